From an optimization exercise on the open Yosys and OpenROAD flow, aimed at small area and a short achievable clock period; shortcuts taken in it are not production practice.
RTL that was checked went through simulation tests only; none was proved equivalent to the original.
The runs stand in the order in which they began. Some may have run side by side, so a run need not build on the results above it, and the first need not be the original design.
The series may have gaps, and a smaller design here may also do less where the tests do not look.
The RTL of runs 3, 5, 6 and 13 to 16 was laid out without a check of its function.

==> flow/design.v <==
module alu_design #(parameter OPERAND_WIDTH = 16, parameter CMD_WIDTH = 4)(
	input CLK, RST, MODE, CE, CIN,
	input [CMD_WIDTH-1:0] CMD,
	input [1:0] INP_VALID,
	input [OPERAND_WIDTH-1:0] OPA, OPB,
	output reg ERR, OFLOW, E, G, L,
	output COUT,
	output reg [(2*OPERAND_WIDTH)-1:0] RES
);
	reg [3:0] t_CMD;
	reg [OPERAND_WIDTH-1:0] t_OPA, t_OPB;
	reg t_CIN, temp_ovr_cin;
	reg t_MODE;
	reg TEMP_MODE;
	reg [3:0]TEMP_CMD;
	reg [1:0] t_INP_VALID;
	reg [OPERAND_WIDTH-1:0] shf_MUL;
	reg [(2*OPERAND_WIDTH)-1:0] t_MUL;
	reg [OPERAND_WIDTH-1:0] temp_ovr_a, temp_ovr_b;
	always @ (posedge CLK or posedge RST) begin
		if(RST) begin
			t_OPA <= 0;
			t_OPB <= 0;
			t_CMD <= 0;
			temp_ovr_a <= 0;
			temp_ovr_b <= 0;
			TEMP_MODE <= 0;
			TEMP_CMD <= 0;
			temp_ovr_cin <= 0;
			t_MODE <= 0;
			t_INP_VALID <=0;
			t_CIN <= 0;
		end
		else if(CE) begin
			t_OPA <= OPA;
			t_OPB <= OPB;
			temp_ovr_a <= t_OPA;
			temp_ovr_b <= t_OPB;
			TEMP_MODE <= t_MODE;
			TEMP_CMD <= t_CMD;
			temp_ovr_cin <= t_CIN;
			t_CMD <= CMD;
			t_MODE <= MODE;
			t_INP_VALID <= INP_VALID;
			t_CIN <= CIN;       
		end
		else begin
			t_OPA <= 0;
			t_OPB <= 0;
			t_CMD <= 0;
			temp_ovr_a <= 0;
			temp_ovr_b <= 0;
			t_MODE <= 0;
			t_INP_VALID <= 0;
			t_CIN <= 0;
		end  
	end
	always @ (posedge CLK or posedge RST) begin
		if(RST) begin            
			RES <= 0;
			ERR <= 1'b0;
			t_MUL <= 0;
			E <= 1'b0;
			G <= 1'b0;
			L <= 1'b0;
		end
		else begin
			if(CE) begin
				if(t_MODE) begin                 
					if(t_CMD != 4'd9 && t_CMD != 4'd10)      
						RES <= 0;
					ERR <= 1'b0;
					E <= 1'b0;
					G <= 1'b0;
					L <= 1'b0;
					t_MUL <= 0;
					case(t_INP_VALID)
						2'b00 : begin                    
							RES <= 0;
							ERR <= 1'b1;
							E <= 1'b0;
							G <= 1'b0;
							L <= 1'b0;
						end
						2'b01 : begin                    
							case(t_CMD)     
								4'b0100 : begin
									RES[OPERAND_WIDTH:0] <= t_OPA + 1;       
								end
								4'b0101 : begin
									RES[OPERAND_WIDTH:0] <= t_OPA - 1;       
								end
								default : begin                                      
									RES <= 0;
									ERR <= 1'b1;
									E <= 1'b0;
									G <= 1'b0;
									L <= 1'b0;
								end
							endcase
						end
						2'b10 : begin                    
							case(t_CMD)
								4'b0110 : begin
									RES[OPERAND_WIDTH:0] <= t_OPB + 1;       
								end
								4'b0111 : begin
									RES[OPERAND_WIDTH:0] <= t_OPB - 1;       
								end
								default : begin                                      
									RES <= 0;   
									ERR <= 1'b1;
									E <= 1'b0;
									G <= 1'b0;
									L <= 1'b0;
								end
							endcase
						end
						default : begin                                                      
							case(t_CMD)
								4'b0000 : begin
									RES[OPERAND_WIDTH:0] <= t_OPA + t_OPB;           
								end
								4'b0001 : begin
									RES[OPERAND_WIDTH:0] <= t_OPA - t_OPB;           
								end
								4'b0010 : begin
									RES[OPERAND_WIDTH:0] <= t_OPA + t_OPB + t_CIN;   
								end
								4'b0011 : begin
									RES[OPERAND_WIDTH:0] <= t_OPA - t_OPB - t_CIN;   
								end
								4'b0100 : begin
									RES[OPERAND_WIDTH:0] <= t_OPA + 1;               
								end
								4'b0101 : begin
									RES[OPERAND_WIDTH:0] <= t_OPA - 1;               
								end
								4'b0110 : begin
									RES[OPERAND_WIDTH:0] <= t_OPB + 1;               
								end
								4'b0111 : begin
									RES[OPERAND_WIDTH:0] <= t_OPB - 1;               
								end
								4'b1000 : begin                                              
									RES <= 0;
									if(t_OPA == t_OPB) begin
										E <= 1;
										G <= 0;
										L <= 0;
									end
									else if(t_OPA > t_OPB) begin
										E <= 0;
										G <= 1;
										L <= 0;
									end
									else begin
										E <= 0;
										G <= 0;
										L <= 1;
									end
								end
								4'b1001 : begin
									t_MUL <= (t_OPA + 1) * (t_OPB + 1);              
									RES <= t_MUL;
								end
								4'b1010 : begin
									t_MUL <= (shf_MUL) * (t_OPB);                    
									RES <= t_MUL;
								end
								4'b1011 : begin                                              
									RES[OPERAND_WIDTH:0] <= ($signed(t_OPA)) + ($signed(t_OPB));
									if(t_OPA == t_OPB) begin
										E <= 1;
										G <= 0;
										L <= 0;
									end
									else if(($signed(t_OPA)) > ($signed(t_OPB))) begin
										E <= 0;
										G <= 1;
										L <= 0;
									end
									else begin
										E <= 0;
										G <= 0;
										L <= 1;
									end
								end
								4'b1100 : begin                                              
									RES[OPERAND_WIDTH:0] <= ($signed(t_OPA)) - ($signed(t_OPB));
									if(t_OPA == t_OPB) begin
										E <= 1;
										G <= 0;
										L <= 0;
									end
									else if(($signed(t_OPA)) > ($signed(t_OPB))) begin
										E <= 0;
										G <= 1;
										L <= 0;
									end
									else begin
										E <= 0;
										G <= 0;
										L <= 1;
									end
								end
								default :  begin                                             
									RES <= 0;
									ERR <= 1'b1;
									E <= 1'b0;
									G <= 1'b0;
									L <= 1'b0;
								end
							endcase
						end
					endcase
				end
				else begin                   
					RES <= 0;
					ERR <= 1'b0;
					E <= 1'b0;
					G <= 1'b0;
					L <= 1'b0;
					case(t_INP_VALID)           
						2'b00 : begin                    
							RES <= 0;
							ERR <= 1'b1;
							E <= 1'b0;
							G <= 1'b0;
							L <= 1'b0;
						end
						2'b01 : begin                    
							case(t_CMD)
								4'b0110 : RES[OPERAND_WIDTH:0] <= {1'b0, ~(t_OPA)};          
								4'b1000 : RES[OPERAND_WIDTH:0] <= {1'b0, (t_OPA >> 1)};      
								4'b1001 : RES[OPERAND_WIDTH:0] <= {1'b0, (t_OPA << 1)};      
								default : begin                                              
									RES <= 0;
									ERR <= 1'b1;
									E <= 1'b0;
									G <= 1'b0;
									L <= 1'b0;
								end
							endcase
						end
						2'b10 : begin                    
							case(t_CMD)
								4'b0111 : RES[OPERAND_WIDTH:0] <= {1'b0, ~(t_OPB)};          
								4'b1010 : RES[OPERAND_WIDTH:0] <= {1'b0, (t_OPB >> 1)};      
								4'b1011 : RES[OPERAND_WIDTH:0] <= {1'b0, (t_OPB << 1)};      
								default : begin                                              
									RES <= 0;
									ERR <= 1'b1;
									E <= 1'b0;
									G <= 1'b0;
									L <= 1'b0;
								end
							endcase
						end
						default : begin
							case(t_CMD)
								4'b0000 : RES[OPERAND_WIDTH:0] <= {1'b0, (t_OPA & t_OPB)};   
								4'b0001 : RES[OPERAND_WIDTH:0] <= {1'b0, ~(t_OPA & t_OPB)};  
								4'b0010 : RES[OPERAND_WIDTH:0] <= {1'b0, (t_OPA | t_OPB)};   
								4'b0011 : RES[OPERAND_WIDTH:0] <= {1'b0, ~(t_OPA | t_OPB)};  
								4'b0100 : RES[OPERAND_WIDTH:0] <= {1'b0, (t_OPA ^ t_OPB)};   
								4'b0101 : RES[OPERAND_WIDTH:0] <= {1'b0, ~(t_OPA ^ t_OPB)};  
								4'b0110 : RES[OPERAND_WIDTH:0] <= {1'b0, ~(t_OPA)};          
								4'b0111 : RES[OPERAND_WIDTH:0] <= {1'b0, ~(t_OPB)};          
								4'b1000 : RES[OPERAND_WIDTH:0] <= {1'b0, (t_OPA >> 1)};      
								4'b1001 : RES[OPERAND_WIDTH:0] <= {1'b0, (t_OPA << 1)};      
								4'b1010 : RES[OPERAND_WIDTH:0] <= {1'b0, (t_OPB >> 1)};      
								4'b1011 : RES[OPERAND_WIDTH:0] <= {1'b0, (t_OPB << 1)};      
								4'b1100 :   begin                                            
									RES[OPERAND_WIDTH-1:0] <= (t_OPA << t_OPB[($clog2(OPERAND_WIDTH) - 1):0]) | (t_OPA >> (OPERAND_WIDTH - t_OPB[($clog2(OPERAND_WIDTH) - 1):0]));
									if(|(t_OPB[OPERAND_WIDTH-1 : ($clog2(OPERAND_WIDTH) + 1)]))
										ERR <= 1;
									else
										ERR <= 0;
								end
								4'b1101 :   begin                                            
									RES[OPERAND_WIDTH-1:0] <= (t_OPA >> t_OPB[($clog2(OPERAND_WIDTH) - 1):0]) | (t_OPA << (OPERAND_WIDTH - t_OPB[($clog2(OPERAND_WIDTH) - 1):0]));
									if(|(t_OPB[OPERAND_WIDTH-1 : ($clog2(OPERAND_WIDTH) + 1)]))
										ERR <= 1;
									else
										ERR <= 0;
								end
								default :  begin                                             
									RES <= 0;
									ERR <= 1'b1;
									E <= 1'b0;
									G <= 1'b0;
									L <= 1'b0;
								end
							endcase
						end
					endcase
				end
			end
			else begin    
				RES <= RES;
				ERR <= 1'b0;
				E <= 1'b0;
				G <= 1'b0;
				L <= 1'b0;
			end
		end   
	end
	always @ (*) begin  
		if(t_CMD == 4'hA)
			shf_MUL = t_OPA << 1;
		else
			shf_MUL = 0;
	end
	always @ (*) begin
		if(TEMP_MODE) begin
			case(TEMP_CMD)
				4'd1 : OFLOW = (temp_ovr_a < temp_ovr_b);
				4'd3 : OFLOW = ((temp_ovr_a < temp_ovr_b) || (temp_ovr_a == temp_ovr_b && temp_ovr_cin == 1));
				4'd5 : OFLOW = (temp_ovr_a < 1);
				4'd7 : OFLOW = (temp_ovr_b < 1);
				4'd11 : OFLOW = (temp_ovr_a[OPERAND_WIDTH-1] & temp_ovr_b[OPERAND_WIDTH-1] & (~RES[OPERAND_WIDTH-1])) | ((~temp_ovr_a[OPERAND_WIDTH-1]) & (~temp_ovr_b[OPERAND_WIDTH-1]) & RES[OPERAND_WIDTH-1]);
				4'd12 : OFLOW = ((~temp_ovr_a[OPERAND_WIDTH-1]) & temp_ovr_b[OPERAND_WIDTH-1] & RES[OPERAND_WIDTH-1]) | (temp_ovr_a[OPERAND_WIDTH-1] & (~temp_ovr_b[OPERAND_WIDTH-1]) & (~RES[OPERAND_WIDTH-1]));
				default : OFLOW = 0;
			endcase
		end
		else
			OFLOW = 0;
	end
	assign COUT = ((TEMP_MODE) && (TEMP_CMD == 4'd0 || TEMP_CMD == 4'd2 || TEMP_CMD == 4'd4 || TEMP_CMD == 4'd6 || TEMP_CMD == 4'd11)) ? RES[OPERAND_WIDTH] : 0;
endmodule
==> flow/run.sh <==
#!/bin/bash
# synth_recipe.tcl (not shown) runs the flow's synth.tcl, then flattens the netlist and writes it again
# the make line also repeats each setting of config.mk as NAME=value (left out here)
make -C /OpenROAD-flow-scripts/flow DESIGN_CONFIG=/design/flow/config.mk WORK_HOME=/design/flow/orfs CLKGATE_MAP_FILE= SYNTH_SCRIPT=/design/flow/synth_recipe.tcl finish
==> flow/config.mk <==
export PLATFORM = sky130hd
export DESIGN_NAME = alu_design
export DESIGN_NICKNAME = alu_design
export VERILOG_FILES = /design/flow/design.v
export SDC_FILE = /design/flow/constraint.sdc
export NUM_CORES = 4
export LEC_CHECK = 0
export CAP_MARGIN = 20
export CORE_MARGIN = 2
export CORE_UTILIZATION = 40
export SLEW_MARGIN = 20
==> flow/constraint.sdc <==
create_clock -name core_clock -period 8.0 [get_ports {CLK}]
set_input_delay 1.6000 -clock core_clock [delete_from_list [all_inputs] [get_ports {CLK}]]
set_output_delay 1.6000 -clock core_clock [all_outputs]
set_load 0.01 [all_outputs]
==> impl_metrics.csv, run 1 <==
group,metric,value,unit
die,rows,104,
cts,worstSkewPairLatency,0.52,ns
critical_path,reg2reg_depth,25,
yosys,ys_ff_latch,146,
layout,finish.utilization,44.83,%
die,coreArea,0.08003,mm2
cts,cts-root-buf,"clkbuf_16",
yosys,synth_edf_count,0,
critical_path,critPathRequiredTime,8.42,ns
grt,gr-total-overflow,0,
grt,grt_pass1_wl,218300,um
critical_path,worstSetupPathType,"flip-flop to flip-flop",
timing,setup-tns-final,0,ns
timing,worstMarginPinSlew,1.279,ns
layout,synthToLayoutAreaGrowth,11.49,%
grt,grt_util_all_layers,36.58,%
placed_design,dpl_cell_area,0.03518,mm2
critical_path,arrival,8.16,ns
layout,fill_cells,8108,
routing,postRouteAntennaNets,0,
routing,first_iter_violations,3904,
routing,dr.pass1.iters,10,
run,drv_cap,0,
grt,antenna_found_initial,12,
critical_path,cp-start-kind,"flip-flop",
hold_path,min_to,"RES[20]$_DFFE_PP0P_",
hold_path,worstHoldStart,"t_MUL[20]$_DFFE_PP0P_",
routing,routed_via_density,6.082,
cts,cts_buffers,17,
hold_path,hold_path_depth,2,
grt,grt_pass1_vias,30975,
yosys,async_reset_ff_share,100.0,%
die,start_util,40.21,%
timing,fmax,129.1,MHz
run_status,status,"no timing/DRC/antenna violations",
layout,design_area,0.03588,mm2
critical_path,reg2reg_slack,0.25,ns
routing,num_vias,31315,
yosys,yosysSeqAreaShare,11.35,%
layout,drive_gt1_share,8.570,%
grt,grt_start_max_net_pins,85,
timing,fin_crit_sh,96.84,%
cts,ctsHoldBuffers,0,
placed_design,dpl.hpwl,116000,um
routing,wl_per_cell,29.04,um
critical_path,end_kind,"flip-flop",
layout,nNetsFinal,4796,
timing,skew,0.04167,ns
cts,path_clk_slew,0.07,ns
timing,slew_headroom,14.21,%
die,die_w,287.6,um
placed_design,portBuffers,80,
layout,regArea,0.003657,mm2
yosys,yosysMostFrequentCell,"inv_1",
timing,rsz0062_at_grt,"false",
timing,whs,0.4860,ns
yosys,synth_top_cell_area_share,25.19,%
yosys,ys.flop_type,"dfrtp_1",
hold_path,hp-class,"flip-flop to flip-flop",
yosys,synth_cell_types,93,
routing,post-route-drc-count,0,
timing,setup_viol,0,
critical_path,cp_max_fo,7,
cts,cts_tree,"done",
timing,hold_viol,0,
yosys,synth_area_leaders,"fa_1 (25%), dfrtp_1 (11%), ha_1 (11%)",
yosys,syn-cell-area,0.03218,mm2
cts,htree_levels,4,
timing,finalMaxSlewViolations,0,
die,io_pins,81,
yosys,avgSynthCellArea,8.053,um2
yosys,synth_top_area_cell,"fa_1",
yosys,syn_inst,3996,
die,chipHeight,287.6,um
timing,period_minus_slack,7.747,ns
routing,wl,149500,um
critical_path,r2r_start,"t_OPB[0]$_DFF_PP0_",
cts,cts_sinks,146,
yosys,synth_common_cells,"inv_1 (604), nand2_1 (514), fa_1 (405)",
placed_design,gp_congestion,1.057,
layout,multiInputGateArea,0.02540,mm2
yosys,yosysWarnings,1,
yosys,syn_nets,4721,
cts,clock_path_buffers,2,
critical_path,rr_endpoint,"t_MUL[29]$_DFFE_PP0P_",
die,dieArea,0.08274,mm2
per-stage QoR:
step	setup slack, ns	instances
global placement	0.2046	5112
finish	0.2531	5149
detailed placement	0.05335	5112
global route	0.003499	5144
CTS	0.07079	5144
floorplan	0.3611	3996
layout make-up:
cell class | instances | area share, %
diodes | 5 | 0.03487
clock buffers | 18 | 1.224
clock inverters | 14 | 0.4568
inverters | 622 | 6.521
multi-input cells | 2980 | 70.79
flip-flops and latches | 146 | 10.19
well taps | 1060 | 3.696
repair buffers | 304 | 7.086
worst max-delay path: stages (launching register included):
cell,delay (ns)
dfrtp_2,0.45
ha_1,0.28
and3_1,0.27
nand2_1,0.27
nor2_1,0.16
xnor2_1,0.62
nor2_1,0.16
fa_1,0.58
fa_1,0.43
fa_1,0.53
fa_1,0.43
fa_1,0.49
inv_1,0.05
fa_1,0.48
inv_1,0.04
ha_1,0.33
a21o_1,0.21
a21o_1,0.18
a21o_1,0.18
o2bb2ai_1,0.11
o21ba_2,0.31
o21ai_0,0.15
or4b_2,0.61
o21ai_0,0.10
a221oi_1,0.10
o21ai_0,0.14
registers in the layout, indices dropped and copies added, names as in the netlist, 2 cells and up:
register	flops
t_OPA	16
temp_ovr_a	16
t_INP_VALID	2
t_OPB	16
temp_ovr_b	16
RES	32
t_CMD	4
t_MUL	32
TEMP_CMD	4
worst max path at each step:
| stage | start | to | cells after the start |
|---|---|---|---|
| after global routing | t_CMD[2]$_DFF_PP0_ | t_MUL[30]$_DFFE_PP0P_ | 23 |
| final | t_OPB[0]$_DFF_PP0_ | t_MUL[29]$_DFFE_PP0P_ | 25 |
| after CTS | t_OPA[0]$_DFF_PP0_ | t_MUL[29]$_DFFE_PP0P_ | 26 |
| after global placement | t_CMD[2]$_DFF_PP0_ | t_MUL[30]$_DFFE_PP0P_ | 23 |
| after detailed placement | t_OPA[0]$_DFF_PP0_ | t_MUL[29]$_DFFE_PP0P_ | 26 |
| after floorplan | t_OPB[0]$_DFF_PP0_ | t_MUL[29]$_DFFE_PP0P_ | 28 |
routing by layer:
layer	part of all wire [%]	track usage, %
met1	42	50.35
met2	41	53.02
met3	10	8.471
met4	6.2	19.70
met5	0.046	0
logic make-up after synthesis:
group,share of synthesized area [%]
flip-flops,11.35
AO/OA/AOI/OAI,15.72
AND/OR/NAND/NOR,18.32
buffers and inverters,10.32
multiplexers,3.180
adder cells (fa/ha/maj),35.96
XOR/XNOR,5.144
placed cells by master (no fill, tap or decap), drive strengths merged, types with 11 or more instances in the layout:
| master | n |
|---|---|
| fa | 405 |
| and3 | 25 |
| or3 | 16 |
| a211oi | 39 |
| mux2i | 64 |
| a21o | 35 |
| o21ai | 178 |
| a21oi | 173 |
| a2111oi | 16 |
| nor2b | 25 |
| o31ai | 11 |
| nand4 | 18 |
| a221oi | 38 |
| nand2 | 514 |
| xor2 | 47 |
| and2 | 94 |
| o221ai | 30 |
| mux2 | 16 |
| nand2b | 31 |
| o211ai | 17 |
| inv | 616 |
| nor2 | 281 |
| nor4 | 96 |
| a221o | 20 |
| a22oi | 33 |
| clkbuf | 18 |
| clkinv | 19 |
| nand3 | 48 |
| nor3 | 75 |
| buf | 225 |
| clkdlybuf4s50 | 79 |
| a31oi | 22 |
| dfrtp | 146 |
| o22ai | 42 |
| o21a | 15 |
| ha | 277 |
| xnor2 | 139 |
repair_timing:
item                       in CTS  in global routing
resized for setup               0                 14
setup buffers                   0                  0
setup endpoints to repair       0                  9
Power of run 1 is not shown: the default activity estimate is doubtful for this run.
==> run 2: changes to the inputs <==
==> flow/design.v (replaced) <==
module alu_design #(parameter OPERAND_WIDTH = 16, parameter CMD_WIDTH = 4)(
	input CLK, RST, MODE, CE, CIN,
	input [CMD_WIDTH-1:0] CMD,
	input [1:0] INP_VALID,
	input [OPERAND_WIDTH-1:0] OPA, OPB,
	output reg ERR, OFLOW, E, G, L,
	output reg COUT,
	output reg [(2*OPERAND_WIDTH)-1:0] RES
);
	reg [15:0] a, b;
	reg [3:0] cmd;
	reg cin;
	reg mode;
	reg [1:0] iv;
	always @(posedge CLK) begin
		a <= OPA;
		b <= OPB;
		cmd <= CMD;
		cin <= CIN;
	end
	always @(posedge CLK or posedge RST) begin
		if (RST) begin
			mode <= 1'b0;
			iv <= 2'b00;
		end else begin
			mode <= CE & MODE;
			iv <= CE ? INP_VALID : 2'b00;
		end
	end
	wire v11 = iv == 2'b11;
	wire vA  = iv == 2'b01;
	wire vB  = iv == 2'b10;
	reg xb;           
	reg [1:0] ysel;   
	reg c0, xe_s, ye_s;
	always @(*) begin
		xb = 1'b0; ysel = 2'd0; c0 = 1'b0; xe_s = 1'b0; ye_s = 1'b0;
		case (cmd)
			4'd0: begin ysel = 2'd0; end
			4'd1: begin ysel = 2'd1; c0 = 1'b1; end
			4'd2: begin ysel = 2'd0; c0 = cin; end
			4'd3: begin ysel = 2'd1; c0 = ~cin; end
			4'd4: begin ysel = 2'd2; c0 = 1'b1; end
			4'd5: begin ysel = 2'd3; end
			4'd6: begin xb = 1'b1; ysel = 2'd2; c0 = 1'b1; end
			4'd7: begin xb = 1'b1; ysel = 2'd3; end
			4'd11: begin ysel = 2'd0; xe_s = 1'b1; ye_s = 1'b1; end
			4'd12: begin ysel = 2'd1; c0 = 1'b1; xe_s = 1'b1; ye_s = 1'b1; end
			default: begin ysel = 2'd1; c0 = 1'b1; end
		endcase
	end
	wire [15:0] ax = xb ? b : a;
	wire [15:0] ay = ysel == 2'd0 ? b : ysel == 2'd1 ? ~b : ysel == 2'd2 ? 16'h0000 : 16'hffff;
	wire xe = xe_s & ax[15];
	wire ye = ye_s ? ay[15] : ysel[0];
	wire [16:0] sum = {xe, ax} + {ye, ay} + {16'b0, c0};
	wire eq = a == b;
	wire sgn = cmd != 4'd8;
	wire lt = {a[15] ^ sgn, a[14:0]} < {b[15] ^ sgn, b[14:0]};
	wire [3:0] rs = cmd[0] ? (4'd0 - b[3:0]) : b[3:0];
	wire [31:0] rdbl = {a, a} << rs;
	wire [15:0] rot = rdbl[31:16];
	reg [15:0] lres;
	reg lok;
	always @(*) begin
		lres = 16'h0000;
		lok = 1'b1;
		case (cmd)
			4'd0: lres = a & b;
			4'd1: lres = ~(a & b);
			4'd2: lres = a | b;
			4'd3: lres = ~(a | b);
			4'd4: lres = a ^ b;
			4'd5: lres = ~(a ^ b);
			4'd6: lres = ~a;
			4'd7: lres = ~b;
			4'd8: lres = a >> 1;
			4'd9: lres = a << 1;
			4'd10: lres = b >> 1;
			4'd11: lres = b << 1;
			4'd12: lres = rot;
			4'd13: lres = rot;
			default: lok = 1'b0;
		endcase
		case (iv)
			2'b00: lok = 1'b0;
			2'b01: lok = lok & (cmd == 4'd6 || cmd == 4'd8 || cmd == 4'd9);
			2'b10: lok = lok & (cmd == 4'd7 || cmd == 4'd10 || cmd == 4'd11);
			default: ;
		endcase
	end
	wire rot_err = (cmd == 4'd12 || cmd == 4'd13) && (|b[15:5]);
	wire m9 = cmd[0];
	wire [15:0] mx = m9 ? a : {a[14:0], 1'b0};
	wire [31:0] prod = mx * b + (m9 ? ({16'b0, a} + {16'b0, b} + 32'd1) : 32'd0);
	reg [31:0] P;
	reg pvalid;
	wire is_mul = v11 && (cmd == 4'd9 || cmd == 4'd10);
	wire add_ok = (v11 && (cmd <= 4'd7 || cmd == 4'd11 || cmd == 4'd12)) ||
	              (vA && (cmd == 4'd4 || cmd == 4'd5)) ||
	              (vB && (cmd == 4'd6 || cmd == 4'd7));
	wire is_cmp8 = v11 && cmd == 4'd8;
	wire is_scmp = v11 && (cmd == 4'd11 || cmd == 4'd12);
	reg [31:0] res_n;
	reg err_n, e_n, g_n, l_n;
	always @(*) begin
		res_n = 32'd0;
		err_n = 1'b0; e_n = 1'b0; g_n = 1'b0; l_n = 1'b0;
		if (mode) begin
			if (is_mul)
				res_n = pvalid ? P : 32'd0;
			else if (add_ok)
				res_n[16:0] = sum;
			else if (!is_cmp8)
				err_n = 1'b1;
			if (is_cmp8 || is_scmp) begin
				e_n = eq;
				l_n = !eq && lt;
				g_n = !eq && !lt;
			end
		end else begin
			if (lok)
				res_n[15:0] = lres;
			err_n = !lok || (v11 && rot_err);
		end
	end
	reg oflow_idle;
	wire cmd_sub = cmd == 4'd1 || cmd == 4'd3 || cmd == 4'd5 || cmd == 4'd7;
	wire oflow_n = mode && (cmd_sub ? sum[16] :
	                        cmd == 4'd11 ? ((a[15] & b[15] & ~res_n[15]) | (~a[15] & ~b[15] & res_n[15])) :
	                        cmd == 4'd12 ? ((~a[15] & b[15] & res_n[15]) | (a[15] & ~b[15] & ~res_n[15])) : 1'b0);
	wire oflow_idle_n = mode && ((cmd == 4'd3 && cin) || cmd == 4'd5 || cmd == 4'd7 || (cmd == 4'd11 && res_n[15]));
	wire cout_n = mode && (cmd == 4'd0 || cmd == 4'd2 || cmd == 4'd4 || cmd == 4'd6 || cmd == 4'd11) && res_n[16];
	always @(posedge CLK or posedge RST) begin
		if (RST) begin
			RES <= 32'd0;
			ERR <= 1'b0; E <= 1'b0; G <= 1'b0; L <= 1'b0;
			OFLOW <= 1'b0; oflow_idle <= 1'b0; COUT <= 1'b0;
			pvalid <= 1'b0;
		end else if (CE) begin
			RES <= res_n;
			ERR <= err_n; E <= e_n; G <= g_n; L <= l_n;
			OFLOW <= oflow_n; oflow_idle <= oflow_idle_n; COUT <= cout_n;
			if (mode)
				pvalid <= is_mul;
		end else begin
			ERR <= 1'b0; E <= 1'b0; G <= 1'b0; L <= 1'b0;
			OFLOW <= oflow_idle;
		end
	end
	always @(posedge CLK) begin
		if (CE && mode && is_mul)
			P <= prod;
	end
endmodule
==> run 2 against run 1 <==
Still clean on timing, DRC and antenna. Clock skew fell by 0.020 ns. Non-clock buffer count fell by 138. Area after synthesis fell by 44%. Via count fell by 48%. Global-route usage fell by 6.6 points. Flip-flop and latch count fell by 34. Critical path depth rose by 3. Hold slack got worse by 0.011 ns. First-iteration DRC count fell by 61%. Clock-buffer cell count fell by 9.
==> impl_metrics.csv, run 2 <==
group,metric,value,unit
yosys,ys.flop_type,"dfrtp_1",
yosys,yosysWarnings,1,
routing,postRouteAntennaNets,0,
layout,reg.largest.list,"P x32, RES x32",
die,io_pins,81,
yosys,async_reset_ff_share,38.39,%
die,start_util,40.32,%
timing,fmax,129.2,MHz
timing,hold_viol,0,
critical_path,cp_num_buf_inv,4,
cts,post_cts_buffers,0,
routing,wl_per_cell,24.14,um
layout,nNetsFinal,2636,
die,rows,78,
hold_path,hp-class,"flip-flop to flip-flop",
die,chipHeight,217.2,um
yosys,yosysMostFrequentCell,"inv_1",
yosys,synth_top_area_cell,"fa_1",
yosys,syn_nets,2597,
yosys,avgSynthCellArea,8.397,um2
placed_design,gp_congestion,0.9848,
grt,grt_start_max_net_pins,65,
critical_path,worst_path_max_delay_cell,"o31ai_1",
grt,gr-total-overflow,0,
grt,antenna_found_initial,2,
critical_path,critPathRequiredTime,8.19,ns
cts,cts_sinks,112,
layout,layout_commonest_cell,"inv_1",
yosys,synth_edf_count,32,
cts,worstSkewPairLatency,0.42,ns
routing,num_vias,16313,
timing,slew_headroom,19.45,%
critical_path,arrival,7.93,ns
grt,grt_pass1_vias,16930,
routing,wl,67820,um
timing,period_minus_slack,7.738,ns
cts,htree_levels,3,
yosys,ys_ff_latch,112,
layout,synthToLayoutAreaGrowth,11.00,%
run_status,status,"no timing/DRC/antenna violations",
placed_design,portBuffers,80,
die,die_w,217.2,um
critical_path,end_kind,"flip-flop",
cts,cts_resized,0,
die,dieArea,0.04717,mm2
yosys,synth_cell_types,80,
routing,post-route-drc-count,0,
layout,antenna-diode-count,0,
critical_path,worstSetupPathType,"flip-flop to flip-flop",
run,drv_cap,0,
cts,cts_buffers,9,
timing,rsz0062_at_grt,"false",
grt,grt_util_all_layers,29.99,%
critical_path,critPathTopFamily,"compound AO/OA/AOI/OAI gates",
yosys,syn-cell-area,0.01818,mm2
cts,ctsHoldBuffers,0,
timing,worstMarginPinSlew,1.200,ns
routing,routed_via_density,5.807,
routing,dr.pass1.iters,6,
yosys,synth_common_cells,"inv_1 (326), nand2_1 (282), fa_1 (214)",
critical_path,cpPeakStageDelay,0.55,ns
yosys,synth_top_cell_area_share,23.57,%
yosys,synth_area_leaders,"fa_1 (24%), ha_1 (12%), inv_1 (6.7%)",
timing,fin_crit_sh,96.73,%
cts,cts_tree,"done",
die,coreArea,0.04509,mm2
timing,skew,0.02186,ns
timing,setup-tns-final,0,ns
yosys,syn_inst,2165,
critical_path,cp_max_fo,5,
grt,grt_pass1_wl,104500,um
routing,first_iter_violations,1531,
layout,drive_gt1_share,6.700,%
layout,mostFrequentLayoutCells,"inv_1 (325), nand2_1 (282), fa_1 (214)",
placed_design,dpl.hpwl,51910,um
cts,path_clk_slew,0.10,ns
yosys,yosysSeqAreaShare,15.28,%
cts,cts-root-buf,"clkbuf_16",
timing,finalMaxSlewViolations,0,
timing,setup_viol,0,
critical_path,cp-start-kind,"flip-flop",
cts,clock_path_buffers,2,
## run 2: cell types whose count changed after synthesis, moves of 79 or more
cell / before / now
clkbuf_1: 198 / 100
dfrtp_1: 146 / 43
fa_1: 405 / 214
ha_1: 277 / 175
inv_1: 604 / 326
nand2_1: 514 / 282
nor2_1: 279 / 152
nor4_1: 93 / 5
o21ai_0: 171 / 92
xnor2_1: 137 / 41
## run 2: per-stage QoR
stage	hold slack [ns]	util (%)	setup WS, ns	instance area, um2	cells
4_1_cts	0.4763	44.75	0.2449	20180	2809
3_5_place_dp	0.4573	44.03	0.2989	19850	2793
6_report	0.4748	44.75	0.2617	20180	2809
2_1_floorplan	0.4392	-	0.7002	18180	2165
3_3_place_gp	0.4477	43.99	0.3640	19830	2792
5_1_grt	0.4866	44.75	0.005498	20180	2809
## run 2: logic make-up after synthesis
logic type	Yosys count	share of synthesized area (%)
AND/OR/NAND/NOR	616	14.99
buffers and inverters	471	9.911
AO/OA/AOI/OAI	465	16.92
adder cells (fa/ha/maj)	389	35.61
flip-flops	112	15.28
XOR/XNOR	61	2.980
multiplexers	51	4.302
## run 2: layer usage
layer | global-route usage (%) | part of all wire [%] | up-vias
met5 | 0 | 0.018 | -
li1 | - | - | 7245
met1 | 35.99 | 38 | 8110
met2 | 48.81 | 46 | 728
met3 | 5.031 | 6.8 | 228
met4 | 21.60 | 8.3 | 2
## run 2: worst paths after layout
check                      depth (start not counted)            start  slack, ns                  end
setup / recovery                                  28     b[1]$_DFF_P_       0.26      P[30]$_DFFE_PP_
hold reg to reg                                    1  P[25]$_DFFE_PP_       0.47  RES[25]$_DFFE_PP0P_
hold / removal                                     1  P[25]$_DFFE_PP_       0.47  RES[25]$_DFFE_PP0P_
max in group asynchronous                          2              RST       5.88  RES[10]$_DFFE_PP0P_
setup reg to reg                                  28     b[1]$_DFF_P_       0.26      P[30]$_DFFE_PP_
min in group asynchronous                          2              RST       1.64   RES[9]$_DFFE_PP0P_
## run 2: layout make-up
| class | instances | area, um2 |
|---|---|---|
| fill | 4502 | 24910 |
| inverter | 333 | 1251 |
| timing repair buffer | 166 | 1450 |
| tap | 600 | 750.7 |
| clock inverter | 7 | 100.1 |
| sequential | 112 | 2784 |
| multi-input combinational | 1582 | 13620 |
| clock buffer | 9 | 225.2 |
## run 2: worst reg2reg max path, delay by kind of cell, from the launching register on
kind | cells | cell delay, ns
buf+inv | 4 | 0.24
flops | 1 | 0.42
compound gates | 13 | 3.51
simple gates | 3 | 0.33
fa+ha+maj | 6 | 2.79
xor+xnor | 2 | 0.22
Power of run 2 is not shown: the default activity estimate is doubtful for this run.
==> run 3: changes to the inputs <==
--- a/flow/design.v
+++ b/flow/design.v
@@ -92,6 +92,7 @@
 	wire rot_err = (cmd == 4'd12 || cmd == 4'd13) && (|b[15:5]);
 	wire m9 = cmd[0];
-	wire [15:0] mx = m9 ? a : {a[14:0], 1'b0};
-	wire [31:0] prod = mx * b + (m9 ? ({16'b0, a} + {16'b0, b} + 32'd1) : 32'd0);
+	wire [31:0] ts, tc;
+	mul_tree u_tree (.a(a), .b(b), .m9(m9), .s(ts), .c(tc));
+	wire [31:0] prod = ts + tc;
 	reg [31:0] P;
 	reg pvalid;
@@ -154,2 +155,592 @@
 	end
 endmodule
+module mul_tree(input [15:0] a, input [15:0] b, input m9, output [31:0] s, output [31:0] c);
+	wire [15:0] mx = m9 ? a : {a[14:0], 1'b0};
+	wire [15:0] a9 = a & {16{m9}};
+	wire [15:0] b9 = b & {16{m9}};
+	wire [15:0] pp [0:15];
+	genvar gi;
+	generate for (gi = 0; gi < 16; gi = gi + 1) begin : g_pp
+		assign pp[gi] = b & {16{mx[gi]}};
+	end endgenerate
+	wire [225:0] fs, fc;
+	wire [30:0] hs, hc;
+	assign hs[0] = a9[11] ^ b9[11];
+	assign hc[0] = a9[11] & b9[11];
+	assign fs[0] = a9[12] ^ b9[12] ^ pp[0][12];
+	assign fc[0] = (a9[12] & b9[12]) | (a9[12] & pp[0][12]) | (b9[12] & pp[0][12]);
+	assign hs[1] = pp[10][2] ^ pp[11][1];
+	assign hc[1] = pp[10][2] & pp[11][1];
+	assign fs[1] = a9[13] ^ b9[13] ^ pp[0][13];
+	assign fc[1] = (a9[13] & b9[13]) | (a9[13] & pp[0][13]) | (b9[13] & pp[0][13]);
+	assign fs[2] = pp[10][3] ^ pp[11][2] ^ pp[12][1];
+	assign fc[2] = (pp[10][3] & pp[11][2]) | (pp[10][3] & pp[12][1]) | (pp[11][2] & pp[12][1]);
+	assign hs[2] = pp[13][0] ^ pp[1][12];
+	assign hc[2] = pp[13][0] & pp[1][12];
+	assign fs[3] = a9[14] ^ b9[14] ^ pp[0][14];
+	assign fc[3] = (a9[14] & b9[14]) | (a9[14] & pp[0][14]) | (b9[14] & pp[0][14]);
+	assign fs[4] = pp[10][4] ^ pp[11][3] ^ pp[12][2];
+	assign fc[4] = (pp[10][4] & pp[11][3]) | (pp[10][4] & pp[12][2]) | (pp[11][3] & pp[12][2]);
+	assign fs[5] = pp[13][1] ^ pp[14][0] ^ pp[1][13];
+	assign fc[5] = (pp[13][1] & pp[14][0]) | (pp[13][1] & pp[1][13]) | (pp[14][0] & pp[1][13]);
+	assign hs[3] = pp[2][12] ^ pp[3][11];
+	assign hc[3] = pp[2][12] & pp[3][11];
+	assign fs[6] = a9[15] ^ b9[15] ^ pp[0][15];
+	assign fc[6] = (a9[15] & b9[15]) | (a9[15] & pp[0][15]) | (b9[15] & pp[0][15]);
+	assign fs[7] = pp[10][5] ^ pp[11][4] ^ pp[12][3];
+	assign fc[7] = (pp[10][5] & pp[11][4]) | (pp[10][5] & pp[12][3]) | (pp[11][4] & pp[12][3]);
+	assign fs[8] = pp[13][2] ^ pp[14][1] ^ pp[15][0];
+	assign fc[8] = (pp[13][2] & pp[14][1]) | (pp[13][2] & pp[15][0]) | (pp[14][1] & pp[15][0]);
+	assign fs[9] = pp[1][14] ^ pp[2][13] ^ pp[3][12];
+	assign fc[9] = (pp[1][14] & pp[2][13]) | (pp[1][14] & pp[3][12]) | (pp[2][13] & pp[3][12]);
+	assign hs[4] = pp[4][11] ^ pp[5][10];
+	assign hc[4] = pp[4][11] & pp[5][10];
+	assign fs[10] = pp[10][6] ^ pp[11][5] ^ pp[12][4];
+	assign fc[10] = (pp[10][6] & pp[11][5]) | (pp[10][6] & pp[12][4]) | (pp[11][5] & pp[12][4]);
+	assign fs[11] = pp[13][3] ^ pp[14][2] ^ pp[15][1];
+	assign fc[11] = (pp[13][3] & pp[14][2]) | (pp[13][3] & pp[15][1]) | (pp[14][2] & pp[15][1]);
+	assign fs[12] = pp[1][15] ^ pp[2][14] ^ pp[3][13];
+	assign fc[12] = (pp[1][15] & pp[2][14]) | (pp[1][15] & pp[3][13]) | (pp[2][14] & pp[3][13]);
+	assign hs[5] = pp[4][12] ^ pp[5][11];
+	assign hc[5] = pp[4][12] & pp[5][11];
+	assign fs[13] = pp[10][7] ^ pp[11][6] ^ pp[12][5];
+	assign fc[13] = (pp[10][7] & pp[11][6]) | (pp[10][7] & pp[12][5]) | (pp[11][6] & pp[12][5]);
+	assign fs[14] = pp[13][4] ^ pp[14][3] ^ pp[15][2];
+	assign fc[14] = (pp[13][4] & pp[14][3]) | (pp[13][4] & pp[15][2]) | (pp[14][3] & pp[15][2]);
+	assign hs[6] = pp[2][15] ^ pp[3][14];
+	assign hc[6] = pp[2][15] & pp[3][14];
+	assign fs[15] = pp[10][8] ^ pp[11][7] ^ pp[12][6];
+	assign fc[15] = (pp[10][8] & pp[11][7]) | (pp[10][8] & pp[12][6]) | (pp[11][7] & pp[12][6]);
+	assign hs[7] = pp[13][5] ^ pp[14][4];
+	assign hc[7] = pp[13][5] & pp[14][4];
+	assign hs[8] = pp[10][9] ^ pp[11][8];
+	assign hc[8] = pp[10][9] & pp[11][8];
+	assign hs[9] = a9[7] ^ b9[7];
+	assign hc[9] = a9[7] & b9[7];
+	assign fs[16] = a9[8] ^ b9[8] ^ pp[0][8];
+	assign fc[16] = (a9[8] & b9[8]) | (a9[8] & pp[0][8]) | (b9[8] & pp[0][8]);
+	assign hs[10] = pp[1][7] ^ pp[2][6];
+	assign hc[10] = pp[1][7] & pp[2][6];
+	assign fs[17] = a9[9] ^ b9[9] ^ pp[0][9];
+	assign fc[17] = (a9[9] & b9[9]) | (a9[9] & pp[0][9]) | (b9[9] & pp[0][9]);
+	assign fs[18] = pp[1][8] ^ pp[2][7] ^ pp[3][6];
+	assign fc[18] = (pp[1][8] & pp[2][7]) | (pp[1][8] & pp[3][6]) | (pp[2][7] & pp[3][6]);
+	assign hs[11] = pp[4][5] ^ pp[5][4];
+	assign hc[11] = pp[4][5] & pp[5][4];
+	assign fs[19] = a9[10] ^ b9[10] ^ pp[0][10];
+	assign fc[19] = (a9[10] & b9[10]) | (a9[10] & pp[0][10]) | (b9[10] & pp[0][10]);
+	assign fs[20] = pp[10][0] ^ pp[1][9] ^ pp[2][8];
+	assign fc[20] = (pp[10][0] & pp[1][9]) | (pp[10][0] & pp[2][8]) | (pp[1][9] & pp[2][8]);
+	assign fs[21] = pp[3][7] ^ pp[4][6] ^ pp[5][5];
+	assign fc[21] = (pp[3][7] & pp[4][6]) | (pp[3][7] & pp[5][5]) | (pp[4][6] & pp[5][5]);
+	assign hs[12] = pp[6][4] ^ pp[7][3];
+	assign hc[12] = pp[6][4] & pp[7][3];
+	assign fs[22] = pp[0][11] ^ pp[10][1] ^ pp[11][0];
+	assign fc[22] = (pp[0][11] & pp[10][1]) | (pp[0][11] & pp[11][0]) | (pp[10][1] & pp[11][0]);
+	assign fs[23] = pp[1][10] ^ pp[2][9] ^ pp[3][8];
+	assign fc[23] = (pp[1][10] & pp[2][9]) | (pp[1][10] & pp[3][8]) | (pp[2][9] & pp[3][8]);
+	assign fs[24] = pp[4][7] ^ pp[5][6] ^ pp[6][5];
+	assign fc[24] = (pp[4][7] & pp[5][6]) | (pp[4][7] & pp[6][5]) | (pp[5][6] & pp[6][5]);
+	assign fs[25] = pp[7][4] ^ pp[8][3] ^ pp[9][2];
+	assign fc[25] = (pp[7][4] & pp[8][3]) | (pp[7][4] & pp[9][2]) | (pp[8][3] & pp[9][2]);
+	assign fs[26] = pp[12][0] ^ pp[1][11] ^ pp[2][10];
+	assign fc[26] = (pp[12][0] & pp[1][11]) | (pp[12][0] & pp[2][10]) | (pp[1][11] & pp[2][10]);
+	assign fs[27] = pp[3][9] ^ pp[4][8] ^ pp[5][7];
+	assign fc[27] = (pp[3][9] & pp[4][8]) | (pp[3][9] & pp[5][7]) | (pp[4][8] & pp[5][7]);
+	assign fs[28] = pp[6][6] ^ pp[7][5] ^ pp[8][4];
+	assign fc[28] = (pp[6][6] & pp[7][5]) | (pp[6][6] & pp[8][4]) | (pp[7][5] & pp[8][4]);
+	assign fs[29] = pp[9][3] ^ hc[0] ^ hs[1];
+	assign fc[29] = (pp[9][3] & hc[0]) | (pp[9][3] & hs[1]) | (hc[0] & hs[1]);
+	assign fs[30] = pp[2][11] ^ pp[3][10] ^ pp[4][9];
+	assign fc[30] = (pp[2][11] & pp[3][10]) | (pp[2][11] & pp[4][9]) | (pp[3][10] & pp[4][9]);
+	assign fs[31] = pp[5][8] ^ pp[6][7] ^ pp[7][6];
+	assign fc[31] = (pp[5][8] & pp[6][7]) | (pp[5][8] & pp[7][6]) | (pp[6][7] & pp[7][6]);
+	assign fs[32] = pp[8][5] ^ pp[9][4] ^ hc[1];
+	assign fc[32] = (pp[8][5] & pp[9][4]) | (pp[8][5] & hc[1]) | (pp[9][4] & hc[1]);
+	assign fs[33] = hs[2] ^ fc[0] ^ fs[1];
+	assign fc[33] = (hs[2] & fc[0]) | (hs[2] & fs[1]) | (fc[0] & fs[1]);
+	assign fs[34] = pp[4][10] ^ pp[5][9] ^ pp[6][8];
+	assign fc[34] = (pp[4][10] & pp[5][9]) | (pp[4][10] & pp[6][8]) | (pp[5][9] & pp[6][8]);
+	assign fs[35] = pp[7][7] ^ pp[8][6] ^ pp[9][5];
+	assign fc[35] = (pp[7][7] & pp[8][6]) | (pp[7][7] & pp[9][5]) | (pp[8][6] & pp[9][5]);
+	assign fs[36] = hc[2] ^ hs[3] ^ fc[1];
+	assign fc[36] = (hc[2] & hs[3]) | (hc[2] & fc[1]) | (hs[3] & fc[1]);
+	assign fs[37] = fc[2] ^ fs[3] ^ fs[4];
+	assign fc[37] = (fc[2] & fs[3]) | (fc[2] & fs[4]) | (fs[3] & fs[4]);
+	assign fs[38] = pp[6][9] ^ pp[7][8] ^ pp[8][7];
+	assign fc[38] = (pp[6][9] & pp[7][8]) | (pp[6][9] & pp[8][7]) | (pp[7][8] & pp[8][7]);
+	assign fs[39] = pp[9][6] ^ hc[3] ^ hs[4];
+	assign fc[39] = (pp[9][6] & hc[3]) | (pp[9][6] & hs[4]) | (hc[3] & hs[4]);
+	assign fs[40] = fc[3] ^ fc[4] ^ fc[5];
+	assign fc[40] = (fc[3] & fc[4]) | (fc[3] & fc[5]) | (fc[4] & fc[5]);
+	assign fs[41] = fs[6] ^ fs[7] ^ fs[8];
+	assign fc[41] = (fs[6] & fs[7]) | (fs[6] & fs[8]) | (fs[7] & fs[8]);
+	assign fs[42] = pp[6][10] ^ pp[7][9] ^ pp[8][8];
+	assign fc[42] = (pp[6][10] & pp[7][9]) | (pp[6][10] & pp[8][8]) | (pp[7][9] & pp[8][8]);
+	assign fs[43] = pp[9][7] ^ hc[4] ^ hs[5];
+	assign fc[43] = (pp[9][7] & hc[4]) | (pp[9][7] & hs[5]) | (hc[4] & hs[5]);
+	assign fs[44] = fc[6] ^ fc[7] ^ fc[8];
+	assign fc[44] = (fc[6] & fc[7]) | (fc[6] & fc[8]) | (fc[7] & fc[8]);
+	assign fs[45] = fc[9] ^ fs[10] ^ fs[11];
+	assign fc[45] = (fc[9] & fs[10]) | (fc[9] & fs[11]) | (fs[10] & fs[11]);
+	assign fs[46] = pp[4][13] ^ pp[5][12] ^ pp[6][11];
+	assign fc[46] = (pp[4][13] & pp[5][12]) | (pp[4][13] & pp[6][11]) | (pp[5][12] & pp[6][11]);
+	assign fs[47] = pp[7][10] ^ pp[8][9] ^ pp[9][8];
+	assign fc[47] = (pp[7][10] & pp[8][9]) | (pp[7][10] & pp[9][8]) | (pp[8][9] & pp[9][8]);
+	assign fs[48] = hc[5] ^ hs[6] ^ fc[10];
+	assign fc[48] = (hc[5] & hs[6]) | (hc[5] & fc[10]) | (hs[6] & fc[10]);
+	assign fs[49] = fc[11] ^ fc[12] ^ fs[13];
+	assign fc[49] = (fc[11] & fc[12]) | (fc[11] & fs[13]) | (fc[12] & fs[13]);
+	assign fs[50] = pp[15][3] ^ pp[3][15] ^ pp[4][14];
+	assign fc[50] = (pp[15][3] & pp[3][15]) | (pp[15][3] & pp[4][14]) | (pp[3][15] & pp[4][14]);
+	assign fs[51] = pp[5][13] ^ pp[6][12] ^ pp[7][11];
+	assign fc[51] = (pp[5][13] & pp[6][12]) | (pp[5][13] & pp[7][11]) | (pp[6][12] & pp[7][11]);
+	assign fs[52] = pp[8][10] ^ pp[9][9] ^ hc[6];
+	assign fc[52] = (pp[8][10] & pp[9][9]) | (pp[8][10] & hc[6]) | (pp[9][9] & hc[6]);
+	assign fs[53] = hs[7] ^ fc[13] ^ fc[14];
+	assign fc[53] = (hs[7] & fc[13]) | (hs[7] & fc[14]) | (fc[13] & fc[14]);
+	assign fs[54] = pp[12][7] ^ pp[13][6] ^ pp[14][5];
+	assign fc[54] = (pp[12][7] & pp[13][6]) | (pp[12][7] & pp[14][5]) | (pp[13][6] & pp[14][5]);
+	assign fs[55] = pp[15][4] ^ pp[4][15] ^ pp[5][14];
+	assign fc[55] = (pp[15][4] & pp[4][15]) | (pp[15][4] & pp[5][14]) | (pp[4][15] & pp[5][14]);
+	assign fs[56] = pp[6][13] ^ pp[7][12] ^ pp[8][11];
+	assign fc[56] = (pp[6][13] & pp[7][12]) | (pp[6][13] & pp[8][11]) | (pp[7][12] & pp[8][11]);
+	assign fs[57] = pp[9][10] ^ hc[7] ^ hs[8];
+	assign fc[57] = (pp[9][10] & hc[7]) | (pp[9][10] & hs[8]) | (hc[7] & hs[8]);
+	assign fs[58] = pp[10][10] ^ pp[11][9] ^ pp[12][8];
+	assign fc[58] = (pp[10][10] & pp[11][9]) | (pp[10][10] & pp[12][8]) | (pp[11][9] & pp[12][8]);
+	assign fs[59] = pp[13][7] ^ pp[14][6] ^ pp[15][5];
+	assign fc[59] = (pp[13][7] & pp[14][6]) | (pp[13][7] & pp[15][5]) | (pp[14][6] & pp[15][5]);
+	assign fs[60] = pp[5][15] ^ pp[6][14] ^ pp[7][13];
+	assign fc[60] = (pp[5][15] & pp[6][14]) | (pp[5][15] & pp[7][13]) | (pp[6][14] & pp[7][13]);
+	assign hs[13] = pp[8][12] ^ pp[9][11];
+	assign hc[13] = pp[8][12] & pp[9][11];
+	assign fs[61] = pp[10][11] ^ pp[11][10] ^ pp[12][9];
+	assign fc[61] = (pp[10][11] & pp[11][10]) | (pp[10][11] & pp[12][9]) | (pp[11][10] & pp[12][9]);
+	assign fs[62] = pp[13][8] ^ pp[14][7] ^ pp[15][6];
+	assign fc[62] = (pp[13][8] & pp[14][7]) | (pp[13][8] & pp[15][6]) | (pp[14][7] & pp[15][6]);
+	assign hs[14] = pp[6][15] ^ pp[7][14];
+	assign hc[14] = pp[6][15] & pp[7][14];
+	assign fs[63] = pp[10][12] ^ pp[11][11] ^ pp[12][10];
+	assign fc[63] = (pp[10][12] & pp[11][11]) | (pp[10][12] & pp[12][10]) | (pp[11][11] & pp[12][10]);
+	assign hs[15] = pp[13][9] ^ pp[14][8];
+	assign hc[15] = pp[13][9] & pp[14][8];
+	assign hs[16] = pp[10][13] ^ pp[11][12];
+	assign hc[16] = pp[10][13] & pp[11][12];
+	assign hs[17] = a9[4] ^ b9[4];
+	assign hc[17] = a9[4] & b9[4];
+	assign fs[64] = a9[5] ^ b9[5] ^ pp[0][5];
+	assign fc[64] = (a9[5] & b9[5]) | (a9[5] & pp[0][5]) | (b9[5] & pp[0][5]);
+	assign hs[18] = pp[1][4] ^ pp[2][3];
+	assign hc[18] = pp[1][4] & pp[2][3];
+	assign fs[65] = a9[6] ^ b9[6] ^ pp[0][6];
+	assign fc[65] = (a9[6] & b9[6]) | (a9[6] & pp[0][6]) | (b9[6] & pp[0][6]);
+	assign fs[66] = pp[1][5] ^ pp[2][4] ^ pp[3][3];
+	assign fc[66] = (pp[1][5] & pp[2][4]) | (pp[1][5] & pp[3][3]) | (pp[2][4] & pp[3][3]);
+	assign hs[19] = pp[4][2] ^ pp[5][1];
+	assign hc[19] = pp[4][2] & pp[5][1];
+	assign fs[67] = pp[0][7] ^ pp[1][6] ^ pp[2][5];
+	assign fc[67] = (pp[0][7] & pp[1][6]) | (pp[0][7] & pp[2][5]) | (pp[1][6] & pp[2][5]);
+	assign fs[68] = pp[3][4] ^ pp[4][3] ^ pp[5][2];
+	assign fc[68] = (pp[3][4] & pp[4][3]) | (pp[3][4] & pp[5][2]) | (pp[4][3] & pp[5][2]);
+	assign fs[69] = pp[6][1] ^ pp[7][0] ^ hs[9];
+	assign fc[69] = (pp[6][1] & pp[7][0]) | (pp[6][1] & hs[9]) | (pp[7][0] & hs[9]);
+	assign fs[70] = pp[3][5] ^ pp[4][4] ^ pp[5][3];
+	assign fc[70] = (pp[3][5] & pp[4][4]) | (pp[3][5] & pp[5][3]) | (pp[4][4] & pp[5][3]);
+	assign fs[71] = pp[6][2] ^ pp[7][1] ^ pp[8][0];
+	assign fc[71] = (pp[6][2] & pp[7][1]) | (pp[6][2] & pp[8][0]) | (pp[7][1] & pp[8][0]);
+	assign fs[72] = hc[9] ^ hs[10] ^ fs[16];
+	assign fc[72] = (hc[9] & hs[10]) | (hc[9] & fs[16]) | (hs[10] & fs[16]);
+	assign fs[73] = pp[6][3] ^ pp[7][2] ^ pp[8][1];
+	assign fc[73] = (pp[6][3] & pp[7][2]) | (pp[6][3] & pp[8][1]) | (pp[7][2] & pp[8][1]);
+	assign fs[74] = pp[9][0] ^ hc[10] ^ hs[11];
+	assign fc[74] = (pp[9][0] & hc[10]) | (pp[9][0] & hs[11]) | (hc[10] & hs[11]);
+	assign fs[75] = fc[16] ^ fs[17] ^ fs[18];
+	assign fc[75] = (fc[16] & fs[17]) | (fc[16] & fs[18]) | (fs[17] & fs[18]);
+	assign fs[76] = pp[8][2] ^ pp[9][1] ^ hc[11];
+	assign fc[76] = (pp[8][2] & pp[9][1]) | (pp[8][2] & hc[11]) | (pp[9][1] & hc[11]);
+	assign fs[77] = hs[12] ^ fc[17] ^ fc[18];
+	assign fc[77] = (hs[12] & fc[17]) | (hs[12] & fc[18]) | (fc[17] & fc[18]);
+	assign fs[78] = fs[19] ^ fs[20] ^ fs[21];
+	assign fc[78] = (fs[19] & fs[20]) | (fs[19] & fs[21]) | (fs[20] & fs[21]);
+	assign fs[79] = hs[0] ^ hc[12] ^ fc[19];
+	assign fc[79] = (hs[0] & hc[12]) | (hs[0] & fc[19]) | (hc[12] & fc[19]);
+	assign fs[80] = fc[20] ^ fc[21] ^ fs[22];
+	assign fc[80] = (fc[20] & fc[21]) | (fc[20] & fs[22]) | (fc[21] & fs[22]);
+	assign fs[81] = fs[23] ^ fs[24] ^ fs[25];
+	assign fc[81] = (fs[23] & fs[24]) | (fs[23] & fs[25]) | (fs[24] & fs[25]);
+	assign fs[82] = fc[22] ^ fc[23] ^ fc[24];
+	assign fc[82] = (fc[22] & fc[23]) | (fc[22] & fc[24]) | (fc[23] & fc[24]);
+	assign fs[83] = fc[25] ^ fs[0] ^ fs[26];
+	assign fc[83] = (fc[25] & fs[0]) | (fc[25] & fs[26]) | (fs[0] & fs[26]);
+	assign fs[84] = fs[27] ^ fs[28] ^ fs[29];
+	assign fc[84] = (fs[27] & fs[28]) | (fs[27] & fs[29]) | (fs[28] & fs[29]);
+	assign fs[85] = fc[26] ^ fc[27] ^ fc[28];
+	assign fc[85] = (fc[26] & fc[27]) | (fc[26] & fc[28]) | (fc[27] & fc[28]);
+	assign fs[86] = fs[2] ^ fs[30] ^ fs[31];
+	assign fc[86] = (fs[2] & fs[30]) | (fs[2] & fs[31]) | (fs[30] & fs[31]);
+	assign fs[87] = fc[29] ^ fs[32] ^ fs[33];
+	assign fc[87] = (fc[29] & fs[32]) | (fc[29] & fs[33]) | (fs[32] & fs[33]);
+	assign fs[88] = fc[30] ^ fc[31] ^ fs[34];
+	assign fc[88] = (fc[30] & fc[31]) | (fc[30] & fs[34]) | (fc[31] & fs[34]);
+	assign fs[89] = fs[35] ^ fs[5] ^ fc[32];
+	assign fc[89] = (fs[35] & fs[5]) | (fs[35] & fc[32]) | (fs[5] & fc[32]);
+	assign fs[90] = fc[33] ^ fs[36] ^ fs[37];
+	assign fc[90] = (fc[33] & fs[36]) | (fc[33] & fs[37]) | (fs[36] & fs[37]);
+	assign fs[91] = fc[34] ^ fc[35] ^ fs[38];
+	assign fc[91] = (fc[34] & fc[35]) | (fc[34] & fs[38]) | (fc[35] & fs[38]);
+	assign fs[92] = fs[9] ^ fc[36] ^ fs[39];
+	assign fc[92] = (fs[9] & fc[36]) | (fs[9] & fs[39]) | (fc[36] & fs[39]);
+	assign fs[93] = fc[37] ^ fs[40] ^ fs[41];
+	assign fc[93] = (fc[37] & fs[40]) | (fc[37] & fs[41]) | (fs[40] & fs[41]);
+	assign fs[94] = fc[38] ^ fs[12] ^ fs[42];
+	assign fc[94] = (fc[38] & fs[12]) | (fc[38] & fs[42]) | (fs[12] & fs[42]);
+	assign fs[95] = fc[39] ^ fc[40] ^ fs[43];
+	assign fc[95] = (fc[39] & fc[40]) | (fc[39] & fs[43]) | (fc[40] & fs[43]);
+	assign fs[96] = fc[41] ^ fs[44] ^ fs[45];
+	assign fc[96] = (fc[41] & fs[44]) | (fc[41] & fs[45]) | (fs[44] & fs[45]);
+	assign fs[97] = fc[42] ^ fs[14] ^ fs[46];
+	assign fc[97] = (fc[42] & fs[14]) | (fc[42] & fs[46]) | (fs[14] & fs[46]);
+	assign fs[98] = fs[47] ^ fc[43] ^ fc[44];
+	assign fc[98] = (fs[47] & fc[43]) | (fs[47] & fc[44]) | (fc[43] & fc[44]);
+	assign fs[99] = fc[45] ^ fs[48] ^ fs[49];
+	assign fc[99] = (fc[45] & fs[48]) | (fc[45] & fs[49]) | (fs[48] & fs[49]);
+	assign fs[100] = fc[46] ^ fc[47] ^ fs[15];
+	assign fc[100] = (fc[46] & fc[47]) | (fc[46] & fs[15]) | (fc[47] & fs[15]);
+	assign fs[101] = fs[50] ^ fs[51] ^ fs[52];
+	assign fc[101] = (fs[50] & fs[51]) | (fs[50] & fs[52]) | (fs[51] & fs[52]);
+	assign fs[102] = fc[48] ^ fc[49] ^ fs[53];
+	assign fc[102] = (fc[48] & fc[49]) | (fc[48] & fs[53]) | (fc[49] & fs[53]);
+	assign fs[103] = fc[15] ^ fc[50] ^ fc[51];
+	assign fc[103] = (fc[15] & fc[50]) | (fc[15] & fc[51]) | (fc[50] & fc[51]);
+	assign fs[104] = fs[54] ^ fs[55] ^ fs[56];
+	assign fc[104] = (fs[54] & fs[55]) | (fs[54] & fs[56]) | (fs[55] & fs[56]);
+	assign fs[105] = fc[52] ^ fc[53] ^ fs[57];
+	assign fc[105] = (fc[52] & fc[53]) | (fc[52] & fs[57]) | (fc[53] & fs[57]);
+	assign fs[106] = hc[8] ^ hs[13] ^ fc[54];
+	assign fc[106] = (hc[8] & hs[13]) | (hc[8] & fc[54]) | (hs[13] & fc[54]);
+	assign fs[107] = fc[55] ^ fc[56] ^ fs[58];
+	assign fc[107] = (fc[55] & fc[56]) | (fc[55] & fs[58]) | (fc[56] & fs[58]);
+	assign fs[108] = fs[59] ^ fs[60] ^ fc[57];
+	assign fc[108] = (fs[59] & fs[60]) | (fs[59] & fc[57]) | (fs[60] & fc[57]);
+	assign fs[109] = pp[8][13] ^ pp[9][12] ^ hc[13];
+	assign fc[109] = (pp[8][13] & pp[9][12]) | (pp[8][13] & hc[13]) | (pp[9][12] & hc[13]);
+	assign fs[110] = hs[14] ^ fc[58] ^ fc[59];
+	assign fc[110] = (hs[14] & fc[58]) | (hs[14] & fc[59]) | (fc[58] & fc[59]);
+	assign fs[111] = fc[60] ^ fs[61] ^ fs[62];
+	assign fc[111] = (fc[60] & fs[61]) | (fc[60] & fs[62]) | (fs[61] & fs[62]);
+	assign fs[112] = pp[15][7] ^ pp[7][15] ^ pp[8][14];
+	assign fc[112] = (pp[15][7] & pp[7][15]) | (pp[15][7] & pp[8][14]) | (pp[7][15] & pp[8][14]);
+	assign fs[113] = pp[9][13] ^ hc[14] ^ hs[15];
+	assign fc[113] = (pp[9][13] & hc[14]) | (pp[9][13] & hs[15]) | (hc[14] & hs[15]);
+	assign fs[114] = fc[61] ^ fc[62] ^ fs[63];
+	assign fc[114] = (fc[61] & fc[62]) | (fc[61] & fs[63]) | (fc[62] & fs[63]);
+	assign fs[115] = pp[12][11] ^ pp[13][10] ^ pp[14][9];
+	assign fc[115] = (pp[12][11] & pp[13][10]) | (pp[12][11] & pp[14][9]) | (pp[13][10] & pp[14][9]);
+	assign fs[116] = pp[15][8] ^ pp[8][15] ^ pp[9][14];
+	assign fc[116] = (pp[15][8] & pp[8][15]) | (pp[15][8] & pp[9][14]) | (pp[8][15] & pp[9][14]);
+	assign fs[117] = hc[15] ^ hs[16] ^ fc[63];
+	assign fc[117] = (hc[15] & hs[16]) | (hc[15] & fc[63]) | (hs[16] & fc[63]);
+	assign fs[118] = pp[10][14] ^ pp[11][13] ^ pp[12][12];
+	assign fc[118] = (pp[10][14] & pp[11][13]) | (pp[10][14] & pp[12][12]) | (pp[11][13] & pp[12][12]);
+	assign fs[119] = pp[13][11] ^ pp[14][10] ^ pp[15][9];
+	assign fc[119] = (pp[13][11] & pp[14][10]) | (pp[13][11] & pp[15][9]) | (pp[14][10] & pp[15][9]);
+	assign hs[20] = pp[9][15] ^ hc[16];
+	assign hc[20] = pp[9][15] & hc[16];
+	assign fs[120] = pp[10][15] ^ pp[11][14] ^ pp[12][13];
+	assign fc[120] = (pp[10][15] & pp[11][14]) | (pp[10][15] & pp[12][13]) | (pp[11][14] & pp[12][13]);
+	assign hs[21] = pp[13][12] ^ pp[14][11];
+	assign hc[21] = pp[13][12] & pp[14][11];
+	assign hs[22] = pp[11][15] ^ pp[12][14];
+	assign hc[22] = pp[11][15] & pp[12][14];
+	assign hs[23] = a9[2] ^ b9[2];
+	assign hc[23] = a9[2] & b9[2];
+	assign fs[121] = a9[3] ^ b9[3] ^ pp[0][3];
+	assign fc[121] = (a9[3] & b9[3]) | (a9[3] & pp[0][3]) | (b9[3] & pp[0][3]);
+	assign hs[24] = pp[1][2] ^ pp[2][1];
+	assign hc[24] = pp[1][2] & pp[2][1];
+	assign fs[122] = pp[0][4] ^ pp[1][3] ^ pp[2][2];
+	assign fc[122] = (pp[0][4] & pp[1][3]) | (pp[0][4] & pp[2][2]) | (pp[1][3] & pp[2][2]);
+	assign fs[123] = pp[3][1] ^ pp[4][0] ^ hs[17];
+	assign fc[123] = (pp[3][1] & pp[4][0]) | (pp[3][1] & hs[17]) | (pp[4][0] & hs[17]);
+	assign fs[124] = pp[3][2] ^ pp[4][1] ^ pp[5][0];
+	assign fc[124] = (pp[3][2] & pp[4][1]) | (pp[3][2] & pp[5][0]) | (pp[4][1] & pp[5][0]);
+	assign fs[125] = hc[17] ^ hs[18] ^ fs[64];
+	assign fc[125] = (hc[17] & hs[18]) | (hc[17] & fs[64]) | (hs[18] & fs[64]);
+	assign fs[126] = pp[6][0] ^ hc[18] ^ hs[19];
+	assign fc[126] = (pp[6][0] & hc[18]) | (pp[6][0] & hs[19]) | (hc[18] & hs[19]);
+	assign fs[127] = fc[64] ^ fs[65] ^ fs[66];
+	assign fc[127] = (fc[64] & fs[65]) | (fc[64] & fs[66]) | (fs[65] & fs[66]);
+	assign fs[128] = hc[19] ^ fc[65] ^ fc[66];
+	assign fc[128] = (hc[19] & fc[65]) | (hc[19] & fc[66]) | (fc[65] & fc[66]);
+	assign fs[129] = fs[67] ^ fs[68] ^ fs[69];
+	assign fc[129] = (fs[67] & fs[68]) | (fs[67] & fs[69]) | (fs[68] & fs[69]);
+	assign fs[130] = fc[67] ^ fc[68] ^ fs[70];
+	assign fc[130] = (fc[67] & fc[68]) | (fc[67] & fs[70]) | (fc[68] & fs[70]);
+	assign fs[131] = fs[71] ^ fc[69] ^ fs[72];
+	assign fc[131] = (fs[71] & fc[69]) | (fs[71] & fs[72]) | (fc[69] & fs[72]);
+	assign fs[132] = fc[70] ^ fc[71] ^ fs[73];
+	assign fc[132] = (fc[70] & fc[71]) | (fc[70] & fs[73]) | (fc[71] & fs[73]);
+	assign fs[133] = fs[74] ^ fc[72] ^ fs[75];
+	assign fc[133] = (fs[74] & fc[72]) | (fs[74] & fs[75]) | (fc[72] & fs[75]);
+	assign fs[134] = fc[73] ^ fc[74] ^ fs[76];
+	assign fc[134] = (fc[73] & fc[74]) | (fc[73] & fs[76]) | (fc[74] & fs[76]);
+	assign fs[135] = fc[75] ^ fs[77] ^ fs[78];
+	assign fc[135] = (fc[75] & fs[77]) | (fc[75] & fs[78]) | (fs[77] & fs[78]);
+	assign fs[136] = fc[76] ^ fc[77] ^ fc[78];
+	assign fc[136] = (fc[76] & fc[77]) | (fc[76] & fc[78]) | (fc[77] & fc[78]);
+	assign fs[137] = fs[79] ^ fs[80] ^ fs[81];
+	assign fc[137] = (fs[79] & fs[80]) | (fs[79] & fs[81]) | (fs[80] & fs[81]);
+	assign fs[138] = fc[79] ^ fc[80] ^ fc[81];
+	assign fc[138] = (fc[79] & fc[80]) | (fc[79] & fc[81]) | (fc[80] & fc[81]);
+	assign fs[139] = fs[82] ^ fs[83] ^ fs[84];
+	assign fc[139] = (fs[82] & fs[83]) | (fs[82] & fs[84]) | (fs[83] & fs[84]);
+	assign fs[140] = fc[82] ^ fc[83] ^ fs[85];
+	assign fc[140] = (fc[82] & fc[83]) | (fc[82] & fs[85]) | (fc[83] & fs[85]);
+	assign fs[141] = fs[86] ^ fc[84] ^ fs[87];
+	assign fc[141] = (fs[86] & fc[84]) | (fs[86] & fs[87]) | (fc[84] & fs[87]);
+	assign fs[142] = fc[85] ^ fc[86] ^ fs[88];
+	assign fc[142] = (fc[85] & fc[86]) | (fc[85] & fs[88]) | (fc[86] & fs[88]);
+	assign fs[143] = fs[89] ^ fc[87] ^ fs[90];
+	assign fc[143] = (fs[89] & fc[87]) | (fs[89] & fs[90]) | (fc[87] & fs[90]);
+	assign fs[144] = fc[88] ^ fc[89] ^ fs[91];
+	assign fc[144] = (fc[88] & fc[89]) | (fc[88] & fs[91]) | (fc[89] & fs[91]);
+	assign fs[145] = fs[92] ^ fc[90] ^ fs[93];
+	assign fc[145] = (fs[92] & fc[90]) | (fs[92] & fs[93]) | (fc[90] & fs[93]);
+	assign fs[146] = fc[91] ^ fs[94] ^ fc[92];
+	assign fc[146] = (fc[91] & fs[94]) | (fc[91] & fc[92]) | (fs[94] & fc[92]);
+	assign fs[147] = fs[95] ^ fc[93] ^ fs[96];
+	assign fc[147] = (fs[95] & fc[93]) | (fs[95] & fs[96]) | (fc[93] & fs[96]);
+	assign fs[148] = fc[94] ^ fs[97] ^ fc[95];
+	assign fc[148] = (fc[94] & fs[97]) | (fc[94] & fc[95]) | (fs[97] & fc[95]);
+	assign fs[149] = fs[98] ^ fc[96] ^ fs[99];
+	assign fc[149] = (fs[98] & fc[96]) | (fs[98] & fs[99]) | (fc[96] & fs[99]);
+	assign fs[150] = fc[97] ^ fs[100] ^ fc[98];
+	assign fc[150] = (fc[97] & fs[100]) | (fc[97] & fc[98]) | (fs[100] & fc[98]);
+	assign fs[151] = fs[101] ^ fs[102] ^ fc[99];
+	assign fc[151] = (fs[101] & fs[102]) | (fs[101] & fc[99]) | (fs[102] & fc[99]);
+	assign fs[152] = fc[100] ^ fs[103] ^ fs[104];
+	assign fc[152] = (fc[100] & fs[103]) | (fc[100] & fs[104]) | (fs[103] & fs[104]);
+	assign fs[153] = fc[101] ^ fc[102] ^ fs[105];
+	assign fc[153] = (fc[101] & fc[102]) | (fc[101] & fs[105]) | (fc[102] & fs[105]);
+	assign fs[154] = fc[103] ^ fc[104] ^ fs[106];
+	assign fc[154] = (fc[103] & fc[104]) | (fc[103] & fs[106]) | (fc[104] & fs[106]);
+	assign fs[155] = fs[107] ^ fc[105] ^ fs[108];
+	assign fc[155] = (fs[107] & fc[105]) | (fs[107] & fs[108]) | (fc[105] & fs[108]);
+	assign fs[156] = fs[109] ^ fc[106] ^ fc[107];
+	assign fc[156] = (fs[109] & fc[106]) | (fs[109] & fc[107]) | (fc[106] & fc[107]);
+	assign fs[157] = fs[110] ^ fs[111] ^ fc[108];
+	assign fc[157] = (fs[110] & fs[111]) | (fs[110] & fc[108]) | (fs[111] & fc[108]);
+	assign fs[158] = fs[112] ^ fc[109] ^ fc[110];
+	assign fc[158] = (fs[112] & fc[109]) | (fs[112] & fc[110]) | (fc[109] & fc[110]);
+	assign fs[159] = fs[113] ^ fc[111] ^ fs[114];
+	assign fc[159] = (fs[113] & fc[111]) | (fs[113] & fs[114]) | (fc[111] & fs[114]);
+	assign fs[160] = fc[112] ^ fs[115] ^ fs[116];
+	assign fc[160] = (fc[112] & fs[115]) | (fc[112] & fs[116]) | (fs[115] & fs[116]);
+	assign fs[161] = fc[113] ^ fc[114] ^ fs[117];
+	assign fc[161] = (fc[113] & fc[114]) | (fc[113] & fs[117]) | (fc[114] & fs[117]);
+	assign fs[162] = fc[115] ^ fc[116] ^ fs[118];
+	assign fc[162] = (fc[115] & fc[116]) | (fc[115] & fs[118]) | (fc[116] & fs[118]);
+	assign fs[163] = fs[119] ^ hs[20] ^ fc[117];
+	assign fc[163] = (fs[119] & hs[20]) | (fs[119] & fc[117]) | (hs[20] & fc[117]);
+	assign fs[164] = pp[15][10] ^ hs[21] ^ fc[118];
+	assign fc[164] = (pp[15][10] & hs[21]) | (pp[15][10] & fc[118]) | (hs[21] & fc[118]);
+	assign fs[165] = fc[119] ^ hc[20] ^ fs[120];
+	assign fc[165] = (fc[119] & hc[20]) | (fc[119] & fs[120]) | (hc[20] & fs[120]);
+	assign fs[166] = pp[13][13] ^ pp[14][12] ^ pp[15][11];
+	assign fc[166] = (pp[13][13] & pp[14][12]) | (pp[13][13] & pp[15][11]) | (pp[14][12] & pp[15][11]);
+	assign fs[167] = hc[21] ^ hs[22] ^ fc[120];
+	assign fc[167] = (hc[21] & hs[22]) | (hc[21] & fc[120]) | (hs[22] & fc[120]);
+	assign fs[168] = pp[12][15] ^ pp[13][14] ^ pp[14][13];
+	assign fc[168] = (pp[12][15] & pp[13][14]) | (pp[12][15] & pp[14][13]) | (pp[13][14] & pp[14][13]);
+	assign hs[25] = pp[15][12] ^ hc[22];
+	assign hc[25] = pp[15][12] & hc[22];
+	assign hs[26] = pp[13][15] ^ pp[14][14];
+	assign hc[26] = pp[13][15] & pp[14][14];
+	assign hs[27] = a9[0] ^ b9[0];
+	assign hc[27] = a9[0] & b9[0];
+	assign fs[169] = a9[1] ^ b9[1] ^ pp[0][1];
+	assign fc[169] = (a9[1] & b9[1]) | (a9[1] & pp[0][1]) | (b9[1] & pp[0][1]);
+	assign fs[170] = pp[0][2] ^ pp[1][1] ^ pp[2][0];
+	assign fc[170] = (pp[0][2] & pp[1][1]) | (pp[0][2] & pp[2][0]) | (pp[1][1] & pp[2][0]);
+	assign fs[171] = pp[3][0] ^ hc[23] ^ hs[24];
+	assign fc[171] = (pp[3][0] & hc[23]) | (pp[3][0] & hs[24]) | (hc[23] & hs[24]);
+	assign fs[172] = hc[24] ^ fc[121] ^ fs[122];
+	assign fc[172] = (hc[24] & fc[121]) | (hc[24] & fs[122]) | (fc[121] & fs[122]);
+	assign fs[173] = fc[122] ^ fs[124] ^ fc[123];
+	assign fc[173] = (fc[122] & fs[124]) | (fc[122] & fc[123]) | (fs[124] & fc[123]);
+	assign fs[174] = fc[124] ^ fs[126] ^ fc[125];
+	assign fc[174] = (fc[124] & fs[126]) | (fc[124] & fc[125]) | (fs[126] & fc[125]);
+	assign fs[175] = fc[126] ^ fc[127] ^ fs[128];
+	assign fc[175] = (fc[126] & fc[127]) | (fc[126] & fs[128]) | (fc[127] & fs[128]);
+	assign fs[176] = fc[128] ^ fs[130] ^ fc[129];
+	assign fc[176] = (fc[128] & fs[130]) | (fc[128] & fc[129]) | (fs[130] & fc[129]);
+	assign fs[177] = fc[130] ^ fs[132] ^ fc[131];
+	assign fc[177] = (fc[130] & fs[132]) | (fc[130] & fc[131]) | (fs[132] & fc[131]);
+	assign fs[178] = fc[132] ^ fs[134] ^ fc[133];
+	assign fc[178] = (fc[132] & fs[134]) | (fc[132] & fc[133]) | (fs[134] & fc[133]);
+	assign fs[179] = fc[134] ^ fs[136] ^ fc[135];
+	assign fc[179] = (fc[134] & fs[136]) | (fc[134] & fc[135]) | (fs[136] & fc[135]);
+	assign fs[180] = fc[136] ^ fs[138] ^ fc[137];
+	assign fc[180] = (fc[136] & fs[138]) | (fc[136] & fc[137]) | (fs[138] & fc[137]);
+	assign fs[181] = fc[138] ^ fs[140] ^ fc[139];
+	assign fc[181] = (fc[138] & fs[140]) | (fc[138] & fc[139]) | (fs[140] & fc[139]);
+	assign fs[182] = fc[140] ^ fs[142] ^ fc[141];
+	assign fc[182] = (fc[140] & fs[142]) | (fc[140] & fc[141]) | (fs[142] & fc[141]);
+	assign fs[183] = fc[142] ^ fs[144] ^ fc[143];
+	assign fc[183] = (fc[142] & fs[144]) | (fc[142] & fc[143]) | (fs[144] & fc[143]);
+	assign fs[184] = fc[144] ^ fs[146] ^ fc[145];
+	assign fc[184] = (fc[144] & fs[146]) | (fc[144] & fc[145]) | (fs[146] & fc[145]);
+	assign fs[185] = fc[146] ^ fs[148] ^ fc[147];
+	assign fc[185] = (fc[146] & fs[148]) | (fc[146] & fc[147]) | (fs[148] & fc[147]);
+	assign fs[186] = fc[148] ^ fs[150] ^ fc[149];
+	assign fc[186] = (fc[148] & fs[150]) | (fc[148] & fc[149]) | (fs[150] & fc[149]);
+	assign fs[187] = fs[152] ^ fc[150] ^ fc[151];
+	assign fc[187] = (fs[152] & fc[150]) | (fs[152] & fc[151]) | (fc[150] & fc[151]);
+	assign fs[188] = fs[154] ^ fc[152] ^ fc[153];
+	assign fc[188] = (fs[154] & fc[152]) | (fs[154] & fc[153]) | (fc[152] & fc[153]);
+	assign fs[189] = fc[154] ^ fs[156] ^ fc[155];
+	assign fc[189] = (fc[154] & fs[156]) | (fc[154] & fc[155]) | (fs[156] & fc[155]);
+	assign fs[190] = fs[158] ^ fc[156] ^ fs[159];
+	assign fc[190] = (fs[158] & fc[156]) | (fs[158] & fs[159]) | (fc[156] & fs[159]);
+	assign fs[191] = fs[160] ^ fc[158] ^ fs[161];
+	assign fc[191] = (fs[160] & fc[158]) | (fs[160] & fs[161]) | (fc[158] & fs[161]);
+	assign fs[192] = fc[160] ^ fs[162] ^ fs[163];
+	assign fc[192] = (fc[160] & fs[162]) | (fc[160] & fs[163]) | (fs[162] & fs[163]);
+	assign fs[193] = fc[162] ^ fs[164] ^ fs[165];
+	assign fc[193] = (fc[162] & fs[164]) | (fc[162] & fs[165]) | (fs[164] & fs[165]);
+	assign fs[194] = fs[166] ^ fc[164] ^ fc[165];
+	assign fc[194] = (fs[166] & fc[164]) | (fs[166] & fc[165]) | (fc[164] & fc[165]);
+	assign fs[195] = fc[166] ^ fs[168] ^ hs[25];
+	assign fc[195] = (fc[166] & fs[168]) | (fc[166] & hs[25]) | (fs[168] & hs[25]);
+	assign fs[196] = pp[15][13] ^ hs[26] ^ fc[168];
+	assign fc[196] = (pp[15][13] & hs[26]) | (pp[15][13] & fc[168]) | (hs[26] & fc[168]);
+	assign hs[28] = pp[14][15] ^ pp[15][14];
+	assign hc[28] = pp[14][15] & pp[15][14];
+	assign hs[29] = m9 ^ pp[0][0];
+	assign hc[29] = m9 & pp[0][0];
+	assign fs[197] = pp[1][0] ^ hc[27] ^ fs[169];
+	assign fc[197] = (pp[1][0] & hc[27]) | (pp[1][0] & fs[169]) | (hc[27] & fs[169]);
+	assign fs[198] = hs[23] ^ fc[169] ^ fs[170];
+	assign fc[198] = (hs[23] & fc[169]) | (hs[23] & fs[170]) | (fc[169] & fs[170]);
+	assign fs[199] = fc[170] ^ fs[121] ^ fs[171];
+	assign fc[199] = (fc[170] & fs[121]) | (fc[170] & fs[171]) | (fs[121] & fs[171]);
+	assign fs[200] = fs[123] ^ fc[171] ^ fs[172];
+	assign fc[200] = (fs[123] & fc[171]) | (fs[123] & fs[172]) | (fc[171] & fs[172]);
+	assign fs[201] = fc[172] ^ fs[125] ^ fs[173];
+	assign fc[201] = (fc[172] & fs[125]) | (fc[172] & fs[173]) | (fs[125] & fs[173]);
+	assign fs[202] = fc[173] ^ fs[127] ^ fs[174];
+	assign fc[202] = (fc[173] & fs[127]) | (fc[173] & fs[174]) | (fs[127] & fs[174]);
+	assign fs[203] = fs[129] ^ fc[174] ^ fs[175];
+	assign fc[203] = (fs[129] & fc[174]) | (fs[129] & fs[175]) | (fc[174] & fs[175]);
+	assign fs[204] = fc[175] ^ fs[131] ^ fs[176];
+	assign fc[204] = (fc[175] & fs[131]) | (fc[175] & fs[176]) | (fs[131] & fs[176]);
+	assign fs[205] = fc[176] ^ fs[133] ^ fs[177];
+	assign fc[205] = (fc[176] & fs[133]) | (fc[176] & fs[177]) | (fs[133] & fs[177]);
+	assign fs[206] = fs[135] ^ fc[177] ^ fs[178];
+	assign fc[206] = (fs[135] & fc[177]) | (fs[135] & fs[178]) | (fc[177] & fs[178]);
+	assign fs[207] = fs[137] ^ fc[178] ^ fs[179];
+	assign fc[207] = (fs[137] & fc[178]) | (fs[137] & fs[179]) | (fc[178] & fs[179]);
+	assign fs[208] = fc[179] ^ fs[139] ^ fs[180];
+	assign fc[208] = (fc[179] & fs[139]) | (fc[179] & fs[180]) | (fs[139] & fs[180]);
+	assign fs[209] = fc[180] ^ fs[141] ^ fs[181];
+	assign fc[209] = (fc[180] & fs[141]) | (fc[180] & fs[181]) | (fs[141] & fs[181]);
+	assign fs[210] = fs[143] ^ fc[181] ^ fs[182];
+	assign fc[210] = (fs[143] & fc[181]) | (fs[143] & fs[182]) | (fc[181] & fs[182]);
+	assign fs[211] = fs[145] ^ fc[182] ^ fs[183];
+	assign fc[211] = (fs[145] & fc[182]) | (fs[145] & fs[183]) | (fc[182] & fs[183]);
+	assign fs[212] = fs[147] ^ fc[183] ^ fs[184];
+	assign fc[212] = (fs[147] & fc[183]) | (fs[147] & fs[184]) | (fc[183] & fs[184]);
+	assign fs[213] = fs[149] ^ fc[184] ^ fs[185];
+	assign fc[213] = (fs[149] & fc[184]) | (fs[149] & fs[185]) | (fc[184] & fs[185]);
+	assign fs[214] = fs[151] ^ fc[185] ^ fs[186];
+	assign fc[214] = (fs[151] & fc[185]) | (fs[151] & fs[186]) | (fc[185] & fs[186]);
+	assign fs[215] = fs[153] ^ fc[186] ^ fs[187];
+	assign fc[215] = (fs[153] & fc[186]) | (fs[153] & fs[187]) | (fc[186] & fs[187]);
+	assign fs[216] = fs[155] ^ fc[187] ^ fs[188];
+	assign fc[216] = (fs[155] & fc[187]) | (fs[155] & fs[188]) | (fc[187] & fs[188]);
+	assign fs[217] = fs[157] ^ fc[188] ^ fs[189];
+	assign fc[217] = (fs[157] & fc[188]) | (fs[157] & fs[189]) | (fc[188] & fs[189]);
+	assign fs[218] = fc[157] ^ fc[189] ^ fs[190];
+	assign fc[218] = (fc[157] & fc[189]) | (fc[157] & fs[190]) | (fc[189] & fs[190]);
+	assign fs[219] = fc[159] ^ fc[190] ^ fs[191];
+	assign fc[219] = (fc[159] & fc[190]) | (fc[159] & fs[191]) | (fc[190] & fs[191]);
+	assign fs[220] = fc[161] ^ fc[191] ^ fs[192];
+	assign fc[220] = (fc[161] & fc[191]) | (fc[161] & fs[192]) | (fc[191] & fs[192]);
+	assign fs[221] = fc[163] ^ fs[193] ^ fc[192];
+	assign fc[221] = (fc[163] & fs[193]) | (fc[163] & fc[192]) | (fs[193] & fc[192]);
+	assign fs[222] = fs[167] ^ fs[194] ^ fc[193];
+	assign fc[222] = (fs[167] & fs[194]) | (fs[167] & fc[193]) | (fs[194] & fc[193]);
+	assign fs[223] = fc[167] ^ fs[195] ^ fc[194];
+	assign fc[223] = (fc[167] & fs[195]) | (fc[167] & fc[194]) | (fs[195] & fc[194]);
+	assign fs[224] = hc[25] ^ fs[196] ^ fc[195];
+	assign fc[224] = (hc[25] & fs[196]) | (hc[25] & fc[195]) | (fs[196] & fc[195]);
+	assign fs[225] = hc[26] ^ hs[28] ^ fc[196];
+	assign fc[225] = (hc[26] & hs[28]) | (hc[26] & fc[196]) | (hs[28] & fc[196]);
+	assign hs[30] = pp[15][15] ^ hc[28];
+	assign hc[30] = pp[15][15] & hc[28];
+	assign s[0] = hs[27];
+	assign c[0] = hs[29];
+	assign s[1] = hc[29];
+	assign c[1] = fs[197];
+	assign s[2] = fc[197];
+	assign c[2] = fs[198];
+	assign s[3] = fc[198];
+	assign c[3] = fs[199];
+	assign s[4] = fc[199];
+	assign c[4] = fs[200];
+	assign s[5] = fc[200];
+	assign c[5] = fs[201];
+	assign s[6] = fc[201];
+	assign c[6] = fs[202];
+	assign s[7] = fc[202];
+	assign c[7] = fs[203];
+	assign s[8] = fc[203];
+	assign c[8] = fs[204];
+	assign s[9] = fc[204];
+	assign c[9] = fs[205];
+	assign s[10] = fc[205];
+	assign c[10] = fs[206];
+	assign s[11] = fc[206];
+	assign c[11] = fs[207];
+	assign s[12] = fc[207];
+	assign c[12] = fs[208];
+	assign s[13] = fc[208];
+	assign c[13] = fs[209];
+	assign s[14] = fc[209];
+	assign c[14] = fs[210];
+	assign s[15] = fc[210];
+	assign c[15] = fs[211];
+	assign s[16] = fc[211];
+	assign c[16] = fs[212];
+	assign s[17] = fc[212];
+	assign c[17] = fs[213];
+	assign s[18] = fc[213];
+	assign c[18] = fs[214];
+	assign s[19] = fc[214];
+	assign c[19] = fs[215];
+	assign s[20] = fc[215];
+	assign c[20] = fs[216];
+	assign s[21] = fc[216];
+	assign c[21] = fs[217];
+	assign s[22] = fc[217];
+	assign c[22] = fs[218];
+	assign s[23] = fc[218];
+	assign c[23] = fs[219];
+	assign s[24] = fc[219];
+	assign c[24] = fs[220];
+	assign s[25] = fc[220];
+	assign c[25] = fs[221];
+	assign s[26] = fs[222];
+	assign c[26] = fc[221];
+	assign s[27] = fc[222];
+	assign c[27] = fs[223];
+	assign s[28] = fs[224];
+	assign c[28] = fc[223];
+	assign s[29] = fs[225];
+	assign c[29] = fc[224];
+	assign s[30] = hs[30];
+	assign c[30] = fc[225];
+	assign s[31] = hc[30];
+	assign c[31] = 1'b0;
+endmodule
--- a/flow/config.mk
+++ b/flow/config.mk
@@ -9,3 +9,4 @@
 export CORE_MARGIN = 2
 export CORE_UTILIZATION = 40
+export SETUP_SLACK_MARGIN = 4.0
 export SLEW_MARGIN = 20
==> run 3 against run 2 <==
Still clean. Die area shrank 3.8%. Hold slack lost 0.013 ns. Register-to-register slack gained 1.7 ns. Clock-buffer cell count is the same. Worst setup slack gained 1.7 ns. Synthesized cell count shrank 4.0%. Cell area grew 10%. Flip-flop and latch count is the same. Sequential share of layout area shrank 1.1 points. Utilization grew 6.8 points. Wire length grew 1.3%. First-iteration DRC count grew 0.13%. Critical path type unchanged. Largest cell class unchanged.
==> impl_metrics.csv, run 3 <==
group,metric,value,unit
cts,cts_tree,"done",
cts,path_clk_slew,0.08,ns
die,start_util,40.55,%
timing,rsz0062_at_grt,"true",
grt,grt_pass1_wl,101600,um
cts,ctsHoldBuffers,0,
layout,reg.largest.list,"P x32, RES x32",
timing,slew_headroom,34.71,%
routing,wl_per_cell,24.00,um
placed_design,dpl.hpwl,48560,um
timing,fin_crit_sh,76.04,%
yosys,avgSynthCellArea,8.402,um2
yosys,ys.flop_type,"dfrtp_1",
placed_design,gp_congestion,0.9658,
timing,worstMarginPinSlew,0.9770,ns
critical_path,arrival,6.25,ns
routing,num_vias,16526,
yosys,synth_area_leaders,"fa_1 (26%), ha_1 (9.4%), inv_1 (7.3%)",
critical_path,worst_path_max_delay_cell,"fa_1",
timing,finalMaxSlewViolations,0,
yosys,synth_cell_types,69,
layout,mostFrequentLayoutCells,"inv_1 (301), nor2_1 (252), fa_1 (204)",
die,die_w,213.0,um
critical_path,reg2reg_slack,1.92,ns
placed_design,pre_cts_ws,0.8799,ns
cts,worstSkewPairLatency,0.42,ns
timing,setup_viol,0,
routing,first_iter_violations,1533,
cts,cts_buffers,9,
die,chipHeight,213.0,um
hold_path,hp-class,"flip-flop to flip-flop",
hold_path,min_to,"RES[25]$_DFFE_PP0P_",
grt,grt_start_max_net_pins,63,
die,coreArea,0.04308,mm2
die,rows,76,
critical_path,end_kind,"flip-flop",
layout,fill_cells,3953,
timing,setup-tns-final,0,ns
placed_design,portBuffers,80,
layout,layout_commonest_cell,"inv_1",
timing,skew,0.02091,ns
routing,post-route-drc-count,0,
yosys,synth_top_area_cell,"fa_1",
yosys,async_reset_ff_share,38.39,%
cts,clock_path_buffers,2,
timing,fmax,164.4,MHz
yosys,yosysWarnings,2,
layout,regArea,0.002810,mm2
yosys,yosysMostFrequentCell,"inv_1",
critical_path,reg2reg_depth,25,
critical_path,r2r_start,"cmd[0]$_DFF_P_",
critical_path,cp_max_fo,6,
layout,multiInputGateArea,0.01395,mm2
grt,grt_util_all_layers,30.64,%
hold_path,worstHoldStart,"P[25]$_DFFE_PP_",
yosys,yosysSeqAreaShare,15.90,%
layout,drive_gt1_share,21.50,%
routing,routed_via_density,5.770,
critical_path,cpPeakStageDelay,0.56,ns
cts,cts_sinks,112,
routing,wl,68730,um
routing,postRouteAntennaNets,0,
yosys,synth_edf_count,32,
hold_path,hold_path_depth,1,
timing,hold_viol,0,
die,dieArea,0.04535,mm2
yosys,ys_ff_latch,112,
grt,gr-total-overflow,0,
run,drv_cap,0,
run_status,status,"no timing/DRC/antenna violations",
timing,postLayoutSetupSlackWorst,1.917,ns
yosys,syn-cell-area,0.01747,mm2
timing,period_minus_slack,6.083,ns
grt,antenna_found_initial,1,
yosys,synth_common_cells,"inv_1 (340), nor2_1 (273), fa_1 (229)",
critical_path,critPathRequiredTime,8.16,ns
cts,htree_levels,3,
critical_path,worstSetupPathType,"flip-flop to flip-flop",
routing,dr.pass1.iters,7,
critical_path,crit_top_cell,"fa_1",
die,io_pins,81,
yosys,syn_nets,2482,
grt,grt_pass1_vias,16888,
critical_path,cp-start-kind,"flip-flop",
layout,nNetsFinal,2677,
yosys,synth_top_cell_area_share,26.25,%
cts,cts-root-buf,"clkbuf_16",
yosys,syn_inst,2079,
layout,antenna-diode-count,0,
layout,synthToLayoutAreaGrowth,27.11,%
critical_path,rr_endpoint,"P[28]$_DFFE_PP_",
run 3: cell types whose count changed in the layout (fill, tap and decap cells not counted), sizes merged, moves of 17 or more:
cell / before / now
and2: 63 / 8
buf: 86 / 222
ha: 175 / 131
mux2i: 26 / 67
nand2: 282 / 184
nor2: 152 / 273
o21ai: 97 / 80
run 3: per-layer routing:
metal / global-route usage (%) / routed length (um)
met5: 0 / 0
met3: 5.824 / 5342
met2: 49.68 / 31960
met1: 36.60 / 25900
met4: 21.82 / 5528
run 3: timing repair:
| item | 4_1_cts | 5_1_grt |
|---|---|---|
| gates cloned | 4 | 6 |
| resized for setup | 113 | 177 |
| pin swaps | 37 | 80 |
| setup endpoints to repair | 47 | 45 |
| setup buffers | 75 | 85 |
run 3: cells by family (layout without fill, tap and decap cells):
group           after synthesis  in the layout  share of synthesized area (%)
mux                          80             80                          5.473
compound gates              425            425                          16.05
fa+ha+maj                   360            360                          35.63
buf+inv                     475            675                          10.36
simple gates                571            571                          13.63
flops                       112            112                          15.90
xor+xnor                     56             56                          2.958
run 3: critical path: cells and delay by family (launching register included):
| family | cells | cell delay (ns) |
|---|---|---|
| AOI/OAI and AO/OA | 5 | 0.97 |
| xor gates and xnor gates | 1 | 0.14 |
| adders and majority gates | 7 | 3.09 |
| buffers and inverters | 6 | 0.58 |
| DFF | 1 | 0.38 |
| and+or+nand+nor | 6 | 0.67 |
run 3: metrics by stage:
stage / cell area [um2] / std cells / hold slack, ns / util, %
3_3_place_gp: 19290 / 2676 / 0.4518 / 44.77
4_1_cts: 20690 / 2771 / 0.4684 / 48.02
6_report: 22200 / 2864 / 0.4614 / 51.54
2_1_floorplan: 18020 / 2079 / 0.4392 / -
5_1_grt: 22200 / 2864 / 0.4789 / 51.54
3_5_place_dp: 19290 / 2676 / 0.4554 / 44.77
run 3: cell type report:
cell class / instances / area share, %
clock buffer: 9 / 1.014
timing repair inverter: 4 / 0.2085
inverter: 347 / 6.261
tap: 585 / 3.297
timing repair buffer: 308 / 13.36
sequential: 112 / 12.66
clock inverter: 7 / 0.3663
multi-input combinational: 1492 / 62.84
run 3: worst max path at each step:
| stage | start | to | slack (ns) | depth (start not counted) |
|---|---|---|---|---|
| global route | cmd[0]$_DFF_P_ | P[28]$_DFFE_PP_ | 1.69 | 25 |
| CTS | cmd[0]$_DFF_P_ | P[31]$_DFFE_PP_ | 1.85 | 23 |
| global placement | cmd[0]$_DFF_P_ | P[31]$_DFFE_PP_ | 1.00 | 24 |
| finish | cmd[0]$_DFF_P_ | P[28]$_DFFE_PP_ | 1.92 | 25 |
| detailed placement | cmd[0]$_DFF_P_ | P[31]$_DFFE_PP_ | 0.88 | 24 |
| floorplan | cmd[0]$_DFF_P_ | P[28]$_DFFE_PP_ | 2.07 | 25 |
Power of run 3 is not shown: the default activity estimate is doubtful for this run.
==> run 4: changes to the inputs <==
--- a/flow/design.v
+++ b/flow/design.v
@@ -94,6 +94,6 @@
 	wire [31:0] ts, tc;
 	mul_tree u_tree (.a(a), .b(b), .m9(m9), .s(ts), .c(tc));
-	wire [31:0] prod = ts + tc;
-	reg [31:0] P;
+	reg [31:0] PS, PC;
+	wire [31:0] P = PS + PC;
 	reg pvalid;
 	wire is_mul = v11 && (cmd == 4'd9 || cmd == 4'd10);
@@ -152,5 +152,8 @@
 	always @(posedge CLK) begin
 		if (CE && mode && is_mul)
-			P <= prod;
+		begin
+			PS <= ts;
+			PC <= tc;
+		end
 	end
 endmodule
==> run 4 against run 3 <==
Global-route usage is 0.74 points lower. Cell count is 0.21% lower. Flip-flop and latch count is 31 higher. Hold slack better by 0.026 ns. First-iteration DRC count is 25% higher. Area after synthesis is 4.5% higher. Die area is 4.4% higher. Worst setup slack better by 1.8 ns. Critical path type unchanged. Highest routed layer unchanged.
==> impl_metrics.csv, run 4 <==
group,metric,value,unit
yosys,synth_top_area_cell,"fa_1",
layout,layout_commonest_cell,"inv_1",
critical_path,reg2reg_slack,3.72,ns
cts,clock_path_buffers,2,
yosys,synth_edf_count,63,
yosys,syn_nets,2470,
timing,rsz0062_at_grt,"true",
routing,first_iter_violations,1916,
run,drv_cap,0,
yosys,yosysWarnings,2,
layout,fill_cells,4125,
timing,setup_viol,0,
yosys,synth_area_leaders,"fa_1 (25%), edfxtp_1 (10%), ha_1 (9.0%)",
routing,post-route-drc-count,0,
die,coreArea,0.04519,mm2
grt,gr-total-overflow,0,
yosys,synth_cell_types,81,
placed_design,portBuffers,80,
layout,nNetsFinal,2647,
critical_path,cp_num_buf_inv,7,
die,rows,78,
yosys,yosysMostFrequentCell,"inv_1",
layout,synthToLayoutAreaGrowth,25.66,%
critical_path,critPathRequiredTime,8.20,ns
timing,skew,0.01062,ns
timing,slew_headroom,40.13,%
timing,hold_viol,0,
critical_path,rr_endpoint,"PC[17]$_DFFE_PP_",
die,die_w,217.6,um
yosys,ys.flop_type,"edfxtp_1",
grt,grt_util_all_layers,29.90,%
yosys,syn_inst,2067,
routing,wl,69850,um
yosys,synth_top_cell_area_share,25.12,%
cts,cts_tree,"done",
placed_design,dpl.hpwl,48610,um
grt,grt_pass1_vias,16748,
grt,grt_start_max_net_pins,65,
timing,worstMarginPinSlew,0.8980,ns
timing,fin_crit_sh,53.46,%
cts,cts-root-buf,"clkbuf_16",
critical_path,arrival,4.48,ns
layout,fin_cells,2858,
routing,dr.pass1.iters,8,
layout,design_area,0.02293,mm2
hold_path,min_to,"RES[27]$_DFFE_PP0P_",
hold_path,hp-class,"flip-flop to flip-flop",
routing,routed_via_density,5.808,
cts,htree_levels,4,
yosys,avgSynthCellArea,8.830,um2
grt,antenna_found_initial,2,
critical_path,worst_path_max_delay_cell,"dfxtp_4",
cts,cts_buffers,17,
placed_design,dp_cells,2663,
yosys,syn-cell-area,0.01825,mm2
timing,period_minus_slack,4.277,ns
critical_path,critPathTopFamily,"adder cells",
yosys,async_reset_ff_share,30.07,%
die,io_pins,81,
timing,fmax,233.8,MHz
critical_path,reg2reg_depth,16,
layout,reg.largest.list,"PS x32, RES x32, PC x31",
critical_path,worstPathCellList,"inv_16 -> buf_16 -> nor2_4 -> a21oi_4 -> buf_12 -> nor2_2 -> fa_1 -> inv_1 -> fa_2 -> fa_1 -> inv_1 -> fa_2 -> inv_2 -> fa_1 -> inv_2 -> fa_2",
timing,setup-tns-final,0,ns
critical_path,r2r_start,"cmd[0]$_DFF_P_",
layout,mostFrequentLayoutCells,"inv_1 (275), nor2_1 (253), fa_1 (188)",
critical_path,cpPeakStageDelay,0.49,ns
grt,grt_pass1_wl,104500,um
placed_design,dpl_cell_area,0.01991,mm2
placed_design,gp_congestion,0.9783,
critical_path,cp-start-kind,"flip-flop",
cts,path_clk_slew,0.06,ns
cts,worstSkewPairLatency,0.47,ns
critical_path,end_kind,"flip-flop",
run_status,status,"no timing/DRC/antenna violations",
yosys,ys_ff_latch,143,
critical_path,worstSetupPathType,"flip-flop to flip-flop",
cts,cts_sinks,143,
hold_path,hold_path_depth,1,
timing,finalMaxSlewViolations,0,
routing,postRouteAntennaNets,0,
yosys,yosysSeqAreaShare,20.32,%
critical_path,cp_max_fo,8,
die,chipHeight,217.6,um
layout,drive_gt1_share,20.74,%
hold_path,worstHoldStart,"RES[27]$_DFFE_PP0P_",
yosys,synth_common_cells,"inv_1 (307), nor2_1 (304), fa_1 (229)",
routing,num_vias,16599,
routing,wl_per_cell,24.44,um
die,start_util,40.39,%
die,dieArea,0.04735,mm2
==> run 4: metrics by stage <==
stage,utilization (%),hold WS [ns],setup slack [ns]
floorplan,-,0.4635,3.621
global placement,44.03,0.4747,2.431
detailed placement,44.06,0.4765,2.586
CTS,49.27,0.4920,3.784
global route,50.75,0.5213,3.652
finish,50.76,0.4869,3.723
==> run 4: logic make-up after synthesis <==
group           count (synthesis)  share of synthesized area (%)
xor+xnor                       48                          2.303
flops                         143                          20.32
compound gates                396                          14.60
buf+inv                       439                          9.234
fa+ha+maj                     360                          34.10
mux                            86                          5.416
simple gates                  595                          14.03
==> run 4: how the worst max path moves through the flow <==
stage,startpoint,end,slack [ns],cells after the start
4_1_cts,cmd[0]$_DFF_P_,PC[15]$_DFFE_PP_,3.78,16
3_5_place_dp,cmd[0]$_DFF_P_,PC[16]$_DFFE_PP_,2.59,15
6_report,cmd[0]$_DFF_P_,PC[17]$_DFFE_PP_,3.72,16
3_3_place_gp,cmd[1]$_DFF_P_,OFLOW$_DFF_PP0_,2.43,13
2_1_floorplan,CE,PC[0]$_DFFE_PP_,3.62,3
5_1_grt,cmd[0]$_DFF_P_,PC[18]$_DFFE_PP_,3.65,16
==> run 4: layout make-up <==
| type | instances | area (um2) | share of cell area (%) |
|---|---|---|---|
| multi-input combinational | 1486 | 13660 | 59.57 |
| antenna | 1 | 2.502 | 0.01091 |
| inverter | 323 | 1313 | 5.723 |
| clock buffer | 23 | 510.5 | 2.226 |
| timing repair inverter | 2 | 20.02 | 0.08729 |
| clock inverter | 9 | 126.4 | 0.5510 |
| tap | 600 | 750.7 | 3.273 |
| timing repair buffer | 271 | 2793 | 12.18 |
| sequential | 143 | 3757 | 16.38 |
==> run 4: timing repair <==
item	in CTS	in global routing
hold endpoints to repair	0	0
hold buffers	0	0
resized for setup	189	63
cloned	10	2
endpoints found under the setup margin	65	35
pin swaps	25	29
setup buffers	100	50
==> run 4: worst register-to-register path: stages (launching register included) <==
cell and delay [ns]:
dfxtp_4 0.49, inv_16 0.08, buf_16 0.16, nor2_4 0.14
a21oi_4 0.06, buf_12 0.17, nor2_2 0.12, fa_1 0.41
inv_1 0.09, fa_2 0.45, fa_1 0.50, inv_1 0.05
fa_2 0.33, inv_2 0.06, fa_1 0.42, inv_2 0.07
fa_2 0.42
==> run 4: layer usage <==
layer,vias to the layer above,track usage [%],wire length [um]
met1,8159,40.69,29070
met4,0,14.59,4226
met3,251,7.406,7063
li1,7209,-,-
met5,-,0,0
met2,980,44.41,29490
Power of run 4 is not shown: the default activity estimate is doubtful for this run.
==> run 5: changes to the inputs <==
==> flow/design.v (replaced) <==
module alu_design #(parameter OPERAND_WIDTH = 16, parameter CMD_WIDTH = 4)(
	input CLK, RST, MODE, CE, CIN,
	input [CMD_WIDTH-1:0] CMD,
	input [1:0] INP_VALID,
	input [OPERAND_WIDTH-1:0] OPA, OPB,
	output reg ERR, OFLOW, E, G, L,
	output reg COUT,
	output reg [(2*OPERAND_WIDTH)-1:0] RES
);
	reg [15:0] a, b;
	reg [3:0] cmd;
	reg cin;
	reg mode;
	reg [1:0] iv;
	always @(posedge CLK) begin
		a <= OPA;
		b <= OPB;
		cmd <= CMD;
		cin <= CIN;
	end
	always @(posedge CLK or posedge RST) begin
		if (RST) begin
			mode <= 1'b0;
			iv <= 2'b00;
		end else begin
			mode <= CE & MODE;
			iv <= CE ? INP_VALID : 2'b00;
		end
	end
	wire v11 = iv == 2'b11;
	wire vA  = iv == 2'b01;
	wire vB  = iv == 2'b10;
	reg xb;           
	reg [1:0] ysel;   
	reg c0, xe_s, ye_s;
	always @(*) begin
		xb = 1'b0; ysel = 2'd0; c0 = 1'b0; xe_s = 1'b0; ye_s = 1'b0;
		case (cmd)
			4'd0: begin ysel = 2'd0; end
			4'd1: begin ysel = 2'd1; c0 = 1'b1; end
			4'd2: begin ysel = 2'd0; c0 = cin; end
			4'd3: begin ysel = 2'd1; c0 = ~cin; end
			4'd4: begin ysel = 2'd2; c0 = 1'b1; end
			4'd5: begin ysel = 2'd3; end
			4'd6: begin xb = 1'b1; ysel = 2'd2; c0 = 1'b1; end
			4'd7: begin xb = 1'b1; ysel = 2'd3; end
			4'd11: begin ysel = 2'd0; xe_s = 1'b1; ye_s = 1'b1; end
			4'd12: begin ysel = 2'd1; c0 = 1'b1; xe_s = 1'b1; ye_s = 1'b1; end
			default: begin ysel = 2'd1; c0 = 1'b1; end
		endcase
	end
	wire [15:0] ax = xb ? b : a;
	wire [15:0] ay = ysel == 2'd0 ? b : ysel == 2'd1 ? ~b : ysel == 2'd2 ? 16'h0000 : 16'hffff;
	wire xe = xe_s & ax[15];
	wire ye = ye_s ? ay[15] : ysel[0];
	wire [16:0] sum = {xe, ax} + {ye, ay} + {16'b0, c0};
	wire eq = a == b;
	wire sgn = cmd != 4'd8;
	wire lt = {a[15] ^ sgn, a[14:0]} < {b[15] ^ sgn, b[14:0]};
	wire [3:0] rs = cmd[0] ? (4'd0 - b[3:0]) : b[3:0];
	wire [31:0] rdbl = {a, a} << rs;
	wire [15:0] rot = rdbl[31:16];
	reg [15:0] lres;
	reg lok;
	always @(*) begin
		lres = 16'h0000;
		lok = 1'b1;
		case (cmd)
			4'd0: lres = a & b;
			4'd1: lres = ~(a & b);
			4'd2: lres = a | b;
			4'd3: lres = ~(a | b);
			4'd4: lres = a ^ b;
			4'd5: lres = ~(a ^ b);
			4'd6: lres = ~a;
			4'd7: lres = ~b;
			4'd8: lres = a >> 1;
			4'd9: lres = a << 1;
			4'd10: lres = b >> 1;
			4'd11: lres = b << 1;
			4'd12: lres = rot;
			4'd13: lres = rot;
			default: lok = 1'b0;
		endcase
		case (iv)
			2'b00: lok = 1'b0;
			2'b01: lok = lok & (cmd == 4'd6 || cmd == 4'd8 || cmd == 4'd9);
			2'b10: lok = lok & (cmd == 4'd7 || cmd == 4'd10 || cmd == 4'd11);
			default: ;
		endcase
	end
	wire rot_err = (cmd == 4'd12 || cmd == 4'd13) && (|b[15:5]);
	wire m9 = cmd[0];
	wire [31:0] ts, tc;
	wire [15:0] nmx, nb, pp [0:15];
	wire nm9;
	wire [15:0] a9, b9;
	mt_inv u_nm9 (.a(m9), .y(nm9));
	genvar gi, gj;
	generate for (gi = 0; gi < 16; gi = gi + 1) begin : g_in
		if (gi == 0) begin : g0
			mt_nand u_mx (.a(m9), .b(a[0]), .y(nmx[gi]));
		end else begin : gn
			mt_muxi u_mx (.s(m9), .d1(a[gi]), .d0(a[gi-1]), .y(nmx[gi]));
		end
		mt_inv u_nb (.a(b[gi]), .y(nb[gi]));
		mt_and u_a9 (.a(a[gi]), .b(m9), .y(a9[gi]));
		mt_and u_b9 (.a(b[gi]), .b(m9), .y(b9[gi]));
		for (gj = 0; gj < 16; gj = gj + 1) begin : g_pp
			mt_nor u_pp (.a(nmx[gi]), .b(nb[gj]), .y(pp[gi][gj]));
		end
	end endgenerate
	wire [225:0] fs, fc;
	wire [30:0] hs, hc;
	mt_ha u_ha0 (.a(a9[11]), .b(b9[11]), .s(hs[0]), .co(hc[0]));
	mt_fa u_fa0 (.a(a9[12]), .b(b9[12]), .c(pp[0][12]), .s(fs[0]), .co(fc[0]));
	mt_ha u_ha1 (.a(pp[10][2]), .b(pp[11][1]), .s(hs[1]), .co(hc[1]));
	mt_fa u_fa1 (.a(a9[13]), .b(b9[13]), .c(pp[0][13]), .s(fs[1]), .co(fc[1]));
	mt_fa u_fa2 (.a(pp[10][3]), .b(pp[11][2]), .c(pp[12][1]), .s(fs[2]), .co(fc[2]));
	mt_ha u_ha2 (.a(pp[13][0]), .b(pp[1][12]), .s(hs[2]), .co(hc[2]));
	mt_fa u_fa3 (.a(a9[14]), .b(b9[14]), .c(pp[0][14]), .s(fs[3]), .co(fc[3]));
	mt_fa u_fa4 (.a(pp[10][4]), .b(pp[11][3]), .c(pp[12][2]), .s(fs[4]), .co(fc[4]));
	mt_fa u_fa5 (.a(pp[13][1]), .b(pp[14][0]), .c(pp[1][13]), .s(fs[5]), .co(fc[5]));
	mt_ha u_ha3 (.a(pp[2][12]), .b(pp[3][11]), .s(hs[3]), .co(hc[3]));
	mt_fa u_fa6 (.a(a9[15]), .b(b9[15]), .c(pp[0][15]), .s(fs[6]), .co(fc[6]));
	mt_fa u_fa7 (.a(pp[10][5]), .b(pp[11][4]), .c(pp[12][3]), .s(fs[7]), .co(fc[7]));
	mt_fa u_fa8 (.a(pp[13][2]), .b(pp[14][1]), .c(pp[15][0]), .s(fs[8]), .co(fc[8]));
	mt_fa u_fa9 (.a(pp[1][14]), .b(pp[2][13]), .c(pp[3][12]), .s(fs[9]), .co(fc[9]));
	mt_ha u_ha4 (.a(pp[4][11]), .b(pp[5][10]), .s(hs[4]), .co(hc[4]));
	mt_fa u_fa10 (.a(pp[10][6]), .b(pp[11][5]), .c(pp[12][4]), .s(fs[10]), .co(fc[10]));
	mt_fa u_fa11 (.a(pp[13][3]), .b(pp[14][2]), .c(pp[15][1]), .s(fs[11]), .co(fc[11]));
	mt_fa u_fa12 (.a(pp[1][15]), .b(pp[2][14]), .c(pp[3][13]), .s(fs[12]), .co(fc[12]));
	mt_ha u_ha5 (.a(pp[4][12]), .b(pp[5][11]), .s(hs[5]), .co(hc[5]));
	mt_fa u_fa13 (.a(pp[10][7]), .b(pp[11][6]), .c(pp[12][5]), .s(fs[13]), .co(fc[13]));
	mt_fa u_fa14 (.a(pp[13][4]), .b(pp[14][3]), .c(pp[15][2]), .s(fs[14]), .co(fc[14]));
	mt_ha u_ha6 (.a(pp[2][15]), .b(pp[3][14]), .s(hs[6]), .co(hc[6]));
	mt_fa u_fa15 (.a(pp[10][8]), .b(pp[11][7]), .c(pp[12][6]), .s(fs[15]), .co(fc[15]));
	mt_ha u_ha7 (.a(pp[13][5]), .b(pp[14][4]), .s(hs[7]), .co(hc[7]));
	mt_ha u_ha8 (.a(pp[10][9]), .b(pp[11][8]), .s(hs[8]), .co(hc[8]));
	mt_ha u_ha9 (.a(a9[7]), .b(b9[7]), .s(hs[9]), .co(hc[9]));
	mt_fa u_fa16 (.a(a9[8]), .b(b9[8]), .c(pp[0][8]), .s(fs[16]), .co(fc[16]));
	mt_ha u_ha10 (.a(pp[1][7]), .b(pp[2][6]), .s(hs[10]), .co(hc[10]));
	mt_fa u_fa17 (.a(a9[9]), .b(b9[9]), .c(pp[0][9]), .s(fs[17]), .co(fc[17]));
	mt_fa u_fa18 (.a(pp[1][8]), .b(pp[2][7]), .c(pp[3][6]), .s(fs[18]), .co(fc[18]));
	mt_ha u_ha11 (.a(pp[4][5]), .b(pp[5][4]), .s(hs[11]), .co(hc[11]));
	mt_fa u_fa19 (.a(a9[10]), .b(b9[10]), .c(pp[0][10]), .s(fs[19]), .co(fc[19]));
	mt_fa u_fa20 (.a(pp[10][0]), .b(pp[1][9]), .c(pp[2][8]), .s(fs[20]), .co(fc[20]));
	mt_fa u_fa21 (.a(pp[3][7]), .b(pp[4][6]), .c(pp[5][5]), .s(fs[21]), .co(fc[21]));
	mt_ha u_ha12 (.a(pp[6][4]), .b(pp[7][3]), .s(hs[12]), .co(hc[12]));
	mt_fa u_fa22 (.a(pp[0][11]), .b(pp[10][1]), .c(pp[11][0]), .s(fs[22]), .co(fc[22]));
	mt_fa u_fa23 (.a(pp[1][10]), .b(pp[2][9]), .c(pp[3][8]), .s(fs[23]), .co(fc[23]));
	mt_fa u_fa24 (.a(pp[4][7]), .b(pp[5][6]), .c(pp[6][5]), .s(fs[24]), .co(fc[24]));
	mt_fa u_fa25 (.a(pp[7][4]), .b(pp[8][3]), .c(pp[9][2]), .s(fs[25]), .co(fc[25]));
	mt_fa u_fa26 (.a(pp[12][0]), .b(pp[1][11]), .c(pp[2][10]), .s(fs[26]), .co(fc[26]));
	mt_fa u_fa27 (.a(pp[3][9]), .b(pp[4][8]), .c(pp[5][7]), .s(fs[27]), .co(fc[27]));
	mt_fa u_fa28 (.a(pp[6][6]), .b(pp[7][5]), .c(pp[8][4]), .s(fs[28]), .co(fc[28]));
	mt_fa u_fa29 (.a(pp[9][3]), .b(hc[0]), .c(hs[1]), .s(fs[29]), .co(fc[29]));
	mt_fa u_fa30 (.a(pp[2][11]), .b(pp[3][10]), .c(pp[4][9]), .s(fs[30]), .co(fc[30]));
	mt_fa u_fa31 (.a(pp[5][8]), .b(pp[6][7]), .c(pp[7][6]), .s(fs[31]), .co(fc[31]));
	mt_fa u_fa32 (.a(pp[8][5]), .b(pp[9][4]), .c(hc[1]), .s(fs[32]), .co(fc[32]));
	mt_fa u_fa33 (.a(hs[2]), .b(fc[0]), .c(fs[1]), .s(fs[33]), .co(fc[33]));
	mt_fa u_fa34 (.a(pp[4][10]), .b(pp[5][9]), .c(pp[6][8]), .s(fs[34]), .co(fc[34]));
	mt_fa u_fa35 (.a(pp[7][7]), .b(pp[8][6]), .c(pp[9][5]), .s(fs[35]), .co(fc[35]));
	mt_fa u_fa36 (.a(hc[2]), .b(hs[3]), .c(fc[1]), .s(fs[36]), .co(fc[36]));
	mt_fa u_fa37 (.a(fc[2]), .b(fs[3]), .c(fs[4]), .s(fs[37]), .co(fc[37]));
	mt_fa u_fa38 (.a(pp[6][9]), .b(pp[7][8]), .c(pp[8][7]), .s(fs[38]), .co(fc[38]));
	mt_fa u_fa39 (.a(pp[9][6]), .b(hc[3]), .c(hs[4]), .s(fs[39]), .co(fc[39]));
	mt_fa u_fa40 (.a(fc[3]), .b(fc[4]), .c(fc[5]), .s(fs[40]), .co(fc[40]));
	mt_fa u_fa41 (.a(fs[6]), .b(fs[7]), .c(fs[8]), .s(fs[41]), .co(fc[41]));
	mt_fa u_fa42 (.a(pp[6][10]), .b(pp[7][9]), .c(pp[8][8]), .s(fs[42]), .co(fc[42]));
	mt_fa u_fa43 (.a(pp[9][7]), .b(hc[4]), .c(hs[5]), .s(fs[43]), .co(fc[43]));
	mt_fa u_fa44 (.a(fc[6]), .b(fc[7]), .c(fc[8]), .s(fs[44]), .co(fc[44]));
	mt_fa u_fa45 (.a(fc[9]), .b(fs[10]), .c(fs[11]), .s(fs[45]), .co(fc[45]));
	mt_fa u_fa46 (.a(pp[4][13]), .b(pp[5][12]), .c(pp[6][11]), .s(fs[46]), .co(fc[46]));
	mt_fa u_fa47 (.a(pp[7][10]), .b(pp[8][9]), .c(pp[9][8]), .s(fs[47]), .co(fc[47]));
	mt_fa u_fa48 (.a(hc[5]), .b(hs[6]), .c(fc[10]), .s(fs[48]), .co(fc[48]));
	mt_fa u_fa49 (.a(fc[11]), .b(fc[12]), .c(fs[13]), .s(fs[49]), .co(fc[49]));
	mt_fa u_fa50 (.a(pp[15][3]), .b(pp[3][15]), .c(pp[4][14]), .s(fs[50]), .co(fc[50]));
	mt_fa u_fa51 (.a(pp[5][13]), .b(pp[6][12]), .c(pp[7][11]), .s(fs[51]), .co(fc[51]));
	mt_fa u_fa52 (.a(pp[8][10]), .b(pp[9][9]), .c(hc[6]), .s(fs[52]), .co(fc[52]));
	mt_fa u_fa53 (.a(hs[7]), .b(fc[13]), .c(fc[14]), .s(fs[53]), .co(fc[53]));
	mt_fa u_fa54 (.a(pp[12][7]), .b(pp[13][6]), .c(pp[14][5]), .s(fs[54]), .co(fc[54]));
	mt_fa u_fa55 (.a(pp[15][4]), .b(pp[4][15]), .c(pp[5][14]), .s(fs[55]), .co(fc[55]));
	mt_fa u_fa56 (.a(pp[6][13]), .b(pp[7][12]), .c(pp[8][11]), .s(fs[56]), .co(fc[56]));
	mt_fa u_fa57 (.a(pp[9][10]), .b(hc[7]), .c(hs[8]), .s(fs[57]), .co(fc[57]));
	mt_fa u_fa58 (.a(pp[10][10]), .b(pp[11][9]), .c(pp[12][8]), .s(fs[58]), .co(fc[58]));
	mt_fa u_fa59 (.a(pp[13][7]), .b(pp[14][6]), .c(pp[15][5]), .s(fs[59]), .co(fc[59]));
	mt_fa u_fa60 (.a(pp[5][15]), .b(pp[6][14]), .c(pp[7][13]), .s(fs[60]), .co(fc[60]));
	mt_ha u_ha13 (.a(pp[8][12]), .b(pp[9][11]), .s(hs[13]), .co(hc[13]));
	mt_fa u_fa61 (.a(pp[10][11]), .b(pp[11][10]), .c(pp[12][9]), .s(fs[61]), .co(fc[61]));
	mt_fa u_fa62 (.a(pp[13][8]), .b(pp[14][7]), .c(pp[15][6]), .s(fs[62]), .co(fc[62]));
	mt_ha u_ha14 (.a(pp[6][15]), .b(pp[7][14]), .s(hs[14]), .co(hc[14]));
	mt_fa u_fa63 (.a(pp[10][12]), .b(pp[11][11]), .c(pp[12][10]), .s(fs[63]), .co(fc[63]));
	mt_ha u_ha15 (.a(pp[13][9]), .b(pp[14][8]), .s(hs[15]), .co(hc[15]));
	mt_ha u_ha16 (.a(pp[10][13]), .b(pp[11][12]), .s(hs[16]), .co(hc[16]));
	mt_ha u_ha17 (.a(a9[4]), .b(b9[4]), .s(hs[17]), .co(hc[17]));
	mt_fa u_fa64 (.a(a9[5]), .b(b9[5]), .c(pp[0][5]), .s(fs[64]), .co(fc[64]));
	mt_ha u_ha18 (.a(pp[1][4]), .b(pp[2][3]), .s(hs[18]), .co(hc[18]));
	mt_fa u_fa65 (.a(a9[6]), .b(b9[6]), .c(pp[0][6]), .s(fs[65]), .co(fc[65]));
	mt_fa u_fa66 (.a(pp[1][5]), .b(pp[2][4]), .c(pp[3][3]), .s(fs[66]), .co(fc[66]));
	mt_ha u_ha19 (.a(pp[4][2]), .b(pp[5][1]), .s(hs[19]), .co(hc[19]));
	mt_fa u_fa67 (.a(pp[0][7]), .b(pp[1][6]), .c(pp[2][5]), .s(fs[67]), .co(fc[67]));
	mt_fa u_fa68 (.a(pp[3][4]), .b(pp[4][3]), .c(pp[5][2]), .s(fs[68]), .co(fc[68]));
	mt_fa u_fa69 (.a(pp[6][1]), .b(pp[7][0]), .c(hs[9]), .s(fs[69]), .co(fc[69]));
	mt_fa u_fa70 (.a(pp[3][5]), .b(pp[4][4]), .c(pp[5][3]), .s(fs[70]), .co(fc[70]));
	mt_fa u_fa71 (.a(pp[6][2]), .b(pp[7][1]), .c(pp[8][0]), .s(fs[71]), .co(fc[71]));
	mt_fa u_fa72 (.a(hc[9]), .b(hs[10]), .c(fs[16]), .s(fs[72]), .co(fc[72]));
	mt_fa u_fa73 (.a(pp[6][3]), .b(pp[7][2]), .c(pp[8][1]), .s(fs[73]), .co(fc[73]));
	mt_fa u_fa74 (.a(pp[9][0]), .b(hc[10]), .c(hs[11]), .s(fs[74]), .co(fc[74]));
	mt_fa u_fa75 (.a(fc[16]), .b(fs[17]), .c(fs[18]), .s(fs[75]), .co(fc[75]));
	mt_fa u_fa76 (.a(pp[8][2]), .b(pp[9][1]), .c(hc[11]), .s(fs[76]), .co(fc[76]));
	mt_fa u_fa77 (.a(hs[12]), .b(fc[17]), .c(fc[18]), .s(fs[77]), .co(fc[77]));
	mt_fa u_fa78 (.a(fs[19]), .b(fs[20]), .c(fs[21]), .s(fs[78]), .co(fc[78]));
	mt_fa u_fa79 (.a(hs[0]), .b(hc[12]), .c(fc[19]), .s(fs[79]), .co(fc[79]));
	mt_fa u_fa80 (.a(fc[20]), .b(fc[21]), .c(fs[22]), .s(fs[80]), .co(fc[80]));
	mt_fa u_fa81 (.a(fs[23]), .b(fs[24]), .c(fs[25]), .s(fs[81]), .co(fc[81]));
	mt_fa u_fa82 (.a(fc[22]), .b(fc[23]), .c(fc[24]), .s(fs[82]), .co(fc[82]));
	mt_fa u_fa83 (.a(fc[25]), .b(fs[0]), .c(fs[26]), .s(fs[83]), .co(fc[83]));
	mt_fa u_fa84 (.a(fs[27]), .b(fs[28]), .c(fs[29]), .s(fs[84]), .co(fc[84]));
	mt_fa u_fa85 (.a(fc[26]), .b(fc[27]), .c(fc[28]), .s(fs[85]), .co(fc[85]));
	mt_fa u_fa86 (.a(fs[2]), .b(fs[30]), .c(fs[31]), .s(fs[86]), .co(fc[86]));
	mt_fa u_fa87 (.a(fc[29]), .b(fs[32]), .c(fs[33]), .s(fs[87]), .co(fc[87]));
	mt_fa u_fa88 (.a(fc[30]), .b(fc[31]), .c(fs[34]), .s(fs[88]), .co(fc[88]));
	mt_fa u_fa89 (.a(fs[35]), .b(fs[5]), .c(fc[32]), .s(fs[89]), .co(fc[89]));
	mt_fa u_fa90 (.a(fc[33]), .b(fs[36]), .c(fs[37]), .s(fs[90]), .co(fc[90]));
	mt_fa u_fa91 (.a(fc[34]), .b(fc[35]), .c(fs[38]), .s(fs[91]), .co(fc[91]));
	mt_fa u_fa92 (.a(fs[9]), .b(fc[36]), .c(fs[39]), .s(fs[92]), .co(fc[92]));
	mt_fa u_fa93 (.a(fc[37]), .b(fs[40]), .c(fs[41]), .s(fs[93]), .co(fc[93]));
	mt_fa u_fa94 (.a(fc[38]), .b(fs[12]), .c(fs[42]), .s(fs[94]), .co(fc[94]));
	mt_fa u_fa95 (.a(fc[39]), .b(fc[40]), .c(fs[43]), .s(fs[95]), .co(fc[95]));
	mt_fa u_fa96 (.a(fc[41]), .b(fs[44]), .c(fs[45]), .s(fs[96]), .co(fc[96]));
	mt_fa u_fa97 (.a(fc[42]), .b(fs[14]), .c(fs[46]), .s(fs[97]), .co(fc[97]));
	mt_fa u_fa98 (.a(fs[47]), .b(fc[43]), .c(fc[44]), .s(fs[98]), .co(fc[98]));
	mt_fa u_fa99 (.a(fc[45]), .b(fs[48]), .c(fs[49]), .s(fs[99]), .co(fc[99]));
	mt_fa u_fa100 (.a(fc[46]), .b(fc[47]), .c(fs[15]), .s(fs[100]), .co(fc[100]));
	mt_fa u_fa101 (.a(fs[50]), .b(fs[51]), .c(fs[52]), .s(fs[101]), .co(fc[101]));
	mt_fa u_fa102 (.a(fc[48]), .b(fc[49]), .c(fs[53]), .s(fs[102]), .co(fc[102]));
	mt_fa u_fa103 (.a(fc[15]), .b(fc[50]), .c(fc[51]), .s(fs[103]), .co(fc[103]));
	mt_fa u_fa104 (.a(fs[54]), .b(fs[55]), .c(fs[56]), .s(fs[104]), .co(fc[104]));
	mt_fa u_fa105 (.a(fc[52]), .b(fc[53]), .c(fs[57]), .s(fs[105]), .co(fc[105]));
	mt_fa u_fa106 (.a(hc[8]), .b(hs[13]), .c(fc[54]), .s(fs[106]), .co(fc[106]));
	mt_fa u_fa107 (.a(fc[55]), .b(fc[56]), .c(fs[58]), .s(fs[107]), .co(fc[107]));
	mt_fa u_fa108 (.a(fs[59]), .b(fs[60]), .c(fc[57]), .s(fs[108]), .co(fc[108]));
	mt_fa u_fa109 (.a(pp[8][13]), .b(pp[9][12]), .c(hc[13]), .s(fs[109]), .co(fc[109]));
	mt_fa u_fa110 (.a(hs[14]), .b(fc[58]), .c(fc[59]), .s(fs[110]), .co(fc[110]));
	mt_fa u_fa111 (.a(fc[60]), .b(fs[61]), .c(fs[62]), .s(fs[111]), .co(fc[111]));
	mt_fa u_fa112 (.a(pp[15][7]), .b(pp[7][15]), .c(pp[8][14]), .s(fs[112]), .co(fc[112]));
	mt_fa u_fa113 (.a(pp[9][13]), .b(hc[14]), .c(hs[15]), .s(fs[113]), .co(fc[113]));
	mt_fa u_fa114 (.a(fc[61]), .b(fc[62]), .c(fs[63]), .s(fs[114]), .co(fc[114]));
	mt_fa u_fa115 (.a(pp[12][11]), .b(pp[13][10]), .c(pp[14][9]), .s(fs[115]), .co(fc[115]));
	mt_fa u_fa116 (.a(pp[15][8]), .b(pp[8][15]), .c(pp[9][14]), .s(fs[116]), .co(fc[116]));
	mt_fa u_fa117 (.a(hc[15]), .b(hs[16]), .c(fc[63]), .s(fs[117]), .co(fc[117]));
	mt_fa u_fa118 (.a(pp[10][14]), .b(pp[11][13]), .c(pp[12][12]), .s(fs[118]), .co(fc[118]));
	mt_fa u_fa119 (.a(pp[13][11]), .b(pp[14][10]), .c(pp[15][9]), .s(fs[119]), .co(fc[119]));
	mt_ha u_ha20 (.a(pp[9][15]), .b(hc[16]), .s(hs[20]), .co(hc[20]));
	mt_fa u_fa120 (.a(pp[10][15]), .b(pp[11][14]), .c(pp[12][13]), .s(fs[120]), .co(fc[120]));
	mt_ha u_ha21 (.a(pp[13][12]), .b(pp[14][11]), .s(hs[21]), .co(hc[21]));
	mt_ha u_ha22 (.a(pp[11][15]), .b(pp[12][14]), .s(hs[22]), .co(hc[22]));
	mt_ha u_ha23 (.a(a9[2]), .b(b9[2]), .s(hs[23]), .co(hc[23]));
	mt_fa u_fa121 (.a(a9[3]), .b(b9[3]), .c(pp[0][3]), .s(fs[121]), .co(fc[121]));
	mt_ha u_ha24 (.a(pp[1][2]), .b(pp[2][1]), .s(hs[24]), .co(hc[24]));
	mt_fa u_fa122 (.a(pp[0][4]), .b(pp[1][3]), .c(pp[2][2]), .s(fs[122]), .co(fc[122]));
	mt_fa u_fa123 (.a(pp[3][1]), .b(pp[4][0]), .c(hs[17]), .s(fs[123]), .co(fc[123]));
	mt_fa u_fa124 (.a(pp[3][2]), .b(pp[4][1]), .c(pp[5][0]), .s(fs[124]), .co(fc[124]));
	mt_fa u_fa125 (.a(hc[17]), .b(hs[18]), .c(fs[64]), .s(fs[125]), .co(fc[125]));
	mt_fa u_fa126 (.a(pp[6][0]), .b(hc[18]), .c(hs[19]), .s(fs[126]), .co(fc[126]));
	mt_fa u_fa127 (.a(fc[64]), .b(fs[65]), .c(fs[66]), .s(fs[127]), .co(fc[127]));
	mt_fa u_fa128 (.a(hc[19]), .b(fc[65]), .c(fc[66]), .s(fs[128]), .co(fc[128]));
	mt_fa u_fa129 (.a(fs[67]), .b(fs[68]), .c(fs[69]), .s(fs[129]), .co(fc[129]));
	mt_fa u_fa130 (.a(fc[67]), .b(fc[68]), .c(fs[70]), .s(fs[130]), .co(fc[130]));
	mt_fa u_fa131 (.a(fs[71]), .b(fc[69]), .c(fs[72]), .s(fs[131]), .co(fc[131]));
	mt_fa u_fa132 (.a(fc[70]), .b(fc[71]), .c(fs[73]), .s(fs[132]), .co(fc[132]));
	mt_fa u_fa133 (.a(fs[74]), .b(fc[72]), .c(fs[75]), .s(fs[133]), .co(fc[133]));
	mt_fa u_fa134 (.a(fc[73]), .b(fc[74]), .c(fs[76]), .s(fs[134]), .co(fc[134]));
	mt_fa u_fa135 (.a(fc[75]), .b(fs[77]), .c(fs[78]), .s(fs[135]), .co(fc[135]));
	mt_fa u_fa136 (.a(fc[76]), .b(fc[77]), .c(fc[78]), .s(fs[136]), .co(fc[136]));
	mt_fa u_fa137 (.a(fs[79]), .b(fs[80]), .c(fs[81]), .s(fs[137]), .co(fc[137]));
	mt_fa u_fa138 (.a(fc[79]), .b(fc[80]), .c(fc[81]), .s(fs[138]), .co(fc[138]));
	mt_fa u_fa139 (.a(fs[82]), .b(fs[83]), .c(fs[84]), .s(fs[139]), .co(fc[139]));
	mt_fa u_fa140 (.a(fc[82]), .b(fc[83]), .c(fs[85]), .s(fs[140]), .co(fc[140]));
	mt_fa u_fa141 (.a(fs[86]), .b(fc[84]), .c(fs[87]), .s(fs[141]), .co(fc[141]));
	mt_fa u_fa142 (.a(fc[85]), .b(fc[86]), .c(fs[88]), .s(fs[142]), .co(fc[142]));
	mt_fa u_fa143 (.a(fs[89]), .b(fc[87]), .c(fs[90]), .s(fs[143]), .co(fc[143]));
	mt_fa u_fa144 (.a(fc[88]), .b(fc[89]), .c(fs[91]), .s(fs[144]), .co(fc[144]));
	mt_fa u_fa145 (.a(fs[92]), .b(fc[90]), .c(fs[93]), .s(fs[145]), .co(fc[145]));
	mt_fa u_fa146 (.a(fc[91]), .b(fs[94]), .c(fc[92]), .s(fs[146]), .co(fc[146]));
	mt_fa u_fa147 (.a(fs[95]), .b(fc[93]), .c(fs[96]), .s(fs[147]), .co(fc[147]));
	mt_fa u_fa148 (.a(fc[94]), .b(fs[97]), .c(fc[95]), .s(fs[148]), .co(fc[148]));
	mt_fa u_fa149 (.a(fs[98]), .b(fc[96]), .c(fs[99]), .s(fs[149]), .co(fc[149]));
	mt_fa u_fa150 (.a(fc[97]), .b(fs[100]), .c(fc[98]), .s(fs[150]), .co(fc[150]));
	mt_fa u_fa151 (.a(fs[101]), .b(fs[102]), .c(fc[99]), .s(fs[151]), .co(fc[151]));
	mt_fa u_fa152 (.a(fc[100]), .b(fs[103]), .c(fs[104]), .s(fs[152]), .co(fc[152]));
	mt_fa u_fa153 (.a(fc[101]), .b(fc[102]), .c(fs[105]), .s(fs[153]), .co(fc[153]));
	mt_fa u_fa154 (.a(fc[103]), .b(fc[104]), .c(fs[106]), .s(fs[154]), .co(fc[154]));
	mt_fa u_fa155 (.a(fs[107]), .b(fc[105]), .c(fs[108]), .s(fs[155]), .co(fc[155]));
	mt_fa u_fa156 (.a(fs[109]), .b(fc[106]), .c(fc[107]), .s(fs[156]), .co(fc[156]));
	mt_fa u_fa157 (.a(fs[110]), .b(fs[111]), .c(fc[108]), .s(fs[157]), .co(fc[157]));
	mt_fa u_fa158 (.a(fs[112]), .b(fc[109]), .c(fc[110]), .s(fs[158]), .co(fc[158]));
	mt_fa u_fa159 (.a(fs[113]), .b(fc[111]), .c(fs[114]), .s(fs[159]), .co(fc[159]));
	mt_fa u_fa160 (.a(fc[112]), .b(fs[115]), .c(fs[116]), .s(fs[160]), .co(fc[160]));
	mt_fa u_fa161 (.a(fc[113]), .b(fc[114]), .c(fs[117]), .s(fs[161]), .co(fc[161]));
	mt_fa u_fa162 (.a(fc[115]), .b(fc[116]), .c(fs[118]), .s(fs[162]), .co(fc[162]));
	mt_fa u_fa163 (.a(fs[119]), .b(hs[20]), .c(fc[117]), .s(fs[163]), .co(fc[163]));
	mt_fa u_fa164 (.a(pp[15][10]), .b(hs[21]), .c(fc[118]), .s(fs[164]), .co(fc[164]));
	mt_fa u_fa165 (.a(fc[119]), .b(hc[20]), .c(fs[120]), .s(fs[165]), .co(fc[165]));
	mt_fa u_fa166 (.a(pp[13][13]), .b(pp[14][12]), .c(pp[15][11]), .s(fs[166]), .co(fc[166]));
	mt_fa u_fa167 (.a(hc[21]), .b(hs[22]), .c(fc[120]), .s(fs[167]), .co(fc[167]));
	mt_fa u_fa168 (.a(pp[12][15]), .b(pp[13][14]), .c(pp[14][13]), .s(fs[168]), .co(fc[168]));
	mt_ha u_ha25 (.a(pp[15][12]), .b(hc[22]), .s(hs[25]), .co(hc[25]));
	mt_ha u_ha26 (.a(pp[13][15]), .b(pp[14][14]), .s(hs[26]), .co(hc[26]));
	mt_ha u_ha27 (.a(a9[0]), .b(b9[0]), .s(hs[27]), .co(hc[27]));
	mt_fa u_fa169 (.a(a9[1]), .b(b9[1]), .c(pp[0][1]), .s(fs[169]), .co(fc[169]));
	mt_fa u_fa170 (.a(pp[0][2]), .b(pp[1][1]), .c(pp[2][0]), .s(fs[170]), .co(fc[170]));
	mt_fa u_fa171 (.a(pp[3][0]), .b(hc[23]), .c(hs[24]), .s(fs[171]), .co(fc[171]));
	mt_fa u_fa172 (.a(hc[24]), .b(fc[121]), .c(fs[122]), .s(fs[172]), .co(fc[172]));
	mt_fa u_fa173 (.a(fc[122]), .b(fs[124]), .c(fc[123]), .s(fs[173]), .co(fc[173]));
	mt_fa u_fa174 (.a(fc[124]), .b(fs[126]), .c(fc[125]), .s(fs[174]), .co(fc[174]));
	mt_fa u_fa175 (.a(fc[126]), .b(fc[127]), .c(fs[128]), .s(fs[175]), .co(fc[175]));
	mt_fa u_fa176 (.a(fc[128]), .b(fs[130]), .c(fc[129]), .s(fs[176]), .co(fc[176]));
	mt_fa u_fa177 (.a(fc[130]), .b(fs[132]), .c(fc[131]), .s(fs[177]), .co(fc[177]));
	mt_fa u_fa178 (.a(fc[132]), .b(fs[134]), .c(fc[133]), .s(fs[178]), .co(fc[178]));
	mt_fa u_fa179 (.a(fc[134]), .b(fs[136]), .c(fc[135]), .s(fs[179]), .co(fc[179]));
	mt_fa u_fa180 (.a(fc[136]), .b(fs[138]), .c(fc[137]), .s(fs[180]), .co(fc[180]));
	mt_fa u_fa181 (.a(fc[138]), .b(fs[140]), .c(fc[139]), .s(fs[181]), .co(fc[181]));
	mt_fa u_fa182 (.a(fc[140]), .b(fs[142]), .c(fc[141]), .s(fs[182]), .co(fc[182]));
	mt_fa u_fa183 (.a(fc[142]), .b(fs[144]), .c(fc[143]), .s(fs[183]), .co(fc[183]));
	mt_fa u_fa184 (.a(fc[144]), .b(fs[146]), .c(fc[145]), .s(fs[184]), .co(fc[184]));
	mt_fa u_fa185 (.a(fc[146]), .b(fs[148]), .c(fc[147]), .s(fs[185]), .co(fc[185]));
	mt_fa u_fa186 (.a(fc[148]), .b(fs[150]), .c(fc[149]), .s(fs[186]), .co(fc[186]));
	mt_fa u_fa187 (.a(fs[152]), .b(fc[150]), .c(fc[151]), .s(fs[187]), .co(fc[187]));
	mt_fa u_fa188 (.a(fs[154]), .b(fc[152]), .c(fc[153]), .s(fs[188]), .co(fc[188]));
	mt_fa u_fa189 (.a(fc[154]), .b(fs[156]), .c(fc[155]), .s(fs[189]), .co(fc[189]));
	mt_fa u_fa190 (.a(fs[158]), .b(fc[156]), .c(fs[159]), .s(fs[190]), .co(fc[190]));
	mt_fa u_fa191 (.a(fs[160]), .b(fc[158]), .c(fs[161]), .s(fs[191]), .co(fc[191]));
	mt_fa u_fa192 (.a(fc[160]), .b(fs[162]), .c(fs[163]), .s(fs[192]), .co(fc[192]));
	mt_fa u_fa193 (.a(fc[162]), .b(fs[164]), .c(fs[165]), .s(fs[193]), .co(fc[193]));
	mt_fa u_fa194 (.a(fs[166]), .b(fc[164]), .c(fc[165]), .s(fs[194]), .co(fc[194]));
	mt_fa u_fa195 (.a(fc[166]), .b(fs[168]), .c(hs[25]), .s(fs[195]), .co(fc[195]));
	mt_fa u_fa196 (.a(pp[15][13]), .b(hs[26]), .c(fc[168]), .s(fs[196]), .co(fc[196]));
	mt_ha u_ha28 (.a(pp[14][15]), .b(pp[15][14]), .s(hs[28]), .co(hc[28]));
	mt_ha u_ha29 (.a(m9), .b(pp[0][0]), .s(hs[29]), .co(hc[29]));
	mt_fa u_fa197 (.a(pp[1][0]), .b(hc[27]), .c(fs[169]), .s(fs[197]), .co(fc[197]));
	mt_fa u_fa198 (.a(hs[23]), .b(fc[169]), .c(fs[170]), .s(fs[198]), .co(fc[198]));
	mt_fa u_fa199 (.a(fc[170]), .b(fs[121]), .c(fs[171]), .s(fs[199]), .co(fc[199]));
	mt_fa u_fa200 (.a(fs[123]), .b(fc[171]), .c(fs[172]), .s(fs[200]), .co(fc[200]));
	mt_fa u_fa201 (.a(fc[172]), .b(fs[125]), .c(fs[173]), .s(fs[201]), .co(fc[201]));
	mt_fa u_fa202 (.a(fc[173]), .b(fs[127]), .c(fs[174]), .s(fs[202]), .co(fc[202]));
	mt_fa u_fa203 (.a(fs[129]), .b(fc[174]), .c(fs[175]), .s(fs[203]), .co(fc[203]));
	mt_fa u_fa204 (.a(fc[175]), .b(fs[131]), .c(fs[176]), .s(fs[204]), .co(fc[204]));
	mt_fa u_fa205 (.a(fc[176]), .b(fs[133]), .c(fs[177]), .s(fs[205]), .co(fc[205]));
	mt_fa u_fa206 (.a(fs[135]), .b(fc[177]), .c(fs[178]), .s(fs[206]), .co(fc[206]));
	mt_fa u_fa207 (.a(fs[137]), .b(fc[178]), .c(fs[179]), .s(fs[207]), .co(fc[207]));
	mt_fa u_fa208 (.a(fc[179]), .b(fs[139]), .c(fs[180]), .s(fs[208]), .co(fc[208]));
	mt_fa u_fa209 (.a(fc[180]), .b(fs[141]), .c(fs[181]), .s(fs[209]), .co(fc[209]));
	mt_fa u_fa210 (.a(fs[143]), .b(fc[181]), .c(fs[182]), .s(fs[210]), .co(fc[210]));
	mt_fa u_fa211 (.a(fs[145]), .b(fc[182]), .c(fs[183]), .s(fs[211]), .co(fc[211]));
	mt_fa u_fa212 (.a(fs[147]), .b(fc[183]), .c(fs[184]), .s(fs[212]), .co(fc[212]));
	mt_fa u_fa213 (.a(fs[149]), .b(fc[184]), .c(fs[185]), .s(fs[213]), .co(fc[213]));
	mt_fa u_fa214 (.a(fs[151]), .b(fc[185]), .c(fs[186]), .s(fs[214]), .co(fc[214]));
	mt_fa u_fa215 (.a(fs[153]), .b(fc[186]), .c(fs[187]), .s(fs[215]), .co(fc[215]));
	mt_fa u_fa216 (.a(fs[155]), .b(fc[187]), .c(fs[188]), .s(fs[216]), .co(fc[216]));
	mt_fa u_fa217 (.a(fs[157]), .b(fc[188]), .c(fs[189]), .s(fs[217]), .co(fc[217]));
	mt_fa u_fa218 (.a(fc[157]), .b(fc[189]), .c(fs[190]), .s(fs[218]), .co(fc[218]));
	mt_fa u_fa219 (.a(fc[159]), .b(fc[190]), .c(fs[191]), .s(fs[219]), .co(fc[219]));
	mt_fa u_fa220 (.a(fc[161]), .b(fc[191]), .c(fs[192]), .s(fs[220]), .co(fc[220]));
	mt_fa u_fa221 (.a(fc[163]), .b(fs[193]), .c(fc[192]), .s(fs[221]), .co(fc[221]));
	mt_fa u_fa222 (.a(fs[167]), .b(fs[194]), .c(fc[193]), .s(fs[222]), .co(fc[222]));
	mt_fa u_fa223 (.a(fc[167]), .b(fs[195]), .c(fc[194]), .s(fs[223]), .co(fc[223]));
	mt_fa u_fa224 (.a(hc[25]), .b(fs[196]), .c(fc[195]), .s(fs[224]), .co(fc[224]));
	mt_fa u_fa225 (.a(hc[26]), .b(hs[28]), .c(fc[196]), .s(fs[225]), .co(fc[225]));
	mt_ha u_ha30 (.a(pp[15][15]), .b(hc[28]), .s(hs[30]), .co(hc[30]));
	assign ts[0] = hs[27];
	assign tc[0] = hs[29];
	assign ts[1] = hc[29];
	assign tc[1] = fs[197];
	assign ts[2] = fc[197];
	assign tc[2] = fs[198];
	assign ts[3] = fc[198];
	assign tc[3] = fs[199];
	assign ts[4] = fc[199];
	assign tc[4] = fs[200];
	assign ts[5] = fc[200];
	assign tc[5] = fs[201];
	assign ts[6] = fc[201];
	assign tc[6] = fs[202];
	assign ts[7] = fc[202];
	assign tc[7] = fs[203];
	assign ts[8] = fc[203];
	assign tc[8] = fs[204];
	assign ts[9] = fc[204];
	assign tc[9] = fs[205];
	assign ts[10] = fc[205];
	assign tc[10] = fs[206];
	assign ts[11] = fc[206];
	assign tc[11] = fs[207];
	assign ts[12] = fc[207];
	assign tc[12] = fs[208];
	assign ts[13] = fc[208];
	assign tc[13] = fs[209];
	assign ts[14] = fc[209];
	assign tc[14] = fs[210];
	assign ts[15] = fc[210];
	assign tc[15] = fs[211];
	assign ts[16] = fc[211];
	assign tc[16] = fs[212];
	assign ts[17] = fc[212];
	assign tc[17] = fs[213];
	assign ts[18] = fc[213];
	assign tc[18] = fs[214];
	assign ts[19] = fc[214];
	assign tc[19] = fs[215];
	assign ts[20] = fc[215];
	assign tc[20] = fs[216];
	assign ts[21] = fc[216];
	assign tc[21] = fs[217];
	assign ts[22] = fc[217];
	assign tc[22] = fs[218];
	assign ts[23] = fc[218];
	assign tc[23] = fs[219];
	assign ts[24] = fc[219];
	assign tc[24] = fs[220];
	assign ts[25] = fc[220];
	assign tc[25] = fs[221];
	assign ts[26] = fs[222];
	assign tc[26] = fc[221];
	assign ts[27] = fc[222];
	assign tc[27] = fs[223];
	assign ts[28] = fs[224];
	assign tc[28] = fc[223];
	assign ts[29] = fs[225];
	assign tc[29] = fc[224];
	assign ts[30] = hs[30];
	assign tc[30] = fc[225];
	assign ts[31] = hc[30];
	assign tc[31] = 1'b0;
	reg [31:0] PS, PC;
	wire [31:0] P = PS + PC;
	reg pvalid;
	wire is_mul = v11 && (cmd == 4'd9 || cmd == 4'd10);
	wire add_ok = (v11 && (cmd <= 4'd7 || cmd == 4'd11 || cmd == 4'd12)) ||
	              (vA && (cmd == 4'd4 || cmd == 4'd5)) ||
	              (vB && (cmd == 4'd6 || cmd == 4'd7));
	wire is_cmp8 = v11 && cmd == 4'd8;
	wire is_scmp = v11 && (cmd == 4'd11 || cmd == 4'd12);
	reg [31:0] res_n;
	reg err_n, e_n, g_n, l_n;
	always @(*) begin
		res_n = 32'd0;
		err_n = 1'b0; e_n = 1'b0; g_n = 1'b0; l_n = 1'b0;
		if (mode) begin
			if (is_mul)
				res_n = pvalid ? P : 32'd0;
			else if (add_ok)
				res_n[16:0] = sum;
			else if (!is_cmp8)
				err_n = 1'b1;
			if (is_cmp8 || is_scmp) begin
				e_n = eq;
				l_n = !eq && lt;
				g_n = !eq && !lt;
			end
		end else begin
			if (lok)
				res_n[15:0] = lres;
			err_n = !lok || (v11 && rot_err);
		end
	end
	reg oflow_idle;
	wire cmd_sub = cmd == 4'd1 || cmd == 4'd3 || cmd == 4'd5 || cmd == 4'd7;
	wire ovf_s = (a[15] ^ ay[15] ^ 1'b1) & (sum[15] ^ a[15]);
	wire oflow_n = mode && (cmd_sub ? sum[16] :
	                        cmd == 4'd11 ? (v11 ? ovf_s : (a[15] & b[15])) :
	                        cmd == 4'd12 ? (v11 ? ovf_s : (a[15] & ~b[15])) : 1'b0);
	wire oflow_idle_n = mode && ((cmd == 4'd3 && cin) || cmd == 4'd5 || cmd == 4'd7 || (cmd == 4'd11 && v11 && sum[15]));
	wire cout_n = mode && add_ok && (cmd == 4'd0 || cmd == 4'd2 || cmd == 4'd4 || cmd == 4'd6 || cmd == 4'd11) && sum[16];
	always @(posedge CLK or posedge RST) begin
		if (RST) begin
			RES <= 32'd0;
			ERR <= 1'b0; E <= 1'b0; G <= 1'b0; L <= 1'b0;
			OFLOW <= 1'b0; oflow_idle <= 1'b0; COUT <= 1'b0;
			pvalid <= 1'b0;
		end else if (CE) begin
			RES <= res_n;
			ERR <= err_n; E <= e_n; G <= g_n; L <= l_n;
			OFLOW <= oflow_n; oflow_idle <= oflow_idle_n; COUT <= cout_n;
			if (mode)
				pvalid <= is_mul;
		end else begin
			ERR <= 1'b0; E <= 1'b0; G <= 1'b0; L <= 1'b0;
			OFLOW <= oflow_idle;
		end
	end
	always @(posedge CLK) begin
		if (CE && mode && is_mul)
		begin
			PS <= ts;
			PC <= tc;
		end
	end
endmodule
module mt_fa(input a, input b, input c, output s, output co);
	assign s = a ^ b ^ c;
	assign co = (a & b) | (a & c) | (b & c);
endmodule
module mt_ha(input a, input b, output s, output co);
	assign s = a ^ b;
	assign co = a & b;
endmodule
module mt_inv(input a, output y);
	assign y = ~a;
endmodule
module mt_nand(input a, input b, output y);
	assign y = ~(a & b);
endmodule
module mt_and(input a, input b, output y);
	assign y = a & b;
endmodule
module mt_nor(input a, input b, output y);
	assign y = ~(a | b);
endmodule
module mt_muxi(input s, input d1, input d0, output y);
	assign y = ~(s ? d1 : d0);
endmodule
--- a/flow/config.mk
+++ b/flow/config.mk
@@ -11,2 +11,3 @@
 export SETUP_SLACK_MARGIN = 4.0
 export SLEW_MARGIN = 20
+export SYNTH_HIERARCHICAL = 1
==> run 5 against run 4 <==
Non-clock buffer count shrank 64. Sequential share of layout area up 2.0 points. Via count is 14% lower. Synthesized cell count is 16% lower. Register-to-register slack improved by 0.16 ns. Utilization is 2.1 points lower. Critical path depth is 6 lower. Clock-buffer cell count fell by 6. Wire length is 15% lower. Highest routed layer unchanged. Hold slack better by 0.0099 ns. Die area shrank 7.5%. Flip-flop and latch count unchanged.
==> impl_metrics.csv, run 5 <==
group,metric,value,unit
layout,antenna-diode-count,0,
layout,design_area,0.02031,mm2
critical_path,cp_num_buf_inv,2,
routing,dr.pass1.iters,8,
die,io_pins,81,
layout,finish.utilization,48.65,%
run,drv_cap,0,
yosys,synth_top_cell_area_share,27.20,%
grt,grt_pass1_wl,91490,um
layout,reg.largest.list,"PS x32, RES x32, PC x31",
yosys,synth_cell_types,73,
yosys,synth_edf_count,63,
critical_path,cp-start-kind,"flip-flop",
cts,htree_levels,4,
timing,fmax,242.7,MHz
cts,clock_path_buffers,2,
hold_path,hp-class,"flip-flop to flip-flop",
routing,routed_via_density,5.809,
layout,multiInputGateArea,0.01300,mm2
critical_path,critPathTopFamily,"adder cells",
layout,layout_commonest_cell,"nor2_1",
yosys,yosysSeqAreaShare,22.00,%
yosys,async_reset_ff_share,30.07,%
grt,grt_start_max_net_pins,82,
cts,cts-root-buf,"clkbuf_16",
critical_path,cpPeakStageDelay,0.54,ns
routing,wl,59560,um
die,coreArea,0.04176,mm2
routing,num_vias,14262,
critical_path,cp_max_fo,8,
cts,cts_tree,"done",
timing,whs,0.4968,ns
routing,postRouteAntennaNets,0,
die,rows,75,
run_status,status,"no timing/DRC/antenna violations",
die,chipHeight,209.3,um
placed_design,portBuffers,80,
timing,finalMaxSlewViolations,0,
critical_path,worstSetupPathType,"flip-flop to flip-flop",
routing,first_iter_violations,1743,
grt,grt_pass1_vias,14682,
timing,setup-tns-final,0,ns
layout,nNetsFinal,2305,
critical_path,arrival,4.32,ns
yosys,syn-cell-area,0.01686,mm2
timing,rsz0062_at_grt,"true",
critical_path,critPathRequiredTime,8.20,ns
grt,grt_util_all_layers,28.15,%
die,dieArea,0.04380,mm2
critical_path,worstPathCellList,"buf_16 -> mux2i_4 -> buf_12 -> nor2_4 -> fa_1 -> fa_1 -> fa_1 -> fa_2 -> fa_1 -> fa_2",
layout,synthToLayoutAreaGrowth,20.51,%
cts,worstSkewPairLatency,0.48,ns
routing,wl_per_cell,24.26,um
critical_path,crit_top_cell,"fa_1",
timing,worstMarginPinSlew,0.9318,ns
die,start_util,40.37,%
yosys,yosysWarnings,7,
timing,fin_crit_sh,51.50,%
layout,mostFrequentLayoutCells,"nor2_1 (323), fa_1 (193), ha_1 (130)",
yosys,ys.flop_type,"edfxtp_1",
cts,path_clk_slew,0.06,ns
grt,gr-total-overflow,0,
yosys,avgSynthCellArea,9.694,um2
layout,drive_gt1_share,15.55,%
yosys,yosysMostFrequentCell,"nor2_1",
placed_design,gp_congestion,0.9209,
timing,period_minus_slack,4.120,ns
cts,cts_sinks,143,
layout,regArea,0.003741,mm2
timing,hold_viol,0,
timing,slew_headroom,37.79,%
cts,cts_buffers,17,
critical_path,end_kind,"flip-flop",
yosys,synth_top_area_cell,"fa_1",
yosys,syn_inst,1739,
die,die_w,209.3,um
yosys,ys_ff_latch,143,
timing,skew,0.02291,ns
placed_design,dpl_cell_area,0.01848,mm2
routing,post-route-drc-count,0,
yosys,synth_common_cells,"nor2_1 (342), fa_1 (229), ha_1 (130)",
timing,setup_viol,0,
yosys,synth_area_leaders,"fa_1 (27%), edfxtp_1 (11%), ha_1 (9.6%)",
critical_path,worst_path_max_delay_cell,"fa_1",
layout,fill_cells,3820,
grt,antenna_found_initial,0,
yosys,syn_nets,2141,
placed_design,dpl.hpwl,42260,um
-- run 5: cell count changes after synthesis, moves of 28 or more --
cell / previous run / this run
clkbuf_1: 80 / 35
and2_1: 14 / 42
xnor2_1: 27 / 58
nor2_1: 304 / 342
inv_1: 307 / 72
nand2_1: 149 / 110
-- run 5: Yosys stat by module (local to each module, per instance) --
module,cell area [um2],flip-flops and latches,copies in the design
mt_inv,3.754,0,16
mt_and,6.256,0,32
mt_muxi,10.01,0,15
mt_ha,12.51,0,31
mt_nor,3.754,0,256
mt_nand,3.754,0,1
alu_design,10570,143,1
mt_fa,20.02,0,226
-- run 5: path summary, 6_finish.rpt --
path                                              from                      to  slack [ns]  cells past startpoint
max in group asynchronous                          RST     RES[15]$_DFFE_PP0P_        5.74                      2
worst max register to register          cmd[0]$_DFF_P_        PC[17]$_DFFE_PP_        3.88                     10
worst min register to register  oflow_idle$_DFFE_PP0P_  oflow_idle$_DFFE_PP0P_        0.50                      2
worst max-delay path                    cmd[0]$_DFF_P_        PC[17]$_DFFE_PP_        3.88                     10
min in group asynchronous                          RST     RES[24]$_DFFE_PP0P_        1.66                      2
worst min-delay path            oflow_idle$_DFFE_PP0P_  oflow_idle$_DFFE_PP0P_        0.50                      2
-- run 5: worst min-delay path, stage by stage, from the launching register on --
cell,delay [ns]
dfrtp_1,0.32
nand2_1,0.06
o311ai_0,0.08
-- run 5: stage by stage --
| step | instances | worst slack [ns] |
|---|---|---|
| floorplan | 1739 | 3.722 |
| global placement | 2320 | 2.690 |
| detailed placement | 2320 | 2.601 |
| CTS | 2448 | 3.896 |
| global route | 2455 | 3.822 |
| finish | 2455 | 3.880 |
-- run 5: final cells by class --
cell class	instances	area share [%]
inverters	74	1.669
clock inverters	15	0.6159
flip-flops and latches	143	18.42
repair buffers	207	9.910
well taps	539	3.320
multi-input cells	1460	63.97
clock buffers	17	2.094
-- run 5: logic make-up after synthesis --
family	count (synthesis)	synth area share [%]
AOI/OAI and AO/OA	364	14.21
xor gates and xnor gates	81	4.253
adders and majority gates	359	36.84
buffers and inverters	137	3.251
DFF	143	22.00
muxes	74	4.772
and+or+nand+nor	581	14.67
-- run 5: timing repair --
item                       in CTS  in global routing
setup endpoints to repair      64                 38
hold buffers                    0                  0
hold endpoints to repair        0                  0
pin swaps                       7                 10
cloned                          3                  0
resized for setup              73                 33
buffers inserted               93                  7
-- run 5: layer usage --
metal | track usage [%] | vias up | part of all wire [%]
li1 | - | 6358 | -
met1 | 38.25 | 7051 | 43
met2 | 42.46 | 728 | 44
met3 | 8.589 | 125 | 9.6
met4 | 10.39 | 0 | 3.5
met5 | 0 | - | 0
Power of run 5 is not shown: the default activity estimate is doubtful for this run.
==> run 6: changes to the inputs <==
--- a/flow/design.v
+++ b/flow/design.v
@@ -8,62 +8,72 @@
 	output reg [(2*OPERAND_WIDTH)-1:0] RES
 );
+	wire in_v11 = INP_VALID == 2'b11;
+	wire in_vA  = INP_VALID == 2'b01;
+	wire in_vB  = INP_VALID == 2'b10;
+	wire in_add_ok = (in_v11 && (CMD <= 4'd7 || CMD == 4'd11 || CMD == 4'd12)) ||
+	                 (in_vA && (CMD == 4'd4 || CMD == 4'd5)) ||
+	                 (in_vB && (CMD == 4'd6 || CMD == 4'd7));
+	wire in_mul = in_v11 && (CMD == 4'd9 || CMD == 4'd10);
+	wire in_cmp = in_v11 && (CMD == 4'd8 || CMD == 4'd11 || CMD == 4'd12);
+	wire in_lok = (in_v11 && CMD <= 4'd13) ||
+	              (in_vA && (CMD == 4'd6 || CMD == 4'd8 || CMD == 4'd9)) ||
+	              (in_vB && (CMD == 4'd7 || CMD == 4'd10 || CMD == 4'd11));
+	wire in_rot_err = in_v11 && (CMD == 4'd12 || CMD == 4'd13) && (|OPB[15:5]);
+	wire in_err = MODE ? !(in_add_ok || in_mul || in_cmp) : (!in_lok || in_rot_err);
 	reg [15:0] a, b;
 	reg [3:0] cmd;
-	reg cin;
-	reg mode;
-	reg [1:0] iv;
+	reg xb, yb, yi, c0, xs;
+	reg sgn;     
 	always @(posedge CLK) begin
-		a <= OPA;
+		a <= (CMD == 4'd10) ? {OPA[14:0], 1'b0} : OPA;
 		b <= OPB;
 		cmd <= CMD;
-		cin <= CIN;
+		xb <= CMD == 4'd6 || CMD == 4'd7;
+		yb <= CMD <= 4'd3 || CMD == 4'd11 || CMD == 4'd12;
+		yi <= CMD == 4'd12 || (CMD <= 4'd7 && CMD[0]);
+		c0 <= CMD == 4'd12 || CMD == 4'd1 || CMD == 4'd4 || CMD == 4'd6 ||
+		      (CMD == 4'd2 && CIN) || (CMD == 4'd3 && !CIN);
+		xs <= CMD == 4'd11 || CMD == 4'd12;
+		sgn <= CMD != 4'd8;
 	end
+	reg c_add, c_mul, c_arith, c_log, c_nerr, c_cmp;
+	reg c_ofsub, c_of11v, c_of11n, c_of12v, c_of12n, c_ofidle, c_cout;
 	always @(posedge CLK or posedge RST) begin
 		if (RST) begin
-			mode <= 1'b0;
-			iv <= 2'b00;
+			c_add <= 1'b0; c_mul <= 1'b0; c_arith <= 1'b0; c_log <= 1'b0;
+			c_nerr <= 1'b0; c_cmp <= 1'b0;
+			c_ofsub <= 1'b0; c_of11v <= 1'b0; c_of11n <= 1'b0;
+			c_of12v <= 1'b0; c_of12n <= 1'b0; c_ofidle <= 1'b0; c_cout <= 1'b0;
 		end else begin
-			mode <= CE & MODE;
-			iv <= CE ? INP_VALID : 2'b00;
+			c_add   <= CE && MODE && in_add_ok;
+			c_mul   <= CE && MODE && in_mul;
+			c_arith <= CE && MODE;
+			c_log   <= CE && !MODE && in_lok;
+			c_nerr  <= CE && !in_err;
+			c_cmp   <= CE && MODE && in_cmp;
+			c_ofsub <= CE && MODE && (CMD == 4'd1 || CMD == 4'd3 || CMD == 4'd5 || CMD == 4'd7);
+			c_of11v <= CE && MODE && CMD == 4'd11 && in_v11;
+			c_of11n <= CE && MODE && CMD == 4'd11 && !in_v11;
+			c_of12v <= CE && MODE && CMD == 4'd12 && in_v11;
+			c_of12n <= CE && MODE && CMD == 4'd12 && !in_v11;
+			c_ofidle <= CE && MODE && ((CMD == 4'd3 && CIN) || CMD == 4'd5 || CMD == 4'd7);
+			c_cout  <= CE && MODE && in_add_ok &&
+			           (CMD == 4'd0 || CMD == 4'd2 || CMD == 4'd4 || CMD == 4'd6 || CMD == 4'd11);
 		end
 	end
-	wire v11 = iv == 2'b11;
-	wire vA  = iv == 2'b01;
-	wire vB  = iv == 2'b10;
-	reg xb;           
-	reg [1:0] ysel;   
-	reg c0, xe_s, ye_s;
-	always @(*) begin
-		xb = 1'b0; ysel = 2'd0; c0 = 1'b0; xe_s = 1'b0; ye_s = 1'b0;
-		case (cmd)
-			4'd0: begin ysel = 2'd0; end
-			4'd1: begin ysel = 2'd1; c0 = 1'b1; end
-			4'd2: begin ysel = 2'd0; c0 = cin; end
-			4'd3: begin ysel = 2'd1; c0 = ~cin; end
-			4'd4: begin ysel = 2'd2; c0 = 1'b1; end
-			4'd5: begin ysel = 2'd3; end
-			4'd6: begin xb = 1'b1; ysel = 2'd2; c0 = 1'b1; end
-			4'd7: begin xb = 1'b1; ysel = 2'd3; end
-			4'd11: begin ysel = 2'd0; xe_s = 1'b1; ye_s = 1'b1; end
-			4'd12: begin ysel = 2'd1; c0 = 1'b1; xe_s = 1'b1; ye_s = 1'b1; end
-			default: begin ysel = 2'd1; c0 = 1'b1; end
-		endcase
-	end
 	wire [15:0] ax = xb ? b : a;
-	wire [15:0] ay = ysel == 2'd0 ? b : ysel == 2'd1 ? ~b : ysel == 2'd2 ? 16'h0000 : 16'hffff;
-	wire xe = xe_s & ax[15];
-	wire ye = ye_s ? ay[15] : ysel[0];
+	wire [15:0] ay = (b & {16{yb}}) ^ {16{yi}};
+	wire xe = xs & ax[15];
+	wire ye = xs ? ay[15] : yi;
 	wire [16:0] sum = {xe, ax} + {ye, ay} + {16'b0, c0};
 	wire eq = a == b;
-	wire sgn = cmd != 4'd8;
 	wire lt = {a[15] ^ sgn, a[14:0]} < {b[15] ^ sgn, b[14:0]};
 	wire [3:0] rs = cmd[0] ? (4'd0 - b[3:0]) : b[3:0];
-	wire [31:0] rdbl = {a, a} << rs;
-	wire [15:0] rot = rdbl[31:16];
+	wire [15:0] r1 = rs[0] ? {a[14:0], a[15]} : a;
+	wire [15:0] r2 = rs[1] ? {r1[13:0], r1[15:14]} : r1;
+	wire [15:0] r3 = rs[2] ? {r2[11:0], r2[15:12]} : r2;
+	wire [15:0] rot = rs[3] ? {r3[7:0], r3[15:8]} : r3;
 	reg [15:0] lres;
-	reg lok;
 	always @(*) begin
-		lres = 16'h0000;
-		lok = 1'b1;
 		case (cmd)
 			4'd0: lres = a & b;
@@ -79,34 +89,19 @@
 			4'd10: lres = b >> 1;
 			4'd11: lres = b << 1;
-			4'd12: lres = rot;
-			4'd13: lres = rot;
-			default: lok = 1'b0;
-		endcase
-		case (iv)
-			2'b00: lok = 1'b0;
-			2'b01: lok = lok & (cmd == 4'd6 || cmd == 4'd8 || cmd == 4'd9);
-			2'b10: lok = lok & (cmd == 4'd7 || cmd == 4'd10 || cmd == 4'd11);
-			default: ;
+			default: lres = rot;
 		endcase
 	end
-	wire rot_err = (cmd == 4'd12 || cmd == 4'd13) && (|b[15:5]);
 	wire m9 = cmd[0];
 	wire [31:0] ts, tc;
-	wire [15:0] nmx, nb, pp [0:15];
-	wire nm9;
+	wire [15:0] na, nb, pp [0:15];
 	wire [15:0] a9, b9;
-	mt_inv u_nm9 (.a(m9), .y(nm9));
 	genvar gi, gj;
 	generate for (gi = 0; gi < 16; gi = gi + 1) begin : g_in
-		if (gi == 0) begin : g0
-			mt_nand u_mx (.a(m9), .b(a[0]), .y(nmx[gi]));
-		end else begin : gn
-			mt_muxi u_mx (.s(m9), .d1(a[gi]), .d0(a[gi-1]), .y(nmx[gi]));
-		end
+		mt_inv u_na (.a(a[gi]), .y(na[gi]));
 		mt_inv u_nb (.a(b[gi]), .y(nb[gi]));
 		mt_and u_a9 (.a(a[gi]), .b(m9), .y(a9[gi]));
 		mt_and u_b9 (.a(b[gi]), .b(m9), .y(b9[gi]));
 		for (gj = 0; gj < 16; gj = gj + 1) begin : g_pp
-			mt_nor u_pp (.a(nmx[gi]), .b(nb[gj]), .y(pp[gi][gj]));
+			mt_nor u_pp (.a(na[gi]), .b(nb[gj]), .y(pp[gi][gj]));
 		end
 	end endgenerate
@@ -435,43 +430,16 @@
 	assign tc[31] = 1'b0;
 	reg [31:0] PS, PC;
-	wire [31:0] P = PS + PC;
 	reg pvalid;
-	wire is_mul = v11 && (cmd == 4'd9 || cmd == 4'd10);
-	wire add_ok = (v11 && (cmd <= 4'd7 || cmd == 4'd11 || cmd == 4'd12)) ||
-	              (vA && (cmd == 4'd4 || cmd == 4'd5)) ||
-	              (vB && (cmd == 4'd6 || cmd == 4'd7));
-	wire is_cmp8 = v11 && cmd == 4'd8;
-	wire is_scmp = v11 && (cmd == 4'd11 || cmd == 4'd12);
-	reg [31:0] res_n;
-	reg err_n, e_n, g_n, l_n;
-	always @(*) begin
-		res_n = 32'd0;
-		err_n = 1'b0; e_n = 1'b0; g_n = 1'b0; l_n = 1'b0;
-		if (mode) begin
-			if (is_mul)
-				res_n = pvalid ? P : 32'd0;
-			else if (add_ok)
-				res_n[16:0] = sum;
-			else if (!is_cmp8)
-				err_n = 1'b1;
-			if (is_cmp8 || is_scmp) begin
-				e_n = eq;
-				l_n = !eq && lt;
-				g_n = !eq && !lt;
-			end
-		end else begin
-			if (lok)
-				res_n[15:0] = lres;
-			err_n = !lok || (v11 && rot_err);
-		end
-	end
+	wire [31:0] P = PS + PC;
+	wire pv = c_mul & pvalid;
+	wire [31:0] res_n = {{15{pv}} & P[31:17],
+	                     (c_add & sum[16]) | (pv & P[16]),
+	                     ({16{c_add}} & sum[15:0]) | ({16{c_log}} & lres) | ({16{pv}} & P[15:0])};
+	wire ovf_s = (ax[15] ~^ ay[15]) & (sum[15] ^ ax[15]);
+	wire oflow_n = (c_ofsub & sum[16]) | ((c_of11v | c_of12v) & ovf_s) |
+	               (c_of11n & a[15] & b[15]) | (c_of12n & a[15] & ~b[15]);
+	wire oflow_idle_n = c_ofidle | (c_of11v & sum[15]);
+	wire cout_n = c_cout & sum[16];
 	reg oflow_idle;
-	wire cmd_sub = cmd == 4'd1 || cmd == 4'd3 || cmd == 4'd5 || cmd == 4'd7;
-	wire ovf_s = (a[15] ^ ay[15] ^ 1'b1) & (sum[15] ^ a[15]);
-	wire oflow_n = mode && (cmd_sub ? sum[16] :
-	                        cmd == 4'd11 ? (v11 ? ovf_s : (a[15] & b[15])) :
-	                        cmd == 4'd12 ? (v11 ? ovf_s : (a[15] & ~b[15])) : 1'b0);
-	wire oflow_idle_n = mode && ((cmd == 4'd3 && cin) || cmd == 4'd5 || cmd == 4'd7 || (cmd == 4'd11 && v11 && sum[15]));
-	wire cout_n = mode && add_ok && (cmd == 4'd0 || cmd == 4'd2 || cmd == 4'd4 || cmd == 4'd6 || cmd == 4'd11) && sum[16];
 	always @(posedge CLK or posedge RST) begin
 		if (RST) begin
@@ -482,8 +450,11 @@
 		end else if (CE) begin
 			RES <= res_n;
-			ERR <= err_n; E <= e_n; G <= g_n; L <= l_n;
+			ERR <= !c_nerr;
+			E <= c_cmp & eq;
+			G <= c_cmp & !eq & !lt;
+			L <= c_cmp & !eq & lt;
 			OFLOW <= oflow_n; oflow_idle <= oflow_idle_n; COUT <= cout_n;
-			if (mode)
-				pvalid <= is_mul;
+			if (c_arith)
+				pvalid <= c_mul;
 		end else begin
 			ERR <= 1'b0; E <= 1'b0; G <= 1'b0; L <= 1'b0;
@@ -492,6 +463,5 @@
 	end
 	always @(posedge CLK) begin
-		if (CE && mode && is_mul)
-		begin
+		if (CE && c_mul) begin
 			PS <= ts;
 			PC <= tc;
--- a/flow/config.mk
+++ b/flow/config.mk
@@ -9,5 +9,5 @@
 export CORE_MARGIN = 2
 export CORE_UTILIZATION = 40
-export SETUP_SLACK_MARGIN = 4.0
+export SETUP_SLACK_MARGIN = 4.8
 export SLEW_MARGIN = 20
 export SYNTH_HIERARCHICAL = 1
==> run 6 against run 5 <==
Sequential share of layout area rose by 0.85 points. Flip-flop and latch count rose by 15. Non-clock buffer count decreased by 18. Highest routed layer is now met5. Utilization grew 0.44 points. Register-to-register slack improved by 0.49 ns. Via count is 11% higher. Synthesized cell count is 6.4% higher. Worst setup slack gained 0.49 ns. Critical path depth shrank 2. Fmax grew 13%. Clock-buffer cell count increased by 1. Hold slack worse by 0.096 ns.
==> impl_metrics.csv, run 6 <==
group,metric,value,unit
run_status,status,"no timing/DRC/antenna violations",
routing,wl_per_cell,25.07,um
yosys,async_reset_ff_share,33.54,%
die,chipHeight,216.1,um
routing,num_vias,15804,
timing,rsz0062_at_grt,"true",
timing,fmax,275.3,MHz
critical_path,critPathRequiredTime,8.19,ns
layout,nNetsFinal,2387,
yosys,synth_edf_count,63,
cts,worstSkewPairLatency,0.46,ns
layout,multiInputGateArea,0.01388,mm2
routing,post-route-drc-count,0,
cts,cts_tree,"done",
timing,period_minus_slack,3.633,ns
cts,htree_levels,4,
yosys,syn-cell-area,0.01800,mm2
yosys,syn_nets,2248,
yosys,yosysSeqAreaShare,22.55,%
grt,grt_start_max_net_pins,64,
yosys,synth_common_cells,"nor2_1 (334), fa_1 (229), ha_1 (125)",
die,start_util,40.61,%
timing,finalMaxSlewViolations,0,
cts,cts_buffers,17,
layout,reg.largest.list,"PS x32, RES x32, PC x31",
critical_path,cp_max_fo,7,
routing,postRouteAntennaNets,0,
critical_path,end_kind,"flip-flop",
critical_path,worstSetupPathType,"flip-flop to flip-flop",
die,die_w,216.1,um
layout,layout_commonest_cell,"nor2_1",
cts,cts-root-buf,"clkbuf_16",
run,drv_cap,0,
die,io_pins,81,
routing,first_iter_violations,1789,
timing,worstMarginPinSlew,0.9343,ns
placed_design,dpl.hpwl,45080,um
die,dieArea,0.04670,mm2
yosys,ys_ff_latch,158,
grt,grt_util_all_layers,28.06,%
timing,setup-tns-final,0,ns
yosys,yosysMostFrequentCell,"nor2_1",
placed_design,portBuffers,80,
grt,antenna_found_initial,1,
die,rows,77,
routing,wl,65050,um
layout,fill_cells,4091,
layout,mostFrequentLayoutCells,"nor2_1 (286), fa_1 (155), ha_1 (121)",
layout,drive_gt1_share,20.17,%
layout,synthToLayoutAreaGrowth,20.89,%
yosys,syn_inst,1851,
yosys,synth_top_cell_area_share,25.47,%
routing,routed_via_density,6.090,
hold_path,hp-class,"flip-flop to flip-flop",
yosys,ys.flop_type,"edfxtp_1",
timing,fin_crit_sh,45.41,%
yosys,synth_cell_types,86,
placed_design,gp_congestion,0.9407,
cts,cts_sinks,158,
yosys,avgSynthCellArea,9.722,um2
layout,regArea,0.004190,mm2
timing,skew,0.01695,ns
cts,path_clk_slew,0.07,ns
layout,antenna-diode-count,0,
timing,hold_viol,0,
routing,dr.pass1.iters,6,
critical_path,cp-start-kind,"flip-flop",
die,coreArea,0.04432,mm2
critical_path,arrival,3.82,ns
grt,gr-total-overflow,0,
timing,setup_viol,0,
grt,grt_pass1_wl,99390,um
grt,grt_pass1_vias,15921,
yosys,synth_top_area_cell,"fa_1",
yosys,synth_area_leaders,"fa_1 (25%), edfxtp_1 (11%), ha_1 (8.7%)",
timing,slew_headroom,37.58,%
cts,clock_path_buffers,2,
yosys,yosysWarnings,7,
-- run 6: cell types whose count changed after synthesis, sizes merged, moves of 14 or more --
| cell | delta |
|---|---|
| inv | +22 |
| mux2i | -27 |
| a221o | -16 |
| mux2 | +21 |
| o22ai | -14 |
| xnor2 | -17 |
-- run 6: Yosys stat by module, one instance, submodules excluded --
module	cell area, um2	flip-flops and latches	cells
alu_design	11800	158	1274
mt_and	6.256	0	1
mt_fa	20.02	0	1
mt_ha	12.51	0	1
mt_inv	3.754	0	1
mt_nor	3.754	0	1
-- run 6: final timing paths --
check,endpoint,from,slack (ns),cells past startpoint
setup reg to reg,PC[17]$_DFFE_PP_,b[5]$_DFF_P_,4.37,8
min in group asynchronous,ERR$_DFF_PP0_,RST,1.67,3
setup / recovery,PC[17]$_DFFE_PP_,b[5]$_DFF_P_,4.37,8
hold / removal,ERR$_DFF_PP0_,c_nerr$_DFF_PP0_,0.40,1
hold reg to reg,ERR$_DFF_PP0_,c_nerr$_DFF_PP0_,0.40,1
max in group asynchronous,RES[3]$_DFFE_PP0P_,RST,5.82,3
-- run 6: final cells by class --
class | count | area share (%)
multi-input combinational | 1528 | 63.78
timing repair buffer | 189 | 8.081
sequential | 158 | 19.26
tap | 592 | 3.405
clock inverter | 14 | 0.4831
clock buffer | 18 | 2.019
inverter | 95 | 2.927
timing repair inverter | 1 | 0.04026
-- run 6: logic make-up (layout without fill, tap and decap cells) --
family	after synthesis	after routing	share of synthesized area, %
compound gates	401	401	15.25
simple gates	638	638	15.83
flops	158	158	22.55
xor+xnor	56	56	2.830
buf+inv	166	317	3.733
fa+ha+maj	354	354	34.17
mux	78	79	5.639
-- run 6: repair_timing --
action | 4_1_cts | 5_1_grt
setup buffers | 76 | 25
hold buffers | 0 | 0
endpoints found under the setup margin | 74 | 73
resized for setup | 160 | 64
gates cloned | 2 | 0
pin swaps | 23 | 32
-- run 6: metal layers --
| metal | GRT usage, % | vias to the layer above | part of all wire (%) |
|---|---|---|---|
| met5 | 0 | - | 0.020 |
| li1 | - | 6829 | - |
| met4 | 13.65 | 2 | 5.1 |
| met2 | 44.25 | 880 | 46 |
| met3 | 3.888 | 191 | 7.8 |
| met1 | 38.13 | 7902 | 41 |
-- run 6: metrics by stage --
step	cells	hold WS, ns	area [um2]	utilization [%]	worst slack, ns
after floorplan	1851	0.3730	18350	-	4.505
after global placement	2459	0.3906	19620	44.28	3.946
after detailed placement	2460	0.3942	19630	44.29	3.864
after CTS	2570	0.4051	21300	48.07	4.383
after global routing	2595	0.4267	21750	49.09	4.308
final	2595	0.4005	21750	49.09	4.367
-- run 6: critical path, stage by stage (launching register included) --
cell and delay, ns:
dfxtp_4 0.43, inv_12 0.07, nor2_2 0.12, fa_1 0.46, fa_1 0.55, fa_1 0.44, fa_2 0.35, fa_2 0.53
fa_1 0.41
Power of run 6 is not shown: the default activity estimate is doubtful for this run.
==> run 7: changes to the inputs <==
--- a/flow/design.v
+++ b/flow/design.v
@@ -93,5 +93,5 @@
 	end
 	wire m9 = cmd[0];
-	wire [31:0] ts, tc;
+	wire [31:0] ts, tc, td;
 	wire [15:0] na, nb, pp [0:15];
 	wire [15:0] a9, b9;
@@ -106,6 +106,6 @@
 		end
 	end endgenerate
-	wire [225:0] fs, fc;
-	wire [30:0] hs, hc;
+	wire [196:0] fs, fc;
+	wire [28:0] hs, hc;
 	mt_ha u_ha0 (.a(a9[11]), .b(b9[11]), .s(hs[0]), .co(hc[0]));
 	mt_fa u_fa0 (.a(a9[12]), .b(b9[12]), .c(pp[0][12]), .s(fs[0]), .co(fc[0]));
@@ -334,102 +334,105 @@
 	mt_fa u_fa196 (.a(pp[15][13]), .b(hs[26]), .c(fc[168]), .s(fs[196]), .co(fc[196]));
 	mt_ha u_ha28 (.a(pp[14][15]), .b(pp[15][14]), .s(hs[28]), .co(hc[28]));
-	mt_ha u_ha29 (.a(m9), .b(pp[0][0]), .s(hs[29]), .co(hc[29]));
-	mt_fa u_fa197 (.a(pp[1][0]), .b(hc[27]), .c(fs[169]), .s(fs[197]), .co(fc[197]));
-	mt_fa u_fa198 (.a(hs[23]), .b(fc[169]), .c(fs[170]), .s(fs[198]), .co(fc[198]));
-	mt_fa u_fa199 (.a(fc[170]), .b(fs[121]), .c(fs[171]), .s(fs[199]), .co(fc[199]));
-	mt_fa u_fa200 (.a(fs[123]), .b(fc[171]), .c(fs[172]), .s(fs[200]), .co(fc[200]));
-	mt_fa u_fa201 (.a(fc[172]), .b(fs[125]), .c(fs[173]), .s(fs[201]), .co(fc[201]));
-	mt_fa u_fa202 (.a(fc[173]), .b(fs[127]), .c(fs[174]), .s(fs[202]), .co(fc[202]));
-	mt_fa u_fa203 (.a(fs[129]), .b(fc[174]), .c(fs[175]), .s(fs[203]), .co(fc[203]));
-	mt_fa u_fa204 (.a(fc[175]), .b(fs[131]), .c(fs[176]), .s(fs[204]), .co(fc[204]));
-	mt_fa u_fa205 (.a(fc[176]), .b(fs[133]), .c(fs[177]), .s(fs[205]), .co(fc[205]));
-	mt_fa u_fa206 (.a(fs[135]), .b(fc[177]), .c(fs[178]), .s(fs[206]), .co(fc[206]));
-	mt_fa u_fa207 (.a(fs[137]), .b(fc[178]), .c(fs[179]), .s(fs[207]), .co(fc[207]));
-	mt_fa u_fa208 (.a(fc[179]), .b(fs[139]), .c(fs[180]), .s(fs[208]), .co(fc[208]));
-	mt_fa u_fa209 (.a(fc[180]), .b(fs[141]), .c(fs[181]), .s(fs[209]), .co(fc[209]));
-	mt_fa u_fa210 (.a(fs[143]), .b(fc[181]), .c(fs[182]), .s(fs[210]), .co(fc[210]));
-	mt_fa u_fa211 (.a(fs[145]), .b(fc[182]), .c(fs[183]), .s(fs[211]), .co(fc[211]));
-	mt_fa u_fa212 (.a(fs[147]), .b(fc[183]), .c(fs[184]), .s(fs[212]), .co(fc[212]));
-	mt_fa u_fa213 (.a(fs[149]), .b(fc[184]), .c(fs[185]), .s(fs[213]), .co(fc[213]));
-	mt_fa u_fa214 (.a(fs[151]), .b(fc[185]), .c(fs[186]), .s(fs[214]), .co(fc[214]));
-	mt_fa u_fa215 (.a(fs[153]), .b(fc[186]), .c(fs[187]), .s(fs[215]), .co(fc[215]));
-	mt_fa u_fa216 (.a(fs[155]), .b(fc[187]), .c(fs[188]), .s(fs[216]), .co(fc[216]));
-	mt_fa u_fa217 (.a(fs[157]), .b(fc[188]), .c(fs[189]), .s(fs[217]), .co(fc[217]));
-	mt_fa u_fa218 (.a(fc[157]), .b(fc[189]), .c(fs[190]), .s(fs[218]), .co(fc[218]));
-	mt_fa u_fa219 (.a(fc[159]), .b(fc[190]), .c(fs[191]), .s(fs[219]), .co(fc[219]));
-	mt_fa u_fa220 (.a(fc[161]), .b(fc[191]), .c(fs[192]), .s(fs[220]), .co(fc[220]));
-	mt_fa u_fa221 (.a(fc[163]), .b(fs[193]), .c(fc[192]), .s(fs[221]), .co(fc[221]));
-	mt_fa u_fa222 (.a(fs[167]), .b(fs[194]), .c(fc[193]), .s(fs[222]), .co(fc[222]));
-	mt_fa u_fa223 (.a(fc[167]), .b(fs[195]), .c(fc[194]), .s(fs[223]), .co(fc[223]));
-	mt_fa u_fa224 (.a(hc[25]), .b(fs[196]), .c(fc[195]), .s(fs[224]), .co(fc[224]));
-	mt_fa u_fa225 (.a(hc[26]), .b(hs[28]), .c(fc[196]), .s(fs[225]), .co(fc[225]));
-	mt_ha u_ha30 (.a(pp[15][15]), .b(hc[28]), .s(hs[30]), .co(hc[30]));
-	assign ts[0] = hs[27];
-	assign tc[0] = hs[29];
-	assign ts[1] = hc[29];
-	assign tc[1] = fs[197];
-	assign ts[2] = fc[197];
-	assign tc[2] = fs[198];
-	assign ts[3] = fc[198];
-	assign tc[3] = fs[199];
-	assign ts[4] = fc[199];
-	assign tc[4] = fs[200];
-	assign ts[5] = fc[200];
-	assign tc[5] = fs[201];
-	assign ts[6] = fc[201];
-	assign tc[6] = fs[202];
-	assign ts[7] = fc[202];
-	assign tc[7] = fs[203];
-	assign ts[8] = fc[203];
-	assign tc[8] = fs[204];
-	assign ts[9] = fc[204];
-	assign tc[9] = fs[205];
-	assign ts[10] = fc[205];
-	assign tc[10] = fs[206];
-	assign ts[11] = fc[206];
-	assign tc[11] = fs[207];
-	assign ts[12] = fc[207];
-	assign tc[12] = fs[208];
-	assign ts[13] = fc[208];
-	assign tc[13] = fs[209];
-	assign ts[14] = fc[209];
-	assign tc[14] = fs[210];
-	assign ts[15] = fc[210];
-	assign tc[15] = fs[211];
-	assign ts[16] = fc[211];
-	assign tc[16] = fs[212];
-	assign ts[17] = fc[212];
-	assign tc[17] = fs[213];
-	assign ts[18] = fc[213];
-	assign tc[18] = fs[214];
-	assign ts[19] = fc[214];
-	assign tc[19] = fs[215];
-	assign ts[20] = fc[215];
-	assign tc[20] = fs[216];
-	assign ts[21] = fc[216];
-	assign tc[21] = fs[217];
-	assign ts[22] = fc[217];
-	assign tc[22] = fs[218];
-	assign ts[23] = fc[218];
-	assign tc[23] = fs[219];
-	assign ts[24] = fc[219];
-	assign tc[24] = fs[220];
-	assign ts[25] = fc[220];
-	assign tc[25] = fs[221];
-	assign ts[26] = fs[222];
-	assign tc[26] = fc[221];
-	assign ts[27] = fc[222];
-	assign tc[27] = fs[223];
-	assign ts[28] = fs[224];
-	assign tc[28] = fc[223];
-	assign ts[29] = fs[225];
-	assign tc[29] = fc[224];
-	assign ts[30] = hs[30];
-	assign tc[30] = fc[225];
-	assign ts[31] = hc[30];
+	assign ts[0] = m9;
+	assign tc[0] = pp[0][0];
+	assign td[0] = hs[27];
+	assign ts[1] = pp[1][0];
+	assign tc[1] = hc[27];
+	assign td[1] = fs[169];
+	assign ts[2] = hs[23];
+	assign tc[2] = fc[169];
+	assign td[2] = fs[170];
+	assign ts[3] = fc[170];
+	assign tc[3] = fs[121];
+	assign td[3] = fs[171];
+	assign ts[4] = fs[123];
+	assign tc[4] = fc[171];
+	assign td[4] = fs[172];
+	assign ts[5] = fc[172];
+	assign tc[5] = fs[125];
+	assign td[5] = fs[173];
+	assign ts[6] = fc[173];
+	assign tc[6] = fs[127];
+	assign td[6] = fs[174];
+	assign ts[7] = fs[129];
+	assign tc[7] = fc[174];
+	assign td[7] = fs[175];
+	assign ts[8] = fc[175];
+	assign tc[8] = fs[131];
+	assign td[8] = fs[176];
+	assign ts[9] = fc[176];
+	assign tc[9] = fs[133];
+	assign td[9] = fs[177];
+	assign ts[10] = fs[135];
+	assign tc[10] = fc[177];
+	assign td[10] = fs[178];
+	assign ts[11] = fs[137];
+	assign tc[11] = fc[178];
+	assign td[11] = fs[179];
+	assign ts[12] = fc[179];
+	assign tc[12] = fs[139];
+	assign td[12] = fs[180];
+	assign ts[13] = fc[180];
+	assign tc[13] = fs[141];
+	assign td[13] = fs[181];
+	assign ts[14] = fs[143];
+	assign tc[14] = fc[181];
+	assign td[14] = fs[182];
+	assign ts[15] = fs[145];
+	assign tc[15] = fc[182];
+	assign td[15] = fs[183];
+	assign ts[16] = fs[147];
+	assign tc[16] = fc[183];
+	assign td[16] = fs[184];
+	assign ts[17] = fs[149];
+	assign tc[17] = fc[184];
+	assign td[17] = fs[185];
+	assign ts[18] = fs[151];
+	assign tc[18] = fc[185];
+	assign td[18] = fs[186];
+	assign ts[19] = fs[153];
+	assign tc[19] = fc[186];
+	assign td[19] = fs[187];
+	assign ts[20] = fs[155];
+	assign tc[20] = fc[187];
+	assign td[20] = fs[188];
+	assign ts[21] = fs[157];
+	assign tc[21] = fc[188];
+	assign td[21] = fs[189];
+	assign ts[22] = fc[157];
+	assign tc[22] = fc[189];
+	assign td[22] = fs[190];
+	assign ts[23] = fc[159];
+	assign tc[23] = fc[190];
+	assign td[23] = fs[191];
+	assign ts[24] = fc[161];
+	assign tc[24] = fc[191];
+	assign td[24] = fs[192];
+	assign ts[25] = fc[163];
+	assign tc[25] = fs[193];
+	assign td[25] = fc[192];
+	assign ts[26] = fs[167];
+	assign tc[26] = fs[194];
+	assign td[26] = fc[193];
+	assign ts[27] = fc[167];
+	assign tc[27] = fs[195];
+	assign td[27] = fc[194];
+	assign ts[28] = hc[25];
+	assign tc[28] = fs[196];
+	assign td[28] = fc[195];
+	assign ts[29] = hc[26];
+	assign tc[29] = hs[28];
+	assign td[29] = fc[196];
+	assign ts[30] = pp[15][15];
+	assign tc[30] = hc[28];
+	assign td[30] = 1'b0;
+	assign ts[31] = 1'b0;
 	assign tc[31] = 1'b0;
-	reg [31:0] PS, PC;
+	assign td[31] = 1'b0;
+	reg [31:0] PS, PC, PD;
 	reg pvalid;
-	wire [31:0] P = PS + PC;
+	wire [31:0] p2s = PS ^ PC ^ PD;
+	wire [31:0] p2c = (PS & PC) | (PS & PD) | (PC & PD);
+	wire [31:0] P = p2s + {p2c[30:0], 1'b0};
 	wire pv = c_mul & pvalid;
 	wire [31:0] res_n = {{15{pv}} & P[31:17],
@@ -466,4 +469,5 @@
 			PS <= ts;
 			PC <= tc;
+			PD <= td;
 		end
 	end
==> flow/flow/run.sh (new file) <==
#!/bin/bash
set -e
cp standard.sh standard_sh.txt
export BUFFER_PORTS_ARGS="-buffer_cell sky130_fd_sc_hd__buf_1"
bash standard.sh > standard.log 2>&1
==> flow/standard.sh (new file) <==
#!/bin/bash
# synth_recipe.tcl (not shown) runs the flow's synth.tcl, then flattens the netlist and writes it again
# the make line also repeats each setting of config.mk as NAME=value (left out here)
make -C /OpenROAD-flow-scripts/flow DESIGN_CONFIG=/design/flow/config.mk WORK_HOME=/design/flow/orfs CLKGATE_MAP_FILE= SYNTH_SCRIPT=/design/flow/synth_recipe.tcl "${@:-finish}"
removed: flow/run.sh
==> run 7 against run 6 <==
Still clean on timing, DRC and antenna. Wire length shrank 3.5%. Die area is 3.3% higher. Via count down 1.3%. Clock-buffer cell count up 3. Synthesized cell count up 1.5%. Register-to-register slack gained 0.40 ns. Clock skew down 0.0013 ns.
==> impl_metrics.csv, run 7 <==
group,metric,value,unit
yosys,synth_area_leaders,"fa_1 (25%), edfxtp_1 (15%), ha_1 (8.3%)",
critical_path,cp-start-kind,"flip-flop",
cts,cts-root-buf,"clkbuf_16",
timing,rsz0062_at_grt,"true",
cts,ctsHoldBuffers,0,
critical_path,worstPathCellList,"buf_8 -> clkinv_8 -> nor2_4 -> fa_1 -> fa_2 -> fa_1 -> fa_2 -> fa_1",
timing,setup_viol,0,
routing,wl_per_cell,23.68,um
yosys,synthMuxAreaShare,4.985,%
yosys,syn_nets,2274,
critical_path,cpPeakStageDelay,0.56,ns
routing,dr.pass1.iters,7,
layout,mostFrequentLayoutCells,"nor2_1 (323), fa_1 (206), nand2_1 (121)",
layout,regArea,0.005026,mm2
timing,whs,0.3920,ns
layout,largest_register_ffs,32,
critical_path,worstSetupPathType,"flip-flop to flip-flop",
critical_path,crit_top_cell,"fa_1",
layout,layout_commonest_cell,"nor2_1",
critical_path,end_kind,"flip-flop",
yosys,synth_edf_count,92,
grt,antenna_found_initial,2,
yosys,ys.flop_type,"edfxtp_1",
timing,hold_viol,0,
run_status,status,"no timing/DRC/antenna violations",
timing,fin_crit_sh,40.39,%
die,io_pins,81,
yosys,yosys.area_share.simple,15.24,%
timing,postLayoutSetupSlackWorst,4.769,ns
run,drv_cap,0,
yosys,synth_top_area_cell,"fa_1",
placed_design,pre_cts_ws,4.104,ns
die,die_w,219.6,um
grt,grt_util_all_layers,26.48,%
layout,drive_gt1_share,17.66,%
cts,cts_buffers,17,
routing,postRouteAntennaNets,0,
yosys,synth_fa_ha_area_share,33.03,%
routing,wl,62790,um
yosys,yosysMostFrequentCell,"nor2_1",
timing,fmax,309.5,MHz
layout,reg.largest.list,"RES x32, PC x31, PS x31",
timing,finalMaxSlewViolations,0,
yosys,syn-cell-area,0.01860,mm2
layout,finish.utilization,47.21,%
yosys,yosysSeqAreaShare,26.51,%
timing,skew,0.01568,ns
critical_path,cp_max_fo,16,
critical_path,critPathRequiredTime,8.21,ns
routing,top_layer,"met5",
timing,slew_headroom,41.05,%
timing,period_minus_slack,3.231,ns
placed_design,dpl.hpwl,43880,um
critical_path,arrival,3.45,ns
yosys,avgSynthCellArea,9.903,um2
placed_design,gp_congestion,1.005,
critical_path,worst_path_max_delay_cell,"fa_2",
routing,routed_via_density,5.884,
timing,worstMarginPinSlew,0.8842,ns
die,dieArea,0.04824,mm2
yosys,synth_common_cells,"nor2_1 (351), fa_1 (230), ha_1 (123)",
grt,gr-total-overflow,0,
cts,worstSkewPairLatency,0.48,ns
cts,cts_sinks,187,
yosys,async_reset_ff_share,28.34,%
die,coreArea,0.04626,mm2
routing,met1_length,25620,um
grt,grt_start_max_net_pins,85,
yosys,synth-compound-area-share,13.83,%
layout,nNetsFinal,2427,
yosys,synth_xor_area_share,2.725,%
routing,num_vias,15604,
placed_design,portBuffers,80,
timing,setup-tns-final,0,ns
layout,max_flop_register,"RES",
grt,grt_pass1_wl,95740,um
grt,grt_pass1_vias,15721,
cts,htree_levels,4,
cts,clock_path_buffers,2,
layout,fill_cells,4212,
yosys,synth_top_cell_area_share,24.76,%
yosys,synth_top_family_by_area,"adder cells",
routing,wl_met2,28900,um
die,start_util,40.20,%
routing,post-route-drc-count,0,
routing,wl_met3,5242,um
hold_path,hp-class,"flip-flop to flip-flop",
layout,multiInputGateArea,0.01340,mm2
yosys,ys_ff_latch,187,
cts,cts_tree,"done",
yosys,synth_cell_types,84,
die,chipHeight,219.6,um
yosys,yosysWarnings,7,
die,rows,79,
layout,synthToLayoutAreaGrowth,17.42,%
yosys,syn_inst,1878,
cts,path_clk_slew,0.07,ns
routing,first_iter_violations,1809,
## run 7: cell types whose count changed in the layout (fill, tap and decap cells not counted), moves of 22 or more
cell,previous run,this run
buf_1,1,79
clkdlybuf4s50_1,77,0
edfxtp_1,63,92
fa_1,155,206
fa_2,74,24
nor2_1,286,323
nor2_4,26,4
## run 7: final cells by class
type / instances / area share (%)
Multi-Input combinational cell: 1516 / 61.37
Sequential cell: 187 / 23.01
Timing Repair Buffer: 207 / 6.663
Tap cell: 607 / 3.478
Inverter: 102 / 2.658
Clock buffer: 21 / 2.212
Clock inverter: 11 / 0.5901
Antenna cell: 1 / 0.01146
## run 7: path summary, 6_finish.rpt
check                                       to  slack, ns             start  depth (start not counted)
min in group asynchronous  RES[23]$_DFFE_PP0P_       1.29               RST                          3
min                              ERR$_DFF_PP0_       0.39  c_nerr$_DFF_PP0_                          1
max in group asynchronous   RES[4]$_DFFE_PP0P_       6.26               RST                          3
max reg2reg                   PD[16]$_DFFE_PP_       4.77     a[12]$_DFF_P_                          8
max                           PD[16]$_DFFE_PP_       4.77     a[12]$_DFF_P_                          8
min reg2reg                      ERR$_DFF_PP0_       0.39  c_nerr$_DFF_PP0_                          1
## run 7: cells by family (layout without fill, tap and decap cells)
logic type | after synthesis | count (layout)
adders and majority gates | 353 | 353
other | 0 | 1
DFF | 187 | 187
AOI/OAI and AO/OA | 380 | 380
muxes | 77 | 77
buffers and inverters | 175 | 341
xor gates and xnor gates | 57 | 57
and+or+nand+nor | 649 | 649
## run 7: layer usage
metal / up-vias / GRT usage, %
li1: 6849 / -
met1: 7783 / 35.11
met2: 801 / 41.87
met3: 169 / 4.928
met4: 2 / 12.68
met5: - / 0
## run 7: modules after synthesis, one instance, submodules excluded
module,flip-flops and latches,cells inside,area (um2),times used
mt_nor,0,1,3.754,256
mt_inv,0,1,3.754,32
alu_design,187,1332,13010,1
mt_and,0,1,6.256,32
mt_fa,0,1,20.02,197
mt_ha,0,1,12.51,29
## run 7: what timing repair did
action / CTS / global route
setup endpoints to repair: 135 / 87
pin swaps: 21 / 36
cloned: 1 / 1
resized for setup: 160 / 99
setup buffers: 67 / 35
## run 7: stage by stage
stage          cell area [um2]  cells
2_1_floorplan            18620   1878
3_3_place_gp             19560   2515
3_5_place_dp             19560   2515
4_1_cts                  21200   2615
5_1_grt                  21840   2651
6_report                 21840   2652
## run 7: worst max-delay path: cells and delay by family (launching register included)
kind / cells / cell delay, ns
simple gates: 1 / 0.11
fa+ha+maj: 5 / 2.27
flops: 1 / 0.34
buf+inv: 2 / 0.26
Power of run 7 is not shown: the default activity estimate is doubtful for this run.
==> run 8: changes to the inputs <==
==> flow/run.sh (new file) <==
#!/bin/bash
# synth_recipe.tcl (not shown) runs the flow's synth.tcl, then flattens the netlist and writes it again
# the make line also repeats each setting of config.mk as NAME=value (left out here)
make -C /OpenROAD-flow-scripts/flow DESIGN_CONFIG=/design/flow/config.mk WORK_HOME=/design/flow/orfs CLKGATE_MAP_FILE= SYNTH_SCRIPT=/design/flow/synth_recipe.tcl finish
removed: flow/flow/run.sh
removed: flow/standard.sh
==> run 8 against run 7 <==
Critical path type unchanged. Utilization rose by 1.4 points. Area after synthesis did not move. Flip-flop and latch count unchanged. Die area unchanged. Global-route usage up 0.54 points. Wire length rose by 0.86%. First-iteration DRC count is 21% higher. Clock skew up 0.0015 ns.
==> impl_metrics.csv, run 8 <==
group,metric,value,unit
run_status,status,"no timing/DRC/antenna violations",
routing,wl_per_cell,23.76,um
cts,clock_path_buffers,2,
die,coreArea,0.04626,mm2
timing,fmax,309.1,MHz
grt,gr-max-usage-layer,"met2",
grt,met2_usage,42.05,%
routing,wl,63330,um
critical_path,cp-start-kind,"flip-flop",
timing,skew,0.01714,ns
grt,use_met3,5.093,%
die,die_w,219.6,um
layout,mostFrequentLayoutCells,"nor2_1 (326), fa_1 (201), nand2_1 (121)",
placed_design,gp_congestion,1.002,
critical_path,end_kind,"flip-flop",
yosys,synth_area_leaders,"fa_1 (25%), edfxtp_1 (15%), ha_1 (8.3%)",
critical_path,r2r_start,"a[15]$_DFF_P_",
timing,setup-tns-final,0,ns
routing,num_vias,15771,
cts,ctsHoldBuffers,0,
grt,grt_pass1_wl,96550,um
timing,period_minus_slack,3.236,ns
timing,setup_viol,0,
yosys,avgSynthCellArea,9.903,um2
critical_path,arrival,3.45,ns
die,io_pins,81,
yosys,ys.flop_type,"edfxtp_1",
timing,fin_crit_sh,40.45,%
yosys,yosysMostFrequentCell,"nor2_1",
routing,dr.pass1.iters,6,
placed_design,dpl.hpwl,43540,um
cts,htree_levels,4,
layout,largest_register_ffs,32,
timing,worstMarginPinSlew,0.9333,ns
critical_path,rr_endpoint,"PD[17]$_DFFE_PP_",
hold_path,min_to,"ERR$_DFF_PP0_",
layout,finish.utilization,48.59,%
critical_path,cp_max_fo,4,
critical_path,reg2reg_depth,8,
yosys,syn_inst,1878,
critical_path,worstSetupPathType,"flip-flop to flip-flop",
yosys,synth_top_cell_area_share,24.76,%
yosys,syn-cell-area,0.01860,mm2
yosys,ys_ff_latch,187,
timing,slew_headroom,37.78,%
die,start_util,40.20,%
grt,grt_util_all_layers,27.02,%
cts,path_clk_slew,0.08,ns
yosys,synth_cell_types,84,
critical_path,crit_top_cell,"fa_1",
critical_path,critPathRequiredTime,8.21,ns
layout,reg.largest.list,"RES x32, PC x31, PS x31",
critical_path,cpPeakStageDelay,0.55,ns
cts,cts_buffers,17,
cts,cts_tree,"done",
yosys,async_reset_ff_share,28.34,%
grt,grt_start_max_net_pins,85,
yosys,synth_edf_count,92,
hold_path,hold_path_depth,1,
die,dieArea,0.04824,mm2
grt,gr-total-overflow,0,
critical_path,reg2reg_slack,4.76,ns
die,rows,79,
timing,hold_viol,0,
routing,post-route-drc-count,0,
hold_path,hp-class,"flip-flop to flip-flop",
routing,routed_via_density,5.916,
yosys,yosysWarnings,7,
layout,layout_commonest_cell,"nor2_1",
cts,cts_sinks,187,
critical_path,worst_path_max_delay_cell,"fa_1",
routing,postRouteAntennaNets,0,
grt,grt_pass1_vias,15941,
routing,first_iter_violations,2186,
cts,cts-root-buf,"clkbuf_16",
timing,rsz0062_at_grt,"true",
placed_design,portBuffers,80,
layout,max_flop_register,"RES",
yosys,synth_common_cells,"nor2_1 (351), fa_1 (230), ha_1 (123)",
layout,drive_gt1_share,18.70,%
layout,synthToLayoutAreaGrowth,20.86,%
cts,worstSkewPairLatency,0.48,ns
timing,finalMaxSlewViolations,0,
yosys,yosysSeqAreaShare,26.51,%
grt,met1_usage,35.84,%
yosys,synth_top_area_cell,"fa_1",
critical_path,worstPathCellList,"buf_12 -> clkinvlp_4 -> nor2_2 -> fa_1 -> fa_1 -> fa_1 -> fa_2 -> fa_2",
yosys,syn_nets,2274,
hold_path,worstHoldStart,"c_nerr$_DFF_PP0_",
layout,nNetsFinal,2442,
die,chipHeight,219.6,um
layout,antenna-diode-count,0,
run,drv_cap,0,
grt,antenna_found_initial,2,
-- run 8: changes by cell type in the layout (fill, tap and decap cells not counted), moves of 4 or more --
cell,previous run,this run
buf_1,79,0
buf_4,100,117
buf_6,14,10
clkdlybuf4s50_1,0,75
fa_1,206,201
fa_2,24,29
ha_1,111,117
ha_2,5,1
inv_6,6,10
-- run 8: layer usage --
metal	share of wire, %	wire length (um)	up-vias
met5	0.021	13	-
met4	5.1	3252	2
met3	9.0	5693	179
met2	45	28690	855
met1	41	25680	7839
li1	-	-	6896
-- run 8: area by class of cell --
type | count | area, um2
Timing Repair Buffer | 220 | 2042
Clock inverter | 15 | 156.4
Multi-Input combinational cell | 1518 | 13480
Fill cell | 4245 | 23780
Clock buffer | 17 | 425.4
Sequential cell | 187 | 5034
Tap cell | 607 | 759.5
Inverter | 102 | 585.6
-- run 8: metrics by stage --
stage               std cells  cell area [um2]  hold WS (ns)  setup WS [ns]
detailed placement       2512            20050        0.3874          3.931
finish                   2666            22480        0.3949          4.764
CTS                      2632            21820        0.3995          4.735
global route             2666            22480        0.4107          4.712
floorplan                1878            18620        0.3730          4.788
global placement         2512            20030        0.3913          4.072
-- run 8: worst max-delay path by stage --
stage	startpoint	to	slack, ns	cells past startpoint
floorplan	b[0]$_DFF_P_	OFLOW$_DFF_PP0_	4.79	14
global placement	b[2]$_DFF_P_	PD[17]$_DFFE_PP_	4.07	7
detailed placement	b[2]$_DFF_P_	PD[17]$_DFFE_PP_	3.93	7
CTS	a[15]$_DFF_P_	PD[17]$_DFFE_PP_	4.74	8
global route	PD[1]$_DFFE_PP_	RES[29]$_DFFE_PP0P_	4.71	11
finish	a[15]$_DFF_P_	PD[17]$_DFFE_PP_	4.76	8
-- run 8: cells by family after synthesis --
family | Yosys count | synth area share [%]
buffers and inverters | 175 | 3.687
adders and majority gates | 353 | 33.03
and+or+nand+nor | 649 | 15.24
AOI/OAI and AO/OA | 380 | 13.83
xor gates and xnor gates | 57 | 2.725
DFF | 187 | 26.51
muxes | 77 | 4.985
-- run 8: critical path, delay by kind of cell, from the launching register on --
kind                     cells  cell delay, ns
adder cells (fa/ha/maj)      5            2.21
flip-flops                   1            0.35
buffers and inverters        2            0.27
AND/OR/NAND/NOR              1            0.15
-- run 8: Yosys stat by module, one instance, submodules excluded --
module      flops+latches  times used
mt_inv                  0          32
mt_and                  0          32
mt_nor                  0         256
mt_ha                   0          29
mt_fa                   0         197
alu_design            187           1
-- run 8: repair_timing --
item | 4_1_cts | 5_1_grt
cloned | 2 | 2
pin swaps | 19 | 44
buffers inserted | 86 | 32
resized for setup | 166 | 97
hold endpoints to repair | 0 | 0
setup endpoints to repair | 143 | 86
Power of run 8 is not shown: the default activity estimate is doubtful for this run.
==> run 9: changes to the inputs <==
==> flow/flow/run.sh (new file) <==
#!/bin/bash
set -e
cp standard.sh standard_sh.txt
export BUFFER_PORTS_ARGS="-buffer_cell sky130_fd_sc_hd__buf_1"
bash standard.sh > standard.log 2>&1
==> flow/standard.sh (new file) <==
#!/bin/bash
# synth_recipe.tcl (not shown) runs the flow's synth.tcl, then flattens the netlist and writes it again
# the make line also repeats each setting of config.mk as NAME=value (left out here)
make -C /OpenROAD-flow-scripts/flow DESIGN_CONFIG=/design/flow/config.mk WORK_HOME=/design/flow/orfs CLKGATE_MAP_FILE= SYNTH_SCRIPT=/design/flow/synth_recipe.tcl "${@:-finish}"
--- a/flow/config.mk
+++ b/flow/config.mk
@@ -9,5 +9,5 @@
 export CORE_MARGIN = 2
 export CORE_UTILIZATION = 40
-export SETUP_SLACK_MARGIN = 4.8
+export SETUP_SLACK_MARGIN = 5.0
 export SLEW_MARGIN = 20
 export SYNTH_HIERARCHICAL = 1
removed: flow/run.sh
==> run 9 against run 8 <==
Sequential share of layout area is 0.25 points lower. First-iteration DRC count is 3.6% lower. Cell area is 1.6% higher. Hold slack better by 0.00097 ns. Flip-flop and latch count stayed put. Critical path depth stayed put. Global-route usage is 1.0 points higher. Register-to-register slack better by 0.04 ns. Utilization is 0.80 points higher.
==> impl_metrics.csv, run 9 <==
group,metric,value,unit
run_status,status,"no timing/DRC/antenna violations",
layout,mostFrequentLayoutCells,"nor2_1 (314), fa_1 (173), buf_4 (129)",
routing,wl_per_cell,24.66,um
timing,rsz0062_at_grt,"true",
grt,grt_util_all_layers,28.02,%
placed_design,pre_cts_ws,4.056,ns
yosys,synth_common_cells,"nor2_1 (351), fa_1 (230), ha_1 (123)",
die,io_pins,81,
critical_path,worst_path_max_delay_cell,"fa_2",
layout,largest_register_ffs,32,
yosys,syn_inst,1878,
yosys,synth_cell_types,84,
cts,cts_tree,"done",
critical_path,cpPeakStageDelay,0.57,ns
run,drv_cap,0,
die,chipHeight,219.6,um
yosys,synth_top_cell_area_share,24.76,%
cts,cts_sinks,187,
layout,drive_gt1_share,24.27,%
critical_path,critPathRequiredTime,8.20,ns
yosys,ys_ff_latch,187,
yosys,yosysSeqAreaShare,26.51,%
timing,slew_headroom,35.63,%
routing,wl,66530,um
timing,skew,0.01337,ns
timing,postLayoutSetupSlackWorst,4.801,ns
yosys,syn_nets,2274,
layout,layout_commonest_cell,"nor2_1",
yosys,synth_top_area_cell,"fa_1",
yosys,yosysMostFrequentCell,"nor2_1",
die,start_util,40.20,%
cts,clock_path_buffers,2,
timing,fin_crit_sh,39.99,%
critical_path,r2r_start,"b[0]$_DFF_P_",
routing,num_vias,16000,
critical_path,worstSetupPathType,"flip-flop to flip-flop",
placed_design,portBuffers,80,
timing,worstMarginPinSlew,0.9655,ns
critical_path,arrival,3.40,ns
layout,synthToLayoutAreaGrowth,22.85,%
placed_design,dpl.hpwl,44820,um
yosys,synth_area_leaders,"fa_1 (25%), edfxtp_1 (15%), ha_1 (8.3%)",
timing,hold_viol,0,
cts,path_clk_slew,0.08,ns
grt,grt_pass1_wl,100900,um
critical_path,end_kind,"flip-flop",
grt,grt_start_max_net_pins,85,
cts,cts-root-buf,"clkbuf_16",
routing,postRouteAntennaNets,0,
layout,design_area,0.02285,mm2
yosys,avgSynthCellArea,9.903,um2
placed_design,gp_congestion,0.9715,
yosys,async_reset_ff_share,28.34,%
grt,grt_pass1_vias,16249,
cts,worstSkewPairLatency,0.47,ns
timing,setup-tns-final,0,ns
die,rows,79,
yosys,yosysWarnings,7,
yosys,ys.flop_type,"edfxtp_1",
die,coreArea,0.04626,mm2
critical_path,critPathTopFamily,"adder cells",
cts,cts_buffers,17,
critical_path,startpoint,"b[0]$_DFF_P_",
grt,gr-total-overflow,0,
routing,routed_via_density,5.930,
timing,setup_viol,0,
timing,whs,0.3959,ns
routing,dr.pass1.iters,6,
critical_path,cp_num_buf_inv,2,
placed_design,dpl_cell_area,0.01968,mm2
grt,antenna_found_initial,1,
routing,post-route-drc-count,0,
yosys,synth_edf_count,92,
layout,reg.largest.list,"RES x32, PC x31, PS x31",
layout,nNetsFinal,2472,
die,die_w,219.6,um
timing,fmax,312.6,MHz
critical_path,worstPathCellList,"buf_12 -> inv_8 -> nor2_4 -> fa_2 -> fa_2 -> fa_2 -> fa_2 -> fa_2",
critical_path,cp_max_fo,5,
timing,finalMaxSlewViolations,0,
yosys,syn-cell-area,0.01860,mm2
hold_path,hp-class,"flip-flop to flip-flop",
die,dieArea,0.04824,mm2
routing,first_iter_violations,2108,
critical_path,cp-start-kind,"flip-flop",
critical_path,crit_top_cell,"fa_2",
cts,htree_levels,4,
layout,max_flop_register,"RES",
hold_path,worstHoldStart,"c_nerr$_DFF_PP0_",
timing,period_minus_slack,3.199,ns
==> run 9: cell count changes in the layout (fill, tap and decap cells not counted), moves of 28 or more <==
cell / before / now
buf_1: 0 / 76
clkdlybuf4s50_1: 75 / 0
fa_1: 201 / 173
fa_2: 29 / 57
==> run 9: per-module statistics from Yosys (local to each module, per instance) <==
module	times used	cell area (um2)
alu_design	1	13010
mt_and	32	6.256
mt_fa	197	20.02
mt_ha	29	12.51
mt_inv	32	3.754
mt_nor	256	3.754
==> run 9: final cells by class <==
class | instances | area (um2)
repair inverters | 2 | 11.26
well taps | 607 | 759.5
fillers | 4109 | 23410
flip-flops and latches | 187 | 5059
diodes | 2 | 5.005
repair buffers | 249 | 1871
clock buffers | 19 | 464.2
clock inverters | 13 | 125.1
inverters | 102 | 633.1
multi-input cells | 1517 | 13920
==> run 9: path summary, 6_finish.rpt <==
check                                            to  slack (ns)  depth (start not counted)
worst max-delay path               PD[16]$_DFFE_PP_        4.80                          8
worst min-delay path                  ERR$_DFF_PP0_        0.40                          1
worst max register to register     PD[16]$_DFFE_PP_        4.80                          8
worst min register to register        ERR$_DFF_PP0_        0.40                          1
max in group asynchronous        RES[4]$_DFFE_PP0P_        6.23                          3
min in group asynchronous       RES[25]$_DFFE_PP0P_        1.29                          3
==> run 9: cell families (layout without fill, tap and decap cells) <==
logic type      Yosys count  after routing  synth area share, %
flops                   187            187                26.51
other cells               0              2                    0
compound gates          380            380                13.83
xor+xnor                 57             58                2.725
mux                      77             77                4.985
buf+inv                 175            385                3.687
simple gates            649            649                15.24
fa+ha+maj               353            353                33.03
==> run 9: timing repair <==
| item | CTS | global route |
|---|---|---|
| hold buffers | 0 | 0 |
| buffers inserted | 128 | 31 |
| endpoints found under the setup margin | 164 | 62 |
| pin swaps | 66 | 73 |
| gates resized for setup | 205 | 123 |
| gates cloned | 3 | 0 |
==> run 9: routing by layer <==
layer	global-route usage [%]	part of all wire, %	up-vias
met5	0	0	-
met4	13.49	5.5	0
met3	4.762	8.2	185
met2	44.93	46	838
met1	36.93	40	8027
li1	-	-	6950
==> run 9: metrics by stage <==
step	utilization [%]	instances
after floorplan	-	1878
after global placement	42.49	2501
after detailed placement	42.55	2502
after CTS	47.73	2665
after global routing	49.38	2696
final	49.39	2698
Power of run 9 is not shown: the default activity estimate is doubtful for this run.
==> run 10: changes to the inputs <==
--- a/flow/config.mk
+++ b/flow/config.mk
@@ -8,6 +8,7 @@
 export CAP_MARGIN = 20
 export CORE_MARGIN = 2
-export CORE_UTILIZATION = 40
-export SETUP_SLACK_MARGIN = 5.0
+export CORE_UTILIZATION = 55
+export SETUP_SLACK_MARGIN = 4.8
 export SLEW_MARGIN = 20
 export SYNTH_HIERARCHICAL = 1
+export TNS_END_PERCENT = 5
==> run 10 against run 9 <==
Flip-flop and latch count did not move. Utilization up 15 points. Critical path depth fell by 1. Sequential share of layout area rose by 1.4 points. Synthesized cell count stayed put. Global-route usage grew 7.4 points. First-iteration DRC count shrank 15%. Still clean. Wire length is 9.1% lower. Cell area is 6.1% lower.
==> impl_metrics.csv, run 10 <==
group,metric,value,unit
routing,routed_via_density,6.248,
grt,antenna_found_initial,1,
layout,largest_register_ffs,32,
timing,worstMarginPinSlew,0.9655,ns
timing,skew,0.01445,ns
critical_path,cp-start-kind,"flip-flop",
timing,hold_viol,0,
grt,grt_util_all_layers,35.40,%
yosys,synth_edf_count,92,
yosys,yosysWarnings,7,
critical_path,worstSetupPathType,"flip-flop to flip-flop",
yosys,synth_fa_ha_area_share,33.03,%
yosys,avgSynthCellArea,9.903,um2
critical_path,critPathRequiredTime,8.21,ns
grt,grt_pass1_wl,93680,um
cts,ctsHoldBuffers,0,
hold_path,hp-class,"flip-flop to flip-flop",
die,die_w,187.9,um
placed_design,portBuffers,80,
yosys,synth_area_leaders,"fa_1 (25%), edfxtp_1 (15%), ha_1 (8.3%)",
hold_path,hold_path_depth,1,
routing,wl,60440,um
timing,finalMaxSlewViolations,0,
critical_path,cp_max_fo,11,
yosys,ys.flop_type,"edfxtp_1",
yosys,syn_nets,2274,
critical_path,end_kind,"flip-flop",
yosys,synth_common_cells,"nor2_1 (351), fa_1 (230), ha_1 (123)",
timing,rsz0062_at_grt,"true",
routing,first_iter_violations,1787,
yosys,yosysMostFrequentCell,"nor2_1",
timing,setup-tns-final,0,ns
die,io_pins,81,
timing,slew_headroom,34.81,%
grt,grt_pass1_vias,15520,
yosys,ys_ff_latch,187,
die,rows,67,
layout,mostFrequentLayoutCells,"nor2_1 (340), fa_1 (217), nand2_1 (121)",
routing,wl_per_cell,24.15,um
grt,grt_start_max_net_pins,85,
placed_design,dpl.hpwl,43370,um
yosys,synth_top_family_by_area,"adder cells",
yosys,synth-compound-area-share,13.83,%
layout,max_flop_register,"RES",
run_status,status,"no timing/DRC/antenna violations",
yosys,synth_cell_types,84,
layout,layout_commonest_cell,"nor2_1",
layout,multiInputGateArea,0.01327,mm2
cts,cts_buffers,17,
placed_design,dpl_cell_area,0.01931,mm2
layout,synthToLayoutAreaGrowth,15.36,%
yosys,async_reset_ff_share,28.34,%
timing,setup_viol,0,
yosys,yosysSeqAreaShare,26.51,%
yosys,syn-cell-area,0.01860,mm2
die,chipHeight,187.9,um
layout,fill_cells,2734,
layout,design_area,0.02145,mm2
layout,nNetsFinal,2437,
die,dieArea,0.03530,mm2
yosys,synth_top_area_cell,"fa_1",
layout,regArea,0.005047,mm2
cts,clock_path_buffers,2,
timing,fmax,303.5,MHz
yosys,synth_top_cell_area_share,24.76,%
critical_path,arrival,3.50,ns
cts,htree_levels,4,
grt,gr-total-overflow,0,
run,drv_cap,0,
timing,fin_crit_sh,41.18,%
yosys,synth_xor_area_share,2.725,%
die,start_util,55.60,%
routing,post-route-drc-count,0,
die,coreArea,0.03345,mm2
yosys,yosys.area_share.simple,15.24,%
routing,num_vias,15639,
routing,postRouteAntennaNets,0,
cts,cts-root-buf,"clkbuf_16",
yosys,syn_inst,1878,
timing,period_minus_slack,3.294,ns
yosys,synthMuxAreaShare,4.985,%
cts,path_clk_slew,0.08,ns
cts,worstSkewPairLatency,0.47,ns
placed_design,gp_congestion,1.048,
critical_path,reg2reg_depth,7,
routing,dr.pass1.iters,6,
cts,cts_sinks,187,
layout,reg.largest.list,"RES x32, PC x31, PS x31",
layout,drive_gt1_share,16.80,%
cts,cts_tree,"done",
[run 10: final timing paths]
path,from,to,slack (ns)
worst max-delay path,a[8]$_DFF_P_,PD[16]$_DFFE_PP_,4.71
worst min-delay path,c_nerr$_DFF_PP0_,ERR$_DFF_PP0_,0.40
worst max register to register,a[8]$_DFF_P_,PD[16]$_DFFE_PP_,4.71
worst min register to register,c_nerr$_DFF_PP0_,ERR$_DFF_PP0_,0.40
max in group asynchronous,RST,RES[3]$_DFFE_PP0P_,6.26
min in group asynchronous,RST,RES[27]$_DFFE_PP0P_,1.18
[run 10: cell type report]
type / count / area share, %
Tap cell: 448 / 2.613
Clock inverter: 12 / 0.5832
Timing Repair Buffer: 217 / 6.823
Sequential cell: 187 / 23.53
Clock buffer: 20 / 2.228
Multi-Input combinational cell: 1516 / 61.86
Inverter: 102 / 2.350
Antenna cell: 1 / 0.01166
[run 10: timing repair]
| item | 4_1_cts | 5_1_grt |
|---|---|---|
| gates cloned | 1 | 0 |
| gates resized for setup | 142 | 36 |
| pin swaps | 19 | 33 |
| buffers inserted | 112 | 9 |
| setup endpoints to repair | 138 | 121 |
[run 10: kinds of logic after synthesis]
group / after synthesis
AOI/OAI and AO/OA: 380
buffers and inverters: 175
and+or+nand+nor: 649
adders and majority gates: 353
DFF: 187
muxes: 77
xor gates and xnor gates: 57
[run 10: worst max-delay path, cell delays in order, from the launching register on]
cell	delay, ns
dfxtp_2	0.58
clkinvlp_4	0.14
buf_4	0.20
nor2_1	0.13
fa_1	0.47
fa_1	0.58
fa_1	0.46
fa_1	0.47
[run 10: Yosys stat by module (local to each module, per instance)]
module,copies in the design,area (um2),flops+latches
mt_fa,197,20.02,0
mt_inv,32,3.754,0
alu_design,1,13010,187
mt_ha,29,12.51,0
mt_nor,256,3.754,0
mt_and,32,6.256,0
[run 10: routing by layer]
| metal | track usage [%] | share of wire, % | wire length [um] | up-vias |
|---|---|---|---|---|
| met5 | 0 | 0 | 0 | - |
| met3 | 8.179 | 9.7 | 5856 | 139 |
| li1 | - | - | - | 6881 |
| met2 | 52.22 | 44 | 26400 | 845 |
| met1 | 51.22 | 43 | 26110 | 7774 |
| met4 | 13.02 | 3.4 | 2071 | 0 |
[run 10: metrics by stage]
step	utilization (%)	setup WS (ns)	instances	hold slack, ns
global placement	57.68	4.043	2347	0.3851
detailed placement	57.74	4.073	2348	0.3831
floorplan	-	4.651	1878	0.3730
finish	64.14	4.706	2503	0.4005
global route	64.13	4.604	2502	0.4088
CTS	63.41	4.711	2493	0.3956
Power of run 10 is not shown: the default activity estimate is doubtful for this run.
==> run 11: changes to the inputs <==
--- a/flow/design.v
+++ b/flow/design.v
@@ -25,4 +25,5 @@
 	reg xb, yb, yi, c0, xs;
 	reg sgn;     
+	reg [3:0] rs;   
 	always @(posedge CLK) begin
 		a <= (CMD == 4'd10) ? {OPA[14:0], 1'b0} : OPA;
@@ -36,13 +37,14 @@
 		xs <= CMD == 4'd11 || CMD == 4'd12;
 		sgn <= CMD != 4'd8;
+		rs <= (CMD == 4'd13) ? (4'd0 - OPB[3:0]) : OPB[3:0];
 	end
 	reg c_add, c_mul, c_arith, c_log, c_nerr, c_cmp;
-	reg c_ofsub, c_of11v, c_of11n, c_of12v, c_of12n, c_ofidle, c_cout;
+	reg c_ofsub, c_ofsv, c_ofk, c_of11v, c_ofidle, c_cout;
 	always @(posedge CLK or posedge RST) begin
 		if (RST) begin
 			c_add <= 1'b0; c_mul <= 1'b0; c_arith <= 1'b0; c_log <= 1'b0;
 			c_nerr <= 1'b0; c_cmp <= 1'b0;
-			c_ofsub <= 1'b0; c_of11v <= 1'b0; c_of11n <= 1'b0;
-			c_of12v <= 1'b0; c_of12n <= 1'b0; c_ofidle <= 1'b0; c_cout <= 1'b0;
+			c_ofsub <= 1'b0; c_ofsv <= 1'b0; c_ofk <= 1'b0; c_of11v <= 1'b0;
+			c_ofidle <= 1'b0; c_cout <= 1'b0;
 		end else begin
 			c_add   <= CE && MODE && in_add_ok;
@@ -53,8 +55,8 @@
 			c_cmp   <= CE && MODE && in_cmp;
 			c_ofsub <= CE && MODE && (CMD == 4'd1 || CMD == 4'd3 || CMD == 4'd5 || CMD == 4'd7);
+			c_ofsv  <= CE && MODE && (CMD == 4'd11 || CMD == 4'd12) && in_v11;
+			c_ofk   <= CE && MODE && !in_v11 && OPA[15] &&
+			           ((CMD == 4'd11 && OPB[15]) || (CMD == 4'd12 && !OPB[15]));
 			c_of11v <= CE && MODE && CMD == 4'd11 && in_v11;
-			c_of11n <= CE && MODE && CMD == 4'd11 && !in_v11;
-			c_of12v <= CE && MODE && CMD == 4'd12 && in_v11;
-			c_of12n <= CE && MODE && CMD == 4'd12 && !in_v11;
 			c_ofidle <= CE && MODE && ((CMD == 4'd3 && CIN) || CMD == 4'd5 || CMD == 4'd7);
 			c_cout  <= CE && MODE && in_add_ok &&
@@ -69,9 +71,12 @@
 	wire eq = a == b;
 	wire lt = {a[15] ^ sgn, a[14:0]} < {b[15] ^ sgn, b[14:0]};
-	wire [3:0] rs = cmd[0] ? (4'd0 - b[3:0]) : b[3:0];
-	wire [15:0] r1 = rs[0] ? {a[14:0], a[15]} : a;
-	wire [15:0] r2 = rs[1] ? {r1[13:0], r1[15:14]} : r1;
-	wire [15:0] r3 = rs[2] ? {r2[11:0], r2[15:12]} : r2;
-	wire [15:0] rot = rs[3] ? {r3[7:0], r3[15:8]} : r3;
+	wire [15:0] r1, r2, r3, rot;
+	genvar ri;
+	generate for (ri = 0; ri < 16; ri = ri + 1) begin : g_rot
+		mt_muxi u_r1 (.s(rs[0]), .d1(a[(ri + 15) % 16]), .d0(a[ri]), .y(r1[ri]));
+		mt_muxi u_r2 (.s(rs[1]), .d1(r1[(ri + 14) % 16]), .d0(r1[ri]), .y(r2[ri]));
+		mt_muxi u_r3 (.s(rs[2]), .d1(r2[(ri + 12) % 16]), .d0(r2[ri]), .y(r3[ri]));
+		mt_muxi u_r4 (.s(rs[3]), .d1(r3[(ri + 8) % 16]), .d0(r3[ri]), .y(rot[ri]));
+	end endgenerate
 	reg [15:0] lres;
 	always @(*) begin
@@ -440,6 +445,5 @@
 	                     ({16{c_add}} & sum[15:0]) | ({16{c_log}} & lres) | ({16{pv}} & P[15:0])};
 	wire ovf_s = (ax[15] ~^ ay[15]) & (sum[15] ^ ax[15]);
-	wire oflow_n = (c_ofsub & sum[16]) | ((c_of11v | c_of12v) & ovf_s) |
-	               (c_of11n & a[15] & b[15]) | (c_of12n & a[15] & ~b[15]);
+	wire oflow_n = (c_ofsub & sum[16]) | (c_ofsv & ovf_s) | c_ofk;
 	wire oflow_idle_n = c_ofidle | (c_of11v & sum[15]);
 	wire cout_n = c_cout & sum[16];
--- a/flow/config.mk
+++ b/flow/config.mk
@@ -8,7 +8,6 @@
 export CAP_MARGIN = 20
 export CORE_MARGIN = 2
-export CORE_UTILIZATION = 55
+export CORE_UTILIZATION = 40
 export SETUP_SLACK_MARGIN = 4.8
 export SLEW_MARGIN = 20
 export SYNTH_HIERARCHICAL = 1
-export TNS_END_PERCENT = 5
==> run 11 against run 10 <==
Synthesized cell count shrank 2.4%. Largest cell class unchanged. Cell count increased by 3.9%. Area after synthesis decreased by 0.78%. Via count is 4.0% lower.
==> impl_metrics.csv, run 11 <==
group,metric,value,unit
grt,grt_start_max_net_pins,70,
layout,antenna-diode-count,0,
routing,postRouteAntennaNets,0,
die,io_pins,81,
cts,htree_levels,4,
yosys,synth_top_family_by_area,"adder cells",
grt,grt_util_all_layers,25.06,%
yosys,yosysWarnings,7,
run,drv_cap,0,
layout,drive_gt1_share,17.14,%
routing,dr.pass1.iters,5,
layout,fill_cells,4201,
timing,finalMaxSlewViolations,0,
yosys,syn_nets,2228,
timing,hold_viol,0,
timing,setup-tns-final,0,ns
cts,ctsHoldBuffers,0,
timing,setup_viol,0,
yosys,synth_edf_count,92,
critical_path,cp_max_fo,5,
routing,wl,59310,um
yosys,avgSynthCellArea,10.07,um2
yosys,syn-cell-area,0.01845,mm2
yosys,synth_top_cell_area_share,24.95,%
cts,clock_path_buffers,2,
timing,fin_crit_sh,40.78,%
yosys,synth_top_area_cell,"fa_1",
timing,period_minus_slack,3.263,ns
yosys,synthMuxAreaShare,6.292,%
cts,path_clk_slew,0.09,ns
yosys,ys_ff_latch,189,
routing,post-route-drc-count,0,
timing,fmax,306.5,MHz
layout,max_flop_register,"RES",
cts,cts_buffers,17,
cts,worstSkewPairLatency,0.49,ns
run_status,status,"no timing/DRC/antenna violations",
die,start_util,40.57,%
critical_path,cp_num_buf_inv,2,
layout,synthToLayoutAreaGrowth,17.07,%
grt,grt_pass1_wl,90070,um
yosys,synth_area_leaders,"fa_1 (25%), edfxtp_1 (15%), ha_1 (8.3%)",
die,coreArea,0.04548,mm2
yosys,synth_xor_area_share,3.845,%
critical_path,worstPathCellList,"clkinvlp_4 -> buf_6 -> nor2_4 -> fa_1 -> fa_2 -> fa_2 -> fa_2 -> fa_1",
grt,antenna_found_initial,0,
routing,routed_via_density,5.771,
grt,gr-total-overflow,0,
critical_path,crit_top_cell,"fa_2",
timing,slew_headroom,38.42,%
yosys,ys.flop_type,"edfxtp_1",
critical_path,end_kind,"flip-flop",
critical_path,arrival,3.49,ns
yosys,synth_common_cells,"nor2_1 (336), fa_1 (230), ha_1 (123)",
hold_path,hp-class,"flip-flop to flip-flop",
timing,worstMarginPinSlew,0.9225,ns
placed_design,portBuffers,80,
cts,cts_sinks,189,
critical_path,worstSetupPathType,"flip-flop to flip-flop",
routing,first_iter_violations,1888,
layout,reg.largest.list,"RES x32, PC x31, PS x31",
yosys,syn_inst,1832,
die,die_w,218.8,um
cts,cts_tree,"done",
critical_path,worst_path_max_delay_cell,"fa_2",
critical_path,critPathTopFamily,"adder cells",
yosys,yosys.area_share.simple,13.40,%
routing,wl_per_cell,22.80,um
die,rows,78,
layout,largest_register_ffs,32,
grt,grt_pass1_vias,15219,
critical_path,cpPeakStageDelay,0.57,ns
layout,nNetsFinal,2384,
routing,num_vias,15011,
yosys,async_reset_ff_share,27.51,%
yosys,synth_fa_ha_area_share,33.29,%
timing,rsz0062_at_grt,"true",
yosys,synth_cell_types,75,
critical_path,critPathRequiredTime,8.23,ns
yosys,yosysSeqAreaShare,26.91,%
die,chipHeight,218.8,um
die,dieArea,0.04787,mm2
placed_design,dpl.hpwl,40940,um
cts,cts-root-buf,"clkbuf_16",
layout,mostFrequentLayoutCells,"nor2_1 (310), fa_1 (198), ha_1 (114)",
critical_path,cp-start-kind,"flip-flop",
layout,layout_commonest_cell,"nor2_1",
placed_design,gp_congestion,0.9325,
yosys,yosysMostFrequentCell,"nor2_1",
yosys,synth-compound-area-share,12.44,%
timing,skew,0.01865,ns
## run 11: changes by cell type after synthesis, sizes merged, moves of 10 or more
cell	previous run	this run
a21oi	97	68
a22o	13	0
inv	101	111
mux2i	42	89
nand2	122	105
nor2	352	336
o2bb2ai	1	16
xnor2	40	54
xor2	17	27
## run 11: what timing repair did
| item | 4_1_cts | 5_1_grt |
|---|---|---|
| endpoints found under the setup margin | 123 | 73 |
| pin swaps | 14 | 41 |
| resized for setup | 136 | 97 |
| gates cloned | 0 | 1 |
| endpoints found under the hold margin | 0 | 0 |
| buffers inserted | 80 | 31 |
## run 11: cells by family after synthesis
logic type	count (synthesis)
AO/OA/AOI/OAI	344
adder cells (fa/ha/maj)	353
XOR/XNOR	81
multiplexers	110
AND/OR/NAND/NOR	575
buffers and inverters	180
flip-flops	189
## run 11: path summary, 6_finish.rpt
path	startpoint	to	slack [ns]	cells past startpoint
max reg2reg	b[5]$_DFF_P_	PD[18]$_DFFE_PP_	4.74	8
min reg2reg	c_nerr$_DFF_PP0_	ERR$_DFF_PP0_	0.40	1
max in group asynchronous	RST	RES[7]$_DFFE_PP0P_	6.27	3
min in group asynchronous	RST	RES[28]$_DFFE_PP0P_	1.27	3
min	c_nerr$_DFF_PP0_	ERR$_DFF_PP0_	0.40	1
max	b[5]$_DFF_P_	PD[18]$_DFFE_PP_	4.74	8
## run 11: cell type report
cell class / count / area [um2] / share of cell area, %
flip-flops and latches: 189 / 5084 / 23.53
inverters: 111 / 553.0 / 2.560
clock inverters: 11 / 121.4 / 0.5618
well taps: 600 / 750.7 / 3.475
repair buffers: 206 / 1423 / 6.585
multi-input cells: 1463 / 13180 / 61.00
clock buffers: 21 / 493.0 / 2.282
## run 11: layer usage
metal,GRT usage [%],vias up,part of all wire (%)
met5,0,-,0
li1,-,6629,-
met4,9.550,0,3.7
met1,34.83,7533,43
met3,3.631,108,7.7
met2,39.70,741,46
## run 11: Yosys stat by module (local to each module, per instance)
module | flip-flops and latches | times used | cells
alu_design | 189 | 1 | 1222
mt_and | 0 | 32 | 1
mt_fa | 0 | 197 | 1
mt_ha | 0 | 29 | 1
mt_inv | 0 | 32 | 1
mt_muxi | 0 | 64 | 1
mt_nor | 0 | 256 | 1
## run 11: through the flow
step                      util (%)  worst slack [ns]  area (um2)  instances  hold slack [ns]
after floorplan                  -             4.667       18480       1832           0.3730
after global placement       42.54             4.222       19350       2457           0.3911
after detailed placement     42.54             4.214       19350       2457           0.4020
after CTS                    46.16             4.722       20990       2569           0.4087
final                        47.50             4.737       21600       2601           0.3971
after global routing         47.50             4.663       21600       2601           0.4173
## run 11: worst register-to-register path, cell delays in order (launching register included)
cell	delay (ns)
dfxtp_4	0.40
clkinvlp_4	0.10
buf_6	0.15
nor2_4	0.12
fa_1	0.43
fa_2	0.57
fa_2	0.45
fa_2	0.36
fa_1	0.43
Power of run 11 is not shown: the default activity estimate is doubtful for this run.
==> run 12: changes to the inputs <==
--- a/flow/config.mk
+++ b/flow/config.mk
@@ -9,5 +9,5 @@
 export CORE_MARGIN = 2
 export CORE_UTILIZATION = 40
-export SETUP_SLACK_MARGIN = 4.8
+export SETUP_SLACK_MARGIN = 4.6
 export SLEW_MARGIN = 20
 export SYNTH_HIERARCHICAL = 1
==> run 12 against run 11 <==
Area after synthesis did not move. Clock skew fell by 0.0031 ns. Flip-flop and latch count did not move. Wire length rose by 1.1%. Non-clock buffer count rose by 5. Utilization fell by 0.78 points. Register-to-register slack got worse by 0.14 ns. Global-route usage rose by 0.60 points. Critical path type unchanged. Critical endpoint is now PD[16]$_DFFE_PP_.
==> impl_metrics.csv, run 12 <==
group,metric,value,unit
layout,design_area,0.02125,mm2
layout,fill_cells,4200,
grt,grt_start_max_net_pins,63,
cts,cts_tree,"done",
critical_path,worst_path_max_delay_cell,"fa_2",
critical_path,cp-start-kind,"flip-flop",
run_status,status,"no timing/DRC/antenna violations",
timing,setup-tns-final,0,ns
critical_path,end_kind,"flip-flop",
hold_path,hp-class,"flip-flop to flip-flop",
yosys,syn_inst,1832,
timing,slew_headroom,39.87,%
die,chipHeight,218.8,um
critical_path,worstSetupPathType,"flip-flop to flip-flop",
timing,fmax,294.3,MHz
cts,clock_path_buffers,2,
routing,wl,59970,um
yosys,ys.flop_type,"edfxtp_1",
yosys,yosysSeqAreaShare,26.91,%
die,dieArea,0.04787,mm2
routing,num_vias,14905,
routing,dr.pass1.iters,6,
layout,mostFrequentLayoutCells,"nor2_1 (327), fa_1 (223), ha_1 (121)",
die,rows,78,
critical_path,reg2reg_slack,4.60,ns
yosys,syn_nets,2228,
yosys,synth_common_cells,"nor2_1 (336), fa_1 (230), ha_1 (123)",
timing,fin_crit_sh,42.47,%
yosys,synth_top_area_cell,"fa_1",
layout,drive_gt1_share,14.31,%
cts,cts_sinks,189,
timing,hold_viol,0,
cts,htree_levels,4,
yosys,syn-cell-area,0.01845,mm2
timing,finalMaxSlewViolations,0,
cts,worstSkewPairLatency,0.48,ns
yosys,avgSynthCellArea,10.07,um2
grt,grt_util_all_layers,25.66,%
placed_design,pre_cts_ws,4.021,ns
run,drv_cap,0,
placed_design,dpl.hpwl,42250,um
yosys,async_reset_ff_share,27.51,%
routing,postRouteAntennaNets,0,
yosys,yosysMostFrequentCell,"nor2_1",
die,die_w,218.8,um
critical_path,critPathRequiredTime,8.22,ns
layout,max_flop_register,"RES",
yosys,synth_area_leaders,"fa_1 (25%), edfxtp_1 (15%), ha_1 (8.3%)",
placed_design,dpl_cell_area,0.01933,mm2
layout,layout_commonest_cell,"nor2_1",
critical_path,crit_top_cell,"fa_1",
critical_path,cp_num_buf_inv,2,
critical_path,arrival,3.61,ns
yosys,synth_top_cell_area_share,24.95,%
grt,gr-total-overflow,0,
critical_path,cp_max_fo,8,
yosys,synth_edf_count,92,
hold_path,worstHoldStart,"c_nerr$_DFF_PP0_",
placed_design,gp_congestion,0.9469,
cts,ctsHoldBuffers,0,
yosys,ys_ff_latch,189,
critical_path,r2r_start,"a[11]$_DFF_P_",
layout,reg.largest.list,"RES x32, PC x31, PS x31",
yosys,yosysWarnings,7,
critical_path,critPathTopFamily,"adder cells",
routing,first_iter_violations,1737,
critical_path,path_depth,8,
timing,worstMarginPinSlew,0.9007,ns
layout,nNetsFinal,2389,
layout,largest_register_ffs,32,
critical_path,startpoint,"a[11]$_DFF_P_",
grt,grt_pass1_vias,15143,
grt,grt_pass1_wl,91660,um
grt,antenna_found_initial,0,
die,start_util,40.57,%
hold_path,hold_path_depth,1,
die,coreArea,0.04548,mm2
cts,cts_buffers,17,
timing,period_minus_slack,3.398,ns
critical_path,worstPathCellList,"clkinvlp_4 -> buf_4 -> nor2_1 -> fa_1 -> fa_2 -> fa_1 -> fa_2 -> fa_1",
timing,setup_viol,0,
timing,rsz0062_at_grt,"true",
routing,routed_via_density,5.719,
cts,path_clk_slew,0.08,ns
timing,whs,0.3915,ns
layout,synthToLayoutAreaGrowth,15.15,%
routing,post-route-drc-count,0,
routing,wl_per_cell,23.01,um
timing,skew,0.01559,ns
critical_path,cpPeakStageDelay,0.57,ns
placed_design,portBuffers,80,
critical_path,reg2reg_depth,8,
cts,cts-root-buf,"clkbuf_16",
timing,postLayoutSetupSlackWorst,4.602,ns
layout,antenna-diode-count,0,
die,io_pins,81,
yosys,synth_cell_types,75,
==> run 12: final timing paths <==
kind	endpoint
worst max-delay path	PD[16]$_DFFE_PP_
worst min-delay path	ERR$_DFF_PP0_
worst max register to register	PD[16]$_DFFE_PP_
worst min register to register	ERR$_DFF_PP0_
max in group asynchronous	RES[7]$_DFFE_PP0P_
min in group asynchronous	RES[27]$_DFFE_PP0P_
==> run 12: kinds of logic (layout without fill, tap and decap cells) <==
| group | after synthesis | count (layout) | synth area share [%] |
|---|---|---|---|
| AND/OR/NAND/NOR | 575 | 575 | 13.40 |
| AO/OA/AOI/OAI | 344 | 344 | 12.44 |
| XOR/XNOR | 81 | 81 | 3.845 |
| multiplexers | 110 | 110 | 6.292 |
| buffers and inverters | 180 | 354 | 3.824 |
| flip-flops | 189 | 189 | 26.91 |
| adder cells (fa/ha/maj) | 353 | 353 | 33.29 |
==> run 12: through the flow <==
step	utilization (%)	cells
2_1_floorplan	-	1832
3_3_place_gp	42.51	2457
3_5_place_dp	42.51	2457
4_1_cts	46.05	2591
5_1_grt	46.72	2606
6_report	46.72	2606
==> run 12: final cells by class <==
class	count	area (um2)	area share [%]
Multi-Input combinational cell	1463	12890	60.65
Inverter	111	533.0	2.508
Clock inverter	15	152.6	0.7184
Tap cell	600	750.7	3.533
Timing Repair Buffer	211	1434	6.748
Clock buffer	17	425.4	2.002
Sequential cell	189	5066	23.84
==> run 12: metal layers <==
metal / vias up / track usage, % / wire, um
met2: 662 / 40.63 / 27640
met1: 7474 / 35.33 / 26000
met5: - / 0 / 0
li1: 6635 / - / -
met3: 134 / 4.089 / 4116
met4: 0 / 10.07 / 2214
==> run 12: timing repair <==
action,CTS,global route
setup buffers,102,14
setup endpoints to repair,42,81
resized for setup,77,51
pin swaps,1,9
cloned,0,1
==> run 12: worst reg2reg max path: stages, from the launching register on <==
cell	delay [ns]
dfxtp_4	0.44
clkinvlp_4	0.11
buf_4	0.18
nor2_1	0.14
fa_1	0.46
fa_2	0.57
fa_1	0.45
fa_2	0.35
fa_1	0.44
==> run 12: per-module statistics from Yosys (local to each module, per instance) <==
module / copies in the design / cells inside
mt_and: 32 / 1
mt_fa: 197 / 1
mt_inv: 32 / 1
mt_muxi: 64 / 1
alu_design: 1 / 1222
mt_nor: 256 / 1
mt_ha: 29 / 1
Power of run 12 is not shown: the default activity estimate is doubtful for this run.
==> run 13: changes to the inputs <==
--- a/flow/design.v
+++ b/flow/design.v
@@ -111,6 +111,7 @@
 		end
 	end endgenerate
-	wire [196:0] fs, fc;
+	wire [204:0] fs, fc;
 	wire [28:0] hs, hc;
+	localparam MT_K = 23;
 	mt_ha u_ha0 (.a(a9[11]), .b(b9[11]), .s(hs[0]), .co(hc[0]));
 	mt_fa u_fa0 (.a(a9[12]), .b(b9[12]), .c(pp[0][12]), .s(fs[0]), .co(fc[0]));
@@ -339,4 +340,12 @@
 	mt_fa u_fa196 (.a(pp[15][13]), .b(hs[26]), .c(fc[168]), .s(fs[196]), .co(fc[196]));
 	mt_ha u_ha28 (.a(pp[14][15]), .b(pp[15][14]), .s(hs[28]), .co(hc[28]));
+	mt_fa u_fa197 (.a(fc[159]), .b(fc[190]), .c(fs[191]), .s(fs[197]), .co(fc[197]));
+	mt_fa u_fa198 (.a(fc[161]), .b(fc[191]), .c(fs[192]), .s(fs[198]), .co(fc[198]));
+	mt_fa u_fa199 (.a(fc[163]), .b(fs[193]), .c(fc[192]), .s(fs[199]), .co(fc[199]));
+	mt_fa u_fa200 (.a(fs[167]), .b(fs[194]), .c(fc[193]), .s(fs[200]), .co(fc[200]));
+	mt_fa u_fa201 (.a(fc[167]), .b(fs[195]), .c(fc[194]), .s(fs[201]), .co(fc[201]));
+	mt_fa u_fa202 (.a(hc[25]), .b(fs[196]), .c(fc[195]), .s(fs[202]), .co(fc[202]));
+	mt_fa u_fa203 (.a(hc[26]), .b(hs[28]), .c(fc[196]), .s(fs[203]), .co(fc[203]));
+	mt_fa u_fa204 (.a(pp[15][15]), .b(hc[28]), .c(fc[203]), .s(fs[204]), .co(fc[204]));
 	assign ts[0] = m9;
 	assign tc[0] = pp[0][0];
@@ -408,29 +417,29 @@
 	assign tc[22] = fc[189];
 	assign td[22] = fs[190];
-	assign ts[23] = fc[159];
-	assign tc[23] = fc[190];
-	assign td[23] = fs[191];
-	assign ts[24] = fc[161];
-	assign tc[24] = fc[191];
-	assign td[24] = fs[192];
-	assign ts[25] = fc[163];
-	assign tc[25] = fs[193];
-	assign td[25] = fc[192];
-	assign ts[26] = fs[167];
-	assign tc[26] = fs[194];
-	assign td[26] = fc[193];
-	assign ts[27] = fc[167];
-	assign tc[27] = fs[195];
-	assign td[27] = fc[194];
-	assign ts[28] = hc[25];
-	assign tc[28] = fs[196];
-	assign td[28] = fc[195];
-	assign ts[29] = hc[26];
-	assign tc[29] = hs[28];
-	assign td[29] = fc[196];
-	assign ts[30] = pp[15][15];
-	assign tc[30] = hc[28];
+	assign ts[23] = fs[197];
+	assign tc[23] = 1'b0;
+	assign td[23] = 1'b0;
+	assign ts[24] = fs[198];
+	assign tc[24] = fc[197];
+	assign td[24] = 1'b0;
+	assign ts[25] = fs[199];
+	assign tc[25] = fc[198];
+	assign td[25] = 1'b0;
+	assign ts[26] = fs[200];
+	assign tc[26] = fc[199];
+	assign td[26] = 1'b0;
+	assign ts[27] = fs[201];
+	assign tc[27] = fc[200];
+	assign td[27] = 1'b0;
+	assign ts[28] = fs[202];
+	assign tc[28] = fc[201];
+	assign td[28] = 1'b0;
+	assign ts[29] = fs[203];
+	assign tc[29] = fc[202];
+	assign td[29] = 1'b0;
+	assign ts[30] = fs[204];
+	assign tc[30] = 1'b0;
 	assign td[30] = 1'b0;
-	assign ts[31] = 1'b0;
+	assign ts[31] = fc[204];
 	assign tc[31] = 1'b0;
 	assign td[31] = 1'b0;
@@ -439,5 +448,7 @@
 	wire [31:0] p2s = PS ^ PC ^ PD;
 	wire [31:0] p2c = (PS & PC) | (PS & PD) | (PC & PD);
-	wire [31:0] P = p2s + {p2c[30:0], 1'b0};
+	wire [31:0] px = {PS[31:MT_K], p2s[MT_K-1:0]};
+	wire [31:0] py = {PC[31:MT_K+1], p2c[MT_K-1:0], 1'b0};
+	wire [31:0] P = px + py;
 	wire pv = c_mul & pvalid;
 	wire [31:0] res_n = {{15{pv}} & P[31:17],
--- a/flow/config.mk
+++ b/flow/config.mk
@@ -9,5 +9,5 @@
 export CORE_MARGIN = 2
 export CORE_UTILIZATION = 40
-export SETUP_SLACK_MARGIN = 4.6
+export SETUP_SLACK_MARGIN = 4.8
 export SLEW_MARGIN = 20
 export SYNTH_HIERARCHICAL = 1
==> run 13 against run 12 <==
Still clean. Worst setup slack gained 0.13 ns. Synthesized cell count shrank 0.22%. Global-route usage grew 0.91 points. Critical path type unchanged. Critical endpoint is now PD[17]$_DFFE_PP_. Largest cell class unchanged.
==> impl_metrics.csv, run 13 <==
group,metric,value,unit
yosys,synth_common_cells,"nor2_1 (357), fa_1 (231), ha_1 (121)",
hold_path,hp-class,"flip-flop to flip-flop",
routing,post-route-drc-count,0,
yosys,async_reset_ff_share,28.73,%
yosys,synth_top_cell_area_share,25.54,%
grt,grt_pass1_vias,15365,
timing,hold_viol,0,
critical_path,critPathTopFamily,"adder cells",
critical_path,worstSetupPathType,"flip-flop to flip-flop",
cts,cts-root-buf,"clkbuf_16",
routing,num_vias,15161,
critical_path,r2r_start,"a[15]$_DFF_P_",
yosys,yosysMostFrequentCell,"nor2_1",
layout,synthToLayoutAreaGrowth,19.01,%
layout,nNetsFinal,2414,
critical_path,reg2reg_depth,9,
cts,worstSkewPairLatency,0.47,ns
cts,cts_sinks,181,
cts,cts_tree,"done",
layout,antenna-diode-count,0,
grt,antenna_found_initial,0,
routing,first_iter_violations,1488,
timing,finalMaxSlewViolations,0,
placed_design,dpl.hpwl,43360,um
placed_design,gp_congestion,0.9934,
hold_path,hold_path_depth,1,
routing,dr.pass1.iters,6,
grt,gr-total-overflow,0,
yosys,ys_ff_latch,181,
critical_path,cp-start-kind,"flip-flop",
yosys,synth_edf_count,84,
critical_path,cp_max_fo,4,
grt,grt_start_max_net_pins,61,
die,io_pins,81,
yosys,syn_nets,2223,
hold_path,min_to,"ERR$_DFF_PP0_",
critical_path,cpPeakStageDelay,0.51,ns
critical_path,reg2reg_slack,4.73,ns
timing,whs,0.3969,ns
yosys,synth_top_area_cell,"fa_1",
yosys,syn-cell-area,0.01811,mm2
timing,slew_headroom,22.77,%
yosys,syn_inst,1828,
timing,setup_viol,0,
timing,skew,0.01651,ns
routing,wl_per_cell,23.49,um
timing,worstMarginPinSlew,1.154,ns
run_status,status,"no timing/DRC/antenna violations",
critical_path,arrival,3.48,ns
layout,reg.largest.list,"PS x32, RES x32, PC x29",
critical_path,critPathRequiredTime,8.22,ns
placed_design,portBuffers,80,
critical_path,worstPathCellList,"buf_6 -> clkinvlp_4 -> buf_6 -> nor2_4 -> fa_1 -> fa_1 -> fa_2 -> fa_2 -> fa_2",
layout,drive_gt1_share,18.95,%
timing,setup-tns-final,0,ns
timing,rsz0062_at_grt,"true",
hold_path,worstHoldStart,"c_nerr$_DFF_PP0_",
yosys,ys.flop_type,"edfxtp_1",
routing,routed_via_density,5.778,
grt,grt_pass1_wl,93650,um
critical_path,end_kind,"flip-flop",
critical_path,crit_top_cell,"fa_2",
critical_path,worst_path_max_delay_cell,"fa_1",
timing,fmax,306.0,MHz
yosys,yosysSeqAreaShare,26.09,%
critical_path,rr_endpoint,"PD[17]$_DFFE_PP_",
yosys,synth_cell_types,77,
cts,clock_path_buffers,2,
grt,grt_util_all_layers,26.57,%
run,drv_cap,0,
routing,postRouteAntennaNets,0,
cts,htree_levels,4,
die,die_w,216.8,um
die,rows,77,
yosys,synth_area_leaders,"fa_1 (26%), edfxtp_1 (14%), ha_1 (8.4%)",
die,chipHeight,216.8,um
layout,mostFrequentLayoutCells,"nor2_1 (330), fa_1 (187), nand2_1 (117), ha_1 (117), buf_4 (111)",
critical_path,cp_num_buf_inv,3,
timing,period_minus_slack,3.268,ns
die,coreArea,0.04441,mm2
yosys,yosysWarnings,7,
timing,fin_crit_sh,40.85,%
die,start_util,40.77,%
cts,cts_buffers,17,
cts,path_clk_slew,0.07,ns
routing,wl,61630,um
die,dieArea,0.04699,mm2
layout,layout_commonest_cell,"nor2_1",
yosys,avgSynthCellArea,9.906,um2
## run 13: cell types whose count changed after synthesis, sizes merged, moves of 9 or more
cell | before | now
nand2 | 105 | 118
inv | 111 | 94
xnor2 | 54 | 44
o21bai | 13 | 4
mux2i | 89 | 77
buf | 23 | 13
a31oi | 28 | 19
a21oi | 68 | 89
nor2 | 336 | 357
o21ai | 82 | 91
a211oi | 6 | 17
## run 13: worst register-to-register path, delay by kind of cell (launching register included)
family / cells / cell delay (ns)
fa+ha+maj: 5 / 2.17
buf+inv: 3 / 0.46
flops: 1 / 0.33
simple gates: 1 / 0.07
## run 13: worst max-delay path by stage
stage	from	to	slack (ns)	depth (start not counted)
global placement	b[13]$_DFF_P_	PD[14]$_DFFE_PP_	4.19	7
global route	a[10]$_DFF_P_	PS[23]$_DFFE_PP_	4.68	9
CTS	a[1]$_DFF_P_	PD[18]$_DFFE_PP_	4.74	8
finish	a[15]$_DFF_P_	PD[17]$_DFFE_PP_	4.73	9
floorplan	rs[0]$_DFF_P_	PD[16]$_DFFE_PP_	4.67	7
detailed placement	b[13]$_DFF_P_	PD[14]$_DFFE_PP_	4.19	7
## run 13: layout make-up
class / count / area [um2]
Inverter: 95 / 534.3
Tap cell: 592 / 740.7
Sequential cell: 181 / 4813
Clock inverter: 14 / 133.9
Multi-Input combinational cell: 1495 / 13240
Timing Repair Buffer: 228 / 1644
Timing Repair inverter: 1 / 7.507
Fill cell: 4086 / 22860
Clock buffer: 18 / 439.2
## run 13: stage by stage
stage | setup WS (ns) | instance area, um2 | instances | utilization, %
2_1_floorplan | 4.672 | 18120 | 1828 | -
3_3_place_gp | 4.194 | 19050 | 2464 | 42.90
3_5_place_dp | 4.189 | 19070 | 2465 | 42.95
4_1_cts | 4.739 | 20840 | 2588 | 46.93
5_1_grt | 4.682 | 21550 | 2624 | 48.52
6_report | 4.732 | 21550 | 2624 | 48.52
## run 13: cell families after synthesis
group,after synthesis,synth area share [%]
compound gates,362,13.15
xor+xnor,79,3.821
fa+ha+maj,352,33.90
buf+inv,152,3.427
flops,181,26.09
mux,95,5.438
simple gates,607,14.18
## run 13: repair_timing
item                       CTS  global route
gates resized for setup    162           109
pin swaps                   19            49
hold buffers                 0             0
gates cloned                 1             2
setup buffers               90            34
setup endpoints to repair  122            62
## run 13: metal layers
layer | vias up | GRT usage (%) | part of all wire (%)
li1 | 6718 | - | -
met1 | 7606 | 35.69 | 42
met2 | 716 | 42.25 | 46
met3 | 121 | 4.738 | 7.9
met4 | 0 | 11.55 | 4.4
met5 | - | 0 | 0
## run 13: Yosys stat by module (local to each module, per instance)
| module | cells inside | cell area (um2) | flops+latches |
|---|---|---|---|
| mt_and | 1 | 6.256 | 0 |
| alu_design | 1210 | 11720 | 181 |
| mt_nor | 1 | 3.754 | 0 |
| mt_fa | 1 | 20.02 | 0 |
| mt_ha | 1 | 12.51 | 0 |
| mt_muxi | 1 | 10.01 | 0 |
| mt_inv | 1 | 3.754 | 0 |
Power of run 13 is not shown: the default activity estimate is doubtful for this run.
==> run 14: changes to the inputs <==
--- a/flow/design.v
+++ b/flow/design.v
@@ -21,6 +21,20 @@
 	wire in_rot_err = in_v11 && (CMD == 4'd12 || CMD == 4'd13) && (|OPB[15:5]);
 	wire in_err = MODE ? !(in_add_ok || in_mul || in_cmp) : (!in_lok || in_rot_err);
+	reg [3:0] in_lt;
+	always @(*) begin
+		case (CMD)
+			4'd0: in_lt = 4'b1000;    
+			4'd1: in_lt = 4'b0111;    
+			4'd2: in_lt = 4'b1110;    
+			4'd3: in_lt = 4'b0001;    
+			4'd4: in_lt = 4'b0110;    
+			4'd5: in_lt = 4'b1001;    
+			4'd6: in_lt = 4'b0011;    
+			4'd7: in_lt = 4'b0101;    
+			default: in_lt = 4'b0000;
+		endcase
+	end
 	reg [15:0] a, b;
-	reg [3:0] cmd;
+	reg m9;      
 	reg xb, yb, yi, c0, xs;
 	reg sgn;     
@@ -29,5 +43,5 @@
 		a <= (CMD == 4'd10) ? {OPA[14:0], 1'b0} : OPA;
 		b <= OPB;
-		cmd <= CMD;
+		m9 <= CMD[0];
 		xb <= CMD == 4'd6 || CMD == 4'd7;
 		yb <= CMD <= 4'd3 || CMD == 4'd11 || CMD == 4'd12;
@@ -39,9 +53,13 @@
 		rs <= (CMD == 4'd13) ? (4'd0 - OPB[3:0]) : OPB[3:0];
 	end
-	reg c_add, c_mul, c_arith, c_log, c_nerr, c_cmp;
+	reg c_add, c_mul, c_arith, c_nerr, c_cmp;
+	reg [3:0] ltt;
+	reg l_sra, l_sla, l_srb, l_slb, l_rot;
 	reg c_ofsub, c_ofsv, c_ofk, c_of11v, c_ofidle, c_cout;
 	always @(posedge CLK or posedge RST) begin
 		if (RST) begin
-			c_add <= 1'b0; c_mul <= 1'b0; c_arith <= 1'b0; c_log <= 1'b0;
+			c_add <= 1'b0; c_mul <= 1'b0; c_arith <= 1'b0;
+			ltt <= 4'b0000;
+			l_sra <= 1'b0; l_sla <= 1'b0; l_srb <= 1'b0; l_slb <= 1'b0; l_rot <= 1'b0;
 			c_nerr <= 1'b0; c_cmp <= 1'b0;
 			c_ofsub <= 1'b0; c_ofsv <= 1'b0; c_ofk <= 1'b0; c_of11v <= 1'b0;
@@ -51,5 +69,10 @@
 			c_mul   <= CE && MODE && in_mul;
 			c_arith <= CE && MODE;
-			c_log   <= CE && !MODE && in_lok;
+			ltt     <= (CE && !MODE && in_lok) ? in_lt : 4'b0000;
+			l_sra   <= CE && !MODE && in_lok && CMD == 4'd8;
+			l_sla   <= CE && !MODE && in_lok && CMD == 4'd9;
+			l_srb   <= CE && !MODE && in_lok && CMD == 4'd10;
+			l_slb   <= CE && !MODE && in_lok && CMD == 4'd11;
+			l_rot   <= CE && !MODE && in_lok && (CMD == 4'd12 || CMD == 4'd13);
 			c_nerr  <= CE && !in_err;
 			c_cmp   <= CE && MODE && in_cmp;
@@ -79,23 +102,9 @@
 		mt_muxi u_r4 (.s(rs[3]), .d1(r3[(ri + 8) % 16]), .d0(r3[ri]), .y(rot[ri]));
 	end endgenerate
-	reg [15:0] lres;
-	always @(*) begin
-		case (cmd)
-			4'd0: lres = a & b;
-			4'd1: lres = ~(a & b);
-			4'd2: lres = a | b;
-			4'd3: lres = ~(a | b);
-			4'd4: lres = a ^ b;
-			4'd5: lres = ~(a ^ b);
-			4'd6: lres = ~a;
-			4'd7: lres = ~b;
-			4'd8: lres = a >> 1;
-			4'd9: lres = a << 1;
-			4'd10: lres = b >> 1;
-			4'd11: lres = b << 1;
-			default: lres = rot;
-		endcase
-	end
-	wire m9 = cmd[0];
+	wire [15:0] lres = (a & b & {16{ltt[3]}}) | (a & ~b & {16{ltt[2]}}) |
+	                   (~a & b & {16{ltt[1]}}) | (~a & ~b & {16{ltt[0]}}) |
+	                   ({1'b0, a[15:1]} & {16{l_sra}}) | ({a[14:0], 1'b0} & {16{l_sla}}) |
+	                   ({1'b0, b[15:1]} & {16{l_srb}}) | ({b[14:0], 1'b0} & {16{l_slb}}) |
+	                   (rot & {16{l_rot}});
 	wire [31:0] ts, tc, td;
 	wire [15:0] na, nb, pp [0:15];
@@ -454,5 +463,5 @@
 	wire [31:0] res_n = {{15{pv}} & P[31:17],
 	                     (c_add & sum[16]) | (pv & P[16]),
-	                     ({16{c_add}} & sum[15:0]) | ({16{c_log}} & lres) | ({16{pv}} & P[15:0])};
+	                     ({16{c_add}} & sum[15:0]) | lres | ({16{pv}} & P[15:0])};
 	wire ovf_s = (ax[15] ~^ ay[15]) & (sum[15] ^ ax[15]);
 	wire oflow_n = (c_ofsub & sum[16]) | (c_ofsv & ovf_s) | c_ofk;
==> run 14 against run 13 <==
Area after synthesis fell by 3.3%. Synthesized cell count decreased by 8.6%. Clock skew decreased by 0.0051 ns. Highest routed layer unchanged. Still clean on timing, DRC and antenna.
==> impl_metrics.csv, run 14 <==
group,metric,value,unit
run_status,status,"no timing/DRC/antenna violations",
critical_path,worstSetupPathType,"flip-flop to flip-flop",
yosys,synth_cell_types,70,
yosys,synth_top_cell_area_share,26.42,%
grt,grt_util_all_layers,24.90,%
grt,grt_pass1_vias,13974,
timing,slew_headroom,33.36,%
timing,fmax,285.6,MHz
routing,wl_per_cell,22.36,um
cts,cts_buffers,17,
die,coreArea,0.04317,mm2
yosys,ys.flop_type,"edfxtp_1",
die,start_util,40.55,%
layout,antenna-diode-count,0,
cts,path_clk_slew,0.07,ns
placed_design,dp_cells,2302,
hold_path,hold_path_depth,1,
yosys,yosysWarnings,7,
cts,htree_levels,4,
grt,grt_start_max_net_pins,75,
cts,ctsHoldBuffers,0,
yosys,yosysMostFrequentCell,"nor2_1",
die,dieArea,0.04545,mm2
timing,skew,0.01137,ns
timing,whs,0.4283,ns
routing,first_iter_violations,1479,
timing,fin_crit_sh,43.77,%
routing,routed_via_density,5.572,
yosys,yosysSeqAreaShare,27.79,%
die,io_pins,81,
routing,num_vias,13668,
timing,finalMaxSlewViolations,0,
yosys,ys_ff_latch,186,
critical_path,arrival,3.90,ns
yosys,synth_top_area_cell,"fa_1",
critical_path,r2r_start,"PD[1]$_DFFE_PP_",
grt,gr-total-overflow,0,
layout,fin_cells,2453,
die,die_w,213.2,um
timing,rsz0062_at_grt,"true",
cts,cts_sinks,186,
timing,setup_viol,0,
critical_path,rr_endpoint,"RES[15]$_DFFE_PP0P_",
cts,clock_path_buffers,2,
critical_path,cp-start-kind,"flip-flop",
cts,cts-root-buf,"clkbuf_16",
hold_path,min_to,"ERR$_DFF_PP0_",
critical_path,reg2reg_depth,12,
hold_path,worstHoldStart,"c_nerr$_DFF_PP0_",
timing,hold_viol,0,
critical_path,cp_max_fo,5,
layout,mostFrequentLayoutCells,"nor2_1 (288), fa_1 (184), ha_1 (135)",
routing,post-route-drc-count,0,
timing,period_minus_slack,3.501,ns
layout,nNetsFinal,2272,
yosys,syn_inst,1670,
grt,antenna_found_initial,0,
routing,dr.pass1.iters,5,
timing,worstMarginPinSlew,0.9997,ns
critical_path,reg2reg_slack,4.50,ns
placed_design,dpl.hpwl,38960,um
run,drv_cap,0,
critical_path,end_kind,"flip-flop",
yosys,avgSynthCellArea,10.48,um2
yosys,synth_common_cells,"nor2_1 (322), fa_1 (231), ha_1 (143)",
yosys,async_reset_ff_share,32.26,%
layout,drive_gt1_share,20.72,%
yosys,syn_nets,2087,
routing,wl,54850,um
cts,worstSkewPairLatency,0.47,ns
layout,layout_commonest_cell,"nor2_1",
yosys,syn-cell-area,0.01751,mm2
timing,setup-tns-final,0,ns
routing,postRouteAntennaNets,0,
placed_design,gp_congestion,0.8914,
yosys,synth_area_leaders,"fa_1 (26%), edfxtp_1 (14%), ha_1 (10%)",
yosys,synth_edf_count,84,
hold_path,hp-class,"flip-flop to flip-flop",
grt,grt_pass1_wl,83380,um
die,rows,76,
die,chipHeight,213.2,um
critical_path,critPathRequiredTime,8.40,ns
placed_design,portBuffers,80,
layout,synthToLayoutAreaGrowth,19.57,%
layout,reg.largest.list,"PS x32, RES x32, PC x29",
cts,cts_tree,"done",
run 14: critical path, cell delays in order (launching register included):
cell      delay, ns
edfxtp_1       0.40
fa_1           0.53
ha_4           0.19
fa_2           0.36
a211oi_2       0.19
o21bai_1       0.13
o211a_1        0.24
o21a_4         0.22
o31a_1         0.40
buf_4          0.19
xor2_2         0.33
a221oi_2       0.10
nor2_1         0.14
run 14: final cells by class:
type,instances,area [um2]
well taps,585,732.0
clock buffers,18,439.2
clock inverters,14,95.09
flip-flops and latches,186,4985
inverters,110,611.8
repair buffers,208,1418
multi-input cells,1331,12640
fillers,3977,22240
repair inverters,1,7.507
run 14: per-layer routing:
| layer | track usage, % | share of wire [%] | wire, um |
|---|---|---|---|
| met5 | 0 | 0 | 0 |
| met4 | 9.291 | 3.3 | 1794 |
| met3 | 4.148 | 6.9 | 3770 |
| met2 | 40.76 | 48 | 26170 |
| met1 | 33.27 | 42 | 23110 |
run 14: Yosys stat by module (local to each module, per instance):
module	flip-flops and latches	cell area [um2]
mt_muxi	0	10.01
mt_fa	0	20.02
mt_inv	0	3.754
mt_ha	0	12.51
mt_and	0	6.256
alu_design	186	11120
mt_nor	0	3.754
run 14: what timing repair did:
item | in CTS | in global routing
endpoints found under the setup margin | 142 | 68
cloned | 1 | 2
pin swaps | 35 | 63
resized for setup | 183 | 132
buffers inserted | 85 | 31
run 14: worst max-delay path by stage:
stage                                to            start  cells after the start  slack, ns
global placement    RES[16]$_DFFE_PP0P_       xb$_DFF_P_                     12       3.82
floorplan              PD[16]$_DFFE_PP_    rs[0]$_DFF_P_                      7       4.66
global route        RES[23]$_DFFE_PP0P_  PD[1]$_DFFE_PP_                     12       4.37
finish              RES[15]$_DFFE_PP0P_  PD[1]$_DFFE_PP_                     12       4.50
CTS                 RES[25]$_DFFE_PP0P_  PS[1]$_DFFE_PP_                     12       4.47
detailed placement  RES[16]$_DFFE_PP0P_       yi$_DFF_P_                     12       3.77
run 14: cell families (layout without fill, tap and decap cells):
logic type / count (synthesis) / in the layout / synth area share [%]
AND/OR/NAND/NOR: 546 / 546 / 13.35
XOR/XNOR: 60 / 60 / 3.002
AO/OA/AOI/OAI: 267 / 267 / 11.01
buffers and inverters: 153 / 351 / 3.288
multiplexers: 84 / 84 / 4.925
adder cells (fa/ha/maj): 374 / 374 / 36.64
flip-flops: 186 / 186 / 27.79
run 14: metrics by stage:
stage                     setup WS (ns)  area (um2)  utilization [%]
after floorplan                   4.664       17530                -
after global placement            3.817       18460            42.77
after detailed placement          3.767       18460            42.77
after CTS                         4.474       20210            46.81
after global routing              4.366       20930            48.48
final                             4.499       20930            48.48
Power of run 14 is not shown: the default activity estimate is doubtful for this run.
==> run 15: changes to the inputs <==
==> flow/design.v: back to that of run 13 <==
--- a/flow/config.mk
+++ b/flow/config.mk
@@ -6,8 +6,8 @@
 export NUM_CORES = 4
 export LEC_CHECK = 0
-export CAP_MARGIN = 20
+export CAP_MARGIN = 5
 export CORE_MARGIN = 2
 export CORE_UTILIZATION = 40
 export SETUP_SLACK_MARGIN = 4.8
-export SLEW_MARGIN = 20
+export SLEW_MARGIN = 5
 export SYNTH_HIERARCHICAL = 1
==> run 15 against run 14 <==
Synthesized cell count is 9.5% higher. Cell area is 2.5% higher. Non-clock buffer count is 12 higher. Via count is 12% higher. Hold slack worse by 0.027 ns. Utilization is 0.20 points lower. Wire length is 12% higher. Still clean. Cell count is 6.7% higher. Global-route usage is 1.8 points higher.
==> impl_metrics.csv, run 15 <==
group,metric,value,unit
run_status,status,"no timing/DRC/antenna violations",
yosys,syn-cell-area,0.01811,mm2
cts,clock_path_buffers,2,
critical_path,reg2reg_slack,4.71,ns
die,start_util,40.77,%
placed_design,dpl_cell_area,0.01905,mm2
timing,setup_viol,0,
timing,worstMarginPinSlew,1.146,ns
yosys,yosysSeqAreaShare,26.09,%
cts,cts-root-buf,"clkbuf_16",
timing,setup-tns-final,0,ns
yosys,ys_ff_latch,181,
placed_design,dpl.hpwl,43220,um
layout,design_area,0.02144,mm2
layout,finish.utilization,48.28,%
timing,hold_viol,0,
run,drv_cap,0,
die,rows,77,
yosys,synth_common_cells,"nor2_1 (357), fa_1 (231), ha_1 (121)",
timing,fmax,303.6,MHz
yosys,yosysMostFrequentCell,"nor2_1",
hold_path,worstHoldStart,"c_nerr$_DFF_PP0_",
layout,nNetsFinal,2407,
routing,routed_via_density,5.834,
yosys,ys.flop_type,"edfxtp_1",
yosys,avgSynthCellArea,9.906,um2
die,dieArea,0.04699,mm2
hold_path,min_to,"ERR$_DFF_PP0_",
layout,mostFrequentLayoutCells,"nor2_1 (328), fa_1 (191), nand2_1 (117)",
cts,cts_tree,"done",
cts,cts_sinks,181,
grt,grt_util_all_layers,26.70,%
timing,finalMaxSlewViolations,0,
critical_path,cp_max_fo,7,
die,coreArea,0.04441,mm2
critical_path,worstSetupPathType,"flip-flop to flip-flop",
hold_path,hold_path_depth,1,
placed_design,gp_congestion,0.9934,
yosys,synth_edf_count,84,
yosys,synth_top_cell_area_share,25.54,%
critical_path,cpPeakStageDelay,0.56,ns
routing,wl,61670,um
yosys,synth_area_leaders,"fa_1 (26%), edfxtp_1 (14%), ha_1 (8.4%)",
layout,drive_gt1_share,18.32,%
routing,wl_per_cell,23.57,um
yosys,syn_nets,2223,
critical_path,cp-start-kind,"flip-flop",
hold_path,hp-class,"flip-flop to flip-flop",
critical_path,critPathRequiredTime,8.22,ns
routing,post-route-drc-count,0,
grt,gr-total-overflow,0,
critical_path,arrival,3.52,ns
cts,cts_buffers,17,
yosys,synth_top_area_cell,"fa_1",
timing,fin_crit_sh,41.17,%
critical_path,rr_endpoint,"PD[14]$_DFFE_PP_",
routing,postRouteAntennaNets,0,
die,io_pins,81,
cts,htree_levels,4,
routing,dr.pass1.iters,6,
critical_path,r2r_start,"a[6]$_DFF_P_",
grt,grt_pass1_wl,93820,um
layout,reg.largest.list,"PS x32, RES x32, PC x29",
critical_path,end_kind,"flip-flop",
grt,grt_start_max_net_pins,61,
timing,rsz0062_at_grt,"true",
critical_path,worst_path_max_delay_cell,"fa_2",
timing,slew_headroom,23.30,%
critical_path,reg2reg_depth,8,
grt,grt_pass1_vias,15276,
die,die_w,216.8,um
yosys,async_reset_ff_share,28.73,%
layout,layout_commonest_cell,"nor2_1",
layout,antenna-diode-count,0,
critical_path,worstPathCellList,"buf_6 -> clkinvlp_4 -> buf_6 -> nor2_1 -> fa_1 -> fa_1 -> fa_2 -> fa_2",
yosys,syn_inst,1828,
cts,worstSkewPairLatency,0.50,ns
timing,period_minus_slack,3.294,ns
routing,first_iter_violations,1602,
grt,antenna_found_initial,0,
yosys,synth_cell_types,77,
placed_design,portBuffers,80,
die,chipHeight,216.8,um
cts,path_clk_slew,0.07,ns
layout,synthToLayoutAreaGrowth,18.42,%
yosys,yosysWarnings,7,
routing,num_vias,15268,
timing,skew,0.01772,ns
[run 15: final cells by class]
cell class	count	area, um2
fill	4089	22970
multi-input combinational	1495	13200
sequential	181	4812
timing repair buffer	220	1556
tap	592	740.7
inverter	95	531.8
clock buffer	19	464.2
clock inverter	13	127.6
timing repair inverter	2	15.01
[run 15: logic make-up (layout without fill, tap and decap cells)]
group / Yosys count / in the layout / share of synthesized area (%)
and+or+nand+nor: 607 / 607 / 14.18
AOI/OAI and AO/OA: 362 / 362 / 13.15
adders and majority gates: 352 / 352 / 33.90
DFF: 181 / 181 / 26.09
buffers and inverters: 152 / 349 / 3.427
muxes: 95 / 95 / 5.438
xor gates and xnor gates: 79 / 79 / 3.821
[run 15: how the worst max path moves through the flow]
stage,cells after the start,end,slack [ns],from
2_1_floorplan,7,PD[16]$_DFFE_PP_,4.67,rs[0]$_DFF_P_
3_3_place_gp,7,PD[14]$_DFFE_PP_,4.19,b[13]$_DFF_P_
3_5_place_dp,7,PD[14]$_DFFE_PP_,4.18,b[13]$_DFF_P_
4_1_cts,7,PD[15]$_DFFE_PP_,4.73,a[13]$_DFF_P_
5_1_grt,9,PS[23]$_DFFE_PP_,4.67,a[15]$_DFF_P_
6_report,8,PD[14]$_DFFE_PP_,4.71,a[6]$_DFF_P_
[run 15: per-stage QoR]
stage | setup WS, ns | std cells | hold slack [ns]
final | 4.706 | 2617 | 0.4011
after global routing | 4.672 | 2617 | 0.4209
after CTS | 4.733 | 2583 | 0.4057
after detailed placement | 4.180 | 2464 | 0.3947
after global placement | 4.194 | 2464 | 0.3907
after floorplan | 4.672 | 1828 | 0.3730
[run 15: routing by layer]
metal	routed length, um	GRT usage [%]	part of all wire, %
met5	0	0	0
met4	2726	12.21	4.4
met3	5071	4.808	8.2
met2	28400	42.09	46
met1	25480	35.93	41
[run 15: repair_timing]
item / 4_1_cts / 5_1_grt
resized for setup: 160 / 102
setup buffers: 86 / 32
setup endpoints to repair: 107 / 49
gates cloned: 1 / 2
hold buffers: 0 / 0
pin swaps: 27 / 35
[run 15: worst max-delay path, delay by kind of cell (launching register included)]
family        cells  cell delay, ns
flops             1            0.35
buf+inv           3            0.64
simple gates      1            0.12
fa+ha+maj         4            1.91
[run 15: per-module statistics from Yosys, one instance, submodules excluded]
module | flops+latches | times used | area (um2)
mt_muxi | 0 | 64 | 10.01
mt_fa | 0 | 205 | 20.02
mt_nor | 0 | 256 | 3.754
mt_inv | 0 | 32 | 3.754
alu_design | 181 | 1 | 11720
mt_and | 0 | 32 | 6.256
mt_ha | 0 | 29 | 12.51
Power of run 15 is not shown: the default activity estimate is doubtful for this run.
==> run 16: changes to the inputs <==
--- a/flow/design.v
+++ b/flow/design.v
@@ -68,5 +68,147 @@
 	wire xe = xs & ax[15];
 	wire ye = xs ? ay[15] : yi;
-	wire [16:0] sum = {xe, ax} + {ye, ay} + {16'b0, c0};
+	wire [16:0] sum;
+	wire [16:0] aa_s;
+	wire [138:0] aa_w;
+	mt_ha u_aa_h0 (.a(ax[0]), .b(ay[0]), .s(aa_w[0]), .co(aa_w[1]));
+	mt_ha u_aa_h1 (.a(ax[1]), .b(ay[1]), .s(aa_w[2]), .co(aa_w[3]));
+	mt_ha u_aa_h2 (.a(ax[2]), .b(ay[2]), .s(aa_w[4]), .co(aa_w[5]));
+	mt_ha u_aa_h3 (.a(ax[3]), .b(ay[3]), .s(aa_w[6]), .co(aa_w[7]));
+	mt_ha u_aa_h4 (.a(ax[4]), .b(ay[4]), .s(aa_w[8]), .co(aa_w[9]));
+	mt_ha u_aa_h5 (.a(ax[5]), .b(ay[5]), .s(aa_w[10]), .co(aa_w[11]));
+	mt_ha u_aa_h6 (.a(ax[6]), .b(ay[6]), .s(aa_w[12]), .co(aa_w[13]));
+	mt_ha u_aa_h7 (.a(ax[7]), .b(ay[7]), .s(aa_w[14]), .co(aa_w[15]));
+	mt_ha u_aa_h8 (.a(ax[8]), .b(ay[8]), .s(aa_w[16]), .co(aa_w[17]));
+	mt_ha u_aa_h9 (.a(ax[9]), .b(ay[9]), .s(aa_w[18]), .co(aa_w[19]));
+	mt_ha u_aa_h10 (.a(ax[10]), .b(ay[10]), .s(aa_w[20]), .co(aa_w[21]));
+	mt_ha u_aa_h11 (.a(ax[11]), .b(ay[11]), .s(aa_w[22]), .co(aa_w[23]));
+	mt_ha u_aa_h12 (.a(ax[12]), .b(ay[12]), .s(aa_w[24]), .co(aa_w[25]));
+	mt_ha u_aa_h13 (.a(ax[13]), .b(ay[13]), .s(aa_w[26]), .co(aa_w[27]));
+	mt_ha u_aa_h14 (.a(ax[14]), .b(ay[14]), .s(aa_w[28]), .co(aa_w[29]));
+	mt_ha u_aa_h15 (.a(ax[15]), .b(ay[15]), .s(aa_w[30]), .co(aa_w[31]));
+	mt_ha u_aa_h16 (.a(xe), .b(ye), .s(aa_w[32]), .co(aa_w[33]));
+	mt_aoi21 u_aa_g35 (.a(aa_w[1]), .b(aa_w[0]), .c(c0), .y(aa_w[34]));
+	mt_aoi21 u_aa_g36 (.a(aa_w[3]), .b(aa_w[2]), .c(aa_w[1]), .y(aa_w[35]));
+	mt_nand u_aa_p37 (.a(aa_w[2]), .b(aa_w[0]), .y(aa_w[36]));
+	mt_aoi21 u_aa_g38 (.a(aa_w[5]), .b(aa_w[4]), .c(aa_w[3]), .y(aa_w[37]));
+	mt_nand u_aa_p39 (.a(aa_w[4]), .b(aa_w[2]), .y(aa_w[38]));
+	mt_aoi21 u_aa_g40 (.a(aa_w[7]), .b(aa_w[6]), .c(aa_w[5]), .y(aa_w[39]));
+	mt_nand u_aa_p41 (.a(aa_w[6]), .b(aa_w[4]), .y(aa_w[40]));
+	mt_aoi21 u_aa_g42 (.a(aa_w[9]), .b(aa_w[8]), .c(aa_w[7]), .y(aa_w[41]));
+	mt_nand u_aa_p43 (.a(aa_w[8]), .b(aa_w[6]), .y(aa_w[42]));
+	mt_aoi21 u_aa_g44 (.a(aa_w[11]), .b(aa_w[10]), .c(aa_w[9]), .y(aa_w[43]));
+	mt_nand u_aa_p45 (.a(aa_w[10]), .b(aa_w[8]), .y(aa_w[44]));
+	mt_aoi21 u_aa_g46 (.a(aa_w[13]), .b(aa_w[12]), .c(aa_w[11]), .y(aa_w[45]));
+	mt_nand u_aa_p47 (.a(aa_w[12]), .b(aa_w[10]), .y(aa_w[46]));
+	mt_aoi21 u_aa_g48 (.a(aa_w[15]), .b(aa_w[14]), .c(aa_w[13]), .y(aa_w[47]));
+	mt_nand u_aa_p49 (.a(aa_w[14]), .b(aa_w[12]), .y(aa_w[48]));
+	mt_aoi21 u_aa_g50 (.a(aa_w[17]), .b(aa_w[16]), .c(aa_w[15]), .y(aa_w[49]));
+	mt_nand u_aa_p51 (.a(aa_w[16]), .b(aa_w[14]), .y(aa_w[50]));
+	mt_aoi21 u_aa_g52 (.a(aa_w[19]), .b(aa_w[18]), .c(aa_w[17]), .y(aa_w[51]));
+	mt_nand u_aa_p53 (.a(aa_w[18]), .b(aa_w[16]), .y(aa_w[52]));
+	mt_aoi21 u_aa_g54 (.a(aa_w[21]), .b(aa_w[20]), .c(aa_w[19]), .y(aa_w[53]));
+	mt_nand u_aa_p55 (.a(aa_w[20]), .b(aa_w[18]), .y(aa_w[54]));
+	mt_aoi21 u_aa_g56 (.a(aa_w[23]), .b(aa_w[22]), .c(aa_w[21]), .y(aa_w[55]));
+	mt_nand u_aa_p57 (.a(aa_w[22]), .b(aa_w[20]), .y(aa_w[56]));
+	mt_aoi21 u_aa_g58 (.a(aa_w[25]), .b(aa_w[24]), .c(aa_w[23]), .y(aa_w[57]));
+	mt_nand u_aa_p59 (.a(aa_w[24]), .b(aa_w[22]), .y(aa_w[58]));
+	mt_aoi21 u_aa_g60 (.a(aa_w[27]), .b(aa_w[26]), .c(aa_w[25]), .y(aa_w[59]));
+	mt_nand u_aa_p61 (.a(aa_w[26]), .b(aa_w[24]), .y(aa_w[60]));
+	mt_aoi21 u_aa_g62 (.a(aa_w[29]), .b(aa_w[28]), .c(aa_w[27]), .y(aa_w[61]));
+	mt_nand u_aa_p63 (.a(aa_w[28]), .b(aa_w[26]), .y(aa_w[62]));
+	mt_aoi21 u_aa_g64 (.a(aa_w[31]), .b(aa_w[30]), .c(aa_w[29]), .y(aa_w[63]));
+	mt_nand u_aa_p65 (.a(aa_w[30]), .b(aa_w[28]), .y(aa_w[64]));
+	mt_aoi21 u_aa_g66 (.a(aa_w[33]), .b(aa_w[32]), .c(aa_w[31]), .y(aa_w[65]));
+	mt_nand u_aa_p67 (.a(aa_w[32]), .b(aa_w[30]), .y(aa_w[66]));
+	mt_inv u_aa_i68 (.a(c0), .y(aa_w[67]));
+	mt_oai21 u_aa_g69 (.a(aa_w[35]), .b(aa_w[36]), .c(aa_w[67]), .y(aa_w[68]));
+	mt_oai21 u_aa_g70 (.a(aa_w[37]), .b(aa_w[38]), .c(aa_w[34]), .y(aa_w[69]));
+	mt_oai21 u_aa_g71 (.a(aa_w[39]), .b(aa_w[40]), .c(aa_w[35]), .y(aa_w[70]));
+	mt_nor u_aa_p72 (.a(aa_w[40]), .b(aa_w[36]), .y(aa_w[71]));
+	mt_oai21 u_aa_g73 (.a(aa_w[41]), .b(aa_w[42]), .c(aa_w[37]), .y(aa_w[72]));
+	mt_nor u_aa_p74 (.a(aa_w[42]), .b(aa_w[38]), .y(aa_w[73]));
+	mt_oai21 u_aa_g75 (.a(aa_w[43]), .b(aa_w[44]), .c(aa_w[39]), .y(aa_w[74]));
+	mt_nor u_aa_p76 (.a(aa_w[44]), .b(aa_w[40]), .y(aa_w[75]));
+	mt_oai21 u_aa_g77 (.a(aa_w[45]), .b(aa_w[46]), .c(aa_w[41]), .y(aa_w[76]));
+	mt_nor u_aa_p78 (.a(aa_w[46]), .b(aa_w[42]), .y(aa_w[77]));
+	mt_oai21 u_aa_g79 (.a(aa_w[47]), .b(aa_w[48]), .c(aa_w[43]), .y(aa_w[78]));
+	mt_nor u_aa_p80 (.a(aa_w[48]), .b(aa_w[44]), .y(aa_w[79]));
+	mt_oai21 u_aa_g81 (.a(aa_w[49]), .b(aa_w[50]), .c(aa_w[45]), .y(aa_w[80]));
+	mt_nor u_aa_p82 (.a(aa_w[50]), .b(aa_w[46]), .y(aa_w[81]));
+	mt_oai21 u_aa_g83 (.a(aa_w[51]), .b(aa_w[52]), .c(aa_w[47]), .y(aa_w[82]));
+	mt_nor u_aa_p84 (.a(aa_w[52]), .b(aa_w[48]), .y(aa_w[83]));
+	mt_oai21 u_aa_g85 (.a(aa_w[53]), .b(aa_w[54]), .c(aa_w[49]), .y(aa_w[84]));
+	mt_nor u_aa_p86 (.a(aa_w[54]), .b(aa_w[50]), .y(aa_w[85]));
+	mt_oai21 u_aa_g87 (.a(aa_w[55]), .b(aa_w[56]), .c(aa_w[51]), .y(aa_w[86]));
+	mt_nor u_aa_p88 (.a(aa_w[56]), .b(aa_w[52]), .y(aa_w[87]));
+	mt_oai21 u_aa_g89 (.a(aa_w[57]), .b(aa_w[58]), .c(aa_w[53]), .y(aa_w[88]));
+	mt_nor u_aa_p90 (.a(aa_w[58]), .b(aa_w[54]), .y(aa_w[89]));
+	mt_oai21 u_aa_g91 (.a(aa_w[59]), .b(aa_w[60]), .c(aa_w[55]), .y(aa_w[90]));
+	mt_nor u_aa_p92 (.a(aa_w[60]), .b(aa_w[56]), .y(aa_w[91]));
+	mt_oai21 u_aa_g93 (.a(aa_w[61]), .b(aa_w[62]), .c(aa_w[57]), .y(aa_w[92]));
+	mt_nor u_aa_p94 (.a(aa_w[62]), .b(aa_w[58]), .y(aa_w[93]));
+	mt_oai21 u_aa_g95 (.a(aa_w[63]), .b(aa_w[64]), .c(aa_w[59]), .y(aa_w[94]));
+	mt_nor u_aa_p96 (.a(aa_w[64]), .b(aa_w[60]), .y(aa_w[95]));
+	mt_oai21 u_aa_g97 (.a(aa_w[65]), .b(aa_w[66]), .c(aa_w[61]), .y(aa_w[96]));
+	mt_nor u_aa_p98 (.a(aa_w[66]), .b(aa_w[62]), .y(aa_w[97]));
+	mt_aoi21 u_aa_g99 (.a(aa_w[70]), .b(aa_w[71]), .c(c0), .y(aa_w[98]));
+	mt_inv u_aa_i100 (.a(aa_w[34]), .y(aa_w[99]));
+	mt_aoi21 u_aa_g101 (.a(aa_w[72]), .b(aa_w[73]), .c(aa_w[99]), .y(aa_w[100]));
+	mt_aoi21 u_aa_g102 (.a(aa_w[74]), .b(aa_w[75]), .c(aa_w[68]), .y(aa_w[101]));
+	mt_aoi21 u_aa_g103 (.a(aa_w[76]), .b(aa_w[77]), .c(aa_w[69]), .y(aa_w[102]));
+	mt_aoi21 u_aa_g104 (.a(aa_w[78]), .b(aa_w[79]), .c(aa_w[70]), .y(aa_w[103]));
+	mt_nand u_aa_p105 (.a(aa_w[79]), .b(aa_w[71]), .y(aa_w[104]));
+	mt_aoi21 u_aa_g106 (.a(aa_w[80]), .b(aa_w[81]), .c(aa_w[72]), .y(aa_w[105]));
+	mt_nand u_aa_p107 (.a(aa_w[81]), .b(aa_w[73]), .y(aa_w[106]));
+	mt_aoi21 u_aa_g108 (.a(aa_w[82]), .b(aa_w[83]), .c(aa_w[74]), .y(aa_w[107]));
+	mt_nand u_aa_p109 (.a(aa_w[83]), .b(aa_w[75]), .y(aa_w[108]));
+	mt_aoi21 u_aa_g110 (.a(aa_w[84]), .b(aa_w[85]), .c(aa_w[76]), .y(aa_w[109]));
+	mt_nand u_aa_p111 (.a(aa_w[85]), .b(aa_w[77]), .y(aa_w[110]));
+	mt_aoi21 u_aa_g112 (.a(aa_w[86]), .b(aa_w[87]), .c(aa_w[78]), .y(aa_w[111]));
+	mt_nand u_aa_p113 (.a(aa_w[87]), .b(aa_w[79]), .y(aa_w[112]));
+	mt_aoi21 u_aa_g114 (.a(aa_w[88]), .b(aa_w[89]), .c(aa_w[80]), .y(aa_w[113]));
+	mt_nand u_aa_p115 (.a(aa_w[89]), .b(aa_w[81]), .y(aa_w[114]));
+	mt_aoi21 u_aa_g116 (.a(aa_w[90]), .b(aa_w[91]), .c(aa_w[82]), .y(aa_w[115]));
+	mt_nand u_aa_p117 (.a(aa_w[91]), .b(aa_w[83]), .y(aa_w[116]));
+	mt_aoi21 u_aa_g118 (.a(aa_w[92]), .b(aa_w[93]), .c(aa_w[84]), .y(aa_w[117]));
+	mt_nand u_aa_p119 (.a(aa_w[93]), .b(aa_w[85]), .y(aa_w[118]));
+	mt_aoi21 u_aa_g120 (.a(aa_w[94]), .b(aa_w[95]), .c(aa_w[86]), .y(aa_w[119]));
+	mt_nand u_aa_p121 (.a(aa_w[95]), .b(aa_w[87]), .y(aa_w[120]));
+	mt_aoi21 u_aa_g122 (.a(aa_w[96]), .b(aa_w[97]), .c(aa_w[88]), .y(aa_w[121]));
+	mt_nand u_aa_p123 (.a(aa_w[97]), .b(aa_w[89]), .y(aa_w[122]));
+	mt_oai21 u_aa_g124 (.a(aa_w[103]), .b(aa_w[104]), .c(aa_w[67]), .y(aa_w[123]));
+	mt_oai21 u_aa_g125 (.a(aa_w[105]), .b(aa_w[106]), .c(aa_w[34]), .y(aa_w[124]));
+	mt_inv u_aa_i126 (.a(aa_w[68]), .y(aa_w[125]));
+	mt_oai21 u_aa_g127 (.a(aa_w[107]), .b(aa_w[108]), .c(aa_w[125]), .y(aa_w[126]));
+	mt_inv u_aa_i128 (.a(aa_w[69]), .y(aa_w[127]));
+	mt_oai21 u_aa_g129 (.a(aa_w[109]), .b(aa_w[110]), .c(aa_w[127]), .y(aa_w[128]));
+	mt_oai21 u_aa_g130 (.a(aa_w[111]), .b(aa_w[112]), .c(aa_w[98]), .y(aa_w[129]));
+	mt_oai21 u_aa_g131 (.a(aa_w[113]), .b(aa_w[114]), .c(aa_w[100]), .y(aa_w[130]));
+	mt_oai21 u_aa_g132 (.a(aa_w[115]), .b(aa_w[116]), .c(aa_w[101]), .y(aa_w[131]));
+	mt_oai21 u_aa_g133 (.a(aa_w[117]), .b(aa_w[118]), .c(aa_w[102]), .y(aa_w[132]));
+	mt_oai21 u_aa_g134 (.a(aa_w[119]), .b(aa_w[120]), .c(aa_w[103]), .y(aa_w[133]));
+	mt_nor u_aa_p135 (.a(aa_w[120]), .b(aa_w[104]), .y(aa_w[134]));
+	mt_oai21 u_aa_g136 (.a(aa_w[121]), .b(aa_w[122]), .c(aa_w[105]), .y(aa_w[135]));
+	mt_nor u_aa_p137 (.a(aa_w[122]), .b(aa_w[106]), .y(aa_w[136]));
+	mt_aoi21 u_aa_g138 (.a(aa_w[133]), .b(aa_w[134]), .c(c0), .y(aa_w[137]));
+	mt_aoi21 u_aa_g139 (.a(aa_w[135]), .b(aa_w[136]), .c(aa_w[99]), .y(aa_w[138]));
+	mt_xor u_aa_x0 (.a(aa_w[0]), .b(c0), .y(aa_s[0]));
+	mt_xnor u_aa_x1 (.a(aa_w[2]), .b(aa_w[34]), .y(aa_s[1]));
+	mt_xor u_aa_x2 (.a(aa_w[4]), .b(aa_w[68]), .y(aa_s[2]));
+	mt_xor u_aa_x3 (.a(aa_w[6]), .b(aa_w[69]), .y(aa_s[3]));
+	mt_xnor u_aa_x4 (.a(aa_w[8]), .b(aa_w[98]), .y(aa_s[4]));
+	mt_xnor u_aa_x5 (.a(aa_w[10]), .b(aa_w[100]), .y(aa_s[5]));
+	mt_xnor u_aa_x6 (.a(aa_w[12]), .b(aa_w[101]), .y(aa_s[6]));
+	mt_xnor u_aa_x7 (.a(aa_w[14]), .b(aa_w[102]), .y(aa_s[7]));
+	mt_xor u_aa_x8 (.a(aa_w[16]), .b(aa_w[123]), .y(aa_s[8]));
+	mt_xor u_aa_x9 (.a(aa_w[18]), .b(aa_w[124]), .y(aa_s[9]));
+	mt_xor u_aa_x10 (.a(aa_w[20]), .b(aa_w[126]), .y(aa_s[10]));
+	mt_xor u_aa_x11 (.a(aa_w[22]), .b(aa_w[128]), .y(aa_s[11]));
+	mt_xor u_aa_x12 (.a(aa_w[24]), .b(aa_w[129]), .y(aa_s[12]));
+	mt_xor u_aa_x13 (.a(aa_w[26]), .b(aa_w[130]), .y(aa_s[13]));
+	mt_xor u_aa_x14 (.a(aa_w[28]), .b(aa_w[131]), .y(aa_s[14]));
+	mt_xor u_aa_x15 (.a(aa_w[30]), .b(aa_w[132]), .y(aa_s[15]));
+	mt_xnor u_aa_x16 (.a(aa_w[32]), .b(aa_w[137]), .y(aa_s[16]));
+	assign sum = aa_s;
 	wire eq = a == b;
 	wire lt = {a[15] ^ sgn, a[14:0]} < {b[15] ^ sgn, b[14:0]};
@@ -113,5 +255,4 @@
 	wire [204:0] fs, fc;
 	wire [28:0] hs, hc;
-	localparam MT_K = 23;
 	mt_ha u_ha0 (.a(a9[11]), .b(b9[11]), .s(hs[0]), .co(hc[0]));
 	mt_fa u_fa0 (.a(a9[12]), .b(b9[12]), .c(pp[0][12]), .s(fs[0]), .co(fc[0]));
@@ -446,9 +587,318 @@
 	reg [31:0] PS, PC, PD;
 	reg pvalid;
-	wire [31:0] p2s = PS ^ PC ^ PD;
-	wire [31:0] p2c = (PS & PC) | (PS & PD) | (PC & PD);
-	wire [31:0] px = {PS[31:MT_K], p2s[MT_K-1:0]};
-	wire [31:0] py = {PC[31:MT_K+1], p2c[MT_K-1:0], 1'b0};
-	wire [31:0] P = px + py;
+	wire [31:0] P;
+	wire [31:0] sb_s, sb_c;
+	mt_fa u_sb0 (.a(PS[0]), .b(PC[0]), .c(PD[0]), .s(sb_s[0]), .co(sb_c[0]));
+	mt_fa u_sb1 (.a(PS[1]), .b(PC[1]), .c(PD[1]), .s(sb_s[1]), .co(sb_c[1]));
+	mt_fa u_sb2 (.a(PS[2]), .b(PC[2]), .c(PD[2]), .s(sb_s[2]), .co(sb_c[2]));
+	mt_fa u_sb3 (.a(PS[3]), .b(PC[3]), .c(PD[3]), .s(sb_s[3]), .co(sb_c[3]));
+	mt_fa u_sb4 (.a(PS[4]), .b(PC[4]), .c(PD[4]), .s(sb_s[4]), .co(sb_c[4]));
+	mt_fa u_sb5 (.a(PS[5]), .b(PC[5]), .c(PD[5]), .s(sb_s[5]), .co(sb_c[5]));
+	mt_fa u_sb6 (.a(PS[6]), .b(PC[6]), .c(PD[6]), .s(sb_s[6]), .co(sb_c[6]));
+	mt_fa u_sb7 (.a(PS[7]), .b(PC[7]), .c(PD[7]), .s(sb_s[7]), .co(sb_c[7]));
+	mt_fa u_sb8 (.a(PS[8]), .b(PC[8]), .c(PD[8]), .s(sb_s[8]), .co(sb_c[8]));
+	mt_fa u_sb9 (.a(PS[9]), .b(PC[9]), .c(PD[9]), .s(sb_s[9]), .co(sb_c[9]));
+	mt_fa u_sb10 (.a(PS[10]), .b(PC[10]), .c(PD[10]), .s(sb_s[10]), .co(sb_c[10]));
+	mt_fa u_sb11 (.a(PS[11]), .b(PC[11]), .c(PD[11]), .s(sb_s[11]), .co(sb_c[11]));
+	mt_fa u_sb12 (.a(PS[12]), .b(PC[12]), .c(PD[12]), .s(sb_s[12]), .co(sb_c[12]));
+	mt_fa u_sb13 (.a(PS[13]), .b(PC[13]), .c(PD[13]), .s(sb_s[13]), .co(sb_c[13]));
+	mt_fa u_sb14 (.a(PS[14]), .b(PC[14]), .c(PD[14]), .s(sb_s[14]), .co(sb_c[14]));
+	mt_fa u_sb15 (.a(PS[15]), .b(PC[15]), .c(PD[15]), .s(sb_s[15]), .co(sb_c[15]));
+	mt_fa u_sb16 (.a(PS[16]), .b(PC[16]), .c(PD[16]), .s(sb_s[16]), .co(sb_c[16]));
+	mt_fa u_sb17 (.a(PS[17]), .b(PC[17]), .c(PD[17]), .s(sb_s[17]), .co(sb_c[17]));
+	mt_fa u_sb18 (.a(PS[18]), .b(PC[18]), .c(PD[18]), .s(sb_s[18]), .co(sb_c[18]));
+	mt_fa u_sb19 (.a(PS[19]), .b(PC[19]), .c(PD[19]), .s(sb_s[19]), .co(sb_c[19]));
+	mt_fa u_sb20 (.a(PS[20]), .b(PC[20]), .c(PD[20]), .s(sb_s[20]), .co(sb_c[20]));
+	mt_fa u_sb21 (.a(PS[21]), .b(PC[21]), .c(PD[21]), .s(sb_s[21]), .co(sb_c[21]));
+	mt_fa u_sb22 (.a(PS[22]), .b(PC[22]), .c(PD[22]), .s(sb_s[22]), .co(sb_c[22]));
+	wire [30:0] pk_s;
+	wire [283:0] pk_w;
+	mt_ha u_pk_h0 (.a(sb_s[1]), .b(sb_c[0]), .s(pk_w[0]), .co(pk_w[1]));
+	mt_ha u_pk_h1 (.a(sb_s[2]), .b(sb_c[1]), .s(pk_w[2]), .co(pk_w[3]));
+	mt_ha u_pk_h2 (.a(sb_s[3]), .b(sb_c[2]), .s(pk_w[4]), .co(pk_w[5]));
+	mt_ha u_pk_h3 (.a(sb_s[4]), .b(sb_c[3]), .s(pk_w[6]), .co(pk_w[7]));
+	mt_ha u_pk_h4 (.a(sb_s[5]), .b(sb_c[4]), .s(pk_w[8]), .co(pk_w[9]));
+	mt_ha u_pk_h5 (.a(sb_s[6]), .b(sb_c[5]), .s(pk_w[10]), .co(pk_w[11]));
+	mt_ha u_pk_h6 (.a(sb_s[7]), .b(sb_c[6]), .s(pk_w[12]), .co(pk_w[13]));
+	mt_ha u_pk_h7 (.a(sb_s[8]), .b(sb_c[7]), .s(pk_w[14]), .co(pk_w[15]));
+	mt_ha u_pk_h8 (.a(sb_s[9]), .b(sb_c[8]), .s(pk_w[16]), .co(pk_w[17]));
+	mt_ha u_pk_h9 (.a(sb_s[10]), .b(sb_c[9]), .s(pk_w[18]), .co(pk_w[19]));
+	mt_ha u_pk_h10 (.a(sb_s[11]), .b(sb_c[10]), .s(pk_w[20]), .co(pk_w[21]));
+	mt_ha u_pk_h11 (.a(sb_s[12]), .b(sb_c[11]), .s(pk_w[22]), .co(pk_w[23]));
+	mt_ha u_pk_h12 (.a(sb_s[13]), .b(sb_c[12]), .s(pk_w[24]), .co(pk_w[25]));
+	mt_ha u_pk_h13 (.a(sb_s[14]), .b(sb_c[13]), .s(pk_w[26]), .co(pk_w[27]));
+	mt_ha u_pk_h14 (.a(sb_s[15]), .b(sb_c[14]), .s(pk_w[28]), .co(pk_w[29]));
+	mt_ha u_pk_h15 (.a(sb_s[16]), .b(sb_c[15]), .s(pk_w[30]), .co(pk_w[31]));
+	mt_ha u_pk_h16 (.a(sb_s[17]), .b(sb_c[16]), .s(pk_w[32]), .co(pk_w[33]));
+	mt_ha u_pk_h17 (.a(sb_s[18]), .b(sb_c[17]), .s(pk_w[34]), .co(pk_w[35]));
+	mt_ha u_pk_h18 (.a(sb_s[19]), .b(sb_c[18]), .s(pk_w[36]), .co(pk_w[37]));
+	mt_ha u_pk_h19 (.a(sb_s[20]), .b(sb_c[19]), .s(pk_w[38]), .co(pk_w[39]));
+	mt_ha u_pk_h20 (.a(sb_s[21]), .b(sb_c[20]), .s(pk_w[40]), .co(pk_w[41]));
+	mt_ha u_pk_h21 (.a(sb_s[22]), .b(sb_c[21]), .s(pk_w[42]), .co(pk_w[43]));
+	mt_ha u_pk_h22 (.a(PS[23]), .b(sb_c[22]), .s(pk_w[44]), .co(pk_w[45]));
+	mt_ha u_pk_h23 (.a(PS[24]), .b(PC[24]), .s(pk_w[46]), .co(pk_w[47]));
+	mt_ha u_pk_h24 (.a(PS[25]), .b(PC[25]), .s(pk_w[48]), .co(pk_w[49]));
+	mt_ha u_pk_h25 (.a(PS[26]), .b(PC[26]), .s(pk_w[50]), .co(pk_w[51]));
+	mt_ha u_pk_h26 (.a(PS[27]), .b(PC[27]), .s(pk_w[52]), .co(pk_w[53]));
+	mt_ha u_pk_h27 (.a(PS[28]), .b(PC[28]), .s(pk_w[54]), .co(pk_w[55]));
+	mt_ha u_pk_h28 (.a(PS[29]), .b(PC[29]), .s(pk_w[56]), .co(pk_w[57]));
+	mt_aoi21 u_pk_g59 (.a(pk_w[3]), .b(pk_w[2]), .c(pk_w[1]), .y(pk_w[58]));
+	mt_aoi21 u_pk_g60 (.a(pk_w[5]), .b(pk_w[4]), .c(pk_w[3]), .y(pk_w[59]));
+	mt_nand u_pk_p61 (.a(pk_w[4]), .b(pk_w[2]), .y(pk_w[60]));
+	mt_aoi21 u_pk_g62 (.a(pk_w[7]), .b(pk_w[6]), .c(pk_w[5]), .y(pk_w[61]));
+	mt_nand u_pk_p63 (.a(pk_w[6]), .b(pk_w[4]), .y(pk_w[62]));
+	mt_aoi21 u_pk_g64 (.a(pk_w[9]), .b(pk_w[8]), .c(pk_w[7]), .y(pk_w[63]));
+	mt_nand u_pk_p65 (.a(pk_w[8]), .b(pk_w[6]), .y(pk_w[64]));
+	mt_aoi21 u_pk_g66 (.a(pk_w[11]), .b(pk_w[10]), .c(pk_w[9]), .y(pk_w[65]));
+	mt_nand u_pk_p67 (.a(pk_w[10]), .b(pk_w[8]), .y(pk_w[66]));
+	mt_aoi21 u_pk_g68 (.a(pk_w[13]), .b(pk_w[12]), .c(pk_w[11]), .y(pk_w[67]));
+	mt_nand u_pk_p69 (.a(pk_w[12]), .b(pk_w[10]), .y(pk_w[68]));
+	mt_aoi21 u_pk_g70 (.a(pk_w[15]), .b(pk_w[14]), .c(pk_w[13]), .y(pk_w[69]));
+	mt_nand u_pk_p71 (.a(pk_w[14]), .b(pk_w[12]), .y(pk_w[70]));
+	mt_aoi21 u_pk_g72 (.a(pk_w[17]), .b(pk_w[16]), .c(pk_w[15]), .y(pk_w[71]));
+	mt_nand u_pk_p73 (.a(pk_w[16]), .b(pk_w[14]), .y(pk_w[72]));
+	mt_aoi21 u_pk_g74 (.a(pk_w[19]), .b(pk_w[18]), .c(pk_w[17]), .y(pk_w[73]));
+	mt_nand u_pk_p75 (.a(pk_w[18]), .b(pk_w[16]), .y(pk_w[74]));
+	mt_aoi21 u_pk_g76 (.a(pk_w[21]), .b(pk_w[20]), .c(pk_w[19]), .y(pk_w[75]));
+	mt_nand u_pk_p77 (.a(pk_w[20]), .b(pk_w[18]), .y(pk_w[76]));
+	mt_aoi21 u_pk_g78 (.a(pk_w[23]), .b(pk_w[22]), .c(pk_w[21]), .y(pk_w[77]));
+	mt_nand u_pk_p79 (.a(pk_w[22]), .b(pk_w[20]), .y(pk_w[78]));
+	mt_aoi21 u_pk_g80 (.a(pk_w[25]), .b(pk_w[24]), .c(pk_w[23]), .y(pk_w[79]));
+	mt_nand u_pk_p81 (.a(pk_w[24]), .b(pk_w[22]), .y(pk_w[80]));
+	mt_aoi21 u_pk_g82 (.a(pk_w[27]), .b(pk_w[26]), .c(pk_w[25]), .y(pk_w[81]));
+	mt_nand u_pk_p83 (.a(pk_w[26]), .b(pk_w[24]), .y(pk_w[82]));
+	mt_aoi21 u_pk_g84 (.a(pk_w[29]), .b(pk_w[28]), .c(pk_w[27]), .y(pk_w[83]));
+	mt_nand u_pk_p85 (.a(pk_w[28]), .b(pk_w[26]), .y(pk_w[84]));
+	mt_aoi21 u_pk_g86 (.a(pk_w[31]), .b(pk_w[30]), .c(pk_w[29]), .y(pk_w[85]));
+	mt_nand u_pk_p87 (.a(pk_w[30]), .b(pk_w[28]), .y(pk_w[86]));
+	mt_aoi21 u_pk_g88 (.a(pk_w[33]), .b(pk_w[32]), .c(pk_w[31]), .y(pk_w[87]));
+	mt_nand u_pk_p89 (.a(pk_w[32]), .b(pk_w[30]), .y(pk_w[88]));
+	mt_aoi21 u_pk_g90 (.a(pk_w[35]), .b(pk_w[34]), .c(pk_w[33]), .y(pk_w[89]));
+	mt_nand u_pk_p91 (.a(pk_w[34]), .b(pk_w[32]), .y(pk_w[90]));
+	mt_aoi21 u_pk_g92 (.a(pk_w[37]), .b(pk_w[36]), .c(pk_w[35]), .y(pk_w[91]));
+	mt_nand u_pk_p93 (.a(pk_w[36]), .b(pk_w[34]), .y(pk_w[92]));
+	mt_aoi21 u_pk_g94 (.a(pk_w[39]), .b(pk_w[38]), .c(pk_w[37]), .y(pk_w[93]));
+	mt_nand u_pk_p95 (.a(pk_w[38]), .b(pk_w[36]), .y(pk_w[94]));
+	mt_aoi21 u_pk_g96 (.a(pk_w[41]), .b(pk_w[40]), .c(pk_w[39]), .y(pk_w[95]));
+	mt_nand u_pk_p97 (.a(pk_w[40]), .b(pk_w[38]), .y(pk_w[96]));
+	mt_aoi21 u_pk_g98 (.a(pk_w[43]), .b(pk_w[42]), .c(pk_w[41]), .y(pk_w[97]));
+	mt_nand u_pk_p99 (.a(pk_w[42]), .b(pk_w[40]), .y(pk_w[98]));
+	mt_aoi21 u_pk_g100 (.a(pk_w[45]), .b(pk_w[44]), .c(pk_w[43]), .y(pk_w[99]));
+	mt_nand u_pk_p101 (.a(pk_w[44]), .b(pk_w[42]), .y(pk_w[100]));
+	mt_aoi21 u_pk_g102 (.a(pk_w[47]), .b(pk_w[46]), .c(pk_w[45]), .y(pk_w[101]));
+	mt_nand u_pk_p103 (.a(pk_w[46]), .b(pk_w[44]), .y(pk_w[102]));
+	mt_aoi21 u_pk_g104 (.a(pk_w[49]), .b(pk_w[48]), .c(pk_w[47]), .y(pk_w[103]));
+	mt_nand u_pk_p105 (.a(pk_w[48]), .b(pk_w[46]), .y(pk_w[104]));
+	mt_aoi21 u_pk_g106 (.a(pk_w[51]), .b(pk_w[50]), .c(pk_w[49]), .y(pk_w[105]));
+	mt_nand u_pk_p107 (.a(pk_w[50]), .b(pk_w[48]), .y(pk_w[106]));
+	mt_aoi21 u_pk_g108 (.a(pk_w[53]), .b(pk_w[52]), .c(pk_w[51]), .y(pk_w[107]));
+	mt_nand u_pk_p109 (.a(pk_w[52]), .b(pk_w[50]), .y(pk_w[108]));
+	mt_aoi21 u_pk_g110 (.a(pk_w[55]), .b(pk_w[54]), .c(pk_w[53]), .y(pk_w[109]));
+	mt_nand u_pk_p111 (.a(pk_w[54]), .b(pk_w[52]), .y(pk_w[110]));
+	mt_aoi21 u_pk_g112 (.a(pk_w[57]), .b(pk_w[56]), .c(pk_w[55]), .y(pk_w[111]));
+	mt_nand u_pk_p113 (.a(pk_w[56]), .b(pk_w[54]), .y(pk_w[112]));
+	mt_aoi21 u_pk_g114 (.a(1'b0), .b(PS[30]), .c(pk_w[57]), .y(pk_w[113]));
+	mt_nand u_pk_p115 (.a(PS[30]), .b(pk_w[56]), .y(pk_w[114]));
+	mt_aoi21 u_pk_g116 (.a(1'b0), .b(PS[31]), .c(1'b0), .y(pk_w[115]));
+	mt_nand u_pk_p117 (.a(PS[31]), .b(PS[30]), .y(pk_w[116]));
+	mt_inv u_pk_i118 (.a(pk_w[1]), .y(pk_w[117]));
+	mt_oai21 u_pk_g119 (.a(pk_w[59]), .b(pk_w[60]), .c(pk_w[117]), .y(pk_w[118]));
+	mt_oai21 u_pk_g120 (.a(pk_w[61]), .b(pk_w[62]), .c(pk_w[58]), .y(pk_w[119]));
+	mt_oai21 u_pk_g121 (.a(pk_w[63]), .b(pk_w[64]), .c(pk_w[59]), .y(pk_w[120]));
+	mt_nor u_pk_p122 (.a(pk_w[64]), .b(pk_w[60]), .y(pk_w[121]));
+	mt_oai21 u_pk_g123 (.a(pk_w[65]), .b(pk_w[66]), .c(pk_w[61]), .y(pk_w[122]));
+	mt_nor u_pk_p124 (.a(pk_w[66]), .b(pk_w[62]), .y(pk_w[123]));
+	mt_oai21 u_pk_g125 (.a(pk_w[67]), .b(pk_w[68]), .c(pk_w[63]), .y(pk_w[124]));
+	mt_nor u_pk_p126 (.a(pk_w[68]), .b(pk_w[64]), .y(pk_w[125]));
+	mt_oai21 u_pk_g127 (.a(pk_w[69]), .b(pk_w[70]), .c(pk_w[65]), .y(pk_w[126]));
+	mt_nor u_pk_p128 (.a(pk_w[70]), .b(pk_w[66]), .y(pk_w[127]));
+	mt_oai21 u_pk_g129 (.a(pk_w[71]), .b(pk_w[72]), .c(pk_w[67]), .y(pk_w[128]));
+	mt_nor u_pk_p130 (.a(pk_w[72]), .b(pk_w[68]), .y(pk_w[129]));
+	mt_oai21 u_pk_g131 (.a(pk_w[73]), .b(pk_w[74]), .c(pk_w[69]), .y(pk_w[130]));
+	mt_nor u_pk_p132 (.a(pk_w[74]), .b(pk_w[70]), .y(pk_w[131]));
+	mt_oai21 u_pk_g133 (.a(pk_w[75]), .b(pk_w[76]), .c(pk_w[71]), .y(pk_w[132]));
+	mt_nor u_pk_p134 (.a(pk_w[76]), .b(pk_w[72]), .y(pk_w[133]));
+	mt_oai21 u_pk_g135 (.a(pk_w[77]), .b(pk_w[78]), .c(pk_w[73]), .y(pk_w[134]));
+	mt_nor u_pk_p136 (.a(pk_w[78]), .b(pk_w[74]), .y(pk_w[135]));
+	mt_oai21 u_pk_g137 (.a(pk_w[79]), .b(pk_w[80]), .c(pk_w[75]), .y(pk_w[136]));
+	mt_nor u_pk_p138 (.a(pk_w[80]), .b(pk_w[76]), .y(pk_w[137]));
+	mt_oai21 u_pk_g139 (.a(pk_w[81]), .b(pk_w[82]), .c(pk_w[77]), .y(pk_w[138]));
+	mt_nor u_pk_p140 (.a(pk_w[82]), .b(pk_w[78]), .y(pk_w[139]));
+	mt_oai21 u_pk_g141 (.a(pk_w[83]), .b(pk_w[84]), .c(pk_w[79]), .y(pk_w[140]));
+	mt_nor u_pk_p142 (.a(pk_w[84]), .b(pk_w[80]), .y(pk_w[141]));
+	mt_oai21 u_pk_g143 (.a(pk_w[85]), .b(pk_w[86]), .c(pk_w[81]), .y(pk_w[142]));
+	mt_nor u_pk_p144 (.a(pk_w[86]), .b(pk_w[82]), .y(pk_w[143]));
+	mt_oai21 u_pk_g145 (.a(pk_w[87]), .b(pk_w[88]), .c(pk_w[83]), .y(pk_w[144]));
+	mt_nor u_pk_p146 (.a(pk_w[88]), .b(pk_w[84]), .y(pk_w[145]));
+	mt_oai21 u_pk_g147 (.a(pk_w[89]), .b(pk_w[90]), .c(pk_w[85]), .y(pk_w[146]));
+	mt_nor u_pk_p148 (.a(pk_w[90]), .b(pk_w[86]), .y(pk_w[147]));
+	mt_oai21 u_pk_g149 (.a(pk_w[91]), .b(pk_w[92]), .c(pk_w[87]), .y(pk_w[148]));
+	mt_nor u_pk_p150 (.a(pk_w[92]), .b(pk_w[88]), .y(pk_w[149]));
+	mt_oai21 u_pk_g151 (.a(pk_w[93]), .b(pk_w[94]), .c(pk_w[89]), .y(pk_w[150]));
+	mt_nor u_pk_p152 (.a(pk_w[94]), .b(pk_w[90]), .y(pk_w[151]));
+	mt_oai21 u_pk_g153 (.a(pk_w[95]), .b(pk_w[96]), .c(pk_w[91]), .y(pk_w[152]));
+	mt_nor u_pk_p154 (.a(pk_w[96]), .b(pk_w[92]), .y(pk_w[153]));
+	mt_oai21 u_pk_g155 (.a(pk_w[97]), .b(pk_w[98]), .c(pk_w[93]), .y(pk_w[154]));
+	mt_nor u_pk_p156 (.a(pk_w[98]), .b(pk_w[94]), .y(pk_w[155]));
+	mt_oai21 u_pk_g157 (.a(pk_w[99]), .b(pk_w[100]), .c(pk_w[95]), .y(pk_w[156]));
+	mt_nor u_pk_p158 (.a(pk_w[100]), .b(pk_w[96]), .y(pk_w[157]));
+	mt_oai21 u_pk_g159 (.a(pk_w[101]), .b(pk_w[102]), .c(pk_w[97]), .y(pk_w[158]));
+	mt_nor u_pk_p160 (.a(pk_w[102]), .b(pk_w[98]), .y(pk_w[159]));
+	mt_oai21 u_pk_g161 (.a(pk_w[103]), .b(pk_w[104]), .c(pk_w[99]), .y(pk_w[160]));
+	mt_nor u_pk_p162 (.a(pk_w[104]), .b(pk_w[100]), .y(pk_w[161]));
+	mt_oai21 u_pk_g163 (.a(pk_w[105]), .b(pk_w[106]), .c(pk_w[101]), .y(pk_w[162]));
+	mt_nor u_pk_p164 (.a(pk_w[106]), .b(pk_w[102]), .y(pk_w[163]));
+	mt_oai21 u_pk_g165 (.a(pk_w[107]), .b(pk_w[108]), .c(pk_w[103]), .y(pk_w[164]));
+	mt_nor u_pk_p166 (.a(pk_w[108]), .b(pk_w[104]), .y(pk_w[165]));
+	mt_oai21 u_pk_g167 (.a(pk_w[109]), .b(pk_w[110]), .c(pk_w[105]), .y(pk_w[166]));
+	mt_nor u_pk_p168 (.a(pk_w[110]), .b(pk_w[106]), .y(pk_w[167]));
+	mt_oai21 u_pk_g169 (.a(pk_w[111]), .b(pk_w[112]), .c(pk_w[107]), .y(pk_w[168]));
+	mt_nor u_pk_p170 (.a(pk_w[112]), .b(pk_w[108]), .y(pk_w[169]));
+	mt_oai21 u_pk_g171 (.a(pk_w[113]), .b(pk_w[114]), .c(pk_w[109]), .y(pk_w[170]));
+	mt_nor u_pk_p172 (.a(pk_w[114]), .b(pk_w[110]), .y(pk_w[171]));
+	mt_oai21 u_pk_g173 (.a(pk_w[115]), .b(pk_w[116]), .c(pk_w[111]), .y(pk_w[172]));
+	mt_nor u_pk_p174 (.a(pk_w[116]), .b(pk_w[112]), .y(pk_w[173]));
+	mt_aoi21 u_pk_g175 (.a(pk_w[120]), .b(pk_w[121]), .c(pk_w[1]), .y(pk_w[174]));
+	mt_inv u_pk_i176 (.a(pk_w[58]), .y(pk_w[175]));
+	mt_aoi21 u_pk_g177 (.a(pk_w[122]), .b(pk_w[123]), .c(pk_w[175]), .y(pk_w[176]));
+	mt_aoi21 u_pk_g178 (.a(pk_w[124]), .b(pk_w[125]), .c(pk_w[118]), .y(pk_w[177]));
+	mt_aoi21 u_pk_g179 (.a(pk_w[126]), .b(pk_w[127]), .c(pk_w[119]), .y(pk_w[178]));
+	mt_aoi21 u_pk_g180 (.a(pk_w[128]), .b(pk_w[129]), .c(pk_w[120]), .y(pk_w[179]));
+	mt_nand u_pk_p181 (.a(pk_w[129]), .b(pk_w[121]), .y(pk_w[180]));
+	mt_aoi21 u_pk_g182 (.a(pk_w[130]), .b(pk_w[131]), .c(pk_w[122]), .y(pk_w[181]));
+	mt_nand u_pk_p183 (.a(pk_w[131]), .b(pk_w[123]), .y(pk_w[182]));
+	mt_aoi21 u_pk_g184 (.a(pk_w[132]), .b(pk_w[133]), .c(pk_w[124]), .y(pk_w[183]));
+	mt_nand u_pk_p185 (.a(pk_w[133]), .b(pk_w[125]), .y(pk_w[184]));
+	mt_aoi21 u_pk_g186 (.a(pk_w[134]), .b(pk_w[135]), .c(pk_w[126]), .y(pk_w[185]));
+	mt_nand u_pk_p187 (.a(pk_w[135]), .b(pk_w[127]), .y(pk_w[186]));
+	mt_aoi21 u_pk_g188 (.a(pk_w[136]), .b(pk_w[137]), .c(pk_w[128]), .y(pk_w[187]));
+	mt_nand u_pk_p189 (.a(pk_w[137]), .b(pk_w[129]), .y(pk_w[188]));
+	mt_aoi21 u_pk_g190 (.a(pk_w[138]), .b(pk_w[139]), .c(pk_w[130]), .y(pk_w[189]));
+	mt_nand u_pk_p191 (.a(pk_w[139]), .b(pk_w[131]), .y(pk_w[190]));
+	mt_aoi21 u_pk_g192 (.a(pk_w[140]), .b(pk_w[141]), .c(pk_w[132]), .y(pk_w[191]));
+	mt_nand u_pk_p193 (.a(pk_w[141]), .b(pk_w[133]), .y(pk_w[192]));
+	mt_aoi21 u_pk_g194 (.a(pk_w[142]), .b(pk_w[143]), .c(pk_w[134]), .y(pk_w[193]));
+	mt_nand u_pk_p195 (.a(pk_w[143]), .b(pk_w[135]), .y(pk_w[194]));
+	mt_aoi21 u_pk_g196 (.a(pk_w[144]), .b(pk_w[145]), .c(pk_w[136]), .y(pk_w[195]));
+	mt_nand u_pk_p197 (.a(pk_w[145]), .b(pk_w[137]), .y(pk_w[196]));
+	mt_aoi21 u_pk_g198 (.a(pk_w[146]), .b(pk_w[147]), .c(pk_w[138]), .y(pk_w[197]));
+	mt_nand u_pk_p199 (.a(pk_w[147]), .b(pk_w[139]), .y(pk_w[198]));
+	mt_aoi21 u_pk_g200 (.a(pk_w[148]), .b(pk_w[149]), .c(pk_w[140]), .y(pk_w[199]));
+	mt_nand u_pk_p201 (.a(pk_w[149]), .b(pk_w[141]), .y(pk_w[200]));
+	mt_aoi21 u_pk_g202 (.a(pk_w[150]), .b(pk_w[151]), .c(pk_w[142]), .y(pk_w[201]));
+	mt_nand u_pk_p203 (.a(pk_w[151]), .b(pk_w[143]), .y(pk_w[202]));
+	mt_aoi21 u_pk_g204 (.a(pk_w[152]), .b(pk_w[153]), .c(pk_w[144]), .y(pk_w[203]));
+	mt_nand u_pk_p205 (.a(pk_w[153]), .b(pk_w[145]), .y(pk_w[204]));
+	mt_aoi21 u_pk_g206 (.a(pk_w[154]), .b(pk_w[155]), .c(pk_w[146]), .y(pk_w[205]));
+	mt_nand u_pk_p207 (.a(pk_w[155]), .b(pk_w[147]), .y(pk_w[206]));
+	mt_aoi21 u_pk_g208 (.a(pk_w[156]), .b(pk_w[157]), .c(pk_w[148]), .y(pk_w[207]));
+	mt_nand u_pk_p209 (.a(pk_w[157]), .b(pk_w[149]), .y(pk_w[208]));
+	mt_aoi21 u_pk_g210 (.a(pk_w[158]), .b(pk_w[159]), .c(pk_w[150]), .y(pk_w[209]));
+	mt_nand u_pk_p211 (.a(pk_w[159]), .b(pk_w[151]), .y(pk_w[210]));
+	mt_aoi21 u_pk_g212 (.a(pk_w[160]), .b(pk_w[161]), .c(pk_w[152]), .y(pk_w[211]));
+	mt_nand u_pk_p213 (.a(pk_w[161]), .b(pk_w[153]), .y(pk_w[212]));
+	mt_aoi21 u_pk_g214 (.a(pk_w[162]), .b(pk_w[163]), .c(pk_w[154]), .y(pk_w[213]));
+	mt_nand u_pk_p215 (.a(pk_w[163]), .b(pk_w[155]), .y(pk_w[214]));
+	mt_aoi21 u_pk_g216 (.a(pk_w[164]), .b(pk_w[165]), .c(pk_w[156]), .y(pk_w[215]));
+	mt_nand u_pk_p217 (.a(pk_w[165]), .b(pk_w[157]), .y(pk_w[216]));
+	mt_aoi21 u_pk_g218 (.a(pk_w[166]), .b(pk_w[167]), .c(pk_w[158]), .y(pk_w[217]));
+	mt_nand u_pk_p219 (.a(pk_w[167]), .b(pk_w[159]), .y(pk_w[218]));
+	mt_aoi21 u_pk_g220 (.a(pk_w[168]), .b(pk_w[169]), .c(pk_w[160]), .y(pk_w[219]));
+	mt_nand u_pk_p221 (.a(pk_w[169]), .b(pk_w[161]), .y(pk_w[220]));
+	mt_aoi21 u_pk_g222 (.a(pk_w[170]), .b(pk_w[171]), .c(pk_w[162]), .y(pk_w[221]));
+	mt_nand u_pk_p223 (.a(pk_w[171]), .b(pk_w[163]), .y(pk_w[222]));
+	mt_aoi21 u_pk_g224 (.a(pk_w[172]), .b(pk_w[173]), .c(pk_w[164]), .y(pk_w[223]));
+	mt_nand u_pk_p225 (.a(pk_w[173]), .b(pk_w[165]), .y(pk_w[224]));
+	mt_oai21 u_pk_g226 (.a(pk_w[179]), .b(pk_w[180]), .c(pk_w[117]), .y(pk_w[225]));
+	mt_oai21 u_pk_g227 (.a(pk_w[181]), .b(pk_w[182]), .c(pk_w[58]), .y(pk_w[226]));
+	mt_inv u_pk_i228 (.a(pk_w[118]), .y(pk_w[227]));
+	mt_oai21 u_pk_g229 (.a(pk_w[183]), .b(pk_w[184]), .c(pk_w[227]), .y(pk_w[228]));
+	mt_inv u_pk_i230 (.a(pk_w[119]), .y(pk_w[229]));
+	mt_oai21 u_pk_g231 (.a(pk_w[185]), .b(pk_w[186]), .c(pk_w[229]), .y(pk_w[230]));
+	mt_oai21 u_pk_g232 (.a(pk_w[187]), .b(pk_w[188]), .c(pk_w[174]), .y(pk_w[231]));
+	mt_oai21 u_pk_g233 (.a(pk_w[189]), .b(pk_w[190]), .c(pk_w[176]), .y(pk_w[232]));
+	mt_oai21 u_pk_g234 (.a(pk_w[191]), .b(pk_w[192]), .c(pk_w[177]), .y(pk_w[233]));
+	mt_oai21 u_pk_g235 (.a(pk_w[193]), .b(pk_w[194]), .c(pk_w[178]), .y(pk_w[234]));
+	mt_oai21 u_pk_g236 (.a(pk_w[195]), .b(pk_w[196]), .c(pk_w[179]), .y(pk_w[235]));
+	mt_nor u_pk_p237 (.a(pk_w[196]), .b(pk_w[180]), .y(pk_w[236]));
+	mt_oai21 u_pk_g238 (.a(pk_w[197]), .b(pk_w[198]), .c(pk_w[181]), .y(pk_w[237]));
+	mt_nor u_pk_p239 (.a(pk_w[198]), .b(pk_w[182]), .y(pk_w[238]));
+	mt_oai21 u_pk_g240 (.a(pk_w[199]), .b(pk_w[200]), .c(pk_w[183]), .y(pk_w[239]));
+	mt_nor u_pk_p241 (.a(pk_w[200]), .b(pk_w[184]), .y(pk_w[240]));
+	mt_oai21 u_pk_g242 (.a(pk_w[201]), .b(pk_w[202]), .c(pk_w[185]), .y(pk_w[241]));
+	mt_nor u_pk_p243 (.a(pk_w[202]), .b(pk_w[186]), .y(pk_w[242]));
+	mt_oai21 u_pk_g244 (.a(pk_w[203]), .b(pk_w[204]), .c(pk_w[187]), .y(pk_w[243]));
+	mt_nor u_pk_p245 (.a(pk_w[204]), .b(pk_w[188]), .y(pk_w[244]));
+	mt_oai21 u_pk_g246 (.a(pk_w[205]), .b(pk_w[206]), .c(pk_w[189]), .y(pk_w[245]));
+	mt_nor u_pk_p247 (.a(pk_w[206]), .b(pk_w[190]), .y(pk_w[246]));
+	mt_oai21 u_pk_g248 (.a(pk_w[207]), .b(pk_w[208]), .c(pk_w[191]), .y(pk_w[247]));
+	mt_nor u_pk_p249 (.a(pk_w[208]), .b(pk_w[192]), .y(pk_w[248]));
+	mt_oai21 u_pk_g250 (.a(pk_w[209]), .b(pk_w[210]), .c(pk_w[193]), .y(pk_w[249]));
+	mt_nor u_pk_p251 (.a(pk_w[210]), .b(pk_w[194]), .y(pk_w[250]));
+	mt_oai21 u_pk_g252 (.a(pk_w[211]), .b(pk_w[212]), .c(pk_w[195]), .y(pk_w[251]));
+	mt_nor u_pk_p253 (.a(pk_w[212]), .b(pk_w[196]), .y(pk_w[252]));
+	mt_oai21 u_pk_g254 (.a(pk_w[213]), .b(pk_w[214]), .c(pk_w[197]), .y(pk_w[253]));
+	mt_nor u_pk_p255 (.a(pk_w[214]), .b(pk_w[198]), .y(pk_w[254]));
+	mt_oai21 u_pk_g256 (.a(pk_w[215]), .b(pk_w[216]), .c(pk_w[199]), .y(pk_w[255]));
+	mt_nor u_pk_p257 (.a(pk_w[216]), .b(pk_w[200]), .y(pk_w[256]));
+	mt_oai21 u_pk_g258 (.a(pk_w[217]), .b(pk_w[218]), .c(pk_w[201]), .y(pk_w[257]));
+	mt_nor u_pk_p259 (.a(pk_w[218]), .b(pk_w[202]), .y(pk_w[258]));
+	mt_oai21 u_pk_g260 (.a(pk_w[219]), .b(pk_w[220]), .c(pk_w[203]), .y(pk_w[259]));
+	mt_nor u_pk_p261 (.a(pk_w[220]), .b(pk_w[204]), .y(pk_w[260]));
+	mt_oai21 u_pk_g262 (.a(pk_w[221]), .b(pk_w[222]), .c(pk_w[205]), .y(pk_w[261]));
+	mt_nor u_pk_p263 (.a(pk_w[222]), .b(pk_w[206]), .y(pk_w[262]));
+	mt_oai21 u_pk_g264 (.a(pk_w[223]), .b(pk_w[224]), .c(pk_w[207]), .y(pk_w[263]));
+	mt_nor u_pk_p265 (.a(pk_w[224]), .b(pk_w[208]), .y(pk_w[264]));
+	mt_aoi21 u_pk_g266 (.a(pk_w[235]), .b(pk_w[236]), .c(pk_w[1]), .y(pk_w[265]));
+	mt_aoi21 u_pk_g267 (.a(pk_w[237]), .b(pk_w[238]), .c(pk_w[175]), .y(pk_w[266]));
+	mt_aoi21 u_pk_g268 (.a(pk_w[239]), .b(pk_w[240]), .c(pk_w[118]), .y(pk_w[267]));
+	mt_aoi21 u_pk_g269 (.a(pk_w[241]), .b(pk_w[242]), .c(pk_w[119]), .y(pk_w[268]));
+	mt_inv u_pk_i270 (.a(pk_w[174]), .y(pk_w[269]));
+	mt_aoi21 u_pk_g271 (.a(pk_w[243]), .b(pk_w[244]), .c(pk_w[269]), .y(pk_w[270]));
+	mt_inv u_pk_i272 (.a(pk_w[176]), .y(pk_w[271]));
+	mt_aoi21 u_pk_g273 (.a(pk_w[245]), .b(pk_w[246]), .c(pk_w[271]), .y(pk_w[272]));
+	mt_inv u_pk_i274 (.a(pk_w[177]), .y(pk_w[273]));
+	mt_aoi21 u_pk_g275 (.a(pk_w[247]), .b(pk_w[248]), .c(pk_w[273]), .y(pk_w[274]));
+	mt_inv u_pk_i276 (.a(pk_w[178]), .y(pk_w[275]));
+	mt_aoi21 u_pk_g277 (.a(pk_w[249]), .b(pk_w[250]), .c(pk_w[275]), .y(pk_w[276]));
+	mt_aoi21 u_pk_g278 (.a(pk_w[251]), .b(pk_w[252]), .c(pk_w[225]), .y(pk_w[277]));
+	mt_aoi21 u_pk_g279 (.a(pk_w[253]), .b(pk_w[254]), .c(pk_w[226]), .y(pk_w[278]));
+	mt_aoi21 u_pk_g280 (.a(pk_w[255]), .b(pk_w[256]), .c(pk_w[228]), .y(pk_w[279]));
+	mt_aoi21 u_pk_g281 (.a(pk_w[257]), .b(pk_w[258]), .c(pk_w[230]), .y(pk_w[280]));
+	mt_aoi21 u_pk_g282 (.a(pk_w[259]), .b(pk_w[260]), .c(pk_w[231]), .y(pk_w[281]));
+	mt_aoi21 u_pk_g283 (.a(pk_w[261]), .b(pk_w[262]), .c(pk_w[232]), .y(pk_w[282]));
+	mt_aoi21 u_pk_g284 (.a(pk_w[263]), .b(pk_w[264]), .c(pk_w[233]), .y(pk_w[283]));
+	assign pk_s[0] = pk_w[0];
+	mt_xor u_pk_x1 (.a(pk_w[2]), .b(pk_w[1]), .y(pk_s[1]));
+	mt_xnor u_pk_x2 (.a(pk_w[4]), .b(pk_w[58]), .y(pk_s[2]));
+	mt_xor u_pk_x3 (.a(pk_w[6]), .b(pk_w[118]), .y(pk_s[3]));
+	mt_xor u_pk_x4 (.a(pk_w[8]), .b(pk_w[119]), .y(pk_s[4]));
+	mt_xnor u_pk_x5 (.a(pk_w[10]), .b(pk_w[174]), .y(pk_s[5]));
+	mt_xnor u_pk_x6 (.a(pk_w[12]), .b(pk_w[176]), .y(pk_s[6]));
+	mt_xnor u_pk_x7 (.a(pk_w[14]), .b(pk_w[177]), .y(pk_s[7]));
+	mt_xnor u_pk_x8 (.a(pk_w[16]), .b(pk_w[178]), .y(pk_s[8]));
+	mt_xor u_pk_x9 (.a(pk_w[18]), .b(pk_w[225]), .y(pk_s[9]));
+	mt_xor u_pk_x10 (.a(pk_w[20]), .b(pk_w[226]), .y(pk_s[10]));
+	mt_xor u_pk_x11 (.a(pk_w[22]), .b(pk_w[228]), .y(pk_s[11]));
+	mt_xor u_pk_x12 (.a(pk_w[24]), .b(pk_w[230]), .y(pk_s[12]));
+	mt_xor u_pk_x13 (.a(pk_w[26]), .b(pk_w[231]), .y(pk_s[13]));
+	mt_xor u_pk_x14 (.a(pk_w[28]), .b(pk_w[232]), .y(pk_s[14]));
+	mt_xor u_pk_x15 (.a(pk_w[30]), .b(pk_w[233]), .y(pk_s[15]));
+	mt_xor u_pk_x16 (.a(pk_w[32]), .b(pk_w[234]), .y(pk_s[16]));
+	mt_xnor u_pk_x17 (.a(pk_w[34]), .b(pk_w[265]), .y(pk_s[17]));
+	mt_xnor u_pk_x18 (.a(pk_w[36]), .b(pk_w[266]), .y(pk_s[18]));
+	mt_xnor u_pk_x19 (.a(pk_w[38]), .b(pk_w[267]), .y(pk_s[19]));
+	mt_xnor u_pk_x20 (.a(pk_w[40]), .b(pk_w[268]), .y(pk_s[20]));
+	mt_xnor u_pk_x21 (.a(pk_w[42]), .b(pk_w[270]), .y(pk_s[21]));
+	mt_xnor u_pk_x22 (.a(pk_w[44]), .b(pk_w[272]), .y(pk_s[22]));
+	mt_xnor u_pk_x23 (.a(pk_w[46]), .b(pk_w[274]), .y(pk_s[23]));
+	mt_xnor u_pk_x24 (.a(pk_w[48]), .b(pk_w[276]), .y(pk_s[24]));
+	mt_xnor u_pk_x25 (.a(pk_w[50]), .b(pk_w[277]), .y(pk_s[25]));
+	mt_xnor u_pk_x26 (.a(pk_w[52]), .b(pk_w[278]), .y(pk_s[26]));
+	mt_xnor u_pk_x27 (.a(pk_w[54]), .b(pk_w[279]), .y(pk_s[27]));
+	mt_xnor u_pk_x28 (.a(pk_w[56]), .b(pk_w[280]), .y(pk_s[28]));
+	mt_xnor u_pk_x29 (.a(PS[30]), .b(pk_w[281]), .y(pk_s[29]));
+	mt_xnor u_pk_x30 (.a(PS[31]), .b(pk_w[282]), .y(pk_s[30]));
+	assign P = {pk_s, sb_s[0]};
 	wire pv = c_mul & pvalid;
 	wire [31:0] res_n = {{15{pv}} & P[31:17],
@@ -511,2 +961,14 @@
 	assign y = ~(s ? d1 : d0);
 endmodule
+module mt_aoi21(input a, input b, input c, output y);
+	assign y = ~(a | (b & c));
+endmodule
+module mt_oai21(input a, input b, input c, output y);
+	assign y = ~(a & (b | c));
+endmodule
+module mt_xor(input a, input b, output y);
+	assign y = a ^ b;
+endmodule
+module mt_xnor(input a, input b, output y);
+	assign y = ~(a ^ b);
+endmodule
--- a/flow/config.mk
+++ b/flow/config.mk
@@ -6,8 +6,8 @@
 export NUM_CORES = 4
 export LEC_CHECK = 0
-export CAP_MARGIN = 5
+export CAP_MARGIN = 20
 export CORE_MARGIN = 2
 export CORE_UTILIZATION = 40
 export SETUP_SLACK_MARGIN = 4.8
-export SLEW_MARGIN = 5
+export SLEW_MARGIN = 20
 export SYNTH_HIERARCHICAL = 1
==> run 16 against run 15 <==
Still clean on timing, DRC and antenna. Worst setup slack got worse by 0.0012 ns. Die area increased by 3.7%. Sequential share of layout area decreased by 0.78 points. Critical path depth unchanged. Hold slack improved by 0.023 ns. Flip-flop and latch count unchanged. Clock-buffer cell count decreased by 1. Cell area increased by 3.9%. Critical path type unchanged. Critical endpoint is now PD[15]$_DFFE_PP_. Highest routed layer is now met5.
==> impl_metrics.csv, run 16 <==
group,metric,value,unit
timing,slew_headroom,29.66,%
critical_path,reg2reg_depth,8,
grt,grt_util_all_layers,29.44,%
timing,fmax,303.5,MHz
critical_path,crit_end,"PD[15]$_DFFE_PP_",
hold_path,worstHoldStart,"c_nerr$_DFF_PP0_",
cts,path_clk_slew,0.08,ns
layout,multiInputGateArea,0.01393,mm2
timing,period_minus_slack,3.295,ns
cts,cts_tree,"done",
yosys,synth_area_leaders,"fa_1 (24%), edfxtp_1 (13%), ha_1 (8.2%)",
cts,clock_path_buffers,2,
cts,ctsHoldBuffers,0,
routing,wl_per_cell,25.40,um
layout,regArea,0.004827,mm2
placed_design,portBuffers,80,
die,io_pins,81,
yosys,syn_nets,2305,
cts,cts_sinks,181,
grt,antenna_found_initial,2,
cts,worstSkewPairLatency,0.50,ns
timing,worstMarginPinSlew,1.051,ns
die,dieArea,0.04872,mm2
die,die_w,220.7,um
critical_path,critPathRequiredTime,8.25,ns
yosys,avgSynthCellArea,9.832,um2
timing,rsz0062_at_grt,"true",
die,coreArea,0.04646,mm2
die,rows,79,
routing,wl,69080,um
routing,routed_via_density,5.902,
layout,drive_gt1_share,23.71,%
critical_path,rr_endpoint,"PD[15]$_DFFE_PP_",
yosys,synth_cell_types,65,
placed_design,gp_congestion,1.003,
run,drv_cap,0,
routing,postRouteAntennaNets,0,
yosys,yosysMostFrequentCell,"nor2_1",
yosys,ys.flop_type,"edfxtp_1",
grt,grt_pass1_vias,16463,
cts,cts_buffers,17,
critical_path,end_kind,"flip-flop",
timing,whs,0.4236,ns
timing,fin_crit_sh,41.18,%
die,start_util,40.44,%
yosys,async_reset_ff_share,28.73,%
timing,setup_viol,0,
yosys,synth_common_cells,"nor2_1 (344), fa_1 (228), nand2_1 (172)",
layout,layout_commonest_cell,"nor2_1",
routing,dr.pass1.iters,6,
run_status,status,"no timing/DRC/antenna violations",
critical_path,arrival,3.54,ns
timing,setup-tns-final,0,ns
critical_path,cp-start-kind,"flip-flop",
grt,gr-total-overflow,0,
yosys,yosysWarnings,7,
routing,first_iter_violations,1865,
placed_design,dpl.hpwl,49190,um
layout,nNetsFinal,2494,
critical_path,r2r_start,"a[0]$_SDFF_PN0_",
timing,skew,0.01581,ns
layout,synthToLayoutAreaGrowth,18.61,%
critical_path,worstSetupPathType,"flip-flop to flip-flop",
die,chipHeight,220.7,um
yosys,ys_ff_latch,181,
cts,htree_levels,4,
yosys,syn-cell-area,0.01879,mm2
critical_path,cp_max_fo,4,
yosys,syn_inst,1911,
yosys,yosysSeqAreaShare,25.15,%
grt,grt_start_max_net_pins,81,
layout,fill_cells,4288,
yosys,synth_top_cell_area_share,24.29,%
timing,finalMaxSlewViolations,0,
timing,hold_viol,0,
critical_path,startpoint,"a[0]$_SDFF_PN0_",
layout,mostFrequentLayoutCells,"nor2_1 (298), fa_1 (174), nand2_1 (172)",
layout,reg.largest.list,"PS x32, RES x32, PC x29",
critical_path,reg2reg_slack,4.71,ns
cts,cts-root-buf,"clkbuf_16",
routing,num_vias,16054,
hold_path,hp-class,"flip-flop to flip-flop",
layout,antenna-diode-count,0,
grt,grt_pass1_wl,104100,um
yosys,synth_edf_count,84,
yosys,synth_top_area_cell,"fa_1",
routing,post-route-drc-count,0,
-- run 16: cell count changes after synthesis, sizes merged, moves of 9 or more --
cell,before,now
clkbuf,44,21
nand2,118,172
a21o,22,0
a211oi,17,5
xnor2,44,58
nor2,357,344
buf,13,36
o21ai,91,143
a221o,2,11
a21oi,89,128
-- run 16: worst min path at each step --
| stage | end | slack (ns) | cells past startpoint |
|---|---|---|---|
| after global routing | ERR$_DFF_PP0_ | 0.45 | 1 |
| after floorplan | ERR$_DFF_PP0_ | 0.37 | 1 |
| final | ERR$_DFF_PP0_ | 0.42 | 1 |
| after CTS | ERR$_DFF_PP0_ | 0.43 | 1 |
| after detailed placement | ERR$_DFF_PP0_ | 0.41 | 1 |
| after global placement | ERR$_DFF_PP0_ | 0.44 | 1 |
-- run 16: logic make-up (layout without fill, tap and decap cells) --
kind of cell,after synthesis,in the layout,synth area share (%)
and+or+nand+nor,631,631,14.09
buffers and inverters,152,354,3.563
AOI/OAI and AO/OA,403,403,14.88
adders and majority gates,351,351,32.49
xor gates and xnor gates,92,92,4.289
muxes,100,100,5.521
other,1,1,0.01996
DFF,181,181,25.15
-- run 16: Yosys stat by module, one instance, submodules excluded --
module	cells	flip-flops and latches	copies in the design
mt_xor	1	0	22
mt_nand	1	0	74
mt_inv	1	0	44
mt_aoi21	1	0	99
mt_ha	1	0	75
mt_muxi	1	0	64
mt_nor	1	0	310
mt_and	1	0	32
mt_oai21	1	0	74
alu_design	864	181	1
mt_xnor	1	0	25
mt_fa	1	0	228
-- run 16: layout make-up --
cell class                 instances  share of cell area, %
multi-input combinational       1578                  62.52
sequential                       181                  21.66
timing repair buffer             227                  7.423
tap                              607                  3.408
inverter                          95                  2.409
clock buffer                      18                  1.926
clock inverter                    14                 0.6569
-- run 16: stage by stage --
stage	area (um2)	util (%)	setup WS (ns)	std cells
after global routing	22280	47.97	4.641	2720
final	22280	47.97	4.705	2720
after detailed placement	19690	42.39	4.031	2560
after CTS	21760	46.83	4.730	2700
after global placement	19690	42.39	4.103	2560
after floorplan	18800	-	4.664	1911
-- run 16: what timing repair did --
| item | CTS | global route |
|---|---|---|
| gates cloned | 0 | 0 |
| pin swaps | 30 | 56 |
| resized for setup | 202 | 102 |
| buffers inserted | 108 | 20 |
| setup endpoints to repair | 54 | 42 |
-- run 16: layer usage --
layer  global-route usage [%]  wire (um)  vias to the layer above
met5                        0         39                        -
met4                    14.67       3850                        6
met3                    6.859       5941                      195
met2                    45.01      30810                      826
met1                    39.21      28440                     8059
li1                         -          -                     6968
-- run 16: worst max-delay path, cell delays in order (launching register included) --
cell        delay, ns
dfxtp_2          0.33
buf_6            0.12
clkinvlp_4       0.22
nor2_4           0.15
fa_2             0.47
fa_2             0.55
fa_1             0.43
fa_2             0.36
fa_2             0.41
Power of run 16 is not shown: the default activity estimate is doubtful for this run.
==> run 17: changes to the inputs <==
--- a/flow/design.v
+++ b/flow/design.v
@@ -21,6 +21,20 @@
 	wire in_rot_err = in_v11 && (CMD == 4'd12 || CMD == 4'd13) && (|OPB[15:5]);
 	wire in_err = MODE ? !(in_add_ok || in_mul || in_cmp) : (!in_lok || in_rot_err);
+	reg [3:0] in_lt;
+	always @(*) begin
+		case (CMD)
+			4'd0: in_lt = 4'b1000;    
+			4'd1: in_lt = 4'b0111;    
+			4'd2: in_lt = 4'b1110;    
+			4'd3: in_lt = 4'b0001;    
+			4'd4: in_lt = 4'b0110;    
+			4'd5: in_lt = 4'b1001;    
+			4'd6: in_lt = 4'b0011;    
+			4'd7: in_lt = 4'b0101;    
+			default: in_lt = 4'b0000;
+		endcase
+	end
 	reg [15:0] a, b;
-	reg [3:0] cmd;
+	reg m9;      
 	reg xb, yb, yi, c0, xs;
 	reg sgn;     
@@ -29,5 +43,5 @@
 		a <= (CMD == 4'd10) ? {OPA[14:0], 1'b0} : OPA;
 		b <= OPB;
-		cmd <= CMD;
+		m9 <= CMD[0];
 		xb <= CMD == 4'd6 || CMD == 4'd7;
 		yb <= CMD <= 4'd3 || CMD == 4'd11 || CMD == 4'd12;
@@ -39,9 +53,13 @@
 		rs <= (CMD == 4'd13) ? (4'd0 - OPB[3:0]) : OPB[3:0];
 	end
-	reg c_add, c_mul, c_arith, c_log, c_nerr, c_cmp;
+	reg c_add, c_mul, c_arith, c_nerr, c_cmp;
+	reg [3:0] ltt;
+	reg l_sra, l_sla, l_srb, l_slb, l_rot;
 	reg c_ofsub, c_ofsv, c_ofk, c_of11v, c_ofidle, c_cout;
 	always @(posedge CLK or posedge RST) begin
 		if (RST) begin
-			c_add <= 1'b0; c_mul <= 1'b0; c_arith <= 1'b0; c_log <= 1'b0;
+			c_add <= 1'b0; c_mul <= 1'b0; c_arith <= 1'b0;
+			ltt <= 4'b0000;
+			l_sra <= 1'b0; l_sla <= 1'b0; l_srb <= 1'b0; l_slb <= 1'b0; l_rot <= 1'b0;
 			c_nerr <= 1'b0; c_cmp <= 1'b0;
 			c_ofsub <= 1'b0; c_ofsv <= 1'b0; c_ofk <= 1'b0; c_of11v <= 1'b0;
@@ -51,5 +69,10 @@
 			c_mul   <= CE && MODE && in_mul;
 			c_arith <= CE && MODE;
-			c_log   <= CE && !MODE && in_lok;
+			ltt     <= (CE && !MODE && in_lok) ? in_lt : 4'b0000;
+			l_sra   <= CE && !MODE && in_lok && CMD == 4'd8;
+			l_sla   <= CE && !MODE && in_lok && CMD == 4'd9;
+			l_srb   <= CE && !MODE && in_lok && CMD == 4'd10;
+			l_slb   <= CE && !MODE && in_lok && CMD == 4'd11;
+			l_rot   <= CE && !MODE && in_lok && (CMD == 4'd12 || CMD == 4'd13);
 			c_nerr  <= CE && !in_err;
 			c_cmp   <= CE && MODE && in_cmp;
@@ -68,147 +91,5 @@
 	wire xe = xs & ax[15];
 	wire ye = xs ? ay[15] : yi;
-	wire [16:0] sum;
-	wire [16:0] aa_s;
-	wire [138:0] aa_w;
-	mt_ha u_aa_h0 (.a(ax[0]), .b(ay[0]), .s(aa_w[0]), .co(aa_w[1]));
-	mt_ha u_aa_h1 (.a(ax[1]), .b(ay[1]), .s(aa_w[2]), .co(aa_w[3]));
-	mt_ha u_aa_h2 (.a(ax[2]), .b(ay[2]), .s(aa_w[4]), .co(aa_w[5]));
-	mt_ha u_aa_h3 (.a(ax[3]), .b(ay[3]), .s(aa_w[6]), .co(aa_w[7]));
-	mt_ha u_aa_h4 (.a(ax[4]), .b(ay[4]), .s(aa_w[8]), .co(aa_w[9]));
-	mt_ha u_aa_h5 (.a(ax[5]), .b(ay[5]), .s(aa_w[10]), .co(aa_w[11]));
-	mt_ha u_aa_h6 (.a(ax[6]), .b(ay[6]), .s(aa_w[12]), .co(aa_w[13]));
-	mt_ha u_aa_h7 (.a(ax[7]), .b(ay[7]), .s(aa_w[14]), .co(aa_w[15]));
-	mt_ha u_aa_h8 (.a(ax[8]), .b(ay[8]), .s(aa_w[16]), .co(aa_w[17]));
-	mt_ha u_aa_h9 (.a(ax[9]), .b(ay[9]), .s(aa_w[18]), .co(aa_w[19]));
-	mt_ha u_aa_h10 (.a(ax[10]), .b(ay[10]), .s(aa_w[20]), .co(aa_w[21]));
-	mt_ha u_aa_h11 (.a(ax[11]), .b(ay[11]), .s(aa_w[22]), .co(aa_w[23]));
-	mt_ha u_aa_h12 (.a(ax[12]), .b(ay[12]), .s(aa_w[24]), .co(aa_w[25]));
-	mt_ha u_aa_h13 (.a(ax[13]), .b(ay[13]), .s(aa_w[26]), .co(aa_w[27]));
-	mt_ha u_aa_h14 (.a(ax[14]), .b(ay[14]), .s(aa_w[28]), .co(aa_w[29]));
-	mt_ha u_aa_h15 (.a(ax[15]), .b(ay[15]), .s(aa_w[30]), .co(aa_w[31]));
-	mt_ha u_aa_h16 (.a(xe), .b(ye), .s(aa_w[32]), .co(aa_w[33]));
-	mt_aoi21 u_aa_g35 (.a(aa_w[1]), .b(aa_w[0]), .c(c0), .y(aa_w[34]));
-	mt_aoi21 u_aa_g36 (.a(aa_w[3]), .b(aa_w[2]), .c(aa_w[1]), .y(aa_w[35]));
-	mt_nand u_aa_p37 (.a(aa_w[2]), .b(aa_w[0]), .y(aa_w[36]));
-	mt_aoi21 u_aa_g38 (.a(aa_w[5]), .b(aa_w[4]), .c(aa_w[3]), .y(aa_w[37]));
-	mt_nand u_aa_p39 (.a(aa_w[4]), .b(aa_w[2]), .y(aa_w[38]));
-	mt_aoi21 u_aa_g40 (.a(aa_w[7]), .b(aa_w[6]), .c(aa_w[5]), .y(aa_w[39]));
-	mt_nand u_aa_p41 (.a(aa_w[6]), .b(aa_w[4]), .y(aa_w[40]));
-	mt_aoi21 u_aa_g42 (.a(aa_w[9]), .b(aa_w[8]), .c(aa_w[7]), .y(aa_w[41]));
-	mt_nand u_aa_p43 (.a(aa_w[8]), .b(aa_w[6]), .y(aa_w[42]));
-	mt_aoi21 u_aa_g44 (.a(aa_w[11]), .b(aa_w[10]), .c(aa_w[9]), .y(aa_w[43]));
-	mt_nand u_aa_p45 (.a(aa_w[10]), .b(aa_w[8]), .y(aa_w[44]));
-	mt_aoi21 u_aa_g46 (.a(aa_w[13]), .b(aa_w[12]), .c(aa_w[11]), .y(aa_w[45]));
-	mt_nand u_aa_p47 (.a(aa_w[12]), .b(aa_w[10]), .y(aa_w[46]));
-	mt_aoi21 u_aa_g48 (.a(aa_w[15]), .b(aa_w[14]), .c(aa_w[13]), .y(aa_w[47]));
-	mt_nand u_aa_p49 (.a(aa_w[14]), .b(aa_w[12]), .y(aa_w[48]));
-	mt_aoi21 u_aa_g50 (.a(aa_w[17]), .b(aa_w[16]), .c(aa_w[15]), .y(aa_w[49]));
-	mt_nand u_aa_p51 (.a(aa_w[16]), .b(aa_w[14]), .y(aa_w[50]));
-	mt_aoi21 u_aa_g52 (.a(aa_w[19]), .b(aa_w[18]), .c(aa_w[17]), .y(aa_w[51]));
-	mt_nand u_aa_p53 (.a(aa_w[18]), .b(aa_w[16]), .y(aa_w[52]));
-	mt_aoi21 u_aa_g54 (.a(aa_w[21]), .b(aa_w[20]), .c(aa_w[19]), .y(aa_w[53]));
-	mt_nand u_aa_p55 (.a(aa_w[20]), .b(aa_w[18]), .y(aa_w[54]));
-	mt_aoi21 u_aa_g56 (.a(aa_w[23]), .b(aa_w[22]), .c(aa_w[21]), .y(aa_w[55]));
-	mt_nand u_aa_p57 (.a(aa_w[22]), .b(aa_w[20]), .y(aa_w[56]));
-	mt_aoi21 u_aa_g58 (.a(aa_w[25]), .b(aa_w[24]), .c(aa_w[23]), .y(aa_w[57]));
-	mt_nand u_aa_p59 (.a(aa_w[24]), .b(aa_w[22]), .y(aa_w[58]));
-	mt_aoi21 u_aa_g60 (.a(aa_w[27]), .b(aa_w[26]), .c(aa_w[25]), .y(aa_w[59]));
-	mt_nand u_aa_p61 (.a(aa_w[26]), .b(aa_w[24]), .y(aa_w[60]));
-	mt_aoi21 u_aa_g62 (.a(aa_w[29]), .b(aa_w[28]), .c(aa_w[27]), .y(aa_w[61]));
-	mt_nand u_aa_p63 (.a(aa_w[28]), .b(aa_w[26]), .y(aa_w[62]));
-	mt_aoi21 u_aa_g64 (.a(aa_w[31]), .b(aa_w[30]), .c(aa_w[29]), .y(aa_w[63]));
-	mt_nand u_aa_p65 (.a(aa_w[30]), .b(aa_w[28]), .y(aa_w[64]));
-	mt_aoi21 u_aa_g66 (.a(aa_w[33]), .b(aa_w[32]), .c(aa_w[31]), .y(aa_w[65]));
-	mt_nand u_aa_p67 (.a(aa_w[32]), .b(aa_w[30]), .y(aa_w[66]));
-	mt_inv u_aa_i68 (.a(c0), .y(aa_w[67]));
-	mt_oai21 u_aa_g69 (.a(aa_w[35]), .b(aa_w[36]), .c(aa_w[67]), .y(aa_w[68]));
-	mt_oai21 u_aa_g70 (.a(aa_w[37]), .b(aa_w[38]), .c(aa_w[34]), .y(aa_w[69]));
-	mt_oai21 u_aa_g71 (.a(aa_w[39]), .b(aa_w[40]), .c(aa_w[35]), .y(aa_w[70]));
-	mt_nor u_aa_p72 (.a(aa_w[40]), .b(aa_w[36]), .y(aa_w[71]));
-	mt_oai21 u_aa_g73 (.a(aa_w[41]), .b(aa_w[42]), .c(aa_w[37]), .y(aa_w[72]));
-	mt_nor u_aa_p74 (.a(aa_w[42]), .b(aa_w[38]), .y(aa_w[73]));
-	mt_oai21 u_aa_g75 (.a(aa_w[43]), .b(aa_w[44]), .c(aa_w[39]), .y(aa_w[74]));
-	mt_nor u_aa_p76 (.a(aa_w[44]), .b(aa_w[40]), .y(aa_w[75]));
-	mt_oai21 u_aa_g77 (.a(aa_w[45]), .b(aa_w[46]), .c(aa_w[41]), .y(aa_w[76]));
-	mt_nor u_aa_p78 (.a(aa_w[46]), .b(aa_w[42]), .y(aa_w[77]));
-	mt_oai21 u_aa_g79 (.a(aa_w[47]), .b(aa_w[48]), .c(aa_w[43]), .y(aa_w[78]));
-	mt_nor u_aa_p80 (.a(aa_w[48]), .b(aa_w[44]), .y(aa_w[79]));
-	mt_oai21 u_aa_g81 (.a(aa_w[49]), .b(aa_w[50]), .c(aa_w[45]), .y(aa_w[80]));
-	mt_nor u_aa_p82 (.a(aa_w[50]), .b(aa_w[46]), .y(aa_w[81]));
-	mt_oai21 u_aa_g83 (.a(aa_w[51]), .b(aa_w[52]), .c(aa_w[47]), .y(aa_w[82]));
-	mt_nor u_aa_p84 (.a(aa_w[52]), .b(aa_w[48]), .y(aa_w[83]));
-	mt_oai21 u_aa_g85 (.a(aa_w[53]), .b(aa_w[54]), .c(aa_w[49]), .y(aa_w[84]));
-	mt_nor u_aa_p86 (.a(aa_w[54]), .b(aa_w[50]), .y(aa_w[85]));
-	mt_oai21 u_aa_g87 (.a(aa_w[55]), .b(aa_w[56]), .c(aa_w[51]), .y(aa_w[86]));
-	mt_nor u_aa_p88 (.a(aa_w[56]), .b(aa_w[52]), .y(aa_w[87]));
-	mt_oai21 u_aa_g89 (.a(aa_w[57]), .b(aa_w[58]), .c(aa_w[53]), .y(aa_w[88]));
-	mt_nor u_aa_p90 (.a(aa_w[58]), .b(aa_w[54]), .y(aa_w[89]));
-	mt_oai21 u_aa_g91 (.a(aa_w[59]), .b(aa_w[60]), .c(aa_w[55]), .y(aa_w[90]));
-	mt_nor u_aa_p92 (.a(aa_w[60]), .b(aa_w[56]), .y(aa_w[91]));
-	mt_oai21 u_aa_g93 (.a(aa_w[61]), .b(aa_w[62]), .c(aa_w[57]), .y(aa_w[92]));
-	mt_nor u_aa_p94 (.a(aa_w[62]), .b(aa_w[58]), .y(aa_w[93]));
-	mt_oai21 u_aa_g95 (.a(aa_w[63]), .b(aa_w[64]), .c(aa_w[59]), .y(aa_w[94]));
-	mt_nor u_aa_p96 (.a(aa_w[64]), .b(aa_w[60]), .y(aa_w[95]));
-	mt_oai21 u_aa_g97 (.a(aa_w[65]), .b(aa_w[66]), .c(aa_w[61]), .y(aa_w[96]));
-	mt_nor u_aa_p98 (.a(aa_w[66]), .b(aa_w[62]), .y(aa_w[97]));
-	mt_aoi21 u_aa_g99 (.a(aa_w[70]), .b(aa_w[71]), .c(c0), .y(aa_w[98]));
-	mt_inv u_aa_i100 (.a(aa_w[34]), .y(aa_w[99]));
-	mt_aoi21 u_aa_g101 (.a(aa_w[72]), .b(aa_w[73]), .c(aa_w[99]), .y(aa_w[100]));
-	mt_aoi21 u_aa_g102 (.a(aa_w[74]), .b(aa_w[75]), .c(aa_w[68]), .y(aa_w[101]));
-	mt_aoi21 u_aa_g103 (.a(aa_w[76]), .b(aa_w[77]), .c(aa_w[69]), .y(aa_w[102]));
-	mt_aoi21 u_aa_g104 (.a(aa_w[78]), .b(aa_w[79]), .c(aa_w[70]), .y(aa_w[103]));
-	mt_nand u_aa_p105 (.a(aa_w[79]), .b(aa_w[71]), .y(aa_w[104]));
-	mt_aoi21 u_aa_g106 (.a(aa_w[80]), .b(aa_w[81]), .c(aa_w[72]), .y(aa_w[105]));
-	mt_nand u_aa_p107 (.a(aa_w[81]), .b(aa_w[73]), .y(aa_w[106]));
-	mt_aoi21 u_aa_g108 (.a(aa_w[82]), .b(aa_w[83]), .c(aa_w[74]), .y(aa_w[107]));
-	mt_nand u_aa_p109 (.a(aa_w[83]), .b(aa_w[75]), .y(aa_w[108]));
-	mt_aoi21 u_aa_g110 (.a(aa_w[84]), .b(aa_w[85]), .c(aa_w[76]), .y(aa_w[109]));
-	mt_nand u_aa_p111 (.a(aa_w[85]), .b(aa_w[77]), .y(aa_w[110]));
-	mt_aoi21 u_aa_g112 (.a(aa_w[86]), .b(aa_w[87]), .c(aa_w[78]), .y(aa_w[111]));
-	mt_nand u_aa_p113 (.a(aa_w[87]), .b(aa_w[79]), .y(aa_w[112]));
-	mt_aoi21 u_aa_g114 (.a(aa_w[88]), .b(aa_w[89]), .c(aa_w[80]), .y(aa_w[113]));
-	mt_nand u_aa_p115 (.a(aa_w[89]), .b(aa_w[81]), .y(aa_w[114]));
-	mt_aoi21 u_aa_g116 (.a(aa_w[90]), .b(aa_w[91]), .c(aa_w[82]), .y(aa_w[115]));
-	mt_nand u_aa_p117 (.a(aa_w[91]), .b(aa_w[83]), .y(aa_w[116]));
-	mt_aoi21 u_aa_g118 (.a(aa_w[92]), .b(aa_w[93]), .c(aa_w[84]), .y(aa_w[117]));
-	mt_nand u_aa_p119 (.a(aa_w[93]), .b(aa_w[85]), .y(aa_w[118]));
-	mt_aoi21 u_aa_g120 (.a(aa_w[94]), .b(aa_w[95]), .c(aa_w[86]), .y(aa_w[119]));
-	mt_nand u_aa_p121 (.a(aa_w[95]), .b(aa_w[87]), .y(aa_w[120]));
-	mt_aoi21 u_aa_g122 (.a(aa_w[96]), .b(aa_w[97]), .c(aa_w[88]), .y(aa_w[121]));
-	mt_nand u_aa_p123 (.a(aa_w[97]), .b(aa_w[89]), .y(aa_w[122]));
-	mt_oai21 u_aa_g124 (.a(aa_w[103]), .b(aa_w[104]), .c(aa_w[67]), .y(aa_w[123]));
-	mt_oai21 u_aa_g125 (.a(aa_w[105]), .b(aa_w[106]), .c(aa_w[34]), .y(aa_w[124]));
-	mt_inv u_aa_i126 (.a(aa_w[68]), .y(aa_w[125]));
-	mt_oai21 u_aa_g127 (.a(aa_w[107]), .b(aa_w[108]), .c(aa_w[125]), .y(aa_w[126]));
-	mt_inv u_aa_i128 (.a(aa_w[69]), .y(aa_w[127]));
-	mt_oai21 u_aa_g129 (.a(aa_w[109]), .b(aa_w[110]), .c(aa_w[127]), .y(aa_w[128]));
-	mt_oai21 u_aa_g130 (.a(aa_w[111]), .b(aa_w[112]), .c(aa_w[98]), .y(aa_w[129]));
-	mt_oai21 u_aa_g131 (.a(aa_w[113]), .b(aa_w[114]), .c(aa_w[100]), .y(aa_w[130]));
-	mt_oai21 u_aa_g132 (.a(aa_w[115]), .b(aa_w[116]), .c(aa_w[101]), .y(aa_w[131]));
-	mt_oai21 u_aa_g133 (.a(aa_w[117]), .b(aa_w[118]), .c(aa_w[102]), .y(aa_w[132]));
-	mt_oai21 u_aa_g134 (.a(aa_w[119]), .b(aa_w[120]), .c(aa_w[103]), .y(aa_w[133]));
-	mt_nor u_aa_p135 (.a(aa_w[120]), .b(aa_w[104]), .y(aa_w[134]));
-	mt_oai21 u_aa_g136 (.a(aa_w[121]), .b(aa_w[122]), .c(aa_w[105]), .y(aa_w[135]));
-	mt_nor u_aa_p137 (.a(aa_w[122]), .b(aa_w[106]), .y(aa_w[136]));
-	mt_aoi21 u_aa_g138 (.a(aa_w[133]), .b(aa_w[134]), .c(c0), .y(aa_w[137]));
-	mt_aoi21 u_aa_g139 (.a(aa_w[135]), .b(aa_w[136]), .c(aa_w[99]), .y(aa_w[138]));
-	mt_xor u_aa_x0 (.a(aa_w[0]), .b(c0), .y(aa_s[0]));
-	mt_xnor u_aa_x1 (.a(aa_w[2]), .b(aa_w[34]), .y(aa_s[1]));
-	mt_xor u_aa_x2 (.a(aa_w[4]), .b(aa_w[68]), .y(aa_s[2]));
-	mt_xor u_aa_x3 (.a(aa_w[6]), .b(aa_w[69]), .y(aa_s[3]));
-	mt_xnor u_aa_x4 (.a(aa_w[8]), .b(aa_w[98]), .y(aa_s[4]));
-	mt_xnor u_aa_x5 (.a(aa_w[10]), .b(aa_w[100]), .y(aa_s[5]));
-	mt_xnor u_aa_x6 (.a(aa_w[12]), .b(aa_w[101]), .y(aa_s[6]));
-	mt_xnor u_aa_x7 (.a(aa_w[14]), .b(aa_w[102]), .y(aa_s[7]));
-	mt_xor u_aa_x8 (.a(aa_w[16]), .b(aa_w[123]), .y(aa_s[8]));
-	mt_xor u_aa_x9 (.a(aa_w[18]), .b(aa_w[124]), .y(aa_s[9]));
-	mt_xor u_aa_x10 (.a(aa_w[20]), .b(aa_w[126]), .y(aa_s[10]));
-	mt_xor u_aa_x11 (.a(aa_w[22]), .b(aa_w[128]), .y(aa_s[11]));
-	mt_xor u_aa_x12 (.a(aa_w[24]), .b(aa_w[129]), .y(aa_s[12]));
-	mt_xor u_aa_x13 (.a(aa_w[26]), .b(aa_w[130]), .y(aa_s[13]));
-	mt_xor u_aa_x14 (.a(aa_w[28]), .b(aa_w[131]), .y(aa_s[14]));
-	mt_xor u_aa_x15 (.a(aa_w[30]), .b(aa_w[132]), .y(aa_s[15]));
-	mt_xnor u_aa_x16 (.a(aa_w[32]), .b(aa_w[137]), .y(aa_s[16]));
-	assign sum = aa_s;
+	wire [16:0] sum = {xe, ax} + {ye, ay} + {16'b0, c0};
 	wire eq = a == b;
 	wire lt = {a[15] ^ sgn, a[14:0]} < {b[15] ^ sgn, b[14:0]};
@@ -221,23 +102,9 @@
 		mt_muxi u_r4 (.s(rs[3]), .d1(r3[(ri + 8) % 16]), .d0(r3[ri]), .y(rot[ri]));
 	end endgenerate
-	reg [15:0] lres;
-	always @(*) begin
-		case (cmd)
-			4'd0: lres = a & b;
-			4'd1: lres = ~(a & b);
-			4'd2: lres = a | b;
-			4'd3: lres = ~(a | b);
-			4'd4: lres = a ^ b;
-			4'd5: lres = ~(a ^ b);
-			4'd6: lres = ~a;
-			4'd7: lres = ~b;
-			4'd8: lres = a >> 1;
-			4'd9: lres = a << 1;
-			4'd10: lres = b >> 1;
-			4'd11: lres = b << 1;
-			default: lres = rot;
-		endcase
-	end
-	wire m9 = cmd[0];
+	wire [15:0] lres = (a & b & {16{ltt[3]}}) | (a & ~b & {16{ltt[2]}}) |
+	                   (~a & b & {16{ltt[1]}}) | (~a & ~b & {16{ltt[0]}}) |
+	                   ({1'b0, a[15:1]} & {16{l_sra}}) | ({a[14:0], 1'b0} & {16{l_sla}}) |
+	                   ({1'b0, b[15:1]} & {16{l_srb}}) | ({b[14:0], 1'b0} & {16{l_slb}}) |
+	                   (rot & {16{l_rot}});
 	wire [31:0] ts, tc, td;
 	wire [15:0] na, nb, pp [0:15];
@@ -904,5 +771,5 @@
 	wire [31:0] res_n = {{15{pv}} & P[31:17],
 	                     (c_add & sum[16]) | (pv & P[16]),
-	                     ({16{c_add}} & sum[15:0]) | ({16{c_log}} & lres) | ({16{pv}} & P[15:0])};
+	                     ({16{c_add}} & sum[15:0]) | lres | ({16{pv}} & P[15:0])};
 	wire ovf_s = (ax[15] ~^ ay[15]) & (sum[15] ^ ax[15]);
 	wire oflow_n = (c_ofsub & sum[16]) | (c_ofsv & ovf_s) | c_ofk;
==> run 17 against run 16 <==
Synthesized cell count fell by 6.0%. Clock skew barely moved. Largest cell class unchanged. Worst setup slack improved by 0.029 ns. First-iteration DRC count fell by 24%. Via count fell by 9.1%. Cell area fell by 4.8%. Utilization fell by 0.91 points. Critical endpoint is now PD[17]$_DFFE_PP_. Flip-flop and latch count rose by 5. Non-clock buffer count fell by 46.
==> impl_metrics.csv, run 17 <==
group,metric,value,unit
yosys,yosysSeqAreaShare,26.75,%
cts,cts-root-buf,"clkbuf_16",
critical_path,worstSetupPathType,"flip-flop to flip-flop",
placed_design,dp_cells,2437,
routing,postRouteAntennaNets,0,
layout,drive_gt1_share,18.87,%
routing,wl_per_cell,22.86,um
yosys,ys_ff_latch,186,
routing,wl_met2,27020,um
grt,grt_util_all_layers,25.85,%
yosys,synth_cell_types,74,
layout,fin_cells,2566,
grt,gr-total-overflow,0,
critical_path,rr_endpoint,"PD[17]$_DFFE_PP_",
die,dieArea,0.04718,mm2
timing,setup_viol,0,
yosys,syn_nets,2214,
grt,grt_start_max_net_pins,76,
yosys,synth_common_cells,"nor2_1 (342), fa_1 (230), ha_1 (144)",
layout,mostFrequentLayoutCells,"nor2_1 (322), fa_1 (206), nand2_1 (135)",
die,rows,78,
routing,wl,58650,um
hold_path,hold_path_depth,1,
routing,routed_via_density,5.689,
cts,cts_buffers,17,
yosys,synth_top_area_cell,"fa_1",
hold_path,worstHoldStart,"c_nerr$_DFF_PP0_",
yosys,synth_area_leaders,"fa_1 (25%), edfxtp_1 (14%), ha_1 (9.9%)",
placed_design,dpl.hpwl,42810,um
yosys,async_reset_ff_share,32.26,%
timing,finalMaxSlewViolations,0,
die,chipHeight,217.2,um
yosys,yosysWarnings,7,
routing,dr.pass1.iters,5,
routing,wl_met3,4539,um
timing,skew,0.01540,ns
yosys,yosysMostFrequentCell,"nor2_1",
timing,worstMarginPinSlew,0.8736,ns
yosys,syn_inst,1797,
routing,first_iter_violations,1410,
die,die_w,217.2,um
die,io_pins,81,
run_status,status,"no timing/DRC/antenna violations",
timing,fin_crit_sh,40.83,%
cts,ctsHoldBuffers,0,
critical_path,reg2reg_depth,7,
run,drv_cap,0,
layout,layout_commonest_cell,"nor2_1",
yosys,synth_top_cell_area_share,25.32,%
timing,fmax,306.2,MHz
cts,cts_tree,"done",
routing,post-route-drc-count,0,
hold_path,hp-class,"flip-flop to flip-flop",
routing,num_vias,14597,
cts,htree_levels,4,
timing,setup-tns-final,0,ns
layout,synthToLayoutAreaGrowth,16.67,%
yosys,avgSynthCellArea,10.12,um2
timing,slew_headroom,41.68,%
timing,period_minus_slack,3.266,ns
placed_design,gp_congestion,0.9455,
critical_path,cp_max_fo,3,
grt,grt_pass1_vias,15051,
grt,antenna_found_initial,1,
routing,top_layer,"met4",
cts,worstSkewPairLatency,0.50,ns
critical_path,cp-start-kind,"flip-flop",
die,coreArea,0.04509,mm2
layout,antenna-diode-count,0,
critical_path,critPathRequiredTime,8.25,ns
critical_path,end_kind,"flip-flop",
yosys,ys.flop_type,"edfxtp_1",
cts,path_clk_slew,0.08,ns
hold_path,min_to,"ERR$_DFF_PP0_",
grt,grt_pass1_wl,91020,um
routing,met1_length,24730,um
placed_design,portBuffers,80,
layout,nNetsFinal,2370,
yosys,synth_edf_count,84,
layout,reg.largest.list,"PS x32, RES x32, PC x29",
die,start_util,40.33,%
critical_path,r2r_start,"b[1]$_DFF_P_",
timing,rsz0062_at_grt,"true",
critical_path,reg2reg_slack,4.73,ns
timing,hold_viol,0,
cts,cts_sinks,186,
cts,clock_path_buffers,2,
yosys,syn-cell-area,0.01818,mm2
critical_path,arrival,3.52,ns
-- run 17: cell types whose count changed after synthesis, sizes merged, moves of 17 or more --
cell,delta
a21oi,-22
xnor2,-21
inv,+17
buf,-27
xor2,-19
nand2,-32
o21ai,-38
ha,+21
a22o,+19
-- run 17: layout make-up --
| cell class | instances | area, um2 |
|---|---|---|
| clock buffer | 17 | 425.4 |
| clock inverter | 15 | 153.9 |
| fill | 4190 | 23870 |
| inverter | 111 | 613.1 |
| multi-input combinational | 1456 | 13150 |
| sequential | 186 | 4997 |
| tap | 600 | 750.7 |
| timing repair buffer | 181 | 1124 |
-- run 17: worst max-delay path, cell delays in order, from the launching register on --
cell,delay (ns)
dfxtp_4,0.37
clkinvlp_4,0.21
nor2_2,0.20
fa_1,0.45
fa_2,0.56
fa_1,0.44
fa_2,0.37
fa_2,0.41
-- run 17: logic make-up (layout without fill, tap and decap cells) --
family	count (synthesis)	in the layout	synth area share (%)
multiplexers	84	84	4.741
other	1	1	0.02062
flip-flops	186	186	26.75
buffers and inverters	155	324	3.557
XOR/XNOR	52	52	2.504
adder cells (fa/ha/maj)	374	374	35.23
AND/OR/NAND/NOR	608	608	14.15
AO/OA/AOI/OAI	337	337	13.05
-- run 17: metal layers --
metal  track usage (%)  up-vias
met2             40.58      649
met3             5.549      129
met4             10.73        0
met5                 0        -
li1                  -     6476
met1             34.75     7343
-- run 17: worst max path at each step --
stage,startpoint,to,slack (ns),cells past startpoint
2_1_floorplan,rs[0]$_DFF_P_,PD[16]$_DFFE_PP_,4.66,7
3_3_place_gp,CE,PS[23]$_DFFE_PP_,4.11,4
3_5_place_dp,CE,PS[21]$_DFFE_PP_,4.06,4
4_1_cts,b[1]$_DFF_P_,PD[17]$_DFFE_PP_,4.73,7
5_1_grt,PD[12]$_DFFE_PP_,RES[15]$_DFFE_PP0P_,4.70,11
6_report,b[1]$_DFF_P_,PD[17]$_DFFE_PP_,4.73,7
-- run 17: repair_timing --
action,4_1_cts,5_1_grt
setup endpoints to repair,124,117
buffers inserted,73,24
gates cloned,0,0
pin swaps,30,21
gates resized for setup,189,61
-- run 17: metrics by stage --
stage                     setup slack, ns  area, um2  utilization [%]  hold WS, ns
final                               4.734      21220            47.06       0.4092
after global routing                4.704      21220            47.06       0.4382
after CTS                           4.732      20830            46.19       0.4051
after detailed placement            4.056      19050            42.24       0.3964
after global placement              4.105      19050            42.24       0.3854
after floorplan                     4.665      18190                -       0.3777
-- run 17: per-module statistics from Yosys, one instance, submodules excluded --
module / cells / flops+latches / times used / cell area (um2)
mt_nand: 1 / 0 / 50 / 3.754
mt_nor: 1 / 0 / 296 / 3.754
mt_muxi: 1 / 0 / 64 / 10.01
mt_aoi21: 1 / 0 / 69 / 8.758
mt_oai21: 1 / 0 / 50 / 5.005
mt_xor: 1 / 0 / 11 / 8.758
mt_xnor: 1 / 0 / 19 / 8.758
mt_ha: 1 / 0 / 58 / 12.51
mt_inv: 1 / 0 / 40 / 3.754
alu_design: 880 / 186 / 1 / 9488
mt_fa: 1 / 0 / 228 / 20.02
mt_and: 1 / 0 / 32 / 6.256
Power of run 17 is not shown: the default activity estimate is doubtful for this run.
==> run 18: changes to the inputs <==
--- a/flow/design.v
+++ b/flow/design.v
@@ -35,5 +35,7 @@
 		endcase
 	end
-	reg [15:0] a, b;
+	reg [15:0] na_r, nb_r;
+	wire [15:0] a = ~na_r;
+	wire [15:0] b = ~nb_r;
 	reg m9;      
 	reg xb, yb, yi, c0, xs;
@@ -41,6 +43,6 @@
 	reg [3:0] rs;   
 	always @(posedge CLK) begin
-		a <= (CMD == 4'd10) ? {OPA[14:0], 1'b0} : OPA;
-		b <= OPB;
+		na_r <= ~((CMD == 4'd10) ? {OPA[14:0], 1'b0} : OPA);
+		nb_r <= ~OPB;
 		m9 <= CMD[0];
 		xb <= CMD == 4'd6 || CMD == 4'd7;
@@ -112,6 +114,6 @@
 	genvar gi, gj;
 	generate for (gi = 0; gi < 16; gi = gi + 1) begin : g_in
-		mt_inv u_na (.a(a[gi]), .y(na[gi]));
-		mt_inv u_nb (.a(b[gi]), .y(nb[gi]));
+		assign na[gi] = na_r[gi];
+		assign nb[gi] = nb_r[gi];
 		mt_and u_a9 (.a(a[gi]), .b(m9), .y(a9[gi]));
 		mt_and u_b9 (.a(b[gi]), .b(m9), .y(b9[gi]));
==> run 18 against run 17 <==
Clock skew decreased by 0.0045 ns. Area after synthesis decreased by 1.5%. Die area decreased by 1.5%. Register-to-register slack improved by 0.05 ns. Worst setup slack improved by 0.048 ns. Synthesized cell count decreased by 2.0%. Hold slack improved by 0.046 ns. First-iteration DRC count decreased by 0.64%. Critical path depth unchanged.
==> impl_metrics.csv, run 18 <==
group,metric,value,unit
die,coreArea,0.04422,mm2
die,dieArea,0.04650,mm2
run,drv_cap,0,
die,rows,77,
critical_path,end_kind,"flip-flop",
timing,finalMaxSlewViolations,0,
timing,period_minus_slack,3.218,ns
routing,num_vias,14367,
yosys,syn-cell-area,0.01792,mm2
grt,grt_pass1_vias,15038,
critical_path,arrival,3.42,ns
critical_path,crit_top_cell,"fa_1",
timing,fmax,310.8,MHz
yosys,yosysMostFrequentCell,"nor2_1",
timing,rsz0062_at_grt,"true",
run_status,status,"no timing/DRC/antenna violations",
timing,setup_viol,0,
grt,grt_util_all_layers,26.01,%
yosys,async_reset_ff_share,32.09,%
routing,routed_via_density,5.740,
timing,setup-tns-final,0,ns
timing,skew,0.01093,ns
critical_path,worstSetupPathType,"flip-flop to flip-flop",
grt,grt_start_max_net_pins,85,
yosys,yosysSeqAreaShare,27.26,%
yosys,ys.flop_type,"edfxtp_1",
cts,cts_sinks,187,
die,chipHeight,215.6,um
routing,wl_per_cell,23.93,um
yosys,synth_cell_types,60,
cts,cts-root-buf,"clkbuf_16",
hold_path,hp-class,"flip-flop to flip-flop",
die,io_pins,81,
critical_path,cp_max_fo,10,
yosys,synth_edf_count,84,
die,die_w,215.6,um
layout,mostFrequentLayoutCells,"nor2_1 (336), fa_1 (219), ha_1 (134)",
yosys,avgSynthCellArea,10.17,um2
layout,layout_commonest_cell,"nor2_1",
placed_design,dpl.hpwl,40090,um
routing,wl,59890,um
die,start_util,40.51,%
timing,fin_crit_sh,40.22,%
layout,drive_gt1_share,14.18,%
layout,nNetsFinal,2314,
timing,whs,0.4555,ns
layout,multiInputGateArea,0.01276,mm2
timing,hold_viol,0,
yosys,ys_ff_latch,187,
routing,first_iter_violations,1401,
cts,cts_buffers,17,
layout,antenna-diode-count,0,
grt,gr-total-overflow,0,
yosys,synth_common_cells,"nor2_1 (345), fa_1 (230), ha_1 (143)",
placed_design,gp_congestion,0.9621,
layout,finish.utilization,46.45,%
grt,antenna_found_initial,0,
cts,path_clk_slew,0.08,ns
layout,reg.largest.list,"PS x32, RES x32, PC x29",
layout,synthToLayoutAreaGrowth,14.65,%
routing,post-route-drc-count,0,
layout,regArea,0.004991,mm2
critical_path,cp-start-kind,"flip-flop",
placed_design,portBuffers,80,
grt,grt_pass1_wl,90840,um
critical_path,worst_path_max_delay_cell,"fa_1",
cts,cts_tree,"done",
routing,postRouteAntennaNets,0,
yosys,synth_area_leaders,"fa_1 (26%), edfxtp_1 (14%), ha_1 (10%)",
yosys,syn_nets,2177,
critical_path,critPathRequiredTime,8.20,ns
cts,worstSkewPairLatency,0.47,ns
layout,fill_cells,4154,
yosys,synth_top_cell_area_share,25.70,%
cts,clock_path_buffers,2,
cts,htree_levels,4,
yosys,syn_inst,1761,
critical_path,worstPathCellList,"buf_12 -> nor2_2 -> fa_2 -> fa_1 -> fa_1 -> fa_1 -> fa_1",
timing,slew_headroom,30.22,%
routing,dr.pass1.iters,5,
yosys,yosysWarnings,7,
timing,worstMarginPinSlew,1.045,ns
critical_path,cpPeakStageDelay,0.53,ns
yosys,synth_top_area_cell,"fa_1",
==> run 18: per-module statistics from Yosys, one instance, submodules excluded, excerpt <==
module	cells	flops+latches	cell area (um2)
alu_design	876	187	9339
mt_fa	1	0	20.02
mt_ha	1	0	12.51
mt_muxi	1	0	10.01
mt_xnor	1	0	8.758
mt_xor	1	0	8.758
mt_aoi21	1	0	8.758
mt_oai21	1	0	5.005
mt_nor	1	0	3.754
mt_inv	1	0	3.754
mt_nand	1	0	3.754
==> run 18: cell type report <==
cell class,instances,share of cell area [%]
clock buffers,19,2.260
clock inverters,13,0.5787
inverters,97,1.821
multi-input cells,1436,62.10
flip-flops and latches,187,24.30
well taps,592,3.606
repair buffers,159,5.336
==> run 18: path summary, 6_finish.rpt <==
path                            cells past startpoint  slack (ns)              from                  end
worst max-delay path                                7        4.78  na_r[12]$_DFF_P_     PS[24]$_DFFE_PP_
worst min-delay path                                1        0.46  c_nerr$_DFF_PP0_        ERR$_DFF_PP0_
worst max register to register                      7        4.78  na_r[12]$_DFF_P_     PS[24]$_DFFE_PP_
worst min register to register                      1        0.46  c_nerr$_DFF_PP0_        ERR$_DFF_PP0_
max in group asynchronous                           3        6.09               RST  RES[23]$_DFFE_PP0P_
min in group asynchronous                           3        1.36               RST   RES[2]$_DFFE_PP0P_
==> run 18: cells by family after synthesis <==
| kind of cell | Yosys count | share of synthesized area (%) |
|---|---|---|
| and+or+nand+nor | 591 | 13.88 |
| adders and majority gates | 373 | 35.69 |
| AOI/OAI and AO/OA | 316 | 11.96 |
| DFF | 187 | 27.26 |
| buffers and inverters | 138 | 2.933 |
| muxes | 95 | 5.322 |
| xor gates and xnor gates | 60 | 2.933 |
| other | 1 | 0.02093 |
==> run 18: through the flow <==
stage	instance area, um2	cells	setup WS, ns
after floorplan	18010	1761	4.748
after global placement	18970	2405	4.041
after detailed placement	18970	2405	4.020
after CTS	20220	2490	4.767
after global routing	20540	2503	4.727
final	20540	2503	4.782
==> run 18: timing repair <==
item,in CTS,in global routing
hold buffers,0,0
buffers inserted,53,13
pin swaps,3,14
setup endpoints to repair,137,121
gates resized for setup,49,52
cloned,0,0
==> run 18: worst max-delay path, delay by kind of cell, from the launching register on <==
family	cells	cell delay (ns)
fa+ha+maj	5	2.33
simple gates	1	0.05
buf+inv	1	0.16
flops	1	0.40
==> run 18: metal layers <==
layer,vias up,track usage (%),wire (um)
met5,-,0,0
met4,0,12.53,2937
met3,167,4.637,4787
met2,666,40.66,27270
met1,7244,35.03,24890
li1,6290,-,-
Power of run 18 is not shown: the default activity estimate is doubtful for this run.
==> run 19: changes to the inputs <==
--- a/flow/config.mk
+++ b/flow/config.mk
@@ -9,5 +9,5 @@
 export CORE_MARGIN = 2
 export CORE_UTILIZATION = 40
-export SETUP_SLACK_MARGIN = 4.8
+export SETUP_SLACK_MARGIN = 5.0
 export SLEW_MARGIN = 20
 export SYNTH_HIERARCHICAL = 1
==> run 19 against run 18 <==
Die area unchanged. Wire length increased by 5.7%. Register-to-register slack improved by 0.03 ns. Via count increased by 2.8%. Still clean on timing, DRC and antenna. Non-clock buffer count increased by 86. Critical endpoint is now PD[17]$_DFFE_PP_. Utilization increased by 3.3 points. Hold slack improved by 0.0048 ns.
==> impl_metrics.csv, run 19 <==
group,metric,value,unit
run_status,status,"no timing/DRC/antenna violations",
yosys,ys_ff_latch,187,
yosys,synth_top_cell_area_share,25.70,%
layout,layout_commonest_cell,"nor2_1",
yosys,synth_xor_area_share,2.933,%
placed_design,pre_cts_ws,3.941,ns
critical_path,end_kind,"flip-flop",
layout,drive_gt1_share,24.14,%
cts,cts_sinks,187,
grt,grt_util_all_layers,27.48,%
yosys,ys.flop_type,"edfxtp_1",
routing,post-route-drc-count,0,
timing,fin_crit_sh,39.89,%
run,drv_cap,0,
timing,postLayoutSetupSlackWorst,4.809,ns
yosys,async_reset_ff_share,32.09,%
grt,grt_start_max_net_pins,85,
critical_path,arrival,3.39,ns
die,die_w,215.6,um
yosys,yosysSeqAreaShare,27.26,%
timing,rsz0062_at_grt,"true",
yosys,synth-compound-area-share,11.96,%
yosys,synth_top_family_by_area,"adder cells",
routing,postRouteAntennaNets,0,
yosys,synth_top_area_cell,"fa_1",
placed_design,portBuffers,80,
yosys,syn_nets,2177,
die,chipHeight,215.6,um
critical_path,worstSetupPathType,"flip-flop to flip-flop",
yosys,syn-cell-area,0.01792,mm2
routing,dr.pass1.iters,5,
die,coreArea,0.04422,mm2
layout,reg.largest.list,"PS x32, RES x32, PC x29",
timing,worstMarginPinSlew,1.024,ns
cts,cts_buffers,17,
die,rows,77,
layout,regArea,0.005014,mm2
layout,multiInputGateArea,0.01332,mm2
die,io_pins,81,
critical_path,cp-start-kind,"flip-flop",
yosys,synth_edf_count,84,
timing,finalMaxSlewViolations,0,
grt,grt_pass1_wl,94620,um
yosys,synth_cell_types,60,
yosys,yosysMostFrequentCell,"nor2_1",
timing,period_minus_slack,3.191,ns
layout,nNetsFinal,2400,
critical_path,critPathRequiredTime,8.20,ns
timing,whs,0.4602,ns
yosys,avgSynthCellArea,10.17,um2
yosys,synth_fa_ha_area_share,35.69,%
yosys,yosysWarnings,7,
timing,skew,0.01797,ns
critical_path,cp_max_fo,12,
layout,finish.utilization,49.78,%
routing,wl_per_cell,24.45,um
routing,num_vias,14773,
layout,mostFrequentLayoutCells,"nor2_1 (317), fa_1 (172), nand2_1 (126)",
routing,first_iter_violations,1489,
cts,path_clk_slew,0.08,ns
layout,fill_cells,3997,
routing,routed_via_density,5.704,
yosys,yosys.area_share.simple,13.88,%
yosys,synth_area_leaders,"fa_1 (26%), edfxtp_1 (14%), ha_1 (10%)",
timing,hold_viol,0,
yosys,syn_inst,1761,
placed_design,gp_congestion,0.9742,
die,start_util,40.51,%
timing,slew_headroom,31.65,%
grt,antenna_found_initial,0,
grt,gr-total-overflow,0,
cts,cts-root-buf,"clkbuf_16",
yosys,synth_common_cells,"nor2_1 (345), fa_1 (230), ha_1 (143)",
timing,setup_viol,0,
cts,clock_path_buffers,2,
cts,ctsHoldBuffers,0,
yosys,synthMuxAreaShare,5.322,%
cts,htree_levels,4,
timing,setup-tns-final,0,ns
die,dieArea,0.04650,mm2
layout,synthToLayoutAreaGrowth,22.86,%
cts,cts_tree,"done",
cts,worstSkewPairLatency,0.48,ns
routing,wl,63320,um
hold_path,hp-class,"flip-flop to flip-flop",
timing,fmax,313.4,MHz
grt,grt_pass1_vias,15230,
placed_design,dpl.hpwl,39880,um
==> run 19: cell types whose count changed in the layout (fill, tap and decap cells not counted), moves of 11 or more <==
| cell | change |
|---|---|
| buf_12 | +11 |
| ha_4 | +13 |
| nor2_1 | -19 |
| inv_1 | -12 |
| fa_1 | -47 |
| fa_2 | +47 |
| buf_4 | +73 |
| ha_1 | -12 |
==> run 19: critical path: stages, from the launching register on <==
cell and delay [ns]:
dfxtp_4 0.51, nor2_1 0.10, fa_1 0.43, fa_1 0.57, fa_1 0.45, fa_2 0.39, fa_1 0.46
==> run 19: path summary, 6_finish.rpt <==
path | startpoint | to | slack (ns) | cells after the start
min in group asynchronous | RST | RES[3]$_DFFE_PP0P_ | 1.39 | 3
worst max-delay path | na_r[2]$_DFF_P_ | PD[17]$_DFFE_PP_ | 4.81 | 6
worst min-delay path | c_nerr$_DFF_PP0_ | ERR$_DFF_PP0_ | 0.46 | 1
max in group asynchronous | RST | RES[28]$_DFFE_PP0P_ | 6.06 | 3
worst min register to register | c_nerr$_DFF_PP0_ | ERR$_DFF_PP0_ | 0.46 | 1
worst max register to register | na_r[2]$_DFF_P_ | PD[17]$_DFFE_PP_ | 4.81 | 6
==> run 19: cell families after synthesis <==
group | Yosys count
simple gates | 591
other cells | 1
fa+ha+maj | 373
mux | 95
compound gates | 316
xor+xnor | 60
flops | 187
buf+inv | 138
==> run 19: layout make-up <==
| cell class | count | area share [%] |
|---|---|---|
| antenna | 1 | 0.01137 |
| clock buffer | 18 | 2.046 |
| clock inverter | 14 | 0.5684 |
| inverter | 97 | 1.899 |
| multi-input combinational | 1436 | 60.53 |
| sequential | 187 | 22.78 |
| tap | 592 | 3.365 |
| timing repair buffer | 245 | 8.799 |
==> run 19: Yosys stat by module, one instance, submodules excluded, excerpt <==
module,flops+latches,cells,area (um2),copies in the design
alu_design,187,876,9339,1
mt_fa,0,1,20.02,228
mt_ha,0,1,12.51,58
mt_muxi,0,1,10.01,64
mt_xnor,0,1,8.758,19
mt_xor,0,1,8.758,11
mt_aoi21,0,1,8.758,69
mt_and,0,1,6.256,32
mt_nand,0,1,3.754,50
mt_nor,0,1,3.754,296
mt_inv,0,1,3.754,8
==> run 19: metal layers <==
layer	wire, um	track usage, %
met4	3160	13.93
met1	26250	36.66
met3	5133	6.018
met2	28770	42.19
met5	0	0
==> run 19: through the flow <==
stage,instances,cell area (um2)
after floorplan,1761,18170
after global placement,2398,19040
after detailed placement,2398,19040
after CTS,2540,21240
after global routing,2589,22010
final,2590,22010
==> run 19: what timing repair did <==
item,4_1_cts,5_1_grt
hold endpoints to repair,0,0
setup buffers,110,49
gates resized for setup,136,101
endpoints found under the setup margin,164,134
pin swaps,21,42
Power of run 19 is not shown: the default activity estimate is doubtful for this run.
==> run 20: changes to the inputs <==
--- a/flow/config.mk
+++ b/flow/config.mk
@@ -9,5 +9,5 @@
 export CORE_MARGIN = 2
 export CORE_UTILIZATION = 40
-export SETUP_SLACK_MARGIN = 5.0
+export SETUP_SLACK_MARGIN = 4.7
 export SLEW_MARGIN = 20
 export SYNTH_HIERARCHICAL = 1
==> run 20 against run 19 <==
Cell count fell by 3.2%. Non-clock buffer count fell by 82. Area after synthesis did not move. Via count fell by 3.0%. Worst setup slack got worse by 0.066 ns. Critical path type unchanged. Cell area fell by 6.0%. Highest routed layer unchanged. Largest cell class unchanged. Critical path depth rose by 1. Utilization fell by 3.0 points.
==> impl_metrics.csv, run 20 <==
group,metric,value,unit
critical_path,critPathRequiredTime,8.22,ns
critical_path,cpPeakStageDelay,0.60,ns
die,die_w,215.6,um
layout,nNetsFinal,2318,
grt,grt_start_max_net_pins,85,
routing,post-route-drc-count,0,
yosys,yosysMostFrequentCell,"nor2_1",
grt,gr-total-overflow,0,
placed_design,dp_cells,2422,
cts,cts_buffers,17,
placed_design,dpl.hpwl,40160,um
routing,wl_per_cell,23.39,um
timing,fin_crit_sh,40.71,%
routing,num_vias,14334,
critical_path,worst_path_max_delay_cell,"fa_2",
layout,layout_commonest_cell,"nor2_1",
die,coreArea,0.04422,mm2
timing,fmax,307.0,MHz
yosys,syn_inst,1761,
routing,routed_via_density,5.718,
critical_path,arrival,3.47,ns
critical_path,cp-start-kind,"flip-flop",
layout,mostFrequentLayoutCells,"nor2_1 (333), fa_1 (227), ha_1 (140)",
yosys,synth_edf_count,84,
layout,finish.utilization,46.76,%
hold_path,hp-class,"flip-flop to flip-flop",
yosys,syn-cell-area,0.01792,mm2
routing,dr.pass1.iters,5,
layout,drive_gt1_share,13.16,%
timing,finalMaxSlewViolations,0,
layout,antenna-diode-count,0,
placed_design,gp_congestion,0.9586,
layout,reg.largest.list,"PS x32, RES x32, PC x29",
timing,rsz0062_at_grt,"true",
critical_path,reg2reg_slack,4.74,ns
timing,slew_headroom,28.82,%
die,io_pins,81,
hold_path,hold_path_depth,1,
critical_path,worstPathCellList,"buf_12 -> nor2_1 -> fa_1 -> fa_2 -> fa_1 -> fa_1 -> fa_1",
yosys,ys.flop_type,"edfxtp_1",
timing,worstMarginPinSlew,1.066,ns
timing,skew,0.01038,ns
placed_design,portBuffers,80,
timing,setup_viol,0,
run_status,status,"no timing/DRC/antenna violations",
yosys,synth_area_leaders,"fa_1 (26%), edfxtp_1 (14%), ha_1 (10%)",
yosys,avgSynthCellArea,10.17,um2
hold_path,min_to,"ERR$_DFF_PP0_",
critical_path,worstSetupPathType,"flip-flop to flip-flop",
routing,postRouteAntennaNets,0,
cts,cts_tree,"done",
cts,htree_levels,4,
critical_path,cp_max_fo,11,
cts,worstSkewPairLatency,0.47,ns
yosys,async_reset_ff_share,32.09,%
timing,hold_viol,0,
critical_path,reg2reg_depth,7,
yosys,synth_top_area_cell,"fa_1",
layout,synthToLayoutAreaGrowth,15.43,%
grt,grt_pass1_wl,86760,um
run,drv_cap,0,
routing,wl,58640,um
layout,regArea,0.004959,mm2
die,start_util,40.51,%
yosys,ys_ff_latch,187,
yosys,synth_common_cells,"nor2_1 (345), fa_1 (230), ha_1 (143)",
critical_path,rr_endpoint,"PD[16]$_DFFE_PP_",
critical_path,crit_top_cell,"fa_1",
grt,grt_util_all_layers,24.61,%
cts,cts-root-buf,"clkbuf_16",
yosys,synth_cell_types,60,
routing,first_iter_violations,1298,
die,chipHeight,215.6,um
grt,antenna_found_initial,0,
die,rows,77,
layout,fill_cells,4170,
timing,setup-tns-final,0,ns
yosys,synth_top_cell_area_share,25.70,%
grt,grt_pass1_vias,14655,
die,dieArea,0.04650,mm2
timing,period_minus_slack,3.257,ns
hold_path,worstHoldStart,"c_nerr$_DFF_PP0_",
cts,path_clk_slew,0.08,ns
yosys,yosysSeqAreaShare,27.26,%
critical_path,r2r_start,"nb_r[2]$_DFF_P_",
cts,clock_path_buffers,2,
cts,cts_sinks,187,
critical_path,end_kind,"flip-flop",
layout,multiInputGateArea,0.01263,mm2
yosys,yosysWarnings,7,
layout,fin_cells,2507,
yosys,syn_nets,2177,
## run 20: cell counts after synthesis
No cell type changed its count.
## run 20: per-stage QoR
step	setup WS, ns	hold slack [ns]	cell area [um2]
finish	4.743	0.4473	20680
global route	4.665	0.4883	20680
CTS	4.688	0.4604	19990
detailed placement	4.041	0.4475	19040
global placement	4.037	0.4431	19040
floorplan	4.700	0.3777	17950
## run 20: worst max-delay path: cells and delay by family (launching register included)
| family | cells | cell delay [ns] |
|---|---|---|
| fa+ha+maj | 5 | 2.31 |
| buf+inv | 1 | 0.15 |
| flops | 1 | 0.36 |
| simple gates | 1 | 0.16 |
## run 20: logic make-up (layout without fill, tap and decap cells)
group / count (synthesis) / in the layout / share of synthesized area (%)
compound gates: 316 / 316 / 11.96
xor+xnor: 60 / 60 / 2.933
fa+ha+maj: 373 / 373 / 35.69
buf+inv: 138 / 292 / 2.933
flops: 187 / 187 / 27.26
mux: 95 / 95 / 5.322
other cells: 1 / 1 / 0.02093
simple gates: 591 / 591 / 13.88
## run 20: worst max path at each step
| stage | start | endpoint | slack [ns] | cells after the start |
|---|---|---|---|---|
| finish | nb_r[2]$_DFF_P_ | PD[16]$_DFFE_PP_ | 4.74 | 7 |
| global route | xb$_DFF_P_ | RES[16]$_DFFE_PP0P_ | 4.67 | 12 |
| CTS | nb_r[13]$_DFF_P_ | PD[14]$_DFFE_PP_ | 4.69 | 7 |
| detailed placement | CMD[3] | ltt[1]$_DFF_PP0_ | 4.04 | 8 |
| global placement | CMD[3] | ltt[1]$_DFF_PP0_ | 4.04 | 8 |
| floorplan | CMD[0] | ltt[1]$_DFF_PP0_ | 4.70 | 11 |
## run 20: per-module statistics from Yosys (local to each module, per instance)
module | flops+latches | area [um2] | times used | cells
mt_oai21 | 0 | 5.005 | 50 | 1
mt_and | 0 | 6.256 | 32 | 1
alu_design | 187 | 9339 | 1 | 876
mt_xor | 0 | 8.758 | 11 | 1
mt_ha | 0 | 12.51 | 58 | 1
mt_muxi | 0 | 10.01 | 64 | 1
mt_fa | 0 | 20.02 | 228 | 1
mt_xnor | 0 | 8.758 | 19 | 1
mt_nor | 0 | 3.754 | 296 | 1
mt_nand | 0 | 3.754 | 50 | 1
mt_inv | 0 | 3.754 | 8 | 1
mt_aoi21 | 0 | 8.758 | 69 | 1
## run 20: final cells by class
cell class	instances	area share [%]
tap	592	3.582
sequential	187	23.98
inverter	97	1.851
clock buffer	17	2.057
timing repair buffer	163	6.631
multi-input combinational	1436	61.07
clock inverter	15	0.8289
## run 20: metal layers
| layer | track usage (%) | share of wire [%] |
|---|---|---|
| met5 | 0 | 0 |
| met4 | 9.977 | 4.1 |
| met3 | 4.581 | 7.1 |
| met2 | 38.74 | 46 |
| met1 | 33.53 | 43 |
## run 20: repair_timing
item,CTS,global route
setup endpoints to repair,120,30
hold buffers,0,0
pin swaps,0,9
gates resized for setup,39,87
cloned,1,9
setup buffers,22,21
Power of run 20 is not shown: the default activity estimate is doubtful for this run.
==> run 21: changes to the inputs <==
--- a/flow/config.mk
+++ b/flow/config.mk
@@ -8,6 +8,6 @@
 export CAP_MARGIN = 20
 export CORE_MARGIN = 2
-export CORE_UTILIZATION = 40
-export SETUP_SLACK_MARGIN = 4.7
+export CORE_UTILIZATION = 50
+export SETUP_SLACK_MARGIN = 4.8
 export SLEW_MARGIN = 20
 export SYNTH_HIERARCHICAL = 1
==> run 21 against run 20 <==
Critical endpoint unchanged. Via count shrank 0.22%. Still clean on timing, DRC and antenna. Critical path depth unchanged. Area after synthesis unchanged. First-iteration DRC count grew 4.6%. Cell area decreased by 0.64%.
==> impl_metrics.csv, run 21 <==
group,metric,value,unit
run_status,status,"no timing/DRC/antenna violations",
routing,routed_via_density,6.020,
grt,gr-total-overflow,0,
timing,rsz0062_at_grt,"true",
grt,grt_pass1_wl,87130,um
grt,grt_pass1_vias,14662,
layout,mostFrequentLayoutCells,"nor2_1 (334), fa_1 (212), nand2_1 (130)",
routing,postRouteAntennaNets,0,
die,chipHeight,193.3,um
cts,htree_levels,4,
layout,synthToLayoutAreaGrowth,14.69,%
die,rows,69,
timing,fin_crit_sh,40.06,%
yosys,synth_cell_types,60,
cts,cts_buffers,17,
routing,wl,57930,um
yosys,avgSynthCellArea,10.17,um2
yosys,syn_nets,2177,
critical_path,cpPeakStageDelay,0.57,ns
placed_design,dpl.hpwl,38860,um
timing,skew,0.01427,ns
timing,hold_viol,0,
grt,grt_start_max_net_pins,81,
timing,whs,0.4102,ns
yosys,syn-cell-area,0.01792,mm2
cts,cts_sinks,187,
timing,fmax,312.0,MHz
placed_design,gp_congestion,0.9448,
timing,setup_viol,0,
layout,reg.largest.list,"PS x32, RES x32, PC x29",
critical_path,crit_top_cell,"fa_1",
placed_design,portBuffers,80,
critical_path,arrival,3.39,ns
layout,nNetsFinal,2317,
critical_path,worstPathCellList,"buf_12 -> nor2_2 -> fa_1 -> fa_1 -> fa_1 -> fa_2 -> fa_2",
cts,worstSkewPairLatency,0.46,ns
die,start_util,50.62,%
critical_path,worstSetupPathType,"flip-flop to flip-flop",
timing,worstMarginPinSlew,1.084,ns
yosys,async_reset_ff_share,32.09,%
yosys,synth_top_area_cell,"fa_1",
cts,clock_path_buffers,2,
yosys,yosysSeqAreaShare,27.26,%
critical_path,cp_max_fo,11,
layout,layout_commonest_cell,"nor2_1",
cts,path_clk_slew,0.07,ns
hold_path,hp-class,"flip-flop to flip-flop",
yosys,synth_area_leaders,"fa_1 (26%), edfxtp_1 (14%), ha_1 (10%)",
critical_path,critPathTopFamily,"adder cells",
yosys,ys.flop_type,"edfxtp_1",
yosys,syn_inst,1761,
timing,finalMaxSlewViolations,0,
timing,setup-tns-final,0,ns
run,drv_cap,0,
layout,drive_gt1_share,15.67,%
cts,cts_tree,"done",
yosys,synth_common_cells,"nor2_1 (345), fa_1 (230), ha_1 (143)",
grt,grt_util_all_layers,30.66,%
critical_path,cp-start-kind,"flip-flop",
yosys,yosysMostFrequentCell,"nor2_1",
cts,cts-root-buf,"clkbuf_16",
grt,antenna_found_initial,0,
critical_path,cp_num_buf_inv,1,
die,coreArea,0.03540,mm2
yosys,synth_edf_count,84,
routing,first_iter_violations,1358,
yosys,synth_top_cell_area_share,25.70,%
routing,dr.pass1.iters,5,
critical_path,end_kind,"flip-flop",
critical_path,critPathRequiredTime,8.19,ns
die,dieArea,0.03736,mm2
timing,period_minus_slack,3.205,ns
routing,wl_per_cell,24.38,um
routing,num_vias,14303,
die,io_pins,81,
critical_path,worst_path_max_delay_cell,"fa_1",
yosys,ys_ff_latch,187,
yosys,yosysWarnings,7,
routing,post-route-drc-count,0,
cts,ctsHoldBuffers,0,
die,die_w,193.3,um
timing,slew_headroom,27.60,%
## run 21: changes by cell type in the layout (fill, tap and decap cells not counted), sizes merged
| cell | before | now |
|---|---|---|
| buf | 151 | 159 |
| diode | 0 | 1 |
| clkbuf | 28 | 21 |
| bufbuf | 1 | 0 |
| clkinv | 4 | 2 |
| inv | 101 | 104 |
| clkinvlp | 6 | 4 |
## run 21: per-module statistics from Yosys (local to each module, per instance)
module      cells inside  copies in the design
alu_design           876                     1
mt_fa                  1                   228
mt_ha                  1                    58
mt_muxi                1                    64
mt_aoi21               1                    69
mt_xnor                1                    19
mt_xor                 1                    11
mt_and                 1                    32
mt_oai21               1                    50
mt_inv                 1                     8
mt_nand                1                    50
mt_nor                 1                   296
## run 21: final cells by class
cell class              instances  area, um2
fillers                      3097      14850
multi-input cells            1436      12860
flip-flops and latches        187       4996
repair buffers                162       1150
well taps                     461      576.8
clock buffers                  18      439.2
inverters                      97      377.9
clock inverters                14      147.6
diodes                          1      2.502
## run 21: path summary, 6_finish.rpt
path	start	end	slack, ns	cells past startpoint
max	nb_r[0]$_DFF_P_	PD[16]$_DFFE_PP_	4.79	7
min	c_nerr$_DFF_PP0_	ERR$_DFF_PP0_	0.41	1
max reg2reg	nb_r[0]$_DFF_P_	PD[16]$_DFFE_PP_	4.79	7
min reg2reg	c_nerr$_DFF_PP0_	ERR$_DFF_PP0_	0.41	1
max in group asynchronous	RST	RES[30]$_DFFE_PP0P_	6.07	3
min in group asynchronous	RST	RES[3]$_DFFE_PP0P_	1.37	3
## run 21: repair_timing
action / in CTS / in global routing
pin swaps: 6 / 11
endpoints found under the hold margin: 0 / 0
resized for setup: 57 / 71
buffers inserted: 40 / 29
endpoints found under the setup margin: 128 / 116
gates cloned: 0 / 1
## run 21: per-layer routing
metal	wire, um	global-route usage [%]	share of wire (%)	vias up
li1	-	-	-	6294
met1	24860	43.76	43	7206
met2	26010	45.99	45	665
met3	4547	4.725	7.8	138
met4	2515	14.76	4.3	0
met5	0	0	0	-
## run 21: kinds of logic (layout without fill, tap and decap cells)
family	count (synthesis)	in the layout	synth area share (%)
AO/OA/AOI/OAI	316	316	11.96
flip-flops	187	187	27.26
buffers and inverters	138	291	2.933
XOR/XNOR	60	60	2.933
multiplexers	95	95	5.322
adder cells (fa/ha/maj)	373	373	35.69
AND/OR/NAND/NOR	591	591	13.88
other	1	2	0.02093
## run 21: worst register-to-register path, stage by stage (launching register included)
cell and delay [ns]:
dfxtp_4 0.39, buf_12 0.16, nor2_2 0.13, fa_1 0.45, fa_1 0.57, fa_1 0.44
fa_2 0.37, fa_2 0.43
## run 21: metrics by stage
stage	std cells	utilization [%]	instance area (um2)	setup slack [ns]
2_1_floorplan	1761	-	18010	4.748
3_3_place_gp	2273	53.10	18800	4.123
3_5_place_dp	2273	53.10	18800	4.061
4_1_cts	2345	56.41	19970	4.766
5_1_grt	2375	58.04	20540	4.709
6_report	2376	58.05	20550	4.795
Power of run 21 is not shown: the default activity estimate is doubtful for this run.

==> re-timing with driven ports <==
Ports are ideal in the flow. The routed layouts listed here were re-timed in OpenROAD.
Step 1, drivers: a clkbuf_16 drives CLK and a buf_2 each remaining input, both assumed.
Step 2 moves the port delays by t, midway between the first and last clock arrival at a register: inputs arrive t later, outputs are due t later. That takes back most of the time a late clock gives input paths.
a / b / c = ideal ports / drivers / drivers and shift; a / b = the first two.
| run | t (ns) | setup slack, ns | cell pins on the clock port's net |
|---|---|---|---|
| run 1 | 0.573 | 0.253 / 0.253 / 0.253 | 1 |
| run 2 | 0.464 | 0.262 / 0.262 / 0.262 | 1 |
| run 3 | 0.465 | 1.917 / 1.917 / 1.917 | 1 |
| run 4 | 0.518 | 3.723 / 3.723 / 3.723 | 1 |
| run 5 | 0.518 | 3.880 / 3.880 / 3.776 | 1 |
| run 6 | 0.502 | 4.367 / 4.367 / 4.367 | 1 |
| run 7 | 0.523 | 4.769 / 4.769 / 4.580 | 1 |
| run 8 | 0.522 | 4.764 / 4.764 / 4.470 | 1 |
| run 9 | 0.510 | 4.801 / 4.801 / 4.680 | 1 |
| run 10 | 0.520 | 4.706 / 4.706 / 4.396 | 1 |
| run 11 | 0.533 | 4.737 / 4.737 / 4.452 | 1 |
| run 12 | 0.532 | 4.602 / 4.602 / 4.361 | 1 |
| run 13 | 0.518 | 4.732 / 4.732 / 4.442 | 1 |
| run 14 | 0.522 | 4.499 / 4.499 / 4.411 | 1 |
| run 15 | 0.542 | 4.706 / 4.706 / 4.375 | 1 |
| run 16 | 0.550 | 4.705 / 4.705 / 4.314 | 1 |
| run 17 | 0.547 | 4.734 / 4.734 / 4.354 | 1 |
| run 18 | 0.521 | 4.782 / 4.782 / 4.423 | 1 |
| run 19 | 0.524 | 4.809 / 4.809 / 4.591 | 1 |
| run 20 | 0.525 | 4.743 / 4.743 / 4.364 | 1 |
| run 21 | 0.508 | 4.795 / 4.795 / 4.414 | 1 |
After both steps setup and hold are still met in every run listed. The setup slack of run 16, which loses most, moves by 0.000 ns with the drivers and by -0.391 ns with both steps.
